What follows belongs to an exercise in optimizing a design on an open flow for small area and a short achievable clock period; a production flow would make more cautious choices.
RTL that was checked went through simulation tests only; none was proved equivalent to the original.
Runs are listed by start time; runs that overlapped did not see each other's results, and the first one shown may already differ from the original design.
Some runs may be left out. An edit can pass the tests and still lose a function that they never use.
For runs 2 to 7, 9 to 12, 15, 16, 19 to 21, 24, 25, 27, 29 to 31, 33, 37, 38, 40 and 47, only the layout was checked, not whether the RTL still works.
Power is estimated from default activity; no workload was simulated.

## flow/config.mk

```make
export PLATFORM = sky130hd
export DESIGN_NAME = mac
export DESIGN_NICKNAME = mac
export VERILOG_FILES = /design/flow/design.v
export SDC_FILE = /design/flow/constraint.sdc
export NUM_CORES = 4
export LEC_CHECK = 0
export CAP_MARGIN = 20
export CORE_MARGIN = 2
export CORE_UTILIZATION = 40
export SLEW_MARGIN = 20
```

## flow/constraint.sdc

```tcl
create_clock -name core_clock -period 7.5 [get_ports {clk}]
set_input_delay 1.5000 -clock core_clock [delete_from_list [all_inputs] [get_ports {clk}]]
set_output_delay 1.5000 -clock core_clock [all_outputs]
set_load 0.01 [all_outputs]
```

## flow/design.v

```verilog
module mac # (
    parameter  int DATA_W = 16,                             
    parameter  int K = 4,                                   
    localparam int ACC_W = 2*DATA_W + $clog2(K) + 1     
)(
    input  logic clk,
    input  logic rst,                                
    input  logic signed [DATA_W-1:0] a_in,           
    input  logic signed [DATA_W-1:0] b_in,           
    input  logic acc_clear,                          
    output logic acc_out_valid,                      
    output logic signed [ACC_W-1:0]  acc_out         
); 
localparam int KCNT_W  = (K <= 1) ? 1 : $clog2(K+1);         
logic signed [ACC_W-1: 0] mult_reg;   
logic [KCNT_W:0] k_sum;                   
always_ff @(posedge clk) begin
    if (rst) begin
        mult_reg <= '0;  
        acc_out  <= '0;  
        acc_out_valid <= 0;
        k_sum <= '0;
    end
    else if (acc_clear) begin
        acc_out <= mult_reg;         
        mult_reg <= a_in * b_in;
        k_sum <= {{(KCNT_W-1){1'b0}}, 1'b1};         
        acc_out_valid <= (K == 1);
    end
    else begin
        mult_reg <= a_in * b_in;     
        if (!acc_out_valid) begin
            acc_out <= mult_reg + acc_out;
            k_sum <= k_sum + {{(KCNT_W-1){1'b0}}, 1'b1};  
            if (k_sum + {{(KCNT_W-1){1'b0}}, 1'b1} == K[KCNT_W-1:0]) begin
                acc_out_valid <= 1;
            end
            else begin
                acc_out_valid <= 0;
            end
        end
        else begin
            acc_out_valid <= 1;
        end
    end
end
endmodule
```

## flow/run.sh

```bash
#!/bin/bash
# synth_recipe.tcl (not shown) runs the flow's synth.tcl, then flattens the netlist and writes it again
# the make line also repeats each setting of config.mk as NAME=value (left out here)
make -C /OpenROAD-flow-scripts/flow DESIGN_CONFIG=/design/flow/config.mk WORK_HOME=/design/flow/orfs CLKGATE_MAP_FILE= SYNTH_SCRIPT=/design/flow/synth_recipe.tcl finish
```

==> impl_results.md, run 1 <==
* Area post-placement at 15820 um^2
* CP max FO at 5
* Post-route ant nets at 0
* Util after Layout at 0.4675
* Kind of start point of the critical path: input port
* Max Transition Viols Final at 0
* Initial Utilization at 0.4071
* Post-DR wirelength/cell at 15.32 um
* Number of antenna violations at the first check in global routing at 0
* Via count normalized by instance count at 4.994
* Routed WL at 32920 um
* Final estimated routing congestion in global placement at 0.8389
* Master cell of the clock root buffer: sky130_fd_sc_hd__clkbuf_16
* Maximum buffer depth of the clock tree at 2
* Number of warnings issued by yosys at 1
* Num CTS Buffers at 9
* Core Box Area at 34540 um^2
* Proportion of synthesized flip-flops having asynchronous set or reset at 0
* Final setup fails at 0
* Endpoint type of the worst setup path: register
* R2R Setup Slk at 4370 ps
* Number of iterations in the first detailed-routing pass at 5
* Count of routing violations after the opening detailed-route iteration at 365
* Clock transition at the registers of the reported paths at 60 ps
* Row cnt at 68
* Count of antenna diodes in the layout at 0
* Net count, final at 2104
* Number of endpoints with negative hold slack in the final report at 0
* Result of the run: timing/DRC/antenna clean
* Total via count after detailed routing at 10730
* Number of library cell types mapped by synthesis at 71
* Most common cell after layout, fill and taps aside: sky130_fd_sc_hd__inv_1
* Layout Cell Area excl Fill at 16150 um^2
* CTS H-Tree Depth at 3
* Layout cell share with drive strength beyond 1 at 0.08323
* Wire length of the first global-routing pass at 55830 um
* Post-DP HPWL at 28100 um
* Clock sink count at 72
* Mean Syn Cell Area at 8.963 um^2
* Pin count of the biggest net entering global routing at 69
* Total congestion overflow at 0
* RSZ-0062 raised after global routing: true
* Most frequent cells in the layout: 299 x sky130_fd_sc_hd__inv_1, 263 x sky130_fd_sc_hd__fa_1, 162 x sky130_fd_sc_hd__nand2_1
* Share of the yosys chip area belonging to registers at 0.1025
* Quantity of I/O buffers inserted on ports at 70
* Filler Cell Count at 3376
* Number of standard cells after synthesis at 1569
* Number of I/O pins at 71
* Clock tree from TritonCTS: yes
* Horizontal die dimension at 191.5 um
* Synthesized flop and latch total at 72
* EDFF count, synth at 0
* Source-to-sink clock delay at the later pin of the worst-skew pair at 340 ps
* Worst-case headroom to the max-slew limit at 0.4010
* Arrival time of data at the critical path endpoint at 7480 ps
* Max-capacitance violation count at 0
* Min-Delay Path Class: reg -> reg
* Post-place setup slack at -109.2 ps
* Vertical die dimension at 191.5 um
* Smallest setup slack after layout at 245.5 ps
* Dominant synthesized flop cell: sky130_fd_sc_hd__dfxtp_1
* Hold buffers post-CTS at 0
* Via count of the first global-routing pass at 11210
* Total global routing track utilization at 0.1884
* Tightest Pin Transition at 897.5 ps
* Required @ worst endpoint at 7730 ps
* Crit Path Category: in -> reg
* Fin Clk Skew at 2.821 ps
* Combined area of all synthesized cells at 14060 um^2
* Flip-flop count of the largest register after layout at 35
* Post-route minimum period at 7254 ps
* Die area at 36670 um^2
* Final period utilization at 0.9673
* Maximum frequency from static timing analysis at 0.1378 GHz
* Layout Area Growth over Synthesis at 14.84%
* DRC violation count after routing at 0
repair_timing:
item                       4_1_cts  5_1_grt
setup endpoints to repair        0        2
setup buffers                    0        0
gates resized for setup          0        3
through the flow:
| stage | TNS, ps | hold WS [ps] | std cells |
|---|---|---|---|
| 2_1_floorplan | 0 | 444.7 | 1569 |
| 3_3_place_gp | -6.607 | 473.2 | 2133 |
| 3_5_place_dp | -232.4 | 477.7 | 2133 |
| 4_1_cts | 0 | 485.8 | 2149 |
| 5_1_grt | -4.376 | 501.2 | 2149 |
| 6_report | 0 | 481.0 | 2149 |
worst paths after layout:
kind,start,to,cells past startpoint
hold / removal,mult_reg[27]$_SDFF_PP0_,acc_out[27]$_SDFFE_PP0P_,2
setup / recovery,a_in[7],mult_reg[25]$_SDFF_PP0_,22
setup reg to reg,acc_out[0]$_SDFFE_PP0P_,acc_out[22]$_SDFFE_PP0P_,12
hold reg to reg,mult_reg[27]$_SDFF_PP0_,acc_out[27]$_SDFFE_PP0P_,2
critical path, cell delays in order:
cell and delay (ps):
sky130_fd_sc_hd__clkdlybuf4s50_1 540, sky130_fd_sc_hd__buf_4 170, sky130_fd_sc_hd__buf_4 130, sky130_fd_sc_hd__nand2_1 70, sky130_fd_sc_hd__fa_1 500, sky130_fd_sc_hd__inv_1 50
sky130_fd_sc_hd__fa_1 490, sky130_fd_sc_hd__fa_1 600, sky130_fd_sc_hd__fa_1 440, sky130_fd_sc_hd__fa_1 500, sky130_fd_sc_hd__inv_1 50, sky130_fd_sc_hd__fa_1 470
sky130_fd_sc_hd__inv_1 40, sky130_fd_sc_hd__ha_1 290, sky130_fd_sc_hd__a21o_1 180, sky130_fd_sc_hd__a21o_1 210, sky130_fd_sc_hd__a2111oi_4 330, sky130_fd_sc_hd__o21ai_2 140
sky130_fd_sc_hd__a31oi_2 240, sky130_fd_sc_hd__a2bb2oi_2 170, sky130_fd_sc_hd__nor4b_1 70, sky130_fd_sc_hd__a211o_1 290
layer usage:
metal / routed length, um / GRT usage / up-vias
li1: - / - / 5175
met1: 15920 / 0.2657 / 5363
met2: 15650 / 0.3174 / 153
met3: 770 / 0.01046 / 42
met4: 584 / 0.04527 / 0
met5: 0 / 0 / -
cells in the mapped netlist (7+ instances only):
library cell,n,area [um^2]
sky130_fd_sc_hd__nor2b_1,10,62.56
sky130_fd_sc_hd__o211a_1,15,150.1
sky130_fd_sc_hd__a21oi_1,64,320.3
sky130_fd_sc_hd__nand3_1,9,45.04
sky130_fd_sc_hd__inv_1,299,1122
sky130_fd_sc_hd__fa_1,263,5265
sky130_fd_sc_hd__a31oi_1,7,43.79
sky130_fd_sc_hd__nor2_1,76,285.3
sky130_fd_sc_hd__o21a_1,7,52.55
sky130_fd_sc_hd__nand2b_1,10,62.56
sky130_fd_sc_hd__nor3_1,16,80.08
sky130_fd_sc_hd__xor2_1,24,210.2
sky130_fd_sc_hd__or3_1,10,62.56
sky130_fd_sc_hd__dfxtp_1,72,1441
sky130_fd_sc_hd__a21o_1,22,165.2
sky130_fd_sc_hd__nand4_1,7,43.79
sky130_fd_sc_hd__o211ai_1,13,97.59
sky130_fd_sc_hd__ha_1,117,1464
sky130_fd_sc_hd__nand2_1,162,608.1
sky130_fd_sc_hd__xnor2_1,33,289.0
sky130_fd_sc_hd__and2_1,129,807.0
sky130_fd_sc_hd__o21bai_1,8,60.06
sky130_fd_sc_hd__o21ai_0,40,200.2
sky130_fd_sc_hd__and3_1,14,87.58
sky130_fd_sc_hd__clkbuf_1,47,176.4
sky130_fd_sc_hd__mux2i_1,8,80.08
logic make-up (layout without fill, tap and decap cells):
| logic type | after synthesis | count (layout) | synth area share |
|---|---|---|---|
| buf+inv | 354 | 479 | 0.09662 |
| xor+xnor | 57 | 57 | 0.03550 |
| fa+ha+maj | 380 | 380 | 0.4785 |
| simple gates | 463 | 463 | 0.1629 |
| mux | 10 | 10 | 0.007295 |
| compound gates | 233 | 233 | 0.1167 |
| flops | 72 | 72 | 0.1025 |
cell type report:
class / instances / area [um^2] / share of cell area
well taps: 455 / 569.3 / 0.03525
clock buffers: 9 / 225.2 / 0.01394
inverters: 300 / 1126 / 0.06972
flip-flops and latches: 72 / 1443 / 0.08932
repair buffers: 163 / 1421 / 0.08801
multi-input cells: 1143 / 11270 / 0.6979
clock inverters: 7 / 95.09 / 0.005888
Power of run 1 is left out: the tool's default activity adds up to more than one toggle a clock period on the data nets, which glitch-free logic cannot reach.
==> run 2: too many edits to list; what changed since run 1 <==
flow/design.v: 47 -> 564 lines; modules unchanged: 0
  mac: edited, 47 -> 564 lines, shown in part
==> module mac, changes in run 2, first 25 of 605 lines <==
@@ -1,47 +1,564 @@
-module mac # (
-    parameter  int DATA_W = 16,                             
-    parameter  int K = 4,                                   
-    localparam int ACC_W = 2*DATA_W + $clog2(K) + 1     
-)(
+module mac (
     input  logic clk,
-    input  logic rst,                                
-    input  logic signed [DATA_W-1:0] a_in,           
-    input  logic signed [DATA_W-1:0] b_in,           
-    input  logic acc_clear,                          
-    output logic acc_out_valid,                      
-    output logic signed [ACC_W-1:0]  acc_out         
-); 
-localparam int KCNT_W  = (K <= 1) ? 1 : $clog2(K+1);         
-logic signed [ACC_W-1: 0] mult_reg;   
-logic [KCNT_W:0] k_sum;                   
+    input  logic rst,
+    input  logic signed [15:0] a_in,
+    input  logic signed [15:0] b_in,
+    input  logic acc_clear,
+    output logic acc_out_valid,
+    output logic signed [34:0] acc_out
+);
==> run 2 against run 1 <==
Effect of this change:
- clock skew is 8.5 ps higher
- flip-flop and latch count is 6 higher
- final cell count is 36% lower
- synthesized cell count is 34% lower
- die area is 32% lower
- design area is 34% lower
- via count is 33% lower
- clock-buffer cell count stayed put
- setup slack better by 1100 ps
- non-clock buffer count is 75 lower
- synthesized area is 33% lower
- global-route usage is 1.2 points higher
- critical endpoint is now acc_out[33]$_SDFFE_PP0P_
==> impl_results.md, run 2 <==
* Result of the run: timing/DRC/antenna clean
* Dominant synthesized flop cell: sky130_fd_sc_hd__dfxtp_1
* Synthesized flop and latch total at 78
* Die area at 24850 um^2
* Routed WL at 23650 um
* Total congestion overflow at 0
* Hold path startpoint: acc_out[7]$_SDFFE_PP0P_
* Post-CTS Setup Inserts at 0
* Clock sink count at 78
* Beginning of the critical path: one_r[3]$_DFF_P_
* Number of endpoints with negative hold slack in the final report at 0
* Initial Utilization at 0.4047
* Most frequent cells in the layout: 121 x sky130_fd_sc_hd__a22oi_1, 120 x sky130_fd_sc_hd__xor2_1, 119 x sky130_fd_sc_hd__fa_1
* Filler Cell Count at 2296
* Total global routing track utilization at 0.2005
* Post-route ant nets at 0
* Core Box Area at 23330 um^2
* Share of Yosys cell area claimed by the top area cell type at 0.2523
* Maximum buffer depth of the clock tree at 2
* Post-DP HPWL at 17490 um
* List of most frequent post-synthesis cells: 121 x sky130_fd_sc_hd__a22oi_1, 120 x sky130_fd_sc_hd__xor2_1, 119 x sky130_fd_sc_hd__fa_1
* R2R Setup Slk at 1370 ps
* Proportion of synthesized flip-flops having asynchronous set or reset at 0
* Master cell of the clock root buffer: sky130_fd_sc_hd__clkbuf_16
* Total negative slack at 0 ps
* Most common cell after layout, fill and taps aside: sky130_fd_sc_hd__a22oi_1
* Post-cts repair resize count at 0
* Min-Delay Path Class: reg -> reg
* Layout Area Growth over Synthesis at 13.04%
* CTS H-Tree Depth at 3
* Number of standard cells after synthesis at 1036
* Number of library cell types mapped by synthesis at 51
* Final period utilization at 0.8168
* Mean Syn Cell Area at 9.115 um^2
* Combined area of all synthesized cells at 9443 um^2
* Count of routing violations after the opening detailed-route iteration at 554
* Count of antenna diodes in the layout at 0
* Sequential Area at 1562 um^2
* Area used by multi-input combinational logic at 7171 um^2
* Fin Clk Skew at 11.37 ps
* Total via count after detailed routing at 7224
* Post-route minimum period at 6126 ps
* End point of the critical path: acc_out[33]$_SDFFE_PP0P_
* Number of I/O pins at 71
* Via count of the first global-routing pass at 7551
* Worst R2R End: acc_out[33]$_SDFFE_PP0P_
* Required @ worst endpoint at 7790 ps
* Arrival time of data at the critical path endpoint at 6410 ps
* EDFF count, synth at 0
* RR Startpoint: one_r[3]$_DFF_P_
* Endpoint type of the worst setup path: register
* Worst-case headroom to the max-slew limit at 0.4353
* Post-DR wirelength/cell at 17.27 um
* Kind of start point of the critical path: register
* RSZ-0062 raised after global routing: false
* Tightest Pin Transition at 845.9 ps
* Vertical die dimension at 157.6 um
* Row cnt at 56
* Hold buffers post-CTS at 0
* Leading area contributor after synthesis: sky130_fd_sc_hd__fa_1
* Most flops, register: acc_out
* DRC violation count after routing at 0
* Max-capacitance violation count at 0
* Net count, final at 1263
* Share of the yosys chip area belonging to registers at 0.1654
* Wire length of the first global-routing pass at 39050 um
* Via count normalized by instance count at 5.273
* Final estimated routing congestion in global placement at 0.8553
* Clock tree from TritonCTS: yes
* Source-to-sink clock delay at the later pin of the worst-skew pair at 360 ps
* Number of iterations in the first detailed-routing pass at 8
* Reg2reg path depth at 22
* Quantity of I/O buffers inserted on ports at 70
* Top post-synthesis cells by area: sky130_fd_sc_hd__fa_1 25%, sky130_fd_sc_hd__dfxtp_1 17%, sky130_fd_sc_hd__xor2_1 11%, sky130_fd_sc_hd__a22oi_1 9.6%, sky130_fd_sc_hd__ha_1 8.3%
* Horizontal die dimension at 157.6 um
* Pin count of the biggest net entering global routing at 57
* Crit Path Category: reg -> reg
* Maximum frequency from static timing analysis at 0.1632 GHz
* Number of antenna violations at the first check in global routing at 0
* Final setup fails at 0
* Clock transition at the registers of the reported paths at 70 ps
* Count leader, synth: sky130_fd_sc_hd__a22oi_1
* Max Transition Viols Final at 0
* Flip-flop count of the largest register after layout at 35
* Num CTS Buffers at 9
* CP max FO at 17
* Number of warnings issued by yosys at 1
* Layout cell share with drive strength beyond 1 at 0.04757
==> run 2: changes by cell type after synthesis, moves of 88 or more <==
cell,change
sky130_fd_sc_hd__fa_1,-144
sky130_fd_sc_hd__xor2_1,+96
sky130_fd_sc_hd__inv_1,-198
sky130_fd_sc_hd__nand2_1,-88
sky130_fd_sc_hd__a22oi_1,+121
sky130_fd_sc_hd__and2_1,-127
==> run 2: through the flow <==
| stage | hold WS (ps) | setup WS [ps] | instances | cell area, um^2 | util |
|---|---|---|---|---|---|
| floorplan | 483.8 | 1658 | 1036 | 9443 | - |
| global placement | 451.8 | 1494 | 1354 | 10350 | 0.4437 |
| detailed placement | 458.9 | 1404 | 1354 | 10350 | 0.4437 |
| CTS | 471.7 | 1398 | 1370 | 10670 | 0.4575 |
| global route | 483.5 | 993.6 | 1370 | 10670 | 0.4575 |
| finish | 468.0 | 1374 | 1370 | 10670 | 0.4575 |
==> run 2: how the worst min path moves through the flow <==
stage | to | slack [ps] | cells after the start
after global routing | acc_out[27]$_SDFFE_PP0P_ | 480 | 2
after CTS | acc_out[27]$_SDFFE_PP0P_ | 470 | 2
after floorplan | acc_out[0]$_SDFFE_PP0P_ | 480 | 2
after global placement | acc_out[0]$_SDFFE_PP0P_ | 450 | 2
after detailed placement | acc_out[27]$_SDFFE_PP0P_ | 460 | 2
final | acc_out[7]$_SDFFE_PP0P_ | 470 | 2
==> run 2: layer usage <==
| metal | routed length (um) | GRT usage | share of wire | up-vias |
|---|---|---|---|---|
| li1 | - | - | - | 3439 |
| met1 | 9670 | 0.2472 | 0.41 | 3535 |
| met2 | 12330 | 0.3557 | 0.52 | 216 |
| met3 | 1081 | 0.03121 | 0.046 | 34 |
| met4 | 569 | 0.06840 | 0.024 | 0 |
| met5 | 0 | 0 | 0 | - |
==> run 2: final cells by class <==
class                           instances  share of cell area
Timing Repair Buffer                   88             0.07901
Inverter                              101             0.03552
Clock inverter                          7            0.008909
Tap cell                              319             0.03739
Clock buffer                            9             0.02110
Multi-Input combinational cell        768              0.6718
Sequential cell                        78              0.1463
==> run 2: critical path, cell delays in order, from the launching register on <==
cell                      delay (ps)
sky130_fd_sc_hd__dfxtp_1         820
sky130_fd_sc_hd__a22oi_1         210
sky130_fd_sc_hd__xor2_1          210
sky130_fd_sc_hd__fa_1            530
sky130_fd_sc_hd__fa_1            530
sky130_fd_sc_hd__inv_1            50
sky130_fd_sc_hd__fa_1            520
sky130_fd_sc_hd__inv_1            50
sky130_fd_sc_hd__fa_1            470
sky130_fd_sc_hd__inv_1            40
sky130_fd_sc_hd__ha_1            270
sky130_fd_sc_hd__ha_1            350
sky130_fd_sc_hd__and3_1          200
sky130_fd_sc_hd__and4_4          250
sky130_fd_sc_hd__nand3_2         110
sky130_fd_sc_hd__a21oi_2         240
sky130_fd_sc_hd__o21ai_2         140
sky130_fd_sc_hd__o21ai_0         240
sky130_fd_sc_hd__nor2_1           80
sky130_fd_sc_hd__fa_1            380
sky130_fd_sc_hd__xnor2_1         150
sky130_fd_sc_hd__nand2_1          70
sky130_fd_sc_hd__a21oi_1         140
==> run 2: kinds of logic (layout without fill, tap and decap cells) <==
| family | after synthesis | after routing | share of synthesized area |
|---|---|---|---|
| compound gates | 228 | 228 | 0.1683 |
| simple gates | 195 | 195 | 0.1035 |
| buf+inv | 190 | 205 | 0.07553 |
| fa+ha+maj | 182 | 182 | 0.3358 |
| xor+xnor | 160 | 160 | 0.1484 |
| flops | 78 | 78 | 0.1654 |
| mux | 3 | 3 | 0.003180 |
Power of run 2 is not shown: the default activity estimate is doubtful for this run.
==> run 3, diff against run 2 <==
--- a/flow/design.v
+++ b/flow/design.v
@@ -344,214 +344,7 @@
 assign c147 = (1'b1 & acc_in[34]) | (c146 & (1'b1 ^ acc_in[34]));
 wire [34:0] rx = {s147, s146, s145, s144, c142, s142, c138, s138, c132, s132, c124, s124, c114, s114, c102, c95, s95, s87, s79, s71, s63, s55, s48, s41, s35, s29, s24, s19, s15, s11, s8, s5, s3, s1, s0};
 wire [34:0] ry = {1'b0, c145, c144, c143, s143, c140, s140, c135, s135, c128, s128, c119, s119, c108, s108, s102, c87, c79, c71, c63, c55, c48, c41, c35, c29, s28, c19, c15, c11, s10, s7, acc_in[3], acc_in[2], acc_in[1], acc_in[0]};
-wire [34:0] g0 = rx & ry;
-wire [34:0] p0 = rx ^ ry;
-wire gg0 = g0[1] | (p0[1] & g0[0]);
-wire pq0 = p0[1] & p0[0];
-wire gg1 = g0[3] | (p0[3] & g0[2]);
-wire pq1 = p0[3] & p0[2];
-wire gg2 = g0[5] | (p0[5] & g0[4]);
-wire pq2 = p0[5] & p0[4];
-wire gg3 = g0[7] | (p0[7] & g0[6]);
-wire pq3 = p0[7] & p0[6];
-wire gg4 = g0[9] | (p0[9] & g0[8]);
-wire pq4 = p0[9] & p0[8];
-wire gg5 = g0[11] | (p0[11] & g0[10]);
-wire pq5 = p0[11] & p0[10];
-wire gg6 = g0[13] | (p0[13] & g0[12]);
-wire pq6 = p0[13] & p0[12];
-wire gg7 = g0[15] | (p0[15] & g0[14]);
-wire pq7 = p0[15] & p0[14];
-wire gg8 = g0[17] | (p0[17] & g0[16]);
-wire pq8 = p0[17] & p0[16];
-wire gg9 = g0[19] | (p0[19] & g0[18]);
-wire pq9 = p0[19] & p0[18];
-wire gg10 = g0[21] | (p0[21] & g0[20]);
-wire pq10 = p0[21] & p0[20];
-wire gg11 = g0[23] | (p0[23] & g0[22]);
-wire pq11 = p0[23] & p0[22];
-wire gg12 = g0[25] | (p0[25] & g0[24]);
-wire pq12 = p0[25] & p0[24];
-wire gg13 = g0[27] | (p0[27] & g0[26]);
-wire pq13 = p0[27] & p0[26];
-wire gg14 = g0[29] | (p0[29] & g0[28]);
-wire pq14 = p0[29] & p0[28];
-wire gg15 = g0[31] | (p0[31] & g0[30]);
-wire pq15 = p0[31] & p0[30];
-wire gg16 = g0[33] | (p0[33] & g0[32]);
-wire pq16 = p0[33] & p0[32];
-wire gg17 = g0[2] | (p0[2] & gg0);
-wire pq17 = p0[2] & pq0;
-wire gg18 = gg1 | (pq1 & gg0);
-wire pq18 = pq1 & pq0;
-wire gg19 = g0[6] | (p0[6] & gg2);
-wire pq19 = p0[6] & pq2;
-wire gg20 = gg3 | (pq3 & gg2);
-wire pq20 = pq3 & pq2;
-wire gg21 = g0[10] | (p0[10] & gg4);
-wire pq21 = p0[10] & pq4;
-wire gg22 = gg5 | (pq5 & gg4);
-wire pq22 = pq5 & pq4;
-wire gg23 = g0[14] | (p0[14] & gg6);
-wire pq23 = p0[14] & pq6;
-wire gg24 = gg7 | (pq7 & gg6);
-wire pq24 = pq7 & pq6;
-wire gg25 = g0[18] | (p0[18] & gg8);
-wire pq25 = p0[18] & pq8;
-wire gg26 = gg9 | (pq9 & gg8);
-wire pq26 = pq9 & pq8;
-wire gg27 = g0[22] | (p0[22] & gg10);
-wire pq27 = p0[22] & pq10;
-wire gg28 = gg11 | (pq11 & gg10);
-wire pq28 = pq11 & pq10;
-wire gg29 = g0[26] | (p0[26] & gg12);
-wire pq29 = p0[26] & pq12;
-wire gg30 = gg13 | (pq13 & gg12);
-wire pq30 = pq13 & pq12;
-wire gg31 = g0[30] | (p0[30] & gg14);
-wire pq31 = p0[30] & pq14;
-wire gg32 = gg15 | (pq15 & gg14);
-wire pq32 = pq15 & pq14;
-wire gg33 = g0[34] | (p0[34] & gg16);
-wire pq33 = p0[34] & pq16;
-wire gg34 = g0[4] | (p0[4] & gg18);
-wire pq34 = p0[4] & pq18;
-wire gg35 = gg2 | (pq2 & gg18);
-wire pq35 = pq2 & pq18;
-wire gg36 = gg19 | (pq19 & gg18);
-wire pq36 = pq19 & pq18;
-wire gg37 = gg20 | (pq20 & gg18);
-wire pq37 = pq20 & pq18;
-wire gg38 = g0[12] | (p0[12] & gg22);
-wire pq38 = p0[12] & pq22;
-wire gg39 = gg6 | (pq6 & gg22);
-wire pq39 = pq6 & pq22;
-wire gg40 = gg23 | (pq23 & gg22);
-wire pq40 = pq23 & pq22;
-wire gg41 = gg24 | (pq24 & gg22);
-wire pq41 = pq24 & pq22;
-wire gg42 = g0[20] | (p0[20] & gg26);
-wire pq42 = p0[20] & pq26;
-wire gg43 = gg10 | (pq10 & gg26);
-wire pq43 = pq10 & pq26;
-wire gg44 = gg27 | (pq27 & gg26);
-wire pq44 = pq27 & pq26;
-wire gg45 = gg28 | (pq28 & gg26);
-wire pq45 = pq28 & pq26;
-wire gg46 = g0[28] | (p0[28] & gg30);
-wire pq46 = p0[28] & pq30;
-wire gg47 = gg14 | (pq14 & gg30);
-wire pq47 = pq14 & pq30;
-wire gg48 = gg31 | (pq31 & gg30);
-wire pq48 = pq31 & pq30;
-wire gg49 = gg32 | (pq32 & gg30);
-wire pq49 = pq32 & pq30;
-wire gg50 = g0[8] | (p0[8] & gg37);
-wire pq50 = p0[8] & pq37;
-wire gg51 = gg4 | (pq4 & gg37);
-wire pq51 = pq4 & pq37;
-wire gg52 = gg21 | (pq21 & gg37);
-wire pq52 = pq21 & pq37;
-wire gg53 = gg22 | (pq22 & gg37);
-wire pq53 = pq22 & pq37;
-wire gg54 = gg38 | (pq38 & gg37);
-wire pq54 = pq38 & pq37;
-wire gg55 = gg39 | (pq39 & gg37);
-wire pq55 = pq39 & pq37;
-wire gg56 = gg40 | (pq40 & gg37);
-wire pq56 = pq40 & pq37;
-wire gg57 = gg41 | (pq41 & gg37);
-wire pq57 = pq41 & pq37;
-wire gg58 = g0[24] | (p0[24] & gg45);
-wire pq58 = p0[24] & pq45;
-wire gg59 = gg12 | (pq12 & gg45);
-wire pq59 = pq12 & pq45;
-wire gg60 = gg29 | (pq29 & gg45);
-wire pq60 = pq29 & pq45;
-wire gg61 = gg30 | (pq30 & gg45);
-wire pq61 = pq30 & pq45;
-wire gg62 = gg46 | (pq46 & gg45);
-wire pq62 = pq46 & pq45;
-wire gg63 = gg47 | (pq47 & gg45);
-wire pq63 = pq47 & pq45;
-wire gg64 = gg48 | (pq48 & gg45);
-wire pq64 = pq48 & pq45;
-wire gg65 = gg49 | (pq49 & gg45);
-wire pq65 = pq49 & pq45;
-wire gg66 = g0[16] | (p0[16] & gg57);
-wire pq66 = p0[16] & pq57;
-wire gg67 = gg8 | (pq8 & gg57);
-wire pq67 = pq8 & pq57;
-wire gg68 = gg25 | (pq25 & gg57);
-wire pq68 = pq25 & pq57;
-wire gg69 = gg26 | (pq26 & gg57);
-wire pq69 = pq26 & pq57;
-wire gg70 = gg42 | (pq42 & gg57);
-wire pq70 = pq42 & pq57;
-wire gg71 = gg43 | (pq43 & gg57);
-wire pq71 = pq43 & pq57;
-wire gg72 = gg44 | (pq44 & gg57);
-wire pq72 = pq44 & pq57;
-wire gg73 = gg45 | (pq45 & gg57);
-wire pq73 = pq45 & pq57;
-wire gg74 = gg58 | (pq58 & gg57);
-wire pq74 = pq58 & pq57;
-wire gg75 = gg59 | (pq59 & gg57);
-wire pq75 = pq59 & pq57;
-wire gg76 = gg60 | (pq60 & gg57);
-wire pq76 = pq60 & pq57;
-wire gg77 = gg61 | (pq61 & gg57);
-wire pq77 = pq61 & pq57;
-wire gg78 = gg62 | (pq62 & gg57);
-wire pq78 = pq62 & pq57;
-wire gg79 = gg63 | (pq63 & gg57);
-wire pq79 = pq63 & pq57;
-wire gg80 = gg64 | (pq64 & gg57);
-wire pq80 = pq64 & pq57;
-wire gg81 = gg65 | (pq65 & gg57);
-wire pq81 = pq65 & pq57;
-wire gg82 = g0[32] | (p0[32] & gg81);
-wire pq82 = p0[32] & pq81;
-wire gg83 = gg16 | (pq16 & gg81);
-wire pq83 = pq16 & pq81;
-wire gg84 = gg33 | (pq33 & gg81);
-wire pq84 = pq33 & pq81;
-wire [34:0] sum;
-assign sum[0] = p0[0];
-assign sum[1] = p0[1] ^ g0[0];
-assign sum[2] = p0[2] ^ gg0;
-assign sum[3] = p0[3] ^ gg17;
-assign sum[4] = p0[4] ^ gg18;
-assign sum[5] = p0[5] ^ gg34;
-assign sum[6] = p0[6] ^ gg35;
-assign sum[7] = p0[7] ^ gg36;
-assign sum[8] = p0[8] ^ gg37;
-assign sum[9] = p0[9] ^ gg50;
-assign sum[10] = p0[10] ^ gg51;
-assign sum[11] = p0[11] ^ gg52;
-assign sum[12] = p0[12] ^ gg53;
-assign sum[13] = p0[13] ^ gg54;
-assign sum[14] = p0[14] ^ gg55;
-assign sum[15] = p0[15] ^ gg56;
-assign sum[16] = p0[16] ^ gg57;
-assign sum[17] = p0[17] ^ gg66;
-assign sum[18] = p0[18] ^ gg67;
-assign sum[19] = p0[19] ^ gg68;
-assign sum[20] = p0[20] ^ gg69;
-assign sum[21] = p0[21] ^ gg70;
-assign sum[22] = p0[22] ^ gg71;
-assign sum[23] = p0[23] ^ gg72;
-assign sum[24] = p0[24] ^ gg73;
-assign sum[25] = p0[25] ^ gg74;
-assign sum[26] = p0[26] ^ gg75;
-assign sum[27] = p0[27] ^ gg76;
-assign sum[28] = p0[28] ^ gg77;
-assign sum[29] = p0[29] ^ gg78;
-assign sum[30] = p0[30] ^ gg79;
-assign sum[31] = p0[31] ^ gg80;
-assign sum[32] = p0[32] ^ gg81;
-assign sum[33] = p0[33] ^ gg82;
-assign sum[34] = p0[34] ^ gg83;
+wire [34:0] sum = rx + ry;
 always_ff @(posedge clk) begin
     if (rst) begin
         acc_out <= '0; acc_out_valid <= 1'b0; t <= 2'd0;
==> run 3 against run 2 <==
Effect of this change:
- critical path depth is 3 lower
- non-clock buffer count is 3 higher
- first-iteration DRC count is 1.6% higher
- worst hold slack worse by 1.2 ps
- sequential share of layout area is 0.73 points lower
- register-to-register slack worse by 150 ps
- final cell count is 8.5% higher
- routed wire length is 11% higher
- core utilization is 0.75 points lower
- largest cell class unchanged
- highest routed layer unchanged
==> impl_results.md, run 3 <==
* Result of the run: timing/DRC/antenna clean
* Synthesized flop and latch total at 78
* Area post-placement at 10960 um^2
* Core Box Area at 24960 um^2
* Post-cts repair resize count at 0
* Reg2reg path depth at 19
* Layout Area Growth over Synthesis at 11.53%
* Final period utilization at 0.8374
* Top post-synthesis cells by area: sky130_fd_sc_hd__fa_1 23%, sky130_fd_sc_hd__dfxtp_1 16%, sky130_fd_sc_hd__xnor2_1 9.8%, sky130_fd_sc_hd__a22oi_1 8.9%, sky130_fd_sc_hd__ha_1 8.0%
* Final estimated routing congestion in global placement at 0.8871
* Required @ worst endpoint at 7740 ps
* Post-CTS Setup Inserts at 0
* Crit Path Category: reg -> reg
* Source-to-sink clock delay at the later pin of the worst-skew pair at 360 ps
* Global-route layer with the greatest usage: met2
* Fin Clk Skew at 8.206 ps
* Share of Yosys cell area claimed by the top area cell type at 0.2266
* Dominant synthesized flop cell: sky130_fd_sc_hd__dfxtp_1
* Hold buffers post-CTS at 0
* Hold Path End: acc_out[1]$_SDFFE_PP0P_
* Mean Syn Cell Area at 8.766 um^2
* Endpoint type of the worst setup path: register
* Routed WL at 26260 um
* Tightest Pin Transition at 750.6 ps
* Row cnt at 58
* Max-capacitance violation count at 0
* Global-route track usage on met1 at 0.2666
* Clock sink count at 78
* Quantity of I/O buffers inserted on ports at 70
* Layout cell share with drive strength beyond 1 at 0.04235
* CTS H-Tree Depth at 3
* RR Startpoint: neg_r[3]$_DFF_P_
* Clock tree from TritonCTS: yes
* Total global routing track utilization at 0.2051
* EDFF count, synth at 0
* Pin count of the biggest net entering global routing at 59
* Number of instances on the worst hold path at 2
* Num CTS Buffers at 9
* Number of iterations in the first detailed-routing pass at 6
* Proportion of synthesized flip-flops having asynchronous set or reset at 0
* Max Transition Viols Final at 0
* Via count of the first global-routing pass at 8041
* Leading area contributor after synthesis: sky130_fd_sc_hd__fa_1
* Most flops, register: acc_out
* Post-route ant nets at 0
* Count leader, synth: sky130_fd_sc_hd__inv_1
* Combined area of all synthesized cells at 10070 um^2
* Total negative slack at 0 ps
* Number of standard cells after synthesis at 1149
* Vertical die dimension at 162.7 um
* Share of the yosys chip area belonging to registers at 0.1550
* Count of routing violations after the opening detailed-route iteration at 563
* Total congestion overflow at 0
* RSZ-0062 raised after global routing: false
* Via count normalized by instance count at 5.471
* Hold path startpoint: acc_out[1]$_SDFFE_PP0P_
* Arrival time of data at the critical path endpoint at 6520 ps
* Kind of start point of the critical path: register
* Initial Utilization at 0.4035
* Global-route met2 utilization at 0.3434
* Worst-case headroom to the max-slew limit at 0.4989
* Clock transition at the registers of the reported paths at 70 ps
* R2R Setup Slk at 1220 ps
* Post-DP HPWL at 19930 um
* Maximum frequency from static timing analysis at 0.1592 GHz
* Die area at 26470 um^2
* Worst R2R End: acc_out[34]$_SDFFE_PP0P_
* DRC violation count after routing at 0
* Net count, final at 1366
* CP max FO at 13
* Number of I/O pins at 71
* Layout Cell Area excl Fill at 11230 um^2
* Routing usage on met3 at 0.02750
* Count of antenna diodes in the layout at 0
* Post-DR wirelength/cell at 17.66 um
* Most common cell after layout, fill and taps aside: sky130_fd_sc_hd__inv_1
* Horizontal die dimension at 162.7 um
* Maximum buffer depth of the clock tree at 2
* Number of library cell types mapped by synthesis at 62
* Number of warnings issued by yosys at 1
* Wire length of the first global-routing pass at 42670 um
* List of most frequent post-synthesis cells: 131 x sky130_fd_sc_hd__inv_1, 120 x sky130_fd_sc_hd__a22oi_1, 114 x sky130_fd_sc_hd__fa_1
* Final setup fails at 0
* Number of antenna violations at the first check in global routing at 0
* Total via count after detailed routing at 8135
* Post-route minimum period at 6281 ps
* Flip-flop count of the largest register after layout at 35
* Number of endpoints with negative hold slack in the final report at 0
* Min-Delay Path Class: reg -> reg
* Most frequent cells in the layout: 131 x sky130_fd_sc_hd__inv_1, 120 x sky130_fd_sc_hd__a22oi_1, 114 x sky130_fd_sc_hd__fa_1
* Master cell of the clock root buffer: sky130_fd_sc_hd__clkbuf_16
==> run 3: cell count changes in the layout (fill, tap and decap cells not counted), sizes merged, moves of 7 or more <==
cell	delta
xnor2	+73
xor2	-65
inv	+30
nand2	-15
a21o	+14
nand3	+13
nand2b	+9
o21ai	+8
nand4	+7
==> run 3: worst max path at each step <==
stage | slack (ps) | depth (start not counted) | from | to
after floorplan | 1450 | 19 | neg_r[2]$_DFF_P_ | acc_out[32]$_SDFFE_PP0P_
after global placement | 1350 | 19 | neg_r[3]$_DFF_P_ | acc_out[24]$_SDFFE_PP0P_
after detailed placement | 1250 | 19 | neg_r[3]$_DFF_P_ | acc_out[24]$_SDFFE_PP0P_
after CTS | 1240 | 19 | neg_r[3]$_DFF_P_ | acc_out[32]$_SDFFE_PP0P_
after global routing | 970 | 19 | neg_r[3]$_DFF_P_ | acc_out[34]$_SDFFE_PP0P_
final | 1220 | 19 | neg_r[3]$_DFF_P_ | acc_out[34]$_SDFFE_PP0P_
==> run 3: area by class of cell <==
type                            instances  area (um^2)
Clock buffer                           10        239.0
Sequential cell                        78         1562
Tap cell                              330        412.9
Multi-Input combinational cell        840         7632
Timing Repair Buffer                   91        853.3
Inverter                              133        499.2
Clock inverter                          5        35.03
Fill cell                            2490        13730
==> run 3: kinds of logic after synthesis <==
logic type / Yosys count / synth area share
buffers and inverters: 231 / 0.08745
AO/OA/AOI/OAI: 276 / 0.1903
flip-flops: 78 / 0.1550
XOR/XNOR: 168 / 0.1461
AND/OR/NAND/NOR: 214 / 0.1109
multiplexers: 4 / 0.004099
adder cells (fa/ha/maj): 178 / 0.3061
==> run 3: through the flow <==
step	hold slack [ps]	instances	setup WS, ps	util
after CTS	469.8	1487	1238	0.4500
after detailed placement	459.7	1472	1249	0.4390
after floorplan	483.8	1149	1450	-
after global routing	492.7	1487	970.5	0.4500
final	466.7	1487	1219	0.4500
after global placement	456.9	1472	1346	0.4390
==> run 3: layer usage <==
metal	vias up	wire, um
met3	55	1221
met1	4002	11110
met2	239	12990
li1	3839	-
met4	0	937
met5	-	0
==> run 3: critical path: stages (launching register included) <==
cell	delay (ps)
sky130_fd_sc_hd__dfxtp_1	490
sky130_fd_sc_hd__clkinv_1	580
sky130_fd_sc_hd__xnor2_1	340
sky130_fd_sc_hd__fa_1	490
sky130_fd_sc_hd__inv_1	50
sky130_fd_sc_hd__fa_1	400
sky130_fd_sc_hd__fa_1	400
sky130_fd_sc_hd__fa_1	450
sky130_fd_sc_hd__fa_1	390
sky130_fd_sc_hd__fa_1	440
sky130_fd_sc_hd__ha_1	390
sky130_fd_sc_hd__and2_1	190
sky130_fd_sc_hd__a221oi_1	320
sky130_fd_sc_hd__nand3_1	130
sky130_fd_sc_hd__a211o_1	300
sky130_fd_sc_hd__nand2_1	130
sky130_fd_sc_hd__o21ai_1	120
sky130_fd_sc_hd__a41o_1	290
sky130_fd_sc_hd__a32oi_1	160
sky130_fd_sc_hd__nand3_1	90
Power of run 3 is left out: the tool's default activity adds up to more than one toggle a clock period on the data nets, which glitch-free logic cannot reach.
==> run 4, diff against run 3 <==
==> flow/design.v: back to that of run 2 <==
--- a/flow/config.mk
+++ b/flow/config.mk
@@ -8,4 +8,5 @@
 export CAP_MARGIN = 20
 export CORE_MARGIN = 2
 export CORE_UTILIZATION = 40
+export SETUP_SLACK_MARGIN = 2.5
 export SLEW_MARGIN = 20
==> run 4 against run 3 <==
Effect of this change:
- critical path depth is 1 higher
- worst hold slack better by 6.4 ps
- setup slack better by 1000 ps
- highest routed layer unchanged
==> impl_results.md, run 4 <==
* Total via count after detailed routing at 7611
* Count of antenna diodes in the layout at 0
* Post-DR wirelength/cell at 17.62 um
* Mean Syn Cell Area at 9.115 um^2
* Source-to-sink clock delay at the later pin of the worst-skew pair at 350 ps
* Number of antenna violations at the first check in global routing at 0
* Most flops, register: acc_out
* EDFF count, synth at 0
* Core Box Area at 23330 um^2
* Required @ worst endpoint at 7770 ps
* Quantity of I/O buffers inserted on ports at 70
* Arrival time of data at the critical path endpoint at 5550 ps
* Fin Clk Skew at 10.25 ps
* Final setup fails at 0
* Clock sink count at 78
* Endpoint type of the worst setup path: register
* Number of warnings issued by yosys at 1
* Count leader, synth: sky130_fd_sc_hd__a22oi_1
* Count of routing violations after the opening detailed-route iteration at 618
* Maximum frequency from static timing analysis at 0.1893 GHz
* Horizontal die dimension at 157.6 um
* Number of I/O pins at 71
* Area post-placement at 10530 um^2
* Layout cell share with drive strength beyond 1 at 0.2236
* Result of the run: timing/DRC/antenna clean
* Most common cell after layout, fill and taps aside: sky130_fd_sc_hd__xor2_1
* Combined area of all synthesized cells at 9443 um^2
* Die area at 24850 um^2
* Max-capacitance violation count at 0
* Pin count of the biggest net entering global routing at 57
* Post-DP HPWL at 17410 um
* Flip-flop count of the largest register after layout at 35
* Share of the yosys chip area belonging to registers at 0.1654
* Row cnt at 56
* Post-route ant nets at 0
* Layout Area Growth over Synthesis at 26.94%
* Leading area contributor after synthesis: sky130_fd_sc_hd__fa_1
* Via count of the first global-routing pass at 7682
* Via count normalized by instance count at 5.296
* CTS H-Tree Depth at 3
* Vertical die dimension at 157.6 um
* Clock tree from TritonCTS: yes
* Most frequent cells in the layout: 119 x sky130_fd_sc_hd__xor2_1, 99 x sky130_fd_sc_hd__fa_1, 98 x sky130_fd_sc_hd__inv_1
* Wire length of the first global-routing pass at 40860 um
* Share of Yosys cell area claimed by the top area cell type at 0.2523
* Clock transition at the registers of the reported paths at 70 ps
* Top post-synthesis cells by area: sky130_fd_sc_hd__fa_1 25%, sky130_fd_sc_hd__dfxtp_1 17%, sky130_fd_sc_hd__xor2_1 11%, sky130_fd_sc_hd__a22oi_1 9.6%, sky130_fd_sc_hd__ha_1 8.3%
* RSZ-0062 raised after global routing: true
* Net count, final at 1330
* Number of iterations in the first detailed-routing pass at 6
* Maximum buffer depth of the clock tree at 2
* Layout Cell Area excl Fill at 11990 um^2
* Total congestion overflow at 0
* Initial Utilization at 0.4047
* CP max FO at 7
* Max Transition Viols Final at 0
* Final estimated routing congestion in global placement at 0.8442
* Master cell of the clock root buffer: sky130_fd_sc_hd__clkbuf_16
* Synthesized flop and latch total at 78
* Number of library cell types mapped by synthesis at 51
* Total global routing track utilization at 0.2113
* Tightest Pin Transition at 645.4 ps
* Number of endpoints with negative hold slack in the final report at 0
* Min-Delay Path Class: reg -> reg
* Total negative slack at 0 ps
* Crit Path Category: reg -> reg
* List of most frequent post-synthesis cells: 121 x sky130_fd_sc_hd__a22oi_1, 120 x sky130_fd_sc_hd__xor2_1, 119 x sky130_fd_sc_hd__fa_1
* Routed WL at 25320 um
* Hold buffers post-CTS at 0
* Proportion of synthesized flip-flops having asynchronous set or reset at 0
* Dominant synthesized flop cell: sky130_fd_sc_hd__dfxtp_1
* Kind of start point of the critical path: register
* Worst-case headroom to the max-slew limit at 0.5697
* Post-route minimum period at 5282 ps
* Final period utilization at 0.7043
* Number of standard cells after synthesis at 1036
* DRC violation count after routing at 0
* Num CTS Buffers at 9
[run 4: layout make-up]
cell class              instances  area (um^2)
inverters                     101        379.1
clock buffers                   9        225.2
flip-flops and latches         78         1693
multi-input cells             768         7767
fillers                      2116        11350
well taps                     319        399.1
repair buffers                155         1420
clock inverters                 7        102.6
[run 4: path summary, 6_finish.rpt]
kind                                 from                  endpoint  slack, ps  cells after the start
hold / removal    acc_out[1]$_SDFFE_PP0P_   acc_out[1]$_SDFFE_PP0P_        470                      2
hold reg to reg   acc_out[1]$_SDFFE_PP0P_   acc_out[1]$_SDFFE_PP0P_        470                      2
setup / recovery       a_r[11]$_SDFF_PP0_  acc_out[29]$_SDFFE_PP0P_       2220                     20
setup reg to reg       a_r[11]$_SDFF_PP0_  acc_out[29]$_SDFFE_PP0P_       2220                     20
[run 4: stage by stage]
| stage | hold slack (ps) | instances | util | setup slack [ps] |
|---|---|---|---|---|
| finish | 473.1 | 1437 | 0.5137 | 2218 |
| global placement | 454.3 | 1349 | 0.4513 | 1574 |
| floorplan | 483.8 | 1036 | - | 2302 |
| CTS | 473.2 | 1433 | 0.5057 | 2222 |
| detailed placement | 460.2 | 1349 | 0.4513 | 1532 |
| global route | 502.9 | 1437 | 0.5137 | 2013 |
[run 4: kinds of logic after synthesis]
family	synth area share
AOI/OAI and AO/OA	0.1683
and+or+nand+nor	0.1035
buffers and inverters	0.07553
adders and majority gates	0.3358
xor gates and xnor gates	0.1484
DFF	0.1654
muxes	0.003180
[run 4: repair_timing]
item / 4_1_cts / 5_1_grt
setup buffers: 68 / 4
resized for setup: 130 / 38
setup endpoints to repair: 24 / 21
cloned: 0 / 0
pin swaps: 25 / 17
[run 4: routing by layer]
layer / global-route usage / wire [um] / up-vias
met2: 0.3596 / 12880 / 240
met5: 0 / 0 / -
met4: 0.07835 / 612 / 0
li1: - / - / 3577
met1: 0.2698 / 10510 / 3757
met3: 0.03449 / 1313 / 37
[run 4: critical path, stage by stage (launching register included)]
cell,delay [ps]
sky130_fd_sc_hd__dfxtp_4,390
sky130_fd_sc_hd__buf_6,150
sky130_fd_sc_hd__a22oi_2,180
sky130_fd_sc_hd__xor2_1,200
sky130_fd_sc_hd__fa_2,480
sky130_fd_sc_hd__fa_2,350
sky130_fd_sc_hd__fa_2,340
sky130_fd_sc_hd__inv_2,60
sky130_fd_sc_hd__fa_1,420
sky130_fd_sc_hd__fa_1,480
sky130_fd_sc_hd__ha_4,300
sky130_fd_sc_hd__ha_4,200
sky130_fd_sc_hd__a21o_1,170
sky130_fd_sc_hd__a21o_1,170
sky130_fd_sc_hd__a21o_1,230
sky130_fd_sc_hd__o21ai_4,230
sky130_fd_sc_hd__buf_6,130
sky130_fd_sc_hd__a21oi_4,50
sky130_fd_sc_hd__buf_6,120
sky130_fd_sc_hd__o31a_4,360
sky130_fd_sc_hd__o311ai_4,210
Power of run 4 is not shown: the default activity estimate is doubtful for this run.
==> run 5, diff against run 4 <==
--- a/flow/config.mk
+++ b/flow/config.mk
@@ -8,5 +8,5 @@
 export CAP_MARGIN = 20
 export CORE_MARGIN = 2
 export CORE_UTILIZATION = 40
-export SETUP_SLACK_MARGIN = 2.5
+export SETUP_SLACK_MARGIN = 4
 export SLEW_MARGIN = 20
==> run 5 against run 4 <==
Effect of this change:
- critical endpoint is now acc_out[33]$_SDFFE_PP0P_
- die area did not move
- first-iteration DRC count decreased by 17%
- synthesized area unchanged
- register-to-register slack got worse by 90 ps
- final cell count increased by 2.2%
- setup slack got worse by 95 ps
- still clean on timing, DRC and antenna
- design area up 5.2%
==> impl_results.md, run 5 <==
* Result of the run: timing/DRC/antenna clean
* EDFF count, synth at 0
* DRC violation count after routing at 0
* Layout Area Growth over Synthesis at 33.59%
* CTS H-Tree Depth at 3
* End point of the critical path: acc_out[33]$_SDFFE_PP0P_
* Max Transition Viols Final at 0
* Source-to-sink clock delay at the later pin of the worst-skew pair at 360 ps
* List of most frequent post-synthesis cells: 121 x sky130_fd_sc_hd__a22oi_1, 120 x sky130_fd_sc_hd__xor2_1, 119 x sky130_fd_sc_hd__fa_1
* Maximum buffer depth of the clock tree at 2
* Number of standard cells after synthesis at 1036
* Kind of start point of the critical path: register
* Count leader, synth: sky130_fd_sc_hd__a22oi_1
* RR Startpoint: a_r[12]$_SDFF_PP0_
* Master cell of the clock root buffer: sky130_fd_sc_hd__clkbuf_16
* Number of warnings issued by yosys at 1
* Final setup fails at 0
* Total negative slack at 0 ps
* Initial Utilization at 0.4047
* Leading area contributor after synthesis: sky130_fd_sc_hd__fa_1
* Reg2reg path depth at 22
* Final period utilization at 0.7169
* Post-route ant nets at 0
* Routed WL at 27160 um
* Number of library cell types mapped by synthesis at 51
* Arrival time of data at the critical path endpoint at 5670 ps
* Worst R2R End: acc_out[33]$_SDFFE_PP0P_
* Most flops, register: acc_out
* Clock transition at the registers of the reported paths at 70 ps
* Via count normalized by instance count at 5.403
* Final estimated routing congestion in global placement at 0.8251
* Number of endpoints with negative hold slack in the final report at 0
* Clock tree from TritonCTS: yes
* Util after Layout at 0.5406
* Total global routing track utilization at 0.2261
* Number of antenna violations at the first check in global routing at 0
* Total via count after detailed routing at 7932
* Horizontal die dimension at 157.6 um
* Core Box Area at 23330 um^2
* Tightest Pin Transition at 674.4 ps
* Quantity of I/O buffers inserted on ports at 70
* Count of non-filler cells in the finished layout at 1468
* Vertical die dimension at 157.6 um
* Via count of the first global-routing pass at 8049
* Required @ worst endpoint at 7790 ps
* Proportion of synthesized flip-flops having asynchronous set or reset at 0
* Net count, final at 1361
* Endpoint type of the worst setup path: register
* Mean Syn Cell Area at 9.115 um^2
* Count of routing violations after the opening detailed-route iteration at 512
* Post-DP HPWL at 17860 um
* Beginning of the critical path: a_r[12]$_SDFF_PP0_
* Max-capacitance violation count at 0
* Share of Yosys cell area claimed by the top area cell type at 0.2523
* Number of cells in the design after placement at 1347
* Combined area of all synthesized cells at 9443 um^2
* Crit Path Category: reg -> reg
* Maximum frequency from static timing analysis at 0.1860 GHz
* Die area at 24850 um^2
* Total congestion overflow at 0
* Count of antenna diodes in the layout at 0
* RSZ-0062 raised after global routing: true
* Clock sink count at 78
* Post-route minimum period at 5377 ps
* Top post-synthesis cells by area: sky130_fd_sc_hd__fa_1 25%, sky130_fd_sc_hd__dfxtp_1 17%, sky130_fd_sc_hd__xor2_1 11%, sky130_fd_sc_hd__a22oi_1 9.6%, sky130_fd_sc_hd__ha_1 8.3%
* Dominant synthesized flop cell: sky130_fd_sc_hd__dfxtp_1
* Fin Clk Skew at 11.60 ps
* Synthesized flop and latch total at 78
* Hold buffers post-CTS at 0
* Layout cell share with drive strength beyond 1 at 0.2950
* Row cnt at 56
* Min-Delay Path Class: reg -> reg
* Number of I/O pins at 71
* Wire length of the first global-routing pass at 43380 um
* Share of the yosys chip area belonging to registers at 0.1654
* CP max FO at 5
* Pin count of the biggest net entering global routing at 57
* Worst-case headroom to the max-slew limit at 0.5504
* Number of iterations in the first detailed-routing pass at 6
* Most frequent cells in the layout: 116 x sky130_fd_sc_hd__xor2_1, 95 x sky130_fd_sc_hd__inv_1, 88 x sky130_fd_sc_hd__fa_1, 88 x sky130_fd_sc_hd__buf_4, 86 x sky130_fd_sc_hd__a22oi_1
* Num CTS Buffers at 9
* Most common cell after layout, fill and taps aside: sky130_fd_sc_hd__xor2_1
* Post-DR wirelength/cell at 18.50 um
* Flip-flop count of the largest register after layout at 35
* R2R Setup Slk at 2120 ps
-- run 5: cell counts after synthesis --
No cell type changed its count.
-- run 5: logic make-up after synthesis --
group	synth area share
fa+ha+maj	0.3358
xor+xnor	0.1484
simple gates	0.1035
buf+inv	0.07553
compound gates	0.1683
mux	0.003180
flops	0.1654
-- run 5: layout make-up --
type                    instances  area, um^2
fillers                      2038       10720
flip-flops and latches         78        1689
clock inverters                 5       42.54
multi-input cells             768        8133
inverters                     101       379.1
well taps                     319       399.1
repair buffers                186        1719
clock buffers                  11       252.7
-- run 5: timing repair --
item | in CTS | in global routing
pin swaps | 48 | 82
buffers inserted | 87 | 18
resized for setup | 173 | 74
endpoints found under the setup margin | 34 | 31
-- run 5: worst max-delay path: stages, from the launching register on --
cell	delay [ps]
sky130_fd_sc_hd__dfxtp_4	360
sky130_fd_sc_hd__buf_12	140
sky130_fd_sc_hd__buf_8	120
sky130_fd_sc_hd__a22oi_2	220
sky130_fd_sc_hd__xnor2_2	110
sky130_fd_sc_hd__fa_1	560
sky130_fd_sc_hd__inv_2	50
sky130_fd_sc_hd__fa_1	590
sky130_fd_sc_hd__inv_1	70
sky130_fd_sc_hd__fa_1	460
sky130_fd_sc_hd__fa_1	570
sky130_fd_sc_hd__ha_4	220
sky130_fd_sc_hd__ha_4	270
sky130_fd_sc_hd__and4_4	240
sky130_fd_sc_hd__nand3_4	90
sky130_fd_sc_hd__a21oi_4	190
sky130_fd_sc_hd__o21ai_4	110
sky130_fd_sc_hd__o21ai_2	170
sky130_fd_sc_hd__nor2_2	70
sky130_fd_sc_hd__fa_2	350
sky130_fd_sc_hd__xnor2_1	170
sky130_fd_sc_hd__nand2_1	80
sky130_fd_sc_hd__a21oi_2	120
-- run 5: how the worst min path moves through the flow --
stage	cells past startpoint	to	start
4_1_cts	2	acc_out[4]$_SDFFE_PP0P_	acc_out[4]$_SDFFE_PP0P_
3_5_place_dp	2	acc_out[4]$_SDFFE_PP0P_	acc_out[4]$_SDFFE_PP0P_
5_1_grt	2	acc_out[25]$_SDFFE_PP0P_	acc_out[25]$_SDFFE_PP0P_
6_report	2	acc_out[4]$_SDFFE_PP0P_	acc_out[4]$_SDFFE_PP0P_
3_3_place_gp	2	acc_out[3]$_SDFFE_PP0P_	acc_out[3]$_SDFFE_PP0P_
2_1_floorplan	2	acc_out[0]$_SDFFE_PP0P_	acc_out[0]$_SDFFE_PP0P_
-- run 5: routing by layer --
metal  global-route usage  wire (um)  vias to the layer above
met5                    0          0                        -
met4              0.09351        979                        0
met3              0.03175       1506                       62
met2               0.3963      14110                      272
met1               0.2789      10560                     3955
li1                     -          -                     3643
-- run 5: metrics by stage --
stage | instance area [um^2] | hold WS [ps] | setup slack [ps]
after floorplan | 10050 | 483.8 | 2306
after global placement | 10610 | 456.2 | 1473
after detailed placement | 10610 | 457.8 | 1381
after CTS | 12120 | 469.0 | 2232
after global routing | 12610 | 494.5 | 1927
final | 12610 | 471.3 | 2123
Power of run 5 is not shown: default switching activity piles up to over one toggle a cycle in this logic, so the estimate is an artifact.
--- run 6: outline of the changes from run 5 ---
flow/design.v: 564 -> 231 lines; modules unchanged: 0
  mac: edited, 564 -> 223 lines, shown in part
  mac_fa: new, 4 lines
  mac_ha: new, 4 lines
==> module mac as of run 6, first 13 of 223 lines <==
module mac (
    input  logic clk,
    input  logic rst,
    input  logic signed [15:0] a_in,
    input  logic signed [15:0] b_in,
    input  logic acc_clear,
    output logic acc_out_valid,
    output logic signed [34:0] acc_out
);
logic [15:0] a_r;
logic [7:0] one_r, two_r, neg_r;
wire  [16:0] bx = {b_in, 1'b0};
integer k;
==> module mac_fa as of run 6 <==
module mac_fa (input logic a, input logic b, input logic c, output logic s, output logic co);
    assign s = a ^ b ^ c;
    assign co = (a & b) | (c & (a ^ b));
endmodule
==> module mac_ha as of run 6 <==
module mac_ha (input logic a, input logic b, output logic s, output logic co);
    assign s = a ^ b;
    assign co = a & b;
endmodule
--- a/flow/config.mk
+++ b/flow/config.mk
@@ -8,5 +8,7 @@
 export CAP_MARGIN = 20
 export CORE_MARGIN = 2
 export CORE_UTILIZATION = 40
-export SETUP_SLACK_MARGIN = 4
+export SETUP_SLACK_MARGIN = 2.5
 export SLEW_MARGIN = 20
+export SYNTH_HIERARCHICAL = 1
+export SYNTH_MINIMUM_KEEP_SIZE = 0
==> run 6 against run 5 <==
Effect of this change:
- final cell count is 12% higher
- via count is 13% higher
- global-route usage is 1.9 points lower
- critical path depth is 11 lower
- routed wire length is 13% higher
- maximum frequency is 13% higher
- synthesized cell count is 22% higher
- register-to-register slack better by 1100 ps
- largest cell class unchanged
- critical endpoint is now acc_out[28]
- flip-flop and latch count is 35 higher
- clock skew is 3.4 ps higher
- non-clock buffer count is 107 lower
- still clean
- clock-buffer cell count is 7 higher
==> impl_results.md, run 6 <==
* Vertical die dimension at 174.6 um
* Number of endpoints with negative hold slack in the final report at 0
* Die area at 30480 um^2
* Number of I/O pins at 71
* Layout cell share with drive strength beyond 1 at 0.05587
* Num CTS Buffers at 17
* Clock network fraction of total power at 0.180
* Synthesized flop and latch total at 113
* Via count of the first global-routing pass at 9081
* Total negative slack at 0 ps
* Total via count after detailed routing at 8950
* Cell Pwr Density at 358.8 nW/um^2
* Top post-synthesis cells by area: sky130_fd_sc_hd__fa_1 27%, sky130_fd_sc_hd__dfxtp_1 19%, sky130_fd_sc_hd__xnor2_1 11%, sky130_fd_sc_hd__a22oi_1 7.7%, sky130_fd_sc_hd__nand2_1 5.5%
* DRC violation count after routing at 0
* Maximum frequency from static timing analysis at 0.2092 GHz
* Wire length of the first global-routing pass at 50470 um
* Maximum buffer depth of the clock tree at 2
* Most common cell after layout, fill and taps aside: sky130_fd_sc_hd__nand2_1
* Sequential fraction of design power at 0.201
* CP max FO at 4
* Switching power share of the total at 0.4338
* Share of the yosys chip area belonging to registers at 0.1944
* Logic pwr share at 0.619
* Quantity of I/O buffers inserted on ports at 70
* RR Startpoint: one_r[0]$_DFF_P_
* Share of Yosys cell area claimed by the top area cell type at 0.2666
* Leading area contributor after synthesis: sky130_fd_sc_hd__fa_1
* Largest voltage drop on the vdd net at 0.0001910 V
* Post-DP HPWL at 21200 um
* Filler Cell Count at 2740
* R2R Setup Slk at 3180 ps
* Max Transition Viols Final at 0
* Final period utilization at 0.6372
* CTS H-Tree Depth at 4
* Result of the run: timing/DRC/antenna clean
* Beginning of the critical path: acc_s[0]$_SDFFE_PP0P_
* Layout Cell Area excl Fill at 13040 um^2
* Required @ worst endpoint at 6000 ps
* Fin Clk Skew at 14.99 ps
* Number of standard cells after synthesis at 1259
* Routed WL at 30770 um
* RSZ-0062 raised after global routing: false
* Worst-case headroom to the max-slew limit at 0.2847
* Post-cts repair resize count at 0
* Min-Delay Path Class: reg -> reg
* End point of the critical path: acc_out[28]
* Count leader, synth: sky130_fd_sc_hd__nand2_1
* Count of routing violations after the opening detailed-route iteration at 820
* Post-route ant nets at 0
* Dominant synthesized flop cell: sky130_fd_sc_hd__dfxtp_1
* Smallest setup slack after layout at 2721 ps
* Number of iterations in the first detailed-routing pass at 6
* EDFF count, synth at 0
* Number of library cell types mapped by synthesis at 63
* Max-capacitance violation count at 0
* Static power due to leakage at 4.971 nW
* Total congestion overflow at 0
* Tightest Pin Transition at 1073 ps
* Number of warnings issued by yosys at 7
* List of most frequent post-synthesis cells: 172 x sky130_fd_sc_hd__nand2_1, 155 x sky130_fd_sc_hd__fa_1, 149 x sky130_fd_sc_hd__xnor2_1
* Clock sink count at 113
* Hold buffers post-CTS at 0
* Post-DR wirelength/cell at 18.80 um
* Post-route minimum period at 4779 ps
* Proportion of synthesized flip-flops having asynchronous set or reset at 0
* Net Switching at 2.029 mW
* Count of antenna diodes in the layout at 0
* Total global routing track utilization at 0.2074
* Arrival time of data at the critical path endpoint at 3280 ps
* Via count normalized by instance count at 5.467
* Combined area of all synthesized cells at 11640 um^2
* Clock transition at the registers of the reported paths at 70 ps
* Endpoint type of the worst setup path: output port
* Final estimated routing congestion in global placement at 0.8762
* Crit Path Category: reg -> out
* Most frequent cells in the layout: 172 x sky130_fd_sc_hd__nand2_1, 155 x sky130_fd_sc_hd__fa_1, 149 x sky130_fd_sc_hd__xnor2_1
* Net count, final at 1465
* Post-place setup slack at 2986 ps
* Area post-placement at 12420 um^2
* Hold path startpoint: acc_cr[7]$_SDFFE_PP0P_
* Final setup fails at 0
* Horizontal die dimension at 174.6 um
* Mean Syn Cell Area at 9.244 um^2
* Row cnt at 62
* Worst R2R End: acc_cr[19]$_SDFFE_PP0P_
* Clock tree from TritonCTS: yes
* Master cell of the clock root buffer: sky130_fd_sc_hd__clkbuf_16
* Number of antenna violations at the first check in global routing at 0
* Core Box Area at 28700 um^2
* Internal power component at 2.648 mW
* Source-to-sink clock delay at the later pin of the worst-skew pair at 430 ps
* Pin count of the biggest net entering global routing at 90
* Initial Utilization at 0.4055
* Kind of start point of the critical path: register
* Post-CTS Setup Inserts at 0
* Reg2reg path depth at 10
* Layout Area Growth over Synthesis at 12.00%
## run 6: cell types whose count changed in the layout (fill, tap and decap cells not counted), moves of 67 or more
cell,previous run,this run
sky130_fd_sc_hd__xnor2_1,35,149
sky130_fd_sc_hd__nand2_1,71,172
sky130_fd_sc_hd__xor2_1,116,28
sky130_fd_sc_hd__buf_4,88,9
sky130_fd_sc_hd__inv_1,95,18
sky130_fd_sc_hd__a21oi_1,24,96
sky130_fd_sc_hd__dfxtp_1,42,110
sky130_fd_sc_hd__fa_1,88,155
## run 6: per-stage QoR
| stage | total power [mW] | std cells | hold slack [ps] | utilization |
|---|---|---|---|---|
| final | 4.677 | 1637 | 466.7 | 0.4541 |
| after global routing | 5.136 | 1637 | 484.0 | 0.4541 |
| after CTS | 4.690 | 1637 | 469.9 | 0.4534 |
| after detailed placement | 3.812 | 1605 | 462.8 | 0.4326 |
| after global placement | 3.778 | 1605 | 453.7 | 0.4326 |
| after floorplan | 2.944 | 1259 | 444.0 | - |
## run 6: power groups by stage
stage | combinational [mW] | clock [mW] | sequential [mW]
floorplan | 2.11 | 0 | 0.835
global placement | 2.83 | 0 | 0.945
detailed placement | 2.87 | 0 | 0.946
CTS | 2.90 | 0.858 | 0.935
global route | 3.30 | 0.883 | 0.958
finish | 2.89 | 0.844 | 0.940
## run 6: logic make-up after synthesis
kind of cell             share of synthesized area
AND/OR/NAND/NOR                             0.1381
AO/OA/AOI/OAI                               0.1820
adder cells (fa/ha/maj)                     0.3042
XOR/XNOR                                    0.1332
buffers and inverters                      0.04633
flip-flops                                  0.1944
multiplexers                              0.001720
## run 6: layer usage
layer	up-vias	GRT usage	routed length [um]
li1	4200	-	-
met1	4342	0.3205	15160
met2	369	0.2941	12800
met3	39	0.03525	2275
met4	0	0.06215	540
met5	-	0	0
## run 6: area by class of cell
cell class                      count  area [um^2]  area share
Clock buffer                       18        439.2     0.03369
Timing Repair Buffer               79        760.7     0.05836
Sequential cell                   113         2266      0.1738
Clock inverter                     14        157.7     0.01209
Tap cell                          384        480.5     0.03686
Inverter                           18        67.56    0.005183
Multi-Input combinational cell   1011         8864      0.6800
## run 6: per-module statistics from Yosys (local to each module, per instance)
module | flops+latches | area (um^2)
mac | 113 | 8556
mac_fa | 0 | 20.02
## run 6: how the worst min path moves through the flow
stage	to	slack (ps)	cells past startpoint
after floorplan	acc_cr[10]$_SDFFE_PP0P_	440	2
after global placement	acc_cr[9]$_SDFFE_PP0P_	450	2
after detailed placement	acc_cr[29]$_SDFFE_PP0P_	460	2
after CTS	acc_cr[7]$_SDFFE_PP0P_	470	2
after global routing	acc_cr[23]$_SDFFE_PP0P_	480	2
final	acc_cr[7]$_SDFFE_PP0P_	470	2
## run 6: critical path, stage by stage (launching register included)
cell	delay, ps
sky130_fd_sc_hd__dfxtp_1	330
sky130_fd_sc_hd__ha_1	210
sky130_fd_sc_hd__inv_1	70
sky130_fd_sc_hd__fa_1	200
sky130_fd_sc_hd__and2b_2	250
sky130_fd_sc_hd__o21bai_4	150
sky130_fd_sc_hd__a21oi_4	100
sky130_fd_sc_hd__o41ai_4	490
sky130_fd_sc_hd__o211ai_2	190
sky130_fd_sc_hd__a21oi_2	170
sky130_fd_sc_hd__xnor2_1	120
sky130_fd_sc_hd__clkdlybuf4s50_1	550
==> run 7, diff against run 6 <==
--- a/flow/config.mk
+++ b/flow/config.mk
@@ -8,7 +8,6 @@
 export CAP_MARGIN = 20
 export CORE_MARGIN = 2
 export CORE_UTILIZATION = 40
-export SETUP_SLACK_MARGIN = 2.5
 export SLEW_MARGIN = 20
 export SYNTH_HIERARCHICAL = 1
 export SYNTH_MINIMUM_KEEP_SIZE = 0
==> run 7 against run 6 <==
Effect of this change:
- combinational power about the same
- core utilization down 0.065 points
- sequential power about the same
- largest power group unchanged
- largest cell class unchanged
==> impl_results.md, run 7 <==
* Proportion of synthesized flip-flops having asynchronous set or reset at 0
* Total negative slack at 0 ps
* Master cell of the clock root buffer: sky130_fd_sc_hd__clkbuf_16
* Number of endpoints with negative hold slack in the final report at 0
* Row cnt at 62
* Number of I/O pins at 71
* Synthesized flop and latch total at 113
* Most common cell after layout, fill and taps aside: sky130_fd_sc_hd__nand2_1
* Clock tree from TritonCTS: yes
* Net count, final at 1465
* Series of cell instances along the critical path: ha_1, inv_1, fa_1, and2b_1, o21bai_4, a21oi_2, o31a_4, a41oi_2, a32oi_1, xor2_1, clkdlybuf4s50_1
* Maximum frequency from static timing analysis at 0.2026 GHz
* Max-capacitance violation count at 0
* Source-to-sink clock delay at the later pin of the worst-skew pair at 430 ps
* Worst path slowest cell: sky130_fd_sc_hd__clkdlybuf4s50_1
* Hold buffers post-CTS at 0
* Routed WL at 30760 um
* Fin Hold WS at 469.4 ps
* Total via count after detailed routing at 9012
* Area used by multi-input combinational logic at 8847 um^2
* Maximum buffer depth of the clock tree at 2
* Post-route minimum period at 4935 ps
* Mean Syn Cell Area at 9.244 um^2
* Total congestion overflow at 0
* Count of antenna diodes in the layout at 0
* Die area at 30480 um^2
* CTS H-Tree Depth at 4
* Combined area of all synthesized cells at 11640 um^2
* Count of routing violations after the opening detailed-route iteration at 868
* Share of Yosys cell area claimed by the top area cell type at 0.2666
* Layout Cell Area excl Fill at 13020 um^2
* Number of antenna violations at the first check in global routing at 0
* Number of buffers and inverters on the critical path at 2
* Max Transition Viols Final at 0
* Result of the run: timing/DRC/antenna clean
* Arrival time of data at the critical path endpoint at 3440 ps
* Dominant synthesized flop cell: sky130_fd_sc_hd__dfxtp_1
* Kind of start point of the critical path: register
* Hold path startpoint: acc_cr[7]$_SDFFE_PP0P_
* Number of library cell types mapped by synthesis at 63
* Wire length of the first global-routing pass at 50470 um
* Initial Utilization at 0.4055
* Crit Path Category: reg -> out
* Leading area contributor after synthesis: sky130_fd_sc_hd__fa_1
* Post-CTS Setup Inserts at 0
* Area post-placement at 12420 um^2
* CP max FO at 4
* Largest voltage drop on the vdd net at 0.0001908 V
* Clock transition at the registers of the reported paths at 70 ps
* RSZ-0062 raised after global routing: false
* Endpoint type of the worst setup path: output port
* Vertical die dimension at 174.6 um
* Number of cells in the design after placement at 1605
* Top delay family on crit path: compound AO/OA/AOI/OAI gates
* Via count of the first global-routing pass at 9081
* Quantity of I/O buffers inserted on ports at 70
* EDFF count, synth at 0
* Final period utilization at 0.6580
* Cell Pwr Density at 359.3 nW/um^2
* Total global routing track utilization at 0.2074
* Post-DP HPWL at 21200 um
* List of most frequent post-synthesis cells: 172 x sky130_fd_sc_hd__nand2_1, 155 x sky130_fd_sc_hd__fa_1, 149 x sky130_fd_sc_hd__xnor2_1
* R2R Setup Slk at 3160 ps
* Final setup fails at 0
* Sequential Area at 2266 um^2
* Share of the yosys chip area belonging to registers at 0.1944
* Beginning of the critical path: acc_s[0]$_SDFFE_PP0P_
* Biggest cell delay along the critical path at 560 ps
* Number of instances on the worst hold path at 2
* Reg2reg path depth at 10
* Clock sink count at 113
* Via count normalized by instance count at 5.505
* Total power at 4.677 mW
* Hold Path End: acc_cr[7]$_SDFFE_PP0P_
* Post-DR wirelength/cell at 18.79 um
* Core Box Area at 28700 um^2
* Num CTS Buffers at 17
* Fin Clk Skew at 17.36 ps
* Count of non-filler cells in the finished layout at 1637
* Horizontal die dimension at 174.6 um
* Number of iterations in the first detailed-routing pass at 5
* Most frequent cells in the layout: 172 x sky130_fd_sc_hd__nand2_1, 155 x sky130_fd_sc_hd__fa_1, 149 x sky130_fd_sc_hd__xnor2_1
* Top post-synthesis cells by area: sky130_fd_sc_hd__fa_1 27%, sky130_fd_sc_hd__dfxtp_1 19%, sky130_fd_sc_hd__xnor2_1 11%, sky130_fd_sc_hd__a22oi_1 7.7%, sky130_fd_sc_hd__nand2_1 5.5%
* Layout cell share with drive strength beyond 1 at 0.05427
* Post-route ant nets at 0
* Worst R2R End: acc_cr[19]$_SDFFE_PP0P_
* Tightest Pin Transition at 1066 ps
* Number of standard cells after synthesis at 1259
* Number of warnings issued by yosys at 7
* Static power due to leakage at 4.960 nW
* Min-Delay Path Class: reg -> reg
* Filler Cell Count at 2741
* Post-cts repair resize count at 0
* Pin count of the biggest net entering global routing at 90
* Count leader, synth: sky130_fd_sc_hd__nand2_1
* RR Startpoint: one_r[0]$_DFF_P_
* DRC violation count after routing at 0
* Final estimated routing congestion in global placement at 0.8762
* Layout Area Growth over Synthesis at 11.84%
* Worst-case headroom to the max-slew limit at 0.2894
* Required @ worst endpoint at 6000 ps
-- run 7: cell counts after synthesis --
Identical to the previous run, type by type.
-- run 7: worst reg2reg max path: stages, from the launching register on --
cell,delay (ps)
sky130_fd_sc_hd__dfxtp_1,800
sky130_fd_sc_hd__o21ai_0,240
sky130_fd_sc_hd__xnor2_1,420
sky130_fd_sc_hd__inv_1,140
sky130_fd_sc_hd__fa_1,580
sky130_fd_sc_hd__fa_1,480
sky130_fd_sc_hd__fa_1,420
sky130_fd_sc_hd__fa_1,480
sky130_fd_sc_hd__fa_1,490
sky130_fd_sc_hd__nand2_1,50
sky130_fd_sc_hd__a21oi_1,160
-- run 7: area by class of cell --
type                       count  share of cell area
multi-input combinational   1011              0.6797
sequential                   113              0.1741
timing repair buffer          79             0.05825
clock inverter                14             0.01211
tap                          384             0.03691
clock buffer                  18             0.03374
inverter                      18            0.005191
-- run 7: cells by family after synthesis --
family | share of synthesized area
xor gates and xnor gates | 0.1332
and+or+nand+nor | 0.1381
buffers and inverters | 0.04633
AOI/OAI and AO/OA | 0.1820
muxes | 0.001720
adders and majority gates | 0.3042
DFF | 0.1944
-- run 7: stage by stage --
step	util	setup slack, ps
after floorplan	-	3699
after global placement	0.4326	3106
after detailed placement	0.4326	2986
after CTS	0.4534	2513
after global routing	0.4535	2356
final	0.4535	2565
-- run 7: worst max-delay path by stage --
stage,end,depth (start not counted)
6_report,acc_out[22],11
5_1_grt,acc_out[22],11
4_1_cts,acc_out[22],11
3_5_place_dp,acc_out[22],11
3_3_place_gp,acc_out[22],11
2_1_floorplan,acc_cr[19]$_SDFFE_PP0P_,11
-- run 7: power by group --
group	internal, mW	total [mW]	switching (mW)
Clock	0.503	0.843	0.340
Sequential	0.756	0.941	0.185
Combinational	1.39	2.89	1.50
Total	2.65	4.68	2.03
-- run 7: per-module statistics from Yosys (local to each module, per instance) --
| module | area [um^2] | flops+latches | copies in the design | cells |
|---|---|---|---|---|
| mac_fa | 20.02 | 0 | 154 | 1 |
| mac | 8556 | 113 | 1 | 1105 |
-- run 7: layer usage --
layer,vias up,wire length [um],global-route usage
met5,-,0,0
met4,0,519,0.06215
met3,42,2339,0.03525
met2,399,12830,0.2941
met1,4377,15070,0.3205
li1,4194,-,-
==> run 8: too many edits to list; what changed since run 7 <==
flow/design.v: 231 -> 302 lines; modules unchanged: 2
  mac: edited, 223 -> 294 lines, shown in part
==> module mac as of run 8, first 24 of 294 lines <==
module mac (
    input  logic clk,
    input  logic rst,
    input  logic signed [15:0] a_in,
    input  logic signed [15:0] b_in,
    input  logic acc_clear,
    output logic acc_out_valid,
    output logic signed [34:0] acc_out
);
logic [15:0] a_r;
logic [7:0] one_r, two_r, neg_r;
wire  [16:0] bx = {b_in, 1'b0};
integer k;
always_ff @(posedge clk) begin
    for (k = 0; k < 8; k = k + 1) begin
        one_r[k] <= bx[2*k+1] ^ bx[2*k];
        two_r[k] <= (bx[2*k+2] & ~bx[2*k+1] & ~bx[2*k]) | (~bx[2*k+2] & bx[2*k+1] & bx[2*k]);
        neg_r[k] <= bx[2*k+2];
    end
    a_r <= rst ? 16'd0 : a_in;
end
wire [17:0] ax = {a_r[15], a_r, 1'b0};
wire [16:0] pp0;
wire [16:0] pp1;
--- a/flow/config.mk
+++ b/flow/config.mk
@@ -8,6 +8,7 @@
 export CAP_MARGIN = 20
 export CORE_MARGIN = 2
 export CORE_UTILIZATION = 40
+export SETUP_SLACK_MARGIN = 4.5
 export SLEW_MARGIN = 20
 export SYNTH_HIERARCHICAL = 1
 export SYNTH_MINIMUM_KEEP_SIZE = 0
==> run 8 against run 7 <==
Effect of this change:
- still clean
- clock power decreased by 48%
- die area is 8.8% lower
- first-iteration DRC count down 25%
- global-route usage rose by 0.93 points
- total power grew 14%
- final cell count fell by 4.2%
- clock skew is 4.4 ps lower
- critical path type is now reg -> reg
==> impl_results.md, run 8 <==
* End point of the critical path: acc_s[19]$_SDFFE_PP0P_
* Clock sink count at 95
* DRC violation count after routing at 0
* Number of iterations in the first detailed-routing pass at 5
* Share of the yosys chip area belonging to registers at 0.1797
* Num CTS Buffers at 9
* Via count of the first global-routing pass at 8705
* Vertical die dimension at 166.7 um
* Die area at 27780 um^2
* Combined area of all synthesized cells at 10590 um^2
* Number of antenna violations at the first check in global routing at 0
* Number of endpoints with negative hold slack in the final report at 0
* Endpoint type of the worst setup path: register
* Row cnt at 59
* Number of cells in the design after placement at 1400
* Crit Path Category: reg -> reg
* Net count, final at 1469
* Master cell of the clock root buffer: sky130_fd_sc_hd__clkbuf_16
* Number of buffers and inverters on the critical path at 0
* Final setup fails at 0
* Worst-case headroom to the max-slew limit at 0.4314
* Critical Path Stages at 12
* Routed WL at 30270 um
* List of most frequent post-synthesis cells: 153 x sky130_fd_sc_hd__fa_1, 151 x sky130_fd_sc_hd__xnor2_1, 130 x sky130_fd_sc_hd__nand2_1
* CTS H-Tree Depth at 3
* Count of routing violations after the opening detailed-route iteration at 649
* Worst path slowest cell: sky130_fd_sc_hd__dfxtp_4
* Most frequent cells in the layout: 124 x sky130_fd_sc_hd__nand2_1, 122 x sky130_fd_sc_hd__xnor2_1, 100 x sky130_fd_sc_hd__buf_4
* Count of non-filler cells in the finished layout at 1568
* CP max FO at 16
* Synthesized flop and latch total at 95
* Min-Delay Path Class: reg -> reg
* Area post-placement at 12080 um^2
* Kind of start point of the critical path: register
* Top post-synthesis cells by area: sky130_fd_sc_hd__fa_1 29%, sky130_fd_sc_hd__dfxtp_1 18%, sky130_fd_sc_hd__xnor2_1 12%, sky130_fd_sc_hd__a22oi_1 8.6%, sky130_fd_sc_hd__ha_1 6.3%
* Hold path startpoint: acc_s[0]$_SDFFE_PP0P_
* Core Box Area at 25980 um^2
* Post-DP HPWL at 19390 um
* Series of cell instances along the critical path: a22oi_1, xnor2_1, fa_1, fa_2, fa_2, fa_1, fa_2, fa_1, ha_4, fa_1, nand2_1, a21oi_2
* Largest voltage drop on the vdd net at 0.0002089 V
* Count of antenna diodes in the layout at 0
* R2R Setup Slk at 3220 ps
* Required @ worst endpoint at 7780 ps
* Most repeated library cell on the critical path: sky130_fd_sc_hd__fa_1
* Horizontal die dimension at 166.7 um
* Result of the run: timing/DRC/antenna clean
* Layout Cell Area excl Fill at 14620 um^2
* Clock tree from TritonCTS: yes
* Pin count of the biggest net entering global routing at 72
* Share of Yosys cell area claimed by the top area cell type at 0.2894
* Final estimated routing congestion in global placement at 0.8301
* Flip-flop count of the largest register after layout at 35
* Reg2reg path depth at 12
* Mean Syn Cell Area at 9.693 um^2
* Arrival time of data at the critical path endpoint at 4560 ps
* Dominant synthesized flop cell: sky130_fd_sc_hd__dfxtp_1
* Maximum frequency from static timing analysis at 0.2336 GHz
* Static power due to leakage at 5.467 nW
* Biggest cell delay along the critical path at 510 ps
* Post-route ant nets at 0
* Fin Clk Skew at 12.95 ps
* Beginning of the critical path: two_r[6]$_DFF_P_
* Total via count after detailed routing at 8514
* Wire length of the first global-routing pass at 48170 um
* Total congestion overflow at 0
* Clock transition at the registers of the reported paths at 70 ps
* Source-to-sink clock delay at the later pin of the worst-skew pair at 350 ps
* Top delay family on crit path: adder cells
* Cell Pwr Density at 365.2 nW/um^2
* Worst R2R End: acc_s[19]$_SDFFE_PP0P_
* Final period utilization at 0.5708
* Number of warnings issued by yosys at 7
* RSZ-0062 raised after global routing: true
* Post-route minimum period at 4281 ps
* Number of library cell types mapped by synthesis at 51
* Maximum buffer depth of the clock tree at 2
* Number of I/O pins at 71
* Count leader, synth: sky130_fd_sc_hd__fa_1
* Number of standard cells after synthesis at 1092
* Total negative slack at 0 ps
* Quantity of I/O buffers inserted on ports at 70
* Max Transition Viols Final at 0
* Max-capacitance violation count at 0
* Post-DR wirelength/cell at 19.30 um
* Hold buffers post-CTS at 0
* Tightest Pin Transition at 852.8 ps
* EDFF count, synth at 0
* Total power at 5.341 mW
* Proportion of synthesized flip-flops having asynchronous set or reset at 0
* RR Startpoint: two_r[6]$_DFF_P_
* Total global routing track utilization at 0.2167
* Layout Area Growth over Synthesis at 38.16%
* Most flops, register: acc_s
* Most common cell after layout, fill and taps aside: sky130_fd_sc_hd__nand2_1
* Initial Utilization at 0.4074
* Filler Cell Count at 2219
* Layout cell share with drive strength beyond 1 at 0.4331
* Leading area contributor after synthesis: sky130_fd_sc_hd__fa_1
* Via count normalized by instance count at 5.430
## run 8: logic make-up after synthesis
group,Yosys count,share of synthesized area
compound gates,240,0.1599
xor+xnor,175,0.1448
fa+ha+maj,206,0.3520
buf+inv,121,0.04563
flops,95,0.1797
mux,1,0.0009457
simple gates,254,0.1170
## run 8: what timing repair did
action,CTS,global route
setup buffers,117,34
resized for setup,363,71
cloned,1,0
pin swaps,126,60
endpoints found under the setup margin,84,75
## run 8: through the flow
stage	utilization	hold slack [ps]	setup slack, ps
final	0.5628	477.1	3219
after CTS	0.5406	471.5	3252
after floorplan	-	440.6	3303
after detailed placement	0.4647	458.1	2413
after global placement	0.4647	454.4	2469
after global routing	0.5628	496.7	3080
## run 8: worst min path at each step
stage,depth (start not counted),slack (ps),end
after floorplan,2,440,acc_s[0]$_SDFFE_PP0P_
after global placement,2,450,acc_s[0]$_SDFFE_PP0P_
after detailed placement,2,460,acc_s[0]$_SDFFE_PP0P_
after CTS,2,470,acc_s[0]$_SDFFE_PP0P_
after global routing,2,500,acc_cr[10]$_SDFFE_PP0P_
final,2,480,acc_s[0]$_SDFFE_PP0P_
## run 8: per-layer routing
layer  vias to the layer above  track usage  share of wire
li1                       3948            -              -
met2                       323       0.3363           0.46
met1                      4216       0.3215           0.46
met3                        27      0.02923          0.062
met5                         -            0              0
met4                         0      0.05135          0.013
## run 8: Yosys stat by module (local to each module, per instance)
module,cells,copies in the design,flip-flops and latches,area [um^2]
mac_ha,1,18,0,12.51
mac_fa,1,136,0,20.02
mac,938,1,95,7637
## run 8: power breakdown
part           total, mW  internal [mW]  switching [mW]
logic               4.02           2.04            1.98
clock network      0.441          0.226           0.215
registers          0.878          0.660           0.217
total               5.34           2.93            2.41
## run 8: layout make-up
cell class                 count  area [um^2]  share of cell area
multi-input combinational    876         9706              0.6637
timing repair buffer         233         2125              0.1453
sequential                    95         2059              0.1408
tap                          335        419.2             0.02866
clock buffer                  11        232.7             0.01591
inverter                      13        48.80            0.003337
clock inverter                 5        33.78            0.002310
## run 8: worst reg2reg max path: stages, from the launching register on
cell and delay (ps):
sky130_fd_sc_hd__dfxtp_4 510, sky130_fd_sc_hd__a22oi_1 160, sky130_fd_sc_hd__xnor2_1 170, sky130_fd_sc_hd__fa_1 440, sky130_fd_sc_hd__fa_2 420, sky130_fd_sc_hd__fa_2 360, sky130_fd_sc_hd__fa_1 450, sky130_fd_sc_hd__fa_2 360
sky130_fd_sc_hd__fa_1 500, sky130_fd_sc_hd__ha_4 180, sky130_fd_sc_hd__fa_1 480, sky130_fd_sc_hd__nand2_1 70, sky130_fd_sc_hd__a21oi_2 130
==> run 9, diff against run 8 <==
==> flow/design.v: back to that of run 6 <==
==> run 9 against run 8 <==
Effect of this change:
- synthesized cell count grew 15%
- final cell count grew 14%
- clock power grew 86%
==> impl_results.md, run 9 <==
* Master cell of the clock root buffer: sky130_fd_sc_hd__clkbuf_16
* Die area at 30480 um^2
* Top delay family on crit path: compound AO/OA/AOI/OAI gates
* Clock transition at the registers of the reported paths at 60 ps
* Total via count after detailed routing at 9792
* Series of cell instances along the critical path: ha_4, inv_2, fa_2, and2b_2, o21bai_4, a21oi_4, o41ai_4, buf_4, o211ai_4, buf_6, a21oi_4, xnor2_2, buf_2
* Via count normalized by instance count at 5.492
* Horizontal die dimension at 174.6 um
* Initial Utilization at 0.4055
* Smallest setup slack after layout at 3218 ps
* Final setup fails at 0
* Share of Yosys cell area claimed by the top area cell type at 0.2666
* Worst-case headroom to the max-slew limit at 0.2230
* Tightest Pin Transition at 1166 ps
* Maximum frequency from static timing analysis at 0.2335 GHz
* Endpoint type of the worst setup path: output port
* Number of antenna violations at the first check in global routing at 0
* List of most frequent post-synthesis cells: 172 x sky130_fd_sc_hd__nand2_1, 155 x sky130_fd_sc_hd__fa_1, 149 x sky130_fd_sc_hd__xnor2_1
* Post-DR wirelength/cell at 19.27 um
* RR Startpoint: a_r[9]$_SDFF_PP0_
* CTS H-Tree Depth at 4
* Required @ worst endpoint at 6000 ps
* Result of the run: timing/DRC/antenna clean
* Total power at 5.336 mW
* Top post-synthesis cells by area: sky130_fd_sc_hd__fa_1 27%, sky130_fd_sc_hd__dfxtp_1 19%, sky130_fd_sc_hd__xnor2_1 11%, sky130_fd_sc_hd__a22oi_1 7.7%, sky130_fd_sc_hd__nand2_1 5.5%
* Cell Pwr Density at 327.1 nW/um^2
* Mean Syn Cell Area at 9.244 um^2
* Core Box Area at 28700 um^2
* Area post-placement at 13230 um^2
* Biggest cell delay along the critical path at 340 ps
* Count of routing violations after the opening detailed-route iteration at 645
* Most repeated library cell on the critical path: sky130_fd_sc_hd__a21oi_4
* Post-route minimum period at 4282 ps
* Quantity of I/O buffers inserted on ports at 70
* Number of standard cells after synthesis at 1259
* Vertical die dimension at 174.6 um
* Reg2reg path depth at 10
* Max Transition Viols Final at 0
* Combined area of all synthesized cells at 11640 um^2
* Count of antenna diodes in the layout at 0
* Layout Cell Area excl Fill at 16310 um^2
* Hold path startpoint: acc_s[1]$_SDFFE_PP0P_
* Number of buffers and inverters on the critical path at 4
* Post-route ant nets at 0
* Worst path slowest cell: sky130_fd_sc_hd__dfxtp_2
* Most common cell after layout, fill and taps aside: sky130_fd_sc_hd__nand2_1
* Leading area contributor after synthesis: sky130_fd_sc_hd__fa_1
* Wire length of the first global-routing pass at 55300 um
* Count leader, synth: sky130_fd_sc_hd__nand2_1
* Row cnt at 62
* CP max FO at 3
* Number of iterations in the first detailed-routing pass at 6
* EDFF count, synth at 0
* Arrival time of data at the critical path endpoint at 2780 ps
* Kind of start point of the critical path: register
* Number of warnings issued by yosys at 7
* Total negative slack at 0 ps
* Number of library cell types mapped by synthesis at 63
* Most frequent cells in the layout: 151 x sky130_fd_sc_hd__nand2_1, 123 x sky130_fd_sc_hd__fa_2, 103 x sky130_fd_sc_hd__xnor2_1
* DRC violation count after routing at 0
* Routed WL at 34360 um
* Clock tree from TritonCTS: yes
* R2R Setup Slk at 3840 ps
* Proportion of synthesized flip-flops having asynchronous set or reset at 0
* Clock sink count at 113
* Dominant synthesized flop cell: sky130_fd_sc_hd__dfxtp_1
* Pin count of the biggest net entering global routing at 90
* Via count of the first global-routing pass at 9867
* Source-to-sink clock delay at the later pin of the worst-skew pair at 430 ps
* Share of the yosys chip area belonging to registers at 0.1944
* RSZ-0062 raised after global routing: true
* Total congestion overflow at 0
* Worst R2R End: acc_cr[18]$_SDFFE_PP0P_
* Hold Path End: acc_s[1]$_SDFFE_PP0P_
* Number of endpoints with negative hold slack in the final report at 0
* Num CTS Buffers at 17
* Total global routing track utilization at 0.2291
* Number of instances on the worst hold path at 2
* Layout cell share with drive strength beyond 1 at 0.4675
* Final period utilization at 0.5709
* Layout Area Growth over Synthesis at 40.15%
* Util after Layout at 0.5683
* Static power due to leakage at 6.108 nW
* Maximum buffer depth of the clock tree at 2
* Post-DP HPWL at 21820 um
* Crit Path Category: reg -> out
* Post-place setup slack at 3064 ps
* Net count, final at 1611
* Min-Delay Path Class: reg -> reg
* Final estimated routing congestion in global placement at 0.8475
* Fin Clk Skew at 11.50 ps
* Largest voltage drop on the vdd net at 0.0002509 V
* Synthesized flop and latch total at 113
* Number of I/O pins at 71
* Max-capacitance violation count at 0
==> run 9: report_power, final <==
| part | internal [mW] | switching, mW |
|---|---|---|
| clock network | 0.491 | 0.328 |
| logic | 1.77 | 1.80 |
| registers | 0.759 | 0.190 |
==> run 9: cell type report <==
| class | instances | area (um^2) |
|---|---|---|
| Timing Repair Buffer | 225 | 2135 |
| Multi-Input combinational cell | 1011 | 10630 |
| Clock inverter | 15 | 158.9 |
| Clock buffer | 17 | 425.4 |
| Fill cell | 2482 | 12390 |
| Tap cell | 384 | 480.5 |
| Sequential cell | 113 | 2414 |
| Inverter | 18 | 67.56 |
==> run 9: tightest hold or removal path: cells and delay by family, from the launching register on <==
| kind | cells | cell delay, ps |
|---|---|---|
| flops | 1 | 330 |
| simple gates | 1 | 50 |
| compound gates | 1 | 50 |
==> run 9: kinds of logic (layout without fill, tap and decap cells) <==
logic type / after synthesis / after routing / share of synthesized area
xor+xnor: 177 / 177 / 0.1332
compound gates: 311 / 311 / 0.1820
fa+ha+maj: 190 / 190 / 0.3042
simple gates: 331 / 331 / 0.1381
flops: 113 / 113 / 0.1944
buf+inv: 135 / 275 / 0.04633
mux: 2 / 2 / 0.001720
==> run 9: timing repair <==
item	CTS	global route
hold buffers	0	0
gates resized for setup	359	118
gates cloned	1	0
setup buffers	127	18
pin swaps	170	111
setup endpoints to repair	99	87
==> run 9: metal layers <==
layer	up-vias	global-route usage	routed length, um
li1	4503	-	-
met1	4878	0.3428	16290
met2	360	0.3416	15390
met3	51	0.04221	2102
met4	0	0.05799	570
met5	-	0	0
==> run 9: Yosys stat by module (local to each module, per instance) <==
module,cells inside,flip-flops and latches,copies in the design,cell area (um^2)
mac,1105,113,1,8556
mac_fa,1,0,154,20.02
==> run 9: per-stage QoR <==
step / cells / hold slack (ps)
floorplan: 1259 / 443.8
global placement: 1605 / 456.9
detailed placement: 1605 / 464.8
CTS: 1765 / 474.8
global route: 1783 / 491.7
finish: 1783 / 472.1
==> run 9: worst max-delay path by stage <==
stage	start	slack [ps]	cells past startpoint	end
after CTS	acc_cr[0]$_SDFFE_PP0P_	3100	13	acc_out[28]
after floorplan	acc_cr[0]$_SDFFE_PP0P_	3890	10	acc_out[22]
after global routing	acc_cr[0]$_SDFFE_PP0P_	3100	13	acc_out[28]
final	acc_s[0]$_SDFFE_PP0P_	3220	13	acc_out[28]
after detailed placement	acc_clear	3060	8	acc_cr[19]$_SDFFE_PP0P_
after global placement	acc_clear	3120	8	acc_cr[20]$_SDFFE_PP0P_
==> run 10, diff against run 9 <==
--- a/flow/config.mk
+++ b/flow/config.mk
@@ -12,3 +12,4 @@
 export SLEW_MARGIN = 20
 export SYNTH_HIERARCHICAL = 1
 export SYNTH_MINIMUM_KEEP_SIZE = 0
+export TNS_END_PERCENT = 0
==> run 10 against run 9 <==
Effect of this change:
- first-iteration DRC count grew 19%
- total power down 11%
- non-clock buffer count is 133 lower
- clock power increased by 5.0%
- flip-flop and latch count is the same
- maximum frequency fell by 1.4%
- critical path type unchanged
- die area stayed put
- critical endpoint is now acc_out[24]
- setup slack lost 61 ps
- sequential power hardly changed
- design area is 19% lower
- synthesized area stayed put
==> impl_results.md, run 10 <==
* Total via count after detailed routing at 9094
* Total congestion overflow at 0
* Combined area of all synthesized cells at 11640 um^2
* DRC violation count after routing at 0
* Cell Pwr Density at 356.0 nW/um^2
* Wire length of the first global-routing pass at 51430 um
* Most repeated library cell on the critical path: sky130_fd_sc_hd__buf_4
* Static power due to leakage at 5.045 nW
* Smallest setup slack after layout at 3157 ps
* Number of I/O pins at 71
* CP max FO at 3
* Number of instances on the worst hold path at 2
* Dominant synthesized flop cell: sky130_fd_sc_hd__dfxtp_1
* Sequential Area at 2276 um^2
* Horizontal die dimension at 174.6 um
* RSZ-0062 raised after global routing: true
* Arrival time of data at the critical path endpoint at 2840 ps
* Clock tree from TritonCTS: yes
* Proportion of synthesized flip-flops having asynchronous set or reset at 0
* Via count of the first global-routing pass at 9205
* Number of library cell types mapped by synthesis at 63
* Most frequent cells in the layout: 171 x sky130_fd_sc_hd__nand2_1, 153 x sky130_fd_sc_hd__fa_1, 149 x sky130_fd_sc_hd__xnor2_1
* Routed WL at 31460 um
* Mean Syn Cell Area at 9.244 um^2
* Number of antenna violations at the first check in global routing at 0
* Post-route minimum period at 4343 ps
* Util after Layout at 0.4629
* Fin Hold WS at 466.6 ps
* Quantity of I/O buffers inserted on ports at 70
* Clock sink count at 113
* Share of the yosys chip area belonging to registers at 0.1944
* CTS H-Tree Depth at 4
* Number of cells in the design after placement at 1604
* Count leader, synth: sky130_fd_sc_hd__nand2_1
* EDFF count, synth at 0
* Vertical die dimension at 174.6 um
* Count of non-filler cells in the finished layout at 1650
* Layout cell share with drive strength beyond 1 at 0.09242
* Filler Cell Count at 2782
* Worst-case headroom to the max-slew limit at 0.3262
* Num CTS Buffers at 17
* Series of cell instances along the critical path: ha_4, inv_2, fa_2, and2b_2, o21bai_4, a21oi_4, o41ai_4, buf_4, buf_4, o21ai_1, xor2_1, clkdlybuf4s15_1
* Kind of start point of the critical path: register
* Number of standard cells after synthesis at 1259
* Hold Path End: acc_cr[13]$_SDFFE_PP0P_
* Required @ worst endpoint at 6000 ps
* Maximum buffer depth of the clock tree at 2
* Total global routing track utilization at 0.2115
* Tightest Pin Transition at 1011 ps
* Final period utilization at 0.5791
* Total negative slack at 0 ps
* Max-capacitance violation count at 0
* Area post-placement at 12440 um^2
* Most common cell after layout, fill and taps aside: sky130_fd_sc_hd__nand2_1
* Number of endpoints with negative hold slack in the final report at 0
* Endpoint type of the worst setup path: output port
* Master cell of the clock root buffer: sky130_fd_sc_hd__clkbuf_16
* Top post-synthesis cells by area: sky130_fd_sc_hd__fa_1 27%, sky130_fd_sc_hd__dfxtp_1 19%, sky130_fd_sc_hd__xnor2_1 11%, sky130_fd_sc_hd__a22oi_1 7.7%, sky130_fd_sc_hd__nand2_1 5.5%
* Core Box Area at 28700 um^2
* Fin Clk Skew at 12.90 ps
* Number of warnings issued by yosys at 7
* Final setup fails at 0
* Post-DR wirelength/cell at 19.06 um
* Crit Path Category: reg -> out
* Hold path startpoint: acc_cr[13]$_SDFFE_PP0P_
* Layout Cell Area excl Fill at 13290 um^2
* Reg2reg path depth at 10
* Max Transition Viols Final at 0
* Pin count of the biggest net entering global routing at 86
* Leading area contributor after synthesis: sky130_fd_sc_hd__fa_1
* Share of Yosys cell area claimed by the top area cell type at 0.2666
* Source-to-sink clock delay at the later pin of the worst-skew pair at 420 ps
* Clock transition at the registers of the reported paths at 60 ps
* Post-DP HPWL at 21730 um
* RR Startpoint: two_r[0]$_DFF_P_
* Row cnt at 62
* Via count normalized by instance count at 5.512
* Worst path slowest cell: sky130_fd_sc_hd__dfxtp_2
* Count of antenna diodes in the layout at 0
* List of most frequent post-synthesis cells: 172 x sky130_fd_sc_hd__nand2_1, 155 x sky130_fd_sc_hd__fa_1, 149 x sky130_fd_sc_hd__xnor2_1
* Min-Delay Path Class: reg -> reg
* Number of iterations in the first detailed-routing pass at 7
* Post-route ant nets at 0
* Largest voltage drop on the vdd net at 0.0001961 V
* Maximum frequency from static timing analysis at 0.2303 GHz
* Total power at 4.729 mW
* Biggest cell delay along the critical path at 350 ps
* Area used by multi-input combinational logic at 9030 um^2
* Final estimated routing congestion in global placement at 0.8444
* R2R Setup Slk at 3310 ps
* Result of the run: timing/DRC/antenna clean
* Post-place setup slack at 3055 ps
* Die area at 30480 um^2
* Synthesized flop and latch total at 113
* Initial Utilization at 0.4055
* Net count, final at 1478
* Layout Area Growth over Synthesis at 14.16%
* Worst R2R End: acc_cr[19]$_SDFFE_PP0P_
* Count of routing violations after the opening detailed-route iteration at 768
## run 10: Yosys stat by module, one instance, submodules excluded
module	flops+latches	area (um^2)	cells inside
mac_fa	0	20.02	1
mac	113	8556	1105
## run 10: cell families (layout without fill, tap and decap cells)
logic type      count (synthesis)  in the layout  synth area share
compound gates                311            311            0.1820
xor+xnor                      177            177            0.1332
fa+ha+maj                     190            190            0.3042
buf+inv                       135            142           0.04633
flops                         113            113            0.1944
mux                             2              2          0.001720
simple gates                  331            331            0.1381
## run 10: worst max path at each step
stage,from,end,slack [ps],depth (start not counted)
after floorplan,acc_cr[0]$_SDFFE_PP0P_,acc_out[22],3890,10
final,acc_cr[0]$_SDFFE_PP0P_,acc_out[24],3160,12
after global routing,acc_cr[0]$_SDFFE_PP0P_,acc_out[28],3050,13
after detailed placement,acc_clear,acc_cr[16]$_SDFFE_PP0P_,3060,8
after global placement,acc_clear,acc_cr[20]$_SDFFE_PP0P_,3140,8
after CTS,acc_cr[0]$_SDFFE_PP0P_,acc_out[28],3150,13
## run 10: repair_timing
action / CTS / global route
hold buffers: 0 / 0
buffers inserted: 14 / 0
resized for setup: 56 / 7
setup endpoints to repair: 98 / 98
pin swaps: 17 / 1
## run 10: cell type report
type                       instances  share of cell area
clock inverter                    14             0.01356
tap                              384             0.03616
inverter                          18            0.005085
clock buffer                      18             0.03230
multi-input combinational       1011              0.6796
timing repair buffer              92             0.06196
sequential                       113              0.1713
## run 10: where the power goes
part	internal, mW	switching [mW]	total [mW]	leakage [nW]
Combinational	1.38	1.54	2.92	3.82
Clock	0.528	0.332	0.860	0.285
Sequential	0.757	0.194	0.951	0.942
## run 10: per-layer routing
| metal | wire length, um | GRT usage |
|---|---|---|
| met4 | 473 | 0.05938 |
| met5 | 0 | 0 |
| met2 | 13300 | 0.3054 |
| met1 | 15550 | 0.3281 |
| met3 | 2131 | 0.02959 |
## run 10: worst max-delay path, delay by kind of cell, from the launching register on
family	cells	cell delay, ps
compound gates	4	590
buf+inv	4	570
simple gates	1	260
xor+xnor	1	160
fa+ha+maj	2	480
flops	1	350
--- run 11: outline of the changes from run 10 ---
flow/design.v: 231 -> 231 lines; modules unchanged: 2
  mac: edited, 223 -> 223 lines, shown in part
==> module mac as of run 11, first 33 of 223 lines <==
module mac (
    input  logic clk,
    input  logic rst,
    input  logic signed [15:0] a_in,
    input  logic signed [15:0] b_in,
    input  logic acc_clear,
    output logic acc_out_valid,
    output logic signed [34:0] acc_out
);
logic [15:0] a_r;
logic [7:0] one_r, two_r, neg_r;
wire  [16:0] bx = {b_in, 1'b0};
integer k;
always_ff @(posedge clk) begin
    for (k = 0; k < 8; k = k + 1) begin
        one_r[k] <= bx[2*k+1] ^ bx[2*k];
        two_r[k] <= (bx[2*k+2] & ~bx[2*k+1] & ~bx[2*k]) | (~bx[2*k+2] & bx[2*k+1] & bx[2*k]);
        neg_r[k] <= bx[2*k+2];
    end
    a_r <= rst ? 16'd0 : a_in;
end
wire [17:0] ax = {a_r[15], a_r, 1'b0};
wire [16:0] pp0;
wire [16:0] pp1;
wire [16:0] pp2;
wire [16:0] pp3;
wire [16:0] pp4;
wire [16:0] pp5;
wire [16:0] pp6;
wire [16:0] pp7;
genvar gi, gj;
generate for (gj = 0; gj < 8; gj = gj + 1) begin : g_pp
    for (gi = 0; gi < 17; gi = gi + 1) begin : g_bit
==> run 11 against run 10 <==
Effect of this change:
- global-route usage decreased by 0.82 points
- largest cell class unchanged
- flip-flop and latch count is 1 lower
- clock skew rose by 0.70 ps
- still clean
- combinational power grew 16%
- sequential share of layout area is essentially flat
- design area up 1.6%
- final cell count up 0.24%
==> impl_results.md, run 11 <==
* Number of buffers and inverters on the critical path at 1
* EDFF count, synth at 0
* List of most frequent post-synthesis cells: 172 x sky130_fd_sc_hd__nand2_1, 154 x sky130_fd_sc_hd__fa_1, 149 x sky130_fd_sc_hd__xnor2_1
* Tightest Pin Transition at 1052 ps
* Most frequent cells in the layout: 171 x sky130_fd_sc_hd__nand2_1, 147 x sky130_fd_sc_hd__xnor2_1, 140 x sky130_fd_sc_hd__fa_1
* Top Layer Used: met4
* Post-DR wirelength/cell at 18.53 um
* Via count of the first global-routing pass at 9386
* Post-DP HPWL at 21960 um
* Final setup fails at 0
* Crit Path Category: reg -> out
* Share of the yosys chip area belonging to registers at 0.1882
* Count of antenna diodes in the layout at 0
* Wire length of the first global-routing pass at 49870 um
* CP max FO at 6
* Total congestion overflow at 0
* Kind of start point of the critical path: register
* Post-route minimum period at 4353 ps
* Top post-synthesis cells by area: sky130_fd_sc_hd__fa_1 26%, sky130_fd_sc_hd__dfxtp_1 19%, sky130_fd_sc_hd__xnor2_1 11%, sky130_fd_sc_hd__a22oi_1 7.6%, sky130_fd_sc_hd__ha_1 7.2%
* Hold buffers post-CTS at 0
* Most common cell after layout, fill and taps aside: sky130_fd_sc_hd__nand2_1
* Net count, final at 1517
* Worst path slowest cell: sky130_fd_sc_hd__clkdlybuf4s50_1
* Layout Area Growth over Synthesis at 13.29%
* Master cell of the clock root buffer: sky130_fd_sc_hd__clkbuf_16
* Area used by multi-input combinational logic at 9515 um^2
* Met1 routed wirelength after detailed routing at 12740 um
* Horizontal die dimension at 176.6 um
* Layout cell share with drive strength beyond 1 at 0.1290
* Sequential Area at 2306 um^2
* Clock transition at the registers of the reported paths at 80 ps
* Dominant synthesized flop cell: sky130_fd_sc_hd__dfxtp_1
* Core Box Area at 29480 um^2
* Proportion of synthesized flip-flops having asynchronous set or reset at 0
* Total via count after detailed routing at 9172
* Combined area of all synthesized cells at 11920 um^2
* Util after Layout at 0.4579
* CTS H-Tree Depth at 3
* Number of I/O pins at 71
* Post-route ant nets at 0
* Final estimated routing congestion in global placement at 0.9171
* Synthesized flop and latch total at 112
* Arrival time of data at the critical path endpoint at 2850 ps
* Smallest setup slack after layout at 3147 ps
* Cell Pwr Density at 364.8 nW/um^2
* Number of warnings issued by yosys at 7
* Series of cell instances along the critical path: ha_2, o211ai_2, o21ai_4, o221ai_4, o31ai_4, xor2_1, clkdlybuf4s50_1
* Via count normalized by instance count at 5.545
* Max-capacitance violation count at 0
* Count of non-filler cells in the finished layout at 1654
* Clock sink count at 112
* Number of library cell types mapped by synthesis at 52
* Num CTS Buffers at 9
* Pin count of the biggest net entering global routing at 89
* Flip-flop count of the largest register after layout at 35
* Min-Delay Path Class: reg -> reg
* Filler Cell Count at 2867
* Routed WL at 30640 um
* Number of cells in the design after placement at 1631
* Detailed route wirelength on metal2 at 15970 um
* Row cnt at 63
* Most flops, register: acc_s
* Die area at 31190 um^2
* Final period utilization at 0.5805
* Layout Cell Area excl Fill at 13500 um^2
* Result of the run: timing/DRC/antenna clean
* Count leader, synth: sky130_fd_sc_hd__nand2_1
* Vertical die dimension at 176.6 um
* Leading area contributor after synthesis: sky130_fd_sc_hd__fa_1
* Post-place setup slack at 2804 ps
* Number of standard cells after synthesis at 1282
* Max Transition Viols Final at 0
* RSZ-0062 raised after global routing: true
* Required @ worst endpoint at 6000 ps
* Initial Utilization at 0.4042
* Worst-case headroom to the max-slew limit at 0.2985
* Total negative slack at 0 ps
* Largest voltage drop on the vdd net at 0.0002054 V
* Count of routing violations after the opening detailed-route iteration at 604
* Clock tree from TritonCTS: yes
* Fin Clk Skew at 13.60 ps
* Quantity of I/O buffers inserted on ports at 70
* Top delay family on crit path: compound AO/OA/AOI/OAI gates
* Static power due to leakage at 5.036 nW
* Total global routing track utilization at 0.2033
* Biggest cell delay along the critical path at 560 ps
* Mean Syn Cell Area at 9.295 um^2
* Maximum frequency from static timing analysis at 0.2297 GHz
* Endpoint type of the worst setup path: output port
* Maximum buffer depth of the clock tree at 2
* Number of iterations in the first detailed-routing pass at 5
* Source-to-sink clock delay at the later pin of the worst-skew pair at 370 ps
* Number of antenna violations at the first check in global routing at 0
* Met3 wirelength from detailed routing at 1341 um
* DRC violation count after routing at 0
* Area post-placement at 12830 um^2
* Share of Yosys cell area claimed by the top area cell type at 0.2587
* Number of endpoints with negative hold slack in the final report at 0
==> run 11: changes by cell type after synthesis, sizes merged, moves of 2 or more <==
cell,before,now
and3,3,0
inv,18,15
a21boi,2,0
o31ai,1,3
o211ai,3,7
a211oi,2,5
clkbuf,102,106
ha,35,69
a21oi,101,105
buf,15,12
o21a,8,5
nor2,22,19
a31oi,3,8
a21o,18,11
==> run 11: tightest hold or removal path, stage by stage (launching register included) <==
cell	delay, ps
sky130_fd_sc_hd__dfxtp_1	330
sky130_fd_sc_hd__nand2_1	50
sky130_fd_sc_hd__a21oi_1	50
==> run 11: modules after synthesis, one instance, submodules excluded <==
module,times used,cells inside,flops+latches,area [um^2]
mac_ha,1,1,0,12.51
mac,1,1128,112,8841
mac_fa,153,1,0,20.02
==> run 11: cells by family after synthesis <==
| kind of cell | after synthesis | share of synthesized area |
|---|---|---|
| multiplexers | 1 | 0.0008400 |
| XOR/XNOR | 177 | 0.1301 |
| adder cells (fa/ha/maj) | 223 | 0.3312 |
| AND/OR/NAND/NOR | 323 | 0.1289 |
| flip-flops | 112 | 0.1882 |
| buffers and inverters | 133 | 0.04336 |
| AO/OA/AOI/OAI | 313 | 0.1774 |
==> run 11: area by class of cell <==
class	count	share of cell area
flip-flops and latches	112	0.1708
well taps	390	0.03614
clock buffers	10	0.01770
inverters	15	0.004171
clock inverters	6	0.009175
multi-input cells	1037	0.7048
repair buffers	84	0.05718
==> run 11: final timing paths <==
path	slack, ps	cells after the start	start	to
worst min-delay path	470	2	acc_s[0]$_SDFFE_PP0P_	acc_s[0]$_SDFFE_PP0P_
worst min register to register	470	2	acc_s[0]$_SDFFE_PP0P_	acc_s[0]$_SDFFE_PP0P_
worst max-delay path	3150	7	acc_cr[5]$_SDFFE_PP0P_	acc_out[17]
worst max register to register	3210	11	a_r[0]$_SDFF_PP0_	acc_s[17]$_SDFFE_PP0P_
==> run 11: where the power goes <==
part / switching, mW / internal [mW]
combinational: 1.72 / 1.65
clock: 0.256 / 0.342
sequential: 0.194 / 0.757
total: 2.17 / 2.75
==> run 11: timing repair <==
item / CTS / global route
endpoints found under the setup margin: 95 / 104
buffers inserted: 4 / 3
gates resized for setup: 79 / 37
pin swaps: 15 / 8
cloned: 0 / 0
==> run 11: per-layer routing <==
layer,vias to the layer above,track usage
met1,4617,0.2590
li1,4279,-
met4,0,0.05785
met5,-,0
met2,242,0.3581
met3,34,0.02929
==> run 11: through the flow <==
stage / hold slack, ps / power (mW)
after floorplan: 440.6 / 3.429
after global placement: 453.8 / 4.329
after detailed placement: 462.2 / 4.375
after CTS: 474.1 / 5.001
after global routing: 491.7 / 5.560
final: 471.1 / 4.925
## Run 12: large edit since run 11, in outline
flow/design.v: 231 -> 302 lines; modules unchanged: 2
  mac: edited, 223 -> 294 lines, shown in part
==> module mac as of run 12, first 33 of 294 lines <==
module mac (
    input  logic clk,
    input  logic rst,
    input  logic signed [15:0] a_in,
    input  logic signed [15:0] b_in,
    input  logic acc_clear,
    output logic acc_out_valid,
    output logic signed [34:0] acc_out
);
logic [15:0] a_r;
logic [7:0] one_r, two_r, neg_r;
wire  [16:0] bx = {b_in, 1'b0};
integer k;
always_ff @(posedge clk) begin
    for (k = 0; k < 8; k = k + 1) begin
        one_r[k] <= bx[2*k+1] ^ bx[2*k];
        two_r[k] <= (bx[2*k+2] & ~bx[2*k+1] & ~bx[2*k]) | (~bx[2*k+2] & bx[2*k+1] & bx[2*k]);
        neg_r[k] <= bx[2*k+2];
    end
    a_r <= rst ? 16'd0 : a_in;
end
wire [17:0] ax = {a_r[15], a_r, 1'b0};
wire [16:0] pp0;
wire [16:0] pp1;
wire [16:0] pp2;
wire [16:0] pp3;
wire [16:0] pp4;
wire [16:0] pp5;
wire [16:0] pp6;
wire [16:0] pp7;
genvar gi, gj;
generate for (gj = 0; gj < 8; gj = gj + 1) begin : g_pp
    for (gi = 0; gi < 17; gi = gi + 1) begin : g_bit
==> run 12 against run 11 <==
Effect of this change:
- still clean on timing, DRC and antenna
- flip-flop and latch count down 17
- synthesized area decreased by 11%
- total power down 1.9%
- non-clock buffer count is 75 higher
- largest cell class unchanged
- highest routed layer unchanged
==> impl_results.md, run 12 <==
* Total via count after detailed routing at 8228
* Mean Syn Cell Area at 9.693 um^2
* Arrival time of data at the critical path endpoint at 4720 ps
* Post-place setup slack at 2438 ps
* Filler Cell Count at 2430
* Count of routing violations after the opening detailed-route iteration at 536
* Number of instances on the worst hold path at 2
* Max-capacitance violation count at 0
* Sequential Area at 2027 um^2
* Number of endpoints with negative hold slack in the final report at 0
* Routed WL at 27750 um
* Required @ worst endpoint at 7780 ps
* CP max FO at 6
* Dominant synthesized flop cell: sky130_fd_sc_hd__dfxtp_1
* DRC violation count after routing at 0
* Layout cell share with drive strength beyond 1 at 0.2036
* Proportion of synthesized flip-flops having asynchronous set or reset at 0
* Maximum buffer depth of the clock tree at 2
* Clock transition at the registers of the reported paths at 70 ps
* CTS H-Tree Depth at 3
* Total congestion overflow at 0
* Combined area of all synthesized cells at 10590 um^2
* Source-to-sink clock delay at the later pin of the worst-skew pair at 360 ps
* Tightest Pin Transition at 868.0 ps
* R2R Setup Slk at 3060 ps
* Most frequent cells in the layout: 141 x sky130_fd_sc_hd__xnor2_1, 130 x sky130_fd_sc_hd__nand2_1, 124 x sky130_fd_sc_hd__fa_1
* Hold Path End: acc_s[18]$_SDFFE_PP0P_
* Die area at 27780 um^2
* Hold path startpoint: acc_s[18]$_SDFFE_PP0P_
* Number of I/O pins at 71
* Min-Delay Path Class: reg -> reg
* Leading area contributor after synthesis: sky130_fd_sc_hd__fa_1
* Via count normalized by instance count at 5.507
* Post-DR wirelength/cell at 18.58 um
* Count leader, synth: sky130_fd_sc_hd__fa_1
* Pin count of the biggest net entering global routing at 72
* Number of iterations in the first detailed-routing pass at 5
* Area post-placement at 11450 um^2
* Clock sink count at 95
* RSZ-0062 raised after global routing: true
* Core Box Area at 25980 um^2
* Number of library cell types mapped by synthesis at 51
* Most common cell after layout, fill and taps aside: sky130_fd_sc_hd__xnor2_1
* Worst R2R End: acc_s[21]$_SDFFE_PP0P_
* Via count of the first global-routing pass at 8532
* RR Startpoint: a_r[14]$_SDFF_PP0_
* Endpoint type of the worst setup path: register
* Quantity of I/O buffers inserted on ports at 70
* Area used by multi-input combinational logic at 8605 um^2
* Final estimated routing congestion in global placement at 0.8412
* Share of the yosys chip area belonging to registers at 0.1797
* Result of the run: timing/DRC/antenna clean
* Reg2reg path depth at 13
* Clock tree from TritonCTS: yes
* List of most frequent post-synthesis cells: 153 x sky130_fd_sc_hd__fa_1, 151 x sky130_fd_sc_hd__xnor2_1, 130 x sky130_fd_sc_hd__nand2_1
* Net count, final at 1395
* Maximum frequency from static timing analysis at 0.2251 GHz
* Crit Path Category: reg -> reg
* Top post-synthesis cells by area: sky130_fd_sc_hd__fa_1 29%, sky130_fd_sc_hd__dfxtp_1 18%, sky130_fd_sc_hd__xnor2_1 12%, sky130_fd_sc_hd__a22oi_1 8.6%, sky130_fd_sc_hd__ha_1 6.3%
* Cell Pwr Density at 373.7 nW/um^2
* Flip-flop count of the largest register after layout at 35
* Total global routing track utilization at 0.2014
* Count of antenna diodes in the layout at 0
* Initial Utilization at 0.4074
* Fin Clk Skew at 16.89 ps
* Fin Hold WS at 470.1 ps
* Layout Cell Area excl Fill at 12920 um^2
* Number of cells in the design after placement at 1397
* Max Transition Viols Final at 0
* Kind of start point of the critical path: register
* Post-DP HPWL at 18770 um
* Largest voltage drop on the vdd net at 0.0002203 V
* Static power due to leakage at 4.817 nW
* Number of standard cells after synthesis at 1092
* Number of warnings issued by yosys at 7
* Count of non-filler cells in the finished layout at 1494
* Horizontal die dimension at 166.7 um
* EDFF count, synth at 0
* Worst-case headroom to the max-slew limit at 0.4213
* Number of antenna violations at the first check in global routing at 0
* Total negative slack at 0 ps
* Master cell of the clock root buffer: sky130_fd_sc_hd__clkbuf_16
* Final period utilization at 0.5925
* Smallest setup slack after layout at 3057 ps
* Layout Area Growth over Synthesis at 22.09%
* Share of Yosys cell area claimed by the top area cell type at 0.2894
* Vertical die dimension at 166.7 um
* Wire length of the first global-routing pass at 44690 um
* Synthesized flop and latch total at 95
* Post-route minimum period at 4443 ps
* Row cnt at 59
* Num CTS Buffers at 9
* Final setup fails at 0
* Post-route ant nets at 0
* Most flops, register: acc_s
-- run 12: cells by family after synthesis --
group / count (synthesis) / synth area share
AO/OA/AOI/OAI: 240 / 0.1599
XOR/XNOR: 175 / 0.1448
adder cells (fa/ha/maj): 206 / 0.3520
buffers and inverters: 121 / 0.04563
flip-flops: 95 / 0.1797
multiplexers: 1 / 0.0009457
AND/OR/NAND/NOR: 254 / 0.1170
-- run 12: final cells by class --
class	count	share of cell area
inverter	13	0.003776
tap	335	0.03243
clock buffer	10	0.01772
multi-input combinational	876	0.6658
sequential	95	0.1568
timing repair buffer	159	0.1165
clock inverter	6	0.006971
-- run 12: worst max-delay path by stage --
stage / end / start / depth (start not counted)
2_1_floorplan: acc_s[17]$_SDFFE_PP0P_ / a_r[14]$_SDFF_PP0_ / 14
3_3_place_gp: acc_s[23]$_SDFFE_PP0P_ / neg_r[2]$_DFF_P_ / 12
3_5_place_dp: acc_s[23]$_SDFFE_PP0P_ / neg_r[2]$_DFF_P_ / 12
4_1_cts: acc_s[19]$_SDFFE_PP0P_ / a_r[5]$_SDFF_PP0_ / 12
5_1_grt: acc_s[19]$_SDFFE_PP0P_ / two_r[2]$_DFF_P_ / 13
6_report: acc_s[21]$_SDFFE_PP0P_ / a_r[14]$_SDFF_PP0_ / 13
-- run 12: power breakdown --
part           internal [mW]  switching [mW]  leakage, nW  total (mW)
clock network          0.295           0.222        0.153       0.517
registers              0.646           0.178        0.807       0.825
logic                   1.75            1.74         3.86        3.49
total                   2.69            2.14         4.82        4.83
-- run 12: modules after synthesis, one instance, submodules excluded --
module	cells inside	flip-flops and latches	copies in the design	cell area (um^2)
mac_fa	1	0	136	20.02
mac_ha	1	0	18	12.51
mac	938	95	1	7637
-- run 12: through the flow --
| stage | util | power, mW |
|---|---|---|
| 3_5_place_dp | 0.4407 | 4.287 |
| 4_1_cts | 0.4911 | 4.903 |
| 2_1_floorplan | - | 3.371 |
| 6_report | 0.4974 | 4.829 |
| 5_1_grt | 0.4974 | 5.446 |
| 3_3_place_gp | 0.4407 | 4.212 |
-- run 12: what timing repair did --
item / CTS / global route
hold buffers: 0 / 0
endpoints found under the setup margin: 85 / 81
resized for setup: 115 / 24
buffers inserted: 74 / 7
pin swaps: 38 / 29
-- run 12: routing by layer --
layer / part of all wire / vias to the layer above / track usage / routed length [um]
met5: 0 / - / 0 / 0
met4: 0.035 / 0 / 0.08546 / 973
met3: 0.042 / 62 / 0.03541 / 1165
met2: 0.50 / 227 / 0.3369 / 13940
met1: 0.42 / 4146 / 0.2575 / 11680
li1: - / 3793 / - / -
-- run 12: worst max-delay path, cell delays in order (launching register included) --
cell,delay (ps)
sky130_fd_sc_hd__dfxtp_4,390
sky130_fd_sc_hd__buf_4,150
sky130_fd_sc_hd__a22oi_2,200
sky130_fd_sc_hd__xnor2_2,140
sky130_fd_sc_hd__fa_1,460
sky130_fd_sc_hd__fa_2,380
sky130_fd_sc_hd__fa_1,510
sky130_fd_sc_hd__fa_2,440
sky130_fd_sc_hd__fa_2,350
sky130_fd_sc_hd__fa_1,470
sky130_fd_sc_hd__ha_2,190
sky130_fd_sc_hd__fa_1,480
sky130_fd_sc_hd__nand2_1,60
sky130_fd_sc_hd__a21oi_2,140
==> run 13, diff against run 12 <==
==> flow/design.v: back to that of run 8 <==
==> run 13 against run 12 <==
Effect of this change:
- flip-flop and latch count unchanged
- routed wire length increased by 3.2%
- critical endpoint is now acc_s[19]$_SDFFE_PP0P_
- die area unchanged
==> impl_results.md, run 13 <==
* Number of I/O pins at 71
* Switching power share of the total at 0.4508
* Endpoint type of the worst setup path: register
* Total negative slack at 0 ps
* Share of the yosys chip area belonging to registers at 0.1797
* List of most frequent post-synthesis cells: 153 x sky130_fd_sc_hd__fa_1, 151 x sky130_fd_sc_hd__xnor2_1, 130 x sky130_fd_sc_hd__nand2_1
* Final setup fails at 0
* Master cell of the clock root buffer: sky130_fd_sc_hd__clkbuf_16
* Num CTS Buffers at 9
* Count of antenna diodes in the layout at 0
* Logic pwr share at 0.721
* Maximum frequency from static timing analysis at 0.2333 GHz
* Row cnt at 59
* Proportion of synthesized flip-flops having asynchronous set or reset at 0
* CTS H-Tree Depth at 3
* Count of routing violations after the opening detailed-route iteration at 582
* Post-route minimum period at 4287 ps
* Combined area of all synthesized cells at 10590 um^2
* Layout Cell Area excl Fill at 12780 um^2
* Total via count after detailed routing at 8186
* Total congestion overflow at 0
* RSZ-0062 raised after global routing: true
* Die area at 27780 um^2
* Count of non-filler cells in the finished layout at 1479
* Area used by multi-input combinational logic at 8623 um^2
* Sequential Area at 2034 um^2
* Core Box Area at 25980 um^2
* Synthesized flop and latch total at 95
* Post-DR wirelength/cell at 19.36 um
* Total power at 4.793 mW
* Leading area contributor after synthesis: sky130_fd_sc_hd__fa_1
* Required @ worst endpoint at 7780 ps
* Clock transition at the registers of the reported paths at 70 ps
* Total global routing track utilization at 0.2097
* Largest voltage drop on the vdd net at 0.0002126 V
* Flip-flop count of the largest register after layout at 35
* Most common cell after layout, fill and taps aside: sky130_fd_sc_hd__xnor2_1
* Crit Path Category: reg -> reg
* Post-route ant nets at 0
* Static power due to leakage at 4.753 nW
* EDFF count, synth at 0
* Sequential fraction of design power at 0.177
* Net Switching at 2.161 mW
* Number of standard cells after synthesis at 1092
* Worst-case headroom to the max-slew limit at 0.4445
* Horizontal die dimension at 166.7 um
* Share of Yosys cell area claimed by the top area cell type at 0.2894
* Post-DP HPWL at 19690 um
* Arrival time of data at the critical path endpoint at 4570 ps
* Maximum buffer depth of the clock tree at 2
* Clock sink count at 95
* Number of endpoints with negative hold slack in the final report at 0
* Top post-synthesis cells by area: sky130_fd_sc_hd__fa_1 29%, sky130_fd_sc_hd__dfxtp_1 18%, sky130_fd_sc_hd__xnor2_1 12%, sky130_fd_sc_hd__a22oi_1 8.6%, sky130_fd_sc_hd__ha_1 6.3%
* Net count, final at 1380
* Initial Utilization at 0.4074
* Max Transition Viols Final at 0
* Clock network fraction of total power at 0.102
* Result of the run: timing/DRC/antenna clean
* Pin count of the biggest net entering global routing at 72
* Vertical die dimension at 166.7 um
* Count leader, synth: sky130_fd_sc_hd__fa_1
* Number of warnings issued by yosys at 7
* Source-to-sink clock delay at the later pin of the worst-skew pair at 360 ps
* Filler Cell Count at 2401
* Clock tree from TritonCTS: yes
* Number of cells in the design after placement at 1398
* Internal power component at 2.632 mW
* Tightest Pin Transition at 833.2 ps
* Number of iterations in the first detailed-routing pass at 5
* Quantity of I/O buffers inserted on ports at 70
* Routed WL at 28640 um
* Max-capacitance violation count at 0
* Final estimated routing congestion in global placement at 0.8662
* Kind of start point of the critical path: register
* Layout Area Growth over Synthesis at 20.76%
* Wire length of the first global-routing pass at 46660 um
* Cell Pwr Density at 374.9 nW/um^2
* Most frequent cells in the layout: 145 x sky130_fd_sc_hd__xnor2_1, 130 x sky130_fd_sc_hd__nand2_1, 127 x sky130_fd_sc_hd__fa_1
* DRC violation count after routing at 0
* Dominant synthesized flop cell: sky130_fd_sc_hd__dfxtp_1
* Number of library cell types mapped by synthesis at 51
* CP max FO at 9
* Final period utilization at 0.5716
* Layout cell share with drive strength beyond 1 at 0.1941
* Area post-placement at 11470 um^2
* Min-Delay Path Class: reg -> reg
* Via count normalized by instance count at 5.535
* Mean Syn Cell Area at 9.693 um^2
* Via count of the first global-routing pass at 8295
* Number of antenna violations at the first check in global routing at 0
* Most flops, register: acc_s
* Fin Clk Skew at 10.63 ps
==> run 13: cell counts after synthesis <==
Identical to the previous run, type by type.
==> run 13: power groups by stage <==
stage,Combinational [mW],Sequential [mW],Clock [mW]
final,3.46,0.848,0.487
after CTS,3.45,0.847,0.499
after floorplan,2.57,0.723,0
after global routing,3.98,0.870,0.518
after detailed placement,3.34,0.862,0
after global placement,3.30,0.858,0
==> run 13: per-module statistics from Yosys, one instance, submodules excluded <==
module	times used	cell area (um^2)	flops+latches
mac_ha	18	12.51	0
mac_fa	136	20.02	0
mac	1	7637	95
==> run 13: final timing paths <==
kind | startpoint | endpoint | slack [ps] | cells past startpoint
worst max-delay path | a_r[15]$_SDFF_PP0_ | acc_s[19]$_SDFFE_PP0P_ | 3210 | 13
worst min register to register | acc_cr[14]$_SDFFE_PP0P_ | acc_cr[14]$_SDFFE_PP0P_ | 470 | 2
worst max register to register | a_r[15]$_SDFF_PP0_ | acc_s[19]$_SDFFE_PP0P_ | 3210 | 13
worst min-delay path | acc_cr[14]$_SDFFE_PP0P_ | acc_cr[14]$_SDFFE_PP0P_ | 470 | 2
==> run 13: final cells by class <==
cell class	count	share of cell area
clock buffer	11	0.01899
clock inverter	5	0.004405
inverter	13	0.003818
multi-input combinational	876	0.6746
sequential	95	0.1592
tap	335	0.03279
timing repair buffer	144	0.1062
==> run 13: worst max-delay path, stage by stage, from the launching register on <==
cell and delay, ps:
sky130_fd_sc_hd__dfxtp_4 380, sky130_fd_sc_hd__buf_4 150, sky130_fd_sc_hd__a22oi_2 180, sky130_fd_sc_hd__xnor2_1 160, sky130_fd_sc_hd__fa_2 490, sky130_fd_sc_hd__fa_2 380
sky130_fd_sc_hd__fa_2 350, sky130_fd_sc_hd__fa_1 460, sky130_fd_sc_hd__fa_2 360, sky130_fd_sc_hd__fa_1 460, sky130_fd_sc_hd__ha_2 190, sky130_fd_sc_hd__fa_1 470
sky130_fd_sc_hd__nand2_1 50, sky130_fd_sc_hd__a21oi_1 150
==> run 13: kinds of logic (layout without fill, tap and decap cells) <==
group | after synthesis | count (layout) | synth area share
xor+xnor | 175 | 175 | 0.1448
simple gates | 254 | 254 | 0.1170
flops | 95 | 95 | 0.1797
mux | 1 | 1 | 0.0009457
compound gates | 240 | 240 | 0.1599
buf+inv | 121 | 173 | 0.04563
fa+ha+maj | 206 | 206 | 0.3520
==> run 13: per-layer routing <==
metal | part of all wire | wire (um) | global-route usage | vias up
li1 | - | - | - | 3765
met1 | 0.47 | 13450 | 0.3152 | 4051
met2 | 0.44 | 12690 | 0.3121 | 338
met3 | 0.074 | 2116 | 0.03921 | 32
met4 | 0.013 | 375 | 0.04948 | 0
met5 | 0 | 0 | 0 | -
==> run 13: what timing repair did <==
| item | CTS | global route |
|---|---|---|
| setup buffers | 62 | 3 |
| resized for setup | 134 | 18 |
| setup endpoints to repair | 85 | 85 |
| pin swaps | 31 | 10 |
| hold buffers | 0 | 0 |
==> run 13: metrics by stage <==
step | setup slack, ps | utilization | hold slack [ps]
after floorplan | 3298 | - | 440.6
after global placement | 2695 | 0.4412 | 450.5
after detailed placement | 2634 | 0.4414 | 460.2
after CTS | 3238 | 0.4878 | 472.1
after global routing | 3085 | 0.4919 | 487.6
final | 3213 | 0.4919 | 468.7
==> run 14, diff against run 13 <==
==> flow/flow/run.sh (new file) <==
#!/bin/bash
# Standard ORFS layout (standard.sh, standard synthesis unchanged); the only
# difference is the cell used for the port buffers that buffer_ports inserts.
set -euo pipefail
export BUFFER_PORTS_ARGS="-buffer_cell sky130_fd_sc_hd__buf_2"
bash standard.sh > standard_flow.log 2>&1
==> flow/standard.sh (new file) <==
#!/bin/bash
# synth_recipe.tcl (not shown) runs the flow's synth.tcl, then flattens the netlist and writes it again
# the make line also repeats each setting of config.mk as NAME=value (left out here)
make -C /OpenROAD-flow-scripts/flow DESIGN_CONFIG=/design/flow/config.mk WORK_HOME=/design/flow/orfs CLKGATE_MAP_FILE= SYNTH_SCRIPT=/design/flow/synth_recipe.tcl "${@:-finish}"
removed: flow/run.sh
==> run 14 against run 13 <==
Effect of this change:
- flip-flop and latch count unchanged
- design area shrank 6.1%
- largest cell class unchanged
- register-to-register slack better by 20 ps
- clock skew down 1.8 ps
- synthesized area is the same
- highest routed layer unchanged
- clock-buffer cell count decreased by 1
- setup slack better by 19 ps
- synthesized cell count is the same
- sequential power hardly changed
- maximum frequency up 0.45%
==> impl_results.md, run 14 <==
* Result of the run: timing/DRC/antenna clean
* Met1 routed wirelength after detailed routing at 13190 um
* Hold buffers post-CTS at 0
* Worst-case headroom to the max-slew limit at 0.4508
* Total congestion overflow at 0
* Die area at 27780 um^2
* Master cell of the clock root buffer: sky130_fd_sc_hd__clkbuf_16
* Number of library cell types mapped by synthesis at 51
* Routed WL at 27770 um
* Post-DR wirelength/cell at 19.16 um
* Met3 wirelength from detailed routing at 1724 um
* List of most frequent post-synthesis cells: 153 x sky130_fd_sc_hd__fa_1, 151 x sky130_fd_sc_hd__xnor2_1, 130 x sky130_fd_sc_hd__nand2_1
* Combined area of all synthesized cells at 10590 um^2
* DRC violation count after routing at 0
* Most common cell after layout, fill and taps aside: sky130_fd_sc_hd__xnor2_1
* Switching power share of the total at 0.4565
* Most frequent cells in the layout: 146 x sky130_fd_sc_hd__xnor2_1, 130 x sky130_fd_sc_hd__nand2_1, 130 x sky130_fd_sc_hd__fa_1
* Filler Cell Count at 2513
* Fin Clk Skew at 8.841 ps
* Clock sink count at 95
* Proportion of synthesized flip-flops having asynchronous set or reset at 0
* Synthesized flop and latch total at 95
* Count leader, synth: sky130_fd_sc_hd__fa_1
* Quantity of I/O buffers inserted on ports at 70
* Leading area contributor after synthesis: sky130_fd_sc_hd__fa_1
* Detailed route wirelength on metal2 at 12340 um
* Tightest Pin Transition at 823.7 ps
* Wire length of the first global-routing pass at 45090 um
* Maximum frequency from static timing analysis at 0.2343 GHz
* Logic pwr share at 0.706
* Initial Utilization at 0.4074
* Layout cell share with drive strength beyond 1 at 0.2145
* Crit Path Category: reg -> reg
* Final setup fails at 0
* Number of standard cells after synthesis at 1092
* Number of antenna violations at the first check in global routing at 0
* Pin count of the biggest net entering global routing at 72
* Mean Syn Cell Area at 9.693 um^2
* Total global routing track utilization at 0.2025
* Util after Layout at 0.4619
* Net count, final at 1350
* Largest voltage drop on the vdd net at 0.0002102 V
* Post-route ant nets at 0
* Kind of start point of the critical path: register
* Layout Area Growth over Synthesis at 13.39%
* Internal power component at 2.469 mW
* Share of Yosys cell area claimed by the top area cell type at 0.2894
* RSZ-0062 raised after global routing: true
* Number of warnings issued by yosys at 7
* Cell Pwr Density at 378.5 nW/um^2
* Clock transition at the registers of the reported paths at 70 ps
* Post-DP HPWL at 20100 um
* Post-route minimum period at 4268 ps
* Endpoint type of the worst setup path: register
* Core Box Area at 25980 um^2
* EDFF count, synth at 0
* CP max FO at 6
* Clock network fraction of total power at 0.107
* Number of I/O pins at 71
* Count of antenna diodes in the layout at 0
* Flip-flop count of the largest register after layout at 35
* Via count of the first global-routing pass at 7946
* Via count normalized by instance count at 5.498
* Maximum buffer depth of the clock tree at 2
* Clock tree from TritonCTS: yes
* Sequential fraction of design power at 0.186
* Vertical die dimension at 166.7 um
* Row cnt at 59
* Total negative slack at 0 ps
* Source-to-sink clock delay at the later pin of the worst-skew pair at 360 ps
* Dominant synthesized flop cell: sky130_fd_sc_hd__dfxtp_1
* Top post-synthesis cells by area: sky130_fd_sc_hd__fa_1 29%, sky130_fd_sc_hd__dfxtp_1 18%, sky130_fd_sc_hd__xnor2_1 12%, sky130_fd_sc_hd__a22oi_1 8.6%, sky130_fd_sc_hd__ha_1 6.3%
* Total via count after detailed routing at 7966
* Share of the yosys chip area belonging to registers at 0.1797
* Max Transition Viols Final at 0
* Top Layer Used: met4
* Static power due to leakage at 4.572 nW
* Final estimated routing congestion in global placement at 0.8418
* Count of routing violations after the opening detailed-route iteration at 752
* Horizontal die dimension at 166.7 um
* Arrival time of data at the critical path endpoint at 4550 ps
* Final period utilization at 0.5690
* Required @ worst endpoint at 7780 ps
* Most flops, register: acc_s
* CTS H-Tree Depth at 3
* Num CTS Buffers at 9
* Number of endpoints with negative hold slack in the final report at 0
* Min-Delay Path Class: reg -> reg
* Max-capacitance violation count at 0
* Net Switching at 2.074 mW
* Number of iterations in the first detailed-routing pass at 5
run 14: cell counts after synthesis:
No cell type changed its count.
run 14: Yosys stat by module, one instance, submodules excluded:
module  cells  flops+latches  copies in the design  cell area [um^2]
mac       938             95                     1              7637
mac_fa      1              0                   136             20.02
mac_ha      1              0                    18             12.51
run 14: final timing paths:
check                         from                     end  slack, ps  cells after the start
min          acc_s[0]$_SDFFE_PP0P_   acc_s[0]$_SDFFE_PP0P_        470                      2
max reg2reg       one_r[2]$_DFF_P_  acc_s[19]$_SDFFE_PP0P_       3230                     12
max               one_r[2]$_DFF_P_  acc_s[19]$_SDFFE_PP0P_       3230                     12
min reg2reg  acc_s[0]$_SDFFE_PP0P_   acc_s[0]$_SDFFE_PP0P_        470                      2
run 14: layout make-up:
type                    instances  area [um^2]  area share
multi-input cells             876         8436      0.7028
flip-flops and latches         95         2042      0.1701
repair buffers                114        752.0     0.06265
well taps                     335        419.2     0.03492
clock buffers                  10        239.0     0.01991
clock inverters                 6        66.31    0.005525
inverters                      13        48.80    0.004065
run 14: cell families (layout without fill, tap and decap cells):
group	count (synthesis)	count (layout)	share of synthesized area
multiplexers	1	1	0.0009457
buffers and inverters	121	143	0.04563
adder cells (fa/ha/maj)	206	206	0.3520
XOR/XNOR	175	175	0.1448
AO/OA/AOI/OAI	240	240	0.1599
AND/OR/NAND/NOR	254	254	0.1170
flip-flops	95	95	0.1797
run 14: power by group through the flow:
stage / sequential [mW] / combinational [mW] / clock, mW
2_1_floorplan: 0.723 / 2.57 / 0
3_3_place_gp: 0.866 / 3.12 / 0
3_5_place_dp: 0.868 / 3.15 / 0
5_1_grt: 0.869 / 3.76 / 0.518
6_report: 0.847 / 3.21 / 0.486
4_1_cts: 0.844 / 3.25 / 0.497
run 14: timing repair:
item	4_1_cts	5_1_grt
endpoints found under the setup margin	83	81
setup buffers	37	0
pin swaps	20	3
cloned	0	0
resized for setup	96	7
run 14: metal layers:
metal / vias up / GRT usage
met2: 278 / 0.3085
met1: 3946 / 0.3017
li1: 3708 / -
met3: 34 / 0.03422
met4: 0 / 0.04535
met5: - / 0
run 14: worst max-delay path, cell delays in order (launching register included):
cell	delay, ps
sky130_fd_sc_hd__dfxtp_4	400
sky130_fd_sc_hd__buf_4	180
sky130_fd_sc_hd__a22oi_2	90
sky130_fd_sc_hd__xnor2_1	240
sky130_fd_sc_hd__fa_1	490
sky130_fd_sc_hd__fa_1	600
sky130_fd_sc_hd__fa_1	440
sky130_fd_sc_hd__fa_1	510
sky130_fd_sc_hd__fa_1	420
sky130_fd_sc_hd__ha_2	190
sky130_fd_sc_hd__fa_1	470
sky130_fd_sc_hd__nand2_1	50
sky130_fd_sc_hd__a21oi_1	120
run 14: through the flow:
step	setup slack, ps	instances	hold WS, ps	instance area (um^2)	power, mW
after floorplan	3298	1092	440.6	10920	3.293
after global routing	3129	1449	492.8	12000	5.143
after CTS	3285	1449	472.1	11980	4.592
final	3232	1449	470.8	12000	4.543
after detailed placement	2664	1396	461.5	11150	4.022
after global placement	2599	1394	448.0	11090	3.989
## Run 15: large edit since run 14, in outline
flow/design.v: 302 -> 231 lines; modules unchanged: 2
  mac: edited, 294 -> 223 lines, shown in part
==> module mac as of run 15, first 33 of 223 lines <==
module mac (
    input  logic clk,
    input  logic rst,
    input  logic signed [15:0] a_in,
    input  logic signed [15:0] b_in,
    input  logic acc_clear,
    output logic acc_out_valid,
    output logic signed [34:0] acc_out
);
logic [15:0] a_r;
logic [7:0] one_r, two_r, neg_r;
wire  [16:0] bx = {b_in, 1'b0};
integer k;
always_ff @(posedge clk) begin
    for (k = 0; k < 8; k = k + 1) begin
        one_r[k] <= bx[2*k+1] ^ bx[2*k];
        two_r[k] <= (bx[2*k+2] & ~bx[2*k+1] & ~bx[2*k]) | (~bx[2*k+2] & bx[2*k+1] & bx[2*k]);
        neg_r[k] <= bx[2*k+2];
    end
    a_r <= rst ? 16'd0 : a_in;
end
wire [17:0] ax = {a_r[15], a_r, 1'b0};
wire [16:0] pp0;
wire [16:0] pp1;
wire [16:0] pp2;
wire [16:0] pp3;
wire [16:0] pp4;
wire [16:0] pp5;
wire [16:0] pp6;
wire [16:0] pp7;
genvar gi, gj;
generate for (gj = 0; gj < 8; gj = gj + 1) begin : g_pp
    for (gi = 0; gi < 17; gi = gi + 1) begin : g_bit
==> run 15 against run 14 <==
Effect of this change:
- still clean on timing, DRC and antenna
- synthesized cell count grew 17%
- first-iteration DRC count is 4.4% lower
- sequential power rose by 11%
- flip-flop and latch count is 17 higher
- clock-buffer cell count up 1
- clock power rose by 8.4%
- register-to-register slack improved by 90 ps
- worst hold slack worse by 8.7 ps
- largest cell class unchanged
==> impl_results.md, run 15 <==
* Result of the run: timing/DRC/antenna clean
* Filler Cell Count at 2943
* Master cell of the clock root buffer: sky130_fd_sc_hd__clkbuf_16
* Wire length of the first global-routing pass at 49470 um
* Proportion of synthesized flip-flops having asynchronous set or reset at 0
* Share of the yosys chip area belonging to registers at 0.1882
* Initial Utilization at 0.4042
* Final setup fails at 0
* Kind of start point of the critical path: register
* Smallest setup slack after layout at 3200 ps
* Post-route ant nets at 0
* Layout Area Growth over Synthesis at 8.211%
* Row cnt at 63
* Share of Yosys cell area claimed by the top area cell type at 0.2587
* List of most frequent post-synthesis cells: 172 x sky130_fd_sc_hd__nand2_1, 154 x sky130_fd_sc_hd__fa_1, 149 x sky130_fd_sc_hd__xnor2_1
* Hold Path End: acc_s[0]$_SDFFE_PP0P_
* Layout Cell Area excl Fill at 12890 um^2
* Number of antenna violations at the first check in global routing at 0
* EDFF count, synth at 0
* Biggest cell delay along the critical path at 360 ps
* Final period utilization at 0.5733
* Quantity of I/O buffers inserted on ports at 70
* Post-DR wirelength/cell at 18.41 um
* Largest voltage drop on the vdd net at 0.0001877 V
* Net count, final at 1516
* Leading area contributor after synthesis: sky130_fd_sc_hd__fa_1
* Post-route minimum period at 4300 ps
* Via count of the first global-routing pass at 9137
* Fin Clk Skew at 16.21 ps
* Horizontal die dimension at 176.6 um
* Vertical die dimension at 176.6 um
* Clock tree from TritonCTS: yes
* Crit Path Category: reg -> out
* Required @ worst endpoint at 6000 ps
* Count of routing violations after the opening detailed-route iteration at 719
* Maximum buffer depth of the clock tree at 2
* Clock transition at the registers of the reported paths at 80 ps
* RSZ-0062 raised after global routing: true
* Clock sink count at 112
* Num CTS Buffers at 9
* Number of I/O pins at 71
* Post-DP HPWL at 22360 um
* Number of library cell types mapped by synthesis at 52
* Combined area of all synthesized cells at 11920 um^2
* Series of cell instances along the critical path: ha_4, fa_2, a211oi_4, o21ai_4, o21bai_4, a41oi_4, o211ai_1, o211ai_2, xor2_2, buf_2
* Top delay family on crit path: compound AO/OA/AOI/OAI gates
* Number of warnings issued by yosys at 7
* Max Transition Viols Final at 0
* Pin count of the biggest net entering global routing at 89
* CTS H-Tree Depth at 3
* Most frequent cells in the layout: 172 x sky130_fd_sc_hd__nand2_1, 147 x sky130_fd_sc_hd__xnor2_1, 144 x sky130_fd_sc_hd__fa_1
* Static power due to leakage at 5.016 nW
* Total global routing track utilization at 0.2005
* Synthesized flop and latch total at 112
* Post-place setup slack at 3125 ps
* Number of instances on the worst hold path at 2
* Count of antenna diodes in the layout at 0
* Most common cell after layout, fill and taps aside: sky130_fd_sc_hd__nand2_1
* Number of standard cells after synthesis at 1282
* Hold buffers post-CTS at 0
* Layout cell share with drive strength beyond 1 at 0.1259
* Top post-synthesis cells by area: sky130_fd_sc_hd__fa_1 26%, sky130_fd_sc_hd__dfxtp_1 19%, sky130_fd_sc_hd__xnor2_1 11%, sky130_fd_sc_hd__a22oi_1 7.6%, sky130_fd_sc_hd__ha_1 7.2%
* Min-Delay Path Class: reg -> reg
* Number of iterations in the first detailed-routing pass at 5
* Number of buffers and inverters on the critical path at 1
* Tightest Pin Transition at 1034 ps
* Most flops, register: acc_s
* DRC violation count after routing at 0
* Die area at 31190 um^2
* Worst R2R End: acc_s[19]$_SDFFE_PP0P_
* Hold path startpoint: acc_s[0]$_SDFFE_PP0P_
* Number of endpoints with negative hold slack in the final report at 0
* Final estimated routing congestion in global placement at 0.8341
* Source-to-sink clock delay at the later pin of the worst-skew pair at 370 ps
* Total congestion overflow at 0
* Max-capacitance violation count at 0
* Routed WL at 30430 um
* Total negative slack at 0 ps
* Total via count after detailed routing at 9118
* Core Box Area at 29480 um^2
* Dominant synthesized flop cell: sky130_fd_sc_hd__dfxtp_1
* Worst-case headroom to the max-slew limit at 0.3106
* Cell Pwr Density at 356.5 nW/um^2
* Endpoint type of the worst setup path: output port
* Maximum frequency from static timing analysis at 0.2326 GHz
* Count leader, synth: sky130_fd_sc_hd__nand2_1
* Via count normalized by instance count at 5.516
* Reg2reg path depth at 11
* RR Startpoint: two_r[0]$_DFF_P_
* Mean Syn Cell Area at 9.295 um^2
* Area post-placement at 12430 um^2
* Flip-flop count of the largest register after layout at 35
* R2R Setup Slk at 3320 ps
* Arrival time of data at the critical path endpoint at 2800 ps
* Worst path slowest cell: sky130_fd_sc_hd__fa_2
* CP max FO at 4
[run 15: metrics by stage]
stage	total power, mW	hold WS (ps)	std cells	utilization
after detailed placement	4.103	453.7	1631	0.4216
after floorplan	3.290	440.6	1282	-
after global routing	5.179	492.4	1653	0.4374
after CTS	4.653	465.2	1651	0.4345
final	4.597	462.1	1653	0.4374
after global placement	4.066	447.5	1631	0.4216
[run 15: logic make-up after synthesis]
| kind of cell | after synthesis | synth area share |
|---|---|---|
| AOI/OAI and AO/OA | 313 | 0.1774 |
| xor gates and xnor gates | 177 | 0.1301 |
| adders and majority gates | 223 | 0.3312 |
| buffers and inverters | 133 | 0.04336 |
| DFF | 112 | 0.1882 |
| muxes | 1 | 0.0008400 |
| and+or+nand+nor | 323 | 0.1289 |
[run 15: how the worst max path moves through the flow]
stage | from | end | cells past startpoint
final | acc_cr[0]$_SDFFE_PP0P_ | acc_out[31] | 10
after global routing | acc_cr[0]$_SDFFE_PP0P_ | acc_out[31] | 10
after CTS | acc_cr[0]$_SDFFE_PP0P_ | acc_out[33] | 10
after detailed placement | acc_clear | acc_s[17]$_SDFFE_PP0P_ | 9
after global placement | acc_clear | acc_s[18]$_SDFFE_PP0P_ | 9
after floorplan | acc_s[1]$_SDFFE_PP0P_ | acc_out[29] | 9
[run 15: area by class of cell]
| class | count | area, um^2 | share of cell area |
|---|---|---|---|
| repair buffers | 83 | 447.9 | 0.03474 |
| multi-input cells | 1037 | 9325 | 0.7232 |
| inverters | 15 | 56.30 | 0.004366 |
| clock inverters | 5 | 61.31 | 0.004754 |
| flip-flops and latches | 112 | 2262 | 0.1754 |
| clock buffers | 11 | 254.0 | 0.01970 |
| well taps | 390 | 488.0 | 0.03784 |
[run 15: worst min-delay path: cells and delay by family (launching register included)]
kind             cells  cell delay, ps
AND/OR/NAND/NOR      1              50
AO/OA/AOI/OAI        1              50
flip-flops           1             320
[run 15: layer usage]
metal,track usage,vias up,share of wire
li1,-,4281,-
met1,0.2683,4562,0.43
met2,0.3374,236,0.50
met3,0.02713,39,0.043
met4,0.06026,0,0.023
met5,0,-,0
[run 15: where the power goes]
part	internal (mW)	leakage (nW)	total (mW)	switching [mW]
registers	0.756	0.930	0.942	0.186
logic	1.45	3.93	3.13	1.68
clock network	0.282	0.155	0.527	0.245
[run 15: repair_timing]
item / in CTS / in global routing
gates cloned: 0 / 0
pin swaps: 9 / 11
endpoints found under the setup margin: 102 / 102
buffers inserted: 4 / 2
gates resized for setup: 7 / 20
[run 15: Yosys stat by module (local to each module, per instance)]
module,copies in the design,flops+latches,cell area (um^2),cells
mac_ha,1,0,12.51,1
mac,1,112,8841,1128
mac_fa,153,0,20.02,1
==> run 16, diff against run 15 <==
==> flow/design.v: back to that of run 6 <==
==> run 16 against run 15 <==
Effect of this change:
- still clean
- first-iteration DRC count is 22% higher
- core utilization increased by 0.70 points
- non-clock buffer count down 2
- setup slack better by 21 ps
- combinational power down 12%
- largest cell class unchanged
==> impl_results.md, run 16 <==
* Result of the run: timing/DRC/antenna clean
* Share of the yosys chip area belonging to registers at 0.1944
* Total negative slack at 0 ps
* Clock sink count at 113
* Number of I/O pins at 71
* Via count normalized by instance count at 5.407
* RR Startpoint: one_r[2]$_DFF_P_
* Leading area contributor after synthesis: sky130_fd_sc_hd__fa_1
* Static power due to leakage at 4.985 nW
* Arrival time of data at the critical path endpoint at 2780 ps
* Hold path startpoint: acc_s[1]$_SDFFE_PP0P_
* CP max FO at 3
* Tightest Pin Transition at 1072 ps
* Net Switching at 2.026 mW
* Layout cell share with drive strength beyond 1 at 0.1267
* Number of endpoints with negative hold slack in the final report at 0
* Source-to-sink clock delay at the later pin of the worst-skew pair at 430 ps
* Number of antenna violations at the first check in global routing at 1
* Post-route ant nets at 0
* Die area at 30480 um^2
* Filler Cell Count at 2821
* Net count, final at 1467
* Count of routing violations after the opening detailed-route iteration at 874
* Crit Path Category: reg -> out
* Internal power component at 2.473 mW
* Most common cell after layout, fill and taps aside: sky130_fd_sc_hd__nand2_1
* Sequential fraction of design power at 0.209
* Logic pwr share at 0.609
* Max-capacitance violation count at 0
* Post-DR wirelength/cell at 18.43 um
* Final estimated routing congestion in global placement at 0.8513
* Maximum frequency from static timing analysis at 0.2337 GHz
* Share of Yosys cell area claimed by the top area cell type at 0.2666
* Worst R2R End: acc_cr[20]$_SDFFE_PP0P_
* Count of antenna diodes in the layout at 0
* Smallest setup slack after layout at 3221 ps
* Num CTS Buffers at 17
* R2R Setup Slk at 3390 ps
* Top post-synthesis cells by area: sky130_fd_sc_hd__fa_1 27%, sky130_fd_sc_hd__dfxtp_1 19%, sky130_fd_sc_hd__xnor2_1 11%, sky130_fd_sc_hd__a22oi_1 7.7%, sky130_fd_sc_hd__nand2_1 5.5%
* Master cell of the clock root buffer: sky130_fd_sc_hd__clkbuf_16
* List of most frequent post-synthesis cells: 172 x sky130_fd_sc_hd__nand2_1, 155 x sky130_fd_sc_hd__fa_1, 149 x sky130_fd_sc_hd__xnor2_1
* Pin count of the biggest net entering global routing at 90
* Count leader, synth: sky130_fd_sc_hd__nand2_1
* Fin Clk Skew at 12.79 ps
* Clock tree from TritonCTS: yes
* Hold Path End: acc_s[1]$_SDFFE_PP0P_
* Total global routing track utilization at 0.2003
* Clock network fraction of total power at 0.182
* Wire length of the first global-routing pass at 48780 um
* Endpoint type of the worst setup path: output port
* CTS H-Tree Depth at 4
* Min-Delay Path Class: reg -> reg
* Core Box Area at 28700 um^2
* Clock transition at the registers of the reported paths at 70 ps
* Required @ worst endpoint at 6000 ps
* DRC violation count after routing at 0
* Total via count after detailed routing at 8862
* Quantity of I/O buffers inserted on ports at 70
* Dominant synthesized flop cell: sky130_fd_sc_hd__dfxtp_1
* Total congestion overflow at 0
* Cell Pwr Density at 352.7 nW/um^2
* Initial Utilization at 0.4055
* Number of instances on the worst hold path at 2
* Max Transition Viols Final at 0
* RSZ-0062 raised after global routing: true
* Via count of the first global-routing pass at 8757
* Mean Syn Cell Area at 9.244 um^2
* Fin Hold WS at 465.8 ps
* Post-DP HPWL at 21020 um
* Combined area of all synthesized cells at 11640 um^2
* Post-place setup slack at 3075 ps
* Post-route minimum period at 4279 ps
* Synthesized flop and latch total at 113
* Switching power share of the total at 0.4503
* Total power at 4.499 mW
* Most frequent cells in the layout: 171 x sky130_fd_sc_hd__nand2_1, 153 x sky130_fd_sc_hd__fa_1, 149 x sky130_fd_sc_hd__xnor2_1
* Kind of start point of the critical path: register
* Number of warnings issued by yosys at 7
* Worst-case headroom to the max-slew limit at 0.2842
* Vertical die dimension at 174.6 um
* Horizontal die dimension at 174.6 um
* Final period utilization at 0.5705
* Row cnt at 62
* Maximum buffer depth of the clock tree at 2
* Number of iterations in the first detailed-routing pass at 5
* Proportion of synthesized flip-flops having asynchronous set or reset at 0
* Routed WL at 30200 um
* Final setup fails at 0
* EDFF count, synth at 0
* Largest voltage drop on the vdd net at 0.0002116 V
* Number of library cell types mapped by synthesis at 63
* Layout Area Growth over Synthesis at 9.600%
* Number of standard cells after synthesis at 1259
* Reg2reg path depth at 10
run 16: changes by cell type in the layout (fill, tap and decap cells not counted), moves of 5 or more:
cell	delta
sky130_fd_sc_hd__a21oi_1	-5
sky130_fd_sc_hd__clkbuf_16	+7
sky130_fd_sc_hd__dfxtp_1	+6
sky130_fd_sc_hd__ha_1	-37
sky130_fd_sc_hd__fa_2	-8
sky130_fd_sc_hd__inv_6	+6
sky130_fd_sc_hd__a31oi_1	-6
sky130_fd_sc_hd__fa_1	+9
sky130_fd_sc_hd__a21o_1	+9
run 16: cell type report:
class / instances / area, um^2 / share of cell area
multi-input cells: 1011 / 8920 / 0.6993
well taps: 384 / 480.5 / 0.03767
inverters: 18 / 67.56 / 0.005297
flip-flops and latches: 113 / 2273 / 0.1782
clock inverters: 14 / 142.6 / 0.01118
repair buffers: 81 / 432.9 / 0.03394
clock buffers: 18 / 439.2 / 0.03443
run 16: cells by family after synthesis:
| kind of cell | share of synthesized area |
|---|---|
| AOI/OAI and AO/OA | 0.1820 |
| and+or+nand+nor | 0.1381 |
| DFF | 0.1944 |
| xor gates and xnor gates | 0.1332 |
| adders and majority gates | 0.3042 |
| muxes | 0.001720 |
| buffers and inverters | 0.04633 |
run 16: power by group through the flow:
stage / combinational, mW / clock (mW) / sequential (mW)
after floorplan: 2.11 / 0 / 0.836
after global placement: 2.67 / 0 / 0.945
after detailed placement: 2.70 / 0 / 0.946
after CTS: 2.73 / 0.837 / 0.935
after global routing: 3.12 / 0.861 / 0.960
final: 2.74 / 0.819 / 0.940
run 16: per-module statistics from Yosys, one instance, submodules excluded:
module / area (um^2) / flip-flops and latches / cells inside
mac: 8556 / 113 / 1105
mac_fa: 20.02 / 0 / 1
run 16: repair_timing:
item | in CTS | in global routing
resized for setup | 1 | 14
buffers inserted | 4 | 1
hold buffers | 0 | 0
pin swaps | 5 | 10
endpoints found under the setup margin | 103 | 103
run 16: worst max-delay path, stage by stage (launching register included):
cell and delay, ps:
sky130_fd_sc_hd__dfxtp_2 350, sky130_fd_sc_hd__ha_4 140, sky130_fd_sc_hd__inv_2 30, sky130_fd_sc_hd__fa_2 330
sky130_fd_sc_hd__and2b_2 250, sky130_fd_sc_hd__o21bai_4 70, sky130_fd_sc_hd__a21oi_4 210, sky130_fd_sc_hd__o31a_4 180
sky130_fd_sc_hd__a41oi_2 150, sky130_fd_sc_hd__a32oi_1 250, sky130_fd_sc_hd__xor2_1 220, sky130_fd_sc_hd__buf_2 170
run 16: metrics by stage:
stage	std cells	cell area, um^2	util
2_1_floorplan	1259	11700	-
6_report	1639	12760	0.4444
3_3_place_gp	1602	12090	0.4211
5_1_grt	1639	12760	0.4444
4_1_cts	1638	12700	0.4425
3_5_place_dp	1602	12090	0.4211
run 16: how the worst max path moves through the flow:
stage	startpoint	end	slack [ps]	depth (start not counted)
2_1_floorplan	acc_cr[0]$_SDFFE_PP0P_	acc_out[22]	3890	10
3_3_place_gp	acc_clear	acc_cr[11]$_SDFFE_PP0P_	3110	8
3_5_place_dp	acc_clear	acc_cr[14]$_SDFFE_PP0P_	3070	8
4_1_cts	acc_cr[0]$_SDFFE_PP0P_	acc_out[22]	3120	11
5_1_grt	acc_s[0]$_SDFFE_PP0P_	acc_out[22]	3120	11
6_report	acc_s[0]$_SDFFE_PP0P_	acc_out[22]	3220	11
run 16: per-layer routing:
layer  GRT usage  vias up  share of wire
met2      0.2933      309           0.42
met3     0.03481       22          0.067
met5           0        -        0.00043
li1            -     4203              -
met1      0.3069     4326           0.50
met4     0.04618        2          0.011
==> run 17, diff against run 16 <==
==> flow/design.v: back to that of run 8 <==
--- a/flow/config.mk
+++ b/flow/config.mk
@@ -8,8 +8,8 @@
 export CAP_MARGIN = 20
 export CORE_MARGIN = 2
 export CORE_UTILIZATION = 40
-export SETUP_SLACK_MARGIN = 4.5
+export SETUP_SLACK_MARGIN = 3.5
 export SLEW_MARGIN = 20
 export SYNTH_HIERARCHICAL = 1
 export SYNTH_MINIMUM_KEEP_SIZE = 0
-export TNS_END_PERCENT = 0
+export TNS_END_PERCENT = 100
==> run 17 against run 16 <==
Effect of this change:
- worst hold slack improved by 3.8 ps
- clock skew down 1.1 ps
- die area decreased by 8.8%
- critical path depth rose by 2
- setup slack got worse by 2.9 ps
- register-to-register slack got worse by 170 ps
- total power grew 8.1%
- largest cell class unchanged
==> impl_results.md, run 17 <==
* Result of the run: timing/DRC/antenna clean
* Routed WL at 29860 um
* Number of instances on the worst hold path at 2
* CP max FO at 8
* Post-DR wirelength/cell at 19.64 um
* Layout cell share with drive strength beyond 1 at 0.3418
* Count of routing violations after the opening detailed-route iteration at 869
* Series of cell instances along the critical path: buf_4, a22oi_2, xnor2_2, fa_2, fa_1, fa_2, fa_1, fa_2, fa_1, ha_2, fa_1, nand2_1, a21oi_1
* Maximum frequency from static timing analysis at 0.2335 GHz
* Num CTS Buffers at 9
* Die area at 27780 um^2
* Horizontal die dimension at 166.7 um
* Post-route ant nets at 0
* Number of I/O pins at 71
* Crit Path Category: reg -> reg
* Most repeated library cell on the critical path: sky130_fd_sc_hd__fa_1
* Number of cells in the design after placement at 1398
* Maximum buffer depth of the clock tree at 2
* Share of the yosys chip area belonging to registers at 0.1797
* Flip-flop count of the largest register after layout at 35
* Min-Delay Path Class: reg -> reg
* Row cnt at 59
* CTS H-Tree Depth at 3
* Clock transition at the registers of the reported paths at 70 ps
* Layout Area Growth over Synthesis at 23.83%
* Arrival time of data at the critical path endpoint at 4570 ps
* Count of non-filler cells in the finished layout at 1520
* Number of iterations in the first detailed-routing pass at 6
* Leading area contributor after synthesis: sky130_fd_sc_hd__fa_1
* Initial Utilization at 0.4074
* Via count normalized by instance count at 5.507
* Number of endpoints with negative hold slack in the final report at 0
* Final estimated routing congestion in global placement at 0.8775
* Total via count after detailed routing at 8370
* Tightest Pin Transition at 822.6 ps
* Hold buffers post-CTS at 0
* Number of standard cells after synthesis at 1092
* Endpoint type of the worst setup path: register
* Biggest cell delay along the critical path at 480 ps
* Pin count of the biggest net entering global routing at 72
* Source-to-sink clock delay at the later pin of the worst-skew pair at 360 ps
* Final period utilization at 0.5709
* Share of Yosys cell area claimed by the top area cell type at 0.2894
* Master cell of the clock root buffer: sky130_fd_sc_hd__clkbuf_16
* Proportion of synthesized flip-flops having asynchronous set or reset at 0
* Vertical die dimension at 166.7 um
* Fin Hold WS at 469.6 ps
* Mean Syn Cell Area at 9.693 um^2
* Post-route minimum period at 4282 ps
* Worst-case headroom to the max-slew limit at 0.4516
* Fin Clk Skew at 11.65 ps
* Net count, final at 1421
* EDFF count, synth at 0
* Quantity of I/O buffers inserted on ports at 70
* Final setup fails at 0
* Most frequent cells in the layout: 141 x sky130_fd_sc_hd__xnor2_1, 130 x sky130_fd_sc_hd__nand2_1, 100 x sky130_fd_sc_hd__fa_1
* Via count of the first global-routing pass at 8276
* Post-DP HPWL at 19560 um
* Synthesized flop and latch total at 95
* Number of warnings issued by yosys at 7
* Combined area of all synthesized cells at 10590 um^2
* Count of antenna diodes in the layout at 0
* Most common cell after layout, fill and taps aside: sky130_fd_sc_hd__xnor2_1
* List of most frequent post-synthesis cells: 153 x sky130_fd_sc_hd__fa_1, 151 x sky130_fd_sc_hd__xnor2_1, 130 x sky130_fd_sc_hd__nand2_1
* Total congestion overflow at 0
* Total power at 4.866 mW
* Kind of start point of the critical path: register
* Cell Pwr Density at 371.2 nW/um^2
* Largest voltage drop on the vdd net at 0.0001967 V
* Wire length of the first global-routing pass at 46500 um
* Count leader, synth: sky130_fd_sc_hd__fa_1
* RSZ-0062 raised after global routing: true
* Top post-synthesis cells by area: sky130_fd_sc_hd__fa_1 29%, sky130_fd_sc_hd__dfxtp_1 18%, sky130_fd_sc_hd__xnor2_1 12%, sky130_fd_sc_hd__a22oi_1 8.6%, sky130_fd_sc_hd__ha_1 6.3%
* Number of antenna violations at the first check in global routing at 0
* Clock sink count at 95
* Static power due to leakage at 4.951 nW
* Total global routing track utilization at 0.2093
* Core Box Area at 25980 um^2
* Clock tree from TritonCTS: yes
* DRC violation count after routing at 0
* Max Transition Viols Final at 0
* Number of library cell types mapped by synthesis at 51
* Max-capacitance violation count at 0
* Required @ worst endpoint at 7780 ps
* Dominant synthesized flop cell: sky130_fd_sc_hd__dfxtp_1
* Reg2reg path depth at 13
* Worst path slowest cell: sky130_fd_sc_hd__fa_1
* Total negative slack at 0 ps
* Most flops, register: acc_s
==> run 17: cell count changes in the layout (fill, tap and decap cells not counted), moves of 10 or more <==
cell,previous run,this run
sky130_fd_sc_hd__a22oi_2,0,30
sky130_fd_sc_hd__xnor2_2,0,10
sky130_fd_sc_hd__nand2_1,171,130
sky130_fd_sc_hd__a22oi_1,120,91
sky130_fd_sc_hd__dfxtp_4,0,36
sky130_fd_sc_hd__a21o_1,18,1
sky130_fd_sc_hd__nor2b_1,82,57
sky130_fd_sc_hd__buf_6,0,17
sky130_fd_sc_hd__o21ai_0,26,14
sky130_fd_sc_hd__a21oi_1,95,53
sky130_fd_sc_hd__buf_4,11,92
sky130_fd_sc_hd__fa_1,153,100
sky130_fd_sc_hd__dfxtp_1,104,50
sky130_fd_sc_hd__fa_2,2,53
==> run 17: repair_timing <==
item,in CTS,in global routing
endpoints found under the setup margin,48,40
pin swaps,46,58
gates resized for setup,149,76
endpoints found under the hold margin,0,0
setup buffers,69,37
==> run 17: metrics by stage <==
stage / area [um^2] / setup WS, ps / util
after global placement: 11180 / 2480 / 0.4301
after floorplan: 11110 / 3305 / -
after CTS: 12490 / 3226 / 0.4807
after global routing: 13110 / 3085 / 0.5044
final: 13110 / 3218 / 0.5044
after detailed placement: 11190 / 2456 / 0.4307
==> run 17: area by class of cell <==
cell class                 instances  area, um^2
clock buffer                      13       271.5
sequential                        95        2048
fill                            2327       12880
inverter                          13       48.80
tap                              335       419.2
clock inverter                     3       23.77
multi-input combinational        876        8964
timing repair buffer             185        1333
==> run 17: cell families after synthesis <==
group           after synthesis  share of synthesized area
simple gates                254                     0.1170
compound gates              240                     0.1599
fa+ha+maj                   206                     0.3520
xor+xnor                    175                     0.1448
buf+inv                     121                    0.04563
flops                        95                     0.1797
mux                           1                  0.0009457
==> run 17: worst paths after layout <==
path / slack (ps) / end / from
setup / recovery: 3220 / acc_s[17]$_SDFFE_PP0P_ / a_r[11]$_SDFF_PP0_
hold / removal: 470 / acc_cr[15]$_SDFFE_PP0P_ / acc_cr[15]$_SDFFE_PP0P_
setup reg to reg: 3220 / acc_s[17]$_SDFFE_PP0P_ / a_r[11]$_SDFF_PP0_
hold reg to reg: 470 / acc_cr[15]$_SDFFE_PP0P_ / acc_cr[15]$_SDFFE_PP0P_
==> run 17: where the power goes <==
part | internal (mW) | total [mW] | switching [mW]
logic | 1.74 | 3.53 | 1.79
clock network | 0.256 | 0.473 | 0.216
registers | 0.655 | 0.865 | 0.211
==> run 17: critical path: cells and delay by family (launching register included) <==
kind,cells,cell delay (ps)
compound gates,2,390
xor+xnor,1,100
fa+ha+maj,8,3110
buf+inv,1,170
flops,1,380
simple gates,1,50
==> run 17: per-layer routing <==
layer  part of all wire  vias up  wire length, um  track usage
met5                  0        -                0            0
met4              0.021        0              617      0.05810
met3              0.077       56             2293      0.04301
met2               0.44      354            13030       0.3099
met1               0.47     4111            13920       0.3099
li1                   -     3849                -            -
==> run 17: modules after synthesis (local to each module, per instance) <==
module / cells / cell area [um^2] / times used
mac_fa: 1 / 20.02 / 136
mac_ha: 1 / 12.51 / 18
mac: 938 / 7637 / 1
==> run 18, diff against run 17 <==
--- a/flow/config.mk
+++ b/flow/config.mk
@@ -8,8 +8,8 @@
 export CAP_MARGIN = 20
 export CORE_MARGIN = 2
 export CORE_UTILIZATION = 40
-export SETUP_SLACK_MARGIN = 3.5
+export SETUP_SLACK_MARGIN = 4.5
 export SLEW_MARGIN = 20
 export SYNTH_HIERARCHICAL = 1
 export SYNTH_MINIMUM_KEEP_SIZE = 0
-export TNS_END_PERCENT = 100
+export TNS_END_PERCENT = 20
==> run 18 against run 17 <==
Effect of this change:
- total power increased by 0.34%
- via count decreased by 3.7%
- synthesized cell count unchanged
- non-clock buffer count fell by 42
- clock-buffer cell count shrank 2
- still clean
- flip-flop and latch count unchanged
- largest power group unchanged
- combinational power is essentially flat
- final cell count decreased by 2.7%
- routed wire length fell by 5.4%
- synthesized area stayed put
- global-route usage shrank 0.98 points
- die area unchanged
==> impl_results.md, run 18 <==
* Total congestion overflow at 0
* Series of cell instances along the critical path: buf_12, a22oi_2, xnor2_1, fa_2, fa_1, fa_2, fa_1, fa_2, fa_1, ha_2, fa_1, nand2_1, a21oi_1
* Quantity of I/O buffers inserted on ports at 70
* Count leader, synth: sky130_fd_sc_hd__fa_1
* Number of cells in the design after placement at 1394
* Logic pwr share at 0.719
* Min-Delay Path Class: reg -> reg
* RSZ-0062 raised after global routing: true
* Total via count after detailed routing at 8063
* Source-to-sink clock delay at the later pin of the worst-skew pair at 360 ps
* Dominant synthesized flop cell: sky130_fd_sc_hd__dfxtp_1
* Post-route ant nets at 0
* Number of endpoints with negative hold slack in the final report at 0
* Max Transition Viols Final at 0
* Layout cell share with drive strength beyond 1 at 0.3150
* Mean Syn Cell Area at 9.693 um^2
* Proportion of synthesized flip-flops having asynchronous set or reset at 0
* Net count, final at 1379
* Portion of netlist area occupied by mux cells at 0.0009456
* Number of buffers and inverters on the critical path at 1
* Net Switching at 2.214 mW
* Total negative slack at 0 ps
* Internal power component at 2.668 mW
* CP max FO at 8
* Via count of the first global-routing pass at 7881
* Routed WL at 28240 um
* Switching power share of the total at 0.4536
* Synthesized-area fraction occupied by adder cells at 0.3520
* Flip-flop count of the largest register after layout at 35
* Horizontal die dimension at 166.7 um
* Number of standard cells after synthesis at 1092
* Worst-case headroom to the max-slew limit at 0.4348
* Biggest cell delay along the critical path at 490 ps
* Vertical die dimension at 166.7 um
* Number of warnings issued by yosys at 7
* Top post-synthesis cells by area: sky130_fd_sc_hd__fa_1 29%, sky130_fd_sc_hd__dfxtp_1 18%, sky130_fd_sc_hd__xnor2_1 12%, sky130_fd_sc_hd__a22oi_1 8.6%, sky130_fd_sc_hd__ha_1 6.3%
* Clock tree from TritonCTS: yes
* Required @ worst endpoint at 7780 ps
* Row cnt at 59
* Combinational family with the most area after synthesis: adder cells
* Final period utilization at 0.5756
* Post-route minimum period at 4317 ps
* Combined area of all synthesized cells at 10590 um^2
* Cell Pwr Density at 383.1 nW/um^2
* Area post-placement at 11180 um^2
* Worst path slowest cell: sky130_fd_sc_hd__fa_1
* Maximum frequency from static timing analysis at 0.2317 GHz
* Layout Area Growth over Synthesis at 20.40%
* Top delay family on crit path: adder cells
* Util after Layout at 0.4905
* Clock transition at the registers of the reported paths at 70 ps
* Leading area contributor after synthesis: sky130_fd_sc_hd__fa_1
* Post-DP HPWL at 20040 um
* Most common cell after layout, fill and taps aside: sky130_fd_sc_hd__xnor2_1
* Max-capacitance violation count at 0
* Number of antenna violations at the first check in global routing at 1
* Core Box Area at 25980 um^2
* Largest voltage drop on the vdd net at 0.0002543 V
* Number of I/O pins at 71
* Post-synthesis share of cell area spent on xor and xnor gates at 0.1448
* Sequential fraction of design power at 0.179
* Fin Clk Skew at 7.847 ps
* Via count normalized by instance count at 5.452
* Most frequent cells in the layout: 146 x sky130_fd_sc_hd__xnor2_1, 129 x sky130_fd_sc_hd__nand2_1, 102 x sky130_fd_sc_hd__fa_1
* Static power due to leakage at 4.716 nW
* Post-DR wirelength/cell at 19.09 um
* Pin count of the biggest net entering global routing at 72
* Endpoint type of the worst setup path: register
* Number of library cell types mapped by synthesis at 51
* Share of the yosys chip area belonging to registers at 0.1797
* Total power at 4.882 mW
* Final estimated routing congestion in global placement at 0.8520
* Wire length of the first global-routing pass at 44260 um
* Post-synthesis compound-gate area fraction at 0.1599
* Final setup fails at 0
* Clock network fraction of total power at 0.102
* Number of iterations in the first detailed-routing pass at 5
* Arrival time of data at the critical path endpoint at 4600 ps
* Die area at 27780 um^2
* Smallest setup slack after layout at 3183 ps
* Crit Path Category: reg -> reg
* Result of the run: timing/DRC/antenna clean
* Most flops, register: acc_s
* Count of routing violations after the opening detailed-route iteration at 661
* Num CTS Buffers at 9
* List of most frequent post-synthesis cells: 153 x sky130_fd_sc_hd__fa_1, 151 x sky130_fd_sc_hd__xnor2_1, 130 x sky130_fd_sc_hd__nand2_1
* Initial Utilization at 0.4074
* Simple-gate area share of the yosys netlist at 0.1170
* CTS H-Tree Depth at 3
* Tightest Pin Transition at 847.8 ps
* Most repeated library cell on the critical path: sky130_fd_sc_hd__fa_1
* DRC violation count after routing at 0
* Maximum buffer depth of the clock tree at 2
* Synthesized flop and latch total at 95
* Master cell of the clock root buffer: sky130_fd_sc_hd__clkbuf_16
* Fin Hold WS at 476.8 ps
* Clock sink count at 95
* Post-place setup slack at 2662 ps
* Kind of start point of the critical path: register
* Layout Cell Area excl Fill at 12740 um^2
* EDFF count, synth at 0
* Total global routing track utilization at 0.1995
* Share of Yosys cell area claimed by the top area cell type at 0.2894
* Filler Cell Count at 2415
* Count of non-filler cells in the finished layout at 1479
run 18: kinds of logic (layout without fill, tap and decap cells):
| logic type | count (synthesis) | in the layout |
|---|---|---|
| adders and majority gates | 206 | 206 |
| muxes | 1 | 1 |
| DFF | 95 | 95 |
| buffers and inverters | 121 | 172 |
| and+or+nand+nor | 254 | 254 |
| other | 0 | 1 |
| AOI/OAI and AO/OA | 240 | 240 |
| xor gates and xnor gates | 175 | 175 |
run 18: what timing repair did:
item	CTS	global route
hold buffers	0	0
resized for setup	111	78
endpoints found under the setup margin	82	79
buffers inserted	40	28
pin swaps	37	49
gates cloned	0	0
run 18: path summary, 6_finish.rpt:
check / start / end / slack [ps] / cells past startpoint
setup / recovery: a_r[15]$_SDFF_PP0_ / acc_s[19]$_SDFFE_PP0P_ / 3180 / 13
hold / removal: acc_s[0]$_SDFFE_PP0P_ / acc_s[0]$_SDFFE_PP0P_ / 480 / 2
setup reg to reg: a_r[15]$_SDFF_PP0_ / acc_s[19]$_SDFFE_PP0P_ / 3180 / 13
hold reg to reg: acc_s[0]$_SDFFE_PP0P_ / acc_s[0]$_SDFFE_PP0P_ / 480 / 2
run 18: final cells by class:
type	instances	area, um^2	share of cell area
Sequential cell	95	2058	0.1615
Tap cell	335	419.2	0.03289
Clock inverter	5	62.56	0.004909
Timing Repair Buffer	143	985.9	0.07736
Clock buffer	11	254.0	0.01993
Multi-Input combinational cell	876	8914	0.6994
Antenna cell	1	2.502	0.0001963
Inverter	13	48.80	0.003829
run 18: tightest hold or removal path: stages, from the launching register on:
cell                      delay [ps]
sky130_fd_sc_hd__dfxtp_1         330
sky130_fd_sc_hd__nand2_1          60
sky130_fd_sc_hd__a21oi_1          50
run 18: power by group through the flow:
stage          clock network, mW  registers (mW)  logic [mW]
2_1_floorplan                  0           0.724        2.62
3_3_place_gp                   0           0.868        3.21
3_5_place_dp                   0           0.871        3.24
4_1_cts                    0.511           0.846        3.38
5_1_grt                    0.531           0.895        4.02
6_report                   0.499           0.875        3.51
run 18: Yosys stat by module (local to each module, per instance):
module | times used | flops+latches | cells
mac | 1 | 95 | 938
mac_fa | 136 | 0 | 1
mac_ha | 18 | 0 | 1
run 18: routing by layer:
layer  track usage  vias to the layer above  routed length (um)  part of all wire
li1              -                     3753                   -                 -
met5             0                        -                   0                 0
met1        0.3003                     4012               13590              0.48
met4       0.04985                        0                 398             0.014
met2        0.2955                      267               12520              0.44
met3       0.03683                       31                1733             0.061
==> run 19, diff against run 18 <==
==> flow/design.v: back to that of run 6 <==
--- a/flow/config.mk
+++ b/flow/config.mk
@@ -9,7 +9,7 @@
 export CORE_MARGIN = 2
 export CORE_UTILIZATION = 40
 export SETUP_SLACK_MARGIN = 4.5
-export SLEW_MARGIN = 20
+export SLEW_MARGIN = 60
 export SYNTH_HIERARCHICAL = 1
 export SYNTH_MINIMUM_KEEP_SIZE = 0
-export TNS_END_PERCENT = 20
+export TNS_END_PERCENT = 0
==> run 19 against run 18 <==
Effect of this change:
- highest routed layer unchanged
- clock skew is 4.5 ps higher
- register-to-register slack better by 480 ps
- routed wire length is 8.2% higher
==> impl_results.md, run 19 <==
* Top Layer Used: met4
* Kind of start point of the critical path: register
* Tightest Pin Transition at 509.2 ps
* Leading area contributor after synthesis: sky130_fd_sc_hd__fa_1
* Total congestion overflow at 0
* Min-Delay Path Class: reg -> reg
* Post-route ant nets at 0
* Sequential fraction of design power at 0.206
* Largest voltage drop on the vdd net at 0.0001852 V
* Clock sink count at 113
* Clock tree from TritonCTS: yes
* Net Switching at 2.034 mW
* Number of instances on the worst hold path at 2
* Max Transition Viols Final at 0
* Worst R2R End: acc_cr[19]$_SDFFE_PP0P_
* Number of antenna violations at the first check in global routing at 0
* Number of I/O pins at 71
* Hold Path End: acc_s[9]$_SDFFE_PP0P_
* Filler Cell Count at 2810
* DRC violation count after routing at 0
* Via count normalized by instance count at 5.475
* Share of the yosys chip area belonging to registers at 0.1944
* Max-capacitance violation count at 0
* Result of the run: timing/DRC/antenna clean
* Number of standard cells after synthesis at 1259
* Source-to-sink clock delay at the later pin of the worst-skew pair at 420 ps
* Worst path slowest cell: sky130_fd_sc_hd__dfxtp_2
* CP max FO at 3
* Vertical die dimension at 174.6 um
* Net count, final at 1473
* Switching power share of the total at 0.4437
* Die area at 30480 um^2
* Final period utilization at 0.5689
* Core Box Area at 28700 um^2
* Layout Area Growth over Synthesis at 11.62%
* Fin Hold WS at 470.6 ps
* Maximum frequency from static timing analysis at 0.2344 GHz
* Share of Yosys cell area claimed by the top area cell type at 0.2666
* Met1 routed wirelength after detailed routing at 15340 um
* Clock network fraction of total power at 0.189
* Logic pwr share at 0.605
* Via count of the first global-routing pass at 8876
* Reg2reg path depth at 10
* Count of antenna diodes in the layout at 0
* Number of warnings issued by yosys at 7
* Pin count of the biggest net entering global routing at 70
* Clock transition at the registers of the reported paths at 60 ps
* Post-DP HPWL at 21590 um
* Cell Pwr Density at 352.8 nW/um^2
* Detailed route wirelength on metal2 at 12980 um
* RSZ-0062 raised after global routing: true
* Num CTS Buffers at 17
* Hold path startpoint: acc_s[9]$_SDFFE_PP0P_
* Master cell of the clock root buffer: sky130_fd_sc_hd__clkbuf_16
* Total via count after detailed routing at 9007
* R2R Setup Slk at 3660 ps
* Synthesized flop and latch total at 113
* Routed WL at 30550 um
* Count leader, synth: sky130_fd_sc_hd__nand2_1
* Total negative slack at 0 ps
* Total power at 4.583 mW
* Final setup fails at 0
* Wire length of the first global-routing pass at 49550 um
* Final estimated routing congestion in global placement at 0.8513
* Most frequent cells in the layout: 170 x sky130_fd_sc_hd__nand2_1, 153 x sky130_fd_sc_hd__fa_1, 149 x sky130_fd_sc_hd__xnor2_1
* Number of endpoints with negative hold slack in the final report at 0
* Arrival time of data at the critical path endpoint at 2770 ps
* Combined area of all synthesized cells at 11640 um^2
* Fin Clk Skew at 12.36 ps
* Static power due to leakage at 5.073 nW
* Horizontal die dimension at 174.6 um
* Dominant synthesized flop cell: sky130_fd_sc_hd__dfxtp_1
* Crit Path Category: reg -> out
* Mean Syn Cell Area at 9.244 um^2
* Met3 wirelength from detailed routing at 1793 um
* EDFF count, synth at 0
* Series of cell instances along the critical path: ha_4, inv_2, fa_2, and2b_2, o21bai_4, a21oi_4, o31a_4, a41oi_2, a32oi_1, xor2_1, buf_2
* Number of library cell types mapped by synthesis at 63
* Internal power component at 2.550 mW
* Quantity of I/O buffers inserted on ports at 70
* Post-DR wirelength/cell at 18.57 um
* Total global routing track utilization at 0.2041
* Endpoint type of the worst setup path: output port
* Most common cell after layout, fill and taps aside: sky130_fd_sc_hd__nand2_1
* Count of routing violations after the opening detailed-route iteration at 790
* Initial Utilization at 0.4055
* Proportion of synthesized flip-flops having asynchronous set or reset at 0
* Post-route minimum period at 4267 ps
* Top post-synthesis cells by area: sky130_fd_sc_hd__fa_1 27%, sky130_fd_sc_hd__dfxtp_1 19%, sky130_fd_sc_hd__xnor2_1 11%, sky130_fd_sc_hd__a22oi_1 7.7%, sky130_fd_sc_hd__nand2_1 5.5%
* RR Startpoint: one_r[0]$_DFF_P_
* Number of iterations in the first detailed-routing pass at 5
* Row cnt at 62
* Maximum buffer depth of the clock tree at 2
* Biggest cell delay along the critical path at 350 ps
* CTS H-Tree Depth at 4
* Layout cell share with drive strength beyond 1 at 0.1610
* Worst-case headroom to the max-slew limit at 0.6605
* List of most frequent post-synthesis cells: 172 x sky130_fd_sc_hd__nand2_1, 155 x sky130_fd_sc_hd__fa_1, 149 x sky130_fd_sc_hd__xnor2_1
* Required @ worst endpoint at 6000 ps
-- run 19: changes by cell type in the layout (fill, tap and decap cells not counted), moves of 27 or more --
cell / delta
sky130_fd_sc_hd__a21oi_1: +36
sky130_fd_sc_hd__a22oi_1: +27
sky130_fd_sc_hd__a22oi_2: -28
sky130_fd_sc_hd__buf_4: -52
sky130_fd_sc_hd__dfxtp_1: +30
sky130_fd_sc_hd__dfxtp_4: -32
sky130_fd_sc_hd__fa_1: +51
sky130_fd_sc_hd__fa_2: -49
sky130_fd_sc_hd__nand2_1: +41
-- run 19: metal layers --
layer  global-route usage  vias up
li1                     -     4214
met5                    0        -
met1               0.3135     4459
met2               0.2976      303
met3              0.02959       31
met4              0.05729        0
-- run 19: repair_timing --
action	in CTS	in global routing
resized for setup	5	18
pin swaps	10	9
endpoints found under the setup margin	83	85
hold buffers	0	0
setup buffers	5	2
-- run 19: worst max-delay path by stage --
stage,slack [ps],endpoint,from
2_1_floorplan,3890,acc_out[22],acc_cr[0]$_SDFFE_PP0P_
3_3_place_gp,3110,acc_cr[11]$_SDFFE_PP0P_,acc_clear
3_5_place_dp,3440,acc_cr[12]$_SDFFE_PP0P_,acc_clear
4_1_cts,3180,acc_out[22],acc_cr[0]$_SDFFE_PP0P_
5_1_grt,3160,acc_out[29],acc_s[18]$_SDFFE_PP0P_
6_report,3230,acc_out[22],acc_cr[0]$_SDFFE_PP0P_
-- run 19: power by group through the flow --
stage	logic [mW]	clock network [mW]	registers, mW
final	2.77	0.867	0.943
after global routing	3.16	0.907	0.962
after CTS	2.74	0.887	0.939
after detailed placement	2.71	0	0.948
after global placement	2.67	0	0.945
after floorplan	2.11	0	0.836
-- run 19: kinds of logic (layout without fill, tap and decap cells) --
kind of cell / count (synthesis) / count (layout) / synth area share
simple gates: 331 / 331 / 0.1381
compound gates: 311 / 311 / 0.1820
fa+ha+maj: 190 / 190 / 0.3042
xor+xnor: 177 / 177 / 0.1332
buf+inv: 135 / 137 / 0.04633
flops: 113 / 113 / 0.1944
mux: 2 / 2 / 0.001720
-- run 19: worst max-delay path, delay by kind of cell, from the launching register on --
kind	cells	cell delay, ps
buffers and inverters	2	200
AOI/OAI and AO/OA	5	830
and+or+nand+nor	1	260
DFF	1	350
adders and majority gates	2	480
xor gates and xnor gates	1	220
-- run 19: modules after synthesis, one instance, submodules excluded --
module  times used  cells inside  cell area, um^2  flops+latches
mac_fa         154             1            20.02              0
mac              1          1105             8556            113
-- run 19: layout make-up --
type / count / area, um^2 / share of cell area
clock inverter: 14 / 180.2 / 0.01387
sequential: 113 / 2323 / 0.1789
timing repair buffer: 87 / 548.0 / 0.04218
multi-input combinational: 1011 / 8962 / 0.6899
clock buffer: 18 / 429.2 / 0.03303
inverter: 18 / 67.56 / 0.005201
tap: 384 / 480.5 / 0.03698
-- run 19: through the flow --
step	instances	setup WS, ps	util	cell area (um^2)
2_1_floorplan	1259	3891	-	11700
3_3_place_gp	1602	3113	0.4211	12090
3_5_place_dp	1606	3436	0.4262	12230
4_1_cts	1643	3178	0.4497	12910
5_1_grt	1645	3165	0.4526	12990
6_report	1645	3233	0.4526	12990
## Run 20: large edit since run 19, in outline
flow/design.v: 231 -> 437 lines; modules unchanged: 2
  mac: edited, 223 -> 429 lines, shown in part
==> module mac, changes in run 20, first 12 of 251 lines <==
@@ -43,16 +43,16 @@
     end
 end endgenerate
 logic [34:0] acc_s;
-logic [34:0] acc_cr;
+logic [33:0] acc_cr;
 wire  [34:0] acc_c;
 logic [1:0] t;
 wire hold = acc_out_valid & ~acc_clear;
 wire [34:0] acc_in_s = acc_clear ? 35'd0 : acc_s;
 wire [34:0] acc_in_c = acc_clear ? 35'd0 : acc_c;
-assign acc_c = {acc_cr[34], acc_cr[33], acc_cr[32], acc_cr[31], acc_cr[30], acc_cr[29], acc_cr[28], acc_cr[27], acc_cr[26], acc_cr[25], acc_cr[24], acc_cr[23], acc_cr[22], acc_cr[21], acc_cr[20], acc_cr[19], acc_cr[18], acc_cr[17], acc_cr[16], acc_cr[15], acc_cr[14], acc_cr[13], acc_cr[12], acc_cr[11], acc_cr[10], acc_cr[9], acc_cr[8], acc_cr[7], acc_cr[6], acc_cr[5], acc_cr[4], acc_cr[3], acc_cr[2], acc_cr[1], acc_cr[0]};
==> run 20 against run 19 <==
Effect of this change:
- still clean on timing, DRC and antenna
- flip-flop and latch count is 1 lower
- core utilization is 0.55 points lower
- non-clock buffer count is 3 higher
- combinational power is 2% higher
- clock-buffer cell count is 9 lower
- first-iteration DRC count is 21% lower
- highest routed layer unchanged
==> impl_results.md, run 20 <==
* Switching power share of the total at 0.4449
* Number of antenna violations at the first check in global routing at 0
* Vertical die dimension at 169.6 um
* Number of I/O pins at 71
* R2R Setup Slk at 3460 ps
* Total global routing track utilization at 0.2021
* Die area at 28780 um^2
* Clock transition at the registers of the reported paths at 70 ps
* Number of standard cells after synthesis at 1169
* Tightest Pin Transition at 481.9 ps
* Dominant synthesized flop cell: sky130_fd_sc_hd__dfxtp_1
* Master cell of the clock root buffer: sky130_fd_sc_hd__clkbuf_16
* Layout cell share with drive strength beyond 1 at 0.1595
* Fin Clk Skew at 16.97 ps
* Final setup fails at 0
* Count of antenna diodes in the layout at 0
* Count leader, synth: sky130_fd_sc_hd__nand2_1
* Filler Cell Count at 2607
* Post-DR wirelength/cell at 18.42 um
* Pin count of the biggest net entering global routing at 89
* Post-route ant nets at 0
* Final period utilization at 0.5788
* Total power at 4.327 mW
* Horizontal die dimension at 169.6 um
* Num CTS Buffers at 9
* Clock network fraction of total power at 0.118
* Util after Layout at 0.4471
* List of most frequent post-synthesis cells: 160 x sky130_fd_sc_hd__nand2_1, 153 x sky130_fd_sc_hd__fa_1, 147 x sky130_fd_sc_hd__xnor2_1
* Routed WL at 27750 um
* Most common cell after layout, fill and taps aside: sky130_fd_sc_hd__nand2_1
* Top post-synthesis cells by area: sky130_fd_sc_hd__fa_1 28%, sky130_fd_sc_hd__dfxtp_1 20%, sky130_fd_sc_hd__xnor2_1 12%, sky130_fd_sc_hd__a22oi_1 8.2%, sky130_fd_sc_hd__nand2_1 5.5%
* Maximum frequency from static timing analysis at 0.2304 GHz
* Source-to-sink clock delay at the later pin of the worst-skew pair at 360 ps
* Number of library cell types mapped by synthesis at 44
* Result of the run: timing/DRC/antenna clean
* Number of endpoints with negative hold slack in the final report at 0
* Core Box Area at 26950 um^2
* EDFF count, synth at 0
* Most frequent cells in the layout: 160 x sky130_fd_sc_hd__nand2_1, 144 x sky130_fd_sc_hd__xnor2_1, 138 x sky130_fd_sc_hd__fa_1
* Sequential fraction of design power at 0.228
* Total congestion overflow at 0
* Final estimated routing congestion in global placement at 0.8397
* Min-Delay Path Class: reg -> reg
* Total negative slack at 0 ps
* Count of routing violations after the opening detailed-route iteration at 624
* Combined area of all synthesized cells at 10980 um^2
* Net count, final at 1392
* Via count of the first global-routing pass at 8508
* CP max FO at 3
* Maximum buffer depth of the clock tree at 2
* Max-capacitance violation count at 0
* Portion of netlist area occupied by mux cells at 0.001824
* Synthesized-area fraction occupied by adder cells at 0.3269
* Post-route minimum period at 4341 ps
* Post-synthesis share of cell area spent on xor and xnor gates at 0.1333
* Initial Utilization at 0.4072
* Logic pwr share at 0.654
* DRC violation count after routing at 0
* Number of instances on the worst hold path at 2
* RSZ-0062 raised after global routing: true
* Quantity of I/O buffers inserted on ports at 70
* Mean Syn Cell Area at 9.389 um^2
* Number of warnings issued by yosys at 7
* Wire length of the first global-routing pass at 45980 um
* Endpoint type of the worst setup path: output port
* Layout Area Growth over Synthesis at 9.792%
* Static power due to leakage at 4.614 nW
* Kind of start point of the critical path: register
* Worst-case headroom to the max-slew limit at 0.6787
* Via count normalized by instance count at 5.465
* Clock sink count at 112
* Flip-flop count of the largest register after layout at 35
* Simple-gate area share of the yosys netlist at 0.1344
* Synthesized flop and latch total at 112
* Arrival time of data at the critical path endpoint at 2840 ps
* Hold Path End: acc_s[0]$_SDFFE_PP0P_
* Reg2reg path depth at 11
* Share of the yosys chip area belonging to registers at 0.2043
* Number of iterations in the first detailed-routing pass at 6
* Internal power component at 2.402 mW
* Worst R2R End: acc_s[19]$_SDFFE_PP0P_
* Clock tree from TritonCTS: yes
* Most flops, register: acc_s
* Hold buffers post-CTS at 0
* Total via count after detailed routing at 8236
* Leading area contributor after synthesis: sky130_fd_sc_hd__fa_1
* Post-synthesis compound-gate area fraction at 0.1555
* CTS H-Tree Depth at 3
* Post-DP HPWL at 19680 um
* Row cnt at 60
* Share of Yosys cell area claimed by the top area cell type at 0.2791
* Area post-placement at 11620 um^2
* Layout Cell Area excl Fill at 12050 um^2
* Cell Pwr Density at 359.0 nW/um^2
* Proportion of synthesized flip-flops having asynchronous set or reset at 0
* Combinational family with the most area after synthesis: adder cells
* Crit Path Category: reg -> out
* Net Switching at 1.925 mW
* Largest voltage drop on the vdd net at 0.0002219 V
* Required @ worst endpoint at 6000 ps
* Hold path startpoint: acc_s[0]$_SDFFE_PP0P_
* RR Startpoint: one_r[0]$_DFF_P_
* Max Transition Viols Final at 0
run 20: how the worst max path moves through the flow:
stage,startpoint,end
after floorplan,acc_clear,acc_s[15]$_SDFFE_PP0P_
after global placement,acc_clear,acc_s[19]$_SDFFE_PP0P_
after detailed placement,acc_clear,acc_s[19]$_SDFFE_PP0P_
after CTS,acc_cr[0]$_SDFFE_PP0P_,acc_out[33]
after global routing,acc_cr[0]$_SDFFE_PP0P_,acc_out[33]
final,acc_cr[0]$_SDFFE_PP0P_,acc_out[33]
run 20: metrics by stage:
stage / worst slack, ps / std cells / hold WS, ps
CTS: 3109 / 1505 / 465.8
global placement: 2937 / 1482 / 451.5
detailed placement: 3231 / 1483 / 453.1
floorplan: 3847 / 1169 / 439.5
global route: 3052 / 1507 / 493.0
finish: 3159 / 1507 / 464.7
run 20: cells by family after synthesis:
kind of cell               count (synthesis)
xor gates and xnor gates                 167
muxes                                      2
adders and majority gates                195
and+or+nand+nor                          312
DFF                                      112
AOI/OAI and AO/OA                        256
buffers and inverters                    125
run 20: metal layers:
metal	up-vias	GRT usage	part of all wire
met4	0	0.07321	0.028
met1	4113	0.2597	0.42
met3	42	0.02729	0.041
met5	-	0	0
li1	3862	-	-
met2	219	0.3484	0.52
run 20: power groups by stage:
stage	registers [mW]	clock network [mW]	logic [mW]
2_1_floorplan	0.872	0	2.24
3_3_place_gp	0.995	0	2.82
3_5_place_dp	0.996	0	2.86
4_1_cts	0.982	0.530	2.89
5_1_grt	1.02	0.555	3.31
6_report	0.986	0.512	2.83
run 20: cell type report:
| cell class | instances | area (um^2) | share of cell area |
|---|---|---|---|
| Clock inverter | 6 | 75.07 | 0.006230 |
| Sequential cell | 112 | 2298 | 0.1907 |
| Timing Repair Buffer | 90 | 538.0 | 0.04465 |
| Multi-Input combinational cell | 932 | 8423 | 0.6990 |
| Inverter | 17 | 63.81 | 0.005295 |
| Tap cell | 341 | 426.7 | 0.03541 |
| Clock buffer | 9 | 225.2 | 0.01869 |
run 20: Yosys stat by module, one instance, submodules excluded:
| module | cells | copies in the design | flops+latches |
|---|---|---|---|
| mac | 1015 | 1 | 112 |
| mac_fa | 1 | 153 | 0 |
| mac_ha | 1 | 1 | 0 |
run 20: worst max-delay path, stage by stage, from the launching register on:
cell and delay [ps]:
sky130_fd_sc_hd__dfxtp_2 340, sky130_fd_sc_hd__ha_4 160, sky130_fd_sc_hd__o211ai_1 280, sky130_fd_sc_hd__a211oi_2 150, sky130_fd_sc_hd__o31ai_4 370, sky130_fd_sc_hd__a211oi_2 120
sky130_fd_sc_hd__a211o_1 280, sky130_fd_sc_hd__o22a_1 250, sky130_fd_sc_hd__ha_2 190, sky130_fd_sc_hd__nor2_4 90, sky130_fd_sc_hd__xnor2_2 100, sky130_fd_sc_hd__buf_2 140
run 20: timing repair:
item,4_1_cts,5_1_grt
pin swaps,9,2
buffers inserted,7,1
endpoints found under the setup margin,95,95
gates resized for setup,5,3
==> run 21: too many edits to list; what changed since run 20 <==
flow/design.v: 437 -> 561 lines; modules unchanged: 2
  mac: edited, 429 -> 553 lines, shown in part
==> module mac, changes in run 21, first 28 of 532 lines <==
@@ -223,207 +223,331 @@
 wire [34:0] og = {1'b0, acc_c[34:1]};
 wire xg0 = og[1] | (op[1] & og[0]);
 wire xp0 = op[1] & op[0];
-wire xg1 = og[3] | (op[3] & og[2]);
-wire xp1 = op[3] & op[2];
-wire xg2 = og[5] | (op[5] & og[4]);
-wire xp2 = op[5] & op[4];
-wire xg3 = og[7] | (op[7] & og[6]);
-wire xp3 = op[7] & op[6];
-wire xg4 = og[9] | (op[9] & og[8]);
-wire xp4 = op[9] & op[8];
-wire xg5 = og[11] | (op[11] & og[10]);
-wire xp5 = op[11] & op[10];
-wire xg6 = og[13] | (op[13] & og[12]);
-wire xp6 = op[13] & op[12];
-wire xg7 = og[15] | (op[15] & og[14]);
-wire xp7 = op[15] & op[14];
-wire xg8 = og[17] | (op[17] & og[16]);
-wire xp8 = op[17] & op[16];
-wire xg9 = og[19] | (op[19] & og[18]);
-wire xp9 = op[19] & op[18];
-wire xg10 = og[21] | (op[21] & og[20]);
-wire xp10 = op[21] & op[20];
-wire xg11 = og[23] | (op[23] & og[22]);
-wire xp11 = op[23] & op[22];
-wire xg12 = og[25] | (op[25] & og[24]);
-wire xp12 = op[25] & op[24];
==> run 21 against run 20 <==
Effect of this change:
- still clean on timing, DRC and antenna
- total power rose by 3.4%
- clock-buffer cell count increased by 1
- clock skew rose by 2.3 ps
- clock power fell by 2%
- core utilization down 1.2 points
- synthesized cell count increased by 9.4%
- synthesized area up 5.3%
- critical endpoint is now acc_out[32]
==> impl_results.md, run 21 <==
* Portion of netlist area occupied by mux cells at 0.001732
* Simple-gate area share of the yosys netlist at 0.1361
* Most flops, register: acc_s
* Total via count after detailed routing at 9052
* Post-route ant nets at 0
* Quantity of I/O buffers inserted on ports at 70
* Initial Utilization at 0.4048
* Number of antenna violations at the first check in global routing at 0
* Total global routing track utilization at 0.2031
* Clock sink count at 112
* Mean Syn Cell Area at 9.036 um^2
* Largest voltage drop on the vdd net at 0.0001762 V
* Count of antenna diodes in the layout at 0
* Row cnt at 62
* Net count, final at 1468
* Via count normalized by instance count at 5.547
* CTS H-Tree Depth at 3
* Final estimated routing congestion in global placement at 0.8361
* Core Box Area at 28550 um^2
* Count leader, synth: sky130_fd_sc_hd__nand2_1
* Vertical die dimension at 174.0 um
* Dominant synthesized flop cell: sky130_fd_sc_hd__dfxtp_1
* Required @ worst endpoint at 6000 ps
* Number of I/O pins at 71
* Most frequent cells in the layout: 179 x sky130_fd_sc_hd__nand2_1, 149 x sky130_fd_sc_hd__xnor2_1, 144 x sky130_fd_sc_hd__fa_1
* R2R Setup Slk at 3440 ps
* Fin Clk Skew at 19.26 ps
* Post-route minimum period at 4436 ps
* Synthesized-area fraction occupied by adder cells at 0.3051
* Clock transition at the registers of the reported paths at 90 ps
* CP max FO at 4
* Number of library cell types mapped by synthesis at 51
* Endpoint type of the worst setup path: output port
* Layout cell share with drive strength beyond 1 at 0.1298
* Total negative slack at 0 ps
* Share of Yosys cell area claimed by the top area cell type at 0.2650
* Number of standard cells after synthesis at 1279
* Most common cell after layout, fill and taps aside: sky130_fd_sc_hd__nand2_1
* Crit Path Category: reg -> out
* Maximum buffer depth of the clock tree at 2
* Filler Cell Count at 2881
* Number of iterations in the first detailed-routing pass at 8
* Fin Hold WS at 477.6 ps
* Layout Area Growth over Synthesis at 7.535%
* Area post-placement at 12040 um^2
* Flip-flop count of the largest register after layout at 35
* Master cell of the clock root buffer: sky130_fd_sc_hd__clkbuf_16
* Min-Delay Path Class: reg -> reg
* Max Transition Viols Final at 0
* Arrival time of data at the critical path endpoint at 2940 ps
* Post-synthesis compound-gate area fraction at 0.1733
* Leading area contributor after synthesis: sky130_fd_sc_hd__fa_1
* Combinational family with the most area after synthesis: adder cells
* Top post-synthesis cells by area: sky130_fd_sc_hd__fa_1 27%, sky130_fd_sc_hd__dfxtp_1 19%, sky130_fd_sc_hd__xnor2_1 11%, sky130_fd_sc_hd__a22oi_1 7.8%, sky130_fd_sc_hd__nand2_1 5.8%
* Clock tree from TritonCTS: yes
* Post-DP HPWL at 22340 um
* Die area at 30270 um^2
* Max-capacitance violation count at 0
* Pin count of the biggest net entering global routing at 75
* Count of routing violations after the opening detailed-route iteration at 723
* Static power due to leakage at 4.748 nW
* Synthesized flop and latch total at 112
* Cell Pwr Density at 360.1 nW/um^2
* Via count of the first global-routing pass at 8946
* EDFF count, synth at 0
* DRC violation count after routing at 0
* Combined area of all synthesized cells at 11560 um^2
* Proportion of synthesized flip-flops having asynchronous set or reset at 0
* Result of the run: timing/DRC/antenna clean
* Layout Cell Area excl Fill at 12430 um^2
* Post-DR wirelength/cell at 18.60 um
* Horizontal die dimension at 174.0 um
* Tightest Pin Transition at 560.5 ps
* Routed WL at 30360 um
* Number of warnings issued by yosys at 7
* Total congestion overflow at 0
* Post-synthesis share of cell area spent on xor and xnor gates at 0.1341
* Number of endpoints with negative hold slack in the final report at 0
* Worst-case headroom to the max-slew limit at 0.6224
* Source-to-sink clock delay at the later pin of the worst-skew pair at 370 ps
* List of most frequent post-synthesis cells: 179 x sky130_fd_sc_hd__nand2_1, 153 x sky130_fd_sc_hd__fa_1, 150 x sky130_fd_sc_hd__xnor2_1
* Share of the yosys chip area belonging to registers at 0.1940
* Wire length of the first global-routing pass at 49200 um
* Final setup fails at 0
* Maximum frequency from static timing analysis at 0.2254 GHz
* RSZ-0062 raised after global routing: true
* Final period utilization at 0.5915
* Num CTS Buffers at 9
* Kind of start point of the critical path: register
==> run 21: stage by stage <==
stage	setup slack, ps	power [mW]	instances	utilization
detailed placement	3234	4.014	1612	0.4219
global placement	3161	3.944	1609	0.4182
CTS	3109	4.544	1630	0.4334
global route	2957	5.025	1632	0.4354
finish	3064	4.475	1632	0.4354
floorplan	3785	3.246	1279	-
==> run 21: what timing repair did <==
| action | 4_1_cts | 5_1_grt |
|---|---|---|
| hold buffers | 0 | 0 |
| setup buffers | 2 | 2 |
| endpoints found under the setup margin | 90 | 91 |
| pin swaps | 3 | 9 |
| gates resized for setup | 2 | 6 |
| gates cloned | 0 | 0 |
==> run 21: final timing paths <==
kind | depth (start not counted) | to | from
worst max-delay path | 10 | acc_out[32] | acc_s[1]$_SDFFE_PP0P_
worst min-delay path | 2 | acc_s[0]$_SDFFE_PP0P_ | acc_s[0]$_SDFFE_PP0P_
worst max register to register | 11 | acc_s[20]$_SDFFE_PP0P_ | a_r[14]$_SDFF_PP0_
worst min register to register | 2 | acc_s[0]$_SDFFE_PP0P_ | acc_s[0]$_SDFFE_PP0P_
==> run 21: cell type report <==
class	instances	area [um^2]	share of cell area
well taps	384	480.5	0.03866
multi-input cells	1014	8766	0.7053
clock inverters	6	60.06	0.004832
repair buffers	84	495.5	0.03987
flip-flops and latches	112	2305	0.1854
clock buffers	10	239.0	0.01923
inverters	22	82.58	0.006645
==> run 21: power breakdown <==
| part | internal [mW] | total (mW) | switching (mW) |
|---|---|---|---|
| clock network | 0.244 | 0.500 | 0.256 |
| logic | 1.40 | 2.92 | 1.52 |
| registers | 0.756 | 1.06 | 0.299 |
| total | 2.40 | 4.48 | 2.07 |
==> run 21: cells by family after synthesis <==
group | count (synthesis)
compound gates | 311
xor+xnor | 177
fa+ha+maj | 190
buf+inv | 153
flops | 112
mux | 2
simple gates | 334
==> run 21: layer usage <==
| layer | vias to the layer above | part of all wire | track usage |
|---|---|---|---|
| li1 | 4184 | - | - |
| met1 | 4530 | 0.41 | 0.2631 |
| met2 | 290 | 0.51 | 0.3534 |
| met3 | 48 | 0.044 | 0.02253 |
| met4 | 0 | 0.030 | 0.06793 |
| met5 | - | 0 | 0 |
==> run 21: per-module statistics from Yosys, one instance, submodules excluded <==
module	cells inside	times used	area [um^2]
mac	1125	1	8482
mac_fa	1	153	20.02
mac_ha	1	1	12.51
==> run 21: critical path, cell delays in order, from the launching register on <==
cell	delay (ps)
sky130_fd_sc_hd__dfxtp_4	380
sky130_fd_sc_hd__ha_4	130
sky130_fd_sc_hd__o211ai_1	120
sky130_fd_sc_hd__a2111oi_2	410
sky130_fd_sc_hd__a311oi_2	120
sky130_fd_sc_hd__or4_4	610
sky130_fd_sc_hd__and4_4	170
sky130_fd_sc_hd__o21ai_2	160
sky130_fd_sc_hd__a311oi_2	140
sky130_fd_sc_hd__xnor2_1	170
sky130_fd_sc_hd__buf_2	150
==> run 22, diff against run 21 <==
==> flow/design.v: back to that of run 8 <==
==> run 22 against run 21 <==
Effect of this change:
- maximum frequency grew 4.7%
- critical endpoint is now acc_s[19]$_SDFFE_PP0P_
- final cell count shrank 12%
- critical path depth grew 3
- clock-buffer cell count grew 1
- total power grew 0.97%
- core utilization grew 2.2 points
- clock skew shrank 7.4 ps
- sequential share of layout area shrank 1.4 points
- global-route usage shrank 0.30 points
- first-iteration DRC count shrank 12%
- register-to-register slack lost 180 ps
==> impl_results.md, run 22 <==
* Number of antenna violations at the first check in global routing at 0
* Initial Utilization at 0.4074
* Result of the run: timing/DRC/antenna clean
* Top delay family on crit path: adder cells
* Share of the yosys chip area belonging to registers at 0.1797
* Max-capacitance violation count at 0
* Post-route ant nets at 0
* Layout Area Growth over Synthesis at 12.33%
* Most frequent cells in the layout: 146 x sky130_fd_sc_hd__xnor2_1, 134 x sky130_fd_sc_hd__fa_1, 130 x sky130_fd_sc_hd__nand2_1
* Wire length of the first global-routing pass at 44640 um
* Total negative slack at 0 ps
* Net count, final at 1336
* Post-synthesis share of cell area spent on xor and xnor gates at 0.1448
* Post-DR wirelength/cell at 19.14 um
* Fin Clk Skew at 11.83 ps
* Simple-gate area share of the yosys netlist at 0.1170
* Number of iterations in the first detailed-routing pass at 5
* Final setup fails at 0
* Static power due to leakage at 4.515 nW
* Final estimated routing congestion in global placement at 0.8418
* Total congestion overflow at 0
* Required @ worst endpoint at 7780 ps
* RSZ-0062 raised after global routing: true
* Synthesized-area fraction occupied by adder cells at 0.3520
* Final period utilization at 0.5648
* Most common cell after layout, fill and taps aside: sky130_fd_sc_hd__xnor2_1
* Hold buffers post-CTS at 0
* Crit Path Category: reg -> reg
* Quantity of I/O buffers inserted on ports at 70
* Number of library cell types mapped by synthesis at 51
* Master cell of the clock root buffer: sky130_fd_sc_hd__clkbuf_16
* Number of standard cells after synthesis at 1092
* Count leader, synth: sky130_fd_sc_hd__fa_1
* Endpoint type of the worst setup path: register
* Kind of start point of the critical path: register
* RR Startpoint: one_r[2]$_DFF_P_
* Min-Delay Path Class: reg -> reg
* Top post-synthesis cells by area: sky130_fd_sc_hd__fa_1 29%, sky130_fd_sc_hd__dfxtp_1 18%, sky130_fd_sc_hd__xnor2_1 12%, sky130_fd_sc_hd__a22oi_1 8.6%, sky130_fd_sc_hd__ha_1 6.3%
* Most repeated library cell on the critical path: sky130_fd_sc_hd__fa_1
* Post-DP HPWL at 20220 um
* Total via count after detailed routing at 7873
* Tightest Pin Transition at 499.0 ps
* Clock sink count at 95
* Area post-placement at 11240 um^2
* CTS H-Tree Depth at 3
* Flip-flop count of the largest register after layout at 35
* Routed WL at 27460 um
* Max Transition Viols Final at 0
* Biggest cell delay along the critical path at 480 ps
* Horizontal die dimension at 166.7 um
* Beginning of the critical path: one_r[2]$_DFF_P_
* Share of Yosys cell area claimed by the top area cell type at 0.2894
* Number of I/O pins at 71
* Cell Pwr Density at 380.0 nW/um^2
* DRC violation count after routing at 0
* EDFF count, synth at 0
* CP max FO at 5
* Number of endpoints with negative hold slack in the final report at 0
* Core Box Area at 25980 um^2
* Layout Cell Area excl Fill at 11890 um^2
* Via count normalized by instance count at 5.486
* Count of routing violations after the opening detailed-route iteration at 637
* Largest voltage drop on the vdd net at 0.0002012 V
* Util after Layout at 0.4576
* Vertical die dimension at 166.7 um
* Dominant synthesized flop cell: sky130_fd_sc_hd__dfxtp_1
* Maximum buffer depth of the clock tree at 2
* Most flops, register: acc_s
* Pin count of the biggest net entering global routing at 72
* Num CTS Buffers at 9
* Worst-case headroom to the max-slew limit at 0.6673
* Combinational family with the most area after synthesis: adder cells
* Source-to-sink clock delay at the later pin of the worst-skew pair at 360 ps
* Worst path slowest cell: sky130_fd_sc_hd__fa_1
* Count of antenna diodes in the layout at 0
* Arrival time of data at the critical path endpoint at 4520 ps
* Die area at 27780 um^2
* Post-synthesis compound-gate area fraction at 0.1599
* Maximum frequency from static timing analysis at 0.2361 GHz
* Row cnt at 59
* Combined area of all synthesized cells at 10590 um^2
* Clock transition at the registers of the reported paths at 80 ps
* Number of buffers and inverters on the critical path at 1
* Synthesized flop and latch total at 95
* Post-route minimum period at 4236 ps
* Layout cell share with drive strength beyond 1 at 0.1982
* Total global routing track utilization at 0.2001
* Mean Syn Cell Area at 9.693 um^2
* Via count of the first global-routing pass at 7858
* Number of warnings issued by yosys at 7
* Hold path startpoint: acc_s[0]$_SDFFE_PP0P_
* Proportion of synthesized flip-flops having asynchronous set or reset at 0
* Clock tree from TritonCTS: yes
* List of most frequent post-synthesis cells: 153 x sky130_fd_sc_hd__fa_1, 151 x sky130_fd_sc_hd__xnor2_1, 130 x sky130_fd_sc_hd__nand2_1
* Leading area contributor after synthesis: sky130_fd_sc_hd__fa_1
* Portion of netlist area occupied by mux cells at 0.0009456
* Series of cell instances along the critical path: buf_12, a22oi_1, xnor2_1, fa_1, fa_2, fa_2, fa_1, fa_2, fa_1, ha_2, fa_1, nand2_1, a21oi_1
run 22: cell types whose count changed after synthesis, moves of 5 or more:
cell                       delta
sky130_fd_sc_hd__a21oi_1     -53
sky130_fd_sc_hd__nand2_1     -49
sky130_fd_sc_hd__clkbuf_1    -19
sky130_fd_sc_hd__dfxtp_1     -17
sky130_fd_sc_hd__ha_1        +16
sky130_fd_sc_hd__o21ai_0     -16
sky130_fd_sc_hd__nor2_1      -15
sky130_fd_sc_hd__a21o_1      -12
sky130_fd_sc_hd__buf_2       +11
sky130_fd_sc_hd__nor2b_1     -10
sky130_fd_sc_hd__a31oi_1      +9
sky130_fd_sc_hd__inv_1        -9
sky130_fd_sc_hd__buf_1        -5
sky130_fd_sc_hd__buf_6        -5
run 22: cells by family after synthesis:
kind of cell / after synthesis
simple gates: 254
compound gates: 240
fa+ha+maj: 206
xor+xnor: 175
buf+inv: 121
flops: 95
mux: 1
run 22: worst min-delay path, stage by stage (launching register included):
cell and delay (ps):
sky130_fd_sc_hd__dfxtp_1 320, sky130_fd_sc_hd__nand2_1 50, sky130_fd_sc_hd__a21oi_1 50
run 22: final cells by class:
class	instances	area (um^2)
clock buffer	11	264.0
clock inverter	5	36.28
fill	2489	14090
inverter	13	48.80
multi-input combinational	876	8429
sequential	95	2037
tap	335	419.2
timing repair buffer	100	655.6
run 22: path summary, 6_finish.rpt:
check                                              end  slack [ps]  cells after the start
worst max-delay path            acc_s[19]$_SDFFE_PP0P_        3260                     13
worst min-delay path             acc_s[0]$_SDFFE_PP0P_         470                      2
worst max register to register  acc_s[19]$_SDFFE_PP0P_        3260                     13
worst min register to register   acc_s[0]$_SDFFE_PP0P_         470                      2
run 22: Yosys stat by module (local to each module, per instance):
module | cell area, um^2 | cells | flops+latches
mac | 7637 | 938 | 95
mac_fa | 20.02 | 1 | 0
mac_ha | 12.51 | 1 | 0
run 22: metal layers:
metal,track usage,wire length [um]
met5,0,0
met4,0.04423,397
met1,0.3018,13400
met3,0.02994,1423
met2,0.3036,12240
run 22: power by group:
part | switching, mW | leakage [nW] | internal, mW | total (mW)
clock | 0.218 | 0.148 | 0.256 | 0.474
combinational | 1.65 | 3.56 | 1.54 | 3.19
sequential | 0.206 | 0.808 | 0.649 | 0.855
run 22: through the flow:
step	total power [mW]	instances	setup WS (ps)	hold WS, ps
floorplan	3.293	1092	3298	440.6
global placement	3.989	1394	2599	448.0
detailed placement	4.035	1397	2971	461.5
CTS	4.578	1435	3263	472.2
global route	5.114	1435	3091	492.8
finish	4.518	1435	3264	466.9
run 22: timing repair:
action	in CTS	in global routing
pin swaps	7	1
endpoints found under the setup margin	77	79
setup buffers	22	0
gates resized for setup	47	3
==> run 23, diff against run 22 <==
--- a/flow/config.mk
+++ b/flow/config.mk
@@ -7,7 +7,7 @@
 export LEC_CHECK = 0
 export CAP_MARGIN = 20
 export CORE_MARGIN = 2
-export CORE_UTILIZATION = 40
+export CORE_UTILIZATION = 60
 export SETUP_SLACK_MARGIN = 4.5
 export SLEW_MARGIN = 60
 export SYNTH_HIERARCHICAL = 1
==> run 23 against run 22 <==
Effect of this change:
- still clean on timing, DRC and antenna
- clock skew grew 2.0 ps
- total power is 0.44% higher
- worst hold slack worse by 1.8 ps
- first-iteration DRC count down 10%
==> impl_results.md, run 23 <==
* Smallest setup slack after layout at 3234 ps
* Number of endpoints with negative hold slack in the final report at 0
* Mean Syn Cell Area at 9.693 um^2
* Global-route met2 utilization at 0.4872
* Clock sink count at 95
* Hold buffers post-CTS at 0
* Filler Cell Count at 1414
* Quantity of I/O buffers inserted on ports at 70
* Routing usage on met3 at 0.04148
* Most frequent cells in the layout: 148 x sky130_fd_sc_hd__xnor2_1, 138 x sky130_fd_sc_hd__fa_1, 130 x sky130_fd_sc_hd__nand2_1
* Combined area of all synthesized cells at 10590 um^2
* Post-DR wirelength/cell at 19.57 um
* Wire length of the first global-routing pass at 41830 um
* Clock tree from TritonCTS: yes
* Count leader, synth: sky130_fd_sc_hd__fa_1
* Global-route track usage on met1 at 0.3874
* Maximum frequency from static timing analysis at 0.2344 GHz
* Row cnt at 48
* Worst path slowest cell: sky130_fd_sc_hd__a221o_1
* Biggest cell delay along the critical path at 420 ps
* Via count normalized by instance count at 6.085
* Leading area contributor after synthesis: sky130_fd_sc_hd__fa_1
* Post-place setup slack at 3029 ps
* Maximum buffer depth of the clock tree at 2
* Total negative slack at 0 ps
* Number of library cell types mapped by synthesis at 51
* Post-route ant nets at 0
* Endpoint type of the worst setup path: output port
* Fin Hold WS at 465.1 ps
* Flip-flop count of the largest register after layout at 35
* Most common cell after layout, fill and taps aside: sky130_fd_sc_hd__xnor2_1
* Synthesized flop and latch total at 95
* Number of warnings issued by yosys at 7
* Max Transition Viols Final at 0
* Via count of the first global-routing pass at 8015
* Most flops, register: acc_s
* Share of the yosys chip area belonging to registers at 0.1797
* Util after Layout at 0.6866
* Area used by multi-input combinational logic at 8387 um^2
* DRC violation count after routing at 0
* Clock network fraction of total power at 0.107
* Number of antenna violations at the first check in global routing at 0
* Number of I/O pins at 71
* Layout cell share with drive strength beyond 1 at 0.2034
* Master cell of the clock root buffer: sky130_fd_sc_hd__clkbuf_16
* Crit Path Category: reg -> out
* Post-route minimum period at 4266 ps
* Kind of start point of the critical path: register
* Number of buffers and inverters on the critical path at 1
* Final period utilization at 0.5688
* Static power due to leakage at 4.625 nW
* Total power at 4.538 mW
* Pin count of the biggest net entering global routing at 39
* Number of iterations in the first detailed-routing pass at 5
* Count of antenna diodes in the layout at 0
* EDFF count, synth at 0
* Required @ worst endpoint at 6000 ps
* Fin Clk Skew at 13.82 ps
* Cell Pwr Density at 382.2 nW/um^2
* Horizontal die dimension at 136.8 um
* Share of Yosys cell area claimed by the top area cell type at 0.2894
* Total via count after detailed routing at 8191
* Final estimated routing congestion in global placement at 0.8421
* Count of routing violations after the opening detailed-route iteration at 572
* List of most frequent post-synthesis cells: 153 x sky130_fd_sc_hd__fa_1, 151 x sky130_fd_sc_hd__xnor2_1, 130 x sky130_fd_sc_hd__nand2_1
* Net count, final at 1357
* Max-capacitance violation count at 0
* Proportion of synthesized flip-flops having asynchronous set or reset at 0
* Top delay family on crit path: compound AO/OA/AOI/OAI gates
* Source-to-sink clock delay at the later pin of the worst-skew pair at 370 ps
* Post-DP HPWL at 18810 um
* Sequential fraction of design power at 0.185
* CP max FO at 4
* Final setup fails at 0
* Sequential Area at 2027 um^2
* Switching power share of the total at 0.4581
* Core Box Area at 17300 um^2
* Result of the run: timing/DRC/antenna clean
* Vertical die dimension at 136.8 um
* RSZ-0062 raised after global routing: true
* Internal power component at 2.459 mW
* Routed WL at 26340 um
* Die area at 18720 um^2
* Number of standard cells after synthesis at 1092
* Dominant synthesized flop cell: sky130_fd_sc_hd__dfxtp_1
* Arrival time of data at the critical path endpoint at 2770 ps
* Series of cell instances along the critical path: ha_1, a31oi_2, o21ba_2, o21ai_1, a221o_1, a31oi_1, xnor2_1, buf_2
* Layout Area Growth over Synthesis at 12.19%
* CTS H-Tree Depth at 3
* Global-route layer with the greatest usage: met2
* Top post-synthesis cells by area: sky130_fd_sc_hd__fa_1 29%, sky130_fd_sc_hd__dfxtp_1 18%, sky130_fd_sc_hd__xnor2_1 12%, sky130_fd_sc_hd__a22oi_1 8.6%, sky130_fd_sc_hd__ha_1 6.3%
* Total congestion overflow at 0
* Min-Delay Path Class: reg -> reg
* Clock transition at the registers of the reported paths at 80 ps
* Tightest Pin Transition at 443.8 ps
* Worst-case headroom to the max-slew limit at 0.7024
* Initial Utilization at 0.6120
* Total global routing track utilization at 0.2905
* Largest voltage drop on the vdd net at 0.0002339 V
* Num CTS Buffers at 9
* Net Switching at 2.079 mW
* Logic pwr share at 0.708
-- run 23: cell types whose count changed in the layout (fill, tap and decap cells not counted), moves of 3 or more --
cell and delta:
sky130_fd_sc_hd__buf_4 +20, sky130_fd_sc_hd__fa_1 +4, sky130_fd_sc_hd__buf_12 +4, sky130_fd_sc_hd__dfxtp_4 -3, sky130_fd_sc_hd__xnor2_2 -3, sky130_fd_sc_hd__fa_2 -4
-- run 23: timing repair --
action,4_1_cts,5_1_grt
resized for setup,33,5
setup endpoints to repair,77,80
pin swaps,2,6
gates cloned,0,0
setup buffers,23,19
-- run 23: final timing paths --
check | startpoint | to | slack, ps | cells past startpoint
worst max-delay path | acc_s[4]$_SDFFE_PP0P_ | acc_out[31] | 3230 | 8
worst min-delay path | acc_s[1]$_SDFFE_PP0P_ | acc_s[1]$_SDFFE_PP0P_ | 470 | 2
worst max register to register | neg_r[5]$_DFF_P_ | acc_s[23]$_SDFFE_PP0P_ | 3260 | 12
worst min register to register | acc_s[1]$_SDFFE_PP0P_ | acc_s[1]$_SDFFE_PP0P_ | 470 | 2
-- run 23: logic make-up (layout without fill, tap and decap cells) --
kind of cell | count (synthesis) | after routing | synth area share
AND/OR/NAND/NOR | 254 | 254 | 0.1170
multiplexers | 1 | 1 | 0.0009457
adder cells (fa/ha/maj) | 206 | 206 | 0.3520
AO/OA/AOI/OAI | 240 | 240 | 0.1599
XOR/XNOR | 175 | 175 | 0.1448
flip-flops | 95 | 95 | 0.1797
buffers and inverters | 121 | 150 | 0.04563
-- run 23: worst min-delay path: cells and delay by family (launching register included) --
family / cells / cell delay, ps
flops: 1 / 320
compound gates: 1 / 50
simple gates: 1 / 50
-- run 23: layout make-up --
type | count | area share
multi-input combinational | 876 | 0.7063
tap | 225 | 0.02371
inverter | 13 | 0.004109
sequential | 95 | 0.1707
timing repair buffer | 121 | 0.06922
clock buffer | 10 | 0.02107
clock inverter | 6 | 0.004952
-- run 23: Yosys stat by module, one instance, submodules excluded --
module	area [um^2]	flip-flops and latches	cells inside	copies in the design
mac	7637	95	938	1
mac_fa	20.02	0	1	136
mac_ha	12.51	0	1	18
-- run 23: per-stage QoR --
stage          cell area, um^2  cells
4_1_cts                  11700   1327
2_1_floorplan            10920   1092
3_5_place_dp             11080   1288
6_report                 11880   1346
3_3_place_gp             10970   1286
5_1_grt                  11880   1346
-- run 23: routing by layer --
metal / vias to the layer above / part of all wire / wire length [um]
met1: 4125 / 0.41 / 10800
li1: 3719 / - / -
met2: 279 / 0.50 / 13300
met4: 0 / 0.033 / 860
met5: - / 0 / 0
met3: 68 / 0.053 / 1384
-- run 23: power groups by stage --
stage                     sequential (mW)  clock, mW  combinational [mW]
after floorplan                     0.723          0                2.57
after global placement              0.856          0                3.18
after detailed placement            0.861          0                3.22
after CTS                           0.838      0.498                3.28
after global routing                0.860      0.519                3.75
final                               0.840      0.486                3.21
--- run 24: outline of the changes from run 23 ---
flow/design.v: 302 -> 511 lines; modules unchanged: 2
  mac: edited, 294 -> 500 lines, not shown
  mac_xor: new, 3 lines
==> module mac_xor as of run 24 <==
module mac_xor (input logic a, input logic b, output logic y);
    assign y = a ^ b;
endmodule
--- a/flow/config.mk
+++ b/flow/config.mk
@@ -7,7 +7,7 @@
 export LEC_CHECK = 0
 export CAP_MARGIN = 20
 export CORE_MARGIN = 2
-export CORE_UTILIZATION = 60
+export CORE_UTILIZATION = 40
 export SETUP_SLACK_MARGIN = 4.5
 export SLEW_MARGIN = 60
 export SYNTH_HIERARCHICAL = 1
==> run 24 against run 23 <==
Effect of this change:
- still clean on timing, DRC and antenna
- flip-flop and latch count is the same
- sequential share of layout area grew 0.093 points
- total power shrank 1.6%
- worst hold slack gained 2.3 ps
- largest power group unchanged
==> impl_results.md, run 24 <==
* Final estimated routing congestion in global placement at 0.8061
* Top post-synthesis cells by area: sky130_fd_sc_hd__fa_1 30%, sky130_fd_sc_hd__dfxtp_1 19%, sky130_fd_sc_hd__xnor2_1 11%, sky130_fd_sc_hd__a22oi_1 8.8%, sky130_fd_sc_hd__ha_1 6.3%
* Total global routing track utilization at 0.1984
* Fin Clk Skew at 5.871 ps
* Horizontal die dimension at 164.3 um
* Number of warnings issued by yosys at 7
* Share of the yosys chip area belonging to registers at 0.1850
* Master cell of the clock root buffer: sky130_fd_sc_hd__clkbuf_16
* CP max FO at 6
* Number of standard cells after synthesis at 1050
* Final period utilization at 0.5672
* Arrival time of data at the critical path endpoint at 4540 ps
* Pin count of the biggest net entering global routing at 72
* Number of library cell types mapped by synthesis at 41
* Count leader, synth: sky130_fd_sc_hd__fa_1
* Number of iterations in the first detailed-routing pass at 5
* Via count normalized by instance count at 5.429
* Crit Path Category: reg -> reg
* Internal power component at 2.462 mW
* Layout cell share with drive strength beyond 1 at 0.2162
* Detailed route wirelength on metal2 at 13430 um
* Number of I/O pins at 71
* Dominant synthesized flop cell: sky130_fd_sc_hd__dfxtp_1
* Total negative slack at 0 ps
* Maximum buffer depth of the clock tree at 2
* Total via count after detailed routing at 7742
* Core Box Area at 25180 um^2
* Count of non-filler cells in the finished layout at 1426
* Proportion of synthesized flip-flops having asynchronous set or reset at 0
* Cell Pwr Density at 376.2 nW/um^2
* Routed WL at 25930 um
* Switching power share of the total at 0.4485
* Vertical die dimension at 164.3 um
* Kind of start point of the critical path: register
* Maximum frequency from static timing analysis at 0.2351 GHz
* Result of the run: timing/DRC/antenna clean
* Max-capacitance violation count at 0
* Static power due to leakage at 4.804 nW
* Clock transition at the registers of the reported paths at 70 ps
* Clock network fraction of total power at 0.111
* Layout Area Growth over Synthesis at 15.47%
* Top delay family on crit path: adder cells
* Wire length of the first global-routing pass at 41600 um
* Series of cell instances along the critical path: buf_4, a22oi_1, xnor2_1, fa_1, fa_1, fa_1, fa_1, fa_1, ha_1, fa_1, nand2_1, a21oi_1
* Endpoint type of the worst setup path: register
* Most common cell after layout, fill and taps aside: sky130_fd_sc_hd__fa_1
* Largest voltage drop on the vdd net at 0.0002452 V
* Number of endpoints with negative hold slack in the final report at 0
* List of most frequent post-synthesis cells: 153 x sky130_fd_sc_hd__fa_1, 131 x sky130_fd_sc_hd__xnor2_1, 121 x sky130_fd_sc_hd__a22oi_1, 121 x sky130_fd_sc_hd__nand2_1, 95 x sky130_fd_sc_hd__dfxtp_1
* Worst path slowest cell: sky130_fd_sc_hd__fa_1
* Quantity of I/O buffers inserted on ports at 70
* Required @ worst endpoint at 7790 ps
* DRC violation count after routing at 0
* Number of cells in the design after placement at 1361
* RSZ-0062 raised after global routing: true
* Total power at 4.465 mW
* Number of buffers and inverters on the critical path at 1
* Most flops, register: acc_s
* EDFF count, synth at 0
* Top Layer Used: met4
* Met3 wirelength from detailed routing at 1191 um
* Area post-placement at 10930 um^2
* Via count of the first global-routing pass at 7758
* Biggest cell delay along the critical path at 550 ps
* Count of routing violations after the opening detailed-route iteration at 511
* Post-route minimum period at 4254 ps
* Flip-flop count of the largest register after layout at 35
* Clock sink count at 95
* Mean Syn Cell Area at 9.789 um^2
* Count of antenna diodes in the layout at 0
* Most repeated library cell on the critical path: sky130_fd_sc_hd__fa_1
* Post-DP HPWL at 18120 um
* Logic pwr share at 0.706
* Post-route ant nets at 0
* Total congestion overflow at 0
* Clock tree from TritonCTS: yes
* Leading area contributor after synthesis: sky130_fd_sc_hd__fa_1
* Initial Utilization at 0.4082
* Smallest setup slack after layout at 3246 ps
* CTS H-Tree Depth at 3
* Net Switching at 2.003 mW
* Synthesized flop and latch total at 95
* Layout Cell Area excl Fill at 11870 um^2
* Max Transition Viols Final at 0
* Post-DR wirelength/cell at 18.18 um
* Post-place setup slack at 2823 ps
* Row cnt at 58
* Fin Hold WS at 467.3 ps
* Combined area of all synthesized cells at 10280 um^2
* Min-Delay Path Class: reg -> reg
* Source-to-sink clock delay at the later pin of the worst-skew pair at 360 ps
* Sequential fraction of design power at 0.183
* Num CTS Buffers at 9
* Final setup fails at 0
* Net count, final at 1332
* Most frequent cells in the layout: 134 x sky130_fd_sc_hd__fa_1, 126 x sky130_fd_sc_hd__xnor2_1, 121 x sky130_fd_sc_hd__nand2_1
* Die area at 26990 um^2
* Number of antenna violations at the first check in global routing at 0
* Util after Layout at 0.4713
* Share of Yosys cell area claimed by the top area cell type at 0.2980
* Met1 routed wirelength after detailed routing at 10520 um
-- run 24: changes by cell type in the layout (fill, tap and decap cells not counted), sizes merged, moves of 8 or more --
cell | before | now
nand2 | 130 | 121
xor2 | 24 | 49
a31oi | 14 | 5
nor2 | 17 | 9
xnor2 | 151 | 131
-- run 24: Yosys stat by module (local to each module, per instance) --
module   cell area (um^2)  copies in the design  cells inside
mac_fa              20.02                   136             1
mac                  7033                     1           862
mac_ha              12.51                    18             1
mac_xor             8.758                    34             1
-- run 24: timing repair --
item                       CTS  global route
cloned                       0             0
gates resized for setup     52             6
setup buffers               48             2
pin swaps                   24             4
setup endpoints to repair   77            77
hold buffers                 0             0
-- run 24: cell families (layout without fill, tap and decap cells) --
| family | Yosys count | in the layout | synth area share |
|---|---|---|---|
| buffers and inverters | 112 | 157 | 0.04224 |
| other | 1 | 2 | 0.0003648 |
| AOI/OAI and AO/OA | 214 | 214 | 0.1408 |
| adders and majority gates | 205 | 205 | 0.3613 |
| and+or+nand+nor | 242 | 242 | 0.1159 |
| muxes | 1 | 1 | 0.0009739 |
| DFF | 95 | 95 | 0.1850 |
| xor gates and xnor gates | 180 | 180 | 0.1534 |
-- run 24: worst reg2reg max path: stages, from the launching register on --
cell                      delay, ps
sky130_fd_sc_hd__dfxtp_4        390
sky130_fd_sc_hd__buf_4          170
sky130_fd_sc_hd__a22oi_1        200
sky130_fd_sc_hd__xnor2_1        180
sky130_fd_sc_hd__fa_1           460
sky130_fd_sc_hd__fa_1           550
sky130_fd_sc_hd__fa_1           440
sky130_fd_sc_hd__fa_1           520
sky130_fd_sc_hd__fa_1           430
sky130_fd_sc_hd__ha_1           200
sky130_fd_sc_hd__fa_1           480
sky130_fd_sc_hd__nand2_1         50
sky130_fd_sc_hd__a21oi_1        120
-- run 24: routing by layer --
metal	vias up	track usage
met3	51	0.02626
li1	3564	-
met4	0	0.07656
met1	3906	0.2534
met5	-	0
met2	221	0.3410
-- run 24: final cells by class --
type | instances | area [um^2]
Fill cell | 2399 | 13310
Inverter | 14 | 52.55
Multi-Input combinational cell | 844 | 8174
Clock buffer | 11 | 254.0
Tap cell | 330 | 412.9
Timing Repair Buffer | 128 | 885.9
Clock inverter | 4 | 52.55
Sequential cell | 95 | 2037
-- run 24: worst paths after layout --
path,start,endpoint,slack [ps],cells past startpoint
max,a_r[12]$_SDFF_PP0_,acc_s[17]$_SDFFE_PP0P_,3250,12
min,acc_s[0]$_SDFFE_PP0P_,acc_s[0]$_SDFFE_PP0P_,470,2
max reg2reg,a_r[12]$_SDFF_PP0_,acc_s[17]$_SDFFE_PP0P_,3250,12
min reg2reg,acc_s[0]$_SDFFE_PP0P_,acc_s[0]$_SDFFE_PP0P_,470,2
-- run 24: power by group through the flow --
stage               registers, mW  logic (mW)  clock network, mW
global route                0.836        3.71              0.529
global placement            0.842        3.07                  0
detailed placement          0.846        3.16                  0
finish                      0.816        3.15              0.497
floorplan                   0.741        2.45                  0
CTS                         0.814        3.24              0.510
--- run 25: outline of the changes from run 24 ---
flow/design.v: 511 -> 635 lines; modules unchanged: 3
  mac: edited, 500 -> 624 lines, shown in part
==> module mac, changes in run 25, first 28 of 532 lines <==
@@ -294,207 +294,331 @@
 wire [34:0] og = acc_s & acc_c;
 wire xg0 = og[1] | (op[1] & og[0]);
 wire xp0 = op[1] & op[0];
-wire xg1 = og[3] | (op[3] & og[2]);
-wire xp1 = op[3] & op[2];
-wire xg2 = og[5] | (op[5] & og[4]);
-wire xp2 = op[5] & op[4];
-wire xg3 = og[7] | (op[7] & og[6]);
-wire xp3 = op[7] & op[6];
-wire xg4 = og[9] | (op[9] & og[8]);
-wire xp4 = op[9] & op[8];
-wire xg5 = og[11] | (op[11] & og[10]);
-wire xp5 = op[11] & op[10];
-wire xg6 = og[13] | (op[13] & og[12]);
-wire xp6 = op[13] & op[12];
-wire xg7 = og[15] | (op[15] & og[14]);
-wire xp7 = op[15] & op[14];
-wire xg8 = og[17] | (op[17] & og[16]);
-wire xp8 = op[17] & op[16];
-wire xg9 = og[19] | (op[19] & og[18]);
-wire xp9 = op[19] & op[18];
-wire xg10 = og[21] | (op[21] & og[20]);
-wire xp10 = op[21] & op[20];
-wire xg11 = og[23] | (op[23] & og[22]);
-wire xp11 = op[23] & op[22];
-wire xg12 = og[25] | (op[25] & og[24]);
-wire xp12 = op[25] & op[24];
==> run 25 against run 24 <==
Effect of this change:
- clock-buffer cell count is the same
- setup slack improved by 7.5 ps
- synthesized cell count grew 3.4%
- final cell count up 3.3%
- clock skew is 7.9 ps higher
- first-iteration DRC count is 23% higher
- design area rose by 2.5%
- critical path type unchanged
==> impl_results.md, run 25 <==
* Result of the run: timing/DRC/antenna clean
* Number of standard cells after synthesis at 1086
* Proportion of synthesized flip-flops having asynchronous set or reset at 0
* Required @ worst endpoint at 7790 ps
* Maximum buffer depth of the clock tree at 2
* Final period utilization at 0.5662
* Leading area contributor after synthesis: sky130_fd_sc_hd__fa_1
* Horizontal die dimension at 165.7 um
* Number of instances on the worst hold path at 2
* Most flops, register: acc_s
* Clock transition at the registers of the reported paths at 70 ps
* Total negative slack at 0 ps
* Logic pwr share at 0.719
* Mean Syn Cell Area at 9.635 um^2
* Number of library cell types mapped by synthesis at 43
* Tightest Pin Transition at 516.9 ps
* Number of warnings issued by yosys at 7
* Net count, final at 1373
* EDFF count, synth at 0
* Hold path startpoint: acc_s[0]$_SDFFE_PP0P_
* Post-route ant nets at 0
* Final estimated routing congestion in global placement at 0.8614
* Util after Layout at 0.4708
* Layout cell share with drive strength beyond 1 at 0.2302
* Routed WL at 27490 um
* CP max FO at 6
* Crit Path Category: reg -> reg
* Reg2reg path depth at 13
* Maximum frequency from static timing analysis at 0.2355 GHz
* Clock sink count at 95
* Wire length of the first global-routing pass at 45010 um
* Number of I/O pins at 71
* Max-capacitance violation count at 0
* Static power due to leakage at 4.900 nW
* Count leader, synth: sky130_fd_sc_hd__fa_1
* List of most frequent post-synthesis cells: 153 x sky130_fd_sc_hd__fa_1, 131 x sky130_fd_sc_hd__xnor2_1, 128 x sky130_fd_sc_hd__nand2_1
* RSZ-0062 raised after global routing: true
* Sequential fraction of design power at 0.181
* Clock network fraction of total power at 0.099
* Share of the yosys chip area belonging to registers at 0.1818
* R2R Setup Slk at 3250 ps
* Arrival time of data at the critical path endpoint at 4540 ps
* Post-DP HPWL at 19120 um
* Final setup fails at 0
* Count of antenna diodes in the layout at 0
* Total via count after detailed routing at 8037
* Number of iterations in the first detailed-routing pass at 5
* Post-DR wirelength/cell at 18.67 um
* Hold Path End: acc_s[0]$_SDFFE_PP0P_
* Worst R2R End: acc_s[19]$_SDFFE_PP0P_
* RR Startpoint: two_r[4]$_DFF_P_
* Via count of the first global-routing pass at 8153
* Quantity of I/O buffers inserted on ports at 70
* Most frequent cells in the layout: 128 x sky130_fd_sc_hd__nand2_1, 128 x sky130_fd_sc_hd__fa_1, 124 x sky130_fd_sc_hd__xnor2_1
* DRC violation count after routing at 0
* Worst-case headroom to the max-slew limit at 0.6554
* Source-to-sink clock delay at the later pin of the worst-skew pair at 360 ps
* Area post-placement at 11130 um^2
* Layout Area Growth over Synthesis at 16.26%
* Num CTS Buffers at 9
* CTS H-Tree Depth at 3
* Cell Pwr Density at 370.7 nW/um^2
* Pin count of the biggest net entering global routing at 72
* Endpoint type of the worst setup path: register
* Number of endpoints with negative hold slack in the final report at 0
* Clock tree from TritonCTS: yes
* Via count normalized by instance count at 5.456
* Vertical die dimension at 165.7 um
* Combined area of all synthesized cells at 10460 um^2
* Row cnt at 59
* Die area at 27470 um^2
* Internal power component at 2.442 mW
* Number of antenna violations at the first check in global routing at 0
* Switching power share of the total at 0.4585
* Master cell of the clock root buffer: sky130_fd_sc_hd__clkbuf_16
* Dominant synthesized flop cell: sky130_fd_sc_hd__dfxtp_1
* Layout Cell Area excl Fill at 12170 um^2
* Synthesized flop and latch total at 95
* Kind of start point of the critical path: register
* Net Switching at 2.068 mW
* Share of Yosys cell area claimed by the top area cell type at 0.2927
* Hold buffers post-CTS at 0
* Flip-flop count of the largest register after layout at 35
* Total global routing track utilization at 0.2015
* Top post-synthesis cells by area: sky130_fd_sc_hd__fa_1 29%, sky130_fd_sc_hd__dfxtp_1 18%, sky130_fd_sc_hd__xnor2_1 11%, sky130_fd_sc_hd__a22oi_1 8.7%, sky130_fd_sc_hd__ha_1 6.2%
* Max Transition Viols Final at 0
* Min-Delay Path Class: reg -> reg
* Core Box Area at 25840 um^2
* Total congestion overflow at 0
* Post-route minimum period at 4246 ps
* Count of routing violations after the opening detailed-route iteration at 631
* Initial Utilization at 0.4050
* Fin Clk Skew at 13.78 ps
* Largest voltage drop on the vdd net at 0.0001922 V
-- run 25: changes by cell type in the layout (fill, tap and decap cells not counted), sizes merged, moves of 2 or more --
cell	change
nand4	+7
nand3	-2
nor2	+2
clkinv	+2
o21ai	+6
o31ai	+3
a31oi	+4
buf	+8
nand2	+7
-- run 25: per-layer routing --
layer	track usage	routed length, um	vias to the layer above
li1	-	-	3730
met5	0	0	-
met1	0.2980	12820	3949
met3	0.03980	2117	34
met2	0.3027	12130	324
met4	0.05142	427	0
-- run 25: worst max path at each step --
| stage | from | endpoint | slack, ps | cells past startpoint |
|---|---|---|---|---|
| after floorplan | a_r[14]$_SDFF_PP0_ | acc_s[19]$_SDFFE_PP0P_ | 3300 | 14 |
| after global placement | neg_r[2]$_DFF_P_ | acc_s[21]$_SDFFE_PP0P_ | 2720 | 11 |
| after detailed placement | two_r[0]$_DFF_P_ | acc_s[21]$_SDFFE_PP0P_ | 2870 | 12 |
| after CTS | two_r[2]$_DFF_P_ | acc_s[19]$_SDFFE_PP0P_ | 3300 | 12 |
| after global routing | one_r[2]$_DFF_P_ | acc_s[23]$_SDFFE_PP0P_ | 3020 | 12 |
| final | two_r[4]$_DFF_P_ | acc_s[19]$_SDFFE_PP0P_ | 3250 | 13 |
-- run 25: kinds of logic (layout without fill, tap and decap cells) --
kind of cell	Yosys count	in the layout	share of synthesized area
AO/OA/AOI/OAI	232	232	0.1483
XOR/XNOR	180	180	0.1507
adder cells (fa/ha/maj)	205	205	0.3549
buffers and inverters	116	167	0.04305
flip-flops	95	95	0.1818
multiplexers	1	1	0.0009566
other	1	2	0.0003584
AND/OR/NAND/NOR	256	256	0.1201
-- run 25: area by class of cell --
cell class,instances,area (um^2)
Timing Repair Buffer,136,967.2
Clock buffer,11,242.7
Fill cell,2440,13670
Sequential cell,95,2027
Multi-Input combinational cell,876,8421
Inverter,15,56.30
Tap cell,335,419.2
Clock inverter,5,32.53
-- run 25: timing repair --
| item | 4_1_cts | 5_1_grt |
|---|---|---|
| gates resized for setup | 77 | 6 |
| pin swaps | 23 | 7 |
| setup endpoints to repair | 78 | 78 |
| buffers inserted | 56 | 0 |
-- run 25: metrics by stage --
| step | instances | total power [mW] | hold slack, ps | setup WS, ps |
|---|---|---|---|---|
| 4_1_cts | 1473 | 4.524 | 470.5 | 3296 |
| 3_5_place_dp | 1401 | 3.979 | 459.4 | 2872 |
| 5_1_grt | 1473 | 5.107 | 487.9 | 3019 |
| 6_report | 1473 | 4.510 | 468.7 | 3254 |
| 3_3_place_gp | 1400 | 3.942 | 457.5 | 2720 |
| 2_1_floorplan | 1087 | 3.215 | 440.6 | 3298 |
-- run 25: worst max-delay path, cell delays in order (launching register included) --
cell and delay (ps):
sky130_fd_sc_hd__dfxtp_4 410, sky130_fd_sc_hd__buf_4 210, sky130_fd_sc_hd__a22oi_2 100, sky130_fd_sc_hd__xnor2_1 150, sky130_fd_sc_hd__fa_2 390, sky130_fd_sc_hd__fa_2 430, sky130_fd_sc_hd__fa_2 380, sky130_fd_sc_hd__fa_1 470
sky130_fd_sc_hd__fa_2 360, sky130_fd_sc_hd__fa_1 460, sky130_fd_sc_hd__ha_2 190, sky130_fd_sc_hd__fa_1 470, sky130_fd_sc_hd__nand2_1 60, sky130_fd_sc_hd__a21oi_2 120
-- run 25: power groups by stage --
stage / Sequential, mW / Clock, mW / Combinational (mW)
after floorplan: 0.738 / 0 / 2.48
after global placement: 0.848 / 0 / 3.09
after detailed placement: 0.851 / 0 / 3.13
after CTS: 0.814 / 0.458 / 3.25
after global routing: 0.839 / 0.482 / 3.79
final: 0.818 / 0.448 / 3.24
-- run 25: modules after synthesis (local to each module, per instance) --
module	cells inside	times used	cell area, um^2
mac	898	1	7218
mac_fa	1	136	20.02
mac_ha	1	18	12.51
mac_xor	1	34	8.758
==> run 26, diff against run 25 <==
==> flow/design.v: back to that of run 8 <==
--- a/flow/config.mk
+++ b/flow/config.mk
@@ -12,4 +12,4 @@
 export SLEW_MARGIN = 60
 export SYNTH_HIERARCHICAL = 1
 export SYNTH_MINIMUM_KEEP_SIZE = 0
-export TNS_END_PERCENT = 0
+export TNS_END_PERCENT = 30
==> run 26 against run 25 <==
Effect of this change:
- still clean on timing, DRC and antenna
- setup slack worse by 36 ps
- total power is 8.9% higher
- critical path type unchanged
- clock skew is 2.2 ps lower
- die area is 1.1% higher
- first-iteration DRC count is 15% lower
- non-clock buffer count is 10 higher
- clock power is 13% higher
- combinational power is 9.0% higher
- synthesized cell count is 0.55% higher
==> impl_results.md, run 26 <==
* Result of the run: timing/DRC/antenna clean
* Maximum frequency from static timing analysis at 0.2335 GHz
* CTS H-Tree Depth at 3
* Final setup fails at 0
* Fin Clk Skew at 11.54 ps
* Initial Utilization at 0.4074
* Die area at 27780 um^2
* Post-route minimum period at 4282 ps
* Most flops, register: acc_s
* Maximum buffer depth of the clock tree at 2
* Total congestion overflow at 0
* Horizontal die dimension at 166.7 um
* Via count normalized by instance count at 5.503
* EDFF count, synth at 0
* Post-DR wirelength/cell at 19.39 um
* Cell Pwr Density at 379.0 nW/um^2
* RSZ-0062 raised after global routing: true
* Worst-case headroom to the max-slew limit at 0.6634
* Count of routing violations after the opening detailed-route iteration at 535
* Master cell of the clock root buffer: sky130_fd_sc_hd__clkbuf_16
* Arrival time of data at the critical path endpoint at 4580 ps
* Post-route ant nets at 0
* Quantity of I/O buffers inserted on ports at 70
* Final estimated routing congestion in global placement at 0.8474
* Global-route track usage on met1 at 0.3052
* Min-Delay Path Class: reg -> reg
* Global-route met2 utilization at 0.3124
* Biggest cell delay along the critical path at 630 ps
* Total negative slack at 0 ps
* Share of the yosys chip area belonging to registers at 0.1797
* Combined area of all synthesized cells at 10590 um^2
* Series of cell instances along the critical path: buf_12, a22oi_2, xnor2_2, fa_1, fa_1, fa_1, fa_1, fa_1, ha_2, fa_1, nand2_1, a21oi_2
* Dominant synthesized flop cell: sky130_fd_sc_hd__dfxtp_1
* Total global routing track utilization at 0.2076
* Count leader, synth: sky130_fd_sc_hd__fa_1
* List of most frequent post-synthesis cells: 153 x sky130_fd_sc_hd__fa_1, 151 x sky130_fd_sc_hd__xnor2_1, 130 x sky130_fd_sc_hd__nand2_1
* Clock transition at the registers of the reported paths at 80 ps
* Number of I/O pins at 71
* Number of library cell types mapped by synthesis at 51
* Total power at 4.913 mW
* DRC violation count after routing at 0
* Kind of start point of the critical path: register
* Vertical die dimension at 166.7 um
* Post-DP HPWL at 20420 um
* Source-to-sink clock delay at the later pin of the worst-skew pair at 370 ps
* Global-route layer with the greatest usage: met2
* Worst path slowest cell: sky130_fd_sc_hd__fa_1
* Layout Area Growth over Synthesis at 22.46%
* Share of Yosys cell area claimed by the top area cell type at 0.2894
* Util after Layout at 0.4988
* Routed WL at 28740 um
* Core Box Area at 25980 um^2
* Final period utilization at 0.5709
* Largest voltage drop on the vdd net at 0.0002215 V
* Routing usage on met3 at 0.03992
* Most common cell after layout, fill and taps aside: sky130_fd_sc_hd__xnor2_1
* CP max FO at 5
* Synthesized flop and latch total at 95
* Net count, final at 1382
* Row cnt at 59
* Max Transition Viols Final at 0
* Num CTS Buffers at 9
* Max-capacitance violation count at 0
* Number of warnings issued by yosys at 7
* Flip-flop count of the largest register after layout at 35
* Fin Hold WS at 460.4 ps
* Endpoint type of the worst setup path: register
* Proportion of synthesized flip-flops having asynchronous set or reset at 0
* Crit Path Category: reg -> reg
* Number of endpoints with negative hold slack in the final report at 0
* Total via count after detailed routing at 8155
* Required @ worst endpoint at 7790 ps
* Via count of the first global-routing pass at 8070
* Most repeated library cell on the critical path: sky130_fd_sc_hd__fa_1
* Top post-synthesis cells by area: sky130_fd_sc_hd__fa_1 29%, sky130_fd_sc_hd__dfxtp_1 18%, sky130_fd_sc_hd__xnor2_1 12%, sky130_fd_sc_hd__a22oi_1 8.6%, sky130_fd_sc_hd__ha_1 6.3%
* Static power due to leakage at 4.824 nW
* Leading area contributor after synthesis: sky130_fd_sc_hd__fa_1
* Number of antenna violations at the first check in global routing at 1
* Wire length of the first global-routing pass at 46220 um
* Most frequent cells in the layout: 133 x sky130_fd_sc_hd__xnor2_1, 129 x sky130_fd_sc_hd__nand2_1, 95 x sky130_fd_sc_hd__fa_1
* Number of standard cells after synthesis at 1092
* Pin count of the biggest net entering global routing at 72
* Number of iterations in the first detailed-routing pass at 5
* Tightest Pin Transition at 504.9 ps
* Layout cell share with drive strength beyond 1 at 0.3412
* Clock tree from TritonCTS: yes
* Clock sink count at 95
* Mean Syn Cell Area at 9.693 um^2
## run 26: cell families (layout without fill, tap and decap cells)
group / after synthesis / in the layout / synth area share
AOI/OAI and AO/OA: 240 / 240 / 0.1599
adders and majority gates: 206 / 206 / 0.3520
xor gates and xnor gates: 175 / 175 / 0.1448
muxes: 1 / 1 / 0.0009457
DFF: 95 / 95 / 0.1797
other: 0 / 1 / 0
buffers and inverters: 121 / 175 / 0.04563
and+or+nand+nor: 254 / 254 / 0.1170
## run 26: critical path: cells and delay by family, from the launching register on
kind | cells | cell delay (ps)
DFF | 1 | 380
buffers and inverters | 1 | 140
AOI/OAI and AO/OA | 2 | 300
xor gates and xnor gates | 1 | 100
adders and majority gates | 7 | 3250
and+or+nand+nor | 1 | 60
## run 26: final cells by class
cell class	instances	area [um^2]
sequential	95	2066
clock inverter	6	75.07
timing repair buffer	146	1062
antenna	1	2.502
tap	335	419.2
multi-input combinational	876	9050
clock buffer	10	239.0
fill	2371	13020
inverter	13	48.80
## run 26: power breakdown
part / switching [mW] / internal [mW] / leakage (nW)
sequential: 0.221 / 0.654 / 0.814
combinational: 1.78 / 1.75 / 3.86
clock: 0.234 / 0.274 / 0.152
total: 2.23 / 2.68 / 4.82
## run 26: per-module statistics from Yosys, one instance, submodules excluded
module,cells,flip-flops and latches
mac,938,95
mac_fa,1,0
mac_ha,1,0
## run 26: through the flow
stage	area [um^2]	instances	setup slack (ps)
6_report	12960	1482	3218
5_1_grt	12960	1481	3130
4_1_cts	12560	1465	3232
3_5_place_dp	11320	1396	2959
3_3_place_gp	11190	1394	2629
2_1_floorplan	11170	1092	3303
## run 26: repair_timing
action                                  4_1_cts  5_1_grt
gates cloned                                  0        0
resized for setup                           132       65
pin swaps                                    68       80
setup buffers                                53       16
hold buffers                                  0        0
endpoints found under the setup margin       77       79
## run 26: worst paths after layout
| path | from | endpoint | slack, ps | cells after the start |
|---|---|---|---|---|
| setup / recovery | a_r[14]$_SDFF_PP0_ | acc_s[19]$_SDFFE_PP0P_ | 3220 | 12 |
| hold / removal | acc_s[1]$_SDFFE_PP0P_ | acc_s[1]$_SDFFE_PP0P_ | 460 | 2 |
| setup reg to reg | a_r[14]$_SDFF_PP0_ | acc_s[19]$_SDFFE_PP0P_ | 3220 | 12 |
| hold reg to reg | acc_s[1]$_SDFFE_PP0P_ | acc_s[1]$_SDFFE_PP0P_ | 460 | 2 |
## run 26: routing by layer
metal | up-vias | share of wire
met4 | 0 | 0.018
met2 | 278 | 0.45
met3 | 36 | 0.060
li1 | 3770 | -
met5 | - | 0
met1 | 4071 | 0.47
==> run 27, diff against run 26 <==
--- a/flow/design.v
+++ b/flow/design.v
@@ -290,7 +290,143 @@
         acc_s <= nxt_s; acc_cr <= nxt_cr; t <= t + 2'd1; acc_out_valid <= (t == 2'd3);
     end
 end
-assign acc_out = acc_s + acc_c;
+wire ao0 = &acc_s[1:0];
+wire ao1 = &acc_s[3:2];
+wire ao2 = &acc_s[5:4];
+wire ao3 = &acc_s[7:6];
+wire ao4 = &acc_s[9:8];
+wire ao5 = &acc_s[11:10];
+wire ao6 = &acc_s[13:12];
+wire ao7 = &acc_s[15:14];
+wire ao8 = &acc_s[17:16];
+wire ao9 = &acc_s[19:18];
+wire ao10 = &acc_s[21:20];
+wire ao11 = &acc_s[23:22];
+wire ao12 = &acc_s[25:24];
+wire ao13 = &acc_s[27:26];
+wire ao14 = &acc_s[29:28];
+wire ao15 = &acc_s[31:30];
+wire ao16 = &acc_s[33:32];
+wire ao17 = &acc_s[34:34];
+wire xg0 = acc_c[4] | (ao1 & acc_c[2]);
+wire xp0 = ao1 & ao0;
+wire xg1 = acc_c[8] | (ao3 & acc_c[6]);
+wire xp1 = ao3 & ao2;
+wire xg2 = acc_c[12] | (ao5 & acc_c[10]);
+wire xp2 = ao5 & ao4;
+wire xg3 = acc_c[16] | (ao7 & acc_c[14]);
+wire xp3 = ao7 & ao6;
+wire xg4 = acc_c[20] | (ao9 & acc_c[18]);
+wire xp4 = ao9 & ao8;
+wire xg5 = acc_c[24] | (ao11 & acc_c[22]);
+wire xp5 = ao11 & ao10;
+wire xg6 = acc_c[28] | (ao13 & acc_c[26]);
+wire xp6 = ao13 & ao12;
+wire xg7 = acc_c[32] | (ao15 & acc_c[30]);
+wire xp7 = ao15 & ao14;
+wire xg8 = acc_c[6] | (ao2 & xg0);
+wire xp8 = ao2 & xp0;
+wire xg9 = xg1 | (xp1 & xg0);
+wire xp9 = xp1 & xp0;
+wire xg10 = acc_c[14] | (ao6 & xg2);
+wire xp10 = ao6 & xp2;
+wire xg11 = xg3 | (xp3 & xg2);
+wire xp11 = xp3 & xp2;
+wire xg12 = acc_c[22] | (ao10 & xg4);
+wire xp12 = ao10 & xp4;
+wire xg13 = xg5 | (xp5 & xg4);
+wire xp13 = xp5 & xp4;
+wire xg14 = acc_c[30] | (ao14 & xg6);
+wire xp14 = ao14 & xp6;
+wire xg15 = xg7 | (xp7 & xg6);
+wire xp15 = xp7 & xp6;
+wire xg16 = acc_c[10] | (ao4 & xg9);
+wire xp16 = ao4 & xp9;
+wire xg17 = xg2 | (xp2 & xg9);
+wire xp17 = xp2 & xp9;
+wire xg18 = xg10 | (xp10 & xg9);
+wire xp18 = xp10 & xp9;
+wire xg19 = xg11 | (xp11 & xg9);
+wire xp19 = xp11 & xp9;
+wire xg20 = acc_c[26] | (ao12 & xg13);
+wire xp20 = ao12 & xp13;
+wire xg21 = xg6 | (xp6 & xg13);
+wire xp21 = xp6 & xp13;
+wire xg22 = xg14 | (xp14 & xg13);
+wire xp22 = xp14 & xp13;
+wire xg23 = xg15 | (xp15 & xg13);
+wire xp23 = xp15 & xp13;
+wire xg24 = acc_c[18] | (ao8 & xg19);
+wire xp24 = ao8 & xp19;
+wire xg25 = xg4 | (xp4 & xg19);
+wire xp25 = xp4 & xp19;
+wire xg26 = xg12 | (xp12 & xg19);
+wire xp26 = xp12 & xp19;
+wire xg27 = xg13 | (xp13 & xg19);
+wire xp27 = xp13 & xp19;
+wire xg28 = xg20 | (xp20 & xg19);
+wire xp28 = xp20 & xp19;
+wire xg29 = xg21 | (xp21 & xg19);
+wire xp29 = xp21 & xp19;
+wire xg30 = xg22 | (xp22 & xg19);
+wire xp30 = xp22 & xp19;
+wire xg31 = xg23 | (xp23 & xg19);
+wire xp31 = xp23 & xp19;
+wire xg32 = acc_c[34] | (ao16 & xg31);
+wire xp32 = ao16 & xp31;
+wire ci0 = 1'b0;
+assign acc_out[0] = acc_s[0] ^ (ci0);
+assign acc_out[1] = acc_s[1] ^ (ci0 & acc_s[0]);
+wire ci1 = acc_c[2];
+assign acc_out[2] = acc_s[2] ^ (ci1);
+assign acc_out[3] = acc_s[3] ^ (ci1 & acc_s[2]);
+wire ci2 = xg0;
+assign acc_out[4] = acc_s[4] ^ (ci2);
+assign acc_out[5] = acc_s[5] ^ (ci2 & acc_s[4]);
+wire ci3 = xg8;
+assign acc_out[6] = acc_s[6] ^ (ci3);
+assign acc_out[7] = acc_s[7] ^ (ci3 & acc_s[6]);
+wire ci4 = xg9;
+assign acc_out[8] = acc_s[8] ^ (ci4);
+assign acc_out[9] = acc_s[9] ^ (ci4 & acc_s[8]);
+wire ci5 = xg16;
+assign acc_out[10] = acc_s[10] ^ (ci5);
+assign acc_out[11] = acc_s[11] ^ (ci5 & acc_s[10]);
+wire ci6 = xg17;
+assign acc_out[12] = acc_s[12] ^ (ci6);
+assign acc_out[13] = acc_s[13] ^ (ci6 & acc_s[12]);
+wire ci7 = xg18;
+assign acc_out[14] = acc_s[14] ^ (ci7);
+assign acc_out[15] = acc_s[15] ^ (ci7 & acc_s[14]);
+wire ci8 = xg19;
+assign acc_out[16] = acc_s[16] ^ (ci8);
+assign acc_out[17] = acc_s[17] ^ (ci8 & acc_s[16]);
+wire ci9 = xg24;
+assign acc_out[18] = acc_s[18] ^ (ci9);
+assign acc_out[19] = acc_s[19] ^ (ci9 & acc_s[18]);
+wire ci10 = xg25;
+assign acc_out[20] = acc_s[20] ^ (ci10);
+assign acc_out[21] = acc_s[21] ^ (ci10 & acc_s[20]);
+wire ci11 = xg26;
+assign acc_out[22] = acc_s[22] ^ (ci11);
+assign acc_out[23] = acc_s[23] ^ (ci11 & acc_s[22]);
+wire ci12 = xg27;
+assign acc_out[24] = acc_s[24] ^ (ci12);
+assign acc_out[25] = acc_s[25] ^ (ci12 & acc_s[24]);
+wire ci13 = xg28;
+assign acc_out[26] = acc_s[26] ^ (ci13);
+assign acc_out[27] = acc_s[27] ^ (ci13 & acc_s[26]);
+wire ci14 = xg29;
+assign acc_out[28] = acc_s[28] ^ (ci14);
+assign acc_out[29] = acc_s[29] ^ (ci14 & acc_s[28]);
+wire ci15 = xg30;
+assign acc_out[30] = acc_s[30] ^ (ci15);
+assign acc_out[31] = acc_s[31] ^ (ci15 & acc_s[30]);
+wire ci16 = xg31;
+assign acc_out[32] = acc_s[32] ^ (ci16);
+assign acc_out[33] = acc_s[33] ^ (ci16 & acc_s[32]);
+wire ci17 = xg32;
+assign acc_out[34] = acc_s[34] ^ (ci17);
 endmodule
 module mac_fa (input logic a, input logic b, input logic c, output logic s, output logic co);
     assign s = a ^ b ^ c;
--- a/flow/config.mk
+++ b/flow/config.mk
@@ -12,4 +12,4 @@
 export SLEW_MARGIN = 60
 export SYNTH_HIERARCHICAL = 1
 export SYNTH_MINIMUM_KEEP_SIZE = 0
-export TNS_END_PERCENT = 30
+export TNS_END_PERCENT = 0
==> run 27 against run 26 <==
Effect of this change:
- maximum frequency rose by 1.3%
- register-to-register slack improved by 60 ps
- design area fell by 10%
- final cell count fell by 6.2%
- highest routed layer unchanged
- core utilization fell by 2.2 points
- critical path type unchanged
- critical path depth rose by 1
- flip-flop and latch count did not move
==> impl_results.md, run 27 <==
* Post-DR wirelength/cell at 18.38 um
* Post-place setup slack at 2840 ps
* Most flops, register: acc_s
* Routed WL at 25550 um
* Area used by multi-input combinational logic at 7923 um^2
* Crit Path Category: reg -> reg
* Final estimated routing congestion in global placement at 0.8334
* Max-capacitance violation count at 0
* Series of cell instances along the critical path: buf_4, a22oi_2, xnor2_2, fa_2, fa_1, fa_2, fa_1, fa_2, fa_1, ha_1, fa_1, nand2_1, a21oi_1
* RSZ-0062 raised after global routing: true
* Synthesized flop and latch total at 95
* Logic pwr share at 0.703
* Total global routing track utilization at 0.2019
* Combined area of all synthesized cells at 9996 um^2
* Number of I/O pins at 71
* Maximum frequency from static timing analysis at 0.2367 GHz
* Met1 routed wirelength after detailed routing at 10570 um
* Top post-synthesis cells by area: sky130_fd_sc_hd__fa_1 31%, sky130_fd_sc_hd__dfxtp_1 19%, sky130_fd_sc_hd__xnor2_1 11%, sky130_fd_sc_hd__a22oi_1 9.0%, sky130_fd_sc_hd__ha_1 6.5%
* Proportion of synthesized flip-flops having asynchronous set or reset at 0
* Total via count after detailed routing at 7543
* Cell Pwr Density at 378.1 nW/um^2
* Number of antenna violations at the first check in global routing at 0
* Final setup fails at 0
* Most repeated library cell on the critical path: sky130_fd_sc_hd__fa_1
* Count of non-filler cells in the finished layout at 1390
* Worst R2R End: acc_s[21]$_SDFFE_PP0P_
* Kind of start point of the critical path: register
* Master cell of the clock root buffer: sky130_fd_sc_hd__clkbuf_16
* Worst path slowest cell: sky130_fd_sc_hd__fa_1
* EDFF count, synth at 0
* Clock transition at the registers of the reported paths at 70 ps
* Total negative slack at 0 ps
* CTS H-Tree Depth at 3
* Source-to-sink clock delay at the later pin of the worst-skew pair at 360 ps
* Leading area contributor after synthesis: sky130_fd_sc_hd__fa_1
* Wire length of the first global-routing pass at 41630 um
* Count leader, synth: sky130_fd_sc_hd__fa_1
* Die area at 26270 um^2
* Switching power share of the total at 0.4489
* Arrival time of data at the critical path endpoint at 4510 ps
* Clock tree from TritonCTS: yes
* End point of the critical path: acc_s[21]$_SDFFE_PP0P_
* Most common cell after layout, fill and taps aside: sky130_fd_sc_hd__fa_1
* Worst-case headroom to the max-slew limit at 0.6843
* Layout Area Growth over Synthesis at 16.61%
* Pin count of the biggest net entering global routing at 72
* List of most frequent post-synthesis cells: 153 x sky130_fd_sc_hd__fa_1, 131 x sky130_fd_sc_hd__xnor2_1, 120 x sky130_fd_sc_hd__a22oi_1, 120 x sky130_fd_sc_hd__nand2_1
* Final period utilization at 0.5634
* Share of the yosys chip area belonging to registers at 0.1903
* Endpoint type of the worst setup path: register
* Number of library cell types mapped by synthesis at 35
* Biggest cell delay along the critical path at 500 ps
* Number of standard cells after synthesis at 1011
* Met3 wirelength from detailed routing at 1051 um
* Total congestion overflow at 0
* Number of endpoints with negative hold slack in the final report at 0
* RR Startpoint: one_r[2]$_DFF_P_
* Number of warnings issued by yosys at 7
* Count of routing violations after the opening detailed-route iteration at 530
* Largest voltage drop on the vdd net at 0.0002888 V
* Required @ worst endpoint at 7790 ps
* Total power at 4.408 mW
* Clock network fraction of total power at 0.108
* Sequential Area at 2038 um^2
* Fin Clk Skew at 9.514 ps
* Quantity of I/O buffers inserted on ports at 70
* Net count, final at 1301
* Share of Yosys cell area claimed by the top area cell type at 0.3064
* Result of the run: timing/DRC/antenna clean
* Vertical die dimension at 162.1 um
* Max Transition Viols Final at 0
* Core Box Area at 24460 um^2
* R2R Setup Slk at 3270 ps
* Filler Cell Count at 2305
* CP max FO at 5
* Static power due to leakage at 4.656 nW
* Min-Delay Path Class: reg -> reg
* Layout cell share with drive strength beyond 1 at 0.2439
* Via count normalized by instance count at 5.427
* DRC violation count after routing at 0
* Number of iterations in the first detailed-routing pass at 5
* Tightest Pin Transition at 473.6 ps
* Dominant synthesized flop cell: sky130_fd_sc_hd__dfxtp_1
* Reg2reg path depth at 13
* Clock sink count at 95
* Initial Utilization at 0.4086
* Horizontal die dimension at 162.1 um
* Internal power component at 2.429 mW
* Hold buffers post-CTS at 0
* Post-DP HPWL at 17870 um
* Number of cells in the design after placement at 1314
* Flip-flop count of the largest register after layout at 35
* Most frequent cells in the layout: 132 x sky130_fd_sc_hd__fa_1, 125 x sky130_fd_sc_hd__xnor2_1, 120 x sky130_fd_sc_hd__nand2_1
* Num CTS Buffers at 9
* Beginning of the critical path: one_r[2]$_DFF_P_
* Post-route ant nets at 0
* Maximum buffer depth of the clock tree at 2
* Row cnt at 57
* Via count of the first global-routing pass at 7874
* Detailed route wirelength on metal2 at 13330 um
* Top Layer Used: met4
* Net Switching at 1.979 mW
* Sequential fraction of design power at 0.189
* Smallest setup slack after layout at 3275 ps
* Post-route minimum period at 4225 ps
* Mean Syn Cell Area at 9.887 um^2
* Count of antenna diodes in the layout at 0
-- run 27: per-module statistics from Yosys (local to each module, per instance) --
module / cells / flops+latches / times used / area, um^2
mac_ha: 1 / 0 / 18 / 12.51
mac: 857 / 95 / 1 / 7048
mac_fa: 1 / 0 / 136 / 20.02
-- run 27: power groups by stage --
stage / clock network [mW] / logic [mW] / registers (mW)
2_1_floorplan: 0 / 2.40 / 0.750
3_3_place_gp: 0 / 3.01 / 0.859
3_5_place_dp: 0 / 3.09 / 0.862
4_1_cts: 0.491 / 3.19 / 0.830
5_1_grt: 0.509 / 3.62 / 0.854
6_report: 0.477 / 3.10 / 0.833
-- run 27: area by class of cell --
class                      count  area share
timing repair buffer         138     0.08126
tap                          324     0.03478
clock buffer                  12     0.02029
clock inverter                 4    0.004616
multi-input combinational    803      0.6797
inverter                      14    0.004508
sequential                    95      0.1749
-- run 27: how the worst min path moves through the flow --
stage                     cells past startpoint                endpoint              startpoint  slack, ps
after floorplan                               2  acc_cr[7]$_SDFFE_PP0P_  acc_cr[7]$_SDFFE_PP0P_        430
after global placement                        2  acc_cr[7]$_SDFFE_PP0P_  acc_cr[7]$_SDFFE_PP0P_        440
after global routing                          2  acc_cr[7]$_SDFFE_PP0P_  acc_cr[7]$_SDFFE_PP0P_        480
after CTS                                     2  acc_cr[7]$_SDFFE_PP0P_  acc_cr[7]$_SDFFE_PP0P_        460
after detailed placement                      2  acc_cr[7]$_SDFFE_PP0P_  acc_cr[7]$_SDFFE_PP0P_        450
final                                         2  acc_cr[7]$_SDFFE_PP0P_  acc_cr[7]$_SDFFE_PP0P_        460
-- run 27: layer usage --
layer / GRT usage / vias up
met3: 0.02860 / 36
met4: 0.06356 / 0
li1: - / 3464
met1: 0.2593 / 3854
met2: 0.3526 / 189
met5: 0 / -
-- run 27: repair_timing --
action	in CTS	in global routing
setup endpoints to repair	76	77
resized for setup	59	11
pin swaps	22	19
setup buffers	56	4
-- run 27: cell families (layout without fill, tap and decap cells) --
family | after synthesis | count (layout) | synth area share
fa+ha+maj | 205 | 205 | 0.3715
xor+xnor | 162 | 162 | 0.1419
buf+inv | 113 | 168 | 0.04318
flops | 95 | 95 | 0.1903
mux | 1 | 1 | 0.001001
simple gates | 222 | 222 | 0.1074
compound gates | 213 | 213 | 0.1447
-- run 27: through the flow --
step | hold WS (ps) | cell area, um^2 | utilization
floorplan | 431.9 | 10380 | -
detailed placement | 450.0 | 10650 | 0.4355
CTS | 459.8 | 11580 | 0.4734
finish | 458.5 | 11660 | 0.4765
global placement | 440.7 | 10560 | 0.4317
global route | 475.9 | 11660 | 0.4765
-- run 27: worst max-delay path: cells and delay by family (launching register included) --
family / cells / cell delay [ps]
buffers and inverters: 1 / 140
and+or+nand+nor: 1 / 50
AOI/OAI and AO/OA: 2 / 310
xor gates and xnor gates: 1 / 100
DFF: 1 / 370
adders and majority gates: 8 / 3180
--- run 28: outline of the changes from run 27 ---
flow/design.v: 438 -> 440 lines; modules unchanged: 2
  mac: edited, 430 -> 429 lines, shown in part
  mac_xor: new, 3 lines
==> module mac as of run 28, first 31 of 429 lines <==
module mac (
    input  logic clk,
    input  logic rst,
    input  logic signed [15:0] a_in,
    input  logic signed [15:0] b_in,
    input  logic acc_clear,
    output logic acc_out_valid,
    output logic signed [34:0] acc_out
);
logic [15:0] a_r;
logic [7:0] one_r, two_r, neg_r;
wire  [16:0] bx = {b_in, 1'b0};
integer k;
always_ff @(posedge clk) begin
    for (k = 0; k < 8; k = k + 1) begin
        one_r[k] <= bx[2*k+1] ^ bx[2*k];
        two_r[k] <= (bx[2*k+2] & ~bx[2*k+1] & ~bx[2*k]) | (~bx[2*k+2] & bx[2*k+1] & bx[2*k]);
        neg_r[k] <= bx[2*k+2];
    end
    a_r <= rst ? 16'd0 : a_in;
end
wire [17:0] ax = {a_r[15], a_r, 1'b0};
wire [16:0] pp0;
wire [16:0] pp1;
wire [16:0] pp2;
wire [16:0] pp3;
wire [16:0] pp4;
wire [16:0] pp5;
wire [16:0] pp6;
wire [16:0] pp7;
genvar gi, gj;
==> module mac_xor as of run 28 <==
module mac_xor (input logic a, input logic b, output logic y);
    assign y = a ^ b;
endmodule
==> run 28 against run 27 <==
Effect of this change:
- clock power grew 1%
- sequential power grew 21%
- setup slack gained 260 ps
- design area grew 3.3%
- core utilization shrank 2.8 points
- global-route usage shrank 0.17 points
- register-to-register slack gained 350 ps
- combinational power shrank 9.7%
- critical endpoint is now acc_out[19]
==> impl_results.md, run 28 <==
* Result of the run: timing/DRC/antenna clean
* Maximum frequency from static timing analysis at 0.2520 GHz
* Total negative slack at 0 ps
* Post-route minimum period at 3968 ps
* Pin count of the biggest net entering global routing at 71
* Number of standard cells after synthesis at 1159
* Count of routing violations after the opening detailed-route iteration at 588
* Number of cells in the design after placement at 1471
* Clock sink count at 112
* Number of warnings issued by yosys at 7
* Global-route track usage on met1 at 0.2582
* Fin Clk Skew at 14.62 ps
* Area used by multi-input combinational logic at 8432 um^2
* Reg2reg path depth at 11
* CP max FO at 5
* Arrival time of data at the critical path endpoint at 2470 ps
* Post-route ant nets at 0
* Die area at 28710 um^2
* Post-DR wirelength/cell at 18.51 um
* Vertical die dimension at 169.4 um
* Net Switching at 1.931 mW
* CTS H-Tree Depth at 3
* Sequential Area at 2335 um^2
* DRC violation count after routing at 0
* Clock transition at the registers of the reported paths at 90 ps
* Static power due to leakage at 4.846 nW
* Maximum buffer depth of the clock tree at 2
* Horizontal die dimension at 169.4 um
* RR Startpoint: one_r[3]$_DFF_P_
* RSZ-0062 raised after global routing: true
* Kind of start point of the critical path: register
* Layout cell share with drive strength beyond 1 at 0.1615
* Master cell of the clock root buffer: sky130_fd_sc_hd__clkbuf_16
* End point of the critical path: acc_out[19]
* Worst R2R End: acc_s[24]$_SDFFE_PP0P_
* Min-Delay Path Class: reg -> reg
* Beginning of the critical path: acc_cr[0]$_SDFFE_PP0P_
* Via count of the first global-routing pass at 8353
* Proportion of synthesized flip-flops having asynchronous set or reset at 0
* Simple-gate area share of the yosys netlist at 0.1258
* Routed WL at 27640 um
* Mean Syn Cell Area at 9.445 um^2
* Number of endpoints with negative hold slack in the final report at 0
* Number of antenna violations at the first check in global routing at 0
* Initial Utilization at 0.4073
* Most frequent cells in the layout: 155 x sky130_fd_sc_hd__nand2_1, 138 x sky130_fd_sc_hd__fa_1, 129 x sky130_fd_sc_hd__xnor2_1
* Num CTS Buffers at 9
* Internal power component at 2.360 mW
* R2R Setup Slk at 3620 ps
* Most common cell after layout, fill and taps aside: sky130_fd_sc_hd__nand2_1
* Share of the yosys chip area belonging to registers at 0.2048
* Row cnt at 60
* Clock network fraction of total power at 0.112
* Most flops, register: acc_s
* Routing usage on met3 at 0.03055
* Number of I/O pins at 71
* Sequential fraction of design power at 0.235
* Count of non-filler cells in the finished layout at 1493
* Max Transition Viols Final at 0
* Global-route layer with the greatest usage: met2
* Combined area of all synthesized cells at 10950 um^2
* Total global routing track utilization at 0.2002
* Hold buffers post-CTS at 0
* Global-route met2 utilization at 0.3498
* Logic pwr share at 0.653
* Count of antenna diodes in the layout at 0
* Largest voltage drop on the vdd net at 0.0002637 V
* Final period utilization at 0.5290
* Post-synthesis share of cell area spent on xor and xnor gates at 0.1432
* Wire length of the first global-routing pass at 45410 um
* Filler Cell Count at 2632
* Combinational family with the most area after synthesis: adder cells
* Max-capacitance violation count at 0
* Number of library cell types mapped by synthesis at 40
* Source-to-sink clock delay at the later pin of the worst-skew pair at 380 ps
* List of most frequent post-synthesis cells: 155 x sky130_fd_sc_hd__nand2_1, 153 x sky130_fd_sc_hd__fa_1, 131 x sky130_fd_sc_hd__xnor2_1
* Layout Cell Area excl Fill at 12040 um^2
* Layout Area Growth over Synthesis at 9.990%
* Endpoint type of the worst setup path: output port
* Total congestion overflow at 0
* Core Box Area at 26880 um^2
* Required @ worst endpoint at 6000 ps
* Quantity of I/O buffers inserted on ports at 70
* Share of Yosys cell area claimed by the top area cell type at 0.2798
* Tightest Pin Transition at 478.9 ps
* Total power at 4.291 mW
* Portion of netlist area occupied by mux cells at 0.0009144
* Post-synthesis compound-gate area fraction at 0.1621
* Synthesized-area fraction occupied by adder cells at 0.3210
* Net count, final at 1372
* Number of iterations in the first detailed-routing pass at 5
* Util after Layout at 0.4480
* Cell Pwr Density at 356.4 nW/um^2
* Leading area contributor after synthesis: sky130_fd_sc_hd__fa_1
* Post-DP HPWL at 19820 um
* Worst-case headroom to the max-slew limit at 0.6807
* Switching power share of the total at 0.4500
* Count leader, synth: sky130_fd_sc_hd__nand2_1
* Dominant synthesized flop cell: sky130_fd_sc_hd__dfxtp_1
* Final estimated routing congestion in global placement at 0.8215
* Area post-placement at 11580 um^2
* Top post-synthesis cells by area: sky130_fd_sc_hd__fa_1 28%, sky130_fd_sc_hd__dfxtp_1 20%, sky130_fd_sc_hd__xnor2_1 10%, sky130_fd_sc_hd__a22oi_1 8.2%, sky130_fd_sc_hd__nand2_1 5.3%
* Total via count after detailed routing at 8147
* EDFF count, synth at 0
* Synthesized flop and latch total at 112
* Flip-flop count of the largest register after layout at 35
* Final setup fails at 0
* Crit Path Category: reg -> out
* Clock tree from TritonCTS: yes
* Via count normalized by instance count at 5.457
[run 28: cell types whose count changed in the layout (fill, tap and decap cells not counted), moves of 22 or more]
| cell | change |
|---|---|
| sky130_fd_sc_hd__dfxtp_4 | -22 |
| sky130_fd_sc_hd__dfxtp_2 | +31 |
| sky130_fd_sc_hd__buf_4 | -48 |
| sky130_fd_sc_hd__nand2_1 | +35 |
| sky130_fd_sc_hd__nor2b_1 | +22 |
| sky130_fd_sc_hd__a21oi_1 | +27 |
[run 28: how the worst min path moves through the flow]
stage,startpoint,endpoint,slack (ps),cells after the start
after floorplan,acc_cr[19]$_SDFFE_PP0P_,acc_cr[19]$_SDFFE_PP0P_,430,2
after global placement,acc_cr[19]$_SDFFE_PP0P_,acc_cr[19]$_SDFFE_PP0P_,440,2
after detailed placement,acc_cr[19]$_SDFFE_PP0P_,acc_cr[19]$_SDFFE_PP0P_,440,2
after CTS,acc_cr[19]$_SDFFE_PP0P_,acc_cr[19]$_SDFFE_PP0P_,460,2
after global routing,acc_cr[1]$_SDFFE_PP0P_,acc_cr[1]$_SDFFE_PP0P_,490,2
final,acc_cr[19]$_SDFFE_PP0P_,acc_cr[19]$_SDFFE_PP0P_,450,2
[run 28: critical path, stage by stage, from the launching register on]
cell and delay, ps:
sky130_fd_sc_hd__dfxtp_2 330, sky130_fd_sc_hd__a21o_1 200, sky130_fd_sc_hd__a22o_1 250, sky130_fd_sc_hd__a41o_4 260
sky130_fd_sc_hd__a211o_1 330, sky130_fd_sc_hd__a21bo_1 220, sky130_fd_sc_hd__a21o_1 160, sky130_fd_sc_hd__xor2_1 170
sky130_fd_sc_hd__buf_2 160
[run 28: per-module statistics from Yosys (local to each module, per instance)]
module | flops+latches | cells | times used
mac_xor | 0 | 1 | 34
mac_fa | 0 | 1 | 153
mac | 112 | 971 | 1
mac_ha | 0 | 1 | 1
[run 28: logic make-up after synthesis]
| logic type | after synthesis |
|---|---|
| simple gates | 288 |
| compound gates | 268 |
| fa+ha+maj | 189 |
| xor+xnor | 179 |
| buf+inv | 122 |
| flops | 112 |
| mux | 1 |
[run 28: layout make-up]
class / instances / area share
well taps: 341 / 0.03544
inverters: 15 / 0.004676
repair buffers: 85 / 0.04229
clock inverters: 6 / 0.004676
multi-input cells: 925 / 0.7003
clock buffers: 9 / 0.01871
flip-flops and latches: 112 / 0.1939
[run 28: per-layer routing]
layer  routed length, um  share of wire  vias to the layer above
met1               11630           0.42                     4129
met5                   0              0                        -
met2               14420           0.52                      162
met4                 577          0.021                        0
li1                    -              -                     3818
met3                1015          0.037                       38
[run 28: power by group through the flow]
stage	Combinational, mW	Sequential (mW)	Clock (mW)
2_1_floorplan	2.21	0.880	0
3_3_place_gp	2.78	1.01	0
3_5_place_dp	2.83	1.01	0
4_1_cts	2.85	1.00	0.495
5_1_grt	3.28	1.04	0.520
6_report	2.80	1.01	0.482
[run 28: timing repair]
item | CTS | global route
resized for setup | 11 | 26
setup buffers | 7 | 0
pin swaps | 10 | 5
setup endpoints to repair | 92 | 94
[run 28: through the flow]
step / hold WS (ps) / worst slack [ps]
2_1_floorplan: 431.9 / 3847
3_3_place_gp: 438.4 / 2962
3_5_place_dp: 443.3 / 2935
4_1_cts: 455.3 / 3507
5_1_grt: 491.7 / 3448
6_report: 454.7 / 3533
## Run 29: large edit since run 28, in outline
flow/design.v: 440 -> 601 lines; modules unchanged: 3
  mac: edited, 429 -> 590 lines, shown in part
==> module mac as of run 29, first 33 of 590 lines <==
module mac (
    input  logic clk,
    input  logic rst,
    input  logic signed [15:0] a_in,
    input  logic signed [15:0] b_in,
    input  logic acc_clear,
    output logic acc_out_valid,
    output logic signed [34:0] acc_out
);
logic [15:0] a_r;
logic [7:0] one_r, two_r, neg_r;
wire  [16:0] bx = {b_in, 1'b0};
integer k;
always_ff @(posedge clk) begin
    for (k = 0; k < 8; k = k + 1) begin
        one_r[k] <= bx[2*k+1] ^ bx[2*k];
        two_r[k] <= (bx[2*k+2] & ~bx[2*k+1] & ~bx[2*k]) | (~bx[2*k+2] & bx[2*k+1] & bx[2*k]);
        neg_r[k] <= bx[2*k+2];
    end
    a_r <= rst ? 16'd0 : a_in;
end
wire [17:0] ax = {a_r[15], a_r, 1'b0};
wire [16:0] pp0;
wire [16:0] pp1;
wire [16:0] pp2;
wire [16:0] pp3;
wire [16:0] pp4;
wire [16:0] pp5;
wire [16:0] pp6;
wire [16:0] pp7;
genvar gi, gj;
generate for (gj = 0; gj < 8; gj = gj + 1) begin : g_pp
    for (gi = 0; gi < 17; gi = gi + 1) begin : g_bit
==> run 29 against run 28 <==
Effect of this change:
- still clean on timing, DRC and antenna
- critical path depth is 4 higher
- clock power up 12%
- first-iteration DRC count is 7.1% lower
- non-clock buffer count increased by 40
- global-route usage about the same
- sequential share of layout area shrank 2.3 points
- flip-flop and latch count down 17
- synthesized area fell by 6.5%
- register-to-register slack got worse by 140 ps
- maximum frequency is 1.3% lower
- sequential power decreased by 16%
- clock skew shrank 2.2 ps
- critical endpoint is now acc_s[19]$_SDFFE_PP0P_
==> impl_results.md, run 29 <==
* Tightest Pin Transition at 547.2 ps
* Clock transition at the registers of the reported paths at 80 ps
* Most repeated library cell on the critical path: sky130_fd_sc_hd__fa_1
* Post-DP HPWL at 18470 um
* Leading area contributor after synthesis: sky130_fd_sc_hd__fa_1
* Synthesized flop and latch total at 95
* Number of standard cells after synthesis at 1043
* Core Box Area at 25180 um^2
* Sequential Area at 2036 um^2
* Final setup fails at 0
* Detailed route wirelength on metal2 at 13730 um
* Combined area of all synthesized cells at 10230 um^2
* Maximum frequency from static timing analysis at 0.2489 GHz
* Count of routing violations after the opening detailed-route iteration at 546
* CTS H-Tree Depth at 3
* List of most frequent post-synthesis cells: 136 x sky130_fd_sc_hd__fa_1, 130 x sky130_fd_sc_hd__xnor2_1, 120 x sky130_fd_sc_hd__a22oi_1
* Clock tree from TritonCTS: yes
* Number of iterations in the first detailed-routing pass at 6
* Post-synthesis compound-gate area fraction at 0.1559
* Min-Delay Path Class: reg -> reg
* Master cell of the clock root buffer: sky130_fd_sc_hd__clkbuf_16
* Most common cell after layout, fill and taps aside: sky130_fd_sc_hd__xnor2_1
* Quantity of I/O buffers inserted on ports at 70
* Row cnt at 58
* Area used by multi-input combinational logic at 8285 um^2
* Flip-flop count of the largest register after layout at 35
* Via count normalized by instance count at 5.464
* Total via count after detailed routing at 7731
* Layout cell share with drive strength beyond 1 at 0.2406
* Number of buffers and inverters on the critical path at 1
* CP max FO at 6
* Number of endpoints with negative hold slack in the final report at 0
* Arrival time of data at the critical path endpoint at 4300 ps
* Biggest cell delay along the critical path at 560 ps
* Pin count of the biggest net entering global routing at 72
* Series of cell instances along the critical path: buf_4, a22oi_2, xnor2_2, fa_1, fa_2, fa_1, fa_1, fa_2, ha_4, xor2_1, nand2_1, a21oi_1
* Num CTS Buffers at 9
* Wire length of the first global-routing pass at 41590 um
* Required @ worst endpoint at 7780 ps
* Max-capacitance violation count at 0
* Count of antenna diodes in the layout at 0
* Util after Layout at 0.4743
* Vertical die dimension at 163.9 um
* Horizontal die dimension at 163.9 um
* EDFF count, synth at 0
* Clock sink count at 95
* Most flops, register: acc_s
* Met1 routed wirelength after detailed routing at 10630 um
* RSZ-0062 raised after global routing: true
* Initial Utilization at 0.4063
* Number of I/O pins at 71
* Max Transition Viols Final at 0
* Met3 wirelength from detailed routing at 1111 um
* Fin Hold WS at 466.0 ps
* Routed WL at 26000 um
* Die area at 26870 um^2
* Source-to-sink clock delay at the later pin of the worst-skew pair at 370 ps
* Static power due to leakage at 4.769 nW
* Total global routing track utilization at 0.2001
* Number of warnings issued by yosys at 7
* Number of antenna violations at the first check in global routing at 0
* Total power at 5.425 mW
* Total congestion overflow at 0
* Via count of the first global-routing pass at 7821
* Kind of start point of the critical path: register
* Top post-synthesis cells by area: sky130_fd_sc_hd__fa_1 27%, sky130_fd_sc_hd__dfxtp_1 19%, sky130_fd_sc_hd__xnor2_1 11%, sky130_fd_sc_hd__a22oi_1 8.8%, sky130_fd_sc_hd__ha_1 8.4%
* Post-DR wirelength/cell at 18.37 um
* Crit Path Category: reg -> reg
* Top Layer Used: met4
* Top delay family on crit path: adder cells
* Layout Cell Area excl Fill at 11940 um^2
* Post-route ant nets at 0
* Share of Yosys cell area claimed by the top area cell type at 0.2661
* Worst-case headroom to the max-slew limit at 0.6352
* DRC violation count after routing at 0
* Combinational family with the most area after synthesis: adder cells
* Post-route minimum period at 4018 ps
* Largest voltage drop on the vdd net at 0.0002853 V
* Net count, final at 1320
* Count leader, synth: sky130_fd_sc_hd__fa_1
* Cell Pwr Density at 454.2 nW/um^2
* Share of the yosys chip area belonging to registers at 0.1859
* Most frequent cells in the layout: 125 x sky130_fd_sc_hd__xnor2_1, 111 x sky130_fd_sc_hd__fa_1, 108 x sky130_fd_sc_hd__a22oi_1
* Maximum buffer depth of the clock tree at 2
* Fin Clk Skew at 12.46 ps
* Layout Area Growth over Synthesis at 16.73%
* Post-synthesis share of cell area spent on xor and xnor gates at 0.1524
* Simple-gate area share of the yosys netlist at 0.1102
* Proportion of synthesized flip-flops having asynchronous set or reset at 0
* Filler Cell Count at 2403
* Area post-placement at 11030 um^2
* Final estimated routing congestion in global placement at 0.8368
* Portion of netlist area occupied by mux cells at 0.0009784
* Final period utilization at 0.5358
* Result of the run: timing/DRC/antenna clean
* Number of library cell types mapped by synthesis at 47
* Worst path slowest cell: sky130_fd_sc_hd__fa_1
* Total negative slack at 0 ps
* Synthesized-area fraction occupied by adder cells at 0.3505
* Mean Syn Cell Area at 9.809 um^2
* Dominant synthesized flop cell: sky130_fd_sc_hd__dfxtp_1
* Endpoint type of the worst setup path: register
==> run 29: routing by layer <==
layer	up-vias	GRT usage
li1	3604	-
met1	3878	0.2538
met2	218	0.3554
met3	31	0.02475
met4	0	0.06100
met5	-	0
==> run 29: per-module statistics from Yosys, one instance, submodules excluded <==
module | flip-flops and latches | cells
mac | 95 | 872
mac_fa | 0 | 1
mac_ha | 0 | 1
mac_xor | 0 | 1
==> run 29: timing repair <==
| item | 4_1_cts | 5_1_grt |
|---|---|---|
| endpoints found under the setup margin | 73 | 75 |
| pin swaps | 10 | 3 |
| hold buffers | 0 | 0 |
| gates resized for setup | 61 | 10 |
| setup buffers | 43 | 3 |
==> run 29: metrics by stage <==
step	setup slack, ps	cells
final	3482	1415
after global routing	3329	1415
after CTS	3507	1412
after detailed placement	2900	1353
after global placement	2914	1352
after floorplan	3576	1043
==> run 29: kinds of logic (layout without fill, tap and decap cells) <==
logic type	after synthesis	in the layout
and+or+nand+nor	228	228
muxes	1	1
buffers and inverters	115	157
adders and majority gates	205	205
AOI/OAI and AO/OA	221	221
DFF	95	95
xor gates and xnor gates	178	178
==> run 29: layout make-up <==
cell class	count	share of cell area
sequential	95	0.1705
tap	330	0.03457
clock buffer	9	0.01886
timing repair buffer	125	0.06799
clock inverter	7	0.009324
inverter	16	0.005029
multi-input combinational	833	0.6938
==> run 29: worst paths after layout <==
kind,start,endpoint,slack [ps],cells after the start
hold reg to reg,acc_s[1]$_SDFFE_PP0P_,acc_s[1]$_SDFFE_PP0P_,470,2
setup / recovery,one_r[2]$_DFF_P_,acc_s[19]$_SDFFE_PP0P_,3480,12
setup reg to reg,one_r[2]$_DFF_P_,acc_s[19]$_SDFFE_PP0P_,3480,12
hold / removal,acc_s[1]$_SDFFE_PP0P_,acc_s[1]$_SDFFE_PP0P_,470,2
==> run 29: power by group <==
part / internal (mW) / switching (mW)
clock network: 0.301 / 0.237
logic: 2.11 / 1.93
registers: 0.652 / 0.195
total: 3.06 / 2.36
==> run 29: worst reg2reg max path: cells and delay by family, from the launching register on <==
family | cells | cell delay [ps]
AO/OA/AOI/OAI | 2 | 380
XOR/XNOR | 2 | 240
adder cells (fa/ha/maj) | 6 | 2720
buffers and inverters | 1 | 170
flip-flops | 1 | 380
AND/OR/NAND/NOR | 1 | 60
==> run 30, diff against run 29 <==
--- a/flow/design.v
+++ b/flow/design.v
@@ -535,58 +535,58 @@
 wire xg32 = acc_c[34] | (ao16 & xg31);
 wire xp32 = ao16 & xp31;
 wire ci0 = 1'b0;
-assign acc_out[0] = acc_s[0] ^ (ci0);
-assign acc_out[1] = acc_s[1] ^ (ci0 & acc_s[0]);
+mac_xor u_xo0 (.a(acc_s[0]), .b(ci0), .y(acc_out[0]));
+mac_xor u_xo1 (.a(acc_s[1]), .b(ci0 & acc_s[0]), .y(acc_out[1]));
 wire ci1 = acc_c[2];
-assign acc_out[2] = acc_s[2] ^ (ci1);
-assign acc_out[3] = acc_s[3] ^ (ci1 & acc_s[2]);
+mac_xor u_xo2 (.a(acc_s[2]), .b(ci1), .y(acc_out[2]));
+mac_xor u_xo3 (.a(acc_s[3]), .b(ci1 & acc_s[2]), .y(acc_out[3]));
 wire ci2 = xg0;
-assign acc_out[4] = acc_s[4] ^ (ci2);
-assign acc_out[5] = acc_s[5] ^ (ci2 & acc_s[4]);
+mac_xor u_xo4 (.a(acc_s[4]), .b(ci2), .y(acc_out[4]));
+mac_xor u_xo5 (.a(acc_s[5]), .b(ci2 & acc_s[4]), .y(acc_out[5]));
 wire ci3 = xg8;
-assign acc_out[6] = acc_s[6] ^ (ci3);
-assign acc_out[7] = acc_s[7] ^ (ci3 & acc_s[6]);
+mac_xor u_xo6 (.a(acc_s[6]), .b(ci3), .y(acc_out[6]));
+mac_xor u_xo7 (.a(acc_s[7]), .b(ci3 & acc_s[6]), .y(acc_out[7]));
 wire ci4 = xg9;
-assign acc_out[8] = acc_s[8] ^ (ci4);
-assign acc_out[9] = acc_s[9] ^ (ci4 & acc_s[8]);
+mac_xor u_xo8 (.a(acc_s[8]), .b(ci4), .y(acc_out[8]));
+mac_xor u_xo9 (.a(acc_s[9]), .b(ci4 & acc_s[8]), .y(acc_out[9]));
 wire ci5 = xg16;
-assign acc_out[10] = acc_s[10] ^ (ci5);
-assign acc_out[11] = acc_s[11] ^ (ci5 & acc_s[10]);
+mac_xor u_xo10 (.a(acc_s[10]), .b(ci5), .y(acc_out[10]));
+mac_xor u_xo11 (.a(acc_s[11]), .b(ci5 & acc_s[10]), .y(acc_out[11]));
 wire ci6 = xg17;
-assign acc_out[12] = acc_s[12] ^ (ci6);
-assign acc_out[13] = acc_s[13] ^ (ci6 & acc_s[12]);
+mac_xor u_xo12 (.a(acc_s[12]), .b(ci6), .y(acc_out[12]));
+mac_xor u_xo13 (.a(acc_s[13]), .b(ci6 & acc_s[12]), .y(acc_out[13]));
 wire ci7 = xg18;
-assign acc_out[14] = acc_s[14] ^ (ci7);
-assign acc_out[15] = acc_s[15] ^ (ci7 & acc_s[14]);
+mac_xor u_xo14 (.a(acc_s[14]), .b(ci7), .y(acc_out[14]));
+mac_xor u_xo15 (.a(acc_s[15]), .b(ci7 & acc_s[14]), .y(acc_out[15]));
 wire ci8 = xg19;
-assign acc_out[16] = acc_s[16] ^ (ci8);
-assign acc_out[17] = acc_s[17] ^ (ci8 & acc_s[16]);
+mac_xor u_xo16 (.a(acc_s[16]), .b(ci8), .y(acc_out[16]));
+mac_xor u_xo17 (.a(acc_s[17]), .b(ci8 & acc_s[16]), .y(acc_out[17]));
 wire ci9 = xg24;
-assign acc_out[18] = acc_s[18] ^ (ci9);
-assign acc_out[19] = acc_s[19] ^ (ci9 & acc_s[18]);
+mac_xor u_xo18 (.a(acc_s[18]), .b(ci9), .y(acc_out[18]));
+mac_xor u_xo19 (.a(acc_s[19]), .b(ci9 & acc_s[18]), .y(acc_out[19]));
 wire ci10 = xg25;
-assign acc_out[20] = acc_s[20] ^ (ci10);
-assign acc_out[21] = acc_s[21] ^ (ci10 & acc_s[20]);
+mac_xor u_xo20 (.a(acc_s[20]), .b(ci10), .y(acc_out[20]));
+mac_xor u_xo21 (.a(acc_s[21]), .b(ci10 & acc_s[20]), .y(acc_out[21]));
 wire ci11 = xg26;
-assign acc_out[22] = acc_s[22] ^ (ci11);
-assign acc_out[23] = acc_s[23] ^ (ci11 & acc_s[22]);
+mac_xor u_xo22 (.a(acc_s[22]), .b(ci11), .y(acc_out[22]));
+mac_xor u_xo23 (.a(acc_s[23]), .b(ci11 & acc_s[22]), .y(acc_out[23]));
 wire ci12 = xg27;
-assign acc_out[24] = acc_s[24] ^ (ci12);
-assign acc_out[25] = acc_s[25] ^ (ci12 & acc_s[24]);
+mac_xor u_xo24 (.a(acc_s[24]), .b(ci12), .y(acc_out[24]));
+mac_xor u_xo25 (.a(acc_s[25]), .b(ci12 & acc_s[24]), .y(acc_out[25]));
 wire ci13 = xg28;
-assign acc_out[26] = acc_s[26] ^ (ci13);
-assign acc_out[27] = acc_s[27] ^ (ci13 & acc_s[26]);
+mac_xor u_xo26 (.a(acc_s[26]), .b(ci13), .y(acc_out[26]));
+mac_xor u_xo27 (.a(acc_s[27]), .b(ci13 & acc_s[26]), .y(acc_out[27]));
 wire ci14 = xg29;
-assign acc_out[28] = acc_s[28] ^ (ci14);
-assign acc_out[29] = acc_s[29] ^ (ci14 & acc_s[28]);
+mac_xor u_xo28 (.a(acc_s[28]), .b(ci14), .y(acc_out[28]));
+mac_xor u_xo29 (.a(acc_s[29]), .b(ci14 & acc_s[28]), .y(acc_out[29]));
 wire ci15 = xg30;
-assign acc_out[30] = acc_s[30] ^ (ci15);
-assign acc_out[31] = acc_s[31] ^ (ci15 & acc_s[30]);
+mac_xor u_xo30 (.a(acc_s[30]), .b(ci15), .y(acc_out[30]));
+mac_xor u_xo31 (.a(acc_s[31]), .b(ci15 & acc_s[30]), .y(acc_out[31]));
 wire ci16 = xg31;
-assign acc_out[32] = acc_s[32] ^ (ci16);
-assign acc_out[33] = acc_s[33] ^ (ci16 & acc_s[32]);
+mac_xor u_xo32 (.a(acc_s[32]), .b(ci16), .y(acc_out[32]));
+mac_xor u_xo33 (.a(acc_s[33]), .b(ci16 & acc_s[32]), .y(acc_out[33]));
 wire ci17 = xg32;
-assign acc_out[34] = acc_s[34] ^ (ci17);
+mac_xor u_xo34 (.a(acc_s[34]), .b(ci17), .y(acc_out[34]));
 endmodule
 module mac_fa (input logic a, input logic b, input logic c, output logic s, output logic co);
     assign s = a ^ b ^ c;
==> run 30 against run 29 <==
Effect of this change:
- still clean on timing, DRC and antenna
- global-route usage is 0.28 points lower
- total power is 0.20% lower
- maximum frequency is 0.70% lower
- combinational power hardly changed
- sequential share of layout area is 0.11 points lower
- highest routed layer unchanged
==> impl_results.md, run 30 <==
* CP max FO at 16
* Top delay family on crit path: adder cells
* RSZ-0062 raised after global routing: true
* Number of standard cells after synthesis at 1062
* Leading area contributor after synthesis: sky130_fd_sc_hd__fa_1
* Wire length of the first global-routing pass at 41840 um
* Number of warnings issued by yosys at 7
* Combined area of all synthesized cells at 10300 um^2
* Area post-placement at 11170 um^2
* EDFF count, synth at 0
* Kind of start point of the critical path: register
* Proportion of synthesized flip-flops having asynchronous set or reset at 0
* Clock sink count at 95
* Post-route minimum period at 4047 ps
* Most repeated library cell on the critical path: sky130_fd_sc_hd__fa_1
* Row cnt at 58
* Most flops, register: acc_s
* Number of I/O pins at 71
* Biggest cell delay along the critical path at 590 ps
* Share of the yosys chip area belonging to registers at 0.1846
* Endpoint type of the worst setup path: register
* Layout Cell Area excl Fill at 11930 um^2
* Max Transition Viols Final at 0
* Required @ worst endpoint at 7780 ps
* Total negative slack at 0 ps
* Clock transition at the registers of the reported paths at 80 ps
* Layout Area Growth over Synthesis at 15.81%
* Util after Layout at 0.4725
* Global-route layer with the greatest usage: met1
* Most frequent cells in the layout: 125 x sky130_fd_sc_hd__xnor2_1, 113 x sky130_fd_sc_hd__fa_1, 108 x sky130_fd_sc_hd__a22oi_1
* Flip-flop count of the largest register after layout at 35
* Total congestion overflow at 0
* Quantity of I/O buffers inserted on ports at 70
* DRC violation count after routing at 0
* Global-route met2 utilization at 0.2839
* Worst path slowest cell: sky130_fd_sc_hd__fa_1
* Area used by multi-input combinational logic at 8393 um^2
* Final estimated routing congestion in global placement at 0.8126
* Initial Utilization at 0.4079
* Number of iterations in the first detailed-routing pass at 5
* Routed WL at 25690 um
* Cell Pwr Density at 453.7 nW/um^2
* Crit Path Category: reg -> reg
* Num CTS Buffers at 9
* Critical Path Stages at 11
* Post-route ant nets at 0
* Smallest setup slack after layout at 3453 ps
* Final period utilization at 0.5396
* Number of endpoints with negative hold slack in the final report at 0
* Number of library cell types mapped by synthesis at 44
* Static power due to leakage at 4.747 nW
* Arrival time of data at the critical path endpoint at 4330 ps
* Max-capacitance violation count at 0
* Top post-synthesis cells by area: sky130_fd_sc_hd__fa_1 26%, sky130_fd_sc_hd__dfxtp_1 18%, sky130_fd_sc_hd__xnor2_1 11%, sky130_fd_sc_hd__a22oi_1 8.7%, sky130_fd_sc_hd__ha_1 6.4%
* Number of antenna violations at the first check in global routing at 0
* Most common cell after layout, fill and taps aside: sky130_fd_sc_hd__xnor2_1
* Share of Yosys cell area claimed by the top area cell type at 0.2643
* Number of instances on the worst hold path at 2
* Via count of the first global-routing pass at 7519
* Source-to-sink clock delay at the later pin of the worst-skew pair at 360 ps
* Via count normalized by instance count at 5.377
* Number of buffers and inverters on the critical path at 0
* Maximum buffer depth of the clock tree at 2
* Min-Delay Path Class: reg -> reg
* Layout cell share with drive strength beyond 1 at 0.2263
* Hold buffers post-CTS at 0
* Routing usage on met3 at 0.03742
* CTS H-Tree Depth at 3
* Master cell of the clock root buffer: sky130_fd_sc_hd__clkbuf_16
* Worst-case headroom to the max-slew limit at 0.6651
* Number of cells in the design after placement at 1375
* Filler Cell Count at 2354
* Fin Clk Skew at 12.41 ps
* Vertical die dimension at 164.5 um
* Tightest Pin Transition at 502.3 ps
* Count of antenna diodes in the layout at 0
* Post-DP HPWL at 18450 um
* Total via count after detailed routing at 7667
* Pin count of the biggest net entering global routing at 72
* Final setup fails at 0
* Sequential Area at 2021 um^2
* Net count, final at 1315
* Core Box Area at 25250 um^2
* Dominant synthesized flop cell: sky130_fd_sc_hd__dfxtp_1
* Synthesized flop and latch total at 95
* Global-route track usage on met1 at 0.3037
* Maximum frequency from static timing analysis at 0.2471 GHz
* Count of non-filler cells in the finished layout at 1426
* Fin Hold WS at 490.0 ps
* Die area at 27060 um^2
* Post-place setup slack at 2905 ps
* Count of routing violations after the opening detailed-route iteration at 519
* Count leader, synth: sky130_fd_sc_hd__fa_1
* Total global routing track utilization at 0.1973
* Post-DR wirelength/cell at 18.02 um
* Largest voltage drop on the vdd net at 0.0003940 V
* Clock tree from TritonCTS: yes
* List of most frequent post-synthesis cells: 136 x sky130_fd_sc_hd__fa_1, 131 x sky130_fd_sc_hd__xnor2_1, 120 x sky130_fd_sc_hd__a22oi_1
* Total power at 5.414 mW
* Result of the run: timing/DRC/antenna clean
* Mean Syn Cell Area at 9.701 um^2
* Reg2reg path depth at 11
* Horizontal die dimension at 164.5 um
* Series of cell instances along the critical path: a22oi_2, xnor2_1, fa_1, fa_1, fa_1, fa_1, fa_2, ha_4, xor2_1, nand2_1, a21oi_1
[run 30: cell types whose count changed in the layout (fill, tap and decap cells not counted), sizes merged, moves of 3 or more]
cell,previous run,this run
nand4,1,5
and2,0,11
nor2b,65,68
buf,124,114
o31ai,4,1
ha,69,53
xor2,48,66
a22o,0,3
[run 30: layout make-up]
class                   instances  area share
clock inverters                 6    0.005977
well taps                     330     0.03461
clock buffers                  10     0.02003
repair buffers                114     0.06250
multi-input cells             858      0.7034
inverters                      13    0.004090
flip-flops and latches         95      0.1694
[run 30: modules after synthesis (local to each module, per instance)]
| module | times used | area (um^2) | flops+latches |
|---|---|---|---|
| mac | 1 | 6899 | 95 |
| mac_ha | 18 | 12.51 | 0 |
| mac_xor | 52 | 8.758 | 0 |
| mac_fa | 136 | 20.02 | 0 |
[run 30: metal layers]
metal / wire length (um) / share of wire
met1: 12720 / 0.49
met4: 263 / 0.010
met5: 0 / 0
met2: 10960 / 0.43
met3: 1757 / 0.068
[run 30: final timing paths]
| kind | endpoint | slack [ps] | from |
|---|---|---|---|
| max | acc_s[17]$_SDFFE_PP0P_ | 3450 | a_r[13]$_SDFF_PP0_ |
| min | acc_s[0]$_SDFFE_PP0P_ | 490 | acc_s[0]$_SDFFE_PP0P_ |
| max reg2reg | acc_s[17]$_SDFFE_PP0P_ | 3450 | a_r[13]$_SDFF_PP0_ |
| min reg2reg | acc_s[0]$_SDFFE_PP0P_ | 490 | acc_s[0]$_SDFFE_PP0P_ |
[run 30: timing repair]
item | in CTS | in global routing
buffers inserted | 23 | 12
endpoints found under the hold margin | 0 | 0
pin swaps | 8 | 6
setup endpoints to repair | 74 | 74
cloned | 0 | 0
gates resized for setup | 41 | 11
[run 30: worst min-delay path: stages, from the launching register on]
cell and delay, ps:
sky130_fd_sc_hd__dfxtp_1 340, sky130_fd_sc_hd__nand2_1 60, sky130_fd_sc_hd__a21oi_1 50
[run 30: kinds of logic after synthesis]
| kind of cell | count (synthesis) | synth area share |
|---|---|---|
| simple gates | 248 | 0.1252 |
| buf+inv | 110 | 0.04129 |
| compound gates | 221 | 0.1514 |
| fa+ha+maj | 189 | 0.3286 |
| mux | 1 | 0.0009716 |
| flops | 95 | 0.1846 |
| xor+xnor | 197 | 0.1675 |
| other cells | 1 | 0.0003640 |
[run 30: report_power, final]
| group | internal (mW) | switching, mW |
|---|---|---|
| Combinational | 2.11 | 1.94 |
| Sequential | 0.650 | 0.216 |
| Clock | 0.273 | 0.220 |
==> run 31: too many edits to list; what changed since run 30 <==
flow/design.v: 601 -> 612 lines; modules unchanged: 3
  mac: edited, 590 -> 601 lines, shown in part
==> module mac as of run 31, first 33 of 601 lines <==
module mac (
    input  logic clk,
    input  logic rst,
    input  logic signed [15:0] a_in,
    input  logic signed [15:0] b_in,
    input  logic acc_clear,
    output logic acc_out_valid,
    output logic signed [34:0] acc_out
);
logic [15:0] a_r;
logic [7:0] one_r, two_r, neg_r;
wire  [16:0] bx = {b_in, 1'b0};
integer k;
always_ff @(posedge clk) begin
    for (k = 0; k < 8; k = k + 1) begin
        one_r[k] <= bx[2*k+1] ^ bx[2*k];
        two_r[k] <= (bx[2*k+2] & ~bx[2*k+1] & ~bx[2*k]) | (~bx[2*k+2] & bx[2*k+1] & bx[2*k]);
        neg_r[k] <= bx[2*k+2];
    end
    a_r <= rst ? 16'd0 : a_in;
end
wire [17:0] ax = {a_r[15], a_r, 1'b0};
wire [16:0] pp0;
wire [16:0] pp1;
wire [16:0] pp2;
wire [16:0] pp3;
wire [16:0] pp4;
wire [16:0] pp5;
wire [16:0] pp6;
wire [16:0] pp7;
genvar gi, gj;
generate for (gj = 0; gj < 8; gj = gj + 1) begin : g_pp
    for (gi = 0; gi < 17; gi = gi + 1) begin : g_bit
==> run 31 against run 30 <==
Effect of this change:
- still clean
- clock power up 3%
- sequential power up 17%
- critical path depth down 3
- via count up 6.7%
- clock-buffer cell count unchanged
- synthesized area up 6.3%
- core utilization down 2.4 points
- global-route usage up 0.052 points
- register-to-register slack better by 170 ps
- largest cell class unchanged
==> impl_results.md, run 31 <==
* Final estimated routing congestion in global placement at 0.8232
* Number of antenna violations at the first check in global routing at 0
* Layout Area Growth over Synthesis at 10.34%
* DRC violation count after routing at 0
* R2R Setup Slk at 3620 ps
* Total negative slack at 0 ps
* Routing usage on met3 at 0.02449
* Post-DP HPWL at 19630 um
* Mean Syn Cell Area at 9.441 um^2
* Most frequent cells in the layout: 155 x sky130_fd_sc_hd__nand2_1, 138 x sky130_fd_sc_hd__fa_1, 128 x sky130_fd_sc_hd__xnor2_1
* Post-route minimum period at 3977 ps
* Kind of start point of the critical path: register
* Max Transition Viols Final at 0
* Number of warnings issued by yosys at 7
* Post-route ant nets at 0
* Horizontal die dimension at 169.5 um
* Pin count of the biggest net entering global routing at 55
* Biggest cell delay along the critical path at 360 ps
* Share of Yosys cell area claimed by the top area cell type at 0.2797
* Beginning of the critical path: acc_s[4]$_SDFFE_PP0P_
* Fin Hold WS at 454.5 ps
* Routed WL at 27510 um
* Leading area contributor after synthesis: sky130_fd_sc_hd__fa_1
* Smallest setup slack after layout at 3523 ps
* Via count normalized by instance count at 5.467
* Global-route met2 utilization at 0.3377
* Global-route layer with the greatest usage: met2
* Die area at 28720 um^2
* Share of the yosys chip area belonging to registers at 0.2047
* Crit Path Category: reg -> out
* EDFF count, synth at 0
* Maximum buffer depth of the clock tree at 2
* Clock tree from TritonCTS: yes
* Proportion of synthesized flip-flops having asynchronous set or reset at 0
* Worst-case headroom to the max-slew limit at 0.6465
* Vertical die dimension at 169.5 um
* Endpoint type of the worst setup path: output port
* Count leader, synth: sky130_fd_sc_hd__nand2_1
* Source-to-sink clock delay at the later pin of the worst-skew pair at 370 ps
* Wire length of the first global-routing pass at 44930 um
* Most flops, register: acc_s
* Number of iterations in the first detailed-routing pass at 5
* RSZ-0062 raised after global routing: true
* Static power due to leakage at 4.881 nW
* Arrival time of data at the critical path endpoint at 2480 ps
* Total congestion overflow at 0
* CTS H-Tree Depth at 3
* Final period utilization at 0.5303
* End point of the critical path: acc_out[23]
* Post-place setup slack at 3169 ps
* Most common cell after layout, fill and taps aside: sky130_fd_sc_hd__nand2_1
* Clock transition at the registers of the reported paths at 90 ps
* Initial Utilization at 0.4064
* Reg2reg path depth at 11
* Core Box Area at 26950 um^2
* Layout cell share with drive strength beyond 1 at 0.1628
* Flip-flop count of the largest register after layout at 35
* Number of I/O pins at 71
* Max-capacitance violation count at 0
* CP max FO at 5
* Dominant synthesized flop cell: sky130_fd_sc_hd__dfxtp_1
* Top post-synthesis cells by area: sky130_fd_sc_hd__fa_1 28%, sky130_fd_sc_hd__dfxtp_1 20%, sky130_fd_sc_hd__xnor2_1 10%, sky130_fd_sc_hd__a22oi_1 8.2%, sky130_fd_sc_hd__nand2_1 5.3%
* Quantity of I/O buffers inserted on ports at 70
* Master cell of the clock root buffer: sky130_fd_sc_hd__clkbuf_16
* Result of the run: timing/DRC/antenna clean
* Worst R2R End: acc_s[21]$_SDFFE_PP0P_
* Total power at 4.337 mW
* Min-Delay Path Class: reg -> reg
* Fin Clk Skew at 14.85 ps
* Count of routing violations after the opening detailed-route iteration at 558
* Required @ worst endpoint at 6000 ps
* RR Startpoint: one_r[2]$_DFF_P_
* Clock sink count at 112
* Combined area of all synthesized cells at 10950 um^2
* Global-route track usage on met1 at 0.2582
* Total via count after detailed routing at 8179
* Via count of the first global-routing pass at 8286
* Cell Pwr Density at 358.9 nW/um^2
* Number of endpoints with negative hold slack in the final report at 0
* Final setup fails at 0
* Count of antenna diodes in the layout at 0
* Hold buffers post-CTS at 0
* Row cnt at 60
* Maximum frequency from static timing analysis at 0.2514 GHz
* Worst path slowest cell: sky130_fd_sc_hd__dfxtp_2
* Number of library cell types mapped by synthesis at 40
* Num CTS Buffers at 9
* Post-DR wirelength/cell at 18.39 um
* Number of standard cells after synthesis at 1160
* Tightest Pin Transition at 530.3 ps
* Series of cell instances along the critical path: and3_4, a22o_4, a41o_4, a21o_4, a41o_1, a21o_1, xor2_2, buf_2
* List of most frequent post-synthesis cells: 155 x sky130_fd_sc_hd__nand2_1, 153 x sky130_fd_sc_hd__fa_1, 131 x sky130_fd_sc_hd__xnor2_1
* Net count, final at 1374
* Total global routing track utilization at 0.1978
* Synthesized flop and latch total at 112
* Largest voltage drop on the vdd net at 0.0001968 V
-- run 31: changes by cell type in the layout (fill, tap and decap cells not counted), moves of 21 or more --
| cell | previous run | this run |
|---|---|---|
| sky130_fd_sc_hd__nand2_1 | 89 | 155 |
| sky130_fd_sc_hd__nor2b_1 | 60 | 81 |
| sky130_fd_sc_hd__a21oi_1 | 36 | 79 |
| sky130_fd_sc_hd__buf_4 | 37 | 12 |
| sky130_fd_sc_hd__fa_1 | 113 | 138 |
-- run 31: stage by stage --
step / cells / utilization / area, um^2
after detailed placement: 1474 / 0.4304 / 11600
final: 1496 / 0.4484 / 12080
after global placement: 1472 / 0.4268 / 11500
after global routing: 1496 / 0.4484 / 12080
after CTS: 1494 / 0.4447 / 11980
after floorplan: 1160 / - / 11350
-- run 31: metal layers --
metal	vias up	routed length, um	share of wire
li1	3826	-	-
met1	4116	11630	0.42
met2	194	14180	0.52
met3	43	947	0.034
met4	0	755	0.027
met5	-	0	0
-- run 31: how the worst min path moves through the flow --
stage / start / to / slack, ps / cells after the start
floorplan: acc_cr[19]$_SDFFE_PP0P_ / acc_cr[19]$_SDFFE_PP0P_ / 430 / 2
global placement: acc_cr[19]$_SDFFE_PP0P_ / acc_cr[19]$_SDFFE_PP0P_ / 440 / 2
detailed placement: acc_cr[19]$_SDFFE_PP0P_ / acc_cr[19]$_SDFFE_PP0P_ / 440 / 2
CTS: acc_cr[19]$_SDFFE_PP0P_ / acc_cr[19]$_SDFFE_PP0P_ / 450 / 2
global route: acc_cr[23]$_SDFFE_PP0P_ / acc_cr[23]$_SDFFE_PP0P_ / 490 / 2
finish: acc_cr[19]$_SDFFE_PP0P_ / acc_cr[19]$_SDFFE_PP0P_ / 450 / 2
-- run 31: timing repair --
action,CTS,global route
gates resized for setup,20,19
endpoints found under the setup margin,89,98
pin swaps,8,10
buffers inserted,4,2
-- run 31: power by group --
part / switching (mW) / leakage [nW] / internal [mW]
combinational: 1.44 / 3.79 / 1.38
clock: 0.263 / 0.149 / 0.245
sequential: 0.248 / 0.944 / 0.758
-- run 31: worst max-delay path, delay by kind of cell, from the launching register on --
kind | cells | cell delay, ps
AO/OA/AOI/OAI | 5 | 1200
XOR/XNOR | 1 | 190
buffers and inverters | 1 | 160
flip-flops | 1 | 360
AND/OR/NAND/NOR | 1 | 180
-- run 31: cell type report --
type / instances / area (um^2)
inverters: 15 / 56.30
well taps: 341 / 426.7
clock inverters: 6 / 57.56
flip-flops and latches: 112 / 2345
fillers: 2665 / 14870
repair buffers: 85 / 506.7
multi-input cells: 927 / 8453
clock buffers: 10 / 239.0
-- run 31: kinds of logic (layout without fill, tap and decap cells) --
group / count (synthesis) / in the layout / synth area share
multiplexers: 1 / 1 / 0.0009140
AND/OR/NAND/NOR: 288 / 288 / 0.1258
flip-flops: 112 / 112 / 0.2047
XOR/XNOR: 180 / 180 / 0.1440
AO/OA/AOI/OAI: 268 / 268 / 0.1620
buffers and inverters: 121 / 116 / 0.04147
other: 1 / 1 / 0.0003424
adder cells (fa/ha/maj): 189 / 189 / 0.3208
-- run 31: modules after synthesis (local to each module, per instance) --
module / flip-flops and latches / cell area, um^2
mac_ha: 0 / 12.51
mac_fa: 0 / 20.02
mac_xor: 0 / 8.758
mac: 112 / 7570
==> run 32, diff against run 31 <==
==> flow/design.v: back to that of run 28 <==
--- a/flow/config.mk
+++ b/flow/config.mk
@@ -9,7 +9,7 @@
 export CORE_MARGIN = 2
 export CORE_UTILIZATION = 40
 export SETUP_SLACK_MARGIN = 4.5
-export SLEW_MARGIN = 60
+export SLEW_MARGIN = 20
 export SYNTH_HIERARCHICAL = 1
 export SYNTH_MINIMUM_KEEP_SIZE = 0
 export TNS_END_PERCENT = 0
==> run 32 against run 31 <==
Effect of this change:
- still clean
- synthesized area hardly changed
- clock-buffer cell count stayed put
- register-to-register slack hardly changed
- sequential power hardly changed
- largest cell class unchanged
==> impl_results.md, run 32 <==
* Worst-case headroom to the max-slew limit at 0.3278
* Clock sink count at 112
* Total via count after detailed routing at 8189
* Number of cells in the design after placement at 1470
* RSZ-0062 raised after global routing: true
* Initial Utilization at 0.4073
* Pin count of the biggest net entering global routing at 89
* Top delay family on crit path: compound AO/OA/AOI/OAI gates
* Number of I/O pins at 71
* Number of antenna violations at the first check in global routing at 0
* Layout Cell Area excl Fill at 12040 um^2
* Num CTS Buffers at 9
* Net count, final at 1373
* Largest voltage drop on the vdd net at 0.0002421 V
* Number of library cell types mapped by synthesis at 40
* Final period utilization at 0.5288
* Maximum frequency from static timing analysis at 0.2521 GHz
* Flip-flop count of the largest register after layout at 35
* Leading area contributor after synthesis: sky130_fd_sc_hd__fa_1
* Maximum buffer depth of the clock tree at 2
* Die area at 28710 um^2
* Combined area of all synthesized cells at 10950 um^2
* Horizontal die dimension at 169.4 um
* Layout Area Growth over Synthesis at 10.00%
* Clock tree from TritonCTS: yes
* Final estimated routing congestion in global placement at 0.8215
* Number of standard cells after synthesis at 1159
* Post-DR wirelength/cell at 18.49 um
* Biggest cell delay along the critical path at 330 ps
* Endpoint type of the worst setup path: output port
* Post-DP HPWL at 19610 um
* Crit Path Category: reg -> out
* Via count normalized by instance count at 5.478
* Min-Delay Path Class: reg -> reg
* Worst path slowest cell: sky130_fd_sc_hd__dfxtp_2
* R2R Setup Slk at 3620 ps
* Row cnt at 60
* Number of iterations in the first detailed-routing pass at 5
* Proportion of synthesized flip-flops having asynchronous set or reset at 0
* Routed WL at 27640 um
* Most frequent cells in the layout: 155 x sky130_fd_sc_hd__nand2_1, 138 x sky130_fd_sc_hd__fa_1, 129 x sky130_fd_sc_hd__xnor2_1
* Total congestion overflow at 0
* RR Startpoint: a_r[9]$_SDFF_PP0_
* Result of the run: timing/DRC/antenna clean
* Synthesized flop and latch total at 112
* Number of warnings issued by yosys at 7
* CP max FO at 5
* Count leader, synth: sky130_fd_sc_hd__nand2_1
* Most repeated library cell on the critical path: sky130_fd_sc_hd__a21o_1
* DRC violation count after routing at 0
* Arrival time of data at the critical path endpoint at 2470 ps
* Number of instances on the worst hold path at 2
* Static power due to leakage at 4.863 nW
* Quantity of I/O buffers inserted on ports at 70
* Critical Path Stages at 8
* Most flops, register: acc_s
* Reg2reg path depth at 10
* Master cell of the clock root buffer: sky130_fd_sc_hd__clkbuf_16
* Most common cell after layout, fill and taps aside: sky130_fd_sc_hd__nand2_1
* Wire length of the first global-routing pass at 45360 um
* List of most frequent post-synthesis cells: 155 x sky130_fd_sc_hd__nand2_1, 153 x sky130_fd_sc_hd__fa_1, 131 x sky130_fd_sc_hd__xnor2_1
* CTS H-Tree Depth at 3
* Required @ worst endpoint at 6000 ps
* Count of non-filler cells in the finished layout at 1495
* Cell Pwr Density at 361.0 nW/um^2
* Area post-placement at 11490 um^2
* Source-to-sink clock delay at the later pin of the worst-skew pair at 380 ps
* EDFF count, synth at 0
* Fin Clk Skew at 13.85 ps
* Top post-synthesis cells by area: sky130_fd_sc_hd__fa_1 28%, sky130_fd_sc_hd__dfxtp_1 20%, sky130_fd_sc_hd__xnor2_1 10%, sky130_fd_sc_hd__a22oi_1 8.2%, sky130_fd_sc_hd__nand2_1 5.3%
* Worst R2R End: acc_s[16]$_SDFFE_PP0P_
* Total power at 4.347 mW
* Share of Yosys cell area claimed by the top area cell type at 0.2798
* Post-place setup slack at 2892 ps
* Number of buffers and inverters on the critical path at 1
* Number of endpoints with negative hold slack in the final report at 0
* Layout cell share with drive strength beyond 1 at 0.1629
* Smallest setup slack after layout at 3534 ps
* Beginning of the critical path: acc_cr[0]$_SDFFE_PP0P_
* Vertical die dimension at 169.4 um
* Post-route ant nets at 0
* Post-route minimum period at 3966 ps
* Share of the yosys chip area belonging to registers at 0.2048
* Count of routing violations after the opening detailed-route iteration at 551
* Via count of the first global-routing pass at 8429
* Dominant synthesized flop cell: sky130_fd_sc_hd__dfxtp_1
* Max-capacitance violation count at 0
* Final setup fails at 0
* Hold Path End: acc_cr[19]$_SDFFE_PP0P_
* Hold path startpoint: acc_cr[19]$_SDFFE_PP0P_
* Count of antenna diodes in the layout at 0
* Clock transition at the registers of the reported paths at 90 ps
* Tightest Pin Transition at 1008 ps
* Total negative slack at 0 ps
* Max Transition Viols Final at 0
* Series of cell instances along the critical path: a21o_1, a22o_1, a41o_4, a21o_4, a41o_1, a21o_1, xor2_1, buf_2
* Total global routing track utilization at 0.2007
* Kind of start point of the critical path: register
* Core Box Area at 26880 um^2
* Mean Syn Cell Area at 9.445 um^2
==> run 32: changes by cell type in the layout (fill, tap and decap cells not counted), sizes merged <==
cell,delta
conb,-1
inv,-1
buf,+1
bufinv,+1
xor2,-1
==> run 32: cells by family after synthesis <==
group           share of synthesized area
flops                              0.2048
buf+inv                           0.04218
compound gates                     0.1621
fa+ha+maj                          0.3210
simple gates                       0.1258
xor+xnor                           0.1432
mux                             0.0009144
==> run 32: metal layers <==
layer  routed length, um  part of all wire  track usage
met5                   0                 0            0
met4                 605             0.022      0.06094
met3                 956             0.035      0.03125
met2               14400              0.52       0.3496
met1               11680              0.42       0.2570
==> run 32: cell type report <==
class / instances / area (um^2)
repair buffers: 86 / 479.2
multi-input cells: 925 / 8423
well taps: 341 / 426.7
flip-flops and latches: 112 / 2333
clock buffers: 10 / 239.0
clock inverters: 6 / 83.83
fillers: 2636 / 14830
inverters: 15 / 56.30
==> run 32: where the power goes <==
part	leakage (nW)	switching (mW)	internal [mW]	total, mW
Clock	0.159	0.263	0.278	0.540
Sequential	0.943	0.250	0.761	1.01
Combinational	3.76	1.43	1.37	2.80
Total	4.86	1.94	2.41	4.35
==> run 32: worst max path at each step <==
stage	end
2_1_floorplan	acc_s[15]$_SDFFE_PP0P_
3_3_place_gp	acc_s[17]$_SDFFE_PP0P_
3_5_place_dp	acc_s[16]$_SDFFE_PP0P_
4_1_cts	acc_out[19]
5_1_grt	acc_out[34]
6_report	acc_out[23]
==> run 32: stage by stage <==
stage / util / hold slack [ps]
final: 0.4480 / 456.1
after global routing: 0.4480 / 492.0
after CTS: 0.4446 / 455.7
after detailed placement: 0.4276 / 443.3
after global placement: 0.4275 / 438.4
after floorplan: - / 431.9
==> run 32: what timing repair did <==
item	4_1_cts	5_1_grt
buffers inserted	7	2
endpoints found under the setup margin	94	95
pin swaps	11	6
hold buffers	0	0
hold endpoints to repair	0	0
resized for setup	43	30
==> run 32: modules after synthesis, one instance, submodules excluded <==
| module | cells | times used |
|---|---|---|
| mac | 971 | 1 |
| mac_fa | 1 | 153 |
| mac_ha | 1 | 1 |
| mac_xor | 1 | 34 |
==> run 32: tightest hold or removal path, stage by stage (launching register included) <==
cell	delay [ps]
sky130_fd_sc_hd__dfxtp_1	320
sky130_fd_sc_hd__nand2_1	50
sky130_fd_sc_hd__a21oi_1	50
## Run 33: large edit since run 32, in outline
flow/design.v: 440 -> 530 lines; modules unchanged: 3
  mac: edited, 429 -> 519 lines, shown in part
==> module mac as of run 33, first 22 of 519 lines <==
module mac (
    input  logic clk,
    input  logic rst,
    input  logic signed [15:0] a_in,
    input  logic signed [15:0] b_in,
    input  logic acc_clear,
    output logic acc_out_valid,
    output logic signed [34:0] acc_out
);
logic [15:0] a_r;
logic [7:0] one_r, two_r, neg_r;
wire  [16:0] bx = {b_in, 1'b0};
integer k;
always_ff @(posedge clk) begin
    for (k = 0; k < 8; k = k + 1) begin
        one_r[k] <= bx[2*k+1] ^ bx[2*k];
        two_r[k] <= (bx[2*k+2] & ~bx[2*k+1] & ~bx[2*k]) | (~bx[2*k+2] & bx[2*k+1] & bx[2*k]);
        neg_r[k] <= bx[2*k+2];
    end
    a_r <= rst ? 16'd0 : a_in;
end
wire [17:0] ax = {a_r[15], a_r, 1'b0};
--- a/flow/config.mk
+++ b/flow/config.mk
@@ -9,7 +9,7 @@
 export CORE_MARGIN = 2
 export CORE_UTILIZATION = 40
 export SETUP_SLACK_MARGIN = 4.5
-export SLEW_MARGIN = 20
+export SLEW_MARGIN = 60
 export SYNTH_HIERARCHICAL = 1
 export SYNTH_MINIMUM_KEEP_SIZE = 0
 export TNS_END_PERCENT = 0
==> run 33 against run 32 <==
Effect of this change:
- clock skew decreased by 0.93 ps
- critical path type unchanged
- synthesized cell count fell by 6.6%
- non-clock buffer count fell by 3
- largest power group unchanged
- critical endpoint is now acc_out[32]
- global-route usage down 1.3 points
- register-to-register slack worse by 90 ps
- synthesized area fell by 4.3%
- core utilization down 0.19 points
- worst hold slack gained 20 ps
- clock power is 3% lower
- critical path depth increased by 3
- routed wire length fell by 8.3%
==> impl_results.md, run 33 <==
* R2R Setup Slk at 3530 ps
* Source-to-sink clock delay at the later pin of the worst-skew pair at 370 ps
* Pin count of the biggest net entering global routing at 79
* Met3 wirelength from detailed routing at 1176 um
* Total negative slack at 0 ps
* Clock sink count at 102
* Number of I/O pins at 71
* Max Transition Viols Final at 0
* Total congestion overflow at 0
* RR Startpoint: one_r[3]$_DFF_P_
* Hold Path End: acc_cr[11]$_SDFFE_PP0P_
* CP max FO at 5
* Number of warnings issued by yosys at 7
* Post-route minimum period at 4104 ps
* CTS H-Tree Depth at 3
* Net count, final at 1302
* Cell Pwr Density at 374.0 nW/um^2
* Post-DR wirelength/cell at 17.87 um
* Top Layer Used: met4
* Number of instances on the worst hold path at 2
* Combined area of all synthesized cells at 10470 um^2
* Post-DP HPWL at 18350 um
* Largest voltage drop on the vdd net at 0.0001772 V
* Via count normalized by instance count at 5.432
* Most frequent cells in the layout: 129 x sky130_fd_sc_hd__xnor2_1, 126 x sky130_fd_sc_hd__fa_1, 122 x sky130_fd_sc_hd__nand2_1
* Arrival time of data at the critical path endpoint at 2600 ps
* Dominant synthesized flop cell: sky130_fd_sc_hd__dfxtp_1
* Master cell of the clock root buffer: sky130_fd_sc_hd__clkbuf_16
* Flip-flop count of the largest register after layout at 35
* Count of routing violations after the opening detailed-route iteration at 657
* Leading area contributor after synthesis: sky130_fd_sc_hd__fa_1
* Mean Syn Cell Area at 9.671 um^2
* Core Box Area at 25910 um^2
* Initial Utilization at 0.4042
* Final estimated routing congestion in global placement at 0.8092
* Reg2reg path depth at 11
* Wire length of the first global-routing pass at 42060 um
* Proportion of synthesized flip-flops having asynchronous set or reset at 0
* List of most frequent post-synthesis cells: 143 x sky130_fd_sc_hd__fa_1, 131 x sky130_fd_sc_hd__xnor2_1, 122 x sky130_fd_sc_hd__nand2_1
* Hold buffers post-CTS at 0
* Number of standard cells after synthesis at 1083
* Max-capacitance violation count at 0
* Layout Area Growth over Synthesis at 10.37%
* Vertical die dimension at 165.8 um
* Hold path startpoint: acc_cr[11]$_SDFFE_PP0P_
* Number of antenna violations at the first check in global routing at 0
* RSZ-0062 raised after global routing: true
* Clock tree from TritonCTS: yes
* Num CTS Buffers at 9
* Required @ worst endpoint at 6000 ps
* Count of antenna diodes in the layout at 0
* Quantity of I/O buffers inserted on ports at 70
* Maximum frequency from static timing analysis at 0.2437 GHz
* Clock transition at the registers of the reported paths at 80 ps
* Die area at 27490 um^2
* Worst-case headroom to the max-slew limit at 0.6518
* Final setup fails at 0
* Share of the yosys chip area belonging to registers at 0.1950
* Number of endpoints with negative hold slack in the final report at 0
* Endpoint type of the worst setup path: output port
* Number of iterations in the first detailed-routing pass at 5
* Kind of start point of the critical path: register
* Post-route ant nets at 0
* Layout cell share with drive strength beyond 1 at 0.1699
* Most common cell after layout, fill and taps aside: sky130_fd_sc_hd__xnor2_1
* Total via count after detailed routing at 7702
* Horizontal die dimension at 165.8 um
* Via count of the first global-routing pass at 7567
* EDFF count, synth at 0
* Static power due to leakage at 4.720 nW
* Fin Clk Skew at 12.91 ps
* Share of Yosys cell area claimed by the top area cell type at 0.2733
* Util after Layout at 0.4461
* DRC violation count after routing at 0
* Min-Delay Path Class: reg -> reg
* Top post-synthesis cells by area: sky130_fd_sc_hd__fa_1 27%, sky130_fd_sc_hd__dfxtp_1 19%, sky130_fd_sc_hd__xnor2_1 11%, sky130_fd_sc_hd__a22oi_1 8.7%, sky130_fd_sc_hd__ha_1 5.5%
* Met1 routed wirelength after detailed routing at 11000 um
* Most flops, register: acc_s
* Row cnt at 59
* Count leader, synth: sky130_fd_sc_hd__fa_1
* Result of the run: timing/DRC/antenna clean
* Total global routing track utilization at 0.1881
* Crit Path Category: reg -> out
* Synthesized flop and latch total at 102
* Maximum buffer depth of the clock tree at 2
* Number of library cell types mapped by synthesis at 36
* Detailed route wirelength on metal2 at 12740 um
* Routed WL at 25340 um
* Worst R2R End: acc_s[24]$_SDFFE_PP0P_
* Final period utilization at 0.5471
* Tightest Pin Transition at 522.4 ps
==> run 33: cell count changes in the layout (fill, tap and decap cells not counted), moves of 4 or more <==
cell,before,now
sky130_fd_sc_hd__nand2_1,155,122
sky130_fd_sc_hd__a21oi_1,80,58
sky130_fd_sc_hd__fa_1,138,126
sky130_fd_sc_hd__xor2_1,48,59
sky130_fd_sc_hd__buf_4,17,7
sky130_fd_sc_hd__nor2b_1,81,71
sky130_fd_sc_hd__ha_1,36,44
sky130_fd_sc_hd__dfxtp_4,13,6
sky130_fd_sc_hd__a211oi_1,1,7
sky130_fd_sc_hd__dfxtp_1,65,60
sky130_fd_sc_hd__nor2_1,18,13
sky130_fd_sc_hd__nor3_1,3,7
==> run 33: through the flow <==
step / hold slack [ps] / cells / setup WS, ps / total power [mW] / cell area [um^2]
floorplan: 440.0 / 1085 / 3846 / 3.158 / 10950
global placement: 454.8 / 1396 / 3199 / 3.792 / 11090
detailed placement: 466.2 / 1396 / 3388 / 3.848 / 11150
CTS: 477.3 / 1417 / 3339 / 4.416 / 11530
global route: 501.7 / 1418 / 3259 / 4.875 / 11560
finish: 476.6 / 1418 / 3396 / 4.323 / 11560
==> run 33: where the power goes <==
part	internal (mW)	total (mW)	switching, mW
Clock	0.297	0.523	0.226
Combinational	1.43	2.86	1.43
Sequential	0.703	0.938	0.235
Total	2.43	4.32	1.89
==> run 33: layout make-up <==
cell class	instances	area, um^2
well taps	335	419.2
inverters	13	48.80
clock inverters	3	40.04
repair buffers	83	483.0
clock buffers	13	281.5
flip-flops and latches	102	2110
fillers	2469	14350
multi-input cells	869	8178
==> run 33: per-layer routing <==
| layer | track usage | vias up |
|---|---|---|
| met5 | 0 | - |
| met4 | 0.04953 | 0 |
| met3 | 0.02526 | 27 |
| met2 | 0.3096 | 232 |
| met1 | 0.2622 | 3848 |
| li1 | - | 3595 |
==> run 33: critical path, cell delays in order, from the launching register on <==
cell	delay, ps
sky130_fd_sc_hd__dfxtp_1	360
sky130_fd_sc_hd__nand4_1	100
sky130_fd_sc_hd__buf_4	140
sky130_fd_sc_hd__o221ai_4	150
sky130_fd_sc_hd__buf_12	170
sky130_fd_sc_hd__a221oi_2	230
sky130_fd_sc_hd__nand3_1	150
sky130_fd_sc_hd__a41o_4	340
sky130_fd_sc_hd__a41oi_4	200
sky130_fd_sc_hd__nor2b_1	90
sky130_fd_sc_hd__xor2_1	160
sky130_fd_sc_hd__buf_2	150
==> run 33: worst max-delay path by stage <==
stage,startpoint,to,depth (start not counted)
detailed placement,neg_r[2]$_DFF_P_,acc_s[20]$_SDFFE_PP0P_,11
finish,acc_s[4]$_SDFFE_PP0P_,acc_out[32],11
global route,acc_s[4]$_SDFFE_PP0P_,acc_out[32],11
floorplan,acc_clear,acc_s[15]$_SDFFE_PP0P_,9
global placement,neg_r[4]$_DFF_P_,acc_s[25]$_SDFFE_PP0P_,10
CTS,acc_s[6]$_SDFFE_PP0P_,acc_out[32],10
==> run 33: logic make-up after synthesis <==
logic type | after synthesis | synth area share
muxes | 1 | 0.0009557
buffers and inverters | 114 | 0.04097
and+or+nand+nor | 251 | 0.1180
adders and majority gates | 189 | 0.3283
AOI/OAI and AO/OA | 235 | 0.1576
xor gates and xnor gates | 190 | 0.1589
other | 1 | 0.0003580
DFF | 102 | 0.1950
==> run 33: per-module statistics from Yosys, one instance, submodules excluded <==
module / times used / cells inside
mac_ha: 11 / 1
mac_xor: 45 / 1
mac_fa: 143 / 1
mac: 1 / 884
==> run 33: repair_timing <==
action	in CTS	in global routing
setup endpoints to repair	82	82
gates cloned	0	0
resized for setup	6	2
setup buffers	5	0
pin swaps	6	0
## Run 34: large edit since run 33, in outline
flow/design.v: 530 -> 552 lines; modules unchanged: 3
  mac: edited, 519 -> 541 lines, shown in part
==> module mac as of run 34, first 33 of 541 lines <==
module mac (
    input  logic clk,
    input  logic rst,
    input  logic signed [15:0] a_in,
    input  logic signed [15:0] b_in,
    input  logic acc_clear,
    output logic acc_out_valid,
    output logic signed [34:0] acc_out
);
logic [15:0] a_r;
logic [7:0] one_r, two_r, neg_r;
wire  [16:0] bx = {b_in, 1'b0};
integer k;
always_ff @(posedge clk) begin
    for (k = 0; k < 8; k = k + 1) begin
        one_r[k] <= bx[2*k+1] ^ bx[2*k];
        two_r[k] <= (bx[2*k+2] & ~bx[2*k+1] & ~bx[2*k]) | (~bx[2*k+2] & bx[2*k+1] & bx[2*k]);
        neg_r[k] <= bx[2*k+2];
    end
    a_r <= rst ? 16'd0 : a_in;
end
wire [17:0] ax = {a_r[15], a_r, 1'b0};
wire [16:0] pp0;
wire [16:0] pp1;
wire [16:0] pp2;
wire [16:0] pp3;
wire [16:0] pp4;
wire [16:0] pp5;
wire [16:0] pp6;
wire [16:0] pp7;
genvar gi, gj;
generate for (gj = 0; gj < 8; gj = gj + 1) begin : g_pp
    for (gi = 0; gi < 17; gi = gi + 1) begin : g_bit
==> run 34 against run 33 <==
Effect of this change:
- synthesized cell count up 4.0%
- worst hold slack improved by 2.7 ps
- die area rose by 2.0%
- clock power increased by 1%
- via count grew 4.2%
- synthesized area grew 2.0%
- total power increased by 0.16%
- critical path depth is 4 lower
- sequential share of layout area is 0.43 points higher
- largest power group unchanged
==> impl_results.md, run 34 <==
* Count of non-filler cells in the finished layout at 1462
* Largest voltage drop on the vdd net at 0.0002039 V
* Met1 routed wirelength after detailed routing at 11160 um
* Number of antenna violations at the first check in global routing at 0
* Post-route ant nets at 0
* Die area at 28030 um^2
* Static power due to leakage at 4.722 nW
* Share of the yosys chip area belonging to registers at 0.1967
* Hold path startpoint: acc_s[0]$_SDFFE_PP0P_
* Vertical die dimension at 167.4 um
* Biggest cell delay along the critical path at 500 ps
* Horizontal die dimension at 167.4 um
* Initial Utilization at 0.4088
* Most common cell after layout, fill and taps aside: sky130_fd_sc_hd__nand2_1
* Number of I/O pins at 71
* Util after Layout at 0.4512
* Via count of the first global-routing pass at 8139
* Routed WL at 27230 um
* Endpoint type of the worst setup path: output port
* Master cell of the clock root buffer: sky130_fd_sc_hd__clkbuf_16
* Combined area of all synthesized cells at 10680 um^2
* Total negative slack at 0 ps
* Final period utilization at 0.5316
* Clock tree from TritonCTS: yes
* Met3 wirelength from detailed routing at 1056 um
* RSZ-0062 raised after global routing: true
* Quantity of I/O buffers inserted on ports at 70
* Worst-case headroom to the max-slew limit at 0.6500
* Final setup fails at 0
* Total congestion overflow at 0
* Total via count after detailed routing at 8026
* Post-DR wirelength/cell at 18.63 um
* Tightest Pin Transition at 525.0 ps
* Flip-flop count of the largest register after layout at 35
* Count of routing violations after the opening detailed-route iteration at 615
* CTS H-Tree Depth at 3
* Clock sink count at 105
* Synthesized flop and latch total at 105
* Maximum frequency from static timing analysis at 0.2508 GHz
* Result of the run: timing/DRC/antenna clean
* Final estimated routing congestion in global placement at 0.8320
* Source-to-sink clock delay at the later pin of the worst-skew pair at 370 ps
* Leading area contributor after synthesis: sky130_fd_sc_hd__fa_1
* Crit Path Category: reg -> out
* Beginning of the critical path: acc_s[5]$_SDFFE_PP0P_
* Count leader, synth: sky130_fd_sc_hd__fa_1
* List of most frequent post-synthesis cells: 146 x sky130_fd_sc_hd__fa_1, 133 x sky130_fd_sc_hd__nand2_1, 131 x sky130_fd_sc_hd__xnor2_1
* Kind of start point of the critical path: register
* Total global routing track utilization at 0.1984
* Top post-synthesis cells by area: sky130_fd_sc_hd__fa_1 27%, sky130_fd_sc_hd__dfxtp_1 20%, sky130_fd_sc_hd__xnor2_1 11%, sky130_fd_sc_hd__a22oi_1 8.5%, sky130_fd_sc_hd__ha_1 5.0%
* Number of warnings issued by yosys at 7
* Total power at 4.330 mW
* Wire length of the first global-routing pass at 44280 um
* Top Layer Used: met4
* Most frequent cells in the layout: 133 x sky130_fd_sc_hd__nand2_1, 131 x sky130_fd_sc_hd__fa_1, 129 x sky130_fd_sc_hd__xnor2_1
* Layout Cell Area excl Fill at 11790 um^2
* Via count normalized by instance count at 5.490
* Fin Clk Skew at 15.76 ps
* Row cnt at 59
* Top delay family on crit path: compound AO/OA/AOI/OAI gates
* Number of endpoints with negative hold slack in the final report at 0
* Hold buffers post-CTS at 0
* Number of library cell types mapped by synthesis at 42
* Count of antenna diodes in the layout at 0
* Post-DP HPWL at 19240 um
* EDFF count, synth at 0
* Number of buffers and inverters on the critical path at 1
* Num CTS Buffers at 9
* Worst path slowest cell: sky130_fd_sc_hd__or4_4
* Arrival time of data at the critical path endpoint at 2490 ps
* DRC violation count after routing at 0
* Dominant synthesized flop cell: sky130_fd_sc_hd__dfxtp_1
* Max-capacitance violation count at 0
* Min-Delay Path Class: reg -> reg
* Smallest setup slack after layout at 3513 ps
* Mean Syn Cell Area at 9.488 um^2
* Number of cells in the design after placement at 1439
* Required @ worst endpoint at 6000 ps
* Post-route minimum period at 3987 ps
* Detailed route wirelength on metal2 at 14520 um
* Post-place setup slack at 3224 ps
* Series of cell instances along the critical path: a211oi_4, a211oi_4, a32o_2, or4_4, a31o_1, xor2_1, buf_2
* Area post-placement at 11310 um^2
* Number of iterations in the first detailed-routing pass at 16
* Core Box Area at 26130 um^2
* Clock transition at the registers of the reported paths at 80 ps
* Share of Yosys cell area claimed by the top area cell type at 0.2736
* RR Startpoint: a_r[10]$_SDFF_PP0_
* Fin Hold WS at 479.3 ps
* Max Transition Viols Final at 0
* Layout Area Growth over Synthesis at 10.35%
* Layout cell share with drive strength beyond 1 at 0.1686
* Most repeated library cell on the critical path: sky130_fd_sc_hd__a211oi_4
* Maximum buffer depth of the clock tree at 2
* Most flops, register: acc_s
* Number of standard cells after synthesis at 1126
* Net count, final at 1346
* Cell Pwr Density at 367.3 nW/um^2
* CP max FO at 5
* Proportion of synthesized flip-flops having asynchronous set or reset at 0
* Pin count of the biggest net entering global routing at 82
## run 34: worst register-to-register path: stages, from the launching register on
cell and delay, ps:
sky130_fd_sc_hd__dfxtp_2 600, sky130_fd_sc_hd__a22oi_1 180, sky130_fd_sc_hd__xnor2_1 180, sky130_fd_sc_hd__fa_1 590, sky130_fd_sc_hd__fa_1 480, sky130_fd_sc_hd__fa_2 380, sky130_fd_sc_hd__fa_1 530, sky130_fd_sc_hd__fa_1 440
sky130_fd_sc_hd__ha_1 290, sky130_fd_sc_hd__nand2_1 50, sky130_fd_sc_hd__a21oi_1 150
## run 34: per-layer routing
| layer | up-vias | track usage |
|---|---|---|
| li1 | 3746 | - |
| met1 | 4053 | 0.2554 |
| met2 | 195 | 0.3538 |
| met3 | 32 | 0.02434 |
| met4 | 0 | 0.05180 |
| met5 | - | 0 |
## run 34: area by class of cell
class | instances | area (um^2)
fill | 2585 | 14340
multi-input combinational | 907 | 8297
sequential | 105 | 2202
timing repair buffer | 85 | 496.7
tap | 335 | 419.2
clock buffer | 11 | 252.7
clock inverter | 5 | 70.07
inverter | 14 | 52.55
## run 34: Yosys stat by module, one instance, submodules excluded
module | area, um^2 | times used | flops+latches
mac_fa | 20.02 | 146 | 0
mac_xor | 8.758 | 42 | 0
mac | 7293 | 1 | 105
mac_ha | 12.51 | 8 | 0
## run 34: timing repair
item,in CTS,in global routing
resized for setup,25,7
pin swaps,7,4
setup buffers,5,1
endpoints found under the setup margin,88,92
## run 34: cells by family after synthesis
group | synth area share
simple gates | 0.1232
compound gates | 0.1602
fa+ha+maj | 0.3239
xor+xnor | 0.1533
buf+inv | 0.04134
flops | 0.1967
other cells | 0.0003510
mux | 0.0009369
## run 34: report_power, final
group | switching, mW | internal [mW] | total (mW)
clock | 0.246 | 0.284 | 0.530
sequential | 0.244 | 0.723 | 0.968
combinational | 1.45 | 1.38 | 2.83
total | 1.94 | 2.39 | 4.33
## run 34: final timing paths
kind,end,slack [ps],depth (start not counted)
hold reg to reg,acc_s[0]$_SDFFE_PP0P_,480,2
hold / removal,acc_s[0]$_SDFFE_PP0P_,480,2
setup / recovery,acc_out[25],3510,7
setup reg to reg,acc_s[18]$_SDFFE_PP0P_,3570,10
==> run 35, diff against run 34 <==
--- a/flow/design.v
+++ b/flow/design.v
@@ -147,60 +147,60 @@
 mac_fa u_fa93 (.a(acc_in_s[18]), .b(acc_in_c[18]), .c(s91), .s(s93), .co(c93));
 mac_fa u_fa94 (.a(c84), .b(c85), .c(s92), .s(s94), .co(c94));
 mac_fa u_fa95 (.a(s93), .b(c86), .c(s94), .s(s95), .co(c95));
-mac_fa u_fa96 (.a(~pp2[15]), .b(pp3[13]), .c(pp4[11]), .s(s96), .co(c96));
+mac_fa u_fa96 (.a(pp2[15]), .b(pp3[13]), .c(pp4[11]), .s(s96), .co(c96));
 mac_fa u_fa97 (.a(pp5[9]), .b(pp6[7]), .c(pp7[5]), .s(s97), .co(c97));
 mac_fa u_fa98 (.a(c88), .b(c89), .c(s96), .s(s98), .co(c98));
 mac_fa u_fa99 (.a(s97), .b(c90), .c(c91), .s(s99), .co(c99));
-mac_fa u_fa100 (.a(acc_in_s[19]), .b(acc_in_c[19]), .c(s98), .s(s100), .co(c100));
+mac_fa u_fa100 (.a(~acc_in_s[19]), .b(acc_in_c[19]), .c(s98), .s(s100), .co(c100));
 mac_fa u_fa101 (.a(c92), .b(c93), .c(s99), .s(s101), .co(c101));
 mac_fa u_fa102 (.a(s100), .b(c94), .c(s101), .s(s102), .co(c102));
 mac_fa u_fa103 (.a(~pp2[16]), .b(pp3[14]), .c(pp4[12]), .s(s103), .co(c103));
 mac_fa u_fa104 (.a(pp5[10]), .b(pp6[8]), .c(pp7[6]), .s(s104), .co(c104));
-mac_fa u_fa105 (.a(pp2[15]), .b(c96), .c(c97), .s(s105), .co(c105));
-mac_fa u_fa106 (.a(s103), .b(s104), .c(s105), .s(s106), .co(c106));
-mac_fa u_fa107 (.a(c98), .b(acc_in_s[20]), .c(acc_in_c[20]), .s(s107), .co(c107));
+mac_fa u_fa105 (.a(c96), .b(c97), .c(s103), .s(s105), .co(c105));
+mac_fa u_fa106 (.a(s104), .b(c98), .c(acc_in_s[20]), .s(s106), .co(c106));
+mac_fa u_fa107 (.a(acc_in_c[20]), .b(acc_in_s[19]), .c(s105), .s(s107), .co(c107));
 mac_fa u_fa108 (.a(c99), .b(c100), .c(s106), .s(s108), .co(c108));
 mac_fa u_fa109 (.a(s107), .b(c101), .c(s108), .s(s109), .co(c109));
-mac_fa u_fa110 (.a(~pp3[15]), .b(pp4[13]), .c(pp5[11]), .s(s110), .co(c110));
+mac_fa u_fa110 (.a(pp3[15]), .b(pp4[13]), .c(pp5[11]), .s(s110), .co(c110));
 mac_fa u_fa111 (.a(pp6[9]), .b(pp7[7]), .c(c103), .s(s111), .co(c111));
-mac_fa u_fa112 (.a(c104), .b(s110), .c(c105), .s(s112), .co(c112));
-mac_fa u_fa113 (.a(s111), .b(acc_in_s[21]), .c(acc_in_c[21]), .s(s113), .co(c113));
-mac_fa u_fa114 (.a(c106), .b(s112), .c(c107), .s(s114), .co(c114));
+mac_fa u_fa112 (.a(c104), .b(s110), .c(s111), .s(s112), .co(c112));
+mac_fa u_fa113 (.a(c105), .b(~acc_in_s[21]), .c(acc_in_c[21]), .s(s113), .co(c113));
+mac_fa u_fa114 (.a(c106), .b(c107), .c(s112), .s(s114), .co(c114));
 mac_fa u_fa115 (.a(s113), .b(c108), .c(s114), .s(s115), .co(c115));
 mac_fa u_fa116 (.a(~pp3[16]), .b(pp4[14]), .c(pp5[12]), .s(s116), .co(c116));
-mac_fa u_fa117 (.a(pp6[10]), .b(pp7[8]), .c(pp3[15]), .s(s117), .co(c117));
-mac_fa u_fa118 (.a(c110), .b(s116), .c(s117), .s(s118), .co(c118));
-mac_fa u_fa119 (.a(c111), .b(acc_in_s[22]), .c(acc_in_c[22]), .s(s119), .co(c119));
-mac_fa u_fa120 (.a(s118), .b(c112), .c(c113), .s(s120), .co(c120));
+mac_fa u_fa117 (.a(pp6[10]), .b(pp7[8]), .c(c110), .s(s117), .co(c117));
+mac_fa u_fa118 (.a(s116), .b(c111), .c(s117), .s(s118), .co(c118));
+mac_fa u_fa119 (.a(acc_in_s[22]), .b(acc_in_c[22]), .c(acc_in_s[21]), .s(s119), .co(c119));
+mac_fa u_fa120 (.a(c112), .b(c113), .c(s118), .s(s120), .co(c120));
 mac_fa u_fa121 (.a(s119), .b(c114), .c(s120), .s(s121), .co(c121));
-mac_fa u_fa122 (.a(~pp4[15]), .b(pp5[13]), .c(pp6[11]), .s(s122), .co(c122));
-mac_fa u_fa123 (.a(pp7[9]), .b(c116), .c(c117), .s(s123), .co(c123));
-mac_fa u_fa124 (.a(s122), .b(s123), .c(c118), .s(s124), .co(c124));
-mac_fa u_fa125 (.a(acc_in_s[23]), .b(acc_in_c[23]), .c(c119), .s(s125), .co(c125));
+mac_fa u_fa122 (.a(pp4[15]), .b(pp5[13]), .c(pp6[11]), .s(s122), .co(c122));
+mac_fa u_fa123 (.a(pp7[9]), .b(c116), .c(s122), .s(s123), .co(c123));
+mac_fa u_fa124 (.a(c117), .b(~acc_in_s[23]), .c(acc_in_c[23]), .s(s124), .co(c124));
+mac_fa u_fa125 (.a(s123), .b(c118), .c(c119), .s(s125), .co(c125));
 mac_fa u_fa126 (.a(s124), .b(c120), .c(s125), .s(s126), .co(c126));
 mac_fa u_fa127 (.a(~pp4[16]), .b(pp5[14]), .c(pp6[12]), .s(s127), .co(c127));
-mac_fa u_fa128 (.a(pp7[10]), .b(pp4[15]), .c(c122), .s(s128), .co(c128));
-mac_fa u_fa129 (.a(s127), .b(c123), .c(s128), .s(s129), .co(c129));
-mac_fa u_fa130 (.a(acc_in_s[24]), .b(acc_in_c[24]), .c(c124), .s(s130), .co(c130));
+mac_fa u_fa128 (.a(pp7[10]), .b(c122), .c(s127), .s(s128), .co(c128));
+mac_fa u_fa129 (.a(c123), .b(acc_in_s[24]), .c(acc_in_c[24]), .s(s129), .co(c129));
+mac_fa u_fa130 (.a(acc_in_s[23]), .b(s128), .c(c124), .s(s130), .co(c130));
 mac_fa u_fa131 (.a(s129), .b(c125), .c(s130), .s(s131), .co(c131));
-mac_fa u_fa132 (.a(~pp5[15]), .b(pp6[13]), .c(pp7[11]), .s(s132), .co(c132));
+mac_fa u_fa132 (.a(pp5[15]), .b(pp6[13]), .c(pp7[11]), .s(s132), .co(c132));
 mac_fa u_fa133 (.a(c127), .b(s132), .c(c128), .s(s133), .co(c133));
-mac_fa u_fa134 (.a(acc_in_s[25]), .b(acc_in_c[25]), .c(c129), .s(s134), .co(c134));
+mac_fa u_fa134 (.a(~acc_in_s[25]), .b(acc_in_c[25]), .c(c129), .s(s134), .co(c134));
 mac_fa u_fa135 (.a(s133), .b(c130), .c(s134), .s(s135), .co(c135));
 mac_fa u_fa136 (.a(~pp5[16]), .b(pp6[14]), .c(pp7[12]), .s(s136), .co(c136));
-mac_fa u_fa137 (.a(pp5[15]), .b(c132), .c(s136), .s(s137), .co(c137));
-mac_fa u_fa138 (.a(acc_in_s[26]), .b(acc_in_c[26]), .c(s137), .s(s138), .co(c138));
-mac_fa u_fa139 (.a(c133), .b(s138), .c(c134), .s(s139), .co(c139));
-mac_fa u_fa140 (.a(~pp6[15]), .b(pp7[13]), .c(c136), .s(s140), .co(c140));
-mac_fa u_fa141 (.a(s140), .b(c137), .c(acc_in_s[27]), .s(s141), .co(c141));
-mac_fa u_fa142 (.a(acc_in_c[27]), .b(c138), .c(s141), .s(s142), .co(c142));
-mac_fa u_fa143 (.a(~pp6[16]), .b(pp7[14]), .c(pp6[15]), .s(s143), .co(c143));
-mac_fa u_fa144 (.a(s143), .b(c140), .c(acc_in_s[28]), .s(s144), .co(c144));
-mac_fa u_fa145 (.a(acc_in_c[28]), .b(c141), .c(s144), .s(s145), .co(c145));
-mac_fa u_fa146 (.a(~pp7[15]), .b(c143), .c(acc_in_s[29]), .s(s146), .co(c146));
+mac_fa u_fa137 (.a(c132), .b(s136), .c(acc_in_s[26]), .s(s137), .co(c137));
+mac_fa u_fa138 (.a(acc_in_c[26]), .b(acc_in_s[25]), .c(c133), .s(s138), .co(c138));
+mac_fa u_fa139 (.a(s137), .b(c134), .c(s138), .s(s139), .co(c139));
+mac_fa u_fa140 (.a(pp6[15]), .b(pp7[13]), .c(c136), .s(s140), .co(c140));
+mac_fa u_fa141 (.a(s140), .b(~acc_in_s[27]), .c(acc_in_c[27]), .s(s141), .co(c141));
+mac_fa u_fa142 (.a(c137), .b(s141), .c(c138), .s(s142), .co(c142));
+mac_fa u_fa143 (.a(~pp6[16]), .b(pp7[14]), .c(c140), .s(s143), .co(c143));
+mac_fa u_fa144 (.a(acc_in_s[28]), .b(acc_in_c[28]), .c(acc_in_s[27]), .s(s144), .co(c144));
+mac_fa u_fa145 (.a(s143), .b(c141), .c(s144), .s(s145), .co(c145));
+mac_fa u_fa146 (.a(pp7[15]), .b(~acc_in_s[29]), .c(c143), .s(s146), .co(c146));
 mac_ha u_ha147 (.a(c144), .b(s146), .s(s147), .co(c147));
-mac_fa u_fa148 (.a(~pp7[16]), .b(pp7[15]), .c(acc_in_s[30]), .s(s148), .co(c148));
-mac_fa u_fa149 (.a(acc_in_c[30]), .b(c146), .c(s148), .s(s149), .co(c149));
+mac_fa u_fa148 (.a(~pp7[16]), .b(acc_in_s[30]), .c(acc_in_c[30]), .s(s148), .co(c148));
+mac_fa u_fa149 (.a(acc_in_s[29]), .b(s148), .c(c146), .s(s149), .co(c149));
 mac_ha u_ha150 (.a(~acc_in_s[31]), .b(c148), .s(s150), .co(c150));
 mac_fa u_fa151 (.a(~acc_in_s[32]), .b(acc_in_c[32]), .c(acc_in_s[31]), .s(s151), .co(c151));
 mac_ha u_ha152 (.a(~acc_in_s[33]), .b(acc_in_s[32]), .s(s152), .co(c152));
--- a/flow/config.mk
+++ b/flow/config.mk
@@ -8,7 +8,7 @@
 export CAP_MARGIN = 20
 export CORE_MARGIN = 2
 export CORE_UTILIZATION = 40
-export SETUP_SLACK_MARGIN = 4.5
+export SETUP_SLACK_MARGIN = 5.0
 export SLEW_MARGIN = 60
 export SYNTH_HIERARCHICAL = 1
 export SYNTH_MINIMUM_KEEP_SIZE = 0
==> run 35 against run 34 <==
Effect of this change:
- sequential share of layout area grew 0.14 points
- flip-flop and latch count is the same
- still clean on timing, DRC and antenna
- die area is the same
- critical endpoint unchanged
- final cell count grew 0.41%
- maximum frequency grew 1.8%
==> impl_results.md, run 35 <==
* Quantity of I/O buffers inserted on ports at 70
* Total global routing track utilization at 0.1960
* Dominant synthesized flop cell: sky130_fd_sc_hd__dfxtp_1
* Total via count after detailed routing at 8025
* Proportion of synthesized flip-flops having asynchronous set or reset at 0
* Post-DP HPWL at 19220 um
* Number of cells in the design after placement at 1440
* Number of library cell types mapped by synthesis at 42
* Clock tree from TritonCTS: yes
* Most flops, register: acc_s
* Largest voltage drop on the vdd net at 0.0001940 V
* Biggest cell delay along the critical path at 500 ps
* Arrival time of data at the critical path endpoint at 2420 ps
* Source-to-sink clock delay at the later pin of the worst-skew pair at 360 ps
* Synthesized flop and latch total at 105
* Clock sink count at 105
* Count of non-filler cells in the finished layout at 1468
* Net count, final at 1354
* Pin count of the biggest net entering global routing at 82
* Endpoint type of the worst setup path: output port
* Number of standard cells after synthesis at 1126
* Clock transition at the registers of the reported paths at 80 ps
* Mean Syn Cell Area at 9.488 um^2
* Min-Delay Path Class: reg -> reg
* Portion of netlist area occupied by mux cells at 0.0009369
* Most common cell after layout, fill and taps aside: sky130_fd_sc_hd__fa_1
* Horizontal die dimension at 167.4 um
* Most frequent cells in the layout: 144 x sky130_fd_sc_hd__fa_1, 133 x sky130_fd_sc_hd__nand2_1, 130 x sky130_fd_sc_hd__xnor2_1
* Via count normalized by instance count at 5.467
* Master cell of the clock root buffer: sky130_fd_sc_hd__clkbuf_16
* Series of cell instances along the critical path: a31oi_4, a211oi_4, a32o_2, or4_4, a31o_1, xor2_1, buf_2
* Share of the yosys chip area belonging to registers at 0.1967
* Count of antenna diodes in the layout at 0
* Final estimated routing congestion in global placement at 0.8706
* CTS H-Tree Depth at 3
* RSZ-0062 raised after global routing: true
* CP max FO at 4
* Initial Utilization at 0.4088
* Row cnt at 59
* Fin Clk Skew at 13.13 ps
* Number of iterations in the first detailed-routing pass at 16
* Synthesized-area fraction occupied by adder cells at 0.3239
* Layout cell share with drive strength beyond 1 at 0.1527
* Static power due to leakage at 4.766 nW
* Combinational family with the most area after synthesis: adder cells
* Maximum frequency from static timing analysis at 0.2553 GHz
* Final period utilization at 0.5223
* Post-synthesis compound-gate area fraction at 0.1602
* Vertical die dimension at 167.4 um
* Result of the run: timing/DRC/antenna clean
* Flip-flop count of the largest register after layout at 35
* Post-route minimum period at 3917 ps
* Num CTS Buffers at 9
* Core Box Area at 26130 um^2
* Total congestion overflow at 0
* Die area at 28030 um^2
* Number of antenna violations at the first check in global routing at 0
* Crit Path Category: reg -> out
* Top post-synthesis cells by area: sky130_fd_sc_hd__fa_1 27%, sky130_fd_sc_hd__dfxtp_1 20%, sky130_fd_sc_hd__xnor2_1 11%, sky130_fd_sc_hd__a22oi_1 8.5%, sky130_fd_sc_hd__ha_1 5.0%
* Cell Pwr Density at 365.2 nW/um^2
* Via count of the first global-routing pass at 8202
* Post-DR wirelength/cell at 18.28 um
* EDFF count, synth at 0
* Routed WL at 26840 um
* Top delay family on crit path: compound AO/OA/AOI/OAI gates
* Number of buffers and inverters on the critical path at 1
* Total negative slack at 0 ps
* List of most frequent post-synthesis cells: 146 x sky130_fd_sc_hd__fa_1, 133 x sky130_fd_sc_hd__nand2_1, 131 x sky130_fd_sc_hd__xnor2_1
* Max Transition Viols Final at 0
* Leading area contributor after synthesis: sky130_fd_sc_hd__fa_1
* Combined area of all synthesized cells at 10680 um^2
* DRC violation count after routing at 0
* Count of routing violations after the opening detailed-route iteration at 528
* Required @ worst endpoint at 6000 ps
* Wire length of the first global-routing pass at 43710 um
* Max-capacitance violation count at 0
* Maximum buffer depth of the clock tree at 2
* Number of warnings issued by yosys at 7
* Number of endpoints with negative hold slack in the final report at 0
* Number of I/O pins at 71
* Worst path slowest cell: sky130_fd_sc_hd__or4_4
* Kind of start point of the critical path: register
* Post-synthesis share of cell area spent on xor and xnor gates at 0.1533
* Post-route ant nets at 0
* Share of Yosys cell area claimed by the top area cell type at 0.2736
* Count leader, synth: sky130_fd_sc_hd__fa_1
* Final setup fails at 0
* Simple-gate area share of the yosys netlist at 0.1232
* Layout Area Growth over Synthesis at 10.23%
## run 35: cell types whose count changed after synthesis, sizes merged
cell / previous run / this run
nand2b: 11 / 17
nor2b: 77 / 71
## run 35: cell type report
class | count | area [um^2]
fillers | 2589 | 14360
multi-input cells | 907 | 8213
flip-flops and latches | 105 | 2216
repair buffers | 93 | 605.6
well taps | 335 | 419.2
clock buffers | 12 | 257.7
inverters | 14 | 52.55
clock inverters | 2 | 13.76
## run 35: what timing repair did
item | in CTS | in global routing
setup endpoints to repair | 98 | 97
pin swaps | 7 | 3
gates cloned | 0 | 0
gates resized for setup | 34 | 15
buffers inserted | 9 | 4
hold buffers | 0 | 0
## run 35: through the flow
step | cell area, um^2 | hold slack, ps | total power [mW] | worst slack [ps] | util
4_1_cts | 11670 | 476.1 | 4.370 | 3556 | 0.4466
5_1_grt | 11780 | 502.7 | 4.825 | 3481 | 0.4507
6_report | 11780 | 475.9 | 4.301 | 3583 | 0.4507
3_3_place_gp | 11140 | 451.7 | 3.784 | 2839 | 0.4262
2_1_floorplan | 10780 | 440.0 | 3.079 | 3727 | -
3_5_place_dp | 11220 | 462.3 | 3.835 | 2813 | 0.4295
## run 35: Yosys stat by module, one instance, submodules excluded
module,times used,cells,area (um^2)
mac_fa,146,1,20.02
mac_xor,42,1,8.758
mac_ha,8,1,12.51
mac,1,930,7293
## run 35: cells by family (layout without fill, tap and decap cells)
| kind of cell | after synthesis | count (layout) |
|---|---|---|
| AND/OR/NAND/NOR | 271 | 271 |
| AO/OA/AOI/OAI | 257 | 257 |
| adder cells (fa/ha/maj) | 189 | 189 |
| XOR/XNOR | 187 | 187 |
| buffers and inverters | 115 | 121 |
| flip-flops | 105 | 105 |
| other | 1 | 2 |
| multiplexers | 1 | 1 |
## run 35: path summary, 6_finish.rpt
path | start | to | slack (ps) | cells after the start
hold reg to reg | acc_cr[7]$_SDFFE_PP0P_ | acc_cr[7]$_SDFFE_PP0P_ | 480 | 2
hold / removal | acc_cr[7]$_SDFFE_PP0P_ | acc_cr[7]$_SDFFE_PP0P_ | 480 | 2
setup reg to reg | a_r[12]$_SDFF_PP0_ | acc_s[15]$_SDFFE_PP0P_ | 3630 | 10
setup / recovery | acc_s[3]$_SDFFE_PP0P_ | acc_out[25] | 3580 | 7
## run 35: power by group
part           internal (mW)  switching, mW  leakage [nW]
clock network          0.243          0.222         0.134
registers              0.723          0.240         0.889
logic                   1.40           1.47          3.74
total                   2.37           1.93          4.77
## run 35: worst min-delay path, delay by kind of cell, from the launching register on
family	cells	cell delay (ps)
flip-flops	1	320
AND/OR/NAND/NOR	1	50
AO/OA/AOI/OAI	1	50
## run 35: metal layers
metal  part of all wire  wire (um)  vias to the layer above  track usage
met5                  0          0                        -            0
met2               0.52      13920                      192       0.3415
met1               0.41      11060                     4023       0.2493
li1                   -          -                     3763            -
met4              0.031        836                        0      0.07486
met3              0.038       1021                       47      0.02411
==> run 36, diff against run 35 <==
--- a/flow/config.mk
+++ b/flow/config.mk
@@ -8,7 +8,7 @@
 export CAP_MARGIN = 20
 export CORE_MARGIN = 2
 export CORE_UTILIZATION = 40
-export SETUP_SLACK_MARGIN = 5.0
+export SETUP_SLACK_MARGIN = 4.5
 export SLEW_MARGIN = 60
 export SYNTH_HIERARCHICAL = 1
 export SYNTH_MINIMUM_KEEP_SIZE = 0
==> run 36 against run 35 <==
Effect of this change:
- non-clock buffer count is the same
- clock-buffer cell count is the same
- synthesized cell count is the same
- sequential power is essentially flat
- worst hold slack is the same
- largest power group unchanged
- highest routed layer unchanged
==> impl_results.md, run 36 <==
* Min-Delay Path Class: reg -> reg
* Share of the yosys chip area belonging to registers at 0.1967
* Proportion of synthesized flip-flops having asynchronous set or reset at 0
* Synthesized flop and latch total at 105
* Number of antenna violations at the first check in global routing at 0
* Top post-synthesis cells by area: sky130_fd_sc_hd__fa_1 27%, sky130_fd_sc_hd__dfxtp_1 20%, sky130_fd_sc_hd__xnor2_1 11%, sky130_fd_sc_hd__a22oi_1 8.5%, sky130_fd_sc_hd__ha_1 5.0%
* Most frequent cells in the layout: 144 x sky130_fd_sc_hd__fa_1, 133 x sky130_fd_sc_hd__nand2_1, 130 x sky130_fd_sc_hd__xnor2_1
* Fin Clk Skew at 13.13 ps
* List of most frequent post-synthesis cells: 146 x sky130_fd_sc_hd__fa_1, 133 x sky130_fd_sc_hd__nand2_1, 131 x sky130_fd_sc_hd__xnor2_1
* Post-DR wirelength/cell at 18.28 um
* Post-route minimum period at 3917 ps
* Master cell of the clock root buffer: sky130_fd_sc_hd__clkbuf_16
* Flip-flop count of the largest register after layout at 35
* Number of library cell types mapped by synthesis at 42
* Required @ worst endpoint at 6000 ps
* Combined area of all synthesized cells at 10680 um^2
* Maximum buffer depth of the clock tree at 2
* Dominant synthesized flop cell: sky130_fd_sc_hd__dfxtp_1
* Die area at 28030 um^2
* EDFF count, synth at 0
* Number of I/O pins at 71
* Count of antenna diodes in the layout at 0
* Num CTS Buffers at 9
* Static power due to leakage at 4.766 nW
* Count of routing violations after the opening detailed-route iteration at 528
* Number of endpoints with negative hold slack in the final report at 0
* Area post-placement at 11220 um^2
* Max Transition Viols Final at 0
* Most common cell after layout, fill and taps aside: sky130_fd_sc_hd__fa_1
* Layout cell share with drive strength beyond 1 at 0.1527
* Total global routing track utilization at 0.1960
* Clock transition at the registers of the reported paths at 80 ps
* Leading area contributor after synthesis: sky130_fd_sc_hd__fa_1
* Post-route ant nets at 0
* Routed WL at 26840 um
* Hold buffers post-CTS at 0
* Quantity of I/O buffers inserted on ports at 70
* Source-to-sink clock delay at the later pin of the worst-skew pair at 360 ps
* Final setup fails at 0
* Row cnt at 59
* Post-DP HPWL at 19220 um
* Number of warnings issued by yosys at 7
* CTS H-Tree Depth at 3
* Endpoint type of the worst setup path: output port
* Filler Cell Count at 2589
* Number of standard cells after synthesis at 1126
* Initial Utilization at 0.4088
* Vertical die dimension at 167.4 um
* Share of Yosys cell area claimed by the top area cell type at 0.2736
* Max-capacitance violation count at 0
* Total congestion overflow at 0
* Via count normalized by instance count at 5.467
* Via count of the first global-routing pass at 8202
* Layout Area Growth over Synthesis at 10.23%
* Most flops, register: acc_s
* Count leader, synth: sky130_fd_sc_hd__fa_1
* Clock tree from TritonCTS: yes
* Result of the run: timing/DRC/antenna clean
* Wire length of the first global-routing pass at 43710 um
* Total via count after detailed routing at 8025
* Arrival time of data at the critical path endpoint at 2420 ps
* Clock sink count at 105
* Net count, final at 1354
* Maximum frequency from static timing analysis at 0.2553 GHz
* Final estimated routing congestion in global placement at 0.8706
* Kind of start point of the critical path: register
* Horizontal die dimension at 167.4 um
* Total negative slack at 0 ps
* Core Box Area at 26130 um^2
* Mean Syn Cell Area at 9.488 um^2
* CP max FO at 4
* Pin count of the biggest net entering global routing at 82
* DRC violation count after routing at 0
* Number of iterations in the first detailed-routing pass at 16
* Cell Pwr Density at 365.2 nW/um^2
* Final period utilization at 0.5223
* Largest voltage drop on the vdd net at 0.0001940 V
* RSZ-0062 raised after global routing: true
* Layout Cell Area excl Fill at 11780 um^2
* Crit Path Category: reg -> out
## run 36: modules after synthesis, one instance, submodules excluded
module / copies in the design / flops+latches / cells inside / cell area [um^2]
mac: 1 / 105 / 930 / 7293
mac_fa: 146 / 0 / 1 / 20.02
mac_ha: 8 / 0 / 1 / 12.51
mac_xor: 42 / 0 / 1 / 8.758
## run 36: metrics by stage
stage | instances | hold slack, ps | util | worst slack (ps) | power, mW
finish | 1468 | 475.9 | 0.4507 | 3583 | 4.301
CTS | 1463 | 476.1 | 0.4466 | 3556 | 4.370
global placement | 1438 | 451.7 | 0.4262 | 2839 | 3.784
floorplan | 1127 | 440.0 | - | 3727 | 3.079
global route | 1468 | 502.7 | 0.4507 | 3481 | 4.825
detailed placement | 1440 | 462.3 | 0.4295 | 2813 | 3.835
## run 36: kinds of logic after synthesis
logic type | synth area share
compound gates | 0.1602
other cells | 0.0003510
xor+xnor | 0.1533
flops | 0.1967
mux | 0.0009369
fa+ha+maj | 0.3239
simple gates | 0.1232
buf+inv | 0.04134
## run 36: power breakdown
| group | leakage, nW | internal, mW | switching (mW) |
|---|---|---|---|
| sequential | 0.889 | 0.723 | 0.240 |
| clock | 0.134 | 0.243 | 0.222 |
| combinational | 3.74 | 1.40 | 1.47 |
## run 36: critical path, cell delays in order, from the launching register on
cell and delay [ps]:
sky130_fd_sc_hd__dfxtp_2 350, sky130_fd_sc_hd__a31oi_4 230, sky130_fd_sc_hd__a211oi_4 110, sky130_fd_sc_hd__a32o_2 310, sky130_fd_sc_hd__or4_4 500, sky130_fd_sc_hd__a31o_1 240, sky130_fd_sc_hd__xor2_1 150, sky130_fd_sc_hd__buf_2 150
## run 36: layout make-up
type                            count  area [um^2]  share of cell area
Tap cell                          335        419.2             0.03559
Clock buffer                       12        257.7             0.02188
Timing Repair Buffer               93        605.6             0.05142
Multi-Input combinational cell    907         8213              0.6973
Inverter                           14        52.55            0.004462
Clock inverter                      2        13.76            0.001169
Sequential cell                   105         2216              0.1881
## run 36: worst paths after layout
kind                          start                endpoint  slack [ps]  depth (start not counted)
min reg2reg  acc_cr[7]$_SDFFE_PP0P_  acc_cr[7]$_SDFFE_PP0P_         480                          2
max reg2reg      a_r[12]$_SDFF_PP0_  acc_s[15]$_SDFFE_PP0P_        3630                         10
max           acc_s[3]$_SDFFE_PP0P_             acc_out[25]        3580                          7
min          acc_cr[7]$_SDFFE_PP0P_  acc_cr[7]$_SDFFE_PP0P_         480                          2
## run 36: timing repair
action,in CTS,in global routing
pin swaps,7,3
setup endpoints to repair,87,84
resized for setup,34,15
buffers inserted,9,4
## run 36: layer usage
| layer | global-route usage | vias up | wire [um] |
|---|---|---|---|
| met5 | 0 | - | 0 |
| met2 | 0.3415 | 192 | 13920 |
| met1 | 0.2493 | 4023 | 11060 |
| li1 | - | 3763 | - |
| met3 | 0.02411 | 47 | 1021 |
| met4 | 0.07486 | 0 | 836 |
==> run 37, diff against run 36 <==
--- a/flow/design.v
+++ b/flow/design.v
@@ -50,6 +50,26 @@
 wire [34:0] acc_in_s = acc_clear ? 35'd0 : acc_s;
 wire [34:0] acc_in_c = acc_clear ? 35'd0 : acc_c;
 assign acc_c = {acc_cr[26], 1'b0, acc_cr[25], 1'b0, acc_cr[24], 1'b0, acc_cr[23], acc_cr[22], acc_cr[21], acc_cr[20], acc_cr[19], acc_cr[18], acc_cr[17], acc_cr[16], acc_cr[15], acc_cr[14], acc_cr[13], acc_cr[12], acc_cr[11], acc_cr[10], acc_cr[9], acc_cr[8], acc_cr[7], acc_cr[6], acc_cr[5], acc_cr[4], acc_cr[3], 1'b0, acc_cr[2], 1'b0, acc_cr[1], 1'b0, acc_cr[0], 1'b0, 1'b0};
+wire acc_in_sn19;
+mac_nclr u_nc19 (.a(acc_s[19]), .clr(acc_clear), .y(acc_in_sn19));
+wire acc_in_sn21;
+mac_nclr u_nc21 (.a(acc_s[21]), .clr(acc_clear), .y(acc_in_sn21));
+wire acc_in_sn23;
+mac_nclr u_nc23 (.a(acc_s[23]), .clr(acc_clear), .y(acc_in_sn23));
+wire acc_in_sn25;
+mac_nclr u_nc25 (.a(acc_s[25]), .clr(acc_clear), .y(acc_in_sn25));
+wire acc_in_sn27;
+mac_nclr u_nc27 (.a(acc_s[27]), .clr(acc_clear), .y(acc_in_sn27));
+wire acc_in_sn29;
+mac_nclr u_nc29 (.a(acc_s[29]), .clr(acc_clear), .y(acc_in_sn29));
+wire acc_in_sn31;
+mac_nclr u_nc31 (.a(acc_s[31]), .clr(acc_clear), .y(acc_in_sn31));
+wire acc_in_sn32;
+mac_nclr u_nc32 (.a(acc_s[32]), .clr(acc_clear), .y(acc_in_sn32));
+wire acc_in_sn33;
+mac_nclr u_nc33 (.a(acc_s[33]), .clr(acc_clear), .y(acc_in_sn33));
+wire acc_in_sn34;
+mac_nclr u_nc34 (.a(acc_s[34]), .clr(acc_clear), .y(acc_in_sn34));
 wire s0, c0, s1, c1, s2, c2, s3, c3, s4, c4, s5, c5, s6, c6, s7, c7, s8, c8, s9, c9, s10, c10, s11, c11, s12, c12, s13, c13, s14, c14, s15, c15, s16, c16, s17, c17, s18, c18, s19, c19, s20, c20, s21, c21, s22, c22, s23, c23, s24, c24, s25, c25, s26, c26, s27, c27, s28, c28, s29, c29, s30, c30, s31, c31, s32, c32, s33, c33, s34, c34, s35, c35, s36, c36, s37, c37, s38, c38, s39, c39, s40, c40, s41, c41, s42, c42, s43, c43, s44, c44, s45, c45, s46, c46, s47, c47, s48, c48, s49, c49, s50, c50, s51, c51, s52, c52, s53, c53, s54, c54, s55, c55, s56, c56, s57, c57, s58, c58, s59, c59, s60, c60, s61, c61, s62, c62, s63, c63, s64, c64, s65, c65, s66, c66, s67, c67, s68, c68, s69, c69, s70, c70, s71, c71, s72, c72, s73, c73, s74, c74, s75, c75, s76, c76, s77, c77, s78, c78, s79, c79, s80, c80, s81, c81, s82, c82, s83, c83, s84, c84, s85, c85, s86, c86, s87, c87, s88, c88, s89, c89, s90, c90, s91, c91, s92, c92, s93, c93, s94, c94, s95, c95, s96, c96, s97, c97, s98, c98, s99, c99, s100, c100, s101, c101, s102, c102, s103, c103, s104, c104, s105, c105, s106, c106, s107, c107, s108, c108, s109, c109, s110, c110, s111, c111, s112, c112, s113, c113, s114, c114, s115, c115, s116, c116, s117, c117, s118, c118, s119, c119, s120, c120, s121, c121, s122, c122, s123, c123, s124, c124, s125, c125, s126, c126, s127, c127, s128, c128, s129, c129, s130, c130, s131, c131, s132, c132, s133, c133, s134, c134, s135, c135, s136, c136, s137, c137, s138, c138, s139, c139, s140, c140, s141, c141, s142, c142, s143, c143, s144, c144, s145, c145, s146, c146, s147, c147, s148, c148, s149, c149, s150, c150, s151, c151, s152, c152, s153, c153;
 mac_ha u_ha0 (.a(neg_r[0]), .b(pp0[0]), .s(s0), .co(c0));
 mac_ha u_ha1 (.a(pp0[1]), .b(c0), .s(s1), .co(c1));
@@ -151,7 +171,7 @@
 mac_fa u_fa97 (.a(pp5[9]), .b(pp6[7]), .c(pp7[5]), .s(s97), .co(c97));
 mac_fa u_fa98 (.a(c88), .b(c89), .c(s96), .s(s98), .co(c98));
 mac_fa u_fa99 (.a(s97), .b(c90), .c(c91), .s(s99), .co(c99));
-mac_fa u_fa100 (.a(~acc_in_s[19]), .b(acc_in_c[19]), .c(s98), .s(s100), .co(c100));
+mac_fa u_fa100 (.a(acc_in_sn19), .b(acc_in_c[19]), .c(s98), .s(s100), .co(c100));
 mac_fa u_fa101 (.a(c92), .b(c93), .c(s99), .s(s101), .co(c101));
 mac_fa u_fa102 (.a(s100), .b(c94), .c(s101), .s(s102), .co(c102));
 mac_fa u_fa103 (.a(~pp2[16]), .b(pp3[14]), .c(pp4[12]), .s(s103), .co(c103));
@@ -164,7 +184,7 @@
 mac_fa u_fa110 (.a(pp3[15]), .b(pp4[13]), .c(pp5[11]), .s(s110), .co(c110));
 mac_fa u_fa111 (.a(pp6[9]), .b(pp7[7]), .c(c103), .s(s111), .co(c111));
 mac_fa u_fa112 (.a(c104), .b(s110), .c(s111), .s(s112), .co(c112));
-mac_fa u_fa113 (.a(c105), .b(~acc_in_s[21]), .c(acc_in_c[21]), .s(s113), .co(c113));
+mac_fa u_fa113 (.a(c105), .b(acc_in_sn21), .c(acc_in_c[21]), .s(s113), .co(c113));
 mac_fa u_fa114 (.a(c106), .b(c107), .c(s112), .s(s114), .co(c114));
 mac_fa u_fa115 (.a(s113), .b(c108), .c(s114), .s(s115), .co(c115));
 mac_fa u_fa116 (.a(~pp3[16]), .b(pp4[14]), .c(pp5[12]), .s(s116), .co(c116));
@@ -175,7 +195,7 @@
 mac_fa u_fa121 (.a(s119), .b(c114), .c(s120), .s(s121), .co(c121));
 mac_fa u_fa122 (.a(pp4[15]), .b(pp5[13]), .c(pp6[11]), .s(s122), .co(c122));
 mac_fa u_fa123 (.a(pp7[9]), .b(c116), .c(s122), .s(s123), .co(c123));
-mac_fa u_fa124 (.a(c117), .b(~acc_in_s[23]), .c(acc_in_c[23]), .s(s124), .co(c124));
+mac_fa u_fa124 (.a(c117), .b(acc_in_sn23), .c(acc_in_c[23]), .s(s124), .co(c124));
 mac_fa u_fa125 (.a(s123), .b(c118), .c(c119), .s(s125), .co(c125));
 mac_fa u_fa126 (.a(s124), .b(c120), .c(s125), .s(s126), .co(c126));
 mac_fa u_fa127 (.a(~pp4[16]), .b(pp5[14]), .c(pp6[12]), .s(s127), .co(c127));
@@ -185,26 +205,26 @@
 mac_fa u_fa131 (.a(s129), .b(c125), .c(s130), .s(s131), .co(c131));
 mac_fa u_fa132 (.a(pp5[15]), .b(pp6[13]), .c(pp7[11]), .s(s132), .co(c132));
 mac_fa u_fa133 (.a(c127), .b(s132), .c(c128), .s(s133), .co(c133));
-mac_fa u_fa134 (.a(~acc_in_s[25]), .b(acc_in_c[25]), .c(c129), .s(s134), .co(c134));
+mac_fa u_fa134 (.a(acc_in_sn25), .b(acc_in_c[25]), .c(c129), .s(s134), .co(c134));
 mac_fa u_fa135 (.a(s133), .b(c130), .c(s134), .s(s135), .co(c135));
 mac_fa u_fa136 (.a(~pp5[16]), .b(pp6[14]), .c(pp7[12]), .s(s136), .co(c136));
 mac_fa u_fa137 (.a(c132), .b(s136), .c(acc_in_s[26]), .s(s137), .co(c137));
 mac_fa u_fa138 (.a(acc_in_c[26]), .b(acc_in_s[25]), .c(c133), .s(s138), .co(c138));
 mac_fa u_fa139 (.a(s137), .b(c134), .c(s138), .s(s139), .co(c139));
 mac_fa u_fa140 (.a(pp6[15]), .b(pp7[13]), .c(c136), .s(s140), .co(c140));
-mac_fa u_fa141 (.a(s140), .b(~acc_in_s[27]), .c(acc_in_c[27]), .s(s141), .co(c141));
+mac_fa u_fa141 (.a(s140), .b(acc_in_sn27), .c(acc_in_c[27]), .s(s141), .co(c141));
 mac_fa u_fa142 (.a(c137), .b(s141), .c(c138), .s(s142), .co(c142));
 mac_fa u_fa143 (.a(~pp6[16]), .b(pp7[14]), .c(c140), .s(s143), .co(c143));
 mac_fa u_fa144 (.a(acc_in_s[28]), .b(acc_in_c[28]), .c(acc_in_s[27]), .s(s144), .co(c144));
 mac_fa u_fa145 (.a(s143), .b(c141), .c(s144), .s(s145), .co(c145));
-mac_fa u_fa146 (.a(pp7[15]), .b(~acc_in_s[29]), .c(c143), .s(s146), .co(c146));
+mac_fa u_fa146 (.a(pp7[15]), .b(acc_in_sn29), .c(c143), .s(s146), .co(c146));
 mac_ha u_ha147 (.a(c144), .b(s146), .s(s147), .co(c147));
 mac_fa u_fa148 (.a(~pp7[16]), .b(acc_in_s[30]), .c(acc_in_c[30]), .s(s148), .co(c148));
 mac_fa u_fa149 (.a(acc_in_s[29]), .b(s148), .c(c146), .s(s149), .co(c149));
-mac_ha u_ha150 (.a(~acc_in_s[31]), .b(c148), .s(s150), .co(c150));
-mac_fa u_fa151 (.a(~acc_in_s[32]), .b(acc_in_c[32]), .c(acc_in_s[31]), .s(s151), .co(c151));
-mac_ha u_ha152 (.a(~acc_in_s[33]), .b(acc_in_s[32]), .s(s152), .co(c152));
-mac_fa u_fa153 (.a(~acc_in_s[34]), .b(acc_in_c[34]), .c(acc_in_s[33]), .s(s153), .co(c153));
+mac_ha u_ha150 (.a(acc_in_sn31), .b(c148), .s(s150), .co(c150));
+mac_fa u_fa151 (.a(acc_in_sn32), .b(acc_in_c[32]), .c(acc_in_s[31]), .s(s151), .co(c151));
+mac_ha u_ha152 (.a(acc_in_sn33), .b(acc_in_s[32]), .s(s152), .co(c152));
+mac_fa u_fa153 (.a(acc_in_sn34), .b(acc_in_c[34]), .c(acc_in_s[33]), .s(s153), .co(c153));
 wire [34:0] rx = {c152, s152, c150, s150, c147, s147, c142, c139, c135, c131, c126, c121, c115, c109, c102, c95, c87, c79, c71, c63, c55, c48, c41, c35, c29, c24, c19, s19, c11, s11, s7, s5, acc_in_c[2], s1, s0};
 wire [34:0] ry = {s153, c151, s151, c149, s149, c145, s145, s142, s139, s135, s131, s126, s121, s115, s109, s102, s95, s87, s79, s71, s63, s55, s48, s41, s35, s29, s24, c15, s15, c8, s8, c3, s3, acc_in_s[1], acc_in_s[0]};
 wire [34:0] nxt_s;
@@ -547,6 +567,9 @@
     assign s = a ^ b;
     assign co = a & b;
 endmodule
+module mac_nclr (input logic a, input logic clr, output logic y);
+    assign y = ~a | clr;
+endmodule
 module mac_xor (input logic a, input logic b, output logic y);
     assign y = a ^ b;
 endmodule
==> run 37 against run 36 <==
Effect of this change:
- clock power increased by about 10%
- worst hold slack worse by 3.8 ps
- setup slack got worse by 120 ps
- clock skew is 2.6 ps lower
- final cell count down 1.8%
- synthesized cell count is 2.0% lower
- routed wire length is 1.7% lower
- critical path depth rose by 2
- critical path type unchanged
- critical endpoint is now acc_out[34]
- largest power group unchanged
==> impl_results.md, run 37 <==
* Net count, final at 1326
* Count leader, synth: sky130_fd_sc_hd__fa_1
* Static power due to leakage at 4.660 nW
* Via count of the first global-routing pass at 7915
* Min-Delay Path Class: reg -> reg
* Dominant synthesized flop cell: sky130_fd_sc_hd__dfxtp_1
* CTS H-Tree Depth at 3
* Tightest Pin Transition at 541.6 ps
* Die area at 27940 um^2
* Flip-flop count of the largest register after layout at 35
* Row cnt at 59
* Fin Clk Skew at 10.57 ps
* Util after Layout at 0.4462
* Result of the run: timing/DRC/antenna clean
* EDFF count, synth at 0
* Number of standard cells after synthesis at 1104
* Source-to-sink clock delay at the later pin of the worst-skew pair at 370 ps
* Number of antenna violations at the first check in global routing at 0
* Maximum buffer depth of the clock tree at 2
* Arrival time of data at the critical path endpoint at 2530 ps
* Num CTS Buffers at 9
* Wire length of the first global-routing pass at 42610 um
* Maximum frequency from static timing analysis at 0.2479 GHz
* Master cell of the clock root buffer: sky130_fd_sc_hd__clkbuf_16
* Worst-case headroom to the max-slew limit at 0.6389
* RSZ-0062 raised after global routing: true
* Number of library cell types mapped by synthesis at 41
* Total congestion overflow at 0
* Number of iterations in the first detailed-routing pass at 16
* Number of warnings issued by yosys at 7
* Most flops, register: acc_s
* Via count normalized by instance count at 5.501
* Vertical die dimension at 167.2 um
* Fin Hold WS at 472.1 ps
* Post-route ant nets at 0
* Clock tree from TritonCTS: yes
* Horizontal die dimension at 167.2 um
* Clock transition at the registers of the reported paths at 80 ps
* Total global routing track utilization at 0.1917
* Pin count of the biggest net entering global routing at 82
* Proportion of synthesized flip-flops having asynchronous set or reset at 0
* Initial Utilization at 0.4074
* Largest voltage drop on the vdd net at 0.0001788 V
* Core Box Area at 26130 um^2
* Total power at 4.362 mW
* Total negative slack at 0 ps
* Cell Pwr Density at 374.1 nW/um^2
* Most common cell after layout, fill and taps aside: sky130_fd_sc_hd__fa_1
* Clock sink count at 105
* Number of I/O pins at 71
* Crit Path Category: reg -> out
* Required @ worst endpoint at 6000 ps
* Post-route minimum period at 4034 ps
* Final period utilization at 0.5379
* Final setup fails at 0
* Mean Syn Cell Area at 9.645 um^2
* R2R Setup Slk at 3510 ps
* Share of Yosys cell area claimed by the top area cell type at 0.2745
* Total via count after detailed routing at 7933
* Count of routing violations after the opening detailed-route iteration at 483
* List of most frequent post-synthesis cells: 146 x sky130_fd_sc_hd__fa_1, 131 x sky130_fd_sc_hd__xnor2_1, 127 x sky130_fd_sc_hd__nand2_1
* Quantity of I/O buffers inserted on ports at 70
* Layout Area Growth over Synthesis at 9.506%
* Max Transition Viols Final at 0
* Top post-synthesis cells by area: sky130_fd_sc_hd__fa_1 27%, sky130_fd_sc_hd__dfxtp_1 20%, sky130_fd_sc_hd__xnor2_1 11%, sky130_fd_sc_hd__a22oi_1 8.5%, sky130_fd_sc_hd__ha_1 5.1%
* Leading area contributor after synthesis: sky130_fd_sc_hd__fa_1
* CP max FO at 3
* Most frequent cells in the layout: 144 x sky130_fd_sc_hd__fa_1, 130 x sky130_fd_sc_hd__xnor2_1, 127 x sky130_fd_sc_hd__nand2_1
* Post-DR wirelength/cell at 18.30 um
* Final estimated routing congestion in global placement at 0.8381
* Endpoint type of the worst setup path: output port
* Share of the yosys chip area belonging to registers at 0.1974
* Count of antenna diodes in the layout at 0
* DRC violation count after routing at 0
* Kind of start point of the critical path: register
* Post-DP HPWL at 18570 um
* Max-capacitance violation count at 0
* Combined area of all synthesized cells at 10650 um^2
* Layout cell share with drive strength beyond 1 at 0.1554
* Number of endpoints with negative hold slack in the final report at 0
* Routed WL at 26390 um
* Synthesized flop and latch total at 105
==> run 37: cell types whose count changed after synthesis, sizes merged, moves of 5 or more <==
cell | before | now
nand3 | 1 | 6
inv | 14 | 3
buf | 8 | 1
o21ai | 26 | 19
a21oi | 69 | 64
nand2 | 133 | 127
clkbuf | 93 | 100
nor2b | 71 | 81
==> run 37: logic make-up after synthesis <==
logic type,after synthesis,synth area share
flops,105,0.1974
compound gates,240,0.1562
fa+ha+maj,189,0.3250
mux,1,0.0009401
buf+inv,104,0.03666
xor+xnor,187,0.1538
other cells,1,0.0003522
simple gates,277,0.1296
==> run 37: final cells by class <==
type | count | area [um^2]
Multi-Input combinational cell | 896 | 8233
Fill cell | 2512 | 14470
Timing Repair Buffer | 87 | 495.5
Clock buffer | 11 | 252.7
Tap cell | 335 | 419.2
Clock inverter | 5 | 61.31
Sequential cell | 105 | 2187
Inverter | 3 | 11.26
==> run 37: per-module statistics from Yosys, one instance, submodules excluded <==
module	flops+latches	cells inside	times used	cell area (um^2)
mac_ha	0	1	8	12.51
mac_nclr	0	1	10	6.256
mac	105	898	1	7194
mac_fa	0	1	146	20.02
mac_xor	0	1	42	8.758
==> run 37: power by group <==
group          internal [mW]  switching (mW)
clock network          0.280           0.233
registers              0.722           0.247
logic                   1.41            1.47
==> run 37: final timing paths <==
path / cells past startpoint / startpoint / to
worst max-delay path: 9 / acc_s[7]$_SDFFE_PP0P_ / acc_out[34]
worst min-delay path: 2 / acc_cr[23]$_SDFFE_PP0P_ / acc_cr[23]$_SDFFE_PP0P_
worst max register to register: 11 / one_r[0]$_DFF_P_ / acc_s[19]$_SDFFE_PP0P_
worst min register to register: 2 / acc_cr[23]$_SDFFE_PP0P_ / acc_cr[23]$_SDFFE_PP0P_
==> run 37: stage by stage <==
stage / worst slack, ps / cell area, um^2 / instances
6_report: 3466 / 11660 / 1442
5_1_grt: 3350 / 11660 / 1442
4_1_cts: 3393 / 11600 / 1438
3_5_place_dp: 2875 / 11170 / 1415
3_3_place_gp: 2938 / 11100 / 1415
2_1_floorplan: 3721 / 10740 / 1105
==> run 37: critical path, cell delays in order, from the launching register on <==
cell and delay, ps:
sky130_fd_sc_hd__dfxtp_4 360, sky130_fd_sc_hd__and4_4 230, sky130_fd_sc_hd__a32oi_4 130, sky130_fd_sc_hd__o211ai_4 250, sky130_fd_sc_hd__a41oi_4 220, sky130_fd_sc_hd__o31ai_4 310
sky130_fd_sc_hd__nor2_2 90, sky130_fd_sc_hd__o31ai_4 250, sky130_fd_sc_hd__xor2_1 160, sky130_fd_sc_hd__buf_2 140
==> run 37: per-layer routing <==
| metal | track usage | wire length, um |
|---|---|---|
| met2 | 0.3383 | 13940 |
| met3 | 0.03120 | 1002 |
| met4 | 0.05860 | 650 |
| met1 | 0.2415 | 10790 |
| met5 | 0 | 0 |
==> run 37: repair_timing <==
item	CTS	global route
endpoints found under the setup margin	86	86
setup buffers	7	3
hold buffers	0	0
gates resized for setup	20	7
pin swaps	8	8
==> run 38: too many edits to list; what changed since run 37 <==
flow/design.v: 575 -> 593 lines; modules unchanged: 4
  mac: edited, 561 -> 579 lines, shown in part
==> module mac, changes in run 38, first 12 of 396 lines <==
@@ -43,13 +43,13 @@
     end
 end endgenerate
 logic [34:0] acc_s;
-logic [26:0] acc_cr;
+logic [28:0] acc_cr;
 wire  [34:0] acc_c;
 logic [1:0] t;
 wire hold = acc_out_valid & ~acc_clear;
 wire [34:0] acc_in_s = acc_clear ? 35'd0 : acc_s;
 wire [34:0] acc_in_c = acc_clear ? 35'd0 : acc_c;
-assign acc_c = {acc_cr[26], 1'b0, acc_cr[25], 1'b0, acc_cr[24], 1'b0, acc_cr[23], acc_cr[22], acc_cr[21], acc_cr[20], acc_cr[19], acc_cr[18], acc_cr[17], acc_cr[16], acc_cr[15], acc_cr[14], acc_cr[13], acc_cr[12], acc_cr[11], acc_cr[10], acc_cr[9], acc_cr[8], acc_cr[7], acc_cr[6], acc_cr[5], acc_cr[4], acc_cr[3], 1'b0, acc_cr[2], 1'b0, acc_cr[1], 1'b0, acc_cr[0], 1'b0, 1'b0};
==> run 38 against run 37 <==
Effect of this change:
- worst hold slack got worse by 1.0 ps
- combinational power grew 2%
- clock skew shrank 0.51 ps
- sequential power up 1%
- sequential share of layout area increased by 0.33 points
- synthesized cell count grew 2.3%
- final cell count rose by 4.0%
- register-to-register slack gained 200 ps
- synthesized area is 1.3% higher
- largest power group unchanged
==> impl_results.md, run 38 <==
* Result of the run: timing/DRC/antenna clean
* Flip-flop count of the largest register after layout at 35
* CP max FO at 6
* Crit Path Category: reg -> out
* Pin count of the biggest net entering global routing at 74
* Number of I/O pins at 71
* Clock network fraction of total power at 0.110
* Clock tree from TritonCTS: yes
* Total congestion overflow at 0
* Via count normalized by instance count at 5.470
* CTS H-Tree Depth at 3
* Layout cell share with drive strength beyond 1 at 0.1900
* Wire length of the first global-routing pass at 45020 um
* Mean Syn Cell Area at 9.555 um^2
* Sequential fraction of design power at 0.223
* Leading area contributor after synthesis: sky130_fd_sc_hd__fa_1
* Count of antenna diodes in the layout at 0
* Routed WL at 27640 um
* Total via count after detailed routing at 8200
* Horizontal die dimension at 168.2 um
* Static power due to leakage at 4.852 nW
* Core Box Area at 26730 um^2
* Net count, final at 1377
* Post-route minimum period at 3823 ps
* Most flops, register: acc_s
* Number of iterations in the first detailed-routing pass at 4
* Final estimated routing congestion in global placement at 0.8183
* Vertical die dimension at 168.2 um
* Share of the yosys chip area belonging to registers at 0.1986
* Count of routing violations after the opening detailed-route iteration at 474
* Quantity of I/O buffers inserted on ports at 70
* Number of standard cells after synthesis at 1129
* Area post-placement at 11300 um^2
* Die area at 28300 um^2
* Arrival time of data at the critical path endpoint at 2320 ps
* Kind of start point of the critical path: register
* Endpoint type of the worst setup path: output port
* DRC violation count after routing at 0
* Min-Delay Path Class: reg -> reg
* Dominant synthesized flop cell: sky130_fd_sc_hd__dfxtp_1
* Row cnt at 60
* Total negative slack at 0 ps
* Combined area of all synthesized cells at 10790 um^2
* Number of antenna violations at the first check in global routing at 0
* Largest voltage drop on the vdd net at 0.0001895 V
* Share of Yosys cell area claimed by the top area cell type at 0.2746
* Count leader, synth: sky130_fd_sc_hd__fa_1
* Switching power share of the total at 0.4492
* Final period utilization at 0.5097
* Most frequent cells in the layout: 144 x sky130_fd_sc_hd__fa_1, 136 x sky130_fd_sc_hd__nand2_1, 130 x sky130_fd_sc_hd__xnor2_1
* Post-DP HPWL at 18960 um
* Number of cells in the design after placement at 1445
* Synthesized flop and latch total at 107
* Required @ worst endpoint at 6000 ps
* EDFF count, synth at 0
* Net Switching at 1.975 mW
* Final setup fails at 0
* Fin Hold WS at 471.1 ps
* Cell Pwr Density at 361.4 nW/um^2
* Count of non-filler cells in the finished layout at 1499
* Proportion of synthesized flip-flops having asynchronous set or reset at 0
* Master cell of the clock root buffer: sky130_fd_sc_hd__clkbuf_16
* List of most frequent post-synthesis cells: 148 x sky130_fd_sc_hd__fa_1, 140 x sky130_fd_sc_hd__nand2_1, 131 x sky130_fd_sc_hd__xnor2_1
* Number of library cell types mapped by synthesis at 44
* Layout Area Growth over Synthesis at 12.75%
* Layout Cell Area excl Fill at 12160 um^2
* Via count of the first global-routing pass at 8314
* Source-to-sink clock delay at the later pin of the worst-skew pair at 370 ps
* Clock sink count at 107
* Number of warnings issued by yosys at 7
* Post-DR wirelength/cell at 18.44 um
* Hold buffers post-CTS at 0
* Total global routing track utilization at 0.2010
* RSZ-0062 raised after global routing: true
* Initial Utilization at 0.4037
* Tightest Pin Transition at 525.3 ps
* Max-capacitance violation count at 0
* Clock transition at the registers of the reported paths at 80 ps
* Max Transition Viols Final at 0
* Num CTS Buffers at 9
* Internal power component at 2.421 mW
* Worst-case headroom to the max-slew limit at 0.6498
* Top post-synthesis cells by area: sky130_fd_sc_hd__fa_1 27%, sky130_fd_sc_hd__dfxtp_1 20%, sky130_fd_sc_hd__xnor2_1 11%, sky130_fd_sc_hd__a22oi_1 8.4%, sky130_fd_sc_hd__nand2_1 4.9%
* Most common cell after layout, fill and taps aside: sky130_fd_sc_hd__fa_1
* Maximum frequency from static timing analysis at 0.2616 GHz
* Maximum buffer depth of the clock tree at 2
* Logic pwr share at 0.667
* Fin Clk Skew at 10.05 ps
* Number of endpoints with negative hold slack in the final report at 0
* Post-route ant nets at 0
==> run 38: cell count changes in the layout (fill, tap and decap cells not counted), moves of 4 or more <==
cell                      delta
sky130_fd_sc_hd__a21oi_1     +4
sky130_fd_sc_hd__buf_4      +22
sky130_fd_sc_hd__dfxtp_1     -7
sky130_fd_sc_hd__dfxtp_2    -24
sky130_fd_sc_hd__dfxtp_4    +33
sky130_fd_sc_hd__nand2_1     +9
sky130_fd_sc_hd__nand2_2     +4
sky130_fd_sc_hd__nand3_1     -4
sky130_fd_sc_hd__o21ai_1     +6
==> run 38: what timing repair did <==
item / CTS / global route
endpoints found under the hold margin: 0 / 0
gates resized for setup: 68 / 25
buffers inserted: 22 / 15
pin swaps: 19 / 14
setup endpoints to repair: 94 / 95
cloned: 0 / 0
==> run 38: stage by stage <==
step / utilization / worst slack (ps) / total power [mW]
floorplan: - / 3720 / 3.106
global placement: 0.4203 / 2875 / 3.845
detailed placement: 0.4230 / 3143 / 3.883
CTS: 0.4471 / 3688 / 4.441
global route: 0.4551 / 3573 / 4.933
finish: 0.4551 / 3677 / 4.396
==> run 38: metal layers <==
metal,routed length [um],global-route usage,share of wire
met1,11350,0.2550,0.41
met2,14390,0.3516,0.52
met3,1138,0.02821,0.041
met4,762,0.06859,0.028
met5,0,0,0
==> run 38: worst paths after layout <==
kind,from,to,slack (ps),cells past startpoint
setup / recovery,acc_s[19]$_SDFFE_PP0P_,acc_out[30],3680,8
hold reg to reg,acc_cr[26]$_SDFFE_PP0P_,acc_cr[26]$_SDFFE_PP0P_,470,2
setup reg to reg,one_r[0]$_DFF_P_,acc_s[15]$_SDFFE_PP0P_,3710,11
hold / removal,acc_cr[26]$_SDFFE_PP0P_,acc_cr[26]$_SDFFE_PP0P_,470,2
==> run 38: area by class of cell <==
| type | count | area, um^2 |
|---|---|---|
| Tap cell | 341 | 426.7 |
| Sequential cell | 107 | 2321 |
| Timing Repair Buffer | 113 | 723.2 |
| Clock buffer | 13 | 261.5 |
| Clock inverter | 3 | 18.77 |
| Fill cell | 2579 | 14560 |
| Multi-Input combinational cell | 914 | 8382 |
| Inverter | 8 | 30.03 |
==> run 38: cell families after synthesis <==
| kind of cell | synth area share |
|---|---|
| fa+ha+maj | 0.3222 |
| buf+inv | 0.03897 |
| mux | 0.0009279 |
| xor+xnor | 0.1502 |
| flops | 0.1986 |
| simple gates | 0.1272 |
| compound gates | 0.1616 |
| other cells | 0.0003476 |
==> run 38: critical path, stage by stage (launching register included) <==
cell,delay (ps)
sky130_fd_sc_hd__dfxtp_4,390
sky130_fd_sc_hd__nand2_2,90
sky130_fd_sc_hd__nor4_4,370
sky130_fd_sc_hd__nand2_2,200
sky130_fd_sc_hd__a31oi_4,280
sky130_fd_sc_hd__a211o_1,170
sky130_fd_sc_hd__a31o_1,160
sky130_fd_sc_hd__xor2_1,140
sky130_fd_sc_hd__buf_2,150
==> run 38: modules after synthesis (local to each module, per instance) <==
module | flip-flops and latches | copies in the design | cell area [um^2] | cells
mac_xor | 0 | 40 | 8.758 | 1
mac_nclr | 0 | 10 | 6.256 | 1
mac_fa | 0 | 148 | 20.02 | 1
mac_ha | 0 | 6 | 12.51 | 1
mac | 107 | 1 | 7337 | 925
==> run 38: power groups by stage <==
stage | registers (mW) | logic [mW] | clock network (mW)
3_3_place_gp | 0.985 | 2.86 | 0
5_1_grt | 1.01 | 3.40 | 0.520
2_1_floorplan | 0.858 | 2.25 | 0
3_5_place_dp | 0.985 | 2.90 | 0
4_1_cts | 0.975 | 2.97 | 0.495
6_report | 0.979 | 2.93 | 0.484
## Run 39: large edit since run 38, in outline
flow/design.v: 593 -> 570 lines; modules unchanged: 3
  mac: edited, 579 -> 559 lines, not shown
  removed: mac_nclr
==> run 39 against run 38 <==
Effect of this change:
- design area decreased by 1.1%
- total power decreased by 1.1%
- die area decreased by 0.46%
- maximum frequency increased by 0.70%
- global-route usage decreased by 0.53 points
- worst hold slack improved by 4.3 ps
- critical path type is now reg -> reg
- largest cell class unchanged
==> impl_results.md, run 39 <==
* Number of warnings issued by yosys at 7
* Total global routing track utilization at 0.1957
* Area post-placement at 11360 um^2
* Flip-flop count of the largest register after layout at 35
* Number of library cell types mapped by synthesis at 44
* Most flops, register: acc_s
* Row cnt at 59
* Max-capacitance violation count at 0
* Count of non-filler cells in the finished layout at 1477
* Layout Cell Area excl Fill at 12030 um^2
* Largest voltage drop on the vdd net at 0.0001949 V
* Proportion of synthesized flip-flops having asynchronous set or reset at 0
* Post-DP HPWL at 19010 um
* Final period utilization at 0.5062
* Result of the run: timing/DRC/antenna clean
* Net Switching at 1.962 mW
* Post-route minimum period at 3796 ps
* Num CTS Buffers at 9
* Tightest Pin Transition at 553.2 ps
* Internal power component at 2.386 mW
* Total via count after detailed routing at 8040
* Total congestion overflow at 0
* Cell Pwr Density at 361.5 nW/um^2
* Most common cell after layout, fill and taps aside: sky130_fd_sc_hd__nand2_1
* Final setup fails at 0
* Initial Utilization at 0.4097
* Via count of the first global-routing pass at 8218
* Layout cell share with drive strength beyond 1 at 0.1996
* Number of standard cells after synthesis at 1129
* Maximum frequency from static timing analysis at 0.2634 GHz
* Kind of start point of the critical path: register
* Source-to-sink clock delay at the later pin of the worst-skew pair at 370 ps
* Count leader, synth: sky130_fd_sc_hd__fa_1
* Top post-synthesis cells by area: sky130_fd_sc_hd__fa_1 28%, sky130_fd_sc_hd__dfxtp_1 20%, sky130_fd_sc_hd__xnor2_1 11%, sky130_fd_sc_hd__a22oi_1 8.4%, sky130_fd_sc_hd__nand2_1 4.9%
* Clock tree from TritonCTS: yes
* Clock sink count at 107
* Net count, final at 1362
* Number of I/O pins at 71
* Number of iterations in the first detailed-routing pass at 5
* Master cell of the clock root buffer: sky130_fd_sc_hd__clkbuf_16
* DRC violation count after routing at 0
* Sequential fraction of design power at 0.227
* Mean Syn Cell Area at 9.510 um^2
* Clock transition at the registers of the reported paths at 80 ps
* Synthesized flop and latch total at 107
* Leading area contributor after synthesis: sky130_fd_sc_hd__fa_1
* Share of Yosys cell area claimed by the top area cell type at 0.2760
* RSZ-0062 raised after global routing: true
* Total negative slack at 0 ps
* Die area at 28170 um^2
* Final estimated routing congestion in global placement at 0.8504
* Combined area of all synthesized cells at 10740 um^2
* Dominant synthesized flop cell: sky130_fd_sc_hd__dfxtp_1
* Logic pwr share at 0.667
* Share of the yosys chip area belonging to registers at 0.1995
* Number of antenna violations at the first check in global routing at 0
* Crit Path Category: reg -> reg
* CTS H-Tree Depth at 3
* Min-Delay Path Class: reg -> reg
* Fin Clk Skew at 11.56 ps
* List of most frequent post-synthesis cells: 148 x sky130_fd_sc_hd__fa_1, 140 x sky130_fd_sc_hd__nand2_1, 131 x sky130_fd_sc_hd__xnor2_1
* Endpoint type of the worst setup path: register
* Arrival time of data at the critical path endpoint at 4090 ps
* Required @ worst endpoint at 7790 ps
* Max Transition Viols Final at 0
* Post-DR wirelength/cell at 18.19 um
* Via count normalized by instance count at 5.443
* CP max FO at 15
* Number of endpoints with negative hold slack in the final report at 0
* Clock network fraction of total power at 0.107
* Wire length of the first global-routing pass at 43960 um
* Count of routing violations after the opening detailed-route iteration at 458
* Pin count of the biggest net entering global routing at 77
* Number of cells in the design after placement at 1441
* Most frequent cells in the layout: 137 x sky130_fd_sc_hd__nand2_1, 133 x sky130_fd_sc_hd__fa_1, 130 x sky130_fd_sc_hd__xnor2_1
* Post-route ant nets at 0
* Horizontal die dimension at 167.8 um
* Vertical die dimension at 167.8 um
* Count of antenna diodes in the layout at 0
* EDFF count, synth at 0
* Routed WL at 26860 um
* Quantity of I/O buffers inserted on ports at 70
* Core Box Area at 26210 um^2
* Layout Area Growth over Synthesis at 12.04%
* Static power due to leakage at 4.818 nW
* Maximum buffer depth of the clock tree at 2
* Worst-case headroom to the max-slew limit at 0.6312
* Switching power share of the total at 0.4513
## run 39: changes by cell type in the layout (fill, tap and decap cells not counted), moves of 3 or more
cell / previous run / this run
sky130_fd_sc_hd__dfxtp_4: 43 / 33
sky130_fd_sc_hd__a21oi_2: 3 / 6
sky130_fd_sc_hd__buf_4: 37 / 23
sky130_fd_sc_hd__fa_1: 144 / 133
sky130_fd_sc_hd__a22oi_2: 1 / 12
sky130_fd_sc_hd__nor2b_1: 79 / 70
sky130_fd_sc_hd__fa_2: 4 / 15
sky130_fd_sc_hd__a22oi_1: 119 / 108
sky130_fd_sc_hd__inv_1: 5 / 16
sky130_fd_sc_hd__dfxtp_2: 14 / 26
## run 39: worst paths after layout
path                            depth (start not counted)  slack [ps]                  start                      to
worst max register to register                         11        3700     a_r[15]$_SDFF_PP0_  acc_s[19]$_SDFFE_PP0P_
worst max-delay path                                   11        3700     a_r[15]$_SDFF_PP0_  acc_s[19]$_SDFFE_PP0P_
worst min register to register                          2         480  acc_s[1]$_SDFFE_PP0P_   acc_s[1]$_SDFFE_PP0P_
worst min-delay path                                    2         480  acc_s[1]$_SDFFE_PP0P_   acc_s[1]$_SDFFE_PP0P_
## run 39: final cells by class
| cell class | count | area, um^2 |
|---|---|---|
| Sequential cell | 107 | 2298 |
| Timing Repair Buffer | 98 | 598.1 |
| Inverter | 17 | 63.81 |
| Multi-Input combinational cell | 905 | 8383 |
| Clock buffer | 11 | 232.7 |
| Fill cell | 2500 | 14180 |
| Clock inverter | 4 | 33.78 |
| Tap cell | 335 | 419.2 |
## run 39: through the flow
step	total power [mW]	hold slack, ps	setup WS, ps	util
after CTS	4.417	475.8	3677	0.4533
after global routing	4.936	504.3	3575	0.4590
final	4.348	475.3	3704	0.4590
after detailed placement	3.893	464.9	3110	0.4333
after floorplan	3.122	436.9	3854	-
after global placement	3.847	455.5	2835	0.4309
## run 39: routing by layer
| metal | part of all wire | GRT usage |
|---|---|---|
| met1 | 0.41 | 0.2497 |
| met2 | 0.52 | 0.3439 |
| met3 | 0.039 | 0.02186 |
| met4 | 0.026 | 0.06994 |
| met5 | 0 | 0 |
## run 39: cell families after synthesis
kind of cell	synth area share
buf+inv	0.04219
fa+ha+maj	0.3237
flops	0.1995
simple gates	0.1222
compound gates	0.1601
xor+xnor	0.1509
mux	0.0009323
other cells	0.0003493
## run 39: critical path, stage by stage (launching register included)
cell	delay, ps
sky130_fd_sc_hd__dfxtp_4	460
sky130_fd_sc_hd__o21ai_2	120
sky130_fd_sc_hd__xnor2_4	210
sky130_fd_sc_hd__inv_1	90
sky130_fd_sc_hd__fa_2	550
sky130_fd_sc_hd__fa_2	490
sky130_fd_sc_hd__fa_2	390
sky130_fd_sc_hd__fa_1	510
sky130_fd_sc_hd__fa_1	420
sky130_fd_sc_hd__ha_1	290
sky130_fd_sc_hd__nand2_1	50
sky130_fd_sc_hd__a21oi_1	140
## run 39: power groups by stage
stage	Sequential [mW]	Combinational, mW	Clock [mW]
after floorplan	0.855	2.27	0
after global placement	0.979	2.87	0
after detailed placement	0.980	2.91	0
after CTS	0.979	2.96	0.481
after global routing	1.02	3.42	0.497
final	0.985	2.90	0.464
## run 39: what timing repair did
item	4_1_cts	5_1_grt
resized for setup	65	20
pin swaps	12	7
gates cloned	0	0
endpoints found under the setup margin	87	87
hold buffers	0	0
buffers inserted	8	12
## run 39: modules after synthesis, one instance, submodules excluded
module / flops+latches / cell area [um^2] / copies in the design
mac: 107 / 7348 / 1
mac_fa: 0 / 20.02 / 148
mac_ha: 0 / 12.51 / 6
mac_xor: 0 / 8.758 / 40
--- run 40: outline of the changes from run 39 ---
flow/design.v: 570 -> 570 lines; modules unchanged: 3
  mac: edited, 559 -> 559 lines, not shown
==> run 40 against run 39 <==
Effect of this change:
- first-iteration DRC count rose by 32%
- clock power increased by 14%
- clock-buffer cell count down 1
- largest cell class unchanged
- combinational power rose by 4%
- synthesized area unchanged
- still clean
- global-route usage is 0.19 points lower
==> impl_results.md, run 40 <==
* Result of the run: timing/DRC/antenna clean
* Share of the yosys chip area belonging to registers at 0.1995
* Die area at 28170 um^2
* Max-capacitance violation count at 0
* Total via count after detailed routing at 8280
* Maximum buffer depth of the clock tree at 2
* Synthesized flop and latch total at 107
* Number of iterations in the first detailed-routing pass at 5
* List of most frequent post-synthesis cells: 148 x sky130_fd_sc_hd__fa_1, 140 x sky130_fd_sc_hd__nand2_1, 131 x sky130_fd_sc_hd__xnor2_1
* Pin count of the biggest net entering global routing at 71
* Post-route ant nets at 0
* Total negative slack at 0 ps
* DRC violation count after routing at 0
* Proportion of synthesized flip-flops having asynchronous set or reset at 0
* Top post-synthesis cells by area: sky130_fd_sc_hd__fa_1 28%, sky130_fd_sc_hd__dfxtp_1 20%, sky130_fd_sc_hd__xnor2_1 11%, sky130_fd_sc_hd__a22oi_1 8.4%, sky130_fd_sc_hd__nand2_1 4.9%
* Min-Delay Path Class: reg -> reg
* Biggest cell delay along the critical path at 350 ps
* Combined area of all synthesized cells at 10740 um^2
* CTS H-Tree Depth at 3
* Number of library cell types mapped by synthesis at 44
* Arrival time of data at the critical path endpoint at 2330 ps
* Horizontal die dimension at 167.8 um
* Vertical die dimension at 167.8 um
* Wire length of the first global-routing pass at 43560 um
* Endpoint type of the worst setup path: output port
* Util after Layout at 0.4812
* Number of antenna violations at the first check in global routing at 0
* Most flops, register: acc_s
* Leading area contributor after synthesis: sky130_fd_sc_hd__fa_1
* Num CTS Buffers at 9
* Core Box Area at 26210 um^2
* Dominant synthesized flop cell: sky130_fd_sc_hd__dfxtp_1
* Initial Utilization at 0.4097
* Number of standard cells after synthesis at 1129
* Master cell of the clock root buffer: sky130_fd_sc_hd__clkbuf_16
* RSZ-0062 raised after global routing: true
* Final estimated routing congestion in global placement at 0.8046
* Final setup fails at 0
* Post-route minimum period at 3831 ps
* Layout cell share with drive strength beyond 1 at 0.2481
* Worst path slowest cell: sky130_fd_sc_hd__dfxtp_1
* CP max FO at 5
* Series of cell instances along the critical path: a21oi_1, o21ai_2, a21oi_2, a31oi_4, a211o_2, a31o_1, xor2_1, buf_2
* Share of Yosys cell area claimed by the top area cell type at 0.2760
* Most common cell after layout, fill and taps aside: sky130_fd_sc_hd__nand2_1
* Most frequent cells in the layout: 135 x sky130_fd_sc_hd__nand2_1, 128 x sky130_fd_sc_hd__xnor2_1, 127 x sky130_fd_sc_hd__fa_1
* Source-to-sink clock delay at the later pin of the worst-skew pair at 370 ps
* Required @ worst endpoint at 6000 ps
* Count of antenna diodes in the layout at 0
* Routed WL at 27130 um
* Tightest Pin Transition at 527.5 ps
* Clock sink count at 107
* Count leader, synth: sky130_fd_sc_hd__fa_1
* Row cnt at 59
* Hold buffers post-CTS at 0
* Post-DP HPWL at 19020 um
* Cell Pwr Density at 359.6 nW/um^2
* Total global routing track utilization at 0.1938
* Via count normalized by instance count at 5.433
* Max Transition Viols Final at 0
* Mean Syn Cell Area at 9.510 um^2
* Quantity of I/O buffers inserted on ports at 70
* Number of endpoints with negative hold slack in the final report at 0
* Layout Area Growth over Synthesis at 17.46%
* Post-DR wirelength/cell at 17.80 um
* Via count of the first global-routing pass at 8117
* Count of routing violations after the opening detailed-route iteration at 604
* EDFF count, synth at 0
* Number of I/O pins at 71
* Worst-case headroom to the max-slew limit at 0.6483
* Final period utilization at 0.5108
* Clock tree from TritonCTS: yes
* Net count, final at 1408
* Crit Path Category: reg -> out
* Clock transition at the registers of the reported paths at 90 ps
* Flip-flop count of the largest register after layout at 35
* Number of warnings issued by yosys at 7
* Static power due to leakage at 5.126 nW
* Largest voltage drop on the vdd net at 0.0002703 V
* Total congestion overflow at 0
* Kind of start point of the critical path: register
* Maximum frequency from static timing analysis at 0.2610 GHz
* Fin Clk Skew at 16.24 ps
==> run 40: cell counts after synthesis <==
Identical to the previous run, type by type.
==> run 40: routing by layer <==
metal  share of wire  global-route usage  vias to the layer above
li1                -                   -                     3867
met3           0.041             0.02280                       47
met5               0                   0                        -
met1            0.42              0.2561                     4142
met4           0.026             0.05974                        0
met2            0.52              0.3340                      224
==> run 40: final cells by class <==
type                       count  area, um^2
timing repair buffer         144        1013
clock buffer                  10       239.0
clock inverter                 6       82.58
multi-input combinational    905        8484
fill                        2487       13600
sequential                   107        2308
inverter                      17       63.81
tap                          335       419.2
==> run 40: through the flow <==
stage	instance area, um^2	power, mW	cells	hold WS (ps)	setup slack (ps)
final	12610	4.535	1524	473.5	3669
after global routing	12610	5.113	1524	495.5	3588
after CTS	11940	4.541	1464	474.2	3656
after detailed placement	11390	3.943	1441	462.7	3276
after global placement	11330	3.891	1441	458.9	3120
after floorplan	11180	3.170	1130	436.9	3839
==> run 40: critical path: cells and delay by family, from the launching register on <==
family,cells,cell delay (ps)
AO/OA/AOI/OAI,6,1320
flip-flops,1,350
buffers and inverters,1,140
XOR/XNOR,1,150
==> run 40: final timing paths <==
check        slack [ps]  cells past startpoint                    start                 endpoint
min                 470                      2  acc_cr[26]$_SDFFE_PP0P_  acc_cr[26]$_SDFFE_PP0P_
max reg2reg        3710                     11         one_r[0]$_DFF_P_   acc_s[11]$_SDFFE_PP0P_
max                3670                      8   acc_cr[8]$_SDFFE_PP0P_              acc_out[30]
min reg2reg         470                      2  acc_cr[26]$_SDFFE_PP0P_  acc_cr[26]$_SDFFE_PP0P_
==> run 40: logic make-up after synthesis <==
| kind of cell | count (synthesis) | synth area share |
|---|---|---|
| simple gates | 271 | 0.1222 |
| compound gates | 257 | 0.1601 |
| fa+ha+maj | 189 | 0.3237 |
| xor+xnor | 185 | 0.1509 |
| buf+inv | 118 | 0.04219 |
| flops | 107 | 0.1995 |
| other cells | 1 | 0.0003493 |
| mux | 1 | 0.0009323 |
==> run 40: repair_timing <==
| item | in CTS | in global routing |
|---|---|---|
| pin swaps | 13 | 25 |
| resized for setup | 63 | 50 |
| buffers inserted | 7 | 59 |
| endpoints found under the setup margin | 87 | 90 |
==> run 40: per-module statistics from Yosys, one instance, submodules excluded <==
| module | cells inside | flip-flops and latches | cell area (um^2) | times used |
|---|---|---|---|---|
| mac | 935 | 107 | 7348 | 1 |
| mac_fa | 1 | 0 | 20.02 | 148 |
| mac_ha | 1 | 0 | 12.51 | 6 |
| mac_xor | 1 | 0 | 8.758 | 40 |
==> run 40: power breakdown <==
group / internal [mW] / switching (mW) / leakage [nW]
Sequential: 0.740 / 0.235 / 0.913
Combinational: 1.49 / 1.54 / 4.05
Clock: 0.277 / 0.251 / 0.160
Total: 2.51 / 2.03 / 5.13
==> run 41, diff against run 40 <==
==> flow/design.v: back to that of run 39 <==
--- a/flow/config.mk
+++ b/flow/config.mk
@@ -7,7 +7,7 @@
 export LEC_CHECK = 0
 export CAP_MARGIN = 20
 export CORE_MARGIN = 2
-export CORE_UTILIZATION = 40
+export CORE_UTILIZATION = 50
 export SETUP_SLACK_MARGIN = 4.5
 export SLEW_MARGIN = 60
 export SYNTH_HIERARCHICAL = 1
==> run 41 against run 40 <==
Effect of this change:
- still clean
- non-clock buffer count is 4 higher
- total power shrank 1.1%
- final cell count fell by 3.7%
- worst hold slack better by 2.4 ps
- sequential share of layout area rose by 0.16 points
- synthesized area unchanged
- maximum frequency is 1.4% higher
- clock power is 4.9% lower
- design area down 0.16%
- core utilization grew 12 points
- largest cell class unchanged
==> impl_results.md, run 41 <==
* Result of the run: timing/DRC/antenna clean
* Maximum frequency from static timing analysis at 0.2648 GHz
* Fin Clk Skew at 14.93 ps
* Final period utilization at 0.5036
* Proportion of synthesized flip-flops having asynchronous set or reset at 0
* Count of antenna diodes in the layout at 0
* Total via count after detailed routing at 8192
* Global-route layer with the greatest usage: met2
* Final setup fails at 0
* Most common cell after layout, fill and taps aside: sky130_fd_sc_hd__nand2_1
* Endpoint type of the worst setup path: output port
* RSZ-0062 raised after global routing: true
* Most flops, register: acc_s
* Largest voltage drop on the vdd net at 0.0002657 V
* Number of standard cells after synthesis at 1129
* Static power due to leakage at 5.162 nW
* Arrival time of data at the critical path endpoint at 2280 ps
* Post-route ant nets at 0
* Filler Cell Count at 1812
* Combined area of all synthesized cells at 10740 um^2
* Number of antenna violations at the first check in global routing at 0
* Via count normalized by instance count at 5.580
* Max-capacitance violation count at 0
* Smallest setup slack after layout at 3723 ps
* Master cell of the clock root buffer: sky130_fd_sc_hd__clkbuf_16
* EDFF count, synth at 0
* Post-DP HPWL at 18440 um
* Horizontal die dimension at 150.5 um
* Clock transition at the registers of the reported paths at 80 ps
* Mean Syn Cell Area at 9.510 um^2
* Total global routing track utilization at 0.2419
* Total negative slack at 0 ps
* Leading area contributor after synthesis: sky130_fd_sc_hd__fa_1
* Core Box Area at 21020 um^2
* Number of warnings issued by yosys at 7
* Share of the yosys chip area belonging to registers at 0.1995
* DRC violation count after routing at 0
* Min-Delay Path Class: reg -> reg
* List of most frequent post-synthesis cells: 148 x sky130_fd_sc_hd__fa_1, 140 x sky130_fd_sc_hd__nand2_1, 131 x sky130_fd_sc_hd__xnor2_1
* Pin count of the biggest net entering global routing at 84
* Most frequent cells in the layout: 136 x sky130_fd_sc_hd__nand2_1, 129 x sky130_fd_sc_hd__xnor2_1, 129 x sky130_fd_sc_hd__fa_1
* Wire length of the first global-routing pass at 42320 um
* Total congestion overflow at 0
* Post-route minimum period at 3777 ps
* Initial Utilization at 0.5107
* Util after Layout at 0.5990
* Reg2reg path depth at 11
* Cell Pwr Density at 356.0 nW/um^2
* Number of instances on the worst hold path at 2
* Dominant synthesized flop cell: sky130_fd_sc_hd__dfxtp_1
* Quantity of I/O buffers inserted on ports at 70
* Number of iterations in the first detailed-routing pass at 5
* Required @ worst endpoint at 6000 ps
* Number of I/O pins at 71
* CP max FO at 5
* Post-place setup slack at 3314 ps
* Global-route track usage on met1 at 0.3112
* Number of library cell types mapped by synthesis at 44
* Row cnt at 53
* Top post-synthesis cells by area: sky130_fd_sc_hd__fa_1 28%, sky130_fd_sc_hd__dfxtp_1 20%, sky130_fd_sc_hd__xnor2_1 11%, sky130_fd_sc_hd__a22oi_1 8.4%, sky130_fd_sc_hd__nand2_1 4.9%
* CTS H-Tree Depth at 3
* Post-DR wirelength/cell at 18.31 um
* Number of cells in the design after placement at 1383
* Count leader, synth: sky130_fd_sc_hd__fa_1
* Source-to-sink clock delay at the later pin of the worst-skew pair at 360 ps
* Clock tree from TritonCTS: yes
* Share of Yosys cell area claimed by the top area cell type at 0.2760
* Synthesized flop and latch total at 107
* Vertical die dimension at 150.5 um
* Routed WL at 26880 um
* Crit Path Category: reg -> out
* Number of endpoints with negative hold slack in the final report at 0
* Num CTS Buffers at 9
* Via count of the first global-routing pass at 7993
* Maximum buffer depth of the clock tree at 2
* Kind of start point of the critical path: register
* Max Transition Viols Final at 0
* Final estimated routing congestion in global placement at 0.8548
* Routing usage on met3 at 0.02848
* Total power at 4.483 mW
* Layout cell share with drive strength beyond 1 at 0.2464
* Net count, final at 1412
* Count of non-filler cells in the finished layout at 1468
* Die area at 22660 um^2
* Layout Area Growth over Synthesis at 17.27%
* Clock sink count at 107
* Flip-flop count of the largest register after layout at 35
* Global-route met2 utilization at 0.4270
* Count of routing violations after the opening detailed-route iteration at 510
-- run 41: cell counts after synthesis --
Identical to the previous run, type by type.
-- run 41: repair_timing --
item / in CTS / in global routing
buffers inserted: 20 / 48
pin swaps: 17 / 18
hold buffers: 0 / 0
endpoints found under the setup margin: 91 / 90
resized for setup: 90 / 31
-- run 41: where the power goes --
part           total (mW)  internal [mW]  switching [mW]
Clock               0.502          0.262           0.240
Combinational        3.01           1.49            1.52
Sequential          0.974          0.744           0.230
-- run 41: metrics by stage --
| stage | hold WS (ps) | area, um^2 |
|---|---|---|
| final | 476.0 | 12590 |
| after global routing | 510.0 | 12590 |
| after CTS | 477.1 | 12000 |
| after detailed placement | 465.4 | 11300 |
| after global placement | 454.7 | 11230 |
| after floorplan | 436.9 | 11100 |
-- run 41: cell families (layout without fill, tap and decap cells) --
group                    Yosys count  count (layout)  synth area share
other                              1               2         0.0003493
flip-flops                       107             107            0.1995
buffers and inverters            118             181           0.04219
AO/OA/AOI/OAI                    257             257            0.1601
AND/OR/NAND/NOR                  271             271            0.1222
adder cells (fa/ha/maj)          189             189            0.3237
XOR/XNOR                         185             185            0.1509
multiplexers                       1               1         0.0009323
-- run 41: worst paths after layout --
check | startpoint | endpoint | slack [ps]
max reg2reg | a_r[13]$_SDFF_PP0_ | acc_s[17]$_SDFFE_PP0P_ | 3740
min | acc_s[1]$_SDFFE_PP0P_ | acc_s[1]$_SDFFE_PP0P_ | 480
max | acc_s[5]$_SDFFE_PP0P_ | acc_out[11] | 3720
min reg2reg | acc_s[1]$_SDFFE_PP0P_ | acc_s[1]$_SDFFE_PP0P_ | 480
-- run 41: routing by layer --
layer / routed length (um) / vias to the layer above / part of all wire
met2: 14060 / 193 / 0.52
met5: 0 / - / 0
met3: 987 / 40 / 0.037
met1: 11190 / 4090 / 0.42
li1: - / 3869 / -
met4: 639 / 0 / 0.024
-- run 41: area by class of cell --
cell class,count,area [um^2],share of cell area
clock buffer,9,225.2,0.01789
clock inverter,7,73.82,0.005863
inverter,17,63.81,0.005068
multi-input combinational,905,8444,0.6707
sequential,107,2325,0.1846
tap,275,344.1,0.02733
timing repair buffer,148,1115,0.08854
-- run 41: modules after synthesis, one instance, submodules excluded --
module,flip-flops and latches,cells
mac_fa,0,1
mac_ha,0,1
mac,107,935
mac_xor,0,1
-- run 41: worst max-delay path, cell delays in order, from the launching register on --
cell and delay (ps):
sky130_fd_sc_hd__dfxtp_4 370, sky130_fd_sc_hd__a211oi_4 270, sky130_fd_sc_hd__a211oi_4 100, sky130_fd_sc_hd__buf_4 150
sky130_fd_sc_hd__buf_4 130, sky130_fd_sc_hd__a21o_1 170, sky130_fd_sc_hd__a21o_1 180, sky130_fd_sc_hd__a21o_1 180
sky130_fd_sc_hd__xor2_1 200, sky130_fd_sc_hd__buf_2 170
==> run 42, diff against run 41 <==
--- a/flow/config.mk
+++ b/flow/config.mk
@@ -7,8 +7,8 @@
 export LEC_CHECK = 0
 export CAP_MARGIN = 20
 export CORE_MARGIN = 2
-export CORE_UTILIZATION = 50
-export SETUP_SLACK_MARGIN = 4.5
+export CORE_UTILIZATION = 40
+export SETUP_SLACK_MARGIN = 4.0
 export SLEW_MARGIN = 60
 export SYNTH_HIERARCHICAL = 1
 export SYNTH_MINIMUM_KEEP_SIZE = 0
==> run 42 against run 41 <==
Effect of this change:
- still clean on timing, DRC and antenna
- first-iteration DRC count fell by 10%
- maximum frequency fell by 0.51%
- total power fell by 3.0%
- register-to-register slack got worse by 40 ps
- flip-flop and latch count did not move
- critical path type is now reg -> reg
- critical endpoint is now acc_s[19]$_SDFFE_PP0P_
- largest cell class unchanged
- largest power group unchanged
==> impl_results.md, run 42 <==
* Biggest cell delay along the critical path at 550 ps
* Flip-flop count of the largest register after layout at 35
* Die area at 28170 um^2
* Final estimated routing congestion in global placement at 0.8504
* Tightest Pin Transition at 553.2 ps
* Hold path startpoint: acc_s[1]$_SDFFE_PP0P_
* Arrival time of data at the critical path endpoint at 4090 ps
* Leading area contributor after synthesis: sky130_fd_sc_hd__fa_1
* Horizontal die dimension at 167.8 um
* Total via count after detailed routing at 8040
* Wire length of the first global-routing pass at 43960 um
* R2R Setup Slk at 3700 ps
* Max-capacitance violation count at 0
* Number of library cell types mapped by synthesis at 44
* DRC violation count after routing at 0
* Proportion of synthesized flip-flops having asynchronous set or reset at 0
* Post-route minimum period at 3796 ps
* Reg2reg path depth at 11
* Hold buffers post-CTS at 0
* Crit Path Category: reg -> reg
* Worst R2R End: acc_s[19]$_SDFFE_PP0P_
* Synthesized flop and latch total at 107
* Most frequent cells in the layout: 137 x sky130_fd_sc_hd__nand2_1, 133 x sky130_fd_sc_hd__fa_1, 130 x sky130_fd_sc_hd__xnor2_1
* Series of cell instances along the critical path: o21ai_2, xnor2_4, inv_1, fa_2, fa_2, fa_2, fa_1, fa_1, ha_1, nand2_1, a21oi_1
* Sequential fraction of design power at 0.227
* Clock transition at the registers of the reported paths at 80 ps
* Internal power component at 2.386 mW
* Total negative slack at 0 ps
* Min-Delay Path Class: reg -> reg
* Required @ worst endpoint at 7790 ps
* Clock network fraction of total power at 0.107
* Endpoint type of the worst setup path: register
* RR Startpoint: a_r[15]$_SDFF_PP0_
* Master cell of the clock root buffer: sky130_fd_sc_hd__clkbuf_16
* Number of standard cells after synthesis at 1129
* Initial Utilization at 0.4097
* Via count normalized by instance count at 5.443
* Number of instances on the worst hold path at 2
* List of most frequent post-synthesis cells: 148 x sky130_fd_sc_hd__fa_1, 140 x sky130_fd_sc_hd__nand2_1, 131 x sky130_fd_sc_hd__xnor2_1
* Quantity of I/O buffers inserted on ports at 70
* Most repeated library cell on the critical path: sky130_fd_sc_hd__fa_2
* Clock sink count at 107
* Result of the run: timing/DRC/antenna clean
* Net Switching at 1.962 mW
* Layout Area Growth over Synthesis at 12.04%
* Source-to-sink clock delay at the later pin of the worst-skew pair at 370 ps
* Total global routing track utilization at 0.1957
* Number of endpoints with negative hold slack in the final report at 0
* Vertical die dimension at 167.8 um
* Final setup fails at 0
* Share of the yosys chip area belonging to registers at 0.1995
* Number of iterations in the first detailed-routing pass at 5
* Row cnt at 59
* Cell Pwr Density at 361.5 nW/um^2
* Dominant synthesized flop cell: sky130_fd_sc_hd__dfxtp_1
* CP max FO at 15
* Via count of the first global-routing pass at 8218
* Worst-case headroom to the max-slew limit at 0.6312
* Filler Cell Count at 2500
* Max Transition Viols Final at 0
* Fin Clk Skew at 11.56 ps
* Share of Yosys cell area claimed by the top area cell type at 0.2760
* Most common cell after layout, fill and taps aside: sky130_fd_sc_hd__nand2_1
* CTS H-Tree Depth at 3
* Most flops, register: acc_s
* RSZ-0062 raised after global routing: true
* Post-DR wirelength/cell at 18.19 um
* Final period utilization at 0.5062
* Post-route ant nets at 0
* Routed WL at 26860 um
* Number of I/O pins at 71
* Kind of start point of the critical path: register
* Count of antenna diodes in the layout at 0
* Hold Path End: acc_s[1]$_SDFFE_PP0P_
* EDFF count, synth at 0
* Post-DP HPWL at 19010 um
* Mean Syn Cell Area at 9.510 um^2
* Total power at 4.348 mW
* Top post-synthesis cells by area: sky130_fd_sc_hd__fa_1 28%, sky130_fd_sc_hd__dfxtp_1 20%, sky130_fd_sc_hd__xnor2_1 11%, sky130_fd_sc_hd__a22oi_1 8.4%, sky130_fd_sc_hd__nand2_1 4.9%
* Maximum buffer depth of the clock tree at 2
* Largest voltage drop on the vdd net at 0.0001949 V
* Switching power share of the total at 0.4513
* Net count, final at 1362
* Count leader, synth: sky130_fd_sc_hd__fa_1
* Number of warnings issued by yosys at 7
* Static power due to leakage at 4.818 nW
* Maximum frequency from static timing analysis at 0.2634 GHz
* Core Box Area at 26210 um^2
* Worst path slowest cell: sky130_fd_sc_hd__fa_2
* Num CTS Buffers at 9
* Number of antenna violations at the first check in global routing at 0
* Layout cell share with drive strength beyond 1 at 0.1996
* Pin count of the biggest net entering global routing at 77
* Logic pwr share at 0.667
* Total congestion overflow at 0
* Combined area of all synthesized cells at 10740 um^2
* Count of routing violations after the opening detailed-route iteration at 458
* Clock tree from TritonCTS: yes
-- run 42: cell counts after synthesis --
Identical to the previous run, type by type.
-- run 42: area by class of cell --
type | count | area (um^2) | share of cell area
clock inverter | 4 | 33.78 | 0.002808
inverter | 17 | 63.81 | 0.005305
tap | 335 | 419.2 | 0.03485
clock buffer | 11 | 232.7 | 0.01935
multi-input combinational | 905 | 8383 | 0.6969
sequential | 107 | 2298 | 0.1911
timing repair buffer | 98 | 598.1 | 0.04972
-- run 42: timing repair --
action                                  CTS  global route
resized for setup                        65            20
pin swaps                                12             7
endpoints found under the setup margin   67            67
buffers inserted                          8            12
-- run 42: Yosys stat by module, one instance, submodules excluded --
module   flip-flops and latches  cell area [um^2]
mac_ha                        0             12.51
mac_xor                       0             8.758
mac                         107              7348
mac_fa                        0             20.02
-- run 42: routing by layer --
metal / track usage / up-vias / share of wire
met1: 0.2497 / 4021 / 0.41
met3: 0.02186 / 43 / 0.039
met4: 0.06994 / 0 / 0.026
met2: 0.3439 / 215 / 0.52
li1: - / 3761 / -
met5: 0 / - / 0
-- run 42: logic make-up (layout without fill, tap and decap cells) --
logic type / after synthesis / after routing / share of synthesized area
AO/OA/AOI/OAI: 257 / 257 / 0.1601
XOR/XNOR: 185 / 185 / 0.1509
multiplexers: 1 / 1 / 0.0009323
other: 1 / 2 / 0.0003493
AND/OR/NAND/NOR: 271 / 271 / 0.1222
flip-flops: 107 / 107 / 0.1995
buffers and inverters: 118 / 130 / 0.04219
adder cells (fa/ha/maj): 189 / 189 / 0.3237
-- run 42: worst max-delay path: cells and delay by family, from the launching register on --
kind / cells / cell delay, ps
buffers and inverters: 1 / 90
AND/OR/NAND/NOR: 1 / 50
adder cells (fa/ha/maj): 6 / 2650
AO/OA/AOI/OAI: 2 / 260
flip-flops: 1 / 460
XOR/XNOR: 1 / 210
-- run 42: stage by stage --
stage	std cells	cell area, um^2	setup slack [ps]	utilization	hold WS (ps)
finish	1477	12030	3704	0.4590	475.3
detailed placement	1441	11360	3110	0.4333	464.9
global placement	1441	11290	2835	0.4309	455.5
CTS	1464	11880	3677	0.4533	475.8
floorplan	1130	11100	3854	-	436.9
global route	1477	12030	3575	0.4590	504.3
-- run 42: worst max-delay path by stage --
| stage | start | endpoint | slack [ps] |
|---|---|---|---|
| after detailed placement | acc_clear | acc_s[23]$_SDFFE_PP0P_ | 3110 |
| after floorplan | a_r[11]$_SDFF_PP0_ | acc_s[15]$_SDFFE_PP0P_ | 3850 |
| final | a_r[15]$_SDFF_PP0_ | acc_s[19]$_SDFFE_PP0P_ | 3700 |
| after global routing | a_r[15]$_SDFF_PP0_ | acc_s[19]$_SDFFE_PP0P_ | 3580 |
| after CTS | acc_cr[0]$_SDFFE_PP0P_ | acc_out[19] | 3680 |
| after global placement | acc_clear | acc_s[23]$_SDFFE_PP0P_ | 2840 |
-- run 42: power by group through the flow --
stage / Combinational (mW) / Clock (mW) / Sequential (mW)
3_5_place_dp: 2.91 / 0 / 0.980
3_3_place_gp: 2.87 / 0 / 0.979
5_1_grt: 3.42 / 0.497 / 1.02
4_1_cts: 2.96 / 0.481 / 0.979
2_1_floorplan: 2.27 / 0 / 0.855
6_report: 2.90 / 0.464 / 0.985
==> run 43, diff against run 42 <==
--- a/flow/config.mk
+++ b/flow/config.mk
@@ -8,7 +8,7 @@
 export CAP_MARGIN = 20
 export CORE_MARGIN = 2
 export CORE_UTILIZATION = 40
-export SETUP_SLACK_MARGIN = 4.0
+export SETUP_SLACK_MARGIN = 3.4
 export SLEW_MARGIN = 60
 export SYNTH_HIERARCHICAL = 1
 export SYNTH_MINIMUM_KEEP_SIZE = 0
==> run 43 against run 42 <==
Effect of this change:
- core utilization fell by 1.4 points
- synthesized cell count unchanged
- clock power is 4% higher
- die area did not move
- combinational power down 2%
- sequential power down 1%
- design area fell by 2.9%
- first-iteration DRC count grew 16%
- routed wire length rose by 0.23%
- register-to-register slack worse by 160 ps
- worst hold slack improved by 0.54 ps
- clock-buffer cell count is the same
- highest routed layer unchanged
==> impl_results.md, run 43 <==
* Result of the run: timing/DRC/antenna clean
* Core Box Area at 26210 um^2
* Area used by multi-input combinational logic at 8214 um^2
* Leading area contributor after synthesis: sky130_fd_sc_hd__fa_1
* Post-DR wirelength/cell at 18.42 um
* Fin Clk Skew at 14.05 ps
* Master cell of the clock root buffer: sky130_fd_sc_hd__clkbuf_16
* Reg2reg path depth at 12
* Wire length of the first global-routing pass at 44130 um
* Number of warnings issued by yosys at 7
* EDFF count, synth at 0
* Pin count of the biggest net entering global routing at 66
* R2R Setup Slk at 3540 ps
* Source-to-sink clock delay at the later pin of the worst-skew pair at 370 ps
* Via count normalized by instance count at 5.512
* Worst R2R End: acc_s[20]$_SDFFE_PP0P_
* DRC violation count after routing at 0
* Fin Hold WS at 475.9 ps
* Biggest cell delay along the critical path at 540 ps
* Maximum frequency from static timing analysis at 0.2526 GHz
* Min-Delay Path Class: reg -> reg
* Most common cell after layout, fill and taps aside: sky130_fd_sc_hd__fa_1
* Final setup fails at 0
* Post-route minimum period at 3959 ps
* Filler Cell Count at 2550
* Top post-synthesis cells by area: sky130_fd_sc_hd__fa_1 28%, sky130_fd_sc_hd__dfxtp_1 20%, sky130_fd_sc_hd__xnor2_1 11%, sky130_fd_sc_hd__a22oi_1 8.4%, sky130_fd_sc_hd__nand2_1 4.9%
* Share of Yosys cell area claimed by the top area cell type at 0.2760
* Sequential Area at 2211 um^2
* Layout Area Growth over Synthesis at 8.740%
* Number of instances on the worst hold path at 2
* Hold path startpoint: acc_cr[19]$_SDFFE_PP0P_
* Number of library cell types mapped by synthesis at 44
* Post-route ant nets at 0
* Total via count after detailed routing at 8059
* Number of standard cells after synthesis at 1129
* Num CTS Buffers at 9
* Number of endpoints with negative hold slack in the final report at 0
* CP max FO at 16
* Proportion of synthesized flip-flops having asynchronous set or reset at 0
* Total congestion overflow at 0
* Count leader, synth: sky130_fd_sc_hd__fa_1
* Combined area of all synthesized cells at 10740 um^2
* Number of buffers and inverters on the critical path at 2
* Via count of the first global-routing pass at 8205
* Vertical die dimension at 167.8 um
* Hold buffers post-CTS at 0
* Arrival time of data at the critical path endpoint at 4260 ps
* Mean Syn Cell Area at 9.510 um^2
* Series of cell instances along the critical path: buf_4, o21ai_1, xnor2_2, inv_1, fa_1, fa_1, fa_1, fa_1, fa_1, ha_1, nand2_1, a21oi_1
* Worst-case headroom to the max-slew limit at 0.6620
* Kind of start point of the critical path: register
* Number of iterations in the first detailed-routing pass at 7
* Number of antenna violations at the first check in global routing at 0
* List of most frequent post-synthesis cells: 148 x sky130_fd_sc_hd__fa_1, 140 x sky130_fd_sc_hd__nand2_1, 131 x sky130_fd_sc_hd__xnor2_1
* Routed WL at 26930 um
* Final estimated routing congestion in global placement at 0.8215
* CTS H-Tree Depth at 3
* Net count, final at 1346
* Quantity of I/O buffers inserted on ports at 70
* Layout cell share with drive strength beyond 1 at 0.1384
* Crit Path Category: reg -> reg
* Total negative slack at 0 ps
* RR Startpoint: a_r[15]$_SDFF_PP0_
* Post-place setup slack at 3112 ps
* Count of antenna diodes in the layout at 0
* Max-capacitance violation count at 0
* Count of routing violations after the opening detailed-route iteration at 530
* Cell Pwr Density at 367.2 nW/um^2
* Flip-flop count of the largest register after layout at 35
* Most repeated library cell on the critical path: sky130_fd_sc_hd__fa_1
* Clock tree from TritonCTS: yes
* Max Transition Viols Final at 0
* Total global routing track utilization at 0.1971
* Post-DP HPWL at 19090 um
* Worst path slowest cell: sky130_fd_sc_hd__fa_1
* Final period utilization at 0.5279
* Clock transition at the registers of the reported paths at 80 ps
* Horizontal die dimension at 167.8 um
* Clock sink count at 107
* Tightest Pin Transition at 507.0 ps
* Initial Utilization at 0.4097
* Synthesized flop and latch total at 107
* Most flops, register: acc_s
* Number of I/O pins at 71
* Required @ worst endpoint at 7800 ps
* Largest voltage drop on the vdd net at 0.0002103 V
* Hold Path End: acc_cr[19]$_SDFFE_PP0P_
* Share of the yosys chip area belonging to registers at 0.1995
* RSZ-0062 raised after global routing: true
* Dominant synthesized flop cell: sky130_fd_sc_hd__dfxtp_1
* Row cnt at 59
* Static power due to leakage at 4.729 nW
* Most frequent cells in the layout: 148 x sky130_fd_sc_hd__fa_1, 140 x sky130_fd_sc_hd__nand2_1, 130 x sky130_fd_sc_hd__xnor2_1
* Die area at 28170 um^2
* Smallest setup slack after layout at 3541 ps
* Endpoint type of the worst setup path: register
* Top delay family on crit path: adder cells
* Maximum buffer depth of the clock tree at 2
## run 43: modules after synthesis (local to each module, per instance)
module	cell area (um^2)	cells	flops+latches
mac	7348	935	107
mac_xor	8.758	1	0
mac_fa	20.02	1	0
mac_ha	12.51	1	0
## run 43: where the power goes
| group | internal, mW | total, mW | switching (mW) |
|---|---|---|---|
| clock | 0.240 | 0.482 | 0.242 |
| sequential | 0.728 | 0.972 | 0.244 |
| combinational | 1.38 | 2.83 | 1.46 |
## run 43: worst reg2reg max path: cells and delay by family (launching register included)
kind,cells,cell delay (ps)
adders and majority gates,6,2670
buffers and inverters,2,330
DFF,1,310
AOI/OAI and AO/OA,2,300
xor gates and xnor gates,1,260
and+or+nand+nor,1,40
## run 43: metal layers
metal,vias up,global-route usage,share of wire
met3,49,0.02915,0.040
met5,-,0,0
met1,4058,0.2543,0.42
li1,3728,-,-
met4,0,0.06578,0.029
met2,224,0.3401,0.51
## run 43: worst max-delay path by stage
stage	start	end	slack [ps]	depth (start not counted)
5_1_grt	a_r[15]$_SDFF_PP0_	acc_s[20]$_SDFFE_PP0P_	3360	12
2_1_floorplan	acc_clear	acc_s[21]$_SDFFE_PP0P_	3540	9
4_1_cts	acc_cr[0]$_SDFFE_PP0P_	acc_out[26]	3390	8
3_5_place_dp	two_r[0]$_DFF_P_	acc_s[19]$_SDFFE_PP0P_	3110	11
6_report	a_r[15]$_SDFF_PP0_	acc_s[20]$_SDFFE_PP0P_	3540	12
3_3_place_gp	acc_clear	acc_s[21]$_SDFFE_PP0P_	2950	9
## run 43: layout make-up
class / instances / area share
Clock buffer: 11 / 0.02079
Clock inverter: 5 / 0.003644
Inverter: 17 / 0.005466
Multi-Input combinational cell: 905 / 0.7036
Sequential cell: 107 / 0.1894
Tap cell: 335 / 0.03590
Timing Repair Buffer: 82 / 0.04126
## run 43: kinds of logic (layout without fill, tap and decap cells)
family          count (synthesis)  in the layout  synth area share
compound gates                257            257            0.1601
xor+xnor                      185            185            0.1509
fa+ha+maj                     189            189            0.3237
buf+inv                       118            115           0.04219
flops                         107            107            0.1995
mux                             1              1         0.0009323
other cells                     1              2         0.0003493
simple gates                  271            271            0.1222
## run 43: repair_timing
item,4_1_cts,5_1_grt
setup buffers,0,3
resized for setup,4,12
gates cloned,0,0
pin swaps,0,2
setup endpoints to repair,18,24
## run 43: metrics by stage
stage / instances / util / area (um^2) / power [mW]
3_5_place_dp: 1443 / 0.4307 / 11290 / 3.846
3_3_place_gp: 1441 / 0.4267 / 11180 / 3.797
4_1_cts: 1459 / 0.4423 / 11590 / 4.348
2_1_floorplan: 1130 / - / 10740 / 3.083
5_1_grt: 1462 / 0.4455 / 11670 / 4.845
6_report: 1462 / 0.4455 / 11670 / 4.287
==> run 44, diff against run 43 <==
--- a/flow/config.mk
+++ b/flow/config.mk
@@ -8,7 +8,7 @@
 export CAP_MARGIN = 20
 export CORE_MARGIN = 2
 export CORE_UTILIZATION = 40
-export SETUP_SLACK_MARGIN = 3.4
+export SETUP_SLACK_MARGIN = 3.55
 export SLEW_MARGIN = 60
 export SYNTH_HIERARCHICAL = 1
 export SYNTH_MINIMUM_KEEP_SIZE = 0
==> run 44 against run 43 <==
Effect of this change:
- still clean on timing, DRC and antenna
- flip-flop and latch count unchanged
- routed wire length about the same
- final cell count did not move
- largest cell class unchanged
- largest power group unchanged
==> impl_results.md, run 44 <==
* Min-Delay Path Class: reg -> reg
* Cell Pwr Density at 365.8 nW/um^2
* Area post-placement at 11250 um^2
* Mean Syn Cell Area at 9.510 um^2
* Initial Utilization at 0.4097
* Hold buffers post-CTS at 0
* Number of cells in the design after placement at 1441
* Quantity of I/O buffers inserted on ports at 70
* R2R Setup Slk at 3660 ps
* Largest voltage drop on the vdd net at 0.0001806 V
* Most common cell after layout, fill and taps aside: sky130_fd_sc_hd__fa_1
* Horizontal die dimension at 167.8 um
* Count leader, synth: sky130_fd_sc_hd__fa_1
* Number of buffers and inverters on the critical path at 1
* Routed WL at 26900 um
* Filler Cell Count at 2586
* Most flops, register: acc_s
* Post-route ant nets at 0
* CP max FO at 4
* Biggest cell delay along the critical path at 370 ps
* Hold path startpoint: acc_cr[26]$_SDFFE_PP0P_
* Layout Area Growth over Synthesis at 9.743%
* Net count, final at 1346
* Number of endpoints with negative hold slack in the final report at 0
* Layout Cell Area excl Fill at 11780 um^2
* Wire length of the first global-routing pass at 43880 um
* Post-route minimum period at 3895 ps
* Total power at 4.310 mW
* Leading area contributor after synthesis: sky130_fd_sc_hd__fa_1
* Row cnt at 59
* Number of library cell types mapped by synthesis at 44
* Worst-case headroom to the max-slew limit at 0.6486
* Most frequent cells in the layout: 147 x sky130_fd_sc_hd__fa_1, 139 x sky130_fd_sc_hd__nand2_1, 130 x sky130_fd_sc_hd__xnor2_1
* Count of non-filler cells in the finished layout at 1462
* Flip-flop count of the largest register after layout at 35
* Total global routing track utilization at 0.1960
* Maximum buffer depth of the clock tree at 2
* Share of the yosys chip area belonging to registers at 0.1995
* Endpoint type of the worst setup path: output port
* Max Transition Viols Final at 0
* Share of Yosys cell area claimed by the top area cell type at 0.2760
* EDFF count, synth at 0
* RR Startpoint: one_r[0]$_DFF_P_
* Clock tree from TritonCTS: yes
* Via count of the first global-routing pass at 7936
* Final estimated routing congestion in global placement at 0.8312
* Fin Hold WS at 470.3 ps
* Most repeated library cell on the critical path: sky130_fd_sc_hd__a21oi_2
* Number of iterations in the first detailed-routing pass at 5
* Total congestion overflow at 0
* Static power due to leakage at 4.749 nW
* Count of routing violations after the opening detailed-route iteration at 527
* Vertical die dimension at 167.8 um
* DRC violation count after routing at 0
* Synthesized flop and latch total at 107
* Top post-synthesis cells by area: sky130_fd_sc_hd__fa_1 28%, sky130_fd_sc_hd__dfxtp_1 20%, sky130_fd_sc_hd__xnor2_1 11%, sky130_fd_sc_hd__a22oi_1 8.4%, sky130_fd_sc_hd__nand2_1 4.9%
* Post-DP HPWL at 18680 um
* RSZ-0062 raised after global routing: true
* Number of instances on the worst hold path at 2
* Series of cell instances along the critical path: a21oi_2, o21ai_0, a21oi_2, a31oi_4, a211o_2, a31o_1, xor2_1, buf_2
* Arrival time of data at the critical path endpoint at 2400 ps
* Source-to-sink clock delay at the later pin of the worst-skew pair at 380 ps
* Post-place setup slack at 2943 ps
* Worst path slowest cell: sky130_fd_sc_hd__dfxtp_1
* Hold Path End: acc_cr[26]$_SDFFE_PP0P_
* Top delay family on crit path: compound AO/OA/AOI/OAI gates
* Count of antenna diodes in the layout at 0
* Num CTS Buffers at 9
* Final period utilization at 0.5194
* Kind of start point of the critical path: register
* Fin Clk Skew at 21.04 ps
* Post-DR wirelength/cell at 18.40 um
* Via count normalized by instance count at 5.480
* Max-capacitance violation count at 0
* Layout cell share with drive strength beyond 1 at 0.1544
* Total negative slack at 0 ps
* Proportion of synthesized flip-flops having asynchronous set or reset at 0
* Combined area of all synthesized cells at 10740 um^2
* Clock sink count at 107
* Number of I/O pins at 71
* Tightest Pin Transition at 527.1 ps
* Number of antenna violations at the first check in global routing at 0
* Dominant synthesized flop cell: sky130_fd_sc_hd__dfxtp_1
* Worst R2R End: acc_s[18]$_SDFFE_PP0P_
* Required @ worst endpoint at 6000 ps
* Smallest setup slack after layout at 3605 ps
* Maximum frequency from static timing analysis at 0.2567 GHz
* Number of warnings issued by yosys at 7
* Reg2reg path depth at 11
* CTS H-Tree Depth at 3
* Final setup fails at 0
* Master cell of the clock root buffer: sky130_fd_sc_hd__clkbuf_16
* Die area at 28170 um^2
* Crit Path Category: reg -> out
* Util after Layout at 0.4496
* Clock transition at the registers of the reported paths at 90 ps
* Result of the run: timing/DRC/antenna clean
* List of most frequent post-synthesis cells: 148 x sky130_fd_sc_hd__fa_1, 140 x sky130_fd_sc_hd__nand2_1, 131 x sky130_fd_sc_hd__xnor2_1
* Pin count of the biggest net entering global routing at 84
* Core Box Area at 26210 um^2
* Number of standard cells after synthesis at 1129
* Total via count after detailed routing at 8012
==> run 44: cell type report <==
class,instances,area [um^2],area share
clock inverters,6,53.80,0.004566
inverters,17,63.81,0.005416
flip-flops and latches,107,2271,0.1927
multi-input cells,905,8260,0.7011
clock buffers,10,229.0,0.01943
well taps,335,419.2,0.03557
repair buffers,82,485.5,0.04120
==> run 44: what timing repair did <==
item / in CTS / in global routing
hold endpoints to repair: 0 / 0
setup buffers: 2 / 2
resized for setup: 13 / 49
endpoints found under the setup margin: 43 / 37
pin swaps: 2 / 4
==> run 44: worst max path at each step <==
stage	start	to	slack, ps	depth (start not counted)
finish	acc_cr[10]$_SDFFE_PP0P_	acc_out[30]	3600	8
CTS	acc_cr[0]$_SDFFE_PP0P_	acc_out[19]	3480	9
floorplan	acc_clear	acc_s[23]$_SDFFE_PP0P_	3570	9
global placement	acc_clear	acc_s[15]$_SDFFE_PP0P_	2970	9
global route	acc_s[12]$_SDFFE_PP0P_	acc_out[27]	3460	8
detailed placement	acc_clear	acc_s[15]$_SDFFE_PP0P_	2940	9
==> run 44: report_power, final <==
part	switching, mW	internal (mW)	leakage, nW
clock network	0.250	0.234	0.138
registers	0.247	0.733	0.907
logic	1.46	1.39	3.70
==> run 44: per-layer routing <==
layer,up-vias,global-route usage,part of all wire
met2,211,0.3354,0.51
met5,-,0,0
met4,0,0.05142,0.024
li1,3731,-,-
met1,4027,0.2593,0.42
met3,43,0.03103,0.043
==> run 44: worst register-to-register path: stages (launching register included) <==
cell,delay [ps]
sky130_fd_sc_hd__dfxtp_4,470
sky130_fd_sc_hd__o21ai_1,140
sky130_fd_sc_hd__xnor2_2,160
sky130_fd_sc_hd__buf_4,160
sky130_fd_sc_hd__fa_1,560
sky130_fd_sc_hd__fa_1,450
sky130_fd_sc_hd__fa_1,400
sky130_fd_sc_hd__fa_1,530
sky130_fd_sc_hd__fa_1,410
sky130_fd_sc_hd__ha_1,280
sky130_fd_sc_hd__nand2_1,40
sky130_fd_sc_hd__a21oi_1,150
==> run 44: Yosys stat by module, one instance, submodules excluded <==
module / times used / flops+latches / cell area [um^2] / cells
mac: 1 / 107 / 7348 / 935
mac_fa: 148 / 0 / 20.02 / 1
mac_ha: 6 / 0 / 12.51 / 1
mac_xor: 40 / 0 / 8.758 / 1
==> run 44: cells by family (layout without fill, tap and decap cells) <==
logic type	after synthesis	count (layout)	synth area share
multiplexers	1	1	0.0009323
AO/OA/AOI/OAI	257	257	0.1601
buffers and inverters	118	115	0.04219
XOR/XNOR	185	185	0.1509
other	1	2	0.0003493
adder cells (fa/ha/maj)	189	189	0.3237
AND/OR/NAND/NOR	271	271	0.1222
flip-flops	107	107	0.1995
==> run 45, diff against run 44 <==
--- a/flow/config.mk
+++ b/flow/config.mk
@@ -8,7 +8,7 @@
 export CAP_MARGIN = 20
 export CORE_MARGIN = 2
 export CORE_UTILIZATION = 40
-export SETUP_SLACK_MARGIN = 3.55
+export SETUP_SLACK_MARGIN = 3.7
 export SLEW_MARGIN = 60
 export SYNTH_HIERARCHICAL = 1
 export SYNTH_MINIMUM_KEEP_SIZE = 0
==> run 45 against run 44 <==
Effect of this change:
- critical path type is now reg -> reg
- clock-buffer cell count increased by 2
- final cell count increased by 0.68%
- synthesized cell count unchanged
- die area did not move
- critical path depth up 3
- register-to-register slack gained 40 ps
- highest routed layer unchanged
- clock power shrank 3%
- largest cell class unchanged
- sequential share of layout area about the same
- non-clock buffer count up 10
- synthesized area stayed put
- still clean on timing, DRC and antenna
- largest power group unchanged
==> impl_results.md, run 45 <==
* RSZ-0062 raised after global routing: true
* CTS H-Tree Depth at 3
* Result of the run: timing/DRC/antenna clean
* Combined area of all synthesized cells at 10740 um^2
* Proportion of synthesized flip-flops having asynchronous set or reset at 0
* Layout Cell Area excl Fill at 11890 um^2
* Number of I/O pins at 71
* CP max FO at 7
* Top post-synthesis cells by area: sky130_fd_sc_hd__fa_1 28%, sky130_fd_sc_hd__dfxtp_1 20%, sky130_fd_sc_hd__xnor2_1 11%, sky130_fd_sc_hd__a22oi_1 8.4%, sky130_fd_sc_hd__nand2_1 4.9%
* Min-Delay Path Class: reg -> reg
* Largest voltage drop on the vdd net at 0.0001906 V
* Required @ worst endpoint at 7790 ps
* Global-route met2 utilization at 0.3441
* Max-capacitance violation count at 0
* Static power due to leakage at 4.795 nW
* Endpoint type of the worst setup path: register
* Final setup fails at 0
* Synthesized flop and latch total at 107
* Count of routing violations after the opening detailed-route iteration at 624
* Post-route ant nets at 0
* Crit Path Category: reg -> reg
* Total global routing track utilization at 0.1946
* Via count of the first global-routing pass at 8204
* Post-route minimum period at 3799 ps
* Cell Pwr Density at 364.0 nW/um^2
* Number of instances on the worst hold path at 2
* Die area at 28170 um^2
* Max Transition Viols Final at 0
* List of most frequent post-synthesis cells: 148 x sky130_fd_sc_hd__fa_1, 140 x sky130_fd_sc_hd__nand2_1, 131 x sky130_fd_sc_hd__xnor2_1
* Number of library cell types mapped by synthesis at 44
* DRC violation count after routing at 0
* Hold Path End: acc_cr[26]$_SDFFE_PP0P_
* Total via count after detailed routing at 8038
* Via count normalized by instance count at 5.461
* Count of non-filler cells in the finished layout at 1472
* Final period utilization at 0.5065
* Core Box Area at 26210 um^2
* Vertical die dimension at 167.8 um
* R2R Setup Slk at 3700 ps
* Global-route track usage on met1 at 0.2518
* RR Startpoint: a_r[15]$_SDFF_PP0_
* Hold path startpoint: acc_cr[26]$_SDFFE_PP0P_
* Clock sink count at 107
* Tightest Pin Transition at 508.6 ps
* Reg2reg path depth at 11
* Util after Layout at 0.4537
* Number of iterations in the first detailed-routing pass at 6
* Flip-flop count of the largest register after layout at 35
* Number of antenna violations at the first check in global routing at 0
* Fin Clk Skew at 12.62 ps
* Global-route layer with the greatest usage: met2
* Source-to-sink clock delay at the later pin of the worst-skew pair at 370 ps
* Post-place setup slack at 3150 ps
* Mean Syn Cell Area at 9.510 um^2
* Post-DP HPWL at 19010 um
* Total negative slack at 0 ps
* Count leader, synth: sky130_fd_sc_hd__fa_1
* Layout Area Growth over Synthesis at 10.75%
* Row cnt at 59
* Net count, final at 1356
* Layout cell share with drive strength beyond 1 at 0.1715
* Final estimated routing congestion in global placement at 0.8436
* Most frequent cells in the layout: 146 x sky130_fd_sc_hd__fa_1, 137 x sky130_fd_sc_hd__nand2_1, 130 x sky130_fd_sc_hd__xnor2_1
* Arrival time of data at the critical path endpoint at 4090 ps
* Most flops, register: acc_s
* Clock transition at the registers of the reported paths at 80 ps
* Kind of start point of the critical path: register
* Post-DR wirelength/cell at 18.03 um
* Leading area contributor after synthesis: sky130_fd_sc_hd__fa_1
* Pin count of the biggest net entering global routing at 84
* Most common cell after layout, fill and taps aside: sky130_fd_sc_hd__fa_1
* Clock tree from TritonCTS: yes
* EDFF count, synth at 0
* Master cell of the clock root buffer: sky130_fd_sc_hd__clkbuf_16
* Number of cells in the design after placement at 1441
* Wire length of the first global-routing pass at 43790 um
* Worst-case headroom to the max-slew limit at 0.6609
* Routed WL at 26550 um
* Maximum buffer depth of the clock tree at 2
* Dominant synthesized flop cell: sky130_fd_sc_hd__dfxtp_1
* Quantity of I/O buffers inserted on ports at 70
* Number of warnings issued by yosys at 7
* Routing usage on met3 at 0.02163
* Total congestion overflow at 0
* Maximum frequency from static timing analysis at 0.2633 GHz
* Num CTS Buffers at 9
* Number of standard cells after synthesis at 1129
* Horizontal die dimension at 167.8 um
* Filler Cell Count at 2540
* Initial Utilization at 0.4097
* Area post-placement at 11240 um^2
* Share of the yosys chip area belonging to registers at 0.1995
* Share of Yosys cell area claimed by the top area cell type at 0.2760
* Smallest setup slack after layout at 3701 ps
* Count of antenna diodes in the layout at 0
* Number of endpoints with negative hold slack in the final report at 0
* Worst R2R End: acc_s[21]$_SDFFE_PP0P_
## run 45: metrics by stage
stage / hold WS, ps / power, mW
3_3_place_gp: 454.8 / 3.792
4_1_cts: 474.6 / 4.385
3_5_place_dp: 461.9 / 3.868
2_1_floorplan: 436.9 / 3.087
5_1_grt: 502.2 / 4.892
6_report: 473.1 / 4.328
## run 45: worst max path at each step
stage,startpoint,cells after the start,endpoint
after floorplan,acc_clear,9,acc_s[23]$_SDFFE_PP0P_
after global placement,acc_clear,9,acc_s[21]$_SDFFE_PP0P_
after detailed placement,one_r[0]$_DFF_P_,11,acc_s[21]$_SDFFE_PP0P_
after CTS,acc_cr[3]$_SDFFE_PP0P_,9,acc_out[19]
after global routing,acc_cr[0]$_SDFFE_PP0P_,9,acc_out[18]
final,a_r[15]$_SDFF_PP0_,11,acc_s[21]$_SDFFE_PP0P_
## run 45: modules after synthesis (local to each module, per instance)
module	times used	cells inside
mac	1	935
mac_fa	148	1
mac_ha	6	1
mac_xor	40	1
## run 45: cell families (layout without fill, tap and decap cells)
kind of cell             Yosys count  in the layout  synth area share
other                              1              2         0.0003493
AO/OA/AOI/OAI                    257            257            0.1601
multiplexers                       1              1         0.0009323
buffers and inverters            118            125           0.04219
flip-flops                       107            107            0.1995
adder cells (fa/ha/maj)          189            189            0.3237
AND/OR/NAND/NOR                  271            271            0.1222
XOR/XNOR                         185            185            0.1509
## run 45: worst max-delay path, cell delays in order, from the launching register on
cell,delay (ps)
sky130_fd_sc_hd__dfxtp_4,400
sky130_fd_sc_hd__clkbuf_2,200
sky130_fd_sc_hd__o21ai_0,120
sky130_fd_sc_hd__xor2_1,220
sky130_fd_sc_hd__fa_1,480
sky130_fd_sc_hd__fa_1,470
sky130_fd_sc_hd__fa_1,400
sky130_fd_sc_hd__fa_1,530
sky130_fd_sc_hd__fa_1,420
sky130_fd_sc_hd__ha_1,290
sky130_fd_sc_hd__nand2_1,50
sky130_fd_sc_hd__a21oi_1,150
## run 45: layer usage
metal	vias to the layer above	share of wire
met5	-	0
met4	0	0.021
met1	4061	0.42
li1	3755	-
met3	38	0.034
met2	184	0.53
## run 45: power breakdown
| group | internal [mW] | total, mW | switching (mW) |
|---|---|---|---|
| logic | 1.41 | 2.88 | 1.48 |
| registers | 0.735 | 0.978 | 0.243 |
| clock network | 0.230 | 0.468 | 0.238 |
| total | 2.37 | 4.33 | 1.96 |
## run 45: area by class of cell
| type | instances | area [um^2] | share of cell area |
|---|---|---|---|
| clock buffer | 12 | 236.5 | 0.01989 |
| clock inverter | 4 | 35.03 | 0.002946 |
| inverter | 17 | 63.81 | 0.005367 |
| multi-input combinational | 905 | 8292 | 0.6974 |
| sequential | 107 | 2293 | 0.1929 |
| tap | 335 | 419.2 | 0.03525 |
| timing repair buffer | 92 | 550.5 | 0.04630 |
## run 45: repair_timing
action | in CTS | in global routing
endpoints found under the setup margin | 54 | 54
hold buffers | 0 | 0
resized for setup | 43 | 46
pin swaps | 10 | 11
buffers inserted | 4 | 10
==> run 46, diff against run 45 <==
--- a/flow/config.mk
+++ b/flow/config.mk
@@ -8,7 +8,7 @@
 export CAP_MARGIN = 20
 export CORE_MARGIN = 2
 export CORE_UTILIZATION = 40
-export SETUP_SLACK_MARGIN = 3.7
+export SETUP_SLACK_MARGIN = 3.8
 export SLEW_MARGIN = 60
 export SYNTH_HIERARCHICAL = 1
 export SYNTH_MINIMUM_KEEP_SIZE = 0
==> run 46 against run 45 <==
Effect of this change:
- synthesized area is the same
- worst hold slack gained 4.9 ps
- via count grew 1.5%
- routed wire length grew 1.7%
- design area grew 1.9%
- first-iteration DRC count shrank 14%
- total power grew 1.1%
- die area is the same
- sequential power shrank 0.4%
- clock power grew 3%
- combinational power grew 1%
- critical path type unchanged
- largest power group unchanged
==> impl_results.md, run 46 <==
* Combined area of all synthesized cells at 10740 um^2
* Most repeated library cell on the critical path: sky130_fd_sc_hd__fa_2
* Count of routing violations after the opening detailed-route iteration at 537
* Via count of the first global-routing pass at 8152
* Layout Cell Area excl Fill at 12120 um^2
* Series of cell instances along the critical path: buf_6, a22oi_2, xnor2_2, fa_2, fa_2, fa_2, fa_1, fa_1, ha_1, nand2_1, a21oi_1
* CTS H-Tree Depth at 3
* Cell Pwr Density at 361.1 nW/um^2
* DRC violation count after routing at 0
* Core Box Area at 26210 um^2
* Final period utilization at 0.5055
* Count leader, synth: sky130_fd_sc_hd__fa_1
* Routed WL at 26990 um
* Total global routing track utilization at 0.1924
* Layout Area Growth over Synthesis at 12.87%
* Count of antenna diodes in the layout at 0
* Share of the yosys chip area belonging to registers at 0.1995
* Post-DR wirelength/cell at 18.16 um
* Die area at 28170 um^2
* Post-route minimum period at 3791 ps
* CP max FO at 6
* Post-route ant nets at 0
* Net count, final at 1371
* Most flops, register: acc_s
* Flip-flop count of the largest register after layout at 35
* Largest voltage drop on the vdd net at 0.0002235 V
* Source-to-sink clock delay at the later pin of the worst-skew pair at 370 ps
* Final setup fails at 0
* Share of Yosys cell area claimed by the top area cell type at 0.2760
* Maximum buffer depth of the clock tree at 2
* Total congestion overflow at 0
* Number of endpoints with negative hold slack in the final report at 0
* Num CTS Buffers at 9
* Hold buffers post-CTS at 0
* Vertical die dimension at 167.8 um
* Number of library cell types mapped by synthesis at 44
* Mean Syn Cell Area at 9.510 um^2
* Master cell of the clock root buffer: sky130_fd_sc_hd__clkbuf_16
* Required @ worst endpoint at 7790 ps
* Number of iterations in the first detailed-routing pass at 5
* Number of buffers and inverters on the critical path at 1
* EDFF count, synth at 0
* Total via count after detailed routing at 8156
* Min-Delay Path Class: reg -> reg
* Fin Clk Skew at 14.82 ps
* Proportion of synthesized flip-flops having asynchronous set or reset at 0
* Biggest cell delay along the critical path at 570 ps
* Via count normalized by instance count at 5.489
* Post-DP HPWL at 18830 um
* Filler Cell Count at 2536
* Layout cell share with drive strength beyond 1 at 0.2007
* Dominant synthesized flop cell: sky130_fd_sc_hd__dfxtp_1
* List of most frequent post-synthesis cells: 148 x sky130_fd_sc_hd__fa_1, 140 x sky130_fd_sc_hd__nand2_1, 131 x sky130_fd_sc_hd__xnor2_1
* Row cnt at 59
* Synthesized flop and latch total at 107
* Clock transition at the registers of the reported paths at 90 ps
* Crit Path Category: reg -> reg
* Arrival time of data at the critical path endpoint at 4080 ps
* Number of antenna violations at the first check in global routing at 0
* Worst path slowest cell: sky130_fd_sc_hd__fa_2
* Number of standard cells after synthesis at 1129
* Total negative slack at 0 ps
* Max Transition Viols Final at 0
* Number of warnings issued by yosys at 7
* Clock sink count at 107
* Quantity of I/O buffers inserted on ports at 70
* Most frequent cells in the layout: 136 x sky130_fd_sc_hd__nand2_1, 136 x sky130_fd_sc_hd__fa_1, 128 x sky130_fd_sc_hd__xnor2_1
* Max-capacitance violation count at 0
* Wire length of the first global-routing pass at 43290 um
* Result of the run: timing/DRC/antenna clean
* Horizontal die dimension at 167.8 um
* Endpoint type of the worst setup path: register
* Top delay family on crit path: adder cells
* Area post-placement at 11260 um^2
* Top post-synthesis cells by area: sky130_fd_sc_hd__fa_1 28%, sky130_fd_sc_hd__dfxtp_1 20%, sky130_fd_sc_hd__xnor2_1 11%, sky130_fd_sc_hd__a22oi_1 8.4%, sky130_fd_sc_hd__nand2_1 4.9%
* Clock tree from TritonCTS: yes
* Pin count of the biggest net entering global routing at 84
* Initial Utilization at 0.4097
* Static power due to leakage at 4.890 nW
* RSZ-0062 raised after global routing: true
* Kind of start point of the critical path: register
* Leading area contributor after synthesis: sky130_fd_sc_hd__fa_1
* Number of I/O pins at 71
* Maximum frequency from static timing analysis at 0.2638 GHz
* Final estimated routing congestion in global placement at 0.8210
## run 46: changes by cell type in the layout (fill, tap and decap cells not counted), moves of 3 or more
cell / before / now
sky130_fd_sc_hd__buf_4: 18 / 31
sky130_fd_sc_hd__dfxtp_2: 25 / 16
sky130_fd_sc_hd__fa_1: 146 / 136
sky130_fd_sc_hd__fa_2: 2 / 12
sky130_fd_sc_hd__buf_6: 2 / 5
sky130_fd_sc_hd__dfxtp_4: 32 / 41
## run 46: per-module statistics from Yosys (local to each module, per instance)
module   copies in the design  cell area [um^2]  cells inside  flops+latches
mac                         1              7348           935            107
mac_fa                    148             20.02             1              0
mac_ha                      6             12.51             1              0
mac_xor                    40             8.758             1              0
## run 46: cell type report
| cell class | instances | area [um^2] | share of cell area |
|---|---|---|---|
| clock inverter | 4 | 36.28 | 0.002994 |
| clock buffer | 11 | 242.7 | 0.02003 |
| inverter | 17 | 63.81 | 0.005266 |
| timing repair buffer | 107 | 676.9 | 0.05586 |
| multi-input combinational | 905 | 8363 | 0.6901 |
| sequential | 107 | 2316 | 0.1911 |
| tap | 335 | 419.2 | 0.03459 |
## run 46: through the flow
step | std cells | hold slack [ps] | utilization | setup WS [ps] | power [mW]
after global routing | 1486 | 502.9 | 0.4624 | 3588 | 4.959
after CTS | 1462 | 479.5 | 0.4474 | 3654 | 4.410
after detailed placement | 1441 | 467.6 | 0.4295 | 3303 | 3.886
after floorplan | 1130 | 436.9 | - | 3797 | 3.097
final | 1486 | 478.0 | 0.4624 | 3709 | 4.376
after global placement | 1441 | 455.3 | 0.4272 | 3024 | 3.829
## run 46: kinds of logic after synthesis
logic type / synth area share
compound gates: 0.1601
xor+xnor: 0.1509
fa+ha+maj: 0.3237
buf+inv: 0.04219
flops: 0.1995
mux: 0.0009323
other cells: 0.0003493
simple gates: 0.1222
## run 46: what timing repair did
item,in CTS,in global routing
setup endpoints to repair,56,59
buffers inserted,6,22
hold endpoints to repair,0,0
gates resized for setup,55,66
pin swaps,13,30
cloned,0,0
## run 46: routing by layer
layer	part of all wire	track usage
met1	0.41	0.2486
met2	0.52	0.3342
met3	0.041	0.02304
met4	0.027	0.06654
met5	0	0
## run 46: where the power goes
group          total, mW  internal [mW]  switching, mW
Sequential         0.974          0.737          0.237
Combinational       2.92           1.43           1.50
Clock              0.481          0.237          0.244
## run 46: worst paths after layout
path / from / end / slack [ps] / depth (start not counted)
max: a_r[15]$_SDFF_PP0_ / acc_s[17]$_SDFFE_PP0P_ / 3710 / 11
min reg2reg: acc_cr[26]$_SDFFE_PP0P_ / acc_cr[26]$_SDFFE_PP0P_ / 480 / 2
max reg2reg: a_r[15]$_SDFF_PP0_ / acc_s[17]$_SDFFE_PP0P_ / 3710 / 11
min: acc_cr[26]$_SDFFE_PP0P_ / acc_cr[26]$_SDFFE_PP0P_ / 480 / 2
## run 46: worst min-delay path: stages, from the launching register on
cell and delay [ps]:
sky130_fd_sc_hd__dfxtp_1 330, sky130_fd_sc_hd__nand2_1 60, sky130_fd_sc_hd__a21oi_1 50
==> run 47, diff against run 46 <==
==> flow/design.v: back to that of run 38 <==
--- a/flow/config.mk
+++ b/flow/config.mk
@@ -8,7 +8,7 @@
 export CAP_MARGIN = 20
 export CORE_MARGIN = 2
 export CORE_UTILIZATION = 40
-export SETUP_SLACK_MARGIN = 3.8
+export SETUP_SLACK_MARGIN = 3.7
 export SLEW_MARGIN = 60
 export SYNTH_HIERARCHICAL = 1
 export SYNTH_MINIMUM_KEEP_SIZE = 0
==> run 47 against run 46 <==
Effect of this change:
- non-clock buffer count is 10 lower
- largest cell class unchanged
- sequential power is 1% higher
- critical path type is now reg -> out
- still clean
- maximum frequency is 0.67% lower
- combinational power hardly changed
- critical path depth is 3 lower
==> impl_results.md, run 47 <==
* Result of the run: timing/DRC/antenna clean
* Max-capacitance violation count at 0
* Largest voltage drop on the vdd net at 0.0001914 V
* Die area at 28300 um^2
* Most common cell after layout, fill and taps aside: sky130_fd_sc_hd__fa_1
* Flip-flop count of the largest register after layout at 35
* Count of routing violations after the opening detailed-route iteration at 573
* Arrival time of data at the critical path endpoint at 2320 ps
* Quantity of I/O buffers inserted on ports at 70
* Source-to-sink clock delay at the later pin of the worst-skew pair at 370 ps
* Max Transition Viols Final at 0
* Met1 routed wirelength after detailed routing at 11290 um
* Combined area of all synthesized cells at 10790 um^2
* Top post-synthesis cells by area: sky130_fd_sc_hd__fa_1 27%, sky130_fd_sc_hd__dfxtp_1 20%, sky130_fd_sc_hd__xnor2_1 11%, sky130_fd_sc_hd__a22oi_1 8.4%, sky130_fd_sc_hd__nand2_1 4.9%
* Via count of the first global-routing pass at 8168
* Number of endpoints with negative hold slack in the final report at 0
* Reg2reg path depth at 10
* CP max FO at 7
* Master cell of the clock root buffer: sky130_fd_sc_hd__clkbuf_16
* Number of iterations in the first detailed-routing pass at 5
* Maximum frequency from static timing analysis at 0.2620 GHz
* Clock sink count at 107
* List of most frequent post-synthesis cells: 148 x sky130_fd_sc_hd__fa_1, 140 x sky130_fd_sc_hd__nand2_1, 131 x sky130_fd_sc_hd__xnor2_1
* Wire length of the first global-routing pass at 44230 um
* Fin Clk Skew at 12.48 ps
* EDFF count, synth at 0
* Worst R2R End: acc_s[17]$_SDFFE_PP0P_
* Total power at 4.413 mW
* Final setup fails at 0
* Required @ worst endpoint at 6000 ps
* Number of I/O pins at 71
* RSZ-0062 raised after global routing: true
* Core Box Area at 26730 um^2
* Total congestion overflow at 0
* Number of antenna violations at the first check in global routing at 0
* Share of Yosys cell area claimed by the top area cell type at 0.2746
* Number of warnings issued by yosys at 7
* Crit Path Category: reg -> out
* Proportion of synthesized flip-flops having asynchronous set or reset at 0
* Post-route minimum period at 3817 ps
* Pin count of the biggest net entering global routing at 84
* Count of antenna diodes in the layout at 0
* Count leader, synth: sky130_fd_sc_hd__fa_1
* Number of library cell types mapped by synthesis at 44
* Layout cell share with drive strength beyond 1 at 0.1716
* Mean Syn Cell Area at 9.555 um^2
* Dominant synthesized flop cell: sky130_fd_sc_hd__dfxtp_1
* DRC violation count after routing at 0
* Kind of start point of the critical path: register
* RR Startpoint: a_r[1]$_SDFF_PP0_
* Total negative slack at 0 ps
* Leading area contributor after synthesis: sky130_fd_sc_hd__fa_1
* Clock transition at the registers of the reported paths at 80 ps
* Maximum buffer depth of the clock tree at 2
* Num CTS Buffers at 9
* Horizontal die dimension at 168.2 um
* Most flops, register: acc_s
* Met3 wirelength from detailed routing at 1090 um
* Vertical die dimension at 168.2 um
* Post-route ant nets at 0
* Total global routing track utilization at 0.1970
* Most frequent cells in the layout: 146 x sky130_fd_sc_hd__fa_1, 139 x sky130_fd_sc_hd__nand2_1, 130 x sky130_fd_sc_hd__xnor2_1
* Min-Delay Path Class: reg -> reg
* Final estimated routing congestion in global placement at 0.8431
* Top Layer Used: met4
* Layout Area Growth over Synthesis at 11.55%
* Static power due to leakage at 4.784 nW
* Via count normalized by instance count at 5.448
* Post-DP HPWL at 19510 um
* Initial Utilization at 0.4037
* Net count, final at 1361
* Beginning of the critical path: acc_s[13]$_SDFFE_PP0P_
* Number of standard cells after synthesis at 1129
* Final period utilization at 0.5089
* R2R Setup Slk at 3700 ps
* Cell Pwr Density at 366.7 nW/um^2
* Share of the yosys chip area belonging to registers at 0.1986
* Synthesized flop and latch total at 107
* Detailed route wirelength on metal2 at 14100 um
* Post-DR wirelength/cell at 18.41 um
* CTS H-Tree Depth at 3
* Clock tree from TritonCTS: yes
* Endpoint type of the worst setup path: output port
* Routed WL at 27310 um
* End point of the critical path: acc_out[29]
* Row cnt at 60
* Total via count after detailed routing at 8080
==> run 47: cell types whose count changed after synthesis, sizes merged <==
| cell | previous run | this run |
|---|---|---|
| buf | 17 | 13 |
| inv | 17 | 8 |
| and2b | 1 | 0 |
| clkbuf | 84 | 88 |
| nor2b | 71 | 81 |
==> run 47: layout make-up <==
| class | instances | area (um^2) |
|---|---|---|
| tap | 341 | 426.7 |
| fill | 2605 | 14690 |
| clock buffer | 10 | 239.0 |
| sequential | 107 | 2310 |
| multi-input combinational | 914 | 8354 |
| clock inverter | 6 | 71.32 |
| timing repair buffer | 97 | 603.1 |
| inverter | 8 | 30.03 |
==> run 47: cells by family after synthesis <==
logic type | Yosys count | share of synthesized area
DFF | 107 | 0.1986
buffers and inverters | 109 | 0.03897
other | 1 | 0.0003476
adders and majority gates | 189 | 0.3222
muxes | 1 | 0.0009279
xor gates and xnor gates | 185 | 0.1502
and+or+nand+nor | 280 | 0.1272
AOI/OAI and AO/OA | 257 | 0.1616
==> run 47: power by group <==
group / internal, mW / switching (mW) / total [mW] / leakage, nW
Combinational: 1.43 / 1.49 / 2.92 / 3.72
Clock: 0.272 / 0.238 / 0.511 / 0.151
Sequential: 0.738 / 0.247 / 0.984 / 0.912
Total: 2.44 / 1.97 / 4.41 / 4.78
==> run 47: how the worst min path moves through the flow <==
stage                                 start                      end  cells after the start
floorplan           acc_cr[26]$_SDFFE_PP0P_  acc_cr[26]$_SDFFE_PP0P_                      2
global placement    acc_cr[26]$_SDFFE_PP0P_  acc_cr[26]$_SDFFE_PP0P_                      2
detailed placement  acc_cr[26]$_SDFFE_PP0P_  acc_cr[26]$_SDFFE_PP0P_                      2
CTS                 acc_cr[26]$_SDFFE_PP0P_  acc_cr[26]$_SDFFE_PP0P_                      2
global route        acc_cr[21]$_SDFFE_PP0P_  acc_cr[21]$_SDFFE_PP0P_                      2
finish              acc_cr[26]$_SDFFE_PP0P_  acc_cr[26]$_SDFFE_PP0P_                      2
==> run 47: timing repair <==
action | in CTS | in global routing
endpoints found under the setup margin | 55 | 44
setup buffers | 14 | 5
resized for setup | 61 | 20
pin swaps | 14 | 8
hold buffers | 0 | 0
==> run 47: through the flow <==
stage	worst slack, ps	cells	util	instance area [um^2]	hold slack, ps
3_5_place_dp	2861	1447	0.4233	11310	456.9
2_1_floorplan	3673	1130	-	10830	436.9
5_1_grt	3587	1483	0.4503	12030	501.9
6_report	3683	1483	0.4503	12030	466.5
4_1_cts	3674	1477	0.4456	11910	471.2
3_3_place_gp	2921	1446	0.4204	11240	454.9
==> run 47: worst max-delay path: stages, from the launching register on <==
cell	delay [ps]
sky130_fd_sc_hd__dfxtp_4	390
sky130_fd_sc_hd__nand2_1	100
sky130_fd_sc_hd__nor4_4	390
sky130_fd_sc_hd__nand2_2	180
sky130_fd_sc_hd__a31oi_4	260
sky130_fd_sc_hd__a211o_1	170
sky130_fd_sc_hd__and2_1	150
sky130_fd_sc_hd__xor2_1	150
sky130_fd_sc_hd__buf_2	160
==> run 47: routing by layer <==
| layer | up-vias | GRT usage |
|---|---|---|
| li1 | 3779 | - |
| met1 | 4035 | 0.2541 |
| met2 | 213 | 0.3412 |
| met3 | 53 | 0.02374 |
| met4 | 0 | 0.07046 |
| met5 | - | 0 |
==> run 47: Yosys stat by module (local to each module, per instance) <==
module    copies in the design  cells inside
mac                          1           925
mac_ha                       6             1
mac_fa                     148             1
mac_xor                     40             1
mac_nclr                    10             1
--- run 48: outline of the changes from run 47 ---
flow/design.v: 593 -> 577 lines; modules unchanged: 3
  mac: edited, 579 -> 566 lines, not shown
  removed: mac_nclr
==> run 48 against run 47 <==
Effect of this change:
- global-route usage down 0.26 points
- synthesized area down 0.85%
- critical path type unchanged
- flip-flop and latch count is 1 higher
- combinational power is 3% lower
- synthesized cell count fell by 1.2%
- non-clock buffer count decreased by 10
- clock skew about the same
- sequential share of layout area grew 0.39 points
- highest routed layer unchanged
- clock-buffer cell count is 1 lower
- core utilization is essentially flat
==> impl_results.md, run 48 <==
* Synthesized flop and latch total at 108
* Proportion of synthesized flip-flops having asynchronous set or reset at 0
* Filler Cell Count at 2527
* CTS H-Tree Depth at 3
* EDFF count, synth at 0
* Maximum buffer depth of the clock tree at 2
* Core Box Area at 26130 um^2
* Max-capacitance violation count at 0
* Net count, final at 1339
* Number of antenna violations at the first check in global routing at 0
* Number of I/O pins at 71
* Hold buffers post-CTS at 0
* Layout Area Growth over Synthesis at 10.09%
* Number of iterations in the first detailed-routing pass at 16
* Top delay family on crit path: simple AND/OR/NAND/NOR gates
* Quantity of I/O buffers inserted on ports at 70
* Post-route minimum period at 3843 ps
* Number of library cell types mapped by synthesis at 44
* Crit Path Category: reg -> out
* Master cell of the clock root buffer: sky130_fd_sc_hd__clkbuf_16
* Vertical die dimension at 167.5 um
* Flip-flop count of the largest register after layout at 35
* Most common cell after layout, fill and taps aside: sky130_fd_sc_hd__fa_1
* Sequential Area at 2306 um^2
* Arrival time of data at the critical path endpoint at 2340 ps
* Post-synthesis compound-gate area fraction at 0.1668
* Clock network fraction of total power at 0.113
* Cell Pwr Density at 354.0 nW/um^2
* Leading area contributor after synthesis: sky130_fd_sc_hd__fa_1
* Number of endpoints with negative hold slack in the final report at 0
* Total global routing track utilization at 0.1944
* Horizontal die dimension at 167.5 um
* Initial Utilization at 0.4093
* Share of the yosys chip area belonging to registers at 0.2021
* Final setup fails at 0
* Internal power component at 2.272 mW
* Static power due to leakage at 4.899 nW
* Total via count after detailed routing at 8034
* Kind of start point of the critical path: register
* Sequential fraction of design power at 0.207
* Total negative slack at 0 ps
* Number of standard cells after synthesis at 1115
* Worst-case headroom to the max-slew limit at 0.6537
* Clock sink count at 108
* Source-to-sink clock delay at the later pin of the worst-skew pair at 360 ps
* Maximum frequency from static timing analysis at 0.2602 GHz
* Die area at 28060 um^2
* CP max FO at 7
* Post-synthesis share of cell area spent on xor and xnor gates at 0.1515
* Pin count of the biggest net entering global routing at 60
* Series of cell instances along the critical path: nand2_4, nor4_4, nand3_4, a31oi_4, a211o_1, a31o_1, xor2_1, buf_2
* Fin Clk Skew at 12.53 ps
* Row cnt at 59
* Share of Yosys cell area claimed by the top area cell type at 0.2770
* Clock tree from TritonCTS: yes
* Num CTS Buffers at 9
* DRC violation count after routing at 0
* Dominant synthesized flop cell: sky130_fd_sc_hd__dfxtp_1
* Logic pwr share at 0.680
* Final period utilization at 0.5125
* Endpoint type of the worst setup path: output port
* Largest voltage drop on the vdd net at 0.0002393 V
* Combinational family with the most area after synthesis: adder cells
* Post-DR wirelength/cell at 18.34 um
* Clock transition at the registers of the reported paths at 80 ps
* Synthesized-area fraction occupied by adder cells at 0.3250
* List of most frequent post-synthesis cells: 148 x sky130_fd_sc_hd__fa_1, 141 x sky130_fd_sc_hd__nand2_1, 130 x sky130_fd_sc_hd__xnor2_1
* Mean Syn Cell Area at 9.593 um^2
* Net Switching at 1.897 mW
* Routed WL at 26670 um
* Min-Delay Path Class: reg -> reg
* Most frequent cells in the layout: 147 x sky130_fd_sc_hd__fa_1, 136 x sky130_fd_sc_hd__nand2_1, 129 x sky130_fd_sc_hd__xnor2_1
* Count of routing violations after the opening detailed-route iteration at 470
* Via count of the first global-routing pass at 8078
* Count of antenna diodes in the layout at 0
* Via count normalized by instance count at 5.525
* Max Transition Viols Final at 0
* Util after Layout at 0.4506
* Area used by multi-input combinational logic at 8222 um^2
* Total congestion overflow at 0
* Portion of netlist area occupied by mux cells at 0.0009358
* Number of buffers and inverters on the critical path at 1
* Switching power share of the total at 0.4551
* Simple-gate area share of the yosys netlist at 0.1112
* Layout cell share with drive strength beyond 1 at 0.1671
* RSZ-0062 raised after global routing: true
* Tightest Pin Transition at 517.5 ps
* Number of warnings issued by yosys at 7
* Worst path slowest cell: sky130_fd_sc_hd__dfxtp_4
* Result of the run: timing/DRC/antenna clean
* Most flops, register: acc_s
* Top post-synthesis cells by area: sky130_fd_sc_hd__fa_1 28%, sky130_fd_sc_hd__dfxtp_1 20%, sky130_fd_sc_hd__xnor2_1 11%, sky130_fd_sc_hd__a22oi_1 8.4%, sky130_fd_sc_hd__nand2_1 4.9%
* Post-DP HPWL at 19240 um
* Required @ worst endpoint at 6000 ps
* Post-route ant nets at 0
* Count leader, synth: sky130_fd_sc_hd__fa_1
* Biggest cell delay along the critical path at 410 ps
* Final estimated routing congestion in global placement at 0.8204
* Combined area of all synthesized cells at 10700 um^2
* Wire length of the first global-routing pass at 43410 um
run 48: changes by cell type after synthesis, moves of 3 or more:
cell,change
sky130_fd_sc_hd__o21ai_0,+6
sky130_fd_sc_hd__a211oi_1,-6
sky130_fd_sc_hd__nor2_1,-5
sky130_fd_sc_hd__inv_1,+9
sky130_fd_sc_hd__nor2b_1,-25
sky130_fd_sc_hd__buf_2,+3
sky130_fd_sc_hd__clkbuf_1,-3
sky130_fd_sc_hd__a21oi_1,+11
sky130_fd_sc_hd__nor3_1,-5
run 48: timing repair:
| action | CTS | global route |
|---|---|---|
| pin swaps | 11 | 13 |
| setup endpoints to repair | 49 | 50 |
| resized for setup | 37 | 43 |
| setup buffers | 3 | 4 |
run 48: worst paths after layout:
check,to,cells past startpoint,slack [ps],start
min reg2reg,acc_cr[26]$_SDFFE_PP0P_,2,470,acc_cr[26]$_SDFFE_PP0P_
max,acc_out[30],8,3660,acc_s[13]$_SDFFE_PP0P_
min,acc_cr[26]$_SDFFE_PP0P_,2,470,acc_cr[26]$_SDFFE_PP0P_
max reg2reg,acc_s[17]$_SDFFE_PP0P_,10,3670,a_r[4]$_DFF_P_
run 48: cells by family (layout without fill, tap and decap cells):
family,count (synthesis),after routing
buffers and inverters,116,119
DFF,108,108
and+or+nand+nor,248,248
AOI/OAI and AO/OA,267,267
other,1,2
adders and majority gates,189,189
muxes,1,1
xor gates and xnor gates,185,185
run 48: modules after synthesis, one instance, submodules excluded:
module   area (um^2)  cells  flip-flops and latches
mac             7308    921                     108
mac_ha         12.51      1                       0
mac_xor        8.758      1                       0
mac_fa         20.02      1                       0
run 48: worst register-to-register path, cell delays in order, from the launching register on:
cell	delay (ps)
sky130_fd_sc_hd__dfxtp_2	610
sky130_fd_sc_hd__a22oi_1	190
sky130_fd_sc_hd__xnor2_1	170
sky130_fd_sc_hd__fa_1	470
sky130_fd_sc_hd__fa_1	520
sky130_fd_sc_hd__fa_1	400
sky130_fd_sc_hd__fa_1	540
sky130_fd_sc_hd__fa_1	420
sky130_fd_sc_hd__ha_1	280
sky130_fd_sc_hd__nand2_1	40
sky130_fd_sc_hd__a21oi_1	130
run 48: metrics by stage:
stage / hold slack (ps) / power (mW) / instance area [um^2] / instances / setup WS [ps]
after floorplan: 436.9 / 2.988 / 10740 / 1116 / 3673
after global placement: 455.1 / 3.681 / 11170 / 1432 / 3114
after global routing: 493.3 / 4.711 / 11780 / 1454 / 3543
final: 465.1 / 4.169 / 11780 / 1454 / 3657
after detailed placement: 454.0 / 3.730 / 11220 / 1432 / 3131
after CTS: 468.4 / 4.238 / 11630 / 1450 / 3646
run 48: power groups by stage:
stage,logic (mW),registers (mW),clock network [mW]
after global placement,2.82,0.861,0
after global routing,3.32,0.881,0.507
after floorplan,2.22,0.768,0
after detailed placement,2.86,0.865,0
after CTS,2.89,0.857,0.492
final,2.84,0.862,0.471
run 48: layout make-up:
cell class / instances / area share
inverters: 17 / 0.005419
flip-flops and latches: 108 / 0.1958
clock inverters: 6 / 0.004462
repair buffers: 87 / 0.04144
well taps: 335 / 0.03559
clock buffers: 9 / 0.01912
multi-input cells: 892 / 0.6982
run 48: routing by layer:
| metal | vias up | GRT usage | share of wire |
|---|---|---|---|
| met1 | 4038 | 0.2463 | 0.41 |
| met2 | 245 | 0.3381 | 0.52 |
| li1 | 3711 | - | - |
| met3 | 40 | 0.03143 | 0.046 |
| met4 | 0 | 0.06578 | 0.025 |
| met5 | - | 0 | 0 |

==> separate check: timing with driven ports <==
Ports are ideal in the flow. The routed layouts listed here were re-timed in OpenROAD. Step 1 assumes that a clkbuf_16 drives the clock port and a buf_2 every other input. Step 2 adds t to the input delays and takes it off the output delays; t is the mean of the earliest and latest rising clock arrival at the registers after step 1. Input paths then give back, and output paths get back, about the clock's delay inside the block. Three values: ideal ports, drivers, drivers and shift; two values: the first two.
run	t, ns	slack for setup (ns)	slew at the worst register clock pin (ns)	worst slew at a driven data input, ns	pins driven straight from the clock port
run 1	0.379	0.246 / 0.257 / -0.122	0.06 / 0.06	0.03	1
run 2	0.396	1.374 / 1.374 / 1.374	0.07 / 0.07	0.04	1
run 3	0.400	1.219 / 1.219 / 1.219	0.07 / 0.07	0.04	1
run 4	0.398	2.218 / 2.218 / 1.919	0.07 / 0.07	0.04	1
run 5	0.401	2.123 / 2.123 / 2.123	0.07 / 0.07	0.04	1
run 6	0.462	2.721 / 2.679 / 3.084	0.07 / 0.07	0.04	1
run 7	0.462	2.565 / 2.523 / 2.985	0.07 / 0.07	0.04	1
run 8	0.394	3.219 / 3.219 / 3.064	0.08 / 0.08	0.09	1
run 9	0.474	3.218 / 3.170 / 3.638	0.06 / 0.06	0.07	1
run 10	0.464	3.157 / 3.110 / 3.067	0.07 / 0.07	0.04	1
run 11	0.418	3.147 / 3.096 / 3.175	0.08 / 0.08	0.04	1
run 12	0.404	3.057 / 3.037 / 3.057	0.08 / 0.08	0.04	1
run 13	0.401	3.213 / 3.210 / 3.084	0.07 / 0.07	0.03	1
run 14	0.404	3.232 / 3.232 / 3.077	0.07 / 0.07	0.03	1
run 15	0.413	3.200 / 3.152 / 3.132	0.09 / 0.09	0.04	1
run 16	0.468	3.221 / 3.173 / 3.099	0.07 / 0.07	0.03	1
run 17	0.405	3.218 / 3.218 / 2.958	0.07 / 0.07	0.04	1
run 18	0.405	3.183 / 3.183 / 3.055	0.07 / 0.07	0.03	1
run 19	0.461	3.233 / 3.190 / 3.384	0.07 / 0.07	0.03	1
run 20	0.401	3.159 / 3.113 / 3.376	0.09 / 0.09	0.04	1
run 21	0.407	3.064 / 3.017 / 3.367	0.09 / 0.09	0.05	1
run 22	0.404	3.264 / 3.243 / 3.058	0.08 / 0.08	0.03	1
run 23	0.402	3.234 / 3.191 / 3.144	0.08 / 0.08	0.03	1
run 24	0.401	3.246 / 3.236 / 2.925	0.07 / 0.07	0.04	1
run 25	0.400	3.254 / 3.254 / 3.101	0.08 / 0.08	0.04	1
run 26	0.412	3.218 / 3.218 / 3.179	0.08 / 0.08	0.04	1
run 27	0.403	3.275 / 3.275 / 2.937	0.07 / 0.07	0.04	1
run 28	0.417	3.533 / 3.485 / 3.282	0.09 / 0.09	0.05	1
run 29	0.407	3.482 / 3.470 / 3.155	0.08 / 0.08	0.04	1
run 30	0.397	3.453 / 3.453 / 3.135	0.08 / 0.08	0.04	1
run 31	0.413	3.523 / 3.476 / 3.248	0.09 / 0.09	0.05	1
run 32	0.426	3.534 / 3.486 / 3.276	0.09 / 0.09	0.04	1
run 33	0.408	3.396 / 3.352 / 3.402	0.08 / 0.08	0.04	1
run 34	0.408	3.513 / 3.466 / 3.205	0.09 / 0.09	0.04	1
run 35	0.400	3.583 / 3.536 / 3.270	0.08 / 0.08	0.04	1
run 36	0.400	3.583 / 3.536 / 3.270	0.08 / 0.08	0.04	1
run 37	0.409	3.466 / 3.419 / 3.221	0.08 / 0.08	0.04	1
run 38	0.416	3.677 / 3.630 / 3.355	0.08 / 0.08	0.05	1
run 39	0.413	3.704 / 3.674 / 3.355	0.08 / 0.08	0.04	1
run 40	0.407	3.669 / 3.622 / 3.353	0.09 / 0.09	0.04	1
run 41	0.402	3.723 / 3.676 / 3.420	0.08 / 0.08	0.04	1
run 42	0.413	3.704 / 3.674 / 3.355	0.08 / 0.08	0.04	1
run 43	0.411	3.541 / 3.525 / 3.411	0.08 / 0.08	0.04	1
run 44	0.416	3.605 / 3.556 / 3.282	0.09 / 0.09	0.04	1
run 45	0.408	3.701 / 3.657 / 3.386	0.08 / 0.08	0.03	1
run 46	0.408	3.709 / 3.666 / 3.438	0.09 / 0.09	0.04	1
run 47	0.408	3.683 / 3.635 / 3.332	0.08 / 0.08	0.04	1
run 48	0.404	3.657 / 3.609 / 3.427	0.08 / 0.08	0.04	1
With both steps, setup timing fails in run 1, where it was met with ideal ports. The setup slack of run 1, which loses most, moves by +0.011 ns with the drivers and by -0.368 ns with both steps.
